What follows belongs to an exercise in optimizing a design on an open flow for small area, a short achievable clock period and few clock cycles; a production flow would make more cautious choices.
At most, simulation tests tie the RTL to the original design; equivalence was not proved.
The runs stand in the order in which they began. Some may have run side by side, so a run need not build on the results above it, and the first need not be the original design.
Not every run is shown, and edits may drop behaviour that the tests do not exercise.
No functional check of the RTL was part of runs 3, 5, 7, 8, 10, 14, 17, 19 to 22, 25, 26, 32, 35, 36 and 39.
No driver is modelled on the clock port, so clocking that relies on it looks cheaper here than on a real chip.
No activity file was given, so power comes from the tool's default toggle rates.

### design.v
module cpu_pl(
    input clk,
    input rst,
    output [31:0] imem_addr,
    input [31:0] imem_rdata,
    output [31:0] dmem_addr,
    output [31:0] dmem_wdata,
    output [3:0] dmem_wstrb,
    input [31:0] dmem_rdata
);
reg [7:0] pc;
reg [7:0] ras;           
reg d_valid;
reg [31:0] d_inst;
reg [7:0] d_pc;
reg [7:0] d_alt;
reg e_we, e_ld, e_st, e_br, e_jalr;
reg [4:0] e_rd;
reg [31:0] e_a, e_b;
reg [11:0] e_i;
reg e_usei, e_fwda, e_fwdb;
reg [2:0] e_f3;          
reg [2:0] e_mf3;         
reg e_sub, e_arith, e_passb;
reg e_pred;
reg [7:0] e_alt;
reg w_we;
reg [4:0] w_rd;
reg [31:0] w_res;
reg [31:0] w_sdata;
reg [3:0] w_strb;
wire w_st = |w_strb;
wire stall;
wire redirect;
wire [7:0] redirect_pc;
wire [31:0] fi = imem_rdata;
wire f_jal = fi[6:2] == 5'b11011;
wire f_br = fi[6:2] == 5'b11000;
wire f_jalr = fi[6:2] == 5'b11001;
wire [7:0] f_off = f_jal ? fi[29:22] : {fi[29:25], fi[11:9]};
wire [7:0] f_tgt = pc + f_off;
wire [7:0] f_inc = pc + 8'd1;
wire [7:0] f_next = f_jalr ? ras : ((f_jal | (f_br & fi[31])) ? f_tgt : f_inc);
wire [7:0] f_alt = f_jalr ? ras : (fi[31] ? f_inc : f_tgt);
assign imem_addr = {18'b0, 2'b11, 2'b00, pc, 2'b00};
always @(posedge clk or posedge rst) begin
    if (rst) begin
        pc <= 8'd0;
        ras <= 8'd0;
    end else begin
        if (redirect) pc <= redirect_pc;
        else if (!stall) pc <= f_next;
        if (!redirect && !stall && (f_jal | f_jalr) && fi[11:7] == 5'd1) ras <= f_inc;
    end
end
always @(posedge clk or posedge rst) begin
    if (rst) d_valid <= 1'b0;
    else if (redirect) d_valid <= 1'b0;
    else if (!stall) d_valid <= 1'b1;
end
always @(posedge clk) begin
    if (!stall) begin
        d_inst <= fi;
        d_pc <= pc;
        d_alt <= f_alt;
    end
end
wire [4:0] op = d_inst[6:2];
wire [2:0] f3 = d_inst[14:12];
wire [4:0] rs1 = d_inst[19:15];
wire [4:0] rs2 = d_inst[24:20];
wire [4:0] rd = d_inst[11:7];
wire i_lui = op == 5'b01101;
wire i_auipc = op == 5'b00101;
wire i_jal = op == 5'b11011;
wire i_jalr = op == 5'b11001;
wire i_br = op == 5'b11000;
wire i_ld = op == 5'b00000;
wire i_st = op == 5'b01000;
wire i_opi = op == 5'b00100;
wire i_op = op == 5'b01100;
wire uses1 = ~(i_lui | i_auipc | i_jal);
wire uses2 = i_op | i_br | i_st;
wire writes = (i_lui | i_auipc | i_jal | i_jalr | i_ld | i_opi | i_op) && rd != 5'd0;
reg [31:0] rf [1:31];
reg [31:1] rf_v;
function [31:0] rf_init(input [4:0] a);
    rf_init = (a == 5'd2) ? 32'h00002ffc : (a == 5'd3) ? 32'h00001800 : 32'h0;
endfunction
wire [31:0] rf1 = rf[rs1];
wire [31:0] rf2 = rf[rs2];
wire v1 = rs1 != 5'd0 && rf_v[rs1];
wire v2 = rs2 != 5'd0 && rf_v[rs2];
wire [31:0] rv1 = (w_we && w_rd == rs1) ? w_res : (v1 ? rf1 : rf_init(rs1));
wire [31:0] rv2 = (w_we && w_rd == rs2) ? w_res : (v2 ? rf2 : rf_init(rs2));
always @(posedge clk or posedge rst) begin
    if (rst) rf_v <= 31'b0;
    else if (w_we) rf_v[w_rd] <= 1'b1;
end
always @(posedge clk) begin
    if (w_we) rf[w_rd] <= w_res;
end
wire [8:0] d_inc = {1'b0, d_pc} + 9'd1;
wire [31:0] link = {18'b0, 2'b11, 1'b0, d_inc, 2'b00};
wire [31:0] pcfull = {18'b0, 2'b11, 2'b00, d_pc, 2'b00};
always @(posedge clk or posedge rst) begin
    if (rst) begin
        e_we <= 1'b0; e_ld <= 1'b0; e_st <= 1'b0; e_br <= 1'b0; e_jalr <= 1'b0;
    end else if (redirect || (!stall && !d_valid)) begin
        e_we <= 1'b0; e_ld <= 1'b0; e_st <= 1'b0; e_br <= 1'b0; e_jalr <= 1'b0;
    end else if (!stall) begin
        e_we <= writes;
        e_ld <= i_ld;
        e_st <= i_st;
        e_br <= i_br;
        e_jalr <= i_jalr;
    end
end
always @(posedge clk) begin
    if (!stall) begin
        e_rd <= rd;
        e_a <= i_auipc ? pcfull : rv1;
        e_b <= (i_lui | i_auipc) ? {d_inst[31:12], 12'b0} : (i_jal | i_jalr) ? link : rv2;
        e_i <= i_st ? {d_inst[31:25], d_inst[11:7]} : d_inst[31:20];
        e_usei <= i_opi | i_ld | i_st | i_jalr;
        e_fwda <= uses1 && e_we && e_rd == rs1;
        e_fwdb <= uses2 && e_we && e_rd == rs2;
        e_f3 <= (i_opi | i_op | i_br) ? f3 : 3'b000;
        e_mf3 <= f3;
        e_sub <= i_br | ((i_op | i_opi) && (f3 == 3'b010 || f3 == 3'b011)) | (i_op && f3 == 3'b000 && d_inst[30]);
        e_arith <= d_inst[30];
        e_passb <= i_lui | i_jal | i_jalr;
        e_pred <= d_inst[31];
        e_alt <= d_alt;
    end
end
wire [31:0] a = e_fwda ? w_res : e_a;
wire [31:0] bf = e_fwdb ? w_res : e_b;
wire [31:0] isx = {{20{e_i[11]}}, e_i};
wire [31:0] b = e_usei ? isx : bf;
wire [9:0] agu = a[9:0] + e_i[9:0];
wire [32:0] sum = {1'b0, a} + {1'b0, e_sub ? ~b : b} + {32'b0, e_sub};
wire ltu = ~sum[32];
wire lt = (a[31] ^ b[31]) ? a[31] : sum[31];
wire eq = a == b;
wire left = ~e_f3[2];
wire [31:0] sh_in;
wire [31:0] sh_out;
genvar gi;
generate
    for (gi = 0; gi < 32; gi = gi + 1) begin : rev
        assign sh_in[gi] = left ? a[31 - gi] : a[gi];
    end
endgenerate
wire [63:0] sh_wide = {{32{e_arith & a[31] & ~left}}, sh_in} >> b[4:0];
wire [31:0] sh_r = sh_wide[31:0];
generate
    for (gi = 0; gi < 32; gi = gi + 1) begin : rev2
        assign sh_out[gi] = left ? sh_r[31 - gi] : sh_r[gi];
    end
endgenerate
reg [31:0] alu;
always @(*) begin
    if (e_passb) alu = bf;
    else case (e_f3)
        3'b000: alu = sum[31:0];
        3'b001: alu = sh_out;
        3'b010: alu = {31'b0, lt};
        3'b011: alu = {31'b0, ltu};
        3'b100: alu = a ^ b;
        3'b101: alu = sh_out;
        3'b110: alu = a | b;
        default: alu = a & b;
    endcase
end
wire cond = (e_f3[2] ? (e_f3[1] ? ltu : lt) : eq) ^ e_f3[0];
wire br_mis = e_br && (cond != e_pred);
wire jalr_mis = e_jalr && (agu[9:2] != e_alt);
assign redirect = br_mis | jalr_mis;
assign redirect_pc = e_jalr ? agu[9:2] : e_alt;
wire [31:0] ld_sh = dmem_rdata >> {agu[1:0], 3'b000};
reg [31:0] ld;
always @(*) begin
    case (e_mf3)
        3'b000: ld = {{24{ld_sh[7]}}, ld_sh[7:0]};
        3'b001: ld = {{16{ld_sh[15]}}, ld_sh[15:0]};
        3'b100: ld = {24'b0, ld_sh[7:0]};
        3'b101: ld = {16'b0, ld_sh[15:0]};
        default: ld = ld_sh;
    endcase
end
assign stall = w_st & e_ld;
wire [31:0] sdata = e_mf3[1] ? bf : e_mf3[0] ? {2{bf[15:0]}} : {4{bf[7:0]}};
wire [3:0] strb = e_mf3[1] ? 4'b1111 : e_mf3[0] ? (agu[1] ? 4'b1100 : 4'b0011) : (4'b0001 << agu[1:0]);
always @(posedge clk or posedge rst) begin
    if (rst) begin
        w_we <= 1'b0;
        w_strb <= 4'b0;
    end else begin
        w_we <= e_we & ~stall;
        w_strb <= e_st ? strb : 4'b0;
    end
end
always @(posedge clk) begin
    w_rd <= e_rd;
    w_res <= e_ld ? ld : alu;
    w_sdata <= sdata;
end
assign dmem_addr = {w_res[31:10], w_st ? w_res[9:2] : agu[9:2], w_res[1:0]};
assign dmem_wdata = w_sdata;
assign dmem_wstrb = w_strb;
endmodule
### run.sh
#!/bin/bash
# synth_recipe.tcl (not shown) runs the flow's synth.tcl, then flattens the netlist and writes it again
# the make line also repeats each setting of config.mk as NAME=value (left out here)
make -C /OpenROAD-flow-scripts/flow DESIGN_CONFIG=/design/flow/config.mk WORK_HOME=/design/flow/orfs CLKGATE_MAP_FILE= SYNTH_SCRIPT=/design/flow/synth_recipe.tcl finish
### config.mk
export PLATFORM = sky130hd
export DESIGN_NAME = cpu_pl
export DESIGN_NICKNAME = cpu_pl
export VERILOG_FILES = /design/flow/design.v
export SDC_FILE = /design/flow/constraint.sdc
export NUM_CORES = 8
export LEC_CHECK = 0
export CAP_MARGIN = 40
export CORE_MARGIN = 2
export CORE_UTILIZATION = 25
export PLACE_DENSITY = 0.35
export SLEW_MARGIN = 40
### constraint.sdc
create_clock -name core_clock -period 10.5 [get_ports {clk}]
set_input_delay 2.1000 -clock core_clock [delete_from_list [all_inputs] [get_ports {clk}]]
set_output_delay 2.1000 -clock core_clock [all_outputs]
set_load 0.01 [all_outputs]
==> run summary, run 1 <==
CP Launch Type flop; vias per cell 5.24; Clk pwr share 0.356; synth warn 1; RSZ-0062 raised after global routing false; Area contributors post-synth edfxtp_1 50%, mux4_2 20%, mux2i_1 4.3%; Fmax 138 MHz; die height 526 um; postcts setup bufs 0; CTS sink count 1275; largest family of logic cells by synthesized area multiplexers; largest fanout on the critical path 7; outcome no timing/DRC/antenna violations; Slew @ Worst Pin 900 ps; DRC violations left 0; Synth Area in XOR/XNOR 0.0169; Setup-failing EPs final 0; mux cell area share after synthesis 0.254; Synth async-reset ratio 0.0455; antenna-violating nets left 0; compound-cell area share of the yosys netlist 0.0773; dpl cell area 74400 um2; fin area 79700 um2; Clock Path Buffers 3; Comb power frac 0.230; depth of the worst register-to-register path 16; synthesized area per cell 14.8 um2; Power Density 198 nW/um2; post-synth top area cell edfxtp_1; Worst Hold Depth 0; HPWL after detailed placement 182 mm; max-slew violations 0; total of max-cap violations 0; share of the yosys chip area belonging to registers 0.546; CTS tree yes; proportion of layout cells with a drive suffix above 1 0.242; Synth Cell Area 68100 um2; first-pass GRT wire length 383 mm; peak supply drop 0.183 mV; post-synthesis cell type count 87; post-synthesis register bit count 1275; Critical Path AT 5160 ps; Cell Rows 191; CTS Hold Bufs 0; Die ar. 277000 um2; most common flop cell mapped by yosys edfxtp_1; initial antenna violation count 14; Initial DRC Count 4448; Sequential Power Share 0.414; via count 44200; vias in the first global route 45100; Syn Inst Count 4607; Worst-Skew Late Latency 830 ps; wire per inst 32.9 um; GRT overflow 0; number of flops mapped to enable cells by yosys 1138; die width 526 um; sw frac 0.318; final core utilization 0.294; worst r2r src e_fwdb$_DFFE_PN_; hold-critical path endpoint e_alt[7]$_DFFE_PN_; DR pass1 iterations 6; total CTS buffers 157; TNS Setup 0 ps; core area 271000 um2; top-area cell type share of the netlist area 0.501; Hold Crit Class flop to flop; crit-path max cell delay 760 ps; largest net degree at the start of global routing 120; number of I/O pins 166; initial core utilization 0.251; Tot GR Track Use 0.197; static leakage 27.1 nW; fin crit share 0.692; Final Critical Period 7260 ps; Root Driver clkbuf_16; Req. time, crit path 8400 ps; placer congestion estimate 0.956; final hold viol count 0; Power Internal 10.8 mW; Worst R2R End ras[0]$_DFFE_PP0P_; Sw Pwr 5.03 mW; Setup Crit Path Kind flop to output pin; Clock H-tree levels 4; Final nets 4924; PortBufs 139; HP Start d_alt[7]$_DFFE_PN_; worst path cell trace mux2i_1, inv_1, ha_1, a211oi_1, o21ai_0, a31o_2, o21ai_1, xor2_1, a21oi_1, clkdlybuf4s50_1; Crit-path slowest cell mux2i_1; Area Overhead vs Synth 17.0%; Resize count post-CTS 0; crit path capture type output pin; adder-cell share of the synthesized area 0.0251; Reg clk slew, reported paths 60 ps; Clock Skew 37.1 ps; final wirelength 277 mm; r2r setup slk 4000 ps; Relative slew margins 0.383; Post-Synth Simple-Gate Area 0.0503
## per-layer routing
| metal | part of all wire | global-route usage | up-vias | wire [um] |
|---|---|---|---|---|
| li1 | - | - | 18700 | - |
| met1 | 0.46 | 0.275 | 23800 | 127000 |
| met2 | 0.47 | 0.314 | 1362 | 130000 |
| met3 | 0.044 | 0.0264 | 328 | 12200 |
| met4 | 0.031 | 0.0638 | 2 | 8690 |
| met5 | 0.000043 | 0 | - | 12 |
## synth_stat cells, types with 48 or more instances
| cell | instances |
|---|---|
| buf_4 | 48 |
| dfrtp_1 | 58 |
| mux2_2 | 86 |
| nand2_1 | 186 |
| edfxtp_1 | 1138 |
| xnor2_1 | 77 |
| o21ai_0 | 207 |
| buf_1 | 76 |
| ha_1 | 132 |
| dfxtp_1 | 79 |
| inv_1 | 105 |
| nor2_1 | 274 |
| clkbuf_1 | 240 |
| mux2i_1 | 292 |
| nor3_1 | 103 |
| mux4_2 | 595 |
| a21oi_1 | 281 |
## worst max-delay path by stage
| stage | from | to | slack [ps] | depth (start not counted) |
|---|---|---|---|---|
| after floorplan | w_strb[1]$_DFF_PP0_ | d_alt[0]$_DFFE_PN_ | 4580 | 5 |
| after global placement | e_fwdb$_DFFE_PN_ | ras[0]$_DFFE_PP0P_ | 3700 | 16 |
| after detailed placement | e_fwdb$_DFFE_PN_ | ras[7]$_DFFE_PP0P_ | 3770 | 16 |
| after CTS | e_fwda$_DFFE_PN_ | dmem_addr[9] | 3130 | 10 |
| after global routing | e_fwda$_DFFE_PN_ | dmem_addr[9] | 3000 | 10 |
| final | e_fwda$_DFFE_PN_ | dmem_addr[9] | 3240 | 10 |
## area by class of cell
class / count / area, um2
clock inverter: 97 / 1100
antenna: 9 / 22.5
tap: 3570 / 4470
fill: 27100 / 191000
inverter: 112 / 438
timing repair buffer: 314 / 2960
clock buffer: 194 / 4160
sequential: 1275 / 37300
multi-input combinational: 2863 / 29300
## flip-flops by register name (all words and copies together), names as in the netlist, 4 cells and up, named ones only
name and count:
e_rd 5, w_sdata 32, d_alt 8, e_alt 8
w_res 32, w_rd 5, pc 8, ras 8
e_i 11, rf 992, e_b 32, rf_v 31
w_strb 4, d_pc 8, d_inst 30, e_a 32
## layout by cell type (no fill, tap or decap), types with 16 or more instances in the layout
cell             netlist  routed
buf_4                 48     143
clkbuf_16              0     158
mux2_2                86      86
mux2i_1              292     288
nand4_1               16      16
nand2b_1              25      25
o21bai_1              32      32
dfrtp_1               58      57
mux4_2               595     595
o21ai_0              207     207
dfxtp_1               79      64
buf_6                  1      17
nor2_1               274     241
xnor2_1               77      77
a31oi_1               29      28
o211ai_1              46      46
o22ai_1               24      24
a21oi_1              281     281
clkdlybuf4s50_1        0     139
ha_1                 132     132
xor2_1                44      44
clkinv_2               0      22
a211oi_1              38      38
bufinv_16              0      18
clkbuf_1             240      29
nand2_1              186     183
a22oi_1               17      17
nor2_4                 0      31
nor4_1                22      21
nor2b_1               23      23
clkinv_1               5      40
conb_1                 2      24
o21a_1                20      20
edfxtp_1            1138    1138
a21o_1                36      36
nand3_1               44      42
inv_1                105     102
nor3_1               103     101
## metrics by stage
stage / hold WS, ps / setup WS (ps) / power [mW] / std cells
after floorplan: 400 / 4580 / 8.57 / 4629
after global placement: 402 / 3700 / 10.3 / 8123
after detailed placement: 406 / 3770 / 10.3 / 8131
after CTS: 419 / 3130 / 16.0 / 8422
after global routing: 426 / 3000 / 16.4 / 8429
final: 419 / 3240 / 15.8 / 8434
## power groups by stage
stage	Clock (mW)	Combinational (mW)	Sequential, mW
after floorplan	0	1.85	6.72
after global placement	0	3.65	6.64
after detailed placement	0	3.62	6.64
after CTS	5.80	3.64	6.54
after global routing	5.97	3.89	6.57
final	5.62	3.63	6.53
## kinds of logic after synthesis
| group | after synthesis |
|---|---|
| xor gates and xnor gates | 125 |
| other | 2 |
| DFF | 1275 |
| and+or+nand+nor | 755 |
| adders and majority gates | 135 |
| buffers and inverters | 491 |
| AOI/OAI and AO/OA | 850 |
| muxes | 974 |
## worst max-delay path: cells and delay by family (launching register included)
kind                     cells  cell delay [ps]
AO/OA/AOI/OAI                5             1310
buffers and inverters        2             1020
flip-flops                   1              690
adder cells (fa/ha/maj)      1              410
XOR/XNOR                     1              140
multiplexers                 1              760
Testbench counts, summed over its fixed seeds: cycles 428,020.
==> inputs of run 2 (changes only) <==
==> config.mk (replaced) <==
export PLATFORM = sky130hd
export DESIGN_NAME = cpu_pl
export DESIGN_NICKNAME = cpu_pl
export VERILOG_FILES = /design/flow/design.v
export SDC_FILE = /design/flow/constraint.sdc
export NUM_CORES = 8
export LEC_CHECK = 0
export CAP_MARGIN = 20
export CORE_MARGIN = 2
export CORE_UTILIZATION = 50
export GPL_TIMING_DRIVEN = 1
export PLACE_DENSITY = 0.6
export SETUP_SLACK_MARGIN = 5
export SLEW_MARGIN = 20
==> run summary, run 2 <==
DRC violations left 0 (unchanged); Worst-Skew Late Latency 800 ps (was 830 ps); Area Overhead vs Synth 13.3% (was 17.0%); crit path capture type output pin (unchanged); Clock Path Buffers 3 (unchanged); max-slew violations 0 (unchanged); Slew @ Worst Pin 1070 ps (was 900 ps); die width 373 um (was 526 um); Setup-failing EPs final 0 (unchanged); via count 45300 (was 44200); Initial DRC Count 5707 (was 4448); worst path cell trace buf_4, buf_4, mux2_4, ha_4, nor3_1, o21ai_2, a31oi_2, xnor2_2, mux2_2, dlygate4sd2_1 (was mux2i_1, inv_1, ha_1, a211oi_1, o21ai_0, a31o_2, o21ai_1, xor2_1, a21oi_1, clkdlybuf4s50_1); number of flops mapped to enable cells by yosys 1138 (unchanged); Power Density 195 nW/um2 (was 198 nW/um2); commonest non-fill, non-tap cell in the layout edfxtp_1 (unchanged); Area contributors post-synth edfxtp_1 50%, mux4_2 20%, mux2i_1 4.3% (unchanged); vias per cell 6.83 (was 5.24); proportion of layout cells with a drive suffix above 1 0.252 (was 0.242); total CTS buffers 139 (was 157); outcome no timing/DRC/antenna violations (unchanged); Req. time, crit path 8400 ps (about the same); top-area cell type share of the netlist area 0.501 (unchanged); DR pass1 iterations 6 (unchanged); Root Driver clkbuf_16 (unchanged); HP Start d_alt[4]$_DFFE_PN_ (was d_alt[7]$_DFFE_PN_); worst path buffer plus inverter count 3 (was 2); Clock H-tree levels 4 (unchanged); total of max-cap violations 0 (unchanged); most common flop cell mapped by yosys edfxtp_1 (unchanged); Placed Instances 6303 (was 8131); first-pass GRT wire length 328 mm (was 383 mm); Final nets 4938 (was 4924); initial core utilization 0.504 (was 0.251); synth warn 1 (unchanged); Final Critical Period 5630 ps (was 7260 ps); post-synth top area cell edfxtp_1 (unchanged); depth of the worst register-to-register path 39 (was 16); placer congestion estimate 0.991 (was 0.956); PortBufs 139 (unchanged); final wirelength 232 mm (was 277 mm); r2r setup slk 5040 ps (was 4000 ps); TNS Setup 0 ps (unchanged); largest fanout on the critical path 7 (unchanged); hold-critical path endpoint e_alt[4]$_DFFE_PN_ (was e_alt[7]$_DFFE_PN_); Relative slew margins 0.284 (was 0.383); CTS Hold Bufs 0 (unchanged); Worst Hold Depth 0 (unchanged); Crit-path slowest cell edfxtp_1 (was mux2i_1); Syn Inst Count 4607 (unchanged); antenna-violating nets left 0 (unchanged); post-route insts no fill 6628 (was 8434); HPWL after detailed placement 144 mm (was 182 mm); most frequent CP cell buf_4; final hold viol count 0 (unchanged); share of the yosys chip area belonging to registers 0.546 (unchanged); die height 373 um (was 526 um); synthesized area per cell 14.8 um2 (unchanged); max reg flops 992 (unchanged); Clock Skew 46.3 ps (was 37.1 ps); Critical Path AT 3530 ps (was 5160 ps); Cell Rows 135 (was 191); Fmax 178 MHz (was 138 MHz); Die ar. 139000 um2 (was 277000 um2); vias in the first global route 43900 (was 45100); CTS sink count 1275 (unchanged); most frequent cell after synthesis edfxtp_1 (unchanged); post-synthesis register bit count 1275 (unchanged); Hold Crit Class flop to flop (unchanged); number of I/O pins 166 (unchanged); CTS tree yes (unchanged); Synth Cell Area 68100 um2 (unchanged); wire per inst 35.0 um (was 32.9 um); worst r2r src e_fwda$_DFFE_PN_ (was e_fwdb$_DFFE_PN_); largest reg by FF count rf (unchanged); Synth async-reset ratio 0.0455 (unchanged); core area 135000 um2 (was 271000 um2); Worst R2R End pc[3]$_DFFE_PP0P_ (was ras[0]$_DFFE_PP0P_); crit-path max cell delay 500 ps (was 760 ps); static leakage 27.0 nW (was 27.1 nW); synth cell count leaders 1138 x edfxtp_1, 595 x mux4_2, 292 x mux2i_1, 281 x a21oi_1, 274 x nor2_1 (unchanged); Tot GR Track Use 0.331 (was 0.197); fin crit share 0.536 (was 0.692); WHS 427 ps (was 419 ps); post-synthesis cell type count 87 (unchanged); Reg clk slew, reported paths 60 ps (about the same); RSZ-0062 raised after global routing true (was false); peak supply drop 0.129 mV (was 0.183 mV); CP Launch Type flop (unchanged); GRT overflow 0 (unchanged); initial antenna violation count 12 (was 14); Setup Crit Path Kind flop to output pin (unchanged); most frequent cells in the layout 1138 x edfxtp_1, 595 x mux4_2, 283 x mux2i_1 (was 1138 x edfxtp_1, 595 x mux4_2, 288 x mux2i_1); Top delay family on crit path buffers and inverters (was compound AO/OA/AOI/OAI gates); largest net degree at the start of global routing 128 (was 120)
==> run 2: how the worst max path moves through the flow <==
stage / from / to / slack, ps / cells after the start
CTS: e_fwda$_DFFE_PN_ / dmem_addr[8] / 4870 / 12
detailed placement: e_usei$_DFFE_PN_ / ras[7]$_DFFE_PP0P_ / 3900 / 14
global placement: e_usei$_DFFE_PN_ / pc[4]$_DFFE_PP0P_ / 3880 / 14
floorplan: e_fwda$_DFFE_PN_ / dmem_addr[8] / 5340 / 12
finish: e_fwda$_DFFE_PN_ / dmem_addr[7] / 4870 / 10
global route: e_fwda$_DFFE_PN_ / dmem_addr[7] / 4750 / 11
==> run 2: logic make-up after synthesis <==
family	Yosys count	synth area share
adder cells (fa/ha/maj)	135	0.0251
flip-flops	1275	0.546
XOR/XNOR	125	0.0169
AO/OA/AOI/OAI	850	0.0773
buffers and inverters	491	0.0301
AND/OR/NAND/NOR	755	0.0503
multiplexers	974	0.254
other	2	0.000110
==> run 2: area by class of cell <==
type	instances	area, um2
fill	10600	58100
clock inverter	77	762
multi-input combinational	2864	29700
sequential	1275	37200
inverter	112	435
clock buffer	172	3680
tap	1781	2230
timing repair buffer	345	3150
antenna	2	5.00
==> run 2: what timing repair did <==
action                                  4_1_cts  5_1_grt
cloned                                        2        0
endpoints found under the setup margin       36       28
buffers inserted                             61       10
gates resized for setup                      88       43
pin swaps                                    16       11
==> run 2: stage by stage <==
| stage | worst slack [ps] | utilization | total power, mW | instance area [um2] |
|---|---|---|---|---|
| floorplan | 5340 | - | 8.57 | 68200 |
| global placement | 3880 | 0.530 | 10.0 | 71700 |
| detailed placement | 3900 | 0.530 | 10.0 | 71700 |
| CTS | 4870 | 0.569 | 15.0 | 76900 |
| global route | 4750 | 0.570 | 15.5 | 77200 |
| finish | 4870 | 0.570 | 15.1 | 77200 |
==> run 2: report_power, final <==
group	internal, mW	switching (mW)
combinational	1.36	2.35
sequential	6.24	0.268
clock	2.76	2.09
total	10.4	4.71
==> run 2: metal layers <==
layer | vias to the layer above | wire (um) | global-route usage | share of wire
met4 | 4 | 12900 | 0.159 | 0.056
met1 | 23400 | 88300 | 0.443 | 0.38
met3 | 560 | 21000 | 0.0585 | 0.091
met2 | 2617 | 110000 | 0.528 | 0.47
li1 | 18700 | - | - | -
met5 | - | 23 | 0 | 0.000099
==> inputs of run 3 (changes only) <==
==> design.v (replaced) <==
module cpu_pl(
    input clk,
    input rst,
    output [31:0] imem_addr,
    input [31:0] imem_rdata,
    output [31:0] dmem_addr,
    output [31:0] dmem_wdata,
    output [3:0] dmem_wstrb,
    input [31:0] dmem_rdata
);
reg [7:0] pc;
reg [7:0] ras;           
reg d_valid;
reg [31:0] d_inst;
reg [7:0] d_pc;
reg [7:0] d_alt;         
reg e_we, e_ld, e_st, e_br, e_jalr;
reg [4:0] e_rd;
reg [9:0] e_agu;         
reg [2:0] e_mf3;         
reg [31:0] e_a, e_b;
reg [11:0] e_i;          
reg [2:0] e_f3;          
reg e_sub, e_arith, e_passb;
reg e_pred;
reg [7:0] e_alt;
reg w_we;
reg [4:0] w_rd;
reg [31:0] w_res;
reg [31:0] w_sdata;
reg [3:0] w_strb;
reg [31:0] m_addr;
wire w_st = |w_strb;
wire stall;              
wire dstall;             
wire stall_f = stall | dstall;
wire redirect;
wire [7:0] redirect_pc;
wire [31:0] ex_res;
wire [9:0] d_agu;
wire [31:0] st_addr;
wire [31:0] fi = imem_rdata;
wire f_jal = fi[6:2] == 5'b11011;
wire f_br = fi[6:2] == 5'b11000;
wire f_jalr = fi[6:2] == 5'b11001;
wire [7:0] f_tgt_j = pc + fi[29:22];
wire [7:0] f_tgt_b = pc + {fi[29:25], fi[11:9]};
wire [7:0] f_inc = pc + 8'd1;
wire [7:0] f_next = f_jal ? f_tgt_j : (f_br & fi[31]) ? f_tgt_b : f_jalr ? ras : f_inc;
wire [7:0] f_alt = f_br ? (fi[31] ? f_inc : f_tgt_b) : ras;
assign imem_addr = {18'b0, 2'b11, 2'b00, pc, 2'b00};
always @(posedge clk or posedge rst) begin
    if (rst) begin
        pc <= 8'd0;
        ras <= 8'd0;
        d_valid <= 1'b0;
    end else begin
        if (redirect) pc <= redirect_pc;
        else if (!stall_f) pc <= f_next;
        if (!stall_f && (f_jal | f_jalr) && fi[11:7] == 5'd1) ras <= f_inc;
        if (redirect) d_valid <= 1'b0;
        else if (!stall_f) d_valid <= 1'b1;
    end
end
always @(posedge clk) begin
    if (!stall_f) begin
        d_inst <= fi;
        d_pc <= pc;
        d_alt <= f_alt;
    end
end
wire [4:0] op = d_inst[6:2];
wire [2:0] f3 = d_inst[14:12];
wire [4:0] rs1 = d_inst[19:15];
wire [4:0] rs2 = d_inst[24:20];
wire [4:0] rd = d_inst[11:7];
wire i_lui = op == 5'b01101;
wire i_auipc = op == 5'b00101;
wire i_jal = op == 5'b11011;
wire i_jalr = op == 5'b11001;
wire i_br = op == 5'b11000;
wire i_ld = op == 5'b00000;
wire i_st = op == 5'b01000;
wire i_opi = op == 5'b00100;
wire i_op = op == 5'b01100;
wire uses1 = ~(i_lui | i_auipc | i_jal);
wire uses2 = i_op | i_br | i_st;
wire writes = (i_lui | i_auipc | i_jal | i_jalr | i_ld | i_opi | i_op) && rd != 5'd0;
reg [31:0] rf [1:31];
reg [31:1] rf_v;
wire byp1 = w_we && w_rd == rs1;
wire byp2 = w_we && w_rd == rs2;
wire [31:1] sel1, sel2;
genvar gr;
generate
    for (gr = 1; gr < 32; gr = gr + 1) begin : rsel
        assign sel1[gr] = rs1 == gr && rf_v[gr] && !byp1;
        assign sel2[gr] = rs2 == gr && rf_v[gr] && !byp2;
    end
endgenerate
reg [31:0] rf1, rf2;
integer ri;
always @(*) begin
    rf1 = byp1 ? w_res : 32'h0;
    rf2 = byp2 ? w_res : 32'h0;
    for (ri = 1; ri < 32; ri = ri + 1) begin
        rf1 = rf1 | (rf[ri] & {32{sel1[ri]}});
        rf2 = rf2 | (rf[ri] & {32{sel2[ri]}});
    end
end
wire [31:0] rv1 = rf1 | ((rs1 == 5'd2 && !rf_v[2] && !byp1) ? 32'h00002ffc : 32'h0)
                      | ((rs1 == 5'd3 && !rf_v[3] && !byp1) ? 32'h00001800 : 32'h0);
wire [31:0] rv2 = rf2 | ((rs2 == 5'd2 && !rf_v[2] && !byp2) ? 32'h00002ffc : 32'h0)
                      | ((rs2 == 5'd3 && !rf_v[3] && !byp2) ? 32'h00001800 : 32'h0);
always @(posedge clk or posedge rst) begin
    if (rst) rf_v <= 31'b0;
    else if (w_we) rf_v[w_rd] <= 1'b1;
end
always @(posedge clk) begin
    if (w_we) rf[w_rd] <= w_res;
end
assign d_agu = rv1[9:0] + d_inst[29:20];
assign dstall = d_valid && (i_ld | i_jalr) && e_we && e_rd == rs1;
wire fwd1 = uses1 && e_we && e_rd == rs1;
wire fwd2 = uses2 && e_we && e_rd == rs2;
wire [8:0] d_inc = {1'b0, d_pc} + 9'd1;
wire [31:0] link = {18'b0, 2'b11, 1'b0, d_inc, 2'b00};
wire [31:0] pcfull = {18'b0, 2'b11, 2'b00, d_pc, 2'b00};
wire [31:0] imm_i = {{20{d_inst[31]}}, d_inst[31:20]};
wire [31:0] imm_u = {d_inst[31:12], 12'b0};
always @(posedge clk or posedge rst) begin
    if (rst) begin
        e_we <= 1'b0; e_ld <= 1'b0; e_st <= 1'b0; e_br <= 1'b0; e_jalr <= 1'b0;
    end else if (stall) begin
    end else if (redirect || dstall || !d_valid) begin
        e_we <= 1'b0; e_ld <= 1'b0; e_st <= 1'b0; e_br <= 1'b0; e_jalr <= 1'b0;
    end else begin
        e_we <= writes;
        e_ld <= i_ld;
        e_st <= i_st;
        e_br <= i_br;
        e_jalr <= i_jalr;
    end
end
always @(posedge clk) begin
    if (!stall) begin
        e_rd <= rd;
        e_agu <= d_agu;
        e_mf3 <= f3;
    end
end
always @(posedge clk) begin
    e_a <= fwd1 ? ex_res : i_auipc ? pcfull : rv1;
    e_b <= fwd2 ? ex_res : (i_lui | i_auipc) ? imm_u : (i_jal | i_jalr) ? link : i_opi ? imm_i : rv2;
    e_i <= {d_inst[31:25], d_inst[11:7]};
    e_f3 <= (i_opi | i_op | i_br) ? f3 : 3'b000;
    e_sub <= i_op && f3 == 3'b000 && d_inst[30];
    e_arith <= d_inst[30];
    e_passb <= i_lui | i_jal | i_jalr;
    e_pred <= d_inst[31];
    e_alt <= d_alt;
end
wire [31:0] a = e_a;
wire [31:0] b = e_b;
wire [31:0] sum = a + (e_sub ? ~b : b) + {31'b0, e_sub};
wire c_eq = a == b;
wire c_ltu = a < b;
wire c_lt = (a[31] ^ b[31]) ? a[31] : c_ltu;
wire left = ~e_f3[2];
wire [31:0] sh_in;
wire [31:0] sh_out;
genvar gi;
generate
    for (gi = 0; gi < 32; gi = gi + 1) begin : rev
        assign sh_in[gi] = left ? a[31 - gi] : a[gi];
    end
endgenerate
wire [63:0] sh_wide = {{32{e_arith & a[31] & ~left}}, sh_in} >> b[4:0];
wire [31:0] sh_r = sh_wide[31:0];
generate
    for (gi = 0; gi < 32; gi = gi + 1) begin : rev2
        assign sh_out[gi] = left ? sh_r[31 - gi] : sh_r[gi];
    end
endgenerate
reg [31:0] alu;
always @(*) begin
    if (e_passb) alu = b;
    else case (e_f3)
        3'b000: alu = sum;
        3'b001: alu = sh_out;
        3'b010: alu = {31'b0, c_lt};
        3'b011: alu = {31'b0, c_ltu};
        3'b100: alu = a ^ b;
        3'b101: alu = sh_out;
        3'b110: alu = a | b;
        default: alu = a & b;
    endcase
end
wire cond = (e_f3[2] ? (e_f3[1] ? c_ltu : c_lt) : c_eq) ^ e_f3[0];
wire br_mis = e_br && (cond != e_pred);
wire jalr_mis = e_jalr && (e_agu[9:2] != e_alt);
assign redirect = br_mis | jalr_mis;
assign redirect_pc = e_jalr ? e_agu[9:2] : e_alt;
wire [31:0] ld_sh = dmem_rdata >> {e_agu[1:0], 3'b000};
reg [31:0] ld;
always @(*) begin
    case (e_mf3)
        3'b000: ld = {{24{ld_sh[7]}}, ld_sh[7:0]};
        3'b001: ld = {{16{ld_sh[15]}}, ld_sh[15:0]};
        3'b100: ld = {24'b0, ld_sh[7:0]};
        3'b101: ld = {16'b0, ld_sh[15:0]};
        default: ld = ld_sh;
    endcase
end
assign ex_res = e_ld ? ld : alu;
assign stall = w_st & e_ld;
assign st_addr = a + {{20{e_i[11]}}, e_i};
wire [31:0] sdata = e_mf3[1] ? b : e_mf3[0] ? {2{b[15:0]}} : {4{b[7:0]}};
wire [3:0] strb = e_mf3[1] ? 4'b1111 : e_mf3[0] ? (st_addr[1] ? 4'b1100 : 4'b0011) : (4'b0001 << st_addr[1:0]);
always @(posedge clk or posedge rst) begin
    if (rst) begin
        w_we <= 1'b0;
        w_strb <= 4'b0;
    end else begin
        w_we <= e_we & ~stall;
        w_strb <= e_st ? strb : 4'b0;
    end
end
always @(posedge clk) begin
    w_rd <= e_rd;
    w_res <= ex_res;
    w_sdata <= sdata;
    m_addr[31:10] <= st_addr[31:10];
    m_addr[1:0] <= st_addr[1:0];
    m_addr[9:2] <= e_st ? st_addr[9:2] : stall ? e_agu[9:2] : d_agu[9:2];
end
assign dmem_addr = m_addr;
assign dmem_wdata = w_sdata;
assign dmem_wstrb = w_strb;
endmodule
==> run summary, run 3 <==
antenna-violating nets left 0 (unchanged); commonest non-fill, non-tap cell in the layout edfxtp_1 (unchanged); vias per cell 7.98 (was 6.83); Clk pwr share 0.356 (was 0.322); Power Internal 10.1 mW (was 10.4 mW); most common flop cell mapped by yosys edfxtp_1 (unchanged); Area contributors post-synth edfxtp_1 48%, dfxtp_1 5.8%, a22oi_1 5.2% (was edfxtp_1 50%, mux4_2 20%, mux2i_1 4.3%); sw frac 0.312 (was 0.313); most frequent cells in the layout 1056 x edfxtp_1, 457 x a22oi_1, 322 x nand2_1 (was 1138 x edfxtp_1, 595 x mux4_2, 283 x mux2i_1); number of flops mapped to enable cells by yosys 1056 (was 1138); Initial DRC Count 13100 (was 5707); final wirelength 343 mm (was 232 mm); Area Overhead vs Synth 15.1% (was 13.3%); proportion of layout cells with a drive suffix above 1 0.130 (was 0.252); initial antenna violation count 27 (was 12); most frequent CP cell buf_4 (unchanged); RSZ-0062 raised after global routing false (was true); most frequent cell after synthesis edfxtp_1 (unchanged); CTS sink count 1304 (was 1275); synthesized area per cell 11.9 um2 (was 14.8 um2); worst path cell trace buf_4, xnor2_4, buf_4, and4_4, a211oi_4, buf_4, a22oi_1, nand4_1, or3_1, ha_1, nand2_1, o22ai_1, o41ai_2, o21a_2, nand2b_1, a21oi_1, a2111oi_2, a21oi_1 (was buf_4, buf_4, mux2_4, ha_4, nor3_1, o21ai_2, a31oi_2, xnor2_2, mux2_2, dlygate4sd2_1); Setup-failing EPs final 0 (unchanged); worst path buffer plus inverter count 3 (unchanged); Final Critical Period 5480 ps (was 5630 ps); Sw Pwr 4.59 mW (was 4.71 mW); via count 60300 (was 45300); peak supply drop 0.186 mV (was 0.129 mV); HPWL after detailed placement 210 mm (was 144 mm); Crit-path slowest cell buf_4 (was edfxtp_1); number of I/O pins 166 (unchanged); Req. time, crit path 11160 ps (was 8400 ps); largest fanout on the critical path 27 (was 7); Relative slew margins 0.0864 (was 0.284); Root Driver clkbuf_16 (unchanged); GRT overflow 0 (unchanged); CP Launch Type flop (unchanged); Die ar. 134000 um2 (was 139000 um2); Critical Path AT 6140 ps (was 3530 ps); wire per inst 45.4 um (was 35.0 um); Tot GR Track Use 0.496 (was 0.331); static leakage 26.7 nW (was 27.0 nW); Cell Rows 132 (was 135); final hold viol count 0 (unchanged); PortBufs 139 (unchanged); Comb power frac 0.191 (was 0.246); Reg clk slew, reported paths 60 ps (about the same); max-slew violations 0 (unchanged); initial core utilization 0.506 (was 0.504); Fmax 182 MHz (was 178 MHz); Power Density 194 nW/um2 (was 195 nW/um2); Synth Cell Area 65600 um2 (was 68100 um2); max reg flops 992 (unchanged); Clock H-tree levels 4 (unchanged); total CTS buffers 140 (was 139); Synth async-reset ratio 0.0445 (was 0.0455); Hold Crit Class flop to flop (unchanged); die height 366 um (was 373 um); DR pass1 iterations 15 (was 6); crit-path max cell delay 790 ps (was 500 ps); CTS tree yes (unchanged); Clock Skew 40.7 ps (was 46.3 ps); post-synthesis register bit count 1304 (was 1275); first-pass GRT wire length 459 mm (was 328 mm); crit path capture type flop (was output pin); die width 366 um (was 373 um); post-synthesis cell type count 92 (was 87); synth warn 1 (unchanged); Final Total Pwr 14.7 mW (was 15.1 mW); Setup Crit Path Kind flop to flop (was flop to output pin); core area 130000 um2 (was 135000 um2); Final nets 5930 (was 4938); Worst-Skew Late Latency 820 ps (was 800 ps); share of the yosys chip area belonging to registers 0.563 (was 0.546); top-area cell type share of the netlist area 0.483 (was 0.501); Slew @ Worst Pin 1370 ps (was 1070 ps); Top delay family on crit path compound AO/OA/AOI/OAI gates (was buffers and inverters); TNS Setup 0 ps (unchanged); Sequential Power Share 0.453 (was 0.432); total of max-cap violations 0 (unchanged); placer congestion estimate 1.08 (was 0.991); outcome no timing/DRC/antenna violations (unchanged); vias in the first global route 55800 (was 43900); post-synth top area cell edfxtp_1 (unchanged); Syn Inst Count 5507 (was 4607); DRC violations left 0 (unchanged); largest net degree at the start of global routing 65 (was 128); synth cell count leaders 1056 x edfxtp_1, 457 x a22oi_1, 324 x nand2_1, 292 x clkbuf_1, 284 x nor2_1 (was 1138 x edfxtp_1, 595 x mux4_2, 292 x mux2i_1, 281 x a21oi_1, 274 x nor2_1); Clock Path Buffers 3 (unchanged); largest reg by FF count rf (unchanged); fin crit share 0.522 (was 0.536)
run 3: final timing paths:
kind | end | slack [ps] | startpoint | cells after the start
max | m_addr[9]$_DFF_P_ | 5020 | d_inst[18]$_DFFE_PP_ | 18
min | e_alt[1]$_DFF_P_ | 340 | d_alt[1]$_DFFE_PP_ | 0
max reg2reg | m_addr[9]$_DFF_P_ | 5020 | d_inst[18]$_DFFE_PP_ | 18
min reg2reg | e_alt[1]$_DFF_P_ | 340 | d_alt[1]$_DFFE_PP_ | 0
max in group asynchronous | rf_v[27]$_DFFE_PP0P_ | 8080 | rst | 3
min in group asynchronous | ras[6]$_DFFE_PP0P_ | 1860 | rst | 3
run 3: what timing repair did:
item / 4_1_cts / 5_1_grt
cloned: 1 / 0
pin swaps: 3 / 11
hold endpoints to repair: 0 / 0
gates resized for setup: 20 / 31
setup endpoints to repair: 15 / 5
buffers inserted: 5 / 5
hold buffers: 0 / 0
run 3: cell families after synthesis:
group / after synthesis / share of synthesized area
fa+ha+maj: 195 / 0.0377
flops: 1304 / 0.563
xor+xnor: 146 / 0.0195
mux: 178 / 0.0399
buf+inv: 545 / 0.0337
other cells: 2 / 0.000114
simple gates: 1300 / 0.0993
compound gates: 1837 / 0.207
run 3: worst reg2reg max path, stage by stage (launching register included):
cell and delay [ps]:
edfxtp_1 350, buf_4 240, xnor2_4 250, buf_4 180, and4_4 300, a211oi_4 640, buf_4 790, a22oi_1 300
nand4_1 140, or3_1 340, ha_1 350, nand2_1 80, o22ai_1 100, o41ai_2 470, o21a_2 230, nand2b_1 110
a21oi_1 70, a2111oi_2 340, a21oi_1 60
run 3: routing by layer:
metal  routed length, um  global-route usage  up-vias
li1                    -                   -    22500
met3               56100               0.232     2100
met5                 808              0.0353        -
met2              138000               0.691     6514
met1              112000               0.580    29100
met4               35500               0.400       29
run 3: metrics by stage:
step                      utilization  area (um2)  hold WS, ps  setup slack, ps  std cells
after floorplan                     -       65700          323             6000       5529
after global placement          0.541       70300          329             3780       7257
after detailed placement        0.542       70300          327             3740       7257
after CTS                       0.580       75300          343             5010       7515
after global routing            0.582       75500          355             4990       7529
final                           0.582       75600          342             5020       7551
run 3: area by class of cell:
class / instances / area [um2]
inverters: 143 / 537
clock buffers: 179 / 3840
repair buffers: 399 / 3400
multi-input cells: 3681 / 27600
clock inverters: 73 / 968
diodes: 30 / 75.1
well taps: 1742 / 2180
flip-flops and latches: 1304 / 37000
fillers: 10800 / 54300
run 3: power groups by stage:
stage | clock network [mW] | logic, mW | registers [mW]
after global placement | 0 | 2.61 | 6.72
after detailed placement | 0 | 2.63 | 6.72
after CTS | 5.21 | 2.65 | 6.62
final | 5.23 | 2.81 | 6.65
after global routing | 5.43 | 2.90 | 6.66
after floorplan | 0 | 1.34 | 6.65
==> inputs of run 4 (changes only) <==
==> design.v (replaced) <==
module cpu_pl(
    input clk,
    input rst,
    output [31:0] imem_addr,
    input [31:0] imem_rdata,
    output [31:0] dmem_addr,
    output [31:0] dmem_wdata,
    output [3:0] dmem_wstrb,
    input [31:0] dmem_rdata
);
reg [7:0] pc;
reg [7:0] ras;           
reg d_valid;
reg [31:0] d_inst;
reg [7:0] d_pc;
reg [7:0] d_alt;         
reg [31:1] d_sel1, d_sel2;   
reg d_x2i1, d_x3i1, d_x2i2, d_x3i2;   
reg e_we, e_ld, e_st, e_br, e_jalr;
reg [4:0] e_rd;
reg [9:0] e_agu;         
reg [2:0] e_mf3;         
reg [31:0] e_a, e_b;
reg [11:0] e_i;          
reg [2:0] e_f3;          
reg e_sub, e_arith, e_passb;
reg e_pred;
reg [7:0] e_alt;
reg w_we;
reg [4:0] w_rd;
reg [31:0] w_res;
reg [31:0] w_sdata;
reg [3:0] w_strb;
reg [31:0] m_addr;
reg [31:0] rf [1:31];
reg [31:1] rf_v;
wire stall;              
wire redirect;
wire [7:0] redirect_pc;
wire [31:0] alu;
wire [31:0] ld;
wire [31:0] fi = imem_rdata;
wire f_jal = fi[6:2] == 5'b11011;
wire f_br = fi[6:2] == 5'b11000;
wire f_jalr = fi[6:2] == 5'b11001;
wire [7:0] f_tgt_j = pc + fi[29:22];
wire [7:0] f_tgt_b = pc + {fi[29:25], fi[11:9]};
wire [7:0] f_inc = pc + 8'd1;
wire [7:0] f_next = f_jal ? f_tgt_j : (f_br & fi[31]) ? f_tgt_b : f_jalr ? ras : f_inc;
wire [7:0] f_alt = f_br ? (fi[31] ? f_inc : f_tgt_b) : ras;
assign imem_addr = {18'b0, 2'b11, 2'b00, pc, 2'b00};
always @(posedge clk or posedge rst) begin
    if (rst) begin
        pc <= 8'd0;
        ras <= 8'd0;
        d_valid <= 1'b0;
    end else begin
        if (redirect) pc <= redirect_pc;
        else if (!stall) pc <= f_next;
        if (!stall && (f_jal | f_jalr) && fi[11:7] == 5'd1) ras <= f_inc;
        if (redirect) d_valid <= 1'b0;
        else if (!stall) d_valid <= 1'b1;
    end
end
always @(posedge clk) begin
    if (!stall) begin
        d_inst <= fi;
        d_pc <= pc;
        d_alt <= f_alt;
    end
end
wire [4:0] n_rs1 = stall ? d_inst[19:15] : fi[19:15];
wire [4:0] n_rs2 = stall ? d_inst[24:20] : fi[24:20];
wire [31:1] n_v;
genvar gr;
generate
    for (gr = 1; gr < 32; gr = gr + 1) begin : rsel
        assign n_v[gr] = rf_v[gr] | (w_we && w_rd == gr);
        always @(posedge clk) begin
            d_sel1[gr] <= n_rs1 == gr && n_v[gr];
            d_sel2[gr] <= n_rs2 == gr && n_v[gr];
        end
    end
endgenerate
always @(posedge clk) begin
    d_x2i1 <= n_rs1 == 5'd2 && !n_v[2];
    d_x3i1 <= n_rs1 == 5'd3 && !n_v[3];
    d_x2i2 <= n_rs2 == 5'd2 && !n_v[2];
    d_x3i2 <= n_rs2 == 5'd3 && !n_v[3];
end
wire [4:0] op = d_inst[6:2];
wire [2:0] f3 = d_inst[14:12];
wire [4:0] rs1 = d_inst[19:15];
wire [4:0] rs2 = d_inst[24:20];
wire [4:0] rd = d_inst[11:7];
wire i_lui = op == 5'b01101;
wire i_auipc = op == 5'b00101;
wire i_jal = op == 5'b11011;
wire i_jalr = op == 5'b11001;
wire i_br = op == 5'b11000;
wire i_ld = op == 5'b00000;
wire i_st = op == 5'b01000;
wire i_opi = op == 5'b00100;
wire i_op = op == 5'b01100;
wire uses1 = ~(i_lui | i_auipc | i_jal);
wire uses2 = i_op | i_br | i_st;
wire writes = (i_lui | i_auipc | i_jal | i_jalr | i_ld | i_opi | i_op) && rd != 5'd0;
reg [31:0] rf1, rf2;
integer ri;
always @(*) begin
    rf1 = (d_x2i1 ? 32'h00002ffc : 32'h0) | (d_x3i1 ? 32'h00001800 : 32'h0);
    rf2 = (d_x2i2 ? 32'h00002ffc : 32'h0) | (d_x3i2 ? 32'h00001800 : 32'h0);
    for (ri = 1; ri < 32; ri = ri + 1) begin
        rf1 = rf1 | (rf[ri] & {32{d_sel1[ri]}});
        rf2 = rf2 | (rf[ri] & {32{d_sel2[ri]}});
    end
end
wire [31:0] rv1 = (w_we && w_rd == rs1) ? w_res : rf1;
wire [31:0] rv2 = (w_we && w_rd == rs2) ? w_res : rf2;
always @(posedge clk or posedge rst) begin
    if (rst) rf_v <= 31'b0;
    else if (w_we) rf_v[w_rd] <= 1'b1;
end
always @(posedge clk) begin
    if (w_we) rf[w_rd] <= w_res;
end
wire [9:0] d_agu = rv1[9:0] + d_inst[29:20];
assign stall = d_valid && (((i_ld | i_jalr) && e_we && e_rd == rs1) || (i_ld && e_st));
wire fwd1 = uses1 && e_we && e_rd == rs1;
wire fwd2 = uses2 && e_we && e_rd == rs2;
wire [8:0] d_inc = {1'b0, d_pc} + 9'd1;
wire [31:0] link = {18'b0, 2'b11, 1'b0, d_inc, 2'b00};
wire [31:0] pcfull = {18'b0, 2'b11, 2'b00, d_pc, 2'b00};
wire [31:0] imm_i = {{20{d_inst[31]}}, d_inst[31:20]};
wire [31:0] imm_u = {d_inst[31:12], 12'b0};
wire [31:0] a_id = i_auipc ? pcfull : rv1;
wire [31:0] b_id = (i_lui | i_auipc) ? imm_u : (i_jal | i_jalr) ? link : i_opi ? imm_i : rv2;
always @(posedge clk or posedge rst) begin
    if (rst) begin
        e_we <= 1'b0; e_ld <= 1'b0; e_st <= 1'b0; e_br <= 1'b0; e_jalr <= 1'b0;
    end else if (redirect || stall || !d_valid) begin
        e_we <= 1'b0; e_ld <= 1'b0; e_st <= 1'b0; e_br <= 1'b0; e_jalr <= 1'b0;
    end else begin
        e_we <= writes;
        e_ld <= i_ld;
        e_st <= i_st;
        e_br <= i_br;
        e_jalr <= i_jalr;
    end
end
wire fa_ld = fwd1 & e_ld;
wire fa_alu = fwd1 & ~e_ld;
wire fb_ld = fwd2 & e_ld;
wire fb_alu = fwd2 & ~e_ld;
always @(posedge clk) begin
    e_rd <= rd;
    e_agu <= d_agu;
    e_mf3 <= f3;
    e_a <= ({32{fa_ld}} & ld) | ({32{fa_alu}} & alu) | ({32{~fwd1}} & a_id);
    e_b <= ({32{fb_ld}} & ld) | ({32{fb_alu}} & alu) | ({32{~fwd2}} & b_id);
    e_i <= {d_inst[31:25], d_inst[11:7]};
    e_f3 <= (i_opi | i_op | i_br) ? f3 : 3'b000;
    e_sub <= i_op && f3 == 3'b000 && d_inst[30];
    e_arith <= d_inst[30];
    e_passb <= i_lui | i_jal | i_jalr;
    e_pred <= d_inst[31];
    e_alt <= d_alt;
end
wire [31:0] a = e_a;
wire [31:0] b = e_b;
wire [31:0] sum = a + (e_sub ? ~b : b) + {31'b0, e_sub};
wire c_eq = a == b;
wire c_ltu = a < b;
wire c_lt = (a[31] ^ b[31]) ? a[31] : c_ltu;
wire left = ~e_f3[2];
wire [31:0] sh_in;
wire [31:0] sh_out;
genvar gi;
generate
    for (gi = 0; gi < 32; gi = gi + 1) begin : rev
        assign sh_in[gi] = left ? a[31 - gi] : a[gi];
    end
endgenerate
wire [63:0] sh_wide = {{32{e_arith & a[31] & ~left}}, sh_in} >> b[4:0];
wire [31:0] sh_r = sh_wide[31:0];
generate
    for (gi = 0; gi < 32; gi = gi + 1) begin : rev2
        assign sh_out[gi] = left ? sh_r[31 - gi] : sh_r[gi];
    end
endgenerate
reg [31:0] alu_r;
always @(*) begin
    if (e_passb) alu_r = b;
    else case (e_f3)
        3'b000: alu_r = sum;
        3'b001: alu_r = sh_out;
        3'b010: alu_r = {31'b0, c_lt};
        3'b011: alu_r = {31'b0, c_ltu};
        3'b100: alu_r = a ^ b;
        3'b101: alu_r = sh_out;
        3'b110: alu_r = a | b;
        default: alu_r = a & b;
    endcase
end
assign alu = alu_r;
wire cond = (e_f3[2] ? (e_f3[1] ? c_ltu : c_lt) : c_eq) ^ e_f3[0];
wire br_mis = e_br && (cond != e_pred);
wire jalr_mis = e_jalr && (e_agu[9:2] != e_alt);
assign redirect = br_mis | jalr_mis;
assign redirect_pc = e_jalr ? e_agu[9:2] : e_alt;
wire [7:0] ld_b0 = e_agu[1] ? (e_agu[0] ? dmem_rdata[31:24] : dmem_rdata[23:16])
                            : (e_agu[0] ? dmem_rdata[15:8] : dmem_rdata[7:0]);
wire [7:0] ld_b1 = e_agu[1] ? dmem_rdata[31:24] : dmem_rdata[15:8];
wire ld_word = e_mf3[1];
wire ld_half = e_mf3[0];
wire ld_sign = ~e_mf3[2] & (ld_half ? ld_b1[7] : ld_b0[7]);
assign ld[7:0] = ld_b0;
assign ld[15:8] = ld_word ? dmem_rdata[15:8] : ld_half ? ld_b1 : {8{ld_sign}};
assign ld[31:16] = ld_word ? dmem_rdata[31:16] : {16{ld_sign}};
wire [31:0] ex_res = e_ld ? ld : alu;
wire [31:0] st_addr = a + {{20{e_i[11]}}, e_i};
wire [31:0] sdata = e_mf3[1] ? b : e_mf3[0] ? {2{b[15:0]}} : {4{b[7:0]}};
wire [3:0] strb = e_mf3[1] ? 4'b1111 : e_mf3[0] ? (st_addr[1] ? 4'b1100 : 4'b0011) : (4'b0001 << st_addr[1:0]);
always @(posedge clk or posedge rst) begin
    if (rst) begin
        w_we <= 1'b0;
        w_strb <= 4'b0;
    end else begin
        w_we <= e_we;
        w_strb <= e_st ? strb : 4'b0;
    end
end
always @(posedge clk) begin
    w_rd <= e_rd;
    w_res <= ex_res;
    w_sdata <= sdata;
    m_addr[31:10] <= st_addr[31:10];
    m_addr[1:0] <= st_addr[1:0];
    m_addr[9:2] <= e_st ? st_addr[9:2] : d_agu[9:2];
end
assign dmem_addr = m_addr;
assign dmem_wdata = w_sdata;
assign dmem_wstrb = w_strb;
endmodule
==> flow/run.sh (new file) <==
#!/bin/bash
# Layout flow: the standard flow (standard.sh), with the port buffers made
# of a fast buffer cell and timing repair aimed below the clock period.
set -euo pipefail
bash standard.sh synth > flow_synth.log 2>&1
bash standard.sh \
    "BUFFER_PORTS_ARGS=-buffer_cell sky130_fd_sc_hd__buf_4" \
    "SETUP_SLACK_MARGIN=${MARGIN:-7}" \
    finish > flow_layout.log 2>&1
==> standard.sh (new file) <==
#!/bin/bash
# synth_recipe.tcl (not shown) runs the flow's synth.tcl, then flattens the netlist and writes it again
# the make line also repeats each setting of config.mk as NAME=value (left out here)
make -C /OpenROAD-flow-scripts/flow DESIGN_CONFIG=/design/flow/config.mk WORK_HOME=/design/flow/orfs CLKGATE_MAP_FILE= SYNTH_SCRIPT=/design/flow/synth_recipe.tcl "${@:-finish}"
--- a/config.mk
+++ b/config.mk
@@ -7,8 +7,7 @@
 export LEC_CHECK = 0
 export CAP_MARGIN = 20
 export CORE_MARGIN = 2
-export CORE_UTILIZATION = 50
+export CORE_UTILIZATION = 40
 export GPL_TIMING_DRIVEN = 1
-export PLACE_DENSITY = 0.6
-export SETUP_SLACK_MARGIN = 5
+export PLACE_DENSITY = 0.5
 export SLEW_MARGIN = 20
removed: run.sh
==> run summary, run 4 <==
total area of sequential cells 38200 um2 (was 37000 um2); PortBufs 139 (unchanged); synthesized area per cell 12.2 um2 (was 11.9 um2); Hold Crit Class flop to flop (unchanged); total of max-cap violations 0 (unchanged); static leakage 27.8 nW (was 26.7 nW); wire per inst 42.9 um (was 45.4 um); Relative slew margins 0.160 (was 0.0864); most frequent cell after synthesis edfxtp_1 (unchanged); Initial DRC Count 11700 (was 13100); Sw Pwr 4.60 mW (was 4.59 mW); max-slew violations 0 (unchanged); Final nets 5926 (was 5930); via count 57700 (was 60300); share of the yosys chip area belonging to registers 0.583 (was 0.563); Top delay family on crit path compound AO/OA/AOI/OAI gates (unchanged); Routed met2 length 138 mm (about the same); initial antenna violation count 17 (was 27); antenna-violating nets left 0 (unchanged); Synth Area in XOR/XNOR 0.0198 (was 0.0195); total CTS buffers 149 (was 140); Power Internal 10.6 mW (was 10.1 mW); synth cell count leaders 1038 x edfxtp_1, 326 x a22oi_1, 317 x a221oi_1, 309 x a22o_1, 291 x a21oi_1 (was 1056 x edfxtp_1, 457 x a22oi_1, 324 x nand2_1, 292 x clkbuf_1, 284 x nor2_1); die width 408 um (was 366 um); Cell Rows 148 (was 132); TNS Setup 0 ps (unchanged); Slew @ Worst Pin 1260 ps (was 1370 ps); post-synthesis register bit count 1365 (was 1304); max reg flops 992 (unchanged); most frequent cells in the layout 1038 x edfxtp_1, 435 x buf_4, 323 x a22oi_1 (was 1056 x edfxtp_1, 457 x a22oi_1, 322 x nand2_1); Die ar. 166000 um2 (was 134000 um2); Sequential Power Share 0.453 (about the same); Clock H-tree levels 4 (unchanged); multi-input logic area 26600 um2 (was 27600 um2); Area contributors post-synth edfxtp_1 48%, dfxtp_1 8.3%, a221oi_1 4.3% (was edfxtp_1 48%, dfxtp_1 5.8%, a22oi_1 5.2%); compound-cell area share of the yosys netlist 0.207 (about the same); sw frac 0.303 (was 0.312); Met3 Wirelength 48.9 mm (was 56.1 mm); fin area 77900 um2 (was 75600 um2); final hold viol count 0 (unchanged); met1 WL 131 mm (was 112 mm); Synth async-reset ratio 0.0425 (was 0.0445); Root Driver clkbuf_16 (unchanged); Comb power frac 0.197 (was 0.191); mux cell area share after synthesis 0.0350 (was 0.0399); vias in the first global route 53600 (was 55800); core area 162000 um2 (was 130000 um2); DR pass1 iterations 9 (was 15); RSZ-0062 raised after global routing true (was false); number of flops mapped to enable cells by yosys 1038 (was 1056); final wirelength 342 mm (was 343 mm); Setup Crit Path Kind flop to flop (unchanged); post-synth top area cell edfxtp_1 (unchanged); CTS sink count 1365 (was 1304); Syn Inst Count 5350 (was 5507); Area Overhead vs Synth 19.6% (was 15.1%); placer congestion estimate 0.986 (was 1.08); Synth Cell Area 65200 um2 (was 65600 um2); largest fanout on the critical path 4 (was 27); CP Launch Type flop (unchanged); Critical Path AT 4510 ps (was 6140 ps); DRC violations left 0 (unchanged); vias per cell 7.23 (was 7.98); Req. time, crit path 11200 ps (was 11160 ps); top sig layer met5 (unchanged); outcome no timing/DRC/antenna violations (unchanged); Fmax 263 MHz (was 182 MHz); peak supply drop 0.197 mV (was 0.186 mV); Clk pwr share 0.351 (was 0.356); GRT overflow 0 (unchanged); Final Critical Period 3800 ps (was 5480 ps); first-pass GRT wire length 455 mm (was 459 mm); Clock Skew 42.4 ps (was 40.7 ps); Crit-path slowest cell nor3_4 (was buf_4); Worst-Skew Late Latency 820 ps (about the same); synth warn 1 (unchanged); HPWL after detailed placement 199 mm (was 210 mm); most common flop cell mapped by yosys edfxtp_1 (unchanged); largest reg by FF count rf (unchanged); Power Density 195 nW/um2 (was 194 nW/um2); top-area cell type share of the netlist area 0.478 (was 0.483); post-synthesis cell type count 86 (was 92); die height 408 um (was 366 um); crit-path max cell delay 530 ps (was 790 ps); largest family of logic cells by synthesized area compound AO/OA/AOI/OAI gates (unchanged); CTS tree yes (unchanged); worst path buffer plus inverter count 6 (was 3); initial core utilization 0.402 (was 0.506); number of I/O pins 166 (unchanged); proportion of layout cells with a drive suffix above 1 0.209 (was 0.130); largest net degree at the start of global routing 63 (was 65); dpl cell area 69400 um2 (was 70300 um2); crit path capture type flop (unchanged); commonest non-fill, non-tap cell in the layout edfxtp_1 (unchanged); adder-cell share of the synthesized area 0.0382 (was 0.0377); worst path cell trace buf_12, buf_16, a22o_1, a221oi_2, nand4_1, nor3_4, a21oi_2, ha_4, inv_2, fa_2, inv_2, a21oi_2, o21bai_1, a21o_1, a21o_1, buf_4, buf_6, xor2_4, mux2_4 (was buf_4, xnor2_4, buf_4, and4_4, a211oi_4, buf_4, a22oi_1, nand4_1, or3_1, ha_1, nand2_1, o22ai_1, o41ai_2, o21a_2, nand2b_1, a21oi_1, a2111oi_2, a21oi_1); Setup-failing EPs final 0 (unchanged); Clock Path Buffers 3 (unchanged); Tot GR Track Use 0.396 (was 0.496); Post-Synth Simple-Gate Area 0.0831 (was 0.0993); Reg clk slew, reported paths 60 ps (about the same); fin crit share 0.362 (was 0.522); fillers 14600 (was 10800)
==> run 4: changes by cell type in the layout (fill, tap and decap cells not counted), sizes merged, moves of 73 or more <==
cell and delta:
clkdlybuf4s50 -139, a22oi -131, a22o +170, dfxtp +79, buf +254, a221oi +130, nand2 -73
==> run 4: layer usage <==
layer / up-vias / GRT usage
li1: 22100 / -
met1: 28800 / 0.539
met2: 5396 / 0.551
met3: 1313 / 0.130
met4: 14 / 0.228
met5: - / 0.00115
==> run 4: cell type report <==
cell class / count / share of cell area
flip-flops and latches: 1365 / 0.491
multi-input cells: 3476 / 0.341
repair buffers: 526 / 0.0628
clock buffers: 210 / 0.0553
well taps: 2175 / 0.0349
inverters: 146 / 0.00736
clock inverters: 63 / 0.00716
diodes: 12 / 0.000385
==> run 4: through the flow <==
step                hold WS [ps]   util  std cells  setup slack (ps)  power (mW)
floorplan                    323      -       5372              6620        8.22
global placement             324  0.428       7507              5560        9.46
detailed placement           327  0.428       7507              5580        9.46
CTS                          318  0.473       7894              6880        14.9
global route                 332  0.480       7962              6690        15.5
finish                       323  0.480       7973              6700        15.2
==> run 4: cells by family after synthesis <==
| family | Yosys count |
|---|---|
| muxes | 159 |
| adders and majority gates | 196 |
| other | 2 |
| xor gates and xnor gates | 147 |
| AOI/OAI and AO/OA | 1840 |
| buffers and inverters | 532 |
| DFF | 1365 |
| and+or+nand+nor | 1109 |
==> run 4: power by group through the flow <==
stage / clock network (mW) / logic, mW / registers, mW
6_report: 5.32 / 2.98 / 6.86
5_1_grt: 5.54 / 3.11 / 6.88
4_1_cts: 5.33 / 2.75 / 6.84
3_5_place_dp: 0 / 2.48 / 6.98
3_3_place_gp: 0 / 2.48 / 6.98
2_1_floorplan: 0 / 1.32 / 6.90
==> run 4: repair_timing <==
action | in CTS | in global routing
buffers inserted | 102 | 64
endpoints found under the setup margin | 195 | 157
resized for setup | 310 | 149
hold buffers | 0 | 0
cloned | 12 | 3
endpoints found under the hold margin | 0 | 0
pin swaps | 63 | 77
==> run 4: path summary, 6_finish.rpt <==
check,from,end,slack (ps),depth (start not counted)
worst max-delay path,d_sel1[2]$_DFF_P_,m_addr[6]$_DFF_P_,6700,19
worst min-delay path,d_alt[3]$_DFFE_PN_,e_alt[3]$_DFF_P_,320,0
worst max register to register,d_sel1[2]$_DFF_P_,m_addr[6]$_DFF_P_,6700,19
worst min register to register,d_alt[3]$_DFFE_PN_,e_alt[3]$_DFF_P_,320,0
max in group asynchronous,rst,pc[0]$_DFFE_PP0P_,8330,3
min in group asynchronous,rst,ras[4]$_DFFE_PP0P_,1520,3
Testbench counts for the RTL of run 4, summed over its fixed seeds: cycles 446,765.
==> inputs of run 5 (changes only) <==
==> design.v (replaced) <==
module cpu_pl(
    input clk,
    input rst,
    output [31:0] imem_addr,
    input [31:0] imem_rdata,
    output [31:0] dmem_addr,
    output [31:0] dmem_wdata,
    output [3:0] dmem_wstrb,
    input [31:0] dmem_rdata
);
reg [7:0] pc;
reg [7:0] ras;           
reg d_valid;
reg [31:0] d_inst;
reg [7:0] d_pc;
reg [7:0] d_alt;         
reg [31:1] d_sel1, d_sel2;   
reg d_x2i1, d_x3i1, d_x2i2, d_x3i2;   
reg d_byp1, d_byp2;      
reg e_we, e_ld, e_st, e_br, e_jalr;
reg [4:0] e_rd;
reg [9:0] e_agu;         
reg [2:0] e_mf3;         
reg [3:0] e_lane;        
reg e_word;              
reg e_h_lo, e_h_hi;      
reg [3:0] e_sgn;         
reg [31:0] e_a, e_b;
reg [11:0] e_i;          
reg [2:0] e_f3;          
reg e_sub, e_arith, e_passb;
reg e_pred;
reg [7:0] e_alt;
reg w_we;
reg [4:0] w_rd;
reg [31:0] w_res;
reg [31:0] w_sdata;
reg [3:0] w_strb;
reg [31:0] m_addr;
reg [31:0] rf [1:31];
reg [31:1] rf_v;
wire stall;              
wire redirect;
wire [7:0] redirect_pc;
wire [31:0] alu;
wire [7:0] f_next, f_alt;
wire f_push;
cpl_fetch fetch (
    .fi(imem_rdata), .pc(pc), .ras(ras),
    .next(f_next), .alt(f_alt), .push(f_push)
);
assign imem_addr = {18'b0, 2'b11, 2'b00, pc, 2'b00};
always @(posedge clk or posedge rst) begin
    if (rst) begin
        pc <= 8'd0;
        ras <= 8'd0;
        d_valid <= 1'b0;
    end else begin
        if (redirect) pc <= redirect_pc;
        else if (!stall) pc <= f_next;
        if (!stall && f_push) ras <= pc + 8'd1;
        if (redirect) d_valid <= 1'b0;
        else if (!stall) d_valid <= 1'b1;
    end
end
always @(posedge clk) begin
    if (!stall) begin
        d_inst <= imem_rdata;
        d_pc <= pc;
        d_alt <= f_alt;
    end
end
wire [4:0] n_rs1 = stall ? d_inst[19:15] : imem_rdata[19:15];
wire [4:0] n_rs2 = stall ? d_inst[24:20] : imem_rdata[24:20];
wire n_byp1 = e_we && e_rd == n_rs1;
wire n_byp2 = e_we && e_rd == n_rs2;
wire [31:1] n_v;
genvar gr;
generate
    for (gr = 1; gr < 32; gr = gr + 1) begin : rsel
        assign n_v[gr] = rf_v[gr] | (w_we && w_rd == gr);
        always @(posedge clk) begin
            d_sel1[gr] <= n_rs1 == gr && n_v[gr] && !n_byp1;
            d_sel2[gr] <= n_rs2 == gr && n_v[gr] && !n_byp2;
        end
    end
endgenerate
always @(posedge clk) begin
    d_byp1 <= n_byp1;
    d_byp2 <= n_byp2;
    d_x2i1 <= n_rs1 == 5'd2 && !n_v[2] && !n_byp1;
    d_x3i1 <= n_rs1 == 5'd3 && !n_v[3] && !n_byp1;
    d_x2i2 <= n_rs2 == 5'd2 && !n_v[2] && !n_byp2;
    d_x3i2 <= n_rs2 == 5'd3 && !n_v[3] && !n_byp2;
end
wire [4:0] op = d_inst[6:2];
wire [2:0] f3 = d_inst[14:12];
wire [4:0] rs1 = d_inst[19:15];
wire [4:0] rs2 = d_inst[24:20];
wire [4:0] rd = d_inst[11:7];
wire i_lui = op == 5'b01101;
wire i_auipc = op == 5'b00101;
wire i_jal = op == 5'b11011;
wire i_jalr = op == 5'b11001;
wire i_br = op == 5'b11000;
wire i_ld = op == 5'b00000;
wire i_st = op == 5'b01000;
wire i_opi = op == 5'b00100;
wire i_op = op == 5'b01100;
wire uses1 = ~(i_lui | i_auipc | i_jal);
wire uses2 = i_op | i_br | i_st;
wire writes = (i_lui | i_auipc | i_jal | i_jalr | i_ld | i_opi | i_op) && rd != 5'd0;
wire [31*32-1:0] rf_flat;
generate
    for (gr = 1; gr < 32; gr = gr + 1) begin : rflat
        assign rf_flat[(gr-1)*32 +: 32] = rf[gr];
    end
endgenerate
wire [31:0] rv1, rv2;
cpl_rfread read1 (
    .rf(rf_flat), .sel(d_sel1), .byp(d_byp1), .x2i(d_x2i1), .x3i(d_x3i1),
    .wres(w_res), .rv(rv1)
);
cpl_rfread read2 (
    .rf(rf_flat), .sel(d_sel2), .byp(d_byp2), .x2i(d_x2i2), .x3i(d_x3i2),
    .wres(w_res), .rv(rv2)
);
always @(posedge clk or posedge rst) begin
    if (rst) rf_v <= 31'b0;
    else if (w_we) rf_v[w_rd] <= 1'b1;
end
always @(posedge clk) begin
    if (w_we) rf[w_rd] <= w_res;
end
wire [9:0] d_agu;
cpl_add10 agu (.a(rv1[9:0]), .b(d_inst[29:20]), .s(d_agu));
assign stall = d_valid && (((i_ld | i_jalr) && e_we && e_rd == rs1) || (i_ld && e_st));
wire fwd1 = uses1 && e_we && e_rd == rs1;
wire fwd2 = uses2 && e_we && e_rd == rs2;
wire [8:0] d_inc = {1'b0, d_pc} + 9'd1;
wire [31:0] link = {18'b0, 2'b11, 1'b0, d_inc, 2'b00};
wire [31:0] pcfull = {18'b0, 2'b11, 2'b00, d_pc, 2'b00};
wire [31:0] imm_i = {{20{d_inst[31]}}, d_inst[31:20]};
wire [31:0] imm_u = {d_inst[31:12], 12'b0};
wire [31:0] a_id = i_auipc ? pcfull : rv1;
wire [31:0] b_id = (i_lui | i_auipc) ? imm_u : (i_jal | i_jalr) ? link : i_opi ? imm_i : rv2;
always @(posedge clk or posedge rst) begin
    if (rst) begin
        e_we <= 1'b0; e_ld <= 1'b0; e_st <= 1'b0; e_br <= 1'b0; e_jalr <= 1'b0;
    end else if (redirect || stall || !d_valid) begin
        e_we <= 1'b0; e_ld <= 1'b0; e_st <= 1'b0; e_br <= 1'b0; e_jalr <= 1'b0;
    end else begin
        e_we <= writes;
        e_ld <= i_ld;
        e_st <= i_st;
        e_br <= i_br;
        e_jalr <= i_jalr;
    end
end
wire [3:0] lane = 4'b0001 << d_agu[1:0];
wire l_half = ~f3[1] & f3[0];
wire l_byte = ~f3[1] & ~f3[0];
wire l_signed = ~f3[2];
wire [31:0] e_a_d, e_b_d, ex_res;
cpl_operand opnd (
    .rdata(dmem_rdata), .lane(e_lane), .word(e_word), .h_lo(e_h_lo), .h_hi(e_h_hi),
    .sgn(e_sgn), .alu(alu),
    .fa_ld(fwd1 & e_ld), .fa_alu(fwd1 & ~e_ld), .a_id(a_id),
    .fb_ld(fwd2 & e_ld), .fb_alu(fwd2 & ~e_ld), .b_id(b_id),
    .ld_on(e_ld), .a_d(e_a_d), .b_d(e_b_d), .res(ex_res)
);
always @(posedge clk) begin
    e_rd <= rd;
    e_agu <= d_agu;
    e_mf3 <= f3;
    e_lane <= lane;
    e_word <= f3[1];
    e_h_lo <= f3[1] | (l_half & lane[0]);
    e_h_hi <= l_half & lane[2];
    e_sgn <= {4{l_signed}} & ((l_byte ? lane : 4'b0) | (l_half ? {lane[2], 1'b0, lane[0], 1'b0} : 4'b0));
    e_a <= e_a_d;
    e_b <= e_b_d;
    e_i <= {d_inst[31:25], d_inst[11:7]};
    e_f3 <= (i_opi | i_op | i_br) ? f3 : 3'b000;
    e_sub <= i_op && f3 == 3'b000 && d_inst[30];
    e_arith <= d_inst[30];
    e_passb <= i_lui | i_jal | i_jalr;
    e_pred <= d_inst[31];
    e_alt <= d_alt;
end
cpl_alu alu_u (
    .a(e_a), .b(e_b), .f3(e_f3), .sub(e_sub), .arith(e_arith), .passb(e_passb),
    .y(alu)
);
wire br_mis;
cpl_branch branch (
    .a(e_a), .b(e_b), .f3(e_f3), .pred(e_pred), .br(e_br), .mis(br_mis)
);
wire jalr_mis = e_jalr && (e_agu[9:2] != e_alt);
assign redirect = br_mis | jalr_mis;
assign redirect_pc = e_jalr ? e_agu[9:2] : e_alt;
wire [31:0] st_addr = e_a + {{20{e_i[11]}}, e_i};
wire [31:0] sdata = e_mf3[1] ? e_b : e_mf3[0] ? {2{e_b[15:0]}} : {4{e_b[7:0]}};
wire [3:0] strb = e_mf3[1] ? 4'b1111 : e_mf3[0] ? (st_addr[1] ? 4'b1100 : 4'b0011) : (4'b0001 << st_addr[1:0]);
always @(posedge clk or posedge rst) begin
    if (rst) begin
        w_we <= 1'b0;
        w_strb <= 4'b0;
    end else begin
        w_we <= e_we;
        w_strb <= e_st ? strb : 4'b0;
    end
end
always @(posedge clk) begin
    w_rd <= e_rd;
    w_res <= ex_res;
    w_sdata <= sdata;
    m_addr[31:10] <= st_addr[31:10];
    m_addr[1:0] <= st_addr[1:0];
    m_addr[9:2] <= e_st ? st_addr[9:2] : d_agu[9:2];
end
assign dmem_addr = m_addr;
assign dmem_wdata = w_sdata;
assign dmem_wstrb = w_strb;
endmodule
module cpl_fetch(
    input [31:0] fi,
    input [7:0] pc,
    input [7:0] ras,
    output [7:0] next,
    output [7:0] alt,
    output push
);
wire jal = fi[6:2] == 5'b11011;
wire br = fi[6:2] == 5'b11000;
wire jalr = fi[6:2] == 5'b11001;
wire [7:0] tgt_j = pc + fi[29:22];
wire [7:0] tgt_b = pc + {fi[29:25], fi[11:9]};
wire [7:0] inc = pc + 8'd1;
assign next = jal ? tgt_j : (br & fi[31]) ? tgt_b : jalr ? ras : inc;
assign alt = br ? (fi[31] ? inc : tgt_b) : ras;
assign push = (jal | jalr) && fi[11:7] == 5'd1;
endmodule
module cpl_rfread(
    input [31*32-1:0] rf,
    input [31:1] sel,
    input byp,
    input x2i,
    input x3i,
    input [31:0] wres,
    output [31:0] rv
);
reg [31:0] r;
integer i;
always @(*) begin
    r = ({32{byp}} & wres) | (x2i ? 32'h00002ffc : 32'h0) | (x3i ? 32'h00001800 : 32'h0);
    for (i = 1; i < 32; i = i + 1)
        r = r | (rf[(i-1)*32 +: 32] & {32{sel[i]}});
end
assign rv = r;
endmodule
module cpl_add10(
    input [9:0] a,
    input [9:0] b,
    output [9:0] s
);
assign s = a + b;
endmodule
module cpl_operand(
    input [31:0] rdata,
    input [3:0] lane,
    input word,
    input h_lo,
    input h_hi,
    input [3:0] sgn,
    input [31:0] alu,
    input fa_ld,
    input fa_alu,
    input [31:0] a_id,
    input fb_ld,
    input fb_alu,
    input [31:0] b_id,
    input ld_on,
    output [31:0] a_d,
    output [31:0] b_d,
    output [31:0] res
);
wire [7:0] b0 = ({8{lane[0]}} & rdata[7:0]) | ({8{lane[1]}} & rdata[15:8])
              | ({8{lane[2]}} & rdata[23:16]) | ({8{lane[3]}} & rdata[31:24]);
wire s = |(sgn & {rdata[31], rdata[23], rdata[15], rdata[7]});
wire [7:0] b1 = ({8{h_lo}} & rdata[15:8]) | ({8{h_hi}} & rdata[31:24]) | ({8{~h_lo & ~h_hi}} & {8{s}});
wire [15:0] hi = word ? rdata[31:16] : {16{s}};
wire [31:0] ld = {hi, b1, b0};
assign a_d = ({32{fa_ld}} & ld) | ({32{fa_alu}} & alu) | ({32{~fa_ld & ~fa_alu}} & a_id);
assign b_d = ({32{fb_ld}} & ld) | ({32{fb_alu}} & alu) | ({32{~fb_ld & ~fb_alu}} & b_id);
assign res = ld_on ? ld : alu;
endmodule
module cpl_alu(
    input [31:0] a,
    input [31:0] b,
    input [2:0] f3,
    input sub,
    input arith,
    input passb,
    output reg [31:0] y
);
wire [31:0] sum = a + (sub ? ~b : b) + {31'b0, sub};
wire ltu = a < b;
wire lt = (a[31] ^ b[31]) ? a[31] : ltu;
wire left = ~f3[2];
wire [31:0] sh_in;
wire [31:0] sh_out;
genvar gi;
generate
    for (gi = 0; gi < 32; gi = gi + 1) begin : rev
        assign sh_in[gi] = left ? a[31 - gi] : a[gi];
    end
endgenerate
wire [63:0] sh_wide = {{32{arith & a[31] & ~left}}, sh_in} >> b[4:0];
wire [31:0] sh_r = sh_wide[31:0];
generate
    for (gi = 0; gi < 32; gi = gi + 1) begin : rev2
        assign sh_out[gi] = left ? sh_r[31 - gi] : sh_r[gi];
    end
endgenerate
always @(*) begin
    if (passb) y = b;
    else case (f3)
        3'b000: y = sum;
        3'b001: y = sh_out;
        3'b010: y = {31'b0, lt};
        3'b011: y = {31'b0, ltu};
        3'b100: y = a ^ b;
        3'b101: y = sh_out;
        3'b110: y = a | b;
        default: y = a & b;
    endcase
end
endmodule
module cpl_branch(
    input [31:0] a,
    input [31:0] b,
    input [2:0] f3,
    input pred,
    input br,
    output mis
);
wire eq = a == b;
wire ltu = a < b;
wire lt = (a[31] ^ b[31]) ? a[31] : ltu;
wire cond = (f3[2] ? (f3[1] ? ltu : lt) : eq) ^ f3[0];
assign mis = br && (cond != pred);
endmodule
--- a/config.mk
+++ b/config.mk
@@ -11,3 +11,5 @@
 export GPL_TIMING_DRIVEN = 1
 export PLACE_DENSITY = 0.5
 export SLEW_MARGIN = 20
+export SYNTH_HIERARCHICAL = 1
+export SYNTH_MINIMUM_KEEP_SIZE = 0
==> run summary, run 5 <==
worst path cell trace buf_12, buf_6, buf_4, xor2_1, ha_2, a21oi_2, o21ai_1, a22oi_2, o21bai_2, a221oi_1, o31ai_1, xnor2_1, o21ai_2, a221o_2 (was buf_12, buf_16, a22o_1, a221oi_2, nand4_1, nor3_4, a21oi_2, ha_4, inv_2, fa_2, inv_2, a21oi_2, o21bai_1, a21o_1, a21o_1, buf_4, buf_6, xor2_4, mux2_4); HP Start d_alt[0]$_DFFE_PN_ (was d_alt[3]$_DFFE_PN_); Setup Crit Path Kind flop to flop (unchanged); Relative slew margins 0.207 (was 0.160); Power Internal 10.8 mW (was 10.6 mW); Power Density 194 nW/um2 (was 195 nW/um2); Worst R2R End w_res[25]$_DFF_P_ (was m_addr[6]$_DFF_P_); placer congestion estimate 0.963 (was 0.986); GRT overflow 0 (unchanged); static leakage 28.6 nW (was 27.8 nW); synthesized area per cell 11.9 um2 (was 12.2 um2); crit-path max cell delay 500 ps (was 530 ps); Die ar. 175000 um2 (was 166000 um2); proportion of layout cells with a drive suffix above 1 0.202 (was 0.209); Worst Hold Depth 0 (unchanged); Critical Path AT 4400 ps (was 4510 ps); DRC violations left 0 (unchanged); final wirelength 337 mm (was 342 mm); die height 418 um (was 408 um); fin crit share 0.357 (was 0.362); post-route insts no fill 8329 (was 7973); largest fanout on the critical path 6 (was 4); final core utilization 0.476 (was 0.480); dpl cell area 72400 um2 (was 69400 um2); Req. time, crit path 11150 ps (was 11200 ps); CTS sink count 1374 (was 1365); Slew @ Worst Pin 1190 ps (was 1260 ps); Cell Rows 151 (was 148); number of I/O pins 166 (unchanged); Setup-failing EPs final 0 (unchanged); Syn Inst Count 5756 (was 5350); Top delay family on crit path compound AO/OA/AOI/OAI gates (unchanged); Synth Cell Area 68600 um2 (was 65200 um2); hold-critical path endpoint e_alt[0]$_DFF_P_ (was e_alt[3]$_DFF_P_); Sw Pwr 4.87 mW (was 4.60 mW); crit path capture type flop (unchanged); Initial DRC Count 10000 (was 11700); total of max-cap violations 0 (unchanged); initial antenna violation count 23 (was 17); Hold Crit Class flop to flop (unchanged); Post-Synth Simple-Gate Area 0.103 (was 0.0831); adder-cell share of the synthesized area 0.0421 (was 0.0382); PnR worst setup slack 6750 ps (was 6700 ps); number of flops mapped to enable cells by yosys 1038 (unchanged); TNS Setup 0 ps (unchanged); Synth Area in XOR/XNOR 0.0170 (was 0.0198); worst path buffer plus inverter count 3 (was 6); first-pass GRT wire length 452 mm (was 455 mm); top-area cell type share of the netlist area 0.454 (was 0.478); Clock H-tree levels 4 (unchanged); vias in the first global route 54900 (was 53600); max reg flops 992 (unchanged); largest reg by FF count rf (unchanged); final hold viol count 0 (unchanged); Fmax 267 MHz (was 263 MHz); Final Critical Period 3750 ps (was 3800 ps); max-slew violations 0 (unchanged); post-synthesis register bit count 1374 (was 1365); total CTS buffers 153 (was 149); Comb power frac 0.215 (was 0.197); r2r setup slk 6750 ps (was 6700 ps); most common flop cell mapped by yosys edfxtp_1 (unchanged); Clock Path Buffers 3 (unchanged); most frequent cell after synthesis edfxtp_1 (unchanged); pre-CTS WS 5400 ps (was 5580 ps); Synth async-reset ratio 0.0422 (was 0.0425); Tot GR Track Use 0.372 (was 0.396); vias per cell 7.10 (was 7.23); DR pass1 iterations 7 (was 9); core area 170000 um2 (was 162000 um2); Clk pwr share 0.344 (was 0.351); Area Overhead vs Synth 17.8% (was 19.6%); antenna-violating nets left 0 (unchanged); most frequent cells in the layout 1038 x edfxtp_1, 950 x a22oi_1, 334 x buf_4 (was 1038 x edfxtp_1, 435 x buf_4, 323 x a22oi_1); Crit-path slowest cell a221o_2 (was nor3_4); mux cell area share after synthesis 0.0398 (was 0.0350); CP Launch Type flop (unchanged); synth warn 9 (was 1); Final nets 6265 (was 5926); Clock Skew 33.7 ps (was 42.4 ps); depth of the worst register-to-register path 14 (was 19); HPWL after detailed placement 196 mm (was 199 mm); peak supply drop 0.175 mV (was 0.197 mV); die width 418 um (was 408 um); wire per inst 40.5 um (was 42.9 um); fin area 80800 um2 (was 77900 um2); fillers 15300 (was 14600); largest family of logic cells by synthesized area compound AO/OA/AOI/OAI gates (unchanged); Reg clk slew, reported paths 60 ps (about the same); PortBufs 139 (unchanged); CTS Hold Bufs 0 (unchanged); CTS tree yes (unchanged); worst r2r src e_sub$_DFF_P_ (was d_sel1[2]$_DFF_P_); commonest non-fill, non-tap cell in the layout edfxtp_1 (unchanged); via count 59100 (was 57700); Area contributors post-synth edfxtp_1 45%, a22oi_1 10%, dfxtp_1 8.1% (was edfxtp_1 48%, dfxtp_1 8.3%, a221oi_1 4.3%); post-synthesis cell type count 113 (was 86); compound-cell area share of the yosys netlist 0.203 (was 0.207); initial core utilization 0.404 (was 0.402); share of the yosys chip area belonging to registers 0.557 (was 0.583); Sequential Power Share 0.440 (was 0.453); RSZ-0062 raised after global routing true (unchanged); largest net degree at the start of global routing 81 (was 63); post-synth top area cell edfxtp_1 (unchanged); outcome no timing/DRC/antenna violations (unchanged); sw frac 0.311 (was 0.303); Placed Instances 7909 (was 7507); synth cell count leaders 1038 x edfxtp_1, 957 x a22oi_1, 296 x nand2_1, 278 x dfxtp_1, 244 x nand4_1 (was 1038 x edfxtp_1, 326 x a22oi_1, 317 x a221oi_1, 309 x a22o_1, 291 x a21oi_1); Root Driver clkbuf_16 (unchanged); Worst-Skew Late Latency 820 ps (about the same)
==> run 5: changes by cell type after synthesis, moves of 41 or more <==
cell	delta
a21oi_1	-67
a221oi_1	-249
a22o_1	-231
a22oi_1	+631
buf_2	+102
clkbuf_1	-85
nand2_1	+45
nand3_1	+56
nand4_1	+105
nor2_1	-46
or4_1	+41
==> run 5: kinds of logic after synthesis <==
logic type                 count (synthesis)
AOI/OAI and AO/OA                       1914
adders and majority gates                228
xor gates and xnor gates                 132
DFF                                     1374
muxes                                    185
and+or+nand+nor                         1351
buffers and inverters                    570
other                                      2
==> run 5: worst max path at each step <==
| stage | start | end | slack (ps) | cells after the start |
|---|---|---|---|---|
| 5_1_grt | e_sub$_DFF_P_ | w_res[26]$_DFF_P_ | 6710 | 16 |
| 3_3_place_gp | e_b[1]$_DFF_P_ | w_res[30]$_DFF_P_ | 5400 | 13 |
| 6_report | e_sub$_DFF_P_ | w_res[25]$_DFF_P_ | 6750 | 14 |
| 3_5_place_dp | e_b[1]$_DFF_P_ | w_res[30]$_DFF_P_ | 5400 | 13 |
| 4_1_cts | e_sub$_DFF_P_ | w_res[24]$_DFF_P_ | 6820 | 14 |
| 2_1_floorplan | imem_rdata[24] | d_sel2[31]$_DFF_P_ | 6500 | 9 |
==> run 5: final cells by class <==
| class | instances | area, um2 | area share |
|---|---|---|---|
| Tap cell | 2218 | 2780 | 0.0344 |
| Antenna cell | 13 | 32.5 | 0.000403 |
| Multi-Input combinational cell | 3836 | 29700 | 0.368 |
| Sequential cell | 1374 | 38400 | 0.476 |
| Timing Repair Buffer | 436 | 4190 | 0.0518 |
| Clock inverter | 50 | 502 | 0.00621 |
| Clock buffer | 232 | 4460 | 0.0552 |
| Inverter | 170 | 676 | 0.00836 |
==> run 5: timing repair <==
item	4_1_cts	5_1_grt
buffers inserted	52	61
gates resized for setup	259	242
gates cloned	9	3
endpoints found under the setup margin	195	209
pin swaps	34	82
==> run 5: through the flow <==
step / total power, mW / hold WS, ps
floorplan: 8.57 / 323
global placement: 9.88 / 326
detailed placement: 9.89 / 327
CTS: 15.4 / 341
global route: 16.1 / 340
finish: 15.6 / 340
==> run 5: routing by layer <==
metal  GRT usage  up-vias  share of wire
met5           0        -        0.00020
met4       0.215       12          0.069
met3      0.0892     1184           0.12
met2       0.559     4557           0.43
met1       0.491    29800           0.38
li1            -    23500              -
==> run 5: worst register-to-register path, delay by kind of cell, from the launching register on <==
kind | cells | cell delay (ps)
fa+ha+maj | 1 | 340
flops | 1 | 370
xor+xnor | 2 | 480
compound gates | 8 | 2020
buf+inv | 3 | 400
==> run 5: power by group through the flow <==
stage               sequential, mW  combinational (mW)  clock (mW)
global route                  6.91                3.55        5.62
detailed placement            6.99                2.90           0
global placement              6.99                2.89           0
finish                        6.88                3.36        5.39
floorplan                     6.97                1.60           0
CTS                           6.87                3.12        5.40
==> run 5: modules after synthesis (local to each module, per instance) <==
module	flip-flops and latches	area (um2)
cpl_fetch	0	1180
cpl_branch	0	896
cpu_pl	1374	44500
cpl_alu	0	8890
cpl_rfread	0	5410
cpl_operand	0	1940
cpl_add10	0	385
==> inputs of run 6 (changes only) <==
==> design.v: back to that of run 4 <==
==> flow/run.sh (replaced) <==
#!/bin/bash
# Layout flow: the standard flow (standard.sh), with the port buffers made
# of a fast buffer cell and timing repair aimed below the clock period.
set -euo pipefail
bash standard.sh synth > flow_synth.log 2>&1
bash standard.sh \
    "BUFFER_PORTS_ARGS=-buffer_cell sky130_fd_sc_hd__buf_2" \
    "SETUP_SLACK_MARGIN=7" \
    finish > flow_layout.log 2>&1
--- a/config.mk
+++ b/config.mk
@@ -8,8 +8,7 @@
 export CAP_MARGIN = 20
 export CORE_MARGIN = 2
 export CORE_UTILIZATION = 40
+export CTS_BUF_LIST = sky130_fd_sc_hd__clkbuf_4 sky130_fd_sc_hd__clkbuf_8
 export GPL_TIMING_DRIVEN = 1
 export PLACE_DENSITY = 0.5
 export SLEW_MARGIN = 20
-export SYNTH_HIERARCHICAL = 1
-export SYNTH_MINIMUM_KEEP_SIZE = 0
==> run summary, run 6 <==
outcome no timing/DRC/antenna violations (unchanged); synth cell count leaders 1038 x edfxtp_1, 326 x a22oi_1, 317 x a221oi_1, 309 x a22o_1, 291 x a21oi_1 (was 1038 x edfxtp_1, 957 x a22oi_1, 296 x nand2_1, 278 x dfxtp_1, 244 x nand4_1); initial antenna violation count 18 (was 23); peak supply drop 0.141 mV (was 0.175 mV); Worst Hold Depth 0 (unchanged); max reg flops 992 (unchanged); post-synthesis cell type count 86 (was 113); worst path cell trace buf_12, buf_16, a22o_1, a221oi_2, nand4_1, nor3_4, a21oi_4, ha_4, inv_2, fa_2, inv_2, a21oi_2, o21bai_1, a21o_1, a21o_1, a21o_1, a21oi_2, xnor2_1, nor2_1, a21oi_1 (was buf_12, buf_6, buf_4, xor2_1, ha_2, a21oi_2, o21ai_1, a22oi_2, o21bai_2, a221oi_1, o31ai_1, xnor2_1, o21ai_2, a221o_2); TNS Setup 0 ps (unchanged); DR pass1 iterations 13 (was 7); Hold Crit Class flop to flop (unchanged); Critical Path AT 4640 ps (was 4400 ps); number of I/O pins 166 (unchanged); hold-critical path endpoint e_alt[2]$_DFF_P_ (was e_alt[0]$_DFF_P_); Area contributors post-synth edfxtp_1 48%, dfxtp_1 8.3%, a221oi_1 4.3% (was edfxtp_1 45%, a22oi_1 10%, dfxtp_1 8.1%); Clock Skew 63.3 ps (was 33.7 ps); Req. time, crit path 11420 ps (was 11150 ps); dpl cell area 69000 um2 (was 72400 um2); Die ar. 166000 um2 (was 175000 um2); Root Driver clkbuf_8 (was clkbuf_16); Power Density 193 nW/um2 (was 194 nW/um2); Clock Path Buffers 3 (unchanged); Clk pwr share 0.349 (was 0.344); Crit-path slowest cell nor3_4 (was a221o_2); max-slew violations 0 (unchanged); CP Launch Type flop (unchanged); most common flop cell mapped by yosys edfxtp_1 (unchanged); Worst R2R End m_addr[8]$_DFF_P_ (was w_res[25]$_DFF_P_); crit path capture type flop (unchanged); final wirelength 343 mm (was 337 mm); placer congestion estimate 1.04 (was 0.963); Relative slew margins 0.180 (was 0.207); CTS tree yes (unchanged); worst path buffer plus inverter count 4 (was 3); final hold viol count 0 (unchanged); Synth Cell Area 65200 um2 (was 68600 um2); largest fanout on the critical path 3 (was 6); Worst-Skew Late Latency 1020 ps (was 820 ps); Syn Inst Count 5350 (was 5756); Sw Pwr 4.69 mW (was 4.87 mW); pre-CTS WS 5500 ps (was 5400 ps); die width 408 um (was 418 um); post-synth top area cell edfxtp_1 (unchanged); final core utilization 0.483 (was 0.476); share of the yosys chip area belonging to registers 0.583 (was 0.557); CTS Hold Bufs 0 (unchanged); DRC violations left 0 (unchanged); Synth async-reset ratio 0.0425 (was 0.0422); Fmax 269 MHz (was 267 MHz); initial core utilization 0.402 (was 0.404); PnR worst setup slack 6780 ps (was 6750 ps); largest net degree at the start of global routing 72 (was 81); Cell Rows 148 (was 151); number of flops mapped to enable cells by yosys 1038 (unchanged); first-pass GRT wire length 454 mm (was 452 mm); Setup-failing EPs final 0 (unchanged); largest reg by FF count rf (unchanged); antenna-violating nets left 0 (unchanged); Power Internal 10.4 mW (was 10.8 mW); total of max-cap violations 0 (unchanged); most frequent cells in the layout 1038 x edfxtp_1, 323 x a22oi_1, 309 x a22o_1 (was 1038 x edfxtp_1, 950 x a22oi_1, 334 x buf_4); Comb power frac 0.193 (was 0.215); HP Start d_alt[2]$_DFFE_PN_ (was d_alt[0]$_DFFE_PN_); wire per inst 42.3 um (was 40.5 um); Slew @ Worst Pin 1230 ps (was 1190 ps); fin crit share 0.355 (was 0.357); post-synthesis register bit count 1365 (was 1374); core area 162000 um2 (was 170000 um2); RSZ-0062 raised after global routing true (unchanged); Area Overhead vs Synth 20.2% (was 17.8%); Clock H-tree levels 4 (unchanged); synthesized area per cell 12.2 um2 (was 11.9 um2); worst r2r src d_sel1[2]$_DFF_P_ (was e_sub$_DFF_P_); Top delay family on crit path compound AO/OA/AOI/OAI gates (unchanged); Tot GR Track Use 0.395 (was 0.372); r2r setup slk 6780 ps (was 6750 ps); HPWL after detailed placement 198 mm (was 196 mm); sw frac 0.311 (about the same); vias per cell 7.20 (was 7.10); top-area cell type share of the netlist area 0.478 (was 0.454); proportion of layout cells with a drive suffix above 1 0.241 (was 0.202); most frequent cell after synthesis edfxtp_1 (unchanged); synth warn 1 (was 9); static leakage 28.2 nW (was 28.6 nW); via count 58500 (was 59100); total CTS buffers 228 (was 153); PortBufs 139 (unchanged); depth of the worst register-to-register path 20 (was 14); Final nets 6006 (was 6265); Sequential Power Share 0.458 (was 0.440); Reg clk slew, reported paths 70 ps (was 60 ps); Setup Crit Path Kind flop to flop (unchanged); CTS sink count 1365 (was 1374); Final Critical Period 3720 ps (was 3750 ps); fin area 78300 um2 (was 80800 um2); GRT overflow 0 (unchanged); Initial DRC Count 12000 (was 10000); die height 408 um (was 418 um); vias in the first global route 54400 (was 54900); most frequent CP cell a21o_1; commonest non-fill, non-tap cell in the layout edfxtp_1 (unchanged); crit-path max cell delay 490 ps (was 500 ps)
[run 6: changes by cell type in the layout (fill, tap and decap cells not counted), sizes merged, moves of 58 or more]
| cell | change |
|---|---|
| nand4 | -106 |
| a221oi | +233 |
| a22oi | -631 |
| a22o | +229 |
| a21oi | +67 |
| clkbuf | +90 |
| nand3 | -58 |
| buf | +81 |
[run 6: kinds of logic after synthesis]
logic type | share of synthesized area
AND/OR/NAND/NOR | 0.0831
multiplexers | 0.0350
adder cells (fa/ha/maj) | 0.0382
XOR/XNOR | 0.0198
other | 0.000115
flip-flops | 0.583
buffers and inverters | 0.0332
AO/OA/AOI/OAI | 0.207
[run 6: area by class of cell]
type / instances / area, um2
clock buffers: 318 / 4030
diodes: 3 / 7.51
flip-flops and latches: 1365 / 38300
repair buffers: 528 / 5090
clock inverters: 111 / 1000
inverters: 146 / 572
well taps: 2175 / 2720
fillers: 14600 / 83900
multi-input cells: 3475 / 26600
[run 6: layer usage]
layer | GRT usage | share of wire | up-vias
met1 | 0.527 | 0.37 | 29000
met4 | 0.230 | 0.074 | 22
met5 | 0.00345 | 0.00071 | -
met3 | 0.156 | 0.16 | 1450
met2 | 0.540 | 0.40 | 5778
li1 | - | - | 22300
[run 6: stage by stage]
stage	std cells	power (mW)	hold slack, ps
floorplan	5372	8.22	323
global placement	7503	9.37	325
CTS	8033	14.8	342
finish	8121	15.1	339
detailed placement	7503	9.38	328
global route	8119	15.5	347
[run 6: repair_timing]
action | in CTS | in global routing
gates cloned | 12 | 8
setup endpoints to repair | 307 | 234
buffers inserted | 89 | 77
pin swaps | 46 | 73
resized for setup | 384 | 188
[run 6: power groups by stage]
| stage | sequential, mW | clock, mW | combinational (mW) |
|---|---|---|---|
| after floorplan | 6.90 | 0 | 1.32 |
| after global placement | 7.00 | 0 | 2.38 |
| final | 6.91 | 5.27 | 2.92 |
| after CTS | 6.87 | 5.28 | 2.66 |
| after global routing | 6.93 | 5.52 | 3.04 |
| after detailed placement | 7.00 | 0 | 2.38 |
[run 6: worst max path at each step]
stage | end | slack [ps] | cells after the start | startpoint
after floorplan | e_b[31]$_DFF_P_ | 6620 | 9 | dmem_rdata[31]
after global placement | m_addr[9]$_DFF_P_ | 5510 | 16 | d_sel1[23]$_DFF_P_
after detailed placement | m_addr[9]$_DFF_P_ | 5500 | 16 | d_sel1[23]$_DFF_P_
after CTS | imem_addr[2] | 6740 | 1 | pc[0]$_DFFE_PP0P_
after global routing | m_addr[9]$_DFF_P_ | 6690 | 16 | d_sel1[10]$_DFF_P_
final | m_addr[8]$_DFF_P_ | 6780 | 20 | d_sel1[2]$_DFF_P_
[run 6: worst reg2reg max path, delay by kind of cell (launching register included)]
family,cells,cell delay (ps)
compound gates,10,1540
simple gates,3,750
xor+xnor,1,160
fa+ha+maj,2,410
flops,1,360
buf+inv,4,380
Testbench counts for the RTL of run 6, summed over its fixed seeds: cycles 446,765.
## Run 7: large edit since run 6, in outline
design.v: 244 -> 340 lines; modules unchanged: 0
  cpu_pl: edited, 244 -> 228 lines, shown in part
  cpl_fetch: new, 18 lines
  cpl_rfread: new, 18 lines
  cpl_add10: new, 7 lines
  cpl_operand: new, 29 lines
  cpl_cmp: new, 14 lines
  cpl_alu: new, 26 lines
==> module cpu_pl, changes in run 7, first 60 of 250 lines <==
@@ -16,14 +16,20 @@
 reg [7:0] d_alt;         
 reg [31:1] d_sel1, d_sel2;   
 reg d_x2i1, d_x3i1, d_x2i2, d_x3i2;   
+reg d_byp1, d_byp2;      
 reg e_we, e_ld, e_st, e_br, e_jalr;
 reg [4:0] e_rd;
 reg [9:0] e_agu;         
 reg [2:0] e_mf3;         
+reg [3:0] e_lane;        
+reg e_word;              
+reg e_h_lo, e_h_hi;      
+reg [3:0] e_sgn;         
 reg [31:0] e_a, e_b;
 reg [11:0] e_i;          
 reg [2:0] e_f3;          
-reg e_sub, e_arith, e_passb;
+reg e_arith;
+reg [9:0] e_op;          
 reg e_pred;
 reg [7:0] e_alt;
 reg w_we;
@@ -38,16 +44,12 @@
 wire redirect;
 wire [7:0] redirect_pc;
 wire [31:0] alu;
-wire [31:0] ld;
-wire [31:0] fi = imem_rdata;
-wire f_jal = fi[6:2] == 5'b11011;
-wire f_br = fi[6:2] == 5'b11000;
-wire f_jalr = fi[6:2] == 5'b11001;
-wire [7:0] f_tgt_j = pc + fi[29:22];
-wire [7:0] f_tgt_b = pc + {fi[29:25], fi[11:9]};
-wire [7:0] f_inc = pc + 8'd1;
-wire [7:0] f_next = f_jal ? f_tgt_j : (f_br & fi[31]) ? f_tgt_b : f_jalr ? ras : f_inc;
-wire [7:0] f_alt = f_br ? (fi[31] ? f_inc : f_tgt_b) : ras;
+wire [7:0] f_next, f_alt;
+wire f_push;
+cpl_fetch fetch (
+    .fi(imem_rdata), .pc(pc), .ras(ras),
+    .next(f_next), .alt(f_alt), .push(f_push)
+);
 assign imem_addr = {18'b0, 2'b11, 2'b00, pc, 2'b00};
 always @(posedge clk or posedge rst) begin
     if (rst) begin
@@ -57,36 +59,40 @@
     end else begin
         if (redirect) pc <= redirect_pc;
         else if (!stall) pc <= f_next;
-        if (!stall && (f_jal | f_jalr) && fi[11:7] == 5'd1) ras <= f_inc;
+        if (!stall && f_push) ras <= pc + 8'd1;
         if (redirect) d_valid <= 1'b0;
         else if (!stall) d_valid <= 1'b1;
     end
 end
 always @(posedge clk) begin
     if (!stall) begin
-        d_inst <= fi;
+        d_inst <= imem_rdata;
         d_pc <= pc;
==> module cpl_fetch as of run 7 <==
module cpl_fetch(
    input [31:0] fi,
    input [7:0] pc,
    input [7:0] ras,
    output [7:0] next,
    output [7:0] alt,
    output push
);
wire jal = fi[6:2] == 5'b11011;
wire br = fi[6:2] == 5'b11000;
wire jalr = fi[6:2] == 5'b11001;
wire [7:0] tgt_j = pc + fi[29:22];
wire [7:0] tgt_b = pc + {fi[29:25], fi[11:9]};
wire [7:0] inc = pc + 8'd1;
assign next = jal ? tgt_j : (br & fi[31]) ? tgt_b : jalr ? ras : inc;
assign alt = br ? (fi[31] ? inc : tgt_b) : ras;
assign push = (jal | jalr) && fi[11:7] == 5'd1;
endmodule
==> module cpl_rfread as of run 7 <==
module cpl_rfread(
    input [31*32-1:0] rf,
    input [31:1] sel,
    input byp,
    input x2i,
    input x3i,
    input [31:0] wres,
    output [31:0] rv
);
reg [31:0] r;
integer i;
always @(*) begin
    r = ({32{byp}} & wres) | (x2i ? 32'h00002ffc : 32'h0) | (x3i ? 32'h00001800 : 32'h0);
    for (i = 1; i < 32; i = i + 1)
        r = r | (rf[(i-1)*32 +: 32] & {32{sel[i]}});
end
assign rv = r;
endmodule
==> module cpl_add10 as of run 7 <==
module cpl_add10(
    input [9:0] a,
    input [9:0] b,
    output [9:0] s
);
assign s = a + b;
endmodule
==> module cpl_operand as of run 7 <==
module cpl_operand(
    input [31:0] rdata,
    input [3:0] lane,
    input word,
    input h_lo,
    input h_hi,
    input [3:0] sgn,
    input [31:0] alu,
    input fa_ld,
    input fa_alu,
    input [31:0] a_id,
    input fb_ld,
    input fb_alu,
    input [31:0] b_id,
    input ld_on,
    output [31:0] a_d,
    output [31:0] b_d,
    output [31:0] res
);
wire [7:0] b0 = ({8{lane[0]}} & rdata[7:0]) | ({8{lane[1]}} & rdata[15:8])
              | ({8{lane[2]}} & rdata[23:16]) | ({8{lane[3]}} & rdata[31:24]);
wire s = |(sgn & {rdata[31], rdata[23], rdata[15], rdata[7]});
wire [7:0] b1 = ({8{h_lo}} & rdata[15:8]) | ({8{h_hi}} & rdata[31:24]) | ({8{~h_lo & ~h_hi}} & {8{s}});
wire [15:0] hi = word ? rdata[31:16] : {16{s}};
wire [31:0] ld = {hi, b1, b0};
assign a_d = ({32{fa_ld}} & ld) | ({32{fa_alu}} & alu) | ({32{~fa_ld & ~fa_alu}} & a_id);
assign b_d = ({32{fb_ld}} & ld) | ({32{fb_alu}} & alu) | ({32{~fb_ld & ~fb_alu}} & b_id);
assign res = ld_on ? ld : alu;
endmodule
==> module cpl_cmp as of run 7 <==
module cpl_cmp(
    input [31:0] a,
    input [31:0] b,
    output [31:0] diff,
    output eq,
    output lt,
    output ltu
);
wire [32:0] d = {1'b0, a} - {1'b0, b};
assign diff = d[31:0];
assign eq = a == b;
assign ltu = d[32];
assign lt = (a[31] ^ b[31]) ? a[31] : ltu;
endmodule
==> module cpl_alu as of run 7 <==
module cpl_alu(
    input [31:0] a,
    input [31:0] b,
    input [9:0] op,
    input [31:0] diff,
    input arith,
    input lt,
    input ltu,
    output [31:0] y
);
wire [31:0] sum = a + b;
wire [31:0] l0 = b[0] ? {a[30:0], 1'b0} : a;
wire [31:0] l1 = b[1] ? {l0[29:0], 2'b0} : l0;
wire [31:0] l2 = b[2] ? {l1[27:0], 4'b0} : l1;
wire [31:0] l3 = b[3] ? {l2[23:0], 8'b0} : l2;
wire [31:0] shl = b[4] ? {l3[15:0], 16'b0} : l3;
wire f = arith & a[31];
wire [31:0] r0 = b[0] ? {f, a[31:1]} : a;
wire [31:0] r1 = b[1] ? {{2{f}}, r0[31:2]} : r0;
wire [31:0] r2 = b[2] ? {{4{f}}, r1[31:4]} : r1;
wire [31:0] r3 = b[3] ? {{8{f}}, r2[31:8]} : r2;
wire [31:0] shr = b[4] ? {{16{f}}, r3[31:16]} : r3;
assign y = ({32{op[0]}} & sum) | ({32{op[1]}} & shl) | {31'b0, op[2] & lt} | {31'b0, op[3] & ltu}
         | ({32{op[4]}} & (a ^ b)) | ({32{op[5]}} & shr) | ({32{op[6]}} & (a | b))
         | ({32{op[7]}} & (a & b)) | ({32{op[8]}} & b) | ({32{op[9]}} & diff);
endmodule
--- a/flow/run.sh
+++ b/flow/run.sh
@@ -4,6 +4,6 @@
 set -euo pipefail
 bash standard.sh synth > flow_synth.log 2>&1
 bash standard.sh \
-    "BUFFER_PORTS_ARGS=-buffer_cell sky130_fd_sc_hd__buf_2" \
-    "SETUP_SLACK_MARGIN=7" \
+    "BUFFER_PORTS_ARGS=-buffer_cell sky130_fd_sc_hd__buf_4" \
+    "SETUP_SLACK_MARGIN=${MARGIN:-7}" \
     finish > flow_layout.log 2>&1
--- a/config.mk
+++ b/config.mk
@@ -8,7 +8,8 @@
 export CAP_MARGIN = 20
 export CORE_MARGIN = 2
 export CORE_UTILIZATION = 40
-export CTS_BUF_LIST = sky130_fd_sc_hd__clkbuf_4 sky130_fd_sc_hd__clkbuf_8
 export GPL_TIMING_DRIVEN = 1
 export PLACE_DENSITY = 0.5
 export SLEW_MARGIN = 20
+export SYNTH_HIERARCHICAL = 1
+export SYNTH_MINIMUM_KEEP_SIZE = 0
==> run summary, run 7 <==
HP Start d_alt[4]$_DFFE_PN_ (was d_alt[2]$_DFFE_PN_); Sw Pwr 4.83 mW (was 4.69 mW); GRT overflow 0 (unchanged); post-synthesis register bit count 1382 (was 1365); depth of the worst register-to-register path 15 (was 20); commonest non-fill, non-tap cell in the layout edfxtp_1 (unchanged); Critical Path AT 4580 ps (was 4640 ps); Area contributors post-synth edfxtp_1 45%, a22oi_1 11%, dfxtp_1 8.3% (was edfxtp_1 48%, dfxtp_1 8.3%, a221oi_1 4.3%); max reg flops 992 (unchanged); Comb power frac 0.217 (was 0.193); Setup Crit Path Kind flop to flop (unchanged); Initial DRC Count 10100 (was 12000); Die ar. 175000 um2 (was 166000 um2); final hold viol count 0 (unchanged); Synth Cell Area 68700 um2 (was 65200 um2); top sig layer met5 (unchanged); synth cell count leaders 1038 x edfxtp_1, 966 x a22oi_1, 344 x nand2_1, 301 x nor2_1, 286 x dfxtp_1 (was 1038 x edfxtp_1, 326 x a22oi_1, 317 x a221oi_1, 309 x a22o_1, 291 x a21oi_1); TNS Setup 0 ps (unchanged); static leakage 28.9 nW (was 28.2 nW); share of the yosys chip area belonging to registers 0.558 (was 0.583); Root Driver clkbuf_16 (was clkbuf_8); Routed met2 length 159 mm (was 136 mm); CTS sink count 1382 (was 1365); largest fanout on the critical path 4 (was 3); CP Launch Type flop (unchanged); max-slew violations 0 (unchanged); largest net degree at the start of global routing 73 (was 72); total CTS buffers 153 (was 228); number of flops mapped to enable cells by yosys 1038 (unchanged); wire per inst 42.4 um (was 42.3 um); CTS tree yes (unchanged); Slew @ Worst Pin 1190 ps (was 1230 ps); Area Overhead vs Synth 19.1% (was 20.2%); Relative slew margins 0.207 (was 0.180); Clk pwr share 0.351 (was 0.349); Final Critical Period 3900 ps (was 3720 ps); die width 418 um (was 408 um); Req. time, crit path 11180 ps (was 11420 ps); post-synthesis cell type count 124 (was 86); Cell Rows 152 (was 148); initial core utilization 0.401 (was 0.402); DRC violations left 0 (unchanged); first-pass GRT wire length 481 mm (was 454 mm); fin crit share 0.371 (was 0.355); initial antenna violation count 29 (was 18); DR pass1 iterations 10 (was 13); PortBufs 139 (unchanged); vias per cell 7.08 (was 7.20); outcome no timing/DRC/antenna violations (unchanged); Final Total Pwr 15.5 mW (was 15.1 mW); RSZ-0062 raised after global routing true (unchanged); post-synth top area cell edfxtp_1 (unchanged); Final nets 6407 (was 6006); Worst-Skew Late Latency 840 ps (was 1020 ps); largest reg by FF count rf (unchanged); Tot GR Track Use 0.401 (was 0.395); top-area cell type share of the netlist area 0.454 (was 0.478); peak supply drop 0.158 mV (was 0.141 mV); hold-critical path endpoint e_alt[4]$_DFF_P_ (was e_alt[2]$_DFF_P_); worst r2r src e_b[1]$_DFF_P_ (was d_sel1[2]$_DFF_P_); core area 171000 um2 (was 162000 um2); Reg clk slew, reported paths 60 ps (was 70 ps); Power Density 190 nW/um2 (was 193 nW/um2); synthesized area per cell 11.6 um2 (was 12.2 um2); Hold Crit Class flop to flop (unchanged); Worst R2R End w_res[29]$_DFF_P_ (was m_addr[8]$_DFF_P_); Synth async-reset ratio 0.0420 (was 0.0425); placer congestion estimate 0.981 (was 1.04); r2r setup slk 6600 ps (was 6780 ps); proportion of layout cells with a drive suffix above 1 0.209 (was 0.241); Met3 Wirelength 42.0 mm (was 54.6 mm); vias in the first global route 56300 (was 54400); Clock Path Buffers 3 (unchanged); synth warn 8 (was 1); Clock Skew 36.4 ps (was 63.3 ps); HPWL after detailed placement 205 mm (was 198 mm); die height 418 um (was 408 um); most frequent cell after synthesis edfxtp_1 (unchanged); sw frac 0.311 (about the same); most common flop cell mapped by yosys edfxtp_1 (unchanged); Fmax 256 MHz (was 269 MHz); met1 WL 130 mm (was 127 mm); Setup-failing EPs final 0 (unchanged); antenna-violating nets left 0 (unchanged); total of max-cap violations 0 (unchanged); Worst Hold Depth 0 (unchanged); Power Internal 10.7 mW (was 10.4 mW); number of I/O pins 166 (unchanged); final wirelength 363 mm (was 343 mm); Sequential Power Share 0.432 (was 0.458); most frequent cells in the layout 1038 x edfxtp_1, 959 x a22oi_1, 372 x buf_4 (was 1038 x edfxtp_1, 323 x a22oi_1, 309 x a22o_1); crit path capture type flop (unchanged); Clock H-tree levels 4 (unchanged); CTS Hold Bufs 0 (unchanged); via count 60600 (was 58500); Syn Inst Count 5919 (was 5350)
==> run 7: changes by cell type after synthesis, sizes merged, moves of 43 or more <==
| cell | change |
|---|---|
| nand2 | +97 |
| nand3 | +55 |
| nor3 | -52 |
| or4 | +43 |
| a22o | -229 |
| nand4 | +113 |
| clkbuf | -75 |
| buf | +106 |
| a22oi | +641 |
| a221oi | -250 |
==> run 7: repair_timing <==
action | CTS | global route
resized for setup | 429 | 192
pin swaps | 91 | 107
endpoints found under the setup margin | 289 | 132
buffers inserted | 119 | 57
cloned | 7 | 5
==> run 7: final cells by class <==
class	count	area, um2
Antenna cell	23	57.6
Clock buffer	203	4200
Clock inverter	77	786
Fill cell	15400	89300
Inverter	182	727
Multi-Input combinational cell	3961	29800
Sequential cell	1382	38700
Tap cell	2233	2790
Timing Repair Buffer	491	4760
==> run 7: Yosys stat by module (local to each module, per instance) <==
module | cells inside | times used
cpl_add10 | 51 | 1
cpl_operand | 320 | 1
cpl_alu | 1089 | 1
cpu_pl | 2444 | 1
cpl_cmp | 293 | 1
cpl_fetch | 180 | 1
cpl_rfread | 771 | 2
==> run 7: critical path, stage by stage, from the launching register on <==
cell and delay, ps:
dfxtp_4 420, buf_12 140, inv_6 30, ha_4 250, nand3b_1 150, a211oi_4 290
or2_4 190, o221ai_4 170, o31ai_4 330, a221oi_2 100, xnor2_1 150, a222oi_1 300
o2111ai_1 170, a221o_1 320, o21bai_4 210, a221o_2 530
==> run 7: worst max-delay path by stage <==
stage                     slack [ps]  depth (start not counted)      startpoint           endpoint
final                           6600                         15  e_b[1]$_DFF_P_  w_res[29]$_DFF_P_
after detailed placement        5370                         14  e_b[1]$_DFF_P_  w_res[24]$_DFF_P_
after floorplan                 6740                          8  imem_rdata[22]  d_sel2[1]$_DFF_P_
after global routing            6510                         15  e_b[1]$_DFF_P_  w_res[29]$_DFF_P_
after CTS                       6640                         15  e_b[1]$_DFF_P_  w_res[29]$_DFF_P_
after global placement          5370                         14  e_b[1]$_DFF_P_  w_res[24]$_DFF_P_
==> run 7: routing by layer <==
layer,up-vias,global-route usage
li1,24200,-
met1,30300,0.493
met2,4728,0.616
met3,1319,0.103
met4,28,0.280
met5,-,0.00111
==> run 7: logic make-up after synthesis <==
logic type | Yosys count | synth area share
xor gates and xnor gates | 131 | 0.0168
DFF | 1382 | 0.558
buffers and inverters | 599 | 0.0396
AOI/OAI and AO/OA | 2024 | 0.216
muxes | 166 | 0.0300
other | 2 | 0.000109
adders and majority gates | 170 | 0.0316
and+or+nand+nor | 1445 | 0.108
==> run 7: through the flow <==
stage | hold slack (ps) | utilization | setup WS [ps] | cell area, um2 | std cells
2_1_floorplan | 323 | - | 6740 | 68900 | 5941
3_3_place_gp | 326 | 0.423 | 5370 | 72300 | 8059
3_5_place_dp | 327 | 0.423 | 5370 | 72300 | 8059
4_1_cts | 341 | 0.469 | 6640 | 80300 | 8465
5_1_grt | 349 | 0.478 | 6510 | 81800 | 8540
6_report | 339 | 0.478 | 6600 | 81800 | 8552
==> run 7: power by group through the flow <==
stage | sequential (mW) | clock (mW) | combinational [mW]
detailed placement | 6.86 | 0 | 2.58
global route | 6.72 | 5.67 | 3.52
CTS | 6.70 | 5.46 | 3.05
finish | 6.71 | 5.46 | 3.38
floorplan | 6.73 | 0 | 1.52
global placement | 6.85 | 0 | 2.59
==> inputs of run 8 (changes only) <==
==> design.v (replaced) <==
module cpu_pl(
    input clk,
    input rst,
    output [31:0] imem_addr,
    input [31:0] imem_rdata,
    output [31:0] dmem_addr,
    output [31:0] dmem_wdata,
    output [3:0] dmem_wstrb,
    input [31:0] dmem_rdata
);
reg [7:0] pc;
reg [7:0] ras;           
reg d_valid;
reg [31:0] d_inst;
reg [7:0] d_pc;
reg [7:0] d_alt;         
reg [31:1] d_sel1, d_sel2;   
reg d_x2i1, d_x3i1, d_x2i2, d_x3i2;   
reg d_byp1, d_byp2;      
reg e_we, e_ld, e_st, e_br, e_jalr;
reg [4:0] e_rd;
reg [9:0] e_agu;         
reg [2:0] e_mf3;         
reg [31:0] e_a, e_b;
reg [11:0] e_i;          
reg [2:0] e_f3;          
reg e_sub, e_arith, e_passb;
reg e_pred;
reg [7:0] e_alt;
reg w_we;
reg [4:0] w_rd;
reg [31:0] w_res;
reg [31:0] w_sdata;
reg [3:0] w_strb;
wire w_st = |w_strb;
reg [31:0] m_addr;       
reg [31:0] rf [1:31];
reg [31:1] rf_v;
wire stall;              
wire redirect;
wire [7:0] redirect_pc;
wire [31:0] alu;
wire [31:0] ld;
wire [31:0] fi = imem_rdata;
wire f_jal = fi[6:2] == 5'b11011;
wire f_br = fi[6:2] == 5'b11000;
wire f_jalr = fi[6:2] == 5'b11001;
wire [7:0] f_tgt_j = pc + fi[29:22];
wire [7:0] f_tgt_b = pc + {fi[29:25], fi[11:9]};
wire [7:0] f_inc = pc + 8'd1;
wire [7:0] f_next = f_jal ? f_tgt_j : (f_br & fi[31]) ? f_tgt_b : f_jalr ? ras : f_inc;
wire [7:0] f_alt = f_br ? (fi[31] ? f_inc : f_tgt_b) : ras;
assign imem_addr = {18'b0, 2'b11, 2'b00, pc, 2'b00};
always @(posedge clk or posedge rst) begin
    if (rst) begin
        pc <= 8'd0;
        ras <= 8'd0;
        d_valid <= 1'b0;
    end else begin
        if (redirect) pc <= redirect_pc;
        else if (!stall) pc <= f_next;
        if (!stall && (f_jal | f_jalr) && fi[11:7] == 5'd1) ras <= f_inc;
        if (redirect) d_valid <= 1'b0;
        else if (!stall) d_valid <= 1'b1;
    end
end
always @(posedge clk) begin
    if (!stall) begin
        d_inst <= fi;
        d_pc <= pc;
        d_alt <= f_alt;
    end
end
wire [4:0] n_rs1 = stall ? d_inst[19:15] : imem_rdata[19:15];
wire [4:0] n_rs2 = stall ? d_inst[24:20] : imem_rdata[24:20];
wire [31:1] g_e, g_v;
genvar gr;
generate
    for (gr = 1; gr < 32; gr = gr + 1) begin : rsel
        assign g_e[gr] = e_we && e_rd == gr;
        assign g_v[gr] = (rf_v[gr] | (w_we && w_rd == gr)) && !g_e[gr];
        always @(posedge clk) begin
            d_sel1[gr] <= n_rs1 == gr && g_v[gr];
            d_sel2[gr] <= n_rs2 == gr && g_v[gr];
        end
    end
endgenerate
always @(posedge clk) begin
    d_byp1 <= e_we && e_rd == n_rs1;
    d_byp2 <= e_we && e_rd == n_rs2;
    d_x2i1 <= n_rs1 == 5'd2 && !(rf_v[2] | (w_we && w_rd == 5'd2)) && !g_e[2];
    d_x3i1 <= n_rs1 == 5'd3 && !(rf_v[3] | (w_we && w_rd == 5'd3)) && !g_e[3];
    d_x2i2 <= n_rs2 == 5'd2 && !(rf_v[2] | (w_we && w_rd == 5'd2)) && !g_e[2];
    d_x3i2 <= n_rs2 == 5'd3 && !(rf_v[3] | (w_we && w_rd == 5'd3)) && !g_e[3];
end
wire [4:0] op = d_inst[6:2];
wire [2:0] f3 = d_inst[14:12];
wire [4:0] rs1 = d_inst[19:15];
wire [4:0] rs2 = d_inst[24:20];
wire [4:0] rd = d_inst[11:7];
wire i_lui = op == 5'b01101;
wire i_auipc = op == 5'b00101;
wire i_jal = op == 5'b11011;
wire i_jalr = op == 5'b11001;
wire i_br = op == 5'b11000;
wire i_ld = op == 5'b00000;
wire i_st = op == 5'b01000;
wire i_opi = op == 5'b00100;
wire i_op = op == 5'b01100;
wire uses1 = ~(i_lui | i_auipc | i_jal);
wire uses2 = i_op | i_br | i_st;
wire writes = (i_lui | i_auipc | i_jal | i_jalr | i_ld | i_opi | i_op) && rd != 5'd0;
reg [31:0] rv1, rv2;
integer ri;
always @(*) begin
    rv1 = ({32{d_byp1}} & w_res) | (d_x2i1 ? 32'h00002ffc : 32'h0) | (d_x3i1 ? 32'h00001800 : 32'h0);
    rv2 = ({32{d_byp2}} & w_res) | (d_x2i2 ? 32'h00002ffc : 32'h0) | (d_x3i2 ? 32'h00001800 : 32'h0);
    for (ri = 1; ri < 32; ri = ri + 1) begin
        rv1 = rv1 | (rf[ri] & {32{d_sel1[ri]}});
        rv2 = rv2 | (rf[ri] & {32{d_sel2[ri]}});
    end
end
always @(posedge clk or posedge rst) begin
    if (rst) rf_v <= 31'b0;
    else if (w_we) rf_v[w_rd] <= 1'b1;
end
always @(posedge clk) begin
    if (w_we) rf[w_rd] <= w_res;
end
wire [9:0] d_agu = rv1[9:0] + d_inst[29:20];
assign stall = d_valid && (((i_ld | i_jalr) && e_we && e_rd == rs1) || (i_ld && e_st));
wire fwd1 = uses1 && e_we && e_rd == rs1;
wire fwd2 = uses2 && e_we && e_rd == rs2;
wire [8:0] d_inc = {1'b0, d_pc} + 9'd1;
wire [31:0] link = {18'b0, 2'b11, 1'b0, d_inc, 2'b00};
wire [31:0] pcfull = {18'b0, 2'b11, 2'b00, d_pc, 2'b00};
wire [31:0] imm_i = {{20{d_inst[31]}}, d_inst[31:20]};
wire [31:0] imm_u = {d_inst[31:12], 12'b0};
wire [31:0] a_id = i_auipc ? pcfull : rv1;
wire [31:0] b_id = (i_lui | i_auipc) ? imm_u : (i_jal | i_jalr) ? link : i_opi ? imm_i : rv2;
always @(posedge clk or posedge rst) begin
    if (rst) begin
        e_we <= 1'b0; e_ld <= 1'b0; e_st <= 1'b0; e_br <= 1'b0; e_jalr <= 1'b0;
    end else if (redirect || stall || !d_valid) begin
        e_we <= 1'b0; e_ld <= 1'b0; e_st <= 1'b0; e_br <= 1'b0; e_jalr <= 1'b0;
    end else begin
        e_we <= writes;
        e_ld <= i_ld;
        e_st <= i_st;
        e_br <= i_br;
        e_jalr <= i_jalr;
    end
end
wire fa_ld = fwd1 & e_ld;
wire fa_alu = fwd1 & ~e_ld;
wire fb_ld = fwd2 & e_ld;
wire fb_alu = fwd2 & ~e_ld;
always @(posedge clk) begin
    e_rd <= rd;
    e_agu <= d_agu;
    e_mf3 <= f3;
    e_a <= ({32{fa_ld}} & ld) | ({32{fa_alu}} & alu) | ({32{~fwd1}} & a_id);
    e_b <= ({32{fb_ld}} & ld) | ({32{fb_alu}} & alu) | ({32{~fwd2}} & b_id);
    e_i <= {d_inst[31:25], d_inst[11:7]};
    e_f3 <= (i_opi | i_op | i_br) ? f3 : 3'b000;
    e_sub <= i_op && f3 == 3'b000 && d_inst[30];
    e_arith <= d_inst[30];
    e_passb <= i_lui | i_jal | i_jalr;
    e_pred <= d_inst[31];
    e_alt <= d_alt;
end
wire [31:0] a = e_a;
wire [31:0] b = e_b;
wire [31:0] sum = a + b;
wire [32:0] dif = {1'b0, a} - {1'b0, b};
wire c_eq = a == b;
wire c_ltu = dif[32];
wire c_lt = (a[31] ^ b[31]) ? a[31] : c_ltu;
wire left = ~e_f3[2];
wire [31:0] sh_in;
wire [31:0] sh_out;
genvar gi;
generate
    for (gi = 0; gi < 32; gi = gi + 1) begin : rev
        assign sh_in[gi] = left ? a[31 - gi] : a[gi];
    end
endgenerate
wire [63:0] sh_wide = {{32{e_arith & a[31] & ~left}}, sh_in} >> b[4:0];
wire [31:0] sh_r = sh_wide[31:0];
generate
    for (gi = 0; gi < 32; gi = gi + 1) begin : rev2
        assign sh_out[gi] = left ? sh_r[31 - gi] : sh_r[gi];
    end
endgenerate
reg [31:0] alu_r;
always @(*) begin
    if (e_passb) alu_r = b;
    else case (e_f3)
        3'b000: alu_r = e_sub ? dif[31:0] : sum;
        3'b001: alu_r = sh_out;
        3'b010: alu_r = {31'b0, c_lt};
        3'b011: alu_r = {31'b0, c_ltu};
        3'b100: alu_r = a ^ b;
        3'b101: alu_r = sh_out;
        3'b110: alu_r = a | b;
        default: alu_r = a & b;
    endcase
end
assign alu = alu_r;
wire cond = (e_f3[2] ? (e_f3[1] ? c_ltu : c_lt) : c_eq) ^ e_f3[0];
wire br_mis = e_br && (cond != e_pred);
wire jalr_mis = e_jalr && (e_agu[9:2] != e_alt);
assign redirect = br_mis | jalr_mis;
assign redirect_pc = e_jalr ? e_agu[9:2] : e_alt;
wire [7:0] ld_b0 = e_agu[1] ? (e_agu[0] ? dmem_rdata[31:24] : dmem_rdata[23:16])
                            : (e_agu[0] ? dmem_rdata[15:8] : dmem_rdata[7:0]);
wire [7:0] ld_b1 = e_agu[1] ? dmem_rdata[31:24] : dmem_rdata[15:8];
wire ld_word = e_mf3[1];
wire ld_half = e_mf3[0];
wire ld_sign = ~e_mf3[2] & (ld_half ? ld_b1[7] : ld_b0[7]);
assign ld[7:0] = ld_b0;
assign ld[15:8] = ld_word ? dmem_rdata[15:8] : ld_half ? ld_b1 : {8{ld_sign}};
assign ld[31:16] = ld_word ? dmem_rdata[31:16] : {16{ld_sign}};
wire [31:0] ex_res = e_ld ? ld : alu;
wire [31:0] st_addr = a + {{20{e_i[11]}}, e_i};
wire [31:0] sdata = e_mf3[1] ? b : e_mf3[0] ? {2{b[15:0]}} : {4{b[7:0]}};
wire [3:0] strb = e_mf3[1] ? 4'b1111 : e_mf3[0] ? (st_addr[1] ? 4'b1100 : 4'b0011) : (4'b0001 << st_addr[1:0]);
always @(posedge clk or posedge rst) begin
    if (rst) begin
        w_we <= 1'b0;
        w_strb <= 4'b0;
    end else begin
        w_we <= e_we;
        w_strb <= e_st ? strb : 4'b0;
    end
end
always @(posedge clk) begin
    w_rd <= e_rd;
    w_res <= ex_res;
    w_sdata <= sdata;
    m_addr <= st_addr;
end
assign dmem_addr = {m_addr[31:10], w_st ? m_addr[9:2] : e_agu[9:2], m_addr[1:0]};
assign dmem_wdata = w_sdata;
assign dmem_wstrb = w_strb;
endmodule
--- a/config.mk
+++ b/config.mk
@@ -11,5 +11,3 @@
 export GPL_TIMING_DRIVEN = 1
 export PLACE_DENSITY = 0.5
 export SLEW_MARGIN = 20
-export SYNTH_HIERARCHICAL = 1
-export SYNTH_MINIMUM_KEEP_SIZE = 0
==> run summary, run 8 <==
Top delay family on crit path flip-flops (was compound AO/OA/AOI/OAI gates); number of flops mapped to enable cells by yosys 1038 (unchanged); Crit-path slowest cell dfrtp_1 (was a221o_2); sw frac 0.313 (was 0.311); Sequential Power Share 0.423 (was 0.432); fin area 80700 um2 (was 81800 um2); Power Density 199 nW/um2 (was 190 nW/um2); WHS 340 ps (was 339 ps); Setup Crit Path Kind flop to output pin (was flop to flop); post-synthesis register bit count 1367 (was 1382); post-synthesis cell type count 94 (was 124); worst path cell trace nor4_4, buf_12, mux2_4, buf_6 (was buf_12, inv_6, ha_4, nand3b_1, a211oi_4, or2_4, o221ai_4, o31ai_4, a221oi_2, xnor2_1, a222oi_1, o2111ai_1, a221o_1, o21bai_4, a221o_2); HPWL after detailed placement 209 mm (was 205 mm); Root Driver clkbuf_16 (unchanged); wire per inst 44.1 um (was 42.4 um); final hold viol count 0 (unchanged); hold-critical path endpoint e_alt[1]$_DFF_P_ (was e_alt[4]$_DFF_P_); largest net degree at the start of global routing 59 (was 73); depth of the worst register-to-register path 17 (was 15); antenna-violating nets left 0 (unchanged); Reg clk slew, reported paths 60 ps (about the same); Clock H-tree levels 4 (unchanged); Setup-failing EPs final 0 (unchanged); Power Internal 11.0 mW (was 10.7 mW); dpl cell area 70600 um2 (was 72300 um2); synth warn 1 (was 8); proportion of layout cells with a drive suffix above 1 0.230 (was 0.209); peak supply drop 0.178 mV (was 0.158 mV); TNS Setup 0 ps (unchanged); Clock Path Buffers 3 (unchanged); Cell Rows 149 (was 152); die width 411 um (was 418 um); initial core utilization 0.402 (was 0.401); most frequent cells in the layout 1038 x edfxtp_1, 496 x a22oi_1, 452 x buf_4 (was 1038 x edfxtp_1, 959 x a22oi_1, 372 x buf_4); r2r setup slk 6850 ps (was 6600 ps); total CTS buffers 150 (was 153); crit-path max cell delay 410 ps (was 530 ps); Area Overhead vs Synth 21.9% (was 19.1%); first-pass GRT wire length 477 mm (was 481 mm); fillers 14600 (was 15400); max reg flops 992 (unchanged); via count 59400 (was 60600); Crit path depth 4 (was 15); Area contributors post-synth edfxtp_1 47%, dfxtp_1 8.2%, a22oi_1 5.6% (was edfxtp_1 45%, a22oi_1 11%, dfxtp_1 8.3%); Sw Pwr 5.02 mW (was 4.83 mW); outcome no timing/DRC/antenna violations (unchanged); total of max-cap violations 0 (unchanged); number of I/O pins 166 (unchanged); synthesized area per cell 12.0 um2 (was 11.6 um2); Worst R2R End e_st$_DFF_PP0_ (was w_res[29]$_DFF_P_); max-slew violations 0 (unchanged); DR pass1 iterations 10 (unchanged); Tot GR Track Use 0.413 (was 0.401); Clk pwr share 0.347 (was 0.351); Final Critical Period 4300 ps (was 3900 ps); CTS sink count 1367 (was 1382); initial antenna violation count 17 (was 29); vias in the first global route 55200 (was 56300); PortBufs 139 (unchanged); commonest non-fill, non-tap cell in the layout edfxtp_1 (unchanged); Req. time, crit path 8400 ps (was 11180 ps); most frequent cell after synthesis edfxtp_1 (unchanged); Slew @ Worst Pin 1370 ps (was 1190 ps); Synth async-reset ratio 0.0424 (was 0.0420); vias per cell 7.26 (was 7.08); CP Launch Type flop (unchanged); crit path capture type output pin (was flop); Critical Path AT 2200 ps (was 4580 ps); placer congestion estimate 0.992 (was 0.981); Hold Crit Class flop to flop (unchanged); static leakage 28.3 nW (was 28.9 nW); RSZ-0062 raised after global routing true (unchanged); Final nets 6090 (was 6407); worst path buffer plus inverter count 2 (unchanged); largest reg by FF count rf (unchanged); HP Start d_alt[1]$_DFFE_PN_ (was d_alt[4]$_DFFE_PN_); Die ar. 169000 um2 (was 175000 um2); Clock Skew 54.2 ps (was 36.4 ps); DRC violations left 0 (unchanged); post-synth top area cell edfxtp_1 (unchanged); die height 411 um (was 418 um); Worst Hold Depth 0 (unchanged); Worst-Skew Late Latency 830 ps (was 840 ps); Synth Cell Area 66200 um2 (was 68700 um2); Initial DRC Count 11700 (was 10100); worst r2r src e_b[3]$_DFF_P_ (was e_b[1]$_DFF_P_); most common flop cell mapped by yosys edfxtp_1 (unchanged); GRT overflow 0 (unchanged); final wirelength 361 mm (was 363 mm); Fmax 233 MHz (was 256 MHz); core area 165000 um2 (was 171000 um2); share of the yosys chip area belonging to registers 0.575 (was 0.558); Comb power frac 0.230 (was 0.217); Syn Inst Count 5518 (was 5919); Relative slew margins 0.0791 (was 0.207); top-area cell type share of the netlist area 0.471 (was 0.454); synth cell count leaders 1038 x edfxtp_1, 498 x a22oi_1, 280 x nor2_1, 273 x nand2_1, 271 x dfxtp_1 (was 1038 x edfxtp_1, 966 x a22oi_1, 344 x nand2_1, 301 x nor2_1, 286 x dfxtp_1); fin crit share 0.409 (was 0.371); largest fanout on the critical path 8 (was 4); CTS tree yes (unchanged)
## run 8: cell count changes after synthesis, moves of 50 or more
| cell | delta |
|---|---|
| nor3_1 | +67 |
| a221oi_1 | +220 |
| o21ai_1 | +51 |
| nand4_1 | -65 |
| nand2_1 | -71 |
| mux4_2 | +50 |
| a22oi_1 | -468 |
| a22o_1 | +177 |
| buf_1 | +57 |
| buf_2 | -111 |
## run 8: layer usage
layer  part of all wire  global-route usage  vias to the layer above
met3               0.14               0.153                     1549
met2               0.42               0.604                     5595
met1               0.35               0.511                    29400
met4              0.084               0.273                       22
li1                   -                   -                    22900
met5            0.00048                   0                        -
## run 8: cell type report
class | count | area (um2) | share of cell area
Antenna cell | 10 | 25.0 | 0.000310
Clock buffer | 191 | 4070 | 0.0504
Clock inverter | 89 | 1090 | 0.0135
Inverter | 145 | 619 | 0.00767
Multi-Input combinational cell | 3617 | 28400 | 0.351
Sequential cell | 1367 | 38300 | 0.475
Tap cell | 2189 | 2740 | 0.0339
Timing Repair Buffer | 576 | 5510 | 0.0683
## run 8: worst max path at each step
stage / startpoint / end / slack, ps
after global placement: e_b[1]$_DFF_P_ / e_b[23]$_DFF_P_ / 5240
after floorplan: imem_rdata[22] / pc[6]$_DFFE_PP0P_ / 6540
final: w_strb[1]$_DFF_PP0_ / dmem_addr[5] / 6200
after CTS: w_strb[2]$_DFF_PP0_ / dmem_addr[5] / 6180
after global routing: w_strb[1]$_DFF_PP0_ / dmem_addr[5] / 6130
after detailed placement: e_b[1]$_DFF_P_ / e_a[23]$_DFF_P_ / 5260
## run 8: kinds of logic (layout without fill, tap and decap cells)
group | Yosys count | after routing | share of synthesized area
xor gates and xnor gates | 123 | 123 | 0.0163
DFF | 1367 | 1367 | 0.575
muxes | 169 | 169 | 0.0386
buffers and inverters | 557 | 1001 | 0.0351
adders and majority gates | 167 | 167 | 0.0322
and+or+nand+nor | 1233 | 1234 | 0.0920
other | 2 | 34 | 0.000113
AOI/OAI and AO/OA | 1900 | 1900 | 0.211
## run 8: timing repair
action                                  CTS  global route
hold buffers                              0             0
endpoints found under the hold margin     0             0
resized for setup                       398           213
gates cloned                             12             3
pin swaps                                65            99
endpoints found under the setup margin  252           202
setup buffers                           123            85
## run 8: worst reg2reg max path, stage by stage, from the launching register on
cell and delay, ps:
dfxtp_4 350, buf_12 120, clkinvlp_4 130, ha_4 350
nor2b_4 50, o31a_1 340, o31ai_4 290, nand4_1 150
buf_6 160, nand4_1 130, a31oi_4 110, buf_12 180
buf_12 120, or3_4 410, buf_6 160, a21oi_4 110
o21a_4 250, nor4b_4 70
## run 8: per-stage QoR
| step | util | total power [mW] | worst slack, ps | instances |
|---|---|---|---|---|
| floorplan | - | 8.45 | 6540 | 5540 |
| global placement | 0.429 | 9.74 | 5240 | 7669 |
| detailed placement | 0.429 | 9.73 | 5260 | 7669 |
| CTS | 0.479 | 15.7 | 6180 | 8084 |
| global route | 0.490 | 16.4 | 6130 | 8174 |
| finish | 0.490 | 16.1 | 6200 | 8184 |
## run 8: power groups by stage
| stage | Sequential (mW) | Clock [mW] | Combinational, mW |
|---|---|---|---|
| 6_report | 6.79 | 5.57 | 3.69 |
| 4_1_cts | 6.78 | 5.58 | 3.30 |
| 5_1_grt | 6.81 | 5.80 | 3.83 |
| 3_3_place_gp | 6.93 | 0 | 2.81 |
| 3_5_place_dp | 6.93 | 0 | 2.80 |
| 2_1_floorplan | 6.83 | 0 | 1.63 |
==> inputs of run 9 (changes only) <==
==> design.v: back to that of run 4 <==
--- a/flow/run.sh
+++ b/flow/run.sh
@@ -5,5 +5,5 @@
 bash standard.sh synth > flow_synth.log 2>&1
 bash standard.sh \
     "BUFFER_PORTS_ARGS=-buffer_cell sky130_fd_sc_hd__buf_4" \
-    "SETUP_SLACK_MARGIN=${MARGIN:-7}" \
+    "SETUP_SLACK_MARGIN=7" \
     finish > flow_layout.log 2>&1
--- a/config.mk
+++ b/config.mk
@@ -8,6 +8,8 @@
 export CAP_MARGIN = 20
 export CORE_MARGIN = 2
 export CORE_UTILIZATION = 40
+export CTS_CLUSTER_DIAMETER = 120
+export CTS_CLUSTER_SIZE = 22
 export GPL_TIMING_DRIVEN = 1
 export PLACE_DENSITY = 0.5
 export SLEW_MARGIN = 20
==> run summary, run 9 <==
outcome no timing/DRC/antenna violations (unchanged); Initial DRC Count 12100 (was 11700); mux cell area share after synthesis 0.0350 (was 0.0386); DRC violations left 0 (unchanged); Area contributors post-synth edfxtp_1 48%, dfxtp_1 8.3%, a221oi_1 4.3% (was edfxtp_1 47%, dfxtp_1 8.2%, a22oi_1 5.6%); initial antenna violation count 18 (was 17); depth of the worst register-to-register path 19 (was 17); Root Driver clkbuf_16 (unchanged); HPWL after detailed placement 199 mm (was 209 mm); final wirelength 341 mm (was 361 mm); Final nets 5857 (was 6090); post-synthesis cell type count 86 (was 94); Clock Path Buffers 3 (unchanged); Tot GR Track Use 0.393 (was 0.413); most frequent cells in the layout 1038 x edfxtp_1, 451 x buf_4, 323 x a22oi_1 (was 1038 x edfxtp_1, 496 x a22oi_1, 452 x buf_4); share of the yosys chip area belonging to registers 0.583 (was 0.575); first-pass GRT wire length 452 mm (was 477 mm); largest reg by FF count rf (unchanged); CTS tree yes (unchanged); Synth async-reset ratio 0.0425 (was 0.0424); Synth Area in XOR/XNOR 0.0198 (was 0.0163); number of flops mapped to enable cells by yosys 1038 (unchanged); final hold viol count 0 (unchanged); gr busiest metal met2 (unchanged); initial core utilization 0.402 (about the same); Clock H-tree levels 3 (was 4); Final Critical Period 3770 ps (was 4300 ps); peak supply drop 0.123 mV (was 0.178 mV); Hold Crit Class flop to flop (unchanged); largest net degree at the start of global routing 63 (was 59); wire per inst 43.5 um (was 44.1 um); most common flop cell mapped by yosys edfxtp_1 (unchanged); total CTS buffers 73 (was 150); DR pass1 iterations 19 (was 10); RSZ-0062 raised after global routing true (unchanged); vias in the first global route 53100 (was 55200); via count 57300 (was 59400); Relative slew margins 0.175 (was 0.0791); total area of sequential cells 38200 um2 (was 38300 um2); compound-cell area share of the yosys netlist 0.207 (was 0.211); GRT overflow 0 (unchanged); Req. time, crit path 11170 ps (was 8400 ps); commonest non-fill, non-tap cell in the layout edfxtp_1 (unchanged); Setup-failing EPs final 0 (unchanged); Setup Crit Path Kind flop to flop (was flop to output pin); Slew @ Worst Pin 1240 ps (was 1370 ps); Worst Hold Depth 0 (unchanged); fillers 14800 (was 14600); Cell Rows 148 (was 149); total of max-cap violations 0 (unchanged); proportion of layout cells with a drive suffix above 1 0.191 (was 0.230); Clock Skew 58.4 ps (was 54.2 ps); die height 408 um (was 411 um); post-synth top area cell edfxtp_1 (unchanged); number of I/O pins 166 (unchanged); Area Overhead vs Synth 15.5% (was 21.9%); CTS Hold Bufs 0 (unchanged); multi-input logic area 26600 um2 (was 28400 um2); die width 408 um (was 411 um); synthesized area per cell 12.2 um2 (was 12.0 um2); Post-Synth Simple-Gate Area 0.0831 (was 0.0920); final core utilization 0.464 (was 0.490); TNS Setup 0 ps (unchanged); synth cell count leaders 1038 x edfxtp_1, 326 x a22oi_1, 317 x a221oi_1, 309 x a22o_1, 291 x a21oi_1 (was 1038 x edfxtp_1, 498 x a22oi_1, 280 x nor2_1, 273 x nand2_1, 271 x dfxtp_1); Critical Path AT 4440 ps (was 2200 ps); GRT met2 Usage 0.548 (was 0.604); Reg clk slew, reported paths 100 ps (was 60 ps); Fmax 266 MHz (was 233 MHz); CTS sink count 1365 (was 1367); crit path capture type flop (was output pin); Power Density 174 nW/um2 (was 199 nW/um2); post-synthesis register bit count 1365 (was 1367); fin crit share 0.359 (was 0.409); vias per cell 7.31 (was 7.26); CP Launch Type flop (unchanged); top-area cell type share of the netlist area 0.478 (was 0.471); antenna-violating nets left 0 (unchanged); Syn Inst Count 5350 (was 5518); largest family of logic cells by synthesized area compound AO/OA/AOI/OAI gates (unchanged); max reg flops 992 (unchanged); placer congestion estimate 0.986 (was 0.992); PortBufs 139 (unchanged); largest fanout on the critical path 15 (was 8); core area 162000 um2 (was 165000 um2); synth warn 1 (unchanged); Die ar. 166000 um2 (was 169000 um2); Worst-Skew Late Latency 770 ps (was 830 ps); adder-cell share of the synthesized area 0.0382 (was 0.0322); max-slew violations 0 (unchanged); met3 Usage GRT 0.127 (was 0.153); GRT met1 Usage 0.538 (was 0.511); static leakage 26.4 nW (was 28.3 nW); Synth Cell Area 65200 um2 (was 66200 um2); most frequent cell after synthesis edfxtp_1 (unchanged)
## run 9: cell count changes in the layout (fill, tap and decap cells not counted), moves of 48 or more
cell / delta
a22o_1: +54
ha_1: +60
clkbuf_16: -77
nand4_1: -48
a221oi_1: +57
a22oi_1: -173
xor2_1: +50
## run 9: cell type report
type,count,area share
Tap cell,2175,0.0361
Inverter,146,0.00766
Clock inverter,12,0.00224
Clock buffer,120,0.0266
Sequential cell,1365,0.508
Timing Repair Buffer,533,0.0655
Multi-Input combinational cell,3476,0.354
Antenna cell,13,0.000432
## run 9: critical path: stages, from the launching register on
cell	delay (ps)
dfxtp_2	330
buf_8	180
a22o_1	240
a221oi_1	260
nand4_1	250
nor3_4	490
a21oi_4	140
ha_4	200
inv_2	50
fa_2	200
inv_2	40
a21oi_2	130
o21bai_1	100
a21o_1	170
a21o_1	190
a21o_1	170
a21oi_2	180
xnor2_2	150
nor2_1	70
a21oi_1	130
## run 9: power by group
part	total [mW]	internal, mW	switching, mW
clock	3.26	1.35	1.91
combinational	2.98	1.09	1.88
sequential	6.84	6.41	0.436
## run 9: cell families (layout without fill, tap and decap cells)
logic type,count (synthesis),in the layout
xor+xnor,147,147
fa+ha+maj,196,196
buf+inv,532,811
other cells,2,37
simple gates,1109,1110
compound gates,1840,1840
flops,1365,1365
mux,159,159
## run 9: routing by layer
metal | up-vias | share of wire
li1 | 21900 | -
met1 | 28500 | 0.38
met2 | 5557 | 0.40
met5 | - | 0.00061
met4 | 18 | 0.070
met3 | 1302 | 0.15
## run 9: per-stage QoR
step	cells	hold WS [ps]	power, mW	cell area, um2	worst slack [ps]
finish	7840	345	13.1	75300	6730
global route	7827	356	13.4	75300	6720
CTS	7748	349	12.8	73800	6860
detailed placement	7507	327	9.46	69400	5580
global placement	7507	324	9.46	69400	5560
floorplan	5372	323	8.22	65400	6620
## run 9: worst paths after layout
path,startpoint,endpoint,slack [ps]
hold reg to reg,d_alt[3]$_DFFE_PN_,e_alt[3]$_DFF_P_,340
setup reg to reg,d_sel1[16]$_DFF_P_,m_addr[8]$_DFF_P_,6730
min in group asynchronous,rst,ras[4]$_DFFE_PP0P_,1570
hold / removal,d_alt[3]$_DFFE_PN_,e_alt[3]$_DFF_P_,340
max in group asynchronous,rst,pc[0]$_DFFE_PP0P_,8280
setup / recovery,d_sel1[16]$_DFF_P_,m_addr[8]$_DFF_P_,6730
## run 9: what timing repair did
item,in CTS,in global routing
endpoints found under the setup margin,200,151
pin swaps,65,74
gates resized for setup,292,163
buffers inserted,100,72
gates cloned,9,7
Testbench counts for the RTL of run 9, summed over its fixed seeds: cycles 446,765.
==> inputs of run 10 (changes only) <==
--- a/design.v
+++ b/design.v
@@ -16,6 +16,7 @@
 reg [7:0] d_alt;         
 reg [31:1] d_sel1, d_sel2;   
 reg d_x2i1, d_x3i1, d_x2i2, d_x3i2;   
+reg d_byp1, d_byp2;      
 reg e_we, e_ld, e_st, e_br, e_jalr;
 reg [4:0] e_rd;
 reg [9:0] e_agu;         
@@ -69,24 +70,27 @@
         d_alt <= f_alt;
     end
 end
-wire [4:0] n_rs1 = stall ? d_inst[19:15] : fi[19:15];
-wire [4:0] n_rs2 = stall ? d_inst[24:20] : fi[24:20];
-wire [31:1] n_v;
+wire [4:0] n_rs1 = stall ? d_inst[19:15] : imem_rdata[19:15];
+wire [4:0] n_rs2 = stall ? d_inst[24:20] : imem_rdata[24:20];
+wire [31:1] g_e, g_v;
 genvar gr;
 generate
     for (gr = 1; gr < 32; gr = gr + 1) begin : rsel
-        assign n_v[gr] = rf_v[gr] | (w_we && w_rd == gr);
+        assign g_e[gr] = e_we && e_rd == gr;
+        assign g_v[gr] = (rf_v[gr] | (w_we && w_rd == gr)) && !g_e[gr];
         always @(posedge clk) begin
-            d_sel1[gr] <= n_rs1 == gr && n_v[gr];
-            d_sel2[gr] <= n_rs2 == gr && n_v[gr];
+            d_sel1[gr] <= n_rs1 == gr && g_v[gr];
+            d_sel2[gr] <= n_rs2 == gr && g_v[gr];
         end
     end
 endgenerate
 always @(posedge clk) begin
-    d_x2i1 <= n_rs1 == 5'd2 && !n_v[2];
-    d_x3i1 <= n_rs1 == 5'd3 && !n_v[3];
-    d_x2i2 <= n_rs2 == 5'd2 && !n_v[2];
-    d_x3i2 <= n_rs2 == 5'd3 && !n_v[3];
+    d_byp1 <= e_we && e_rd == n_rs1;
+    d_byp2 <= e_we && e_rd == n_rs2;
+    d_x2i1 <= n_rs1 == 5'd2 && !(rf_v[2] | (w_we && w_rd == 5'd2)) && !g_e[2];
+    d_x3i1 <= n_rs1 == 5'd3 && !(rf_v[3] | (w_we && w_rd == 5'd3)) && !g_e[3];
+    d_x2i2 <= n_rs2 == 5'd2 && !(rf_v[2] | (w_we && w_rd == 5'd2)) && !g_e[2];
+    d_x3i2 <= n_rs2 == 5'd3 && !(rf_v[3] | (w_we && w_rd == 5'd3)) && !g_e[3];
 end
 wire [4:0] op = d_inst[6:2];
 wire [2:0] f3 = d_inst[14:12];
@@ -105,18 +109,16 @@
 wire uses1 = ~(i_lui | i_auipc | i_jal);
 wire uses2 = i_op | i_br | i_st;
 wire writes = (i_lui | i_auipc | i_jal | i_jalr | i_ld | i_opi | i_op) && rd != 5'd0;
-reg [31:0] rf1, rf2;
+reg [31:0] rv1, rv2;
 integer ri;
 always @(*) begin
-    rf1 = (d_x2i1 ? 32'h00002ffc : 32'h0) | (d_x3i1 ? 32'h00001800 : 32'h0);
-    rf2 = (d_x2i2 ? 32'h00002ffc : 32'h0) | (d_x3i2 ? 32'h00001800 : 32'h0);
+    rv1 = ({32{d_byp1}} & w_res) | (d_x2i1 ? 32'h00002ffc : 32'h0) | (d_x3i1 ? 32'h00001800 : 32'h0);
+    rv2 = ({32{d_byp2}} & w_res) | (d_x2i2 ? 32'h00002ffc : 32'h0) | (d_x3i2 ? 32'h00001800 : 32'h0);
     for (ri = 1; ri < 32; ri = ri + 1) begin
-        rf1 = rf1 | (rf[ri] & {32{d_sel1[ri]}});
-        rf2 = rf2 | (rf[ri] & {32{d_sel2[ri]}});
-    end
-end
-wire [31:0] rv1 = (w_we && w_rd == rs1) ? w_res : rf1;
-wire [31:0] rv2 = (w_we && w_rd == rs2) ? w_res : rf2;
+        rv1 = rv1 | (rf[ri] & {32{d_sel1[ri]}});
+        rv2 = rv2 | (rf[ri] & {32{d_sel2[ri]}});
+    end
+end
 always @(posedge clk or posedge rst) begin
     if (rst) rf_v <= 31'b0;
     else if (w_we) rf_v[w_rd] <= 1'b1;
@@ -168,9 +170,10 @@
 end
 wire [31:0] a = e_a;
 wire [31:0] b = e_b;
-wire [31:0] sum = a + (e_sub ? ~b : b) + {31'b0, e_sub};
+wire [31:0] sum = a + b;
+wire [32:0] dif = {1'b0, a} - {1'b0, b};
 wire c_eq = a == b;
-wire c_ltu = a < b;
+wire c_ltu = dif[32];
 wire c_lt = (a[31] ^ b[31]) ? a[31] : c_ltu;
 wire left = ~e_f3[2];
 wire [31:0] sh_in;
@@ -192,7 +195,7 @@
 always @(*) begin
     if (e_passb) alu_r = b;
     else case (e_f3)
-        3'b000: alu_r = sum;
+        3'b000: alu_r = e_sub ? dif[31:0] : sum;
         3'b001: alu_r = sh_out;
         3'b010: alu_r = {31'b0, c_lt};
         3'b011: alu_r = {31'b0, c_ltu};
--- a/flow/run.sh
+++ b/flow/run.sh
@@ -5,5 +5,5 @@
 bash standard.sh synth > flow_synth.log 2>&1
 bash standard.sh \
     "BUFFER_PORTS_ARGS=-buffer_cell sky130_fd_sc_hd__buf_4" \
-    "SETUP_SLACK_MARGIN=7" \
+    "SETUP_SLACK_MARGIN=${MARGIN:-7}" \
     finish > flow_layout.log 2>&1
--- a/config.mk
+++ b/config.mk
@@ -8,8 +8,6 @@
 export CAP_MARGIN = 20
 export CORE_MARGIN = 2
 export CORE_UTILIZATION = 40
-export CTS_CLUSTER_DIAMETER = 120
-export CTS_CLUSTER_SIZE = 22
 export GPL_TIMING_DRIVEN = 1
 export PLACE_DENSITY = 0.5
 export SLEW_MARGIN = 20
==> run summary, run 10 <==
outcome no timing/DRC/antenna violations (unchanged); CTS tree yes (unchanged); first-pass GRT wire length 482 mm (was 452 mm); proportion of layout cells with a drive suffix above 1 0.237 (was 0.191); DR pass1 iterations 9 (was 19); PortBufs 139 (unchanged); Syn Inst Count 5475 (was 5350); Worst-Skew Late Latency 830 ps (was 770 ps); Synth Cell Area 66300 um2 (was 65200 um2); GRT overflow 0 (unchanged); placer congestion estimate 0.995 (was 0.986); antenna-violating nets left 0 (unchanged); Clock Path Buffers 3 (unchanged); post-synth top area cell edfxtp_1 (unchanged); max reg flops 992 (unchanged); most frequent cells in the layout 1038 x edfxtp_1, 451 x a22oi_1, 442 x buf_4 (was 1038 x edfxtp_1, 451 x buf_4, 323 x a22oi_1); Hold Crit Class flop to flop (unchanged); CP Launch Type flop (unchanged); Initial DRC Count 12500 (was 12100); synth warn 1 (unchanged); Setup crit start d_sel1[8]$_DFF_P_ (was d_sel1[16]$_DFF_P_); Tot GR Track Use 0.416 (was 0.393); final core utilization 0.494 (was 0.464); TNS Setup 0 ps (unchanged); RSZ-0062 raised after global routing true (unchanged); Area contributors post-synth edfxtp_1 47%, dfxtp_1 8.2%, a22oi_1 5.2% (was edfxtp_1 48%, dfxtp_1 8.3%, a221oi_1 4.3%); synthesized area per cell 12.1 um2 (was 12.2 um2); Final nets 6074 (was 5857); Reg clk slew, reported paths 60 ps (was 100 ps); WHS 330 ps (was 345 ps); Cell Rows 149 (was 148); total CTS buffers 151 (was 73); total of max-cap violations 0 (unchanged); top-area cell type share of the netlist area 0.470 (was 0.478); number of I/O pins 166 (unchanged); DRC violations left 0 (unchanged); most frequent cell after synthesis edfxtp_1 (unchanged); Req. time, crit path 11190 ps (was 11170 ps); Setup Crit Path Kind flop to flop (unchanged); Clock H-tree levels 4 (was 3); final hold viol count 0 (unchanged); Die ar. 169000 um2 (was 166000 um2); Power Density 196 nW/um2 (was 174 nW/um2); max-slew violations 0 (unchanged); via count 60700 (was 57300); Final Critical Period 3730 ps (was 3770 ps); Clock Skew 52.5 ps (was 58.4 ps); sw frac 0.313 (was 0.324); end point of the critical path m_addr[8]$_DFF_P_ (unchanged); die width 411 um (was 408 um); CTS sink count 1367 (was 1365); most common flop cell mapped by yosys edfxtp_1 (unchanged); crit path capture type flop (unchanged); initial antenna violation count 19 (was 18); fin crit share 0.355 (was 0.359); Synth async-reset ratio 0.0424 (was 0.0425); wire per inst 44.5 um (was 43.5 um); largest net degree at the start of global routing 59 (was 63); Critical Path AT 4420 ps (was 4440 ps); largest fanout on the critical path 24 (was 15); vias per cell 7.43 (was 7.31); Root Driver clkbuf_16 (unchanged); Sw Pwr 5.00 mW (was 4.23 mW); core area 165000 um2 (was 162000 um2); number of flops mapped to enable cells by yosys 1038 (unchanged); share of the yosys chip area belonging to registers 0.574 (was 0.583); Comb power frac 0.230 (was 0.227); Clk pwr share 0.347 (was 0.249); Area Overhead vs Synth 22.8% (was 15.5%); Worst R2R End m_addr[8]$_DFF_P_ (unchanged); initial core utilization 0.402 (about the same); Setup-failing EPs final 0 (unchanged); post-synthesis cell type count 90 (was 86); depth of the worst register-to-register path 15 (was 19); static leakage 28.6 nW (was 26.4 nW); Relative slew margins 0.103 (was 0.175); worst r2r src d_sel1[8]$_DFF_P_ (was d_sel1[16]$_DFF_P_); Power Internal 11.0 mW (was 8.85 mW); post-synthesis register bit count 1367 (was 1365); die height 411 um (was 408 um); peak supply drop 0.155 mV (was 0.123 mV); largest reg by FF count rf (unchanged); synth cell count leaders 1038 x edfxtp_1, 455 x a22oi_1, 286 x a221oi_1, 280 x clkbuf_1, 272 x a22o_1 (was 1038 x edfxtp_1, 326 x a22oi_1, 317 x a221oi_1, 309 x a22o_1, 291 x a21oi_1); Fmax 268 MHz (was 266 MHz); r2r setup slk 6770 ps (was 6730 ps); Slew @ Worst Pin 1340 ps (was 1240 ps); HPWL after detailed placement 213 mm (was 199 mm); final wirelength 364 mm (was 341 mm); commonest non-fill, non-tap cell in the layout edfxtp_1 (unchanged); Sequential Power Share 0.423 (was 0.523); vias in the first global route 55800 (was 53100)
==> run 10: through the flow <==
stage / worst slack, ps / total power [mW] / area, um2 / cells
4_1_cts: 6880 / 15.6 / 79800 / 8096
5_1_grt: 6740 / 16.3 / 81400 / 8162
3_5_place_dp: 5160 / 9.62 / 70900 / 7656
2_1_floorplan: 6670 / 8.32 / 66800 / 5497
3_3_place_gp: 5240 / 9.63 / 70800 / 7654
6_report: 6770 / 16.0 / 81400 / 8174
==> run 10: worst min path at each step <==
stage / end / depth (start not counted) / from / slack [ps]
finish: e_alt[0]$_DFF_P_ / 0 / d_alt[0]$_DFFE_PN_ / 330
global route: e_alt[4]$_DFF_P_ / 0 / d_alt[4]$_DFFE_PN_ / 350
CTS: e_alt[2]$_DFF_P_ / 0 / d_alt[2]$_DFFE_PN_ / 330
detailed placement: e_alt[2]$_DFF_P_ / 0 / d_alt[2]$_DFFE_PN_ / 330
global placement: e_alt[0]$_DFF_P_ / 0 / d_alt[0]$_DFFE_PN_ / 330
floorplan: e_alt[0]$_DFF_P_ / 0 / d_alt[0]$_DFFE_PN_ / 320
==> run 10: cell families (layout without fill, tap and decap cells) <==
kind of cell	after synthesis	in the layout	share of synthesized area
AND/OR/NAND/NOR	1163	1164	0.0879
flip-flops	1367	1367	0.574
buffers and inverters	553	1026	0.0341
XOR/XNOR	111	111	0.0147
other	2	38	0.000113
adder cells (fa/ha/maj)	167	167	0.0322
multiplexers	188	188	0.0428
AO/OA/AOI/OAI	1924	1924	0.214
==> run 10: cell type report <==
| class | instances | area, um2 |
|---|---|---|
| Antenna cell | 14 | 35.0 |
| Tap cell | 2189 | 2740 |
| Sequential cell | 1367 | 38200 |
| Clock inverter | 77 | 875 |
| Fill cell | 14500 | 83400 |
| Multi-Input combinational cell | 3578 | 28800 |
| Inverter | 155 | 624 |
| Clock buffer | 206 | 4230 |
| Timing Repair Buffer | 588 | 5870 |
==> run 10: power groups by stage <==
| stage | Clock, mW | Sequential (mW) | Combinational, mW |
|---|---|---|---|
| final | 5.55 | 6.76 | 3.68 |
| after global placement | 0 | 6.87 | 2.75 |
| after floorplan | 0 | 6.83 | 1.50 |
| after CTS | 5.55 | 6.74 | 3.30 |
| after detailed placement | 0 | 6.88 | 2.74 |
| after global routing | 5.75 | 6.78 | 3.81 |
==> run 10: metal layers <==
metal	part of all wire	up-vias	GRT usage
met2	0.41	6017	0.585
met3	0.15	1538	0.151
li1	-	23000	-
met5	0.00021	-	0
met1	0.36	30200	0.543
met4	0.082	6	0.257
==> run 10: repair_timing <==
| item | CTS | global route |
|---|---|---|
| setup buffers | 139 | 61 |
| gates resized for setup | 475 | 214 |
| gates cloned | 18 | 3 |
| hold buffers | 0 | 0 |
| endpoints found under the setup margin | 289 | 198 |
| pin swaps | 94 | 111 |
==> run 10: critical path: stages (launching register included) <==
cell and delay, ps:
dfxtp_2 450, buf_6 340, a22oi_1 240, nand3_1 100, or4_4 580, ha_4 200, fa_2 350, a21oi_2 150
nor2_1 50, nor2_1 150, o21bai_1 110, a21oi_2 160, o21bai_1 110, a21oi_2 190, xnor2_2 120, mux2_2 280
==> inputs of run 11 (changes only) <==
==> design.v: back to that of run 4 <==
--- a/flow/run.sh
+++ b/flow/run.sh
@@ -5,5 +5,5 @@
 bash standard.sh synth > flow_synth.log 2>&1
 bash standard.sh \
     "BUFFER_PORTS_ARGS=-buffer_cell sky130_fd_sc_hd__buf_4" \
-    "SETUP_SLACK_MARGIN=${MARGIN:-7}" \
+    "SETUP_SLACK_MARGIN=6.5" \
     finish > flow_layout.log 2>&1
--- a/config.mk
+++ b/config.mk
@@ -8,6 +8,8 @@
 export CAP_MARGIN = 20
 export CORE_MARGIN = 2
 export CORE_UTILIZATION = 40
+export CTS_CLUSTER_DIAMETER = 120
+export CTS_CLUSTER_SIZE = 22
 export GPL_TIMING_DRIVEN = 1
 export PLACE_DENSITY = 0.5
 export SLEW_MARGIN = 20
==> run summary, run 11 <==
post-synthesis cell type count 86 (was 90); Power Density 176 nW/um2 (was 196 nW/um2); Top delay family on crit path compound AO/OA/AOI/OAI gates (unchanged); placer congestion estimate 1.00 (was 0.995); worst r2r src e_f3[2]$_SDFF_PN0_ (was d_sel1[8]$_DFF_P_); Tot GR Track Use 0.386 (was 0.416); fin crit share 0.385 (was 0.355); Clock Skew 48.6 ps (was 52.5 ps); total area of sequential cells 38200 um2 (about the same); first-pass GRT wire length 444 mm (was 482 mm); initial antenna violation count 14 (was 19); hold-critical path endpoint e_alt[2]$_DFF_P_ (was e_alt[0]$_DFF_P_); die width 408 um (was 411 um); Setup Crit Path Kind flop to flop (unchanged); r2r setup slk 6460 ps (was 6770 ps); synth cell count leaders 1038 x edfxtp_1, 326 x a22oi_1, 317 x a221oi_1, 309 x a22o_1, 291 x a21oi_1 (was 1038 x edfxtp_1, 455 x a22oi_1, 286 x a221oi_1, 280 x clkbuf_1, 272 x a22o_1); Area contributors post-synth edfxtp_1 48%, dfxtp_1 8.3%, a221oi_1 4.3% (was edfxtp_1 47%, dfxtp_1 8.2%, a22oi_1 5.2%); Clk pwr share 0.254 (was 0.347); Worst-Skew Late Latency 750 ps (was 830 ps); CTS tree yes (unchanged); Area Overhead vs Synth 11.2% (was 22.8%); Synth async-reset ratio 0.0425 (was 0.0424); Sequential Power Share 0.545 (was 0.423); sw frac 0.320 (was 0.313); worst path buffer plus inverter count 2 (was 1); largest net degree at the start of global routing 59 (unchanged); Setup-failing EPs final 0 (unchanged); Worst Hold Depth 0 (unchanged); Initial DRC Count 12100 (was 12500); via count 56100 (was 60700); HP Start d_alt[2]$_DFFE_PN_ (was d_alt[0]$_DFFE_PN_); Worst R2R End e_b[16]$_DFF_P_ (was m_addr[8]$_DFF_P_); TNS Setup 0 ps (unchanged); fillers 15100 (was 14500); DR pass1 iterations 12 (was 9); Die ar. 166000 um2 (was 169000 um2); Hold Crit Class flop to flop (unchanged); final wirelength 335 mm (was 364 mm); Sw Pwr 4.09 mW (was 5.00 mW); core area 162000 um2 (was 165000 um2); outcome no timing/DRC/antenna violations (unchanged); vias per cell 7.30 (was 7.43); synthesized area per cell 12.2 um2 (was 12.1 um2); Syn Inst Count 5350 (was 5475); total CTS buffers 73 (was 151); Req. time, crit path 11110 ps (was 11190 ps); PortBufs 139 (unchanged); crit-path max cell delay 570 ps (was 580 ps); top-area cell type share of the netlist area 0.478 (was 0.470); Final nets 5710 (was 6074); Comb power frac 0.201 (was 0.230); final hold viol count 0 (unchanged); RSZ-0062 raised after global routing true (unchanged); largest reg by FF count rf (unchanged); post-synth top area cell edfxtp_1 (unchanged); number of I/O pins 166 (unchanged); synth warn 1 (unchanged); Synth Cell Area 65200 um2 (was 66300 um2); crit path capture type flop (unchanged); commonest non-fill, non-tap cell in the layout edfxtp_1 (unchanged); number of flops mapped to enable cells by yosys 1038 (unchanged); Fmax 248 MHz (was 268 MHz); CTS sink count 1365 (was 1367); largest fanout on the critical path 35 (was 24); share of the yosys chip area belonging to registers 0.583 (was 0.574); GRT overflow 0 (unchanged); depth of the worst register-to-register path 10 (was 15); PnR worst setup slack 6460 ps (was 6770 ps); antenna-violating nets left 0 (unchanged); static leakage 25.4 nW (was 28.6 nW); proportion of layout cells with a drive suffix above 1 0.140 (was 0.237); fin area 72500 um2 (was 81400 um2); most frequent cell after synthesis edfxtp_1 (unchanged); vias in the first global route 51900 (was 55800); worst path cell trace buf_4, buf_12, mux4_2, mux2_2, a21oi_1, mux2i_1, o311ai_2, o221ai_1, a21o_1, a21bo_2 (was buf_6, a22oi_1, nand3_1, or4_4, ha_4, fa_2, a21oi_2, nor2_1, nor2_1, o21bai_1, a21oi_2, o21bai_1, a21oi_2, xnor2_2, mux2_2); multi-input logic area 25700 um2 (was 28800 um2); Relative slew margins 0.131 (was 0.103); total of max-cap violations 0 (unchanged); post-synthesis register bit count 1365 (was 1367); HPWL after detailed placement 200 mm (was 213 mm); CP Launch Type flop (unchanged); Power Internal 8.67 mW (was 11.0 mW); Final Total Pwr 12.8 mW (was 16.0 mW); Slew @ Worst Pin 1290 ps (was 1340 ps); pre-CTS WS 5500 ps (was 5160 ps); Clock H-tree levels 3 (was 4); max-slew violations 0 (unchanged); peak supply drop 0.133 mV (was 0.155 mV); Clock Path Buffers 3 (unchanged); most common flop cell mapped by yosys edfxtp_1 (unchanged); dpl cell area 69400 um2 (was 70900 um2); Root Driver clkbuf_16 (unchanged); die height 408 um (was 411 um); Final Critical Period 4040 ps (was 3730 ps); most frequent cells in the layout 1038 x edfxtp_1, 356 x buf_4, 324 x a22oi_1 (was 1038 x edfxtp_1, 451 x a22oi_1, 442 x buf_4); Critical Path AT 4650 ps (was 4420 ps); initial core utilization 0.402 (about the same); DRC violations left 0 (unchanged); Cell Rows 148 (was 149); Crit-path slowest cell mux4_2 (was or4_4); wire per inst 43.5 um (was 44.5 um); Reg clk slew, reported paths 90 ps (was 60 ps); CTS Hold Bufs 0 (unchanged); max reg flops 992 (unchanged)
run 11: worst max path at each step:
stage / start / end / cells after the start
2_1_floorplan: dmem_rdata[31] / e_b[31]$_DFF_P_ / 9
3_5_place_dp: d_inst[18]$_DFFE_PN_ / m_addr[8]$_DFF_P_ / 18
3_3_place_gp: w_rd[4]$_DFF_P_ / m_addr[8]$_DFF_P_ / 18
4_1_cts: d_inst[16]$_DFFE_PN_ / m_addr[8]$_DFF_P_ / 18
6_report: e_f3[2]$_SDFF_PN0_ / e_b[16]$_DFF_P_ / 10
5_1_grt: d_sel1[16]$_DFF_P_ / m_addr[8]$_DFF_P_ / 20
run 11: layout make-up:
type	count	area share
Inverter	146	0.00765
Timing Repair Buffer	386	0.0437
Antenna cell	15	0.000518
Sequential cell	1365	0.526
Multi-Input combinational cell	3476	0.354
Clock buffer	117	0.0281
Tap cell	2175	0.0376
Clock inverter	8	0.00171
run 11: power by group through the flow:
stage / Combinational, mW / Sequential, mW / Clock [mW]
floorplan: 1.31 / 6.90 / 0
global placement: 2.38 / 7.05 / 0
detailed placement: 2.38 / 7.05 / 0
CTS: 2.42 / 6.93 / 3.26
global route: 2.69 / 6.97 / 3.43
finish: 2.56 / 6.95 / 3.25
run 11: per-layer routing:
layer / global-route usage / wire, um / vias up
met5: 0 / 233 / -
met4: 0.211 / 23300 / 10
met3: 0.112 / 48500 / 1232
met2: 0.548 / 136000 / 5305
met1: 0.530 / 127000 / 28000
li1: - / - / 21600
run 11: timing repair:
item / in CTS / in global routing
setup endpoints to repair: 117 / 117
pin swaps: 7 / 12
gates cloned: 1 / 2
resized for setup: 85 / 61
buffers inserted: 13 / 20
run 11: worst reg2reg max path, delay by kind of cell (launching register included):
kind	cells	cell delay, ps
multiplexers	3	1230
flip-flops	1	320
buffers and inverters	2	740
AO/OA/AOI/OAI	5	1660
run 11: per-stage QoR:
stage	util	cells	hold WS, ps
floorplan	-	5372	323
global placement	0.428	7511	324
detailed placement	0.428	7511	327
CTS	0.444	7650	351
global route	0.447	7673	357
finish	0.447	7688	346
run 11: logic make-up after synthesis:
| group | synth area share |
|---|---|
| flip-flops | 0.583 |
| AND/OR/NAND/NOR | 0.0831 |
| multiplexers | 0.0350 |
| AO/OA/AOI/OAI | 0.207 |
| adder cells (fa/ha/maj) | 0.0382 |
| buffers and inverters | 0.0332 |
| other | 0.000115 |
| XOR/XNOR | 0.0198 |
Testbench counts for the RTL of run 11, summed over its fixed seeds: cycles 446,765.
==> inputs of run 12 (changes only) <==
--- a/flow/run.sh
+++ b/flow/run.sh
@@ -5,5 +5,5 @@
 bash standard.sh synth > flow_synth.log 2>&1
 bash standard.sh \
     "BUFFER_PORTS_ARGS=-buffer_cell sky130_fd_sc_hd__buf_4" \
-    "SETUP_SLACK_MARGIN=6.5" \
+    "SETUP_SLACK_MARGIN=7" \
     finish > flow_layout.log 2>&1
--- a/config.mk
+++ b/config.mk
@@ -8,8 +8,8 @@
 export CAP_MARGIN = 20
 export CORE_MARGIN = 2
 export CORE_UTILIZATION = 40
-export CTS_CLUSTER_DIAMETER = 120
-export CTS_CLUSTER_SIZE = 22
+export CTS_CLUSTER_DIAMETER = 130
+export CTS_CLUSTER_SIZE = 26
 export GPL_TIMING_DRIVEN = 1
 export PLACE_DENSITY = 0.5
 export SLEW_MARGIN = 20
==> run summary, run 12 <==
Tot GR Track Use 0.391 (was 0.386); Worst Hold Depth 0 (unchanged); Hold Crit Class flop to flop (unchanged); post-synth top area cell edfxtp_1 (unchanged); Area Overhead vs Synth 15.0% (was 11.2%); die width 408 um (unchanged); Clock Skew 110 ps (was 48.6 ps); fillers 14900 (was 15100); Area contributors post-synth edfxtp_1 48%, dfxtp_1 8.3%, a221oi_1 4.3% (unchanged); TNS Setup 0 ps (unchanged); Cell Rows 148 (unchanged); CTS sink count 1365 (unchanged); total CTS buffers 60 (was 73); most frequent cell after synthesis edfxtp_1 (unchanged); largest fanout on the critical path 18 (was 35); Final nets 5844 (was 5710); core area 162000 um2 (unchanged); final wirelength 340 mm (was 335 mm); total of max-cap violations 0 (unchanged); vias in the first global route 52600 (was 51900); RSZ-0062 raised after global routing true (unchanged); die height 408 um (unchanged); r2r setup slk 6790 ps (was 6460 ps); largest net degree at the start of global routing 63 (was 59); Initial DRC Count 12100 (about the same); synth cell count leaders 1038 x edfxtp_1, 326 x a22oi_1, 317 x a221oi_1, 309 x a22o_1, 291 x a21oi_1 (unchanged); post-synthesis register bit count 1365 (unchanged); Critical Path AT 4410 ps (was 4650 ps); Setup-failing EPs final 0 (unchanged); GRT overflow 0 (unchanged); antenna-violating nets left 0 (unchanged); Die ar. 166000 um2 (unchanged); PnR worst setup slack 6790 ps (was 6460 ps); Slew @ Worst Pin 1250 ps (was 1290 ps); fin crit share 0.354 (was 0.385); Fmax 269 MHz (was 248 MHz); Worst R2R End m_addr[8]$_DFF_P_ (was e_b[16]$_DFF_P_); vias per cell 7.26 (was 7.30); commonest non-fill, non-tap cell in the layout edfxtp_1 (unchanged); via count 56800 (was 56100); DR pass1 iterations 10 (was 12); worst r2r src d_sel1[20]$_DFF_P_ (was e_f3[2]$_SDFF_PN0_); static leakage 26.3 nW (was 25.4 nW); Clock Path Buffers 3 (unchanged); Syn Inst Count 5350 (unchanged); Req. time, crit path 11200 ps (was 11110 ps); PortBufs 139 (unchanged); Root Driver clkbuf_16 (unchanged); outcome no timing/DRC/antenna violations (unchanged); hold-critical path endpoint e_alt[7]$_DFF_P_ (was e_alt[2]$_DFF_P_); Synth Cell Area 65200 um2 (unchanged); Power Density 171 nW/um2 (was 176 nW/um2); CP Launch Type flop (unchanged); proportion of layout cells with a drive suffix above 1 0.188 (was 0.140); Worst-Skew Late Latency 820 ps (was 750 ps); synth warn 1 (unchanged); Final Total Pwr 12.8 mW (about the same); Final Critical Period 3710 ps (was 4040 ps); synthesized area per cell 12.2 um2 (unchanged); DRC violations left 0 (unchanged); Relative slew margins 0.166 (was 0.131); number of I/O pins 166 (unchanged); max-slew violations 0 (unchanged); largest reg by FF count rf (unchanged); crit path capture type flop (unchanged); HP Start d_alt[7]$_DFFE_PN_ (was d_alt[2]$_DFFE_PN_); peak supply drop 0.159 mV (was 0.133 mV); depth of the worst register-to-register path 19 (was 10); wire per inst 43.6 um (was 43.5 um); Synth async-reset ratio 0.0425 (unchanged); most frequent cells in the layout 1038 x edfxtp_1, 444 x buf_4, 324 x a22oi_1 (was 1038 x edfxtp_1, 356 x buf_4, 324 x a22oi_1); Clock H-tree levels 2 (was 3); first-pass GRT wire length 450 mm (was 444 mm); CTS tree yes (unchanged); Setup Crit Path Kind flop to flop (unchanged); multi-input logic area 26600 um2 (was 25700 um2); max reg flops 992 (unchanged); final hold viol count 0 (unchanged); total area of sequential cells 38200 um2 (about the same); pre-CTS WS 5580 ps (was 5500 ps); placer congestion estimate 0.986 (was 1.00); HPWL after detailed placement 199 mm (was 200 mm); number of flops mapped to enable cells by yosys 1038 (unchanged); most common flop cell mapped by yosys edfxtp_1 (unchanged); top-area cell type share of the netlist area 0.478 (unchanged); share of the yosys chip area belonging to registers 0.583 (unchanged); initial core utilization 0.402 (unchanged); post-synthesis cell type count 86 (unchanged); initial antenna violation count 19 (was 14); Reg clk slew, reported paths 110 ps (was 90 ps)
-- run 12: area by class of cell --
cell class | count | share of cell area
Tap cell | 2175 | 0.0363
Antenna cell | 12 | 0.000401
Multi-Input combinational cell | 3476 | 0.355
Clock inverter | 7 | 0.00194
Clock buffer | 101 | 0.0222
Inverter | 146 | 0.00774
Timing Repair Buffer | 533 | 0.0661
Sequential cell | 1365 | 0.510
-- run 12: layer usage --
metal | vias up | share of wire | GRT usage
met5 | - | 0.00096 | 0.00948
met4 | 22 | 0.068 | 0.207
met3 | 1203 | 0.15 | 0.122
met2 | 5286 | 0.41 | 0.552
met1 | 28400 | 0.38 | 0.536
li1 | 21900 | - | -
-- run 12: per-stage QoR --
stage,cell area [um2],utilization,std cells,hold slack [ps]
2_1_floorplan,65400,-,5372,323
6_report,75000,0.462,7815,351
3_5_place_dp,69400,0.428,7507,327
5_1_grt,74900,0.462,7803,360
3_3_place_gp,69400,0.428,7507,324
4_1_cts,73400,0.453,7718,353
-- run 12: report_power, final --
group	switching (mW)	leakage (nW)	total [mW]	internal, mW
Combinational	1.89	12.8	2.99	1.10
Clock	1.84	0.861	2.96	1.12
Sequential	0.436	12.6	6.84	6.41
Total	4.17	26.3	12.8	8.63
-- run 12: repair_timing --
item,4_1_cts,5_1_grt
endpoints found under the hold margin,0,0
resized for setup,295,169
hold buffers,0,0
pin swaps,59,77
setup buffers,93,77
endpoints found under the setup margin,199,157
cloned,10,8
-- run 12: kinds of logic (layout without fill, tap and decap cells) --
group | after synthesis | in the layout | share of synthesized area
flops | 1365 | 1365 | 0.583
xor+xnor | 147 | 147 | 0.0198
fa+ha+maj | 196 | 196 | 0.0382
simple gates | 1109 | 1110 | 0.0831
other cells | 2 | 36 | 0.000115
mux | 159 | 159 | 0.0350
compound gates | 1840 | 1840 | 0.207
buf+inv | 532 | 787 | 0.0332
-- run 12: critical path, cell delays in order (launching register included) --
cell,delay [ps]
dfxtp_2,330
buf_6,210
buf_8,260
a22oi_1,190
nand4_1,190
nor3_4,430
a21oi_4,140
ha_4,200
inv_2,50
fa_2,200
inv_2,40
a21oi_2,130
o21bai_1,90
a21o_1,170
a21o_1,190
a21o_1,160
a21oi_2,180
xnor2_2,150
nor2_1,70
a21oi_1,130
-- run 12: worst max-delay path by stage --
stage,start,end,depth (start not counted)
2_1_floorplan,dmem_rdata[31],e_b[31]$_DFF_P_,9
3_3_place_gp,dmem_rdata[23],w_res[19]$_DFF_P_,9
3_5_place_dp,dmem_rdata[23],w_res[19]$_DFF_P_,9
4_1_cts,d_sel1[2]$_DFF_P_,m_addr[8]$_DFF_P_,20
5_1_grt,d_sel1[2]$_DFF_P_,m_addr[8]$_DFF_P_,20
6_report,d_sel1[20]$_DFF_P_,m_addr[8]$_DFF_P_,19
==> inputs of run 13 (changes only) <==
--- a/flow/run.sh
+++ b/flow/run.sh
@@ -5,5 +5,5 @@
 bash standard.sh synth > flow_synth.log 2>&1
 bash standard.sh \
     "BUFFER_PORTS_ARGS=-buffer_cell sky130_fd_sc_hd__buf_4" \
-    "SETUP_SLACK_MARGIN=7" \
+    "SETUP_SLACK_MARGIN=7.5" \
     finish > flow_layout.log 2>&1
==> run summary, run 13 <==
Relative slew margins 0.198 (was 0.166); Post-Synth Simple-Gate Area 0.0831 (unchanged); GRT overflow 0 (unchanged); Fmax 276 MHz (was 269 MHz); CTS tree yes (unchanged); Sw Pwr 4.31 mW (was 4.17 mW); Synth Cell Area 65200 um2 (unchanged); adder-cell share of the synthesized area 0.0382 (unchanged); fillers 14600 (was 14900); dpl cell area 69600 um2 (was 69400 um2); Tot GR Track Use 0.397 (was 0.391); largest reg by FF count rf (unchanged); die height 408 um (unchanged); compound-cell area share of the yosys netlist 0.207 (unchanged); CP Launch Type flop (unchanged); Root Driver clkbuf_16 (unchanged); core area 162000 um2 (unchanged); Setup Crit Path Kind flop to flop (unchanged); largest net degree at the start of global routing 65 (was 63); Clock H-tree levels 2 (unchanged); Crit-path slowest cell nor4_4 (was nor3_4); DR pass1 iterations 8 (was 10); hold-critical path endpoint e_alt[3]$_DFF_P_ (was e_alt[7]$_DFF_P_); Final Critical Period 3630 ps (was 3710 ps); post-synthesis cell type count 86 (unchanged); vias in the first global route 53500 (was 52600); number of flops mapped to enable cells by yosys 1038 (unchanged); worst path cell trace buf_12, buf_4, a22o_1, a221oi_1, nand3_1, nor4_4, a21oi_2, ha_4, a21o_1, a21o_1, a21o_1, a21oi_2, xnor2_2, nor2_1, a21oi_1 (was buf_6, buf_8, a22oi_1, nand4_1, nor3_4, a21oi_4, ha_4, inv_2, fa_2, inv_2, a21oi_2, o21bai_1, a21o_1, a21o_1, a21o_1, a21oi_2, xnor2_2, nor2_1, a21oi_1); fin crit share 0.345 (was 0.354); HPWL after detailed placement 197 mm (was 199 mm); synth cell count leaders 1038 x edfxtp_1, 326 x a22oi_1, 317 x a221oi_1, 309 x a22o_1, 291 x a21oi_1 (unchanged); TNS Setup 0 ps (unchanged); Comb power frac 0.255 (was 0.234); post-synthesis register bit count 1365 (unchanged); Critical Path AT 4320 ps (was 4410 ps); commonest non-fill, non-tap cell in the layout edfxtp_1 (unchanged); post-synth top area cell edfxtp_1 (unchanged); worst r2r src d_sel1[31]$_DFF_P_ (was d_sel1[20]$_DFF_P_); Power Density 168 nW/um2 (was 171 nW/um2); r2r setup slk 6870 ps (was 6790 ps); Setup-failing EPs final 0 (unchanged); Worst R2R End m_addr[8]$_DFF_P_ (unchanged); max-slew violations 0 (unchanged); synthesized area per cell 12.2 um2 (unchanged); outcome no timing/DRC/antenna violations (unchanged); HP Start d_alt[3]$_DFFE_PN_ (was d_alt[7]$_DFFE_PN_); Clock Skew 90.4 ps (was 110 ps); antenna-violating nets left 0 (unchanged); Initial DRC Count 11300 (was 12100); Hold Crit Class flop to flop (unchanged); via count 57800 (was 56800); final wirelength 346 mm (was 340 mm); Sequential Power Share 0.521 (was 0.535); CTS sink count 1365 (unchanged); sw frac 0.326 (about the same); number of I/O pins 166 (unchanged); final hold viol count 0 (unchanged); most frequent CP cell a21o_1 (unchanged); Area contributors post-synth edfxtp_1 48%, dfxtp_1 8.3%, a221oi_1 4.3% (unchanged); Cell Rows 148 (unchanged); Synth async-reset ratio 0.0425 (unchanged); crit-path max cell delay 610 ps (was 430 ps); Clk pwr share 0.224 (was 0.232); Worst-Skew Late Latency 790 ps (was 820 ps); initial antenna violation count 21 (was 19); final core utilization 0.484 (was 0.462); placer congestion estimate 1.03 (was 0.986); top-area cell type share of the netlist area 0.478 (unchanged); total of max-cap violations 0 (unchanged); wire per inst 43.6 um (about the same); Synth Area in XOR/XNOR 0.0198 (unchanged); largest fanout on the critical path 4 (was 18); Area Overhead vs Synth 20.5% (was 15.0%); first-pass GRT wire length 457 mm (was 450 mm); pre-CTS WS 5680 ps (was 5580 ps); WHS 358 ps (was 351 ps); Slew @ Worst Pin 1200 ps (was 1250 ps); Die ar. 166000 um2 (unchanged); proportion of layout cells with a drive suffix above 1 0.259 (was 0.188); mux cell area share after synthesis 0.0350 (unchanged); static leakage 27.5 nW (was 26.3 nW); share of the yosys chip area belonging to registers 0.583 (unchanged); most frequent cells in the layout 1038 x edfxtp_1, 414 x buf_4, 319 x a22oi_1 (was 1038 x edfxtp_1, 444 x buf_4, 324 x a22oi_1); DRC violations left 0 (unchanged); initial core utilization 0.402 (unchanged); peak supply drop 0.165 mV (was 0.159 mV); largest family of logic cells by synthesized area compound AO/OA/AOI/OAI gates (unchanged); Worst Hold Depth 0 (unchanged); depth of the worst register-to-register path 15 (was 19); Reg clk slew, reported paths 100 ps (was 110 ps); PortBufs 139 (unchanged); most common flop cell mapped by yosys edfxtp_1 (unchanged); PnR worst setup slack 6870 ps (was 6790 ps); total CTS buffers 60 (unchanged); die width 408 um (unchanged); vias per cell 7.28 (was 7.26); RSZ-0062 raised after global routing true (unchanged); Final nets 5960 (was 5844); most frequent cell after synthesis edfxtp_1 (unchanged); Syn Inst Count 5350 (unchanged); Power Internal 8.89 mW (was 8.63 mW); crit path capture type flop (unchanged); synth warn 1 (unchanged); fin area 78500 um2 (was 75000 um2); Req. time, crit path 11190 ps (was 11200 ps); max reg flops 992 (unchanged); Clock Path Buffers 3 (unchanged)
[run 13: how the worst max path moves through the flow]
stage,startpoint,end,slack (ps),cells past startpoint
finish,d_sel1[31]$_DFF_P_,m_addr[8]$_DFF_P_,6870,15
global route,d_sel1[2]$_DFF_P_,m_addr[8]$_DFF_P_,6830,19
CTS,d_sel1[2]$_DFF_P_,m_addr[8]$_DFF_P_,6870,19
detailed placement,dmem_rdata[23],e_a[30]$_DFF_P_,5680,11
global placement,e_f3[2]$_SDFF_PN0_,e_b[3]$_DFF_P_,5690,12
floorplan,dmem_rdata[31],e_b[31]$_DFF_P_,6620,9
[run 13: cells by family (layout without fill, tap and decap cells)]
logic type,Yosys count,after routing
AO/OA/AOI/OAI,1840,1840
XOR/XNOR,147,147
adder cells (fa/ha/maj),196,196
buffers and inverters,532,907
flip-flops,1365,1365
multiplexers,159,159
other,2,35
AND/OR/NAND/NOR,1109,1112
[run 13: per-stage QoR]
step | cells | power, mW
after global routing | 7925 | 13.5
after floorplan | 5372 | 8.25
after detailed placement | 7501 | 9.46
final | 7936 | 13.2
after CTS | 7853 | 12.9
after global placement | 7501 | 9.45
[run 13: power groups by stage]
stage               Clock (mW)  Sequential, mW  Combinational, mW
floorplan                    0            6.90               1.35
global placement             0            7.01               2.44
detailed placement           0            7.02               2.44
CTS                       2.96            6.87               3.04
global route              3.13            6.90               3.50
finish                    2.96            6.88               3.37
[run 13: worst max-delay path: cells and delay by family (launching register included)]
family | cells | cell delay, ps
DFF | 1 | 360
and+or+nand+nor | 3 | 850
xor gates and xnor gates | 1 | 140
adders and majority gates | 1 | 290
AOI/OAI and AO/OA | 8 | 1550
buffers and inverters | 2 | 340
[run 13: final cells by class]
class                   count  area, um2  share of cell area
repair buffers            646       6500              0.0828
multi-input cells        3478      28400               0.362
inverters                 146        612             0.00779
clock inverters             7        125             0.00159
clock buffers             107       1700              0.0216
repair inverters            1       16.3            0.000207
flip-flops and latches   1365      38400               0.489
well taps                2175       2720              0.0347
diodes                     11       27.5            0.000351
[run 13: routing by layer]
layer | GRT usage | routed length (um) | share of wire
met3 | 0.133 | 50800 | 0.15
met1 | 0.534 | 130000 | 0.38
met2 | 0.557 | 141000 | 0.41
met4 | 0.226 | 24400 | 0.070
met5 | 0.00977 | 426 | 0.0012
[run 13: repair_timing]
item                       4_1_cts  5_1_grt
setup endpoints to repair      405      331
buffers inserted               220       67
gates cloned                    18        4
pin swaps                      192      166
resized for setup              749      280
hold buffers                     0        0
==> inputs of run 14 (changes only) <==
--- a/design.v
+++ b/design.v
@@ -17,7 +17,9 @@
 reg [31:1] d_sel1, d_sel2;   
 reg d_x2i1, d_x3i1, d_x2i2, d_x3i2;   
 reg e_we, e_ld, e_st, e_br, e_jalr;
+reg e_shf;               
 reg [4:0] e_rd;
+reg [4:0] e_rs1;         
 reg [9:0] e_agu;         
 reg [2:0] e_mf3;         
 reg [31:0] e_a, e_b;
@@ -35,6 +37,8 @@
 reg [31:0] rf [1:31];
 reg [31:1] rf_v;
 wire stall;              
+wire d_stall;            
+wire sh_more;            
 wire redirect;
 wire [7:0] redirect_pc;
 wire [31:0] alu;
@@ -125,7 +129,9 @@
     if (w_we) rf[w_rd] <= w_res;
 end
 wire [9:0] d_agu = rv1[9:0] + d_inst[29:20];
-assign stall = d_valid && (((i_ld | i_jalr) && e_we && e_rd == rs1) || (i_ld && e_st));
+wire ld_fwd = i_ld && f3 == 3'b010 && e_st && e_mf3 == 3'b010 && rs1 == e_rs1 && d_inst[31:20] == e_i;
+assign d_stall = d_valid && (((i_ld | i_jalr) && e_we && e_rd == rs1) || (i_ld && e_st && !ld_fwd));
+assign stall = d_stall | sh_more;
 wire fwd1 = uses1 && e_we && e_rd == rs1;
 wire fwd2 = uses2 && e_we && e_rd == rs2;
 wire [8:0] d_inc = {1'b0, d_pc} + 9'd1;
@@ -134,35 +140,43 @@
 wire [31:0] imm_i = {{20{d_inst[31]}}, d_inst[31:20]};
 wire [31:0] imm_u = {d_inst[31:12], 12'b0};
 wire [31:0] a_id = i_auipc ? pcfull : rv1;
-wire [31:0] b_id = (i_lui | i_auipc) ? imm_u : (i_jal | i_jalr) ? link : i_opi ? imm_i : rv2;
+wire [31:0] b_id = ld_fwd ? e_b : (i_lui | i_auipc) ? imm_u : (i_jal | i_jalr) ? link : i_opi ? imm_i : rv2;
 always @(posedge clk or posedge rst) begin
     if (rst) begin
-        e_we <= 1'b0; e_ld <= 1'b0; e_st <= 1'b0; e_br <= 1'b0; e_jalr <= 1'b0;
-    end else if (redirect || stall || !d_valid) begin
-        e_we <= 1'b0; e_ld <= 1'b0; e_st <= 1'b0; e_br <= 1'b0; e_jalr <= 1'b0;
+        e_we <= 1'b0; e_ld <= 1'b0; e_st <= 1'b0; e_br <= 1'b0; e_jalr <= 1'b0; e_shf <= 1'b0;
+    end else if (sh_more) begin
+    end else if (redirect || d_stall || !d_valid) begin
+        e_we <= 1'b0; e_ld <= 1'b0; e_st <= 1'b0; e_br <= 1'b0; e_jalr <= 1'b0; e_shf <= 1'b0;
     end else begin
+        e_shf <= (i_opi | i_op) && f3[1:0] == 2'b01;
         e_we <= writes;
-        e_ld <= i_ld;
+        e_ld <= i_ld && !ld_fwd;
         e_st <= i_st;
         e_br <= i_br;
         e_jalr <= i_jalr;
     end
 end
-wire fa_ld = fwd1 & e_ld;
-wire fa_alu = fwd1 & ~e_ld;
-wire fb_ld = fwd2 & e_ld;
-wire fb_alu = fwd2 & ~e_ld;
-always @(posedge clk) begin
-    e_rd <= rd;
+wire fa_ld = fwd1 & e_ld & ~sh_more;
+wire fa_alu = (fwd1 & ~e_ld) | sh_more;
+wire fa_id = ~fwd1 & ~sh_more;
+wire fb_ld = fwd2 & e_ld & ~sh_more;
+wire fb_alu = fwd2 & ~e_ld & ~sh_more;
+wire fb_id = ~fwd2 & ~sh_more;
+always @(posedge clk) begin
+    if (!sh_more) e_rd <= rd;
+    e_rs1 <= rs1;
     e_agu <= d_agu;
     e_mf3 <= f3;
-    e_a <= ({32{fa_ld}} & ld) | ({32{fa_alu}} & alu) | ({32{~fwd1}} & a_id);
-    e_b <= ({32{fb_ld}} & ld) | ({32{fb_alu}} & alu) | ({32{~fwd2}} & b_id);
+    e_a <= ({32{fa_ld}} & ld) | ({32{fa_alu}} & alu) | ({32{fa_id}} & a_id);
+    e_b <= ({32{fb_ld}} & ld) | ({32{fb_alu}} & alu) | ({32{fb_id}} & b_id)
+         | ({32{sh_more}} & {27'b0, e_b[4:0] - 5'd3});
     e_i <= {d_inst[31:25], d_inst[11:7]};
-    e_f3 <= (i_opi | i_op | i_br) ? f3 : 3'b000;
-    e_sub <= i_op && f3 == 3'b000 && d_inst[30];
-    e_arith <= d_inst[30];
-    e_passb <= i_lui | i_jal | i_jalr;
+    if (!sh_more) begin
+        e_f3 <= (i_opi | i_op | i_br) ? f3 : 3'b000;
+        e_sub <= i_op && f3 == 3'b000 && d_inst[30];
+        e_arith <= d_inst[30];
+        e_passb <= i_lui | i_jal | i_jalr | ld_fwd;
+    end
     e_pred <= d_inst[31];
     e_alt <= d_alt;
 end
@@ -172,6 +186,8 @@
 wire c_eq = a == b;
 wire c_ltu = a < b;
 wire c_lt = (a[31] ^ b[31]) ? a[31] : c_ltu;
+assign sh_more = e_shf && b[4:2] != 3'b000;
+wire [1:0] sh_n = b[1:0] | {2{sh_more}};
 wire left = ~e_f3[2];
 wire [31:0] sh_in;
 wire [31:0] sh_out;
@@ -181,8 +197,9 @@
         assign sh_in[gi] = left ? a[31 - gi] : a[gi];
     end
 endgenerate
-wire [63:0] sh_wide = {{32{e_arith & a[31] & ~left}}, sh_in} >> b[4:0];
-wire [31:0] sh_r = sh_wide[31:0];
+wire sh_fill = e_arith & a[31] & ~left;
+wire [31:0] sh_1 = sh_n[0] ? {sh_fill, sh_in[31:1]} : sh_in;
+wire [31:0] sh_r = sh_n[1] ? {{2{sh_fill}}, sh_1[31:2]} : sh_1;
 generate
     for (gi = 0; gi < 32; gi = gi + 1) begin : rev2
         assign sh_out[gi] = left ? sh_r[31 - gi] : sh_r[gi];
@@ -226,7 +243,7 @@
         w_we <= 1'b0;
         w_strb <= 4'b0;
     end else begin
-        w_we <= e_we;
+        w_we <= e_we & ~sh_more;
         w_strb <= e_st ? strb : 4'b0;
     end
 end
--- a/flow/run.sh
+++ b/flow/run.sh
@@ -5,5 +5,5 @@
 bash standard.sh synth > flow_synth.log 2>&1
 bash standard.sh \
     "BUFFER_PORTS_ARGS=-buffer_cell sky130_fd_sc_hd__buf_4" \
-    "SETUP_SLACK_MARGIN=7.5" \
+    "SETUP_SLACK_MARGIN=7" \
     finish > flow_layout.log 2>&1
==> run summary, run 14 <==
DRC violations left 0 (unchanged); total CTS buffers 60 (unchanged); fillers 14900 (was 14600); share of the yosys chip area belonging to registers 0.584 (was 0.583); Slew @ Worst Pin 1270 ps (was 1200 ps); Root Driver clkbuf_16 (unchanged); synth warn 1 (unchanged); Final nets 5914 (was 5960); via count 57500 (was 57800); vias in the first global route 52600 (was 53500); most common flop cell mapped by yosys edfxtp_1 (unchanged); Crit path depth 13 (was 15); vias per cell 7.30 (was 7.28); total area of sequential cells 38600 um2 (was 38400 um2); max reg flops 992 (unchanged); first-pass GRT wire length 449 mm (was 457 mm); Top delay family on crit path compound AO/OA/AOI/OAI gates (unchanged); largest reg by FF count rf (unchanged); Req. time, crit path 11100 ps (was 11190 ps); DR pass1 iterations 10 (was 8); worst path buffer plus inverter count 2 (unchanged); Clock H-tree levels 2 (unchanged); Area contributors post-synth edfxtp_1 48%, dfxtp_1 8.2%, a22oi_1 4.3% (was edfxtp_1 48%, dfxtp_1 8.3%, a221oi_1 4.3%); Fmax 269 MHz (was 276 MHz); largest net degree at the start of global routing 63 (was 65); core area 163000 um2 (was 162000 um2); Setup-failing EPs final 0 (unchanged); peak supply drop 0.157 mV (was 0.165 mV); largest fanout on the critical path 12 (was 4); Syn Inst Count 5405 (was 5350); Critical Path AT 4320 ps (about the same); final core utilization 0.464 (was 0.484); proportion of layout cells with a drive suffix above 1 0.198 (was 0.259); Tot GR Track Use 0.388 (was 0.397); number of I/O pins 166 (unchanged); worst path cell trace buf_4, mux2i_4, fa_2, nor2b_2, o31a_1, o311ai_4, buf_6, a32oi_4, a2111oi_4, nor3_4, xor2_2, a2111oi_4, o31ai_2 (was buf_12, buf_4, a22o_1, a221oi_1, nand3_1, nor4_4, a21oi_2, ha_4, a21o_1, a21o_1, a21o_1, a21oi_2, xnor2_2, nor2_1, a21oi_1); most frequent cell after synthesis edfxtp_1 (unchanged); synth cell count leaders 1049 x edfxtp_1, 378 x a22oi_1, 322 x a221oi_1, 298 x nor2_1, 297 x clkbuf_1 (was 1038 x edfxtp_1, 326 x a22oi_1, 317 x a221oi_1, 309 x a22o_1, 291 x a21oi_1); Setup Crit Path Kind flop to flop (unchanged); post-synthesis register bit count 1377 (was 1365); Area Overhead vs Synth 15.2% (was 20.5%); Synth Cell Area 65700 um2 (was 65200 um2); GRT overflow 0 (unchanged); static leakage 26.4 nW (was 27.5 nW); Hold Crit Class flop to flop (unchanged); outcome no timing/DRC/antenna violations (unchanged); post-synthesis cell type count 102 (was 86); Crit-path slowest cell a2111oi_4 (was nor4_4); fin crit share 0.354 (was 0.345); multi-input logic area 27300 um2 (was 28400 um2); Power Density 181 nW/um2 (was 168 nW/um2); wire per inst 43.1 um (was 43.6 um); Clock Skew 112 ps (was 90.4 ps); RSZ-0062 raised after global routing true (unchanged); Die ar. 168000 um2 (was 166000 um2); depth of the worst register-to-register path 13 (was 15); final wirelength 340 mm (was 346 mm); most frequent CP cell a2111oi_4 (was a21o_1); synthesized area per cell 12.2 um2 (about the same); Reg clk slew, reported paths 120 ps (was 100 ps); commonest non-fill, non-tap cell in the layout edfxtp_1 (unchanged); post-synth top area cell edfxtp_1 (unchanged); placer congestion estimate 1.00 (was 1.03); CTS tree yes (unchanged); Relative slew margins 0.153 (was 0.198); TNS Setup 0 ps (unchanged); CTS sink count 1377 (was 1365); Initial DRC Count 11500 (was 11300); Final Critical Period 3720 ps (was 3630 ps); crit-path max cell delay 450 ps (was 610 ps); Synth async-reset ratio 0.0428 (was 0.0425); die height 409 um (was 408 um); CTS Hold Bufs 0 (unchanged); top-area cell type share of the netlist area 0.479 (was 0.478); CP Launch Type flop (unchanged); initial core utilization 0.403 (was 0.402); crit path capture type flop (unchanged); Clock Path Buffers 3 (unchanged); PortBufs 139 (unchanged); Worst-Skew Late Latency 820 ps (was 790 ps); Worst Hold Depth 0 (unchanged); dpl cell area 70000 um2 (was 69600 um2); antenna-violating nets left 0 (unchanged); max-slew violations 0 (unchanged); initial antenna violation count 13 (was 21); HPWL after detailed placement 199 mm (was 197 mm); fin area 75700 um2 (was 78500 um2); die width 409 um (was 408 um); number of flops mapped to enable cells by yosys 1049 (was 1038); most frequent cells in the layout 1049 x edfxtp_1, 472 x buf_4, 376 x a22oi_1 (was 1038 x edfxtp_1, 414 x buf_4, 319 x a22oi_1); total of max-cap violations 0 (unchanged); final hold viol count 0 (unchanged); Cell Rows 148 (unchanged)
## run 14: worst reg2reg max path, stage by stage (launching register included)
cell and delay (ps):
dfxtp_1 330, buf_4 280, mux2i_4 380, fa_2 280, nor2b_2 60, o31a_1 310
o311ai_4 240, buf_6 170, a32oi_4 160, a2111oi_4 450, nor3_4 120, xor2_2 180
a2111oi_4 450, o31ai_2 140
## run 14: timing repair
action	CTS	global route
setup endpoints to repair	264	235
resized for setup	262	202
gates cloned	5	6
buffers inserted	102	84
pin swaps	47	104
## run 14: cell type report
class,instances,share of cell area
Antenna cell,10,0.000331
Clock buffer,90,0.0213
Clock inverter,10,0.00215
Inverter,127,0.00658
Multi-Input combinational cell,3541,0.361
Sequential cell,1377,0.510
Tap cell,2175,0.0360
Timing Repair Buffer,542,0.0628
Timing Repair inverter,1,0.0000827
## run 14: stage by stage
stage	hold slack, ps	setup WS [ps]	cells	total power [mW]
3_3_place_gp	326	5550	7565	10.3
6_report	344	6780	7873	13.7
5_1_grt	347	6680	7863	14.1
4_1_cts	352	6790	7772	13.4
2_1_floorplan	323	6650	5427	8.85
3_5_place_dp	327	5590	7565	10.3
## run 14: metal layers
layer	vias to the layer above	track usage	share of wire
met3	1123	0.137	0.16
li1	22100	-	-
met2	5414	0.538	0.40
met1	28800	0.529	0.37
met5	-	0	0.00029
met4	16	0.204	0.068
## run 14: final timing paths
kind                                        end  slack [ps]               start
max                           w_res[30]$_DFF_P_        6780      e_b[0]$_DFF_P_
min                            e_alt[1]$_DFF_P_         340  d_alt[1]$_DFFE_PN_
min reg2reg                    e_alt[1]$_DFF_P_         340  d_alt[1]$_DFFE_PN_
max in group asynchronous      e_st$_DFFE_PP0N_        8260                 rst
min in group asynchronous  rf_v[20]$_DFFE_PP0P_        1580                 rst
max reg2reg                   w_res[30]$_DFF_P_        6780      e_b[0]$_DFF_P_
## run 14: cell families after synthesis
kind of cell,after synthesis,share of synthesized area
simple gates,1152,0.0861
compound gates,1896,0.213
xor+xnor,161,0.0215
mux,109,0.0242
flops,1377,0.584
fa+ha+maj,198,0.0383
other cells,2,0.000114
buf+inv,510,0.0326
## run 14: where the power goes
group	total, mW	switching (mW)	internal, mW
logic	3.58	2.26	1.33
registers	7.19	0.534	6.65
clock network	2.94	1.83	1.12
total	13.7	4.62	9.10
==> inputs of run 15 (changes only) <==
--- a/design.v
+++ b/design.v
@@ -17,7 +17,6 @@
 reg [31:1] d_sel1, d_sel2;   
 reg d_x2i1, d_x3i1, d_x2i2, d_x3i2;   
 reg e_we, e_ld, e_st, e_br, e_jalr;
-reg e_shf;               
 reg [4:0] e_rd;
 reg [4:0] e_rs1;         
 reg [9:0] e_agu;         
@@ -37,8 +36,6 @@
 reg [31:0] rf [1:31];
 reg [31:1] rf_v;
 wire stall;              
-wire d_stall;            
-wire sh_more;            
 wire redirect;
 wire [7:0] redirect_pc;
 wire [31:0] alu;
@@ -130,8 +127,7 @@
 end
 wire [9:0] d_agu = rv1[9:0] + d_inst[29:20];
 wire ld_fwd = i_ld && f3 == 3'b010 && e_st && e_mf3 == 3'b010 && rs1 == e_rs1 && d_inst[31:20] == e_i;
-assign d_stall = d_valid && (((i_ld | i_jalr) && e_we && e_rd == rs1) || (i_ld && e_st && !ld_fwd));
-assign stall = d_stall | sh_more;
+assign stall = d_valid && (((i_ld | i_jalr) && e_we && e_rd == rs1) || (i_ld && e_st && !ld_fwd));
 wire fwd1 = uses1 && e_we && e_rd == rs1;
 wire fwd2 = uses2 && e_we && e_rd == rs2;
 wire [8:0] d_inc = {1'b0, d_pc} + 9'd1;
@@ -143,12 +139,10 @@
 wire [31:0] b_id = ld_fwd ? e_b : (i_lui | i_auipc) ? imm_u : (i_jal | i_jalr) ? link : i_opi ? imm_i : rv2;
 always @(posedge clk or posedge rst) begin
     if (rst) begin
-        e_we <= 1'b0; e_ld <= 1'b0; e_st <= 1'b0; e_br <= 1'b0; e_jalr <= 1'b0; e_shf <= 1'b0;
-    end else if (sh_more) begin
-    end else if (redirect || d_stall || !d_valid) begin
-        e_we <= 1'b0; e_ld <= 1'b0; e_st <= 1'b0; e_br <= 1'b0; e_jalr <= 1'b0; e_shf <= 1'b0;
+        e_we <= 1'b0; e_ld <= 1'b0; e_st <= 1'b0; e_br <= 1'b0; e_jalr <= 1'b0;
+    end else if (redirect || stall || !d_valid) begin
+        e_we <= 1'b0; e_ld <= 1'b0; e_st <= 1'b0; e_br <= 1'b0; e_jalr <= 1'b0;
     end else begin
-        e_shf <= (i_opi | i_op) && f3[1:0] == 2'b01;
         e_we <= writes;
         e_ld <= i_ld && !ld_fwd;
         e_st <= i_st;
@@ -156,27 +150,22 @@
         e_jalr <= i_jalr;
     end
 end
-wire fa_ld = fwd1 & e_ld & ~sh_more;
-wire fa_alu = (fwd1 & ~e_ld) | sh_more;
-wire fa_id = ~fwd1 & ~sh_more;
-wire fb_ld = fwd2 & e_ld & ~sh_more;
-wire fb_alu = fwd2 & ~e_ld & ~sh_more;
-wire fb_id = ~fwd2 & ~sh_more;
-always @(posedge clk) begin
-    if (!sh_more) e_rd <= rd;
+wire fa_ld = fwd1 & e_ld;
+wire fa_alu = fwd1 & ~e_ld;
+wire fb_ld = fwd2 & e_ld;
+wire fb_alu = fwd2 & ~e_ld;
+always @(posedge clk) begin
+    e_rd <= rd;
     e_rs1 <= rs1;
     e_agu <= d_agu;
     e_mf3 <= f3;
-    e_a <= ({32{fa_ld}} & ld) | ({32{fa_alu}} & alu) | ({32{fa_id}} & a_id);
-    e_b <= ({32{fb_ld}} & ld) | ({32{fb_alu}} & alu) | ({32{fb_id}} & b_id)
-         | ({32{sh_more}} & {27'b0, e_b[4:0] - 5'd3});
+    e_a <= ({32{fa_ld}} & ld) | ({32{fa_alu}} & alu) | ({32{~fwd1}} & a_id);
+    e_b <= ({32{fb_ld}} & ld) | ({32{fb_alu}} & alu) | ({32{~fwd2}} & b_id);
     e_i <= {d_inst[31:25], d_inst[11:7]};
-    if (!sh_more) begin
-        e_f3 <= (i_opi | i_op | i_br) ? f3 : 3'b000;
-        e_sub <= i_op && f3 == 3'b000 && d_inst[30];
-        e_arith <= d_inst[30];
-        e_passb <= i_lui | i_jal | i_jalr | ld_fwd;
-    end
+    e_f3 <= (i_opi | i_op | i_br) ? f3 : 3'b000;
+    e_sub <= i_op && f3 == 3'b000 && d_inst[30];
+    e_arith <= d_inst[30];
+    e_passb <= i_lui | i_jal | i_jalr | ld_fwd;
     e_pred <= d_inst[31];
     e_alt <= d_alt;
 end
@@ -186,8 +175,6 @@
 wire c_eq = a == b;
 wire c_ltu = a < b;
 wire c_lt = (a[31] ^ b[31]) ? a[31] : c_ltu;
-assign sh_more = e_shf && b[4:2] != 3'b000;
-wire [1:0] sh_n = b[1:0] | {2{sh_more}};
 wire left = ~e_f3[2];
 wire [31:0] sh_in;
 wire [31:0] sh_out;
@@ -197,9 +184,8 @@
         assign sh_in[gi] = left ? a[31 - gi] : a[gi];
     end
 endgenerate
-wire sh_fill = e_arith & a[31] & ~left;
-wire [31:0] sh_1 = sh_n[0] ? {sh_fill, sh_in[31:1]} : sh_in;
-wire [31:0] sh_r = sh_n[1] ? {{2{sh_fill}}, sh_1[31:2]} : sh_1;
+wire [63:0] sh_wide = {{32{e_arith & a[31] & ~left}}, sh_in} >> b[4:0];
+wire [31:0] sh_r = sh_wide[31:0];
 generate
     for (gi = 0; gi < 32; gi = gi + 1) begin : rev2
         assign sh_out[gi] = left ? sh_r[31 - gi] : sh_r[gi];
@@ -243,7 +229,7 @@
         w_we <= 1'b0;
         w_strb <= 4'b0;
     end else begin
-        w_we <= e_we & ~sh_more;
+        w_we <= e_we;
         w_strb <= e_st ? strb : 4'b0;
     end
 end
==> run summary, run 15 <==
CP Launch Type flop (unchanged); largest net degree at the start of global routing 61 (was 63); Tot GR Track Use 0.404 (was 0.388); core area 165000 um2 (was 163000 um2); Synth async-reset ratio 0.0423 (was 0.0428); Fmax 273 MHz (was 269 MHz); antenna-violating nets left 0 (unchanged); pre-CTS WS 5840 ps (was 5590 ps); Hold Crit Class flop to flop (unchanged); placer congestion estimate 1.00 (unchanged); synth cell count leaders 1038 x edfxtp_1, 330 x a221oi_1, 326 x a22o_1, 301 x a22oi_1, 300 x clkbuf_1 (was 1049 x edfxtp_1, 378 x a22oi_1, 322 x a221oi_1, 298 x nor2_1, 297 x clkbuf_1); HP Start d_alt[4]$_DFFE_PN_ (was d_alt[1]$_DFFE_PN_); Req. time, crit path 11160 ps (was 11100 ps); fin crit share 0.349 (was 0.354); die width 412 um (was 409 um); outcome no timing/DRC/antenna violations (unchanged); post-synthesis cell type count 99 (was 102); via count 59300 (was 57500); post-synth top area cell edfxtp_1 (unchanged); Setup Crit Path Kind flop to flop (unchanged); Area Overhead vs Synth 15.3% (was 15.2%); final hold viol count 0 (unchanged); fillers 15000 (was 14900); most common flop cell mapped by yosys edfxtp_1 (unchanged); number of flops mapped to enable cells by yosys 1038 (was 1049); peak supply drop 0.138 mV (was 0.157 mV); Worst-Skew Late Latency 790 ps (was 820 ps); Power Density 169 nW/um2 (was 181 nW/um2); die height 412 um (was 409 um); Critical Path AT 4330 ps (was 4320 ps); PortBufs 139 (unchanged); wire per inst 44.8 um (was 43.1 um); Relative slew margins 0.150 (was 0.153); Clock H-tree levels 2 (unchanged); vias per cell 7.42 (was 7.30); DR pass1 iterations 9 (was 10); PnR worst setup slack 6830 ps (was 6780 ps); most frequent cell after synthesis edfxtp_1 (unchanged); max-slew violations 0 (unchanged); most frequent CP cell a21oi_2 (was a2111oi_4); Final Critical Period 3670 ps (was 3720 ps); final wirelength 358 mm (was 340 mm); Setup-failing EPs final 0 (unchanged); Final nets 6004 (was 5914); crit-path max cell delay 410 ps (was 450 ps); DRC violations left 0 (unchanged); initial core utilization 0.403 (about the same); crit path capture type flop (unchanged); vias in the first global route 53400 (was 52600); Reg clk slew, reported paths 110 ps (was 120 ps); TNS Setup 0 ps (unchanged); Clock Skew 69.6 ps (was 112 ps); static leakage 26.9 nW (was 26.4 nW); Setup crit start d_sel1[5]$_DFF_P_ (was e_b[0]$_DFF_P_); total CTS buffers 59 (was 60); first-pass GRT wire length 469 mm (was 449 mm); Crit-path slowest cell nor3_4 (was a2111oi_4); max reg flops 992 (unchanged); CTS sink count 1370 (was 1377); Synth Cell Area 66600 um2 (was 65700 um2); Syn Inst Count 5520 (was 5405); largest fanout on the critical path 14 (was 12); Root Driver clkbuf_16 (unchanged); largest reg by FF count rf (unchanged); worst r2r src d_sel1[5]$_DFF_P_ (was e_b[0]$_DFF_P_); number of I/O pins 166 (unchanged); Cell Rows 149 (was 148); top-area cell type share of the netlist area 0.468 (was 0.479); RSZ-0062 raised after global routing true (unchanged); CTS tree yes (unchanged); worst path cell trace buf_4, a221oi_2, nand4_1, nor3_4, a21oi_2, ha_2, fa_2, a21o_1, a21oi_2, o21bai_1, a21oi_2, o21bai_1, a21oi_2, xnor2_2, nand2_2, o21ai_2 (was buf_4, mux2i_4, fa_2, nor2b_2, o31a_1, o311ai_4, buf_6, a32oi_4, a2111oi_4, nor3_4, xor2_2, a2111oi_4, o31ai_2); post-synthesis register bit count 1370 (was 1377); Die ar. 170000 um2 (was 168000 um2); synth warn 1 (unchanged); synthesized area per cell 12.1 um2 (was 12.2 um2); Clock Path Buffers 3 (unchanged); Slew @ Worst Pin 1270 ps (about the same); total of max-cap violations 0 (unchanged); share of the yosys chip area belonging to registers 0.572 (was 0.584); GRT overflow 0 (unchanged); Initial DRC Count 12600 (was 11500); proportion of layout cells with a drive suffix above 1 0.189 (was 0.198); commonest non-fill, non-tap cell in the layout edfxtp_1 (unchanged); HPWL after detailed placement 206 mm (was 199 mm); most frequent cells in the layout 1038 x edfxtp_1, 435 x buf_4, 324 x a22o_1 (was 1049 x edfxtp_1, 472 x buf_4, 376 x a22oi_1); initial antenna violation count 19 (was 13); Area contributors post-synth edfxtp_1 47%, dfxtp_1 8.2%, a221oi_1 4.3% (was edfxtp_1 48%, dfxtp_1 8.2%, a22oi_1 4.3%)
## run 15: cell count changes after synthesis, moves of 19 or more
cell / delta
xor2_1: -19
o21ai_1: +40
mux4_2: +25
o22ai_1: +21
a22oi_1: -77
inv_1: +27
and3_1: +20
nand2_1: +27
o21ai_0: -74
a211oi_1: +30
a22o_1: +30
## run 15: worst paths after layout
kind / end / slack (ps) / depth (start not counted)
hold reg to reg: e_alt[4]$_DFF_P_ / 350 / 0
setup reg to reg: m_addr[8]$_DFF_P_ / 6830 / 16
max in group asynchronous: pc[2]$_DFFE_PP0P_ / 8290 / 3
hold / removal: e_alt[4]$_DFF_P_ / 350 / 0
min in group asynchronous: ras[3]$_DFFE_PP0P_ / 1570 / 3
setup / recovery: m_addr[8]$_DFF_P_ / 6830 / 16
## run 15: what timing repair did
action | CTS | global route
cloned | 11 | 10
gates resized for setup | 279 | 213
endpoints found under the setup margin | 268 | 188
hold buffers | 0 | 0
pin swaps | 37 | 71
buffers inserted | 70 | 92
## run 15: layout make-up
class	instances	area [um2]	share of cell area
inverters	153	593	0.00772
clock inverters	5	87.6	0.00114
clock buffers	106	1680	0.0219
well taps	2189	2740	0.0357
flip-flops and latches	1370	38300	0.498
multi-input cells	3614	28000	0.364
repair buffers	544	5410	0.0704
diodes	10	25.0	0.000326
## run 15: layer usage
metal	wire, um	GRT usage	vias to the layer above
met5	103	0	-
met4	26700	0.233	14
met3	51600	0.114	1354
met2	146000	0.572	5717
met1	133000	0.552	29600
li1	-	-	22600
## run 15: power by group
| part | internal [mW] | switching, mW | leakage [nW] | total [mW] |
|---|---|---|---|---|
| logic | 1.14 | 2.01 | 13.4 | 3.15 |
| registers | 6.44 | 0.476 | 12.7 | 6.92 |
| clock network | 1.11 | 1.82 | 0.839 | 2.93 |
## run 15: logic make-up (layout without fill, tap and decap cells)
family | after synthesis | count (layout) | synth area share
mux | 155 | 155 | 0.0368
buf+inv | 558 | 808 | 0.0345
other cells | 2 | 34 | 0.000113
flops | 1370 | 1370 | 0.572
simple gates | 1192 | 1192 | 0.0869
xor+xnor | 153 | 153 | 0.0201
compound gates | 1894 | 1894 | 0.212
fa+ha+maj | 196 | 196 | 0.0374
## run 15: metrics by stage
stage	power (mW)	area, um2	hold slack [ps]	instances	util
after floorplan	8.33	66800	323	5542	-
after CTS	12.7	74800	348	7879	0.453
after global placement	9.67	70900	326	7687	0.429
final	13.0	76800	347	7991	0.465
after detailed placement	9.67	70900	327	7687	0.429
after global routing	13.3	76800	358	7981	0.465
## run 15: critical path: cells and delay by family (launching register included)
family / cells / cell delay [ps]
AO/OA/AOI/OAI: 9 / 1460
AND/OR/NAND/NOR: 3 / 730
adder cells (fa/ha/maj): 2 / 610
flip-flops: 1 / 330
buffers and inverters: 1 / 250
XOR/XNOR: 1 / 150
Testbench counts for the RTL of run 15, summed over its fixed seeds: cycles 440,911.
==> inputs of run 16 (changes only) <==
--- a/config.mk
+++ b/config.mk
@@ -7,9 +7,9 @@
 export LEC_CHECK = 0
 export CAP_MARGIN = 20
 export CORE_MARGIN = 2
-export CORE_UTILIZATION = 40
+export CORE_UTILIZATION = 50
 export CTS_CLUSTER_DIAMETER = 130
 export CTS_CLUSTER_SIZE = 26
 export GPL_TIMING_DRIVEN = 1
-export PLACE_DENSITY = 0.5
+export PLACE_DENSITY = 0.58
 export SLEW_MARGIN = 20
==> run summary, run 16 <==
post-synthesis register bit count 1370 (unchanged); Req. time, crit path 11200 ps (was 11160 ps); wire per inst 44.3 um (was 44.8 um); placer congestion estimate 1.04 (was 1.00); Power Density 171 nW/um2 (was 169 nW/um2); Fmax 271 MHz (was 273 MHz); Final Total Pwr 12.8 mW (was 13.0 mW); crit path capture type flop (unchanged); share of the yosys chip area belonging to registers 0.572 (unchanged); Clock Skew 98.6 ps (was 69.6 ps); Worst Hold Depth 0 (unchanged); total CTS buffers 60 (was 59); final hold viol count 0 (unchanged); largest net degree at the start of global routing 63 (was 61); most common flop cell mapped by yosys edfxtp_1 (unchanged); Clock H-tree levels 2 (unchanged); Reg clk slew, reported paths 110 ps (about the same); CP Launch Type flop (unchanged); synthesized area per cell 12.1 um2 (unchanged); vias in the first global route 53600 (was 53400); Area Overhead vs Synth 13.0% (was 15.3%); Setup-failing EPs final 0 (unchanged); largest fanout on the critical path 7 (was 14); antenna-violating nets left 0 (unchanged); proportion of layout cells with a drive suffix above 1 0.178 (was 0.189); max-slew violations 0 (unchanged); largest reg by FF count rf (unchanged); Final nets 5946 (was 6004); synth warn 1 (unchanged); Initial DRC Count 13900 (was 12600); synth cell count leaders 1038 x edfxtp_1, 330 x a221oi_1, 326 x a22o_1, 301 x a22oi_1, 300 x clkbuf_1 (unchanged); peak supply drop 0.177 mV (was 0.138 mV); total of max-cap violations 0 (unchanged); fin crit share 0.352 (was 0.349); initial antenna violation count 18 (was 19); Tot GR Track Use 0.469 (was 0.404); number of I/O pins 166 (unchanged); Die ar. 136000 um2 (was 170000 um2); post-synthesis cell type count 99 (unchanged); most frequent cells in the layout 1038 x edfxtp_1, 415 x buf_4, 324 x a22o_1 (was 1038 x edfxtp_1, 435 x buf_4, 324 x a22o_1); Syn Inst Count 5520 (unchanged); Clock Path Buffers 3 (unchanged); vias per cell 7.91 (was 7.42); Worst-Skew Late Latency 800 ps (was 790 ps); post-synth top area cell edfxtp_1 (unchanged); Slew @ Worst Pin 1250 ps (was 1270 ps); Setup Crit Path Kind flop to flop (unchanged); PnR worst setup slack 6800 ps (was 6830 ps); Cell Rows 133 (was 149); Critical Path AT 4390 ps (was 4330 ps); DRC violations left 0 (unchanged); CTS sink count 1370 (unchanged); most frequent cell after synthesis edfxtp_1 (unchanged); Final Critical Period 3700 ps (was 3670 ps); final wirelength 332 mm (was 358 mm); static leakage 26.4 nW (was 26.9 nW); Area contributors post-synth edfxtp_1 47%, dfxtp_1 8.2%, a221oi_1 4.3% (unchanged); PortBufs 139 (unchanged); core area 132000 um2 (was 165000 um2); initial core utilization 0.505 (was 0.403); CTS Hold Bufs 0 (unchanged); Hold Crit Class flop to flop (unchanged); first-pass GRT wire length 441 mm (was 469 mm); top-area cell type share of the netlist area 0.468 (unchanged); Relative slew margins 0.163 (was 0.150); Synth async-reset ratio 0.0423 (unchanged); depth of the worst register-to-register path 17 (was 16); die height 369 um (was 412 um); via count 59400 (was 59300); GRT overflow 0 (unchanged); commonest non-fill, non-tap cell in the layout edfxtp_1 (unchanged); CTS tree yes (unchanged); number of flops mapped to enable cells by yosys 1038 (unchanged); pre-CTS WS 5660 ps (was 5840 ps); Root Driver clkbuf_16 (unchanged); HPWL after detailed placement 193 mm (was 206 mm); Synth Cell Area 66600 um2 (unchanged); die width 369 um (was 412 um); max reg flops 992 (unchanged); TNS Setup 0 ps (unchanged); outcome no timing/DRC/antenna violations (unchanged); RSZ-0062 raised after global routing true (unchanged); DR pass1 iterations 13 (was 9)
## run 16: cell counts after synthesis
Identical to the previous run, type by type.
## run 16: per-layer routing
metal / vias to the layer above / GRT usage / share of wire / wire length, um
li1: 22500 / - / - / -
met4: 22 / 0.254 / 0.072 / 23900
met5: - / 0.00285 / 0.0012 / 403
met1: 29100 / 0.631 / 0.35 / 117000
met3: 1427 / 0.197 / 0.18 / 59500
met2: 6334 / 0.637 / 0.40 / 131000
## run 16: cell families (layout without fill, tap and decap cells)
kind of cell / count (synthesis) / count (layout) / share of synthesized area
compound gates: 1894 / 1894 / 0.212
flops: 1370 / 1370 / 0.572
simple gates: 1192 / 1192 / 0.0869
buf+inv: 558 / 751 / 0.0345
fa+ha+maj: 196 / 196 / 0.0374
mux: 155 / 155 / 0.0368
xor+xnor: 153 / 153 / 0.0201
other cells: 2 / 36 / 0.000113
## run 16: area by class of cell
type / instances / area, um2
Fill cell: 11100 / 56500
Inverter: 153 / 597
Antenna cell: 12 / 30.0
Clock inverter: 7 / 144
Timing Repair Buffer: 485 / 4400
Multi-Input combinational cell: 3614 / 27900
Sequential cell: 1370 / 38300
Clock buffer: 106 / 1670
Tap cell: 1755 / 2200
## run 16: report_power, final
group	leakage (nW)	internal, mW	switching, mW
combinational	12.9	1.08	1.88
clock	0.853	1.12	1.82
sequential	12.7	6.44	0.513
total	26.4	8.64	4.21
## run 16: final timing paths
path	start	end	slack, ps
worst min register to register	d_alt[4]$_DFFE_PN_	e_alt[4]$_DFF_P_	350
worst min-delay path	d_alt[4]$_DFFE_PN_	e_alt[4]$_DFF_P_	350
min in group asynchronous	rst	ras[7]$_DFFE_PP0P_	1590
max in group asynchronous	rst	pc[1]$_DFFE_PP0P_	8290
worst max register to register	d_sel1[3]$_DFF_P_	m_addr[8]$_DFF_P_	6800
worst max-delay path	d_sel1[3]$_DFF_P_	m_addr[8]$_DFF_P_	6800
## run 16: through the flow
step                      hold slack (ps)  cells  instance area (um2)   util
after detailed placement              327   7223                70100  0.532
after global placement                325   7222                70100  0.532
final                                 350   7502                75300  0.571
after CTS                             353   7386                73300  0.556
after floorplan                       323   5542                66800      -
after global routing                  362   7491                75200  0.571
## run 16: what timing repair did
item	CTS	global route
gates resized for setup	220	215
setup buffers	45	97
cloned	5	4
pin swaps	23	82
setup endpoints to repair	273	139
## run 16: critical path: stages (launching register included)
cell and delay, ps:
dfxtp_4 430, buf_4 250, a22o_1 230, a221oi_1 270, nand4_1 190, nor3_2 240, buf_6 200, a21oi_1 120
ha_1 370, a21o_1 220, a21oi_2 160, o21bai_1 120, a21oi_2 160, o21bai_1 100, a21oi_2 180, xnor2_2 170
nand2_1 90, o21ai_1 90
==> inputs of run 17 (changes only) <==
--- a/design.v
+++ b/design.v
@@ -14,8 +14,9 @@
 reg [31:0] d_inst;
 reg [7:0] d_pc;
 reg [7:0] d_alt;         
-reg [31:1] d_sel1, d_sel2;   
-reg d_x2i1, d_x3i1, d_x2i2, d_x3i2;   
+reg [31:0] d_rv1;        
+reg [31:1] d_sel2;       
+reg d_x2i2, d_x3i2;      
 reg e_we, e_ld, e_st, e_br, e_jalr;
 reg [4:0] e_rd;
 reg [4:0] e_rs1;         
@@ -70,7 +71,6 @@
         d_alt <= f_alt;
     end
 end
-wire [4:0] n_rs1 = stall ? d_inst[19:15] : fi[19:15];
 wire [4:0] n_rs2 = stall ? d_inst[24:20] : fi[24:20];
 wire [31:1] n_v;
 genvar gr;
@@ -78,14 +78,11 @@
     for (gr = 1; gr < 32; gr = gr + 1) begin : rsel
         assign n_v[gr] = rf_v[gr] | (w_we && w_rd == gr);
         always @(posedge clk) begin
-            d_sel1[gr] <= n_rs1 == gr && n_v[gr];
             d_sel2[gr] <= n_rs2 == gr && n_v[gr];
         end
     end
 endgenerate
 always @(posedge clk) begin
-    d_x2i1 <= n_rs1 == 5'd2 && !n_v[2];
-    d_x3i1 <= n_rs1 == 5'd3 && !n_v[3];
     d_x2i2 <= n_rs2 == 5'd2 && !n_v[2];
     d_x3i2 <= n_rs2 == 5'd3 && !n_v[3];
 end
@@ -106,17 +103,23 @@
 wire uses1 = ~(i_lui | i_auipc | i_jal);
 wire uses2 = i_op | i_br | i_st;
 wire writes = (i_lui | i_auipc | i_jal | i_jalr | i_ld | i_opi | i_op) && rd != 5'd0;
-reg [31:0] rf1, rf2;
+wire [4:0] f_rs1 = imem_rdata[19:15];
+reg [31:0] f_rf1, rf2;
 integer ri;
 always @(*) begin
-    rf1 = (d_x2i1 ? 32'h00002ffc : 32'h0) | (d_x3i1 ? 32'h00001800 : 32'h0);
+    f_rf1 = ((f_rs1 == 5'd2 && !rf_v[2]) ? 32'h00002ffc : 32'h0)
+          | ((f_rs1 == 5'd3 && !rf_v[3]) ? 32'h00001800 : 32'h0);
     rf2 = (d_x2i2 ? 32'h00002ffc : 32'h0) | (d_x3i2 ? 32'h00001800 : 32'h0);
     for (ri = 1; ri < 32; ri = ri + 1) begin
-        rf1 = rf1 | (rf[ri] & {32{d_sel1[ri]}});
+        f_rf1 = f_rf1 | (rf[ri] & {32{f_rs1 == ri && rf_v[ri]}});
         rf2 = rf2 | (rf[ri] & {32{d_sel2[ri]}});
     end
 end
-wire [31:0] rv1 = (w_we && w_rd == rs1) ? w_res : rf1;
+wire [31:0] f_rv1 = (w_we && w_rd == f_rs1) ? w_res : f_rf1;
+wire [31:0] rv1 = (w_we && w_rd == rs1) ? w_res : d_rv1;
+always @(posedge clk) begin
+    d_rv1 <= stall ? rv1 : f_rv1;
+end
 wire [31:0] rv2 = (w_we && w_rd == rs2) ? w_res : rf2;
 always @(posedge clk or posedge rst) begin
     if (rst) rf_v <= 31'b0;
--- a/config.mk
+++ b/config.mk
@@ -7,9 +7,9 @@
 export LEC_CHECK = 0
 export CAP_MARGIN = 20
 export CORE_MARGIN = 2
-export CORE_UTILIZATION = 50
+export CORE_UTILIZATION = 40
 export CTS_CLUSTER_DIAMETER = 130
 export CTS_CLUSTER_SIZE = 26
 export GPL_TIMING_DRIVEN = 1
-export PLACE_DENSITY = 0.58
+export PLACE_DENSITY = 0.5
 export SLEW_MARGIN = 20
==> run summary, run 17 <==
commonest non-fill, non-tap cell in the layout edfxtp_1 (unchanged); vias per cell 7.31 (was 7.91); worst path cell trace buf_6, and3_4, and3_4, buf_6, a22o_1, a221oi_2, nand4_1, a211oi_2, nand2_1, o221a_2 (was buf_4, a22o_1, a221oi_1, nand4_1, nor3_2, buf_6, a21oi_1, ha_1, a21o_1, a21oi_2, o21bai_1, a21oi_2, o21bai_1, a21oi_2, xnor2_2, nand2_1, o21ai_1); synth warn 1 (unchanged); Top delay family on crit path compound AO/OA/AOI/OAI gates (unchanged); worst path buffer plus inverter count 2 (unchanged); Final Critical Period 3660 ps (was 3700 ps); Hold Crit Class flop to flop (unchanged); antenna-violating nets left 0 (unchanged); most frequent cell after synthesis edfxtp_1 (unchanged); max-slew violations 0 (unchanged); post-synth top area cell edfxtp_1 (unchanged); total CTS buffers 59 (was 60); Synth Cell Area 67100 um2 (was 66600 um2); number of I/O pins 166 (unchanged); die width 413 um (was 369 um); CTS tree yes (unchanged); worst r2r src w_rd[2]$_DFF_P_ (was d_sel1[3]$_DFF_P_); Met3 Wirelength 50.1 mm (was 59.5 mm); crit-path max cell delay 420 ps (was 430 ps); fin area 79700 um2 (was 75300 um2); Syn Inst Count 5519 (was 5520); Slew @ Worst Pin 1230 ps (was 1250 ps); Critical Path AT 4270 ps (was 4390 ps); Setup Crit Path Kind primary input to flop (was flop to flop); synth cell count leaders 1038 x edfxtp_1, 325 x clkbuf_1, 314 x a221oi_1, 305 x a22oi_1, 298 x a22o_1 (was 1038 x edfxtp_1, 330 x a221oi_1, 326 x a22o_1, 301 x a22oi_1, 300 x clkbuf_1); Root Driver clkbuf_16 (unchanged); outcome no timing/DRC/antenna violations (unchanged); Final nets 6085 (was 5946); number of flops mapped to enable cells by yosys 1038 (unchanged); HPWL after detailed placement 206 mm (was 193 mm); synthesized area per cell 12.1 um2 (about the same); Fmax 274 MHz (was 271 MHz); post-synthesis cell type count 93 (was 99); Setup-failing EPs final 0 (unchanged); CTS sink count 1369 (was 1370); Clock H-tree levels 2 (unchanged); Relative slew margins 0.181 (was 0.163); Crit path depth 10 (was 17); final wirelength 359 mm (was 332 mm); Crit-path slowest cell a211oi_2 (was dfxtp_4); Clock Skew 110 ps (was 98.6 ps); crit path capture type flop (unchanged); via count 59200 (was 59400); total of max-cap violations 0 (unchanged); proportion of layout cells with a drive suffix above 1 0.239 (was 0.178); end point of the critical path d_rv1[13]$_DFF_P_ (was m_addr[8]$_DFF_P_); CP Launch Type primary input (was flop); fin crit share 0.348 (was 0.352); Clock Path Buffers 3 (unchanged); die height 413 um (was 369 um); CTS Hold Bufs 0 (unchanged); peak supply drop 0.199 mV (was 0.177 mV); fillers 14900 (was 11100); Req. time, crit path 11120 ps (was 11200 ps); max reg flops 992 (unchanged); Worst R2R End m_addr[8]$_DFF_P_ (unchanged); Power Density 161 nW/um2 (was 171 nW/um2); Setup crit start imem_rdata[17] (was d_sel1[3]$_DFF_P_); initial antenna violation count 15 (was 18); Cell Rows 150 (was 133); initial core utilization 0.402 (was 0.505); Initial DRC Count 11800 (was 13900); wire per inst 44.3 um (about the same); static leakage 28.4 nW (was 26.4 nW); DRC violations left 0 (unchanged); Area Overhead vs Synth 18.8% (was 13.0%); met1 WL 127 mm (was 117 mm); Worst-Skew Late Latency 820 ps (was 800 ps); Tot GR Track Use 0.403 (was 0.469); TNS Setup 0 ps (unchanged); Routed met2 length 149 mm (was 131 mm); top-area cell type share of the netlist area 0.465 (was 0.468); vias in the first global route 53900 (was 53600); core area 167000 um2 (was 132000 um2); top sig layer met5 (unchanged); Die ar. 171000 um2 (was 136000 um2); DR pass1 iterations 12 (was 13); Reg clk slew, reported paths 110 ps (about the same); RSZ-0062 raised after global routing true (unchanged); largest reg by FF count rf (unchanged); r2r setup slk 6920 ps (was 6800 ps); largest fanout on the critical path 18 (was 7); first-pass GRT wire length 472 mm (was 441 mm); dpl cell area 71800 um2 (was 70100 um2); Area contributors post-synth edfxtp_1 46%, dfxtp_1 8.2%, a221oi_1 4.1% (was edfxtp_1 47%, dfxtp_1 8.2%, a221oi_1 4.3%); placer congestion estimate 0.979 (was 1.04); share of the yosys chip area belonging to registers 0.568 (was 0.572); most frequent cells in the layout 1038 x edfxtp_1, 514 x buf_4, 299 x a22oi_1 (was 1038 x edfxtp_1, 415 x buf_4, 324 x a22o_1); Synth async-reset ratio 0.0424 (was 0.0423); GRT overflow 0 (unchanged); depth of the worst register-to-register path 18 (was 17); post-synthesis register bit count 1369 (was 1370); largest net degree at the start of global routing 59 (was 63); most common flop cell mapped by yosys edfxtp_1 (unchanged); PortBufs 139 (unchanged); final hold viol count 0 (unchanged)
[run 17: cell types whose count changed after synthesis, sizes merged, moves of 20 or more]
cell,change
o21ai,-20
nand2,-38
a22o,-28
nor3,-50
mux2i,+45
xor2,+20
o221a,+20
nand3,+49
a21oi,-62
nand4,-24
clkbuf,+24
[run 17: cell type report]
cell class	instances	area, um2	area share
diodes	18	45.0	0.000565
repair buffers	657	6690	0.0840
flip-flops and latches	1369	38200	0.480
multi-input cells	3600	29600	0.372
clock inverters	5	113	0.00141
well taps	2204	2760	0.0346
inverters	137	529	0.00664
clock buffers	106	1670	0.0210
[run 17: kinds of logic after synthesis]
logic type                 share of synthesized area
AOI/OAI and AO/OA                              0.205
xor gates and xnor gates                      0.0213
adders and majority gates                     0.0369
buffers and inverters                         0.0349
DFF                                            0.568
muxes                                         0.0446
other                                       0.000112
and+or+nand+nor                               0.0889
[run 17: worst min-delay path by stage]
stage	from	end	slack, ps	cells past startpoint
floorplan	d_alt[0]$_DFFE_PN_	e_alt[0]$_DFF_P_	320	0
global placement	d_alt[1]$_DFFE_PN_	e_alt[1]$_DFF_P_	330	0
detailed placement	d_alt[1]$_DFFE_PN_	e_alt[1]$_DFF_P_	330	0
CTS	d_alt[2]$_DFFE_PN_	e_alt[2]$_DFF_P_	350	0
global route	d_alt[1]$_DFFE_PN_	e_alt[1]$_DFF_P_	360	0
finish	d_alt[2]$_DFFE_PN_	e_alt[2]$_DFF_P_	350	0
[run 17: worst reg2reg max path: cells and delay by family, from the launching register on]
family,cells,cell delay [ps]
xor gates and xnor gates,2,350
AOI/OAI and AO/OA,6,850
DFF,1,420
and+or+nand+nor,2,560
buffers and inverters,4,320
adders and majority gates,2,390
muxes,2,590
[run 17: stage by stage]
step	power, mW	instances	hold WS [ps]	utilization	worst slack [ps]
2_1_floorplan	8.27	5541	323	-	6600
3_3_place_gp	9.51	7662	325	0.430	5160
3_5_place_dp	9.52	7663	330	0.431	5190
4_1_cts	12.6	7967	351	0.465	6940
5_1_grt	13.2	8089	359	0.477	6770
6_report	12.8	8096	350	0.477	6840
[run 17: repair_timing]
action                     in CTS  in global routing
gates cloned                   15                  5
pin swaps                      99                122
buffers inserted              178                105
setup endpoints to repair     281                184
resized for setup             402                216
[run 17: power breakdown]
group / switching [mW] / leakage [nW] / internal, mW
clock network: 1.83 / 0.841 / 1.11
registers: 0.424 / 12.6 / 6.41
logic: 1.92 / 14.9 / 1.15
total: 4.17 / 28.4 / 8.67
[run 17: per-layer routing]
| layer | global-route usage | vias to the layer above |
|---|---|---|
| met4 | 0.272 | 18 |
| met5 | 0.00961 | - |
| met2 | 0.591 | 5470 |
| met1 | 0.504 | 29400 |
| li1 | - | 22800 |
| met3 | 0.134 | 1569 |
==> inputs of run 18 (changes only) <==
--- a/design.v
+++ b/design.v
@@ -14,9 +14,8 @@
 reg [31:0] d_inst;
 reg [7:0] d_pc;
 reg [7:0] d_alt;         
-reg [31:0] d_rv1;        
-reg [31:1] d_sel2;       
-reg d_x2i2, d_x3i2;      
+reg [31:1] d_sel1, d_sel2;   
+reg d_x2i1, d_x3i1, d_x2i2, d_x3i2;   
 reg e_we, e_ld, e_st, e_br, e_jalr;
 reg [4:0] e_rd;
 reg [4:0] e_rs1;         
@@ -71,6 +70,7 @@
         d_alt <= f_alt;
     end
 end
+wire [4:0] n_rs1 = stall ? d_inst[19:15] : fi[19:15];
 wire [4:0] n_rs2 = stall ? d_inst[24:20] : fi[24:20];
 wire [31:1] n_v;
 genvar gr;
@@ -78,11 +78,14 @@
     for (gr = 1; gr < 32; gr = gr + 1) begin : rsel
         assign n_v[gr] = rf_v[gr] | (w_we && w_rd == gr);
         always @(posedge clk) begin
+            d_sel1[gr] <= n_rs1 == gr && n_v[gr];
             d_sel2[gr] <= n_rs2 == gr && n_v[gr];
         end
     end
 endgenerate
 always @(posedge clk) begin
+    d_x2i1 <= n_rs1 == 5'd2 && !n_v[2];
+    d_x3i1 <= n_rs1 == 5'd3 && !n_v[3];
     d_x2i2 <= n_rs2 == 5'd2 && !n_v[2];
     d_x3i2 <= n_rs2 == 5'd3 && !n_v[3];
 end
@@ -103,23 +106,17 @@
 wire uses1 = ~(i_lui | i_auipc | i_jal);
 wire uses2 = i_op | i_br | i_st;
 wire writes = (i_lui | i_auipc | i_jal | i_jalr | i_ld | i_opi | i_op) && rd != 5'd0;
-wire [4:0] f_rs1 = imem_rdata[19:15];
-reg [31:0] f_rf1, rf2;
+reg [31:0] rf1, rf2;
 integer ri;
 always @(*) begin
-    f_rf1 = ((f_rs1 == 5'd2 && !rf_v[2]) ? 32'h00002ffc : 32'h0)
-          | ((f_rs1 == 5'd3 && !rf_v[3]) ? 32'h00001800 : 32'h0);
+    rf1 = (d_x2i1 ? 32'h00002ffc : 32'h0) | (d_x3i1 ? 32'h00001800 : 32'h0);
     rf2 = (d_x2i2 ? 32'h00002ffc : 32'h0) | (d_x3i2 ? 32'h00001800 : 32'h0);
     for (ri = 1; ri < 32; ri = ri + 1) begin
-        f_rf1 = f_rf1 | (rf[ri] & {32{f_rs1 == ri && rf_v[ri]}});
+        rf1 = rf1 | (rf[ri] & {32{d_sel1[ri]}});
         rf2 = rf2 | (rf[ri] & {32{d_sel2[ri]}});
     end
 end
-wire [31:0] f_rv1 = (w_we && w_rd == f_rs1) ? w_res : f_rf1;
-wire [31:0] rv1 = (w_we && w_rd == rs1) ? w_res : d_rv1;
-always @(posedge clk) begin
-    d_rv1 <= stall ? rv1 : f_rv1;
-end
+wire [31:0] rv1 = (w_we && w_rd == rs1) ? w_res : rf1;
 wire [31:0] rv2 = (w_we && w_rd == rs2) ? w_res : rf2;
 always @(posedge clk or posedge rst) begin
     if (rst) rf_v <= 31'b0;
--- a/config.mk
+++ b/config.mk
@@ -5,11 +5,11 @@
 export SDC_FILE = /design/flow/constraint.sdc
 export NUM_CORES = 8
 export LEC_CHECK = 0
-export CAP_MARGIN = 20
+export CAP_MARGIN = 10
 export CORE_MARGIN = 2
 export CORE_UTILIZATION = 40
 export CTS_CLUSTER_DIAMETER = 130
 export CTS_CLUSTER_SIZE = 26
 export GPL_TIMING_DRIVEN = 1
 export PLACE_DENSITY = 0.5
-export SLEW_MARGIN = 20
+export SLEW_MARGIN = 10
==> run summary, run 18 <==
post-synth top area cell edfxtp_1 (unchanged); Tot GR Track Use 0.404 (was 0.403); total of max-cap violations 0 (unchanged); final wirelength 358 mm (was 359 mm); compound-cell area share of the yosys netlist 0.212 (was 0.205); post-synthesis cell type count 99 (was 93); final core utilization 0.465 (was 0.477); antenna-violating nets left 0 (unchanged); initial antenna violation count 19 (was 15); Final nets 6004 (was 6085); synth cell count leaders 1038 x edfxtp_1, 330 x a221oi_1, 326 x a22o_1, 301 x a22oi_1, 300 x clkbuf_1 (was 1038 x edfxtp_1, 325 x clkbuf_1, 314 x a221oi_1, 305 x a22oi_1, 298 x a22o_1); Area contributors post-synth edfxtp_1 47%, dfxtp_1 8.2%, a221oi_1 4.3% (was edfxtp_1 46%, dfxtp_1 8.2%, a221oi_1 4.1%); Die ar. 170000 um2 (was 171000 um2); Setup crit start d_sel1[5]$_DFF_P_ (was imem_rdata[17]); GRT overflow 0 (unchanged); HPWL after detailed placement 206 mm (about the same); Synth Area in XOR/XNOR 0.0201 (was 0.0213); CTS tree yes (unchanged); Syn Inst Count 5520 (was 5519); Fmax 274 MHz (about the same); Worst R2R End m_addr[8]$_DFF_P_ (unchanged); Cell Rows 149 (was 150); Root Driver clkbuf_16 (unchanged); final hold viol count 0 (unchanged); Area Overhead vs Synth 15.3% (was 18.8%); Hold Crit Class flop to flop (unchanged); max-slew violations 0 (unchanged); via count 59200 (about the same); CP Launch Type flop (was primary input); static leakage 26.9 nW (was 28.4 nW); peak supply drop 0.138 mV (was 0.199 mV); number of flops mapped to enable cells by yosys 1038 (unchanged); crit path capture type flop (unchanged); TNS Setup 0 ps (unchanged); Relative slew margins 0.153 (was 0.181); Post-Synth Simple-Gate Area 0.0869 (was 0.0889); r2r setup slk 6850 ps (was 6920 ps); fin crit share 0.347 (was 0.348); Slew @ Worst Pin 1270 ps (was 1230 ps); largest net degree at the start of global routing 61 (was 59); vias in the first global route 53400 (was 53900); largest family of logic cells by synthesized area compound AO/OA/AOI/OAI gates (unchanged); synthesized area per cell 12.1 um2 (about the same); DR pass1 iterations 10 (was 12); largest fanout on the critical path 14 (was 18); top-area cell type share of the netlist area 0.468 (was 0.465); wire per inst 44.8 um (was 44.3 um); most frequent cells in the layout 1038 x edfxtp_1, 435 x buf_4, 324 x a22o_1 (was 1038 x edfxtp_1, 514 x buf_4, 299 x a22oi_1); placer congestion estimate 1.00 (was 0.979); Synth async-reset ratio 0.0423 (was 0.0424); vias per cell 7.42 (was 7.31); Clock H-tree levels 2 (unchanged); adder-cell share of the synthesized area 0.0374 (was 0.0369); CTS sink count 1370 (was 1369); end point of the critical path m_addr[8]$_DFF_P_ (was d_rv1[13]$_DFF_P_); commonest non-fill, non-tap cell in the layout edfxtp_1 (unchanged); Power Density 169 nW/um2 (was 161 nW/um2); initial core utilization 0.403 (was 0.402); Reg clk slew, reported paths 110 ps (about the same); Critical Path AT 4310 ps (was 4270 ps); Setup Crit Path Kind flop to flop (was primary input to flop); Synth Cell Area 66600 um2 (was 67100 um2); Initial DRC Count 12500 (was 11800); most frequent cell after synthesis edfxtp_1 (unchanged); core area 165000 um2 (was 167000 um2); mux cell area share after synthesis 0.0368 (was 0.0446); Clock Skew 71.1 ps (was 110 ps); depth of the worst register-to-register path 16 (was 18); largest reg by FF count rf (unchanged); Worst-Skew Late Latency 790 ps (was 820 ps); HP Start d_alt[4]$_DFFE_PN_ (was d_alt[2]$_DFFE_PN_); post-synthesis register bit count 1370 (was 1369); Final Critical Period 3650 ps (was 3660 ps); Req. time, crit path 11160 ps (was 11120 ps); PortBufs 139 (unchanged); max reg flops 992 (unchanged); synth warn 1 (unchanged); worst r2r src d_sel1[5]$_DFF_P_ (was w_rd[2]$_DFF_P_); first-pass GRT wire length 469 mm (was 472 mm); Clock Path Buffers 3 (unchanged); share of the yosys chip area belonging to registers 0.572 (was 0.568); Setup-failing EPs final 0 (unchanged); RSZ-0062 raised after global routing true (unchanged); outcome no timing/DRC/antenna violations (unchanged); most common flop cell mapped by yosys edfxtp_1 (unchanged); number of I/O pins 166 (unchanged); die width 412 um (was 413 um); proportion of layout cells with a drive suffix above 1 0.187 (was 0.239); total CTS buffers 59 (unchanged); die height 412 um (was 413 um); DRC violations left 0 (unchanged)
## run 18: changes by cell type after synthesis, sizes merged, moves of 19 or more
cell	delta
clkbuf	-24
a21oi	+62
nand4	+24
mux2i	-45
nor4	-19
nand3	-49
o21ai	+20
a22o	+28
o221a	-20
xor2	-20
nor3	+50
nand2	+38
## run 18: worst min path at each step
stage / to / slack (ps) / cells past startpoint
after global routing: e_alt[3]$_DFF_P_ / 360 / 0
after detailed placement: e_alt[4]$_DFF_P_ / 330 / 0
after global placement: e_alt[7]$_DFF_P_ / 330 / 0
after CTS: e_alt[4]$_DFF_P_ / 350 / 0
after floorplan: e_alt[0]$_DFF_P_ / 320 / 0
final: e_alt[4]$_DFF_P_ / 350 / 0
## run 18: where the power goes
group          switching [mW]  internal [mW]  leakage (nW)
Combinational            2.01           1.14          13.4
Sequential              0.478           6.44          12.6
Clock                    1.82           1.11         0.839
Total                    4.31           8.69          26.9
## run 18: cell type report
type                       count  area (um2)
multi-input combinational   3614       28000
antenna                        4        10.0
clock buffer                 106        1680
clock inverter                 5        87.6
fill                       15000       88400
sequential                  1370       38300
timing repair buffer         544        5410
tap                         2189        2740
inverter                     153         593
## run 18: worst max-delay path: stages, from the launching register on
cell      delay, ps
dfxtp_2         340
buf_4           260
a221oi_2        330
nand4_1         210
nor3_4          400
a21oi_2         140
ha_2            210
fa_2            400
a21o_1          180
a21oi_2         170
o21bai_1        100
a21oi_2         140
o21bai_1         80
a21oi_2         190
xnor2_2         150
nand2_2         100
o21ai_2         100
## run 18: logic make-up (layout without fill, tap and decap cells)
logic type                 after synthesis  after routing
AOI/OAI and AO/OA                     1894           1894
xor gates and xnor gates               153            153
other                                    2             28
DFF                                   1370           1370
adders and majority gates              196            196
buffers and inverters                  558            808
and+or+nand+nor                       1192           1192
muxes                                  155            155
## run 18: metrics by stage
step | instance area, um2 | worst slack (ps) | hold slack [ps] | std cells | power, mW
after floorplan | 66800 | 6650 | 323 | 5542 | 8.33
after global routing | 76800 | 6770 | 358 | 7981 | 13.3
after CTS | 74800 | 6850 | 348 | 7879 | 12.7
after detailed placement | 70900 | 5840 | 327 | 7687 | 9.67
final | 76800 | 6850 | 345 | 7985 | 13.0
after global placement | 70900 | 5900 | 326 | 7687 | 9.67
## run 18: repair_timing
action | 4_1_cts | 5_1_grt
buffers inserted | 70 | 92
resized for setup | 279 | 212
pin swaps | 37 | 71
hold buffers | 0 | 0
endpoints found under the setup margin | 268 | 187
gates cloned | 11 | 10
## run 18: layer usage
metal | track usage | wire length [um] | up-vias
met5 | 0 | 130 | -
met4 | 0.233 | 26600 | 18
met3 | 0.114 | 51600 | 1338
met2 | 0.572 | 147000 | 5817
met1 | 0.552 | 133000 | 29500
li1 | - | - | 22600
Testbench counts for the RTL of run 18, summed over its fixed seeds: cycles 440,911.
==> inputs of run 19 (changes only) <==
--- a/design.v
+++ b/design.v
@@ -15,7 +15,6 @@
 reg [7:0] d_pc;
 reg [7:0] d_alt;         
 reg [31:1] d_sel1, d_sel2;   
-reg d_x2i1, d_x3i1, d_x2i2, d_x3i2;   
 reg e_we, e_ld, e_st, e_br, e_jalr;
 reg [4:0] e_rd;
 reg [4:0] e_rs1;         
@@ -33,8 +32,7 @@
 reg [31:0] w_sdata;
 reg [3:0] w_strb;
 reg [31:0] m_addr;
-reg [31:0] rf [1:31];
-reg [31:1] rf_v;
+wire [31:0] rf [1:31];
 wire stall;              
 wire redirect;
 wire [7:0] redirect_pc;
@@ -72,23 +70,15 @@
 end
 wire [4:0] n_rs1 = stall ? d_inst[19:15] : fi[19:15];
 wire [4:0] n_rs2 = stall ? d_inst[24:20] : fi[24:20];
-wire [31:1] n_v;
 genvar gr;
 generate
     for (gr = 1; gr < 32; gr = gr + 1) begin : rsel
-        assign n_v[gr] = rf_v[gr] | (w_we && w_rd == gr);
         always @(posedge clk) begin
-            d_sel1[gr] <= n_rs1 == gr && n_v[gr];
-            d_sel2[gr] <= n_rs2 == gr && n_v[gr];
+            d_sel1[gr] <= n_rs1 == gr;
+            d_sel2[gr] <= n_rs2 == gr;
         end
     end
 endgenerate
-always @(posedge clk) begin
-    d_x2i1 <= n_rs1 == 5'd2 && !n_v[2];
-    d_x3i1 <= n_rs1 == 5'd3 && !n_v[3];
-    d_x2i2 <= n_rs2 == 5'd2 && !n_v[2];
-    d_x3i2 <= n_rs2 == 5'd3 && !n_v[3];
-end
 wire [4:0] op = d_inst[6:2];
 wire [2:0] f3 = d_inst[14:12];
 wire [4:0] rs1 = d_inst[19:15];
@@ -109,8 +99,8 @@
 reg [31:0] rf1, rf2;
 integer ri;
 always @(*) begin
-    rf1 = (d_x2i1 ? 32'h00002ffc : 32'h0) | (d_x3i1 ? 32'h00001800 : 32'h0);
-    rf2 = (d_x2i2 ? 32'h00002ffc : 32'h0) | (d_x3i2 ? 32'h00001800 : 32'h0);
+    rf1 = 32'h0;
+    rf2 = 32'h0;
     for (ri = 1; ri < 32; ri = ri + 1) begin
         rf1 = rf1 | (rf[ri] & {32{d_sel1[ri]}});
         rf2 = rf2 | (rf[ri] & {32{d_sel2[ri]}});
@@ -118,13 +108,20 @@
 end
 wire [31:0] rv1 = (w_we && w_rd == rs1) ? w_res : rf1;
 wire [31:0] rv2 = (w_we && w_rd == rs2) ? w_res : rf2;
-always @(posedge clk or posedge rst) begin
-    if (rst) rf_v <= 31'b0;
-    else if (w_we) rf_v[w_rd] <= 1'b1;
-end
-always @(posedge clk) begin
-    if (w_we) rf[w_rd] <= w_res;
-end
+wire [31:0] rf_wd = rst ? 32'h0 : w_res;
+generate
+    for (gr = 1; gr < 32; gr = gr + 1) begin : rfile
+        reg [31:0] q;
+        always @(posedge clk) begin
+            if (rst || (w_we && w_rd == gr)) begin
+                if (gr == 2) q <= rst ? 32'h00002ffc : w_res;
+                else if (gr == 3) q <= rst ? 32'h00001800 : w_res;
+                else q <= rf_wd;
+            end
+        end
+        assign rf[gr] = q;
+    end
+endgenerate
 wire [9:0] d_agu = rv1[9:0] + d_inst[29:20];
 wire ld_fwd = i_ld && f3 == 3'b010 && e_st && e_mf3 == 3'b010 && rs1 == e_rs1 && d_inst[31:20] == e_i;
 assign stall = d_valid && (((i_ld | i_jalr) && e_we && e_rd == rs1) || (i_ld && e_st && !ld_fwd));
==> run summary, run 19 <==
Synth async-reset ratio 0.0202 (was 0.0423); Worst-Skew Late Latency 800 ps (was 790 ps); number of flops mapped to enable cells by yosys 1038 (unchanged); largest reg by FF count rfile.q (was rf); crit-path max cell delay 970 ps (was 400 ps); Setup Crit Path Kind flop to flop (unchanged); CTS Hold Bufs 0 (unchanged); crit path capture type flop (unchanged); CTS tree yes (unchanged); number of I/O pins 166 (unchanged); largest net degree at the start of global routing 56 (was 61); Hold Crit Class flop to flop (unchanged); GRT met1 Usage 0.485 (was 0.552); initial antenna violation count 21 (was 19); synth warn 1 (unchanged); RSZ-0062 raised after global routing true (unchanged); total CTS buffers 59 (unchanged); antenna-violating nets left 0 (unchanged); share of the yosys chip area belonging to registers 0.575 (was 0.572); Clock Path Buffers 3 (unchanged); Critical Path AT 4200 ps (was 4310 ps); commonest non-fill, non-tap cell in the layout edfxtp_1 (unchanged); worst path cell trace nand2b_1, nor2_2, a21o_4, buf_4 (was buf_4, a221oi_2, nand4_1, nor3_4, a21oi_2, ha_2, fa_2, a21o_1, a21oi_2, o21bai_1, a21oi_2, o21bai_1, a21oi_2, xnor2_2, nand2_2, o21ai_2); max reg flops 992 (unchanged); PnR worst setup slack 6680 ps (was 6850 ps); most frequent cell after synthesis edfxtp_1 (unchanged); Final nets 5684 (was 6004); most frequent cells in the layout 1038 x edfxtp_1, 391 x buf_4, 356 x a22o_1 (was 1038 x edfxtp_1, 435 x buf_4, 324 x a22o_1); DR pass1 iterations 11 (was 10); post-synth top area cell edfxtp_1 (unchanged); Initial DRC Count 11700 (was 12500); Area contributors post-synth edfxtp_1 48%, dfxtp_1 8.3%, a221oi_1 4.9% (was edfxtp_1 47%, dfxtp_1 8.2%, a221oi_1 4.3%); dpl cell area 69000 um2 (was 70900 um2); synthesized area per cell 12.3 um2 (was 12.1 um2); worst path buffer plus inverter count 1 (unchanged); Die ar. 165000 um2 (was 170000 um2); final wirelength 338 mm (was 358 mm); Clock Skew 68.7 ps (was 71.1 ps); GRT overflow 0 (unchanged); top-area cell type share of the netlist area 0.481 (was 0.468); Top delay family on crit path simple AND/OR/NAND/NOR gates (was compound AO/OA/AOI/OAI gates); placer congestion estimate 1.02 (was 1.00); Crit-path slowest cell dfrtp_1 (was nor3_4); die width 406 um (was 412 um); Setup-failing EPs final 0 (unchanged); fin crit share 0.364 (was 0.347); initial core utilization 0.403 (about the same); max-slew violations 0 (unchanged); CP Launch Type flop (unchanged); Synth Cell Area 64800 um2 (was 66600 um2); met3 Usage GRT 0.132 (was 0.114); Slew @ Worst Pin 1380 ps (was 1270 ps); CTS sink count 1335 (was 1370); Power Density 218 nW/um2 (was 169 nW/um2); Root Driver clkbuf_16 (unchanged); post-synthesis cell type count 85 (was 99); final hold viol count 0 (unchanged); Tot GR Track Use 0.394 (was 0.404); synth cell count leaders 1038 x edfxtp_1, 363 x a221oi_1, 357 x a22o_1, 295 x clkbuf_1, 270 x dfxtp_1 (was 1038 x edfxtp_1, 330 x a221oi_1, 326 x a22o_1, 301 x a22oi_1, 300 x clkbuf_1); HP Start d_alt[6]$_DFFE_PN_ (was d_alt[4]$_DFFE_PN_); GRT met2 Usage 0.588 (was 0.572); total of max-cap violations 0 (unchanged); Syn Inst Count 5259 (was 5520); vias per cell 7.31 (was 7.42); static leakage 27.0 nW (was 26.9 nW); peak supply drop 0.163 mV (was 0.138 mV); TNS Setup 0 ps (unchanged); most common flop cell mapped by yosys edfxtp_1 (unchanged); DRC violations left 0 (unchanged); Final Critical Period 3820 ps (was 3650 ps); Setup crit start w_we$_DFF_PP0_ (was d_sel1[5]$_DFF_P_); wire per inst 44.2 um (was 44.8 um); die height 406 um (was 412 um); core area 161000 um2 (was 165000 um2); Req. time, crit path 10880 ps (was 11160 ps); Cell Rows 147 (was 149); Reg clk slew, reported paths 120 ps (was 110 ps); Clock H-tree levels 2 (unchanged); outcome no timing/DRC/antenna violations (unchanged); gr busiest metal met2 (unchanged); largest fanout on the critical path 17 (was 14); Area Overhead vs Synth 15.5% (was 15.3%); Fmax 262 MHz (was 274 MHz); fin area 74800 um2 (was 76800 um2); via count 56000 (was 59200); pre-CTS WS 5410 ps (was 5840 ps); post-synthesis register bit count 1335 (was 1370); PortBufs 139 (unchanged); worst r2r src w_we$_DFF_PP0_ (was d_sel1[5]$_DFF_P_); first-pass GRT wire length 445 mm (was 469 mm); final core utilization 0.465 (about the same); HPWL after detailed placement 192 mm (was 206 mm); Relative slew margins 0.0789 (was 0.153); vias in the first global route 51600 (was 53400); proportion of layout cells with a drive suffix above 1 0.207 (was 0.187)
[run 19: cell types whose count changed after synthesis, moves of 33 or more]
cell / before / now
a221oi_1: 330 / 363
a22oi_1: 301 / 199
nand2_1: 279 / 233
nand3_1: 113 / 79
nor2b_1: 27 / 92
nor3_1: 153 / 65
o21ai_1: 42 / 8
[run 19: logic make-up after synthesis]
| kind of cell | after synthesis | share of synthesized area |
|---|---|---|
| adder cells (fa/ha/maj) | 183 | 0.0359 |
| other | 2 | 0.000116 |
| buffers and inverters | 537 | 0.0337 |
| flip-flops | 1335 | 0.575 |
| multiplexers | 196 | 0.0448 |
| XOR/XNOR | 152 | 0.0206 |
| AO/OA/AOI/OAI | 1801 | 0.209 |
| AND/OR/NAND/NOR | 1053 | 0.0806 |
[run 19: repair_timing]
action                                  4_1_cts  5_1_grt
gates resized for setup                     295      192
gates cloned                                 13        4
pin swaps                                    58       95
endpoints found under the setup margin      760      393
buffers inserted                            104       71
[run 19: path summary, 6_finish.rpt]
path | endpoint | slack (ps) | cells past startpoint
hold reg to reg | e_alt[6]$_DFF_P_ | 350 | 0
setup reg to reg | rfile[11].q[10]$_DFFE_PP_ | 6680 | 4
setup / recovery | rfile[11].q[10]$_DFFE_PP_ | 6680 | 4
min in group asynchronous | w_strb[2]$_DFF_PP0_ | 1980 | 3
max in group asynchronous | pc[7]$_DFFE_PP0P_ | 8160 | 3
hold / removal | e_alt[6]$_DFF_P_ | 350 | 0
[run 19: through the flow]
step                total power [mW]  hold WS [ps]  cells
floorplan                       10.4           323   5281
global placement                12.5           326   7342
detailed placement              12.5           330   7342
CTS                             15.7           358   7571
global route                    16.8           362   7646
finish                          16.3           353   7652
[run 19: metal layers]
| metal | vias to the layer above | wire [um] |
|---|---|---|
| met4 | 22 | 29200 |
| met3 | 1522 | 46600 |
| met1 | 27800 | 118000 |
| met2 | 5150 | 144000 |
| li1 | 21500 | - |
| met5 | - | 195 |
[run 19: power by group]
part / switching, mW / internal (mW) / leakage (nW) / total [mW]
clock network: 1.82 / 1.10 / 0.844 / 2.92
logic: 3.30 / 2.09 / 12.9 / 5.40
registers: 0.956 / 7.05 / 13.3 / 8.00
total: 6.08 / 10.2 / 27.0 / 16.3
[run 19: cell type report]
cell class	instances	area, um2
clock inverters	8	149
diodes	6	15.0
well taps	2160	2700
flip-flops and latches	1335	37500
multi-input cells	3413	27600
repair buffers	487	4630
fillers	14500	86000
clock buffers	104	1650
repair inverters	1	5.00
inverters	138	537
==> inputs of run 20 (changes only) <==
--- a/design.v
+++ b/design.v
@@ -18,7 +18,6 @@
 reg e_we, e_ld, e_st, e_br, e_jalr;
 reg [4:0] e_rd;
 reg [4:0] e_rs1;         
-reg [9:0] e_agu;         
 reg [2:0] e_mf3;         
 reg [31:0] e_a, e_b;
 reg [11:0] e_i;          
@@ -108,14 +107,16 @@
 end
 wire [31:0] rv1 = (w_we && w_rd == rs1) ? w_res : rf1;
 wire [31:0] rv2 = (w_we && w_rd == rs2) ? w_res : rf2;
-wire [31:0] rf_wd = rst ? 32'h0 : w_res;
+reg rf_rst;
+always @(posedge clk) rf_rst <= rst;
+wire [31:0] rf_wd = rf_rst ? 32'h0 : w_res;
 generate
     for (gr = 1; gr < 32; gr = gr + 1) begin : rfile
         reg [31:0] q;
         always @(posedge clk) begin
-            if (rst || (w_we && w_rd == gr)) begin
-                if (gr == 2) q <= rst ? 32'h00002ffc : w_res;
-                else if (gr == 3) q <= rst ? 32'h00001800 : w_res;
+            if (rf_rst || (w_we && w_rd == gr)) begin
+                if (gr == 2) q <= rf_rst ? 32'h00002ffc : w_res;
+                else if (gr == 3) q <= rf_rst ? 32'h00001800 : w_res;
                 else q <= rf_wd;
             end
         end
@@ -124,7 +125,7 @@
 endgenerate
 wire [9:0] d_agu = rv1[9:0] + d_inst[29:20];
 wire ld_fwd = i_ld && f3 == 3'b010 && e_st && e_mf3 == 3'b010 && rs1 == e_rs1 && d_inst[31:20] == e_i;
-assign stall = d_valid && (((i_ld | i_jalr) && e_we && e_rd == rs1) || (i_ld && e_st && !ld_fwd));
+assign stall = d_valid && (((i_ld | i_jalr) && e_we && e_rd == rs1) || (i_ld && e_st && !ld_fwd) || (i_jalr && e_st));
 wire fwd1 = uses1 && e_we && e_rd == rs1;
 wire fwd2 = uses2 && e_we && e_rd == rs2;
 wire [8:0] d_inc = {1'b0, d_pc} + 9'd1;
@@ -154,7 +155,6 @@
 always @(posedge clk) begin
     e_rd <= rd;
     e_rs1 <= rs1;
-    e_agu <= d_agu;
     e_mf3 <= f3;
     e_a <= ({32{fa_ld}} & ld) | ({32{fa_alu}} & alu) | ({32{~fwd1}} & a_id);
     e_b <= ({32{fb_ld}} & ld) | ({32{fb_alu}} & alu) | ({32{~fwd2}} & b_id);
@@ -205,6 +205,7 @@
 assign alu = alu_r;
 wire cond = (e_f3[2] ? (e_f3[1] ? c_ltu : c_lt) : c_eq) ^ e_f3[0];
 wire br_mis = e_br && (cond != e_pred);
+wire [9:0] e_agu = m_addr[9:0];
 wire jalr_mis = e_jalr && (e_agu[9:2] != e_alt);
 assign redirect = br_mis | jalr_mis;
 assign redirect_pc = e_jalr ? e_agu[9:2] : e_alt;
@@ -235,8 +236,7 @@
     w_res <= ex_res;
     w_sdata <= sdata;
     m_addr[31:10] <= st_addr[31:10];
-    m_addr[1:0] <= st_addr[1:0];
-    m_addr[9:2] <= e_st ? st_addr[9:2] : d_agu[9:2];
+    m_addr[9:0] <= e_st ? st_addr[9:0] : d_agu;
 end
 assign dmem_addr = m_addr;
 assign dmem_wdata = w_sdata;
==> run summary, run 20 <==
Worst-Skew Late Latency 820 ps (was 800 ps); peak supply drop 0.158 mV (was 0.163 mV); Tot GR Track Use 0.401 (was 0.394); number of I/O pins 166 (unchanged); DR pass1 iterations 10 (was 11); most frequent cells in the layout 1038 x edfxtp_1, 429 x buf_4, 386 x a22o_1, 386 x a221oi_1, 302 x nor2_1 (was 1038 x edfxtp_1, 391 x buf_4, 356 x a22o_1); Area contributors post-synth edfxtp_1 48%, dfxtp_1 8.1%, a221oi_1 5.4% (was edfxtp_1 48%, dfxtp_1 8.3%, a221oi_1 4.9%); vias in the first global route 52300 (was 51600); Placed Instances 7489 (was 7342); CTS sink count 1326 (was 1335); largest net degree at the start of global routing 53 (was 56); top-area cell type share of the netlist area 0.481 (about the same); adder-cell share of the synthesized area 0.0359 (about the same); vias per cell 7.32 (was 7.31); max reg flops 992 (unchanged); largest family of logic cells by synthesized area compound AO/OA/AOI/OAI gates (unchanged); synth cell count leaders 1038 x edfxtp_1, 401 x a221oi_1, 387 x a22o_1, 309 x clkbuf_1, 309 x nor2_1 (was 1038 x edfxtp_1, 363 x a221oi_1, 357 x a22o_1, 295 x clkbuf_1, 270 x dfxtp_1); RSZ-0062 raised after global routing true (unchanged); Final nets 5790 (was 5684); proportion of layout cells with a drive suffix above 1 0.186 (was 0.207); wire per inst 44.4 um (was 44.2 um); initial core utilization 0.403 (about the same); crit-path max cell delay 730 ps (was 970 ps); DRC violations left 0 (unchanged); via count 56700 (was 56000); crit path capture type flop (unchanged); core area 161000 um2 (unchanged); static leakage 27.0 nW (about the same); Final Total Pwr 16.1 mW (was 16.3 mW); placer congestion estimate 0.994 (was 1.02); post-synth top area cell edfxtp_1 (unchanged); CTS Hold Bufs 0 (unchanged); Relative slew margins 0.148 (was 0.0789); Setup-failing EPs final 0 (unchanged); Fmax 273 MHz (was 262 MHz); post-route insts no fill 7742 (was 7652); Synth Area in XOR/XNOR 0.0193 (was 0.0206); worst path buffer plus inverter count 2 (was 1); TNS Setup 0 ps (unchanged); first-pass GRT wire length 453 mm (was 445 mm); post-synthesis cell type count 83 (was 85); Syn Inst Count 5341 (was 5259); total of max-cap violations 0 (unchanged); final core utilization 0.462 (was 0.465); final hold viol count 0 (unchanged); share of the yosys chip area belonging to registers 0.572 (was 0.575); Req. time, crit path 11160 ps (was 10880 ps); total CTS buffers 58 (was 59); max-slew violations 0 (unchanged); Crit-path slowest cell dfxtp_2 (was dfrtp_1); Slew @ Worst Pin 1280 ps (was 1380 ps); Critical Path AT 4320 ps (was 4200 ps); HPWL after detailed placement 198 mm (was 192 mm); CP Launch Type flop (unchanged); Area Overhead vs Synth 14.6% (was 15.5%); Final Critical Period 3660 ps (was 3820 ps); Hold Crit Class flop to flop (unchanged); synthesized area per cell 12.1 um2 (was 12.3 um2); Die ar. 165000 um2 (about the same); initial antenna violation count 18 (was 21); CTS tree yes (unchanged); most common flop cell mapped by yosys edfxtp_1 (unchanged); mux cell area share after synthesis 0.0396 (was 0.0448); Clock Skew 113 ps (was 68.7 ps); Synth Cell Area 64800 um2 (about the same); Root Driver clkbuf_16 (unchanged); post-synthesis register bit count 1326 (was 1335); Setup Crit Path Kind flop to flop (unchanged); Post-Synth Simple-Gate Area 0.0873 (was 0.0806); fillers 14700 (was 14500); antenna-violating nets left 0 (unchanged); largest fanout on the critical path 24 (was 17); outcome no timing/DRC/antenna violations (unchanged); Top delay family on crit path compound AO/OA/AOI/OAI gates (was simple AND/OR/NAND/NOR gates); Reg clk slew, reported paths 110 ps (was 120 ps); synth warn 1 (unchanged); Cell Rows 147 (unchanged); PortBufs 139 (unchanged); Synth async-reset ratio 0.0204 (was 0.0202); GRT overflow 0 (unchanged); Initial DRC Count 11400 (was 11700); Clock H-tree levels 2 (unchanged); Power Density 217 nW/um2 (was 218 nW/um2); commonest non-fill, non-tap cell in the layout edfxtp_1 (unchanged); die width 407 um (was 406 um); fin crit share 0.348 (was 0.364); most frequent cell after synthesis edfxtp_1 (unchanged); worst path cell trace buf_8, a22oi_1, nand4_1, nor3_4, a21oi_4, ha_4, inv_2, fa_2, nor2b_2, o21ai_2, a21boi_2, o21ai_1, nand2b_1, a21o_1, a21oi_2, xor2_1, mux2i_1 (was nand2b_1, nor2_2, a21o_4, buf_4); number of flops mapped to enable cells by yosys 1038 (unchanged); compound-cell area share of the yosys netlist 0.211 (was 0.209); largest reg by FF count rfile.q (unchanged); final wirelength 344 mm (was 338 mm); die height 407 um (was 406 um); Clock Path Buffers 3 (unchanged)
[run 20: cell types whose count changed in the layout (fill, tap and decap cells not counted), moves of 30 or more]
cell      previous run  this run
a221oi_1           354       386
nor2b_2             33         2
a22oi_1            198       161
nor2_1             254       302
a22o_1             356       386
nor3_1              49        86
buf_4              391       429
nand2_1            214       259
[run 20: report_power, final]
part           internal, mW  switching (mW)
Sequential             6.99            1.00
Clock                  1.06            1.78
Combinational          1.93            3.32
[run 20: final timing paths]
check | startpoint | to | slack, ps | cells past startpoint
setup reg to reg | d_sel1[31]$_DFF_P_ | m_addr[8]$_DFF_P_ | 6840 | 17
hold / removal | d_alt[0]$_DFFE_PN_ | e_alt[0]$_DFF_P_ | 350 | 0
setup / recovery | d_sel1[31]$_DFF_P_ | m_addr[8]$_DFF_P_ | 6840 | 17
min in group asynchronous | rst | w_we$_DFF_PP0_ | 1420 | 3
hold reg to reg | d_alt[0]$_DFFE_PN_ | e_alt[0]$_DFF_P_ | 350 | 0
max in group asynchronous | rst | pc[5]$_DFFE_PP0P_ | 8730 | 3
[run 20: per-layer routing]
layer / wire length (um) / vias up / track usage
met5: 115 / - / 0
met4: 31500 / 16 / 0.289
met3: 48000 / 1572 / 0.130
met2: 145000 / 5283 / 0.594
met1: 119000 / 28000 / 0.490
li1: - / 21800 / -
[run 20: layout make-up]
class	instances	area, um2	share of cell area
tap	2160	2700	0.0364
clock buffer	86	1570	0.0211
multi-input combinational	3477	27100	0.365
inverter	160	627	0.00844
timing repair buffer	518	4820	0.0649
clock inverter	8	140	0.00189
antenna	7	17.5	0.000236
sequential	1326	37300	0.502
[run 20: stage by stage]
| stage | cell area [um2] | hold slack (ps) | setup WS, ps |
|---|---|---|---|
| global placement | 69300 | 325 | 5550 |
| detailed placement | 69300 | 329 | 5580 |
| CTS | 73000 | 355 | 6980 |
| finish | 74300 | 355 | 6840 |
| floorplan | 65300 | 323 | 6600 |
| global route | 74200 | 361 | 6810 |
[run 20: worst register-to-register path, delay by kind of cell (launching register included)]
family                   cells  cell delay (ps)
flip-flops                   1              730
buffers and inverters        2              490
adder cells (fa/ha/maj)      2              550
XOR/XNOR                     1              210
multiplexers                 1              100
AND/OR/NAND/NOR              4              530
AO/OA/AOI/OAI                7              940
[run 20: timing repair]
item	CTS	global route
gates cloned	6	8
endpoints found under the setup margin	250	129
pin swaps	35	58
gates resized for setup	283	139
buffers inserted	83	54
[run 20: cells by family (layout without fill, tap and decap cells)]
group | Yosys count | count (layout)
muxes | 165 | 165
buffers and inverters | 560 | 772
adders and majority gates | 183 | 183
xor gates and xnor gates | 143 | 143
and+or+nand+nor | 1158 | 1158
AOI/OAI and AO/OA | 1804 | 1804
DFF | 1326 | 1326
other | 2 | 31
==> inputs of run 21 (changes only) <==
--- a/design.v
+++ b/design.v
@@ -16,6 +16,7 @@
 reg [7:0] d_alt;         
 reg [31:1] d_sel1, d_sel2;   
 reg e_we, e_ld, e_st, e_br, e_jalr;
+reg e_shf;               
 reg [4:0] e_rd;
 reg [4:0] e_rs1;         
 reg [2:0] e_mf3;         
@@ -33,6 +34,8 @@
 reg [31:0] m_addr;
 wire [31:0] rf [1:31];
 wire stall;              
+wire d_stall;            
+wire sh_more;            
 wire redirect;
 wire [7:0] redirect_pc;
 wire [31:0] alu;
@@ -125,7 +128,8 @@
 endgenerate
 wire [9:0] d_agu = rv1[9:0] + d_inst[29:20];
 wire ld_fwd = i_ld && f3 == 3'b010 && e_st && e_mf3 == 3'b010 && rs1 == e_rs1 && d_inst[31:20] == e_i;
-assign stall = d_valid && (((i_ld | i_jalr) && e_we && e_rd == rs1) || (i_ld && e_st && !ld_fwd) || (i_jalr && e_st));
+assign d_stall = d_valid && (((i_ld | i_jalr) && e_we && e_rd == rs1) || (i_ld && e_st && !ld_fwd) || (i_jalr && e_st));
+assign stall = d_stall | sh_more;
 wire fwd1 = uses1 && e_we && e_rd == rs1;
 wire fwd2 = uses2 && e_we && e_rd == rs2;
 wire [8:0] d_inc = {1'b0, d_pc} + 9'd1;
@@ -137,10 +141,12 @@
 wire [31:0] b_id = ld_fwd ? e_b : (i_lui | i_auipc) ? imm_u : (i_jal | i_jalr) ? link : i_opi ? imm_i : rv2;
 always @(posedge clk or posedge rst) begin
     if (rst) begin
-        e_we <= 1'b0; e_ld <= 1'b0; e_st <= 1'b0; e_br <= 1'b0; e_jalr <= 1'b0;
-    end else if (redirect || stall || !d_valid) begin
-        e_we <= 1'b0; e_ld <= 1'b0; e_st <= 1'b0; e_br <= 1'b0; e_jalr <= 1'b0;
+        e_we <= 1'b0; e_ld <= 1'b0; e_st <= 1'b0; e_br <= 1'b0; e_jalr <= 1'b0; e_shf <= 1'b0;
+    end else if (sh_more) begin
+    end else if (redirect || d_stall || !d_valid) begin
+        e_we <= 1'b0; e_ld <= 1'b0; e_st <= 1'b0; e_br <= 1'b0; e_jalr <= 1'b0; e_shf <= 1'b0;
     end else begin
+        e_shf <= (i_opi | i_op) && f3[1:0] == 2'b01;
         e_we <= writes;
         e_ld <= i_ld && !ld_fwd;
         e_st <= i_st;
@@ -148,21 +154,26 @@
         e_jalr <= i_jalr;
     end
 end
-wire fa_ld = fwd1 & e_ld;
-wire fa_alu = fwd1 & ~e_ld;
-wire fb_ld = fwd2 & e_ld;
-wire fb_alu = fwd2 & ~e_ld;
+wire fa_ld = fwd1 & e_ld & ~sh_more;
+wire fa_alu = (fwd1 & ~e_ld) | sh_more;
+wire fa_id = ~fwd1 & ~sh_more;
+wire fb_ld = fwd2 & e_ld & ~sh_more;
+wire fb_alu = fwd2 & ~e_ld & ~sh_more;
+wire fb_id = ~fwd2 & ~sh_more;
 always @(posedge clk) begin
-    e_rd <= rd;
+    if (!sh_more) e_rd <= rd;
     e_rs1 <= rs1;
     e_mf3 <= f3;
-    e_a <= ({32{fa_ld}} & ld) | ({32{fa_alu}} & alu) | ({32{~fwd1}} & a_id);
-    e_b <= ({32{fb_ld}} & ld) | ({32{fb_alu}} & alu) | ({32{~fwd2}} & b_id);
+    e_a <= ({32{fa_ld}} & ld) | ({32{fa_alu}} & alu) | ({32{fa_id}} & a_id);
+    e_b <= ({32{fb_ld}} & ld) | ({32{fb_alu}} & alu) | ({32{fb_id}} & b_id)
+         | ({32{sh_more}} & {27'b0, e_b[4:0] - 5'd3});
     e_i <= {d_inst[31:25], d_inst[11:7]};
-    e_f3 <= (i_opi | i_op | i_br) ? f3 : 3'b000;
-    e_sub <= i_op && f3 == 3'b000 && d_inst[30];
-    e_arith <= d_inst[30];
-    e_passb <= i_lui | i_jal | i_jalr | ld_fwd;
+    if (!sh_more) begin
+        e_f3 <= (i_opi | i_op | i_br) ? f3 : 3'b000;
+        e_sub <= i_op && f3 == 3'b000 && d_inst[30];
+        e_arith <= d_inst[30];
+        e_passb <= i_lui | i_jal | i_jalr | ld_fwd;
+    end
     e_pred <= d_inst[31];
     e_alt <= d_alt;
 end
@@ -172,6 +183,8 @@
 wire c_eq = a == b;
 wire c_ltu = a < b;
 wire c_lt = (a[31] ^ b[31]) ? a[31] : c_ltu;
+assign sh_more = e_shf && b[4:2] != 3'b000;
+wire [1:0] sh_n = b[1:0] | {2{sh_more}};
 wire left = ~e_f3[2];
 wire [31:0] sh_in;
 wire [31:0] sh_out;
@@ -181,8 +194,9 @@
         assign sh_in[gi] = left ? a[31 - gi] : a[gi];
     end
 endgenerate
-wire [63:0] sh_wide = {{32{e_arith & a[31] & ~left}}, sh_in} >> b[4:0];
-wire [31:0] sh_r = sh_wide[31:0];
+wire sh_fill = e_arith & a[31] & ~left;
+wire [31:0] sh_1 = sh_n[0] ? {sh_fill, sh_in[31:1]} : sh_in;
+wire [31:0] sh_r = sh_n[1] ? {{2{sh_fill}}, sh_1[31:2]} : sh_1;
 generate
     for (gi = 0; gi < 32; gi = gi + 1) begin : rev2
         assign sh_out[gi] = left ? sh_r[31 - gi] : sh_r[gi];
@@ -227,7 +241,7 @@
         w_we <= 1'b0;
         w_strb <= 4'b0;
     end else begin
-        w_we <= e_we;
+        w_we <= e_we & ~sh_more;
         w_strb <= e_st ? strb : 4'b0;
     end
 end
==> run summary, run 21 <==
Fmax 251 MHz (was 273 MHz); vias in the first global route 51600 (was 52300); total area of sequential cells 37500 um2 (was 37300 um2); multi-input logic area 26400 um2 (was 27100 um2); Relative slew margins 0.0722 (was 0.148); PnR worst setup slack 6520 ps (was 6840 ps); total CTS buffers 58 (unchanged); synth warn 1 (unchanged); post-synthesis cell type count 81 (was 83); PortBufs 139 (unchanged); CTS tree yes (unchanged); Setup crit start e_sub$_DFFE_PN_ (was d_sel1[31]$_DFF_P_); pre-CTS WS 5600 ps (was 5580 ps); HP Start d_alt[0]$_DFFE_PN_ (unchanged); Reg clk slew, reported paths 120 ps (was 110 ps); Root Driver clkbuf_16 (unchanged); commonest non-fill, non-tap cell in the layout edfxtp_1 (unchanged); crit path capture type flop (unchanged); core area 158000 um2 (was 161000 um2); fin crit share 0.380 (was 0.348); TNS Setup 0 ps (unchanged); CP Launch Type flop (unchanged); Die ar. 162000 um2 (was 165000 um2); Final nets 5684 (was 5790); Area Overhead vs Synth 14.7% (was 14.6%); final core utilization 0.462 (about the same); max-slew violations 0 (unchanged); initial core utilization 0.402 (was 0.403); Clock H-tree levels 2 (unchanged); post-synthesis register bit count 1333 (was 1326); max reg flops 992 (unchanged); via count 55700 (was 56700); post-synth top area cell edfxtp_1 (unchanged); Setup Crit Path Kind flop to flop (unchanged); GRT met2 Usage 0.534 (was 0.594); Cell Rows 146 (was 147); die width 403 um (was 407 um); DR pass1 iterations 10 (unchanged); initial antenna violation count 14 (was 18); fillers 14300 (was 14700); Clock Path Buffers 3 (unchanged); Hold Crit Class flop to flop (unchanged); Syn Inst Count 5249 (was 5341); vias per cell 7.38 (was 7.32); proportion of layout cells with a drive suffix above 1 0.188 (was 0.186); first-pass GRT wire length 438 mm (was 453 mm); peak supply drop 0.166 mV (was 0.158 mV); total of max-cap violations 0 (unchanged); placer congestion estimate 0.973 (was 0.994); Initial DRC Count 11800 (was 11400); most frequent cell after synthesis edfxtp_1 (unchanged); final wirelength 329 mm (was 344 mm); Synth Cell Area 63600 um2 (was 64800 um2); static leakage 26.3 nW (was 27.0 nW); worst path cell trace buf_12, mux2_4, inv_1, fa_2, nor2b_2, o21a_1, o21ai_4, a2111oi_4, nor2_2, or4_4, a32oi_4, xor2_2, a221o_1, o21a_1 (was buf_8, a22oi_1, nand4_1, nor3_4, a21oi_4, ha_4, inv_2, fa_2, nor2b_2, o21ai_2, a21boi_2, o21ai_1, nand2b_1, a21o_1, a21oi_2, xor2_1, mux2i_1); most common flop cell mapped by yosys edfxtp_1 (unchanged); Critical Path AT 4600 ps (was 4320 ps); Top delay family on crit path compound AO/OA/AOI/OAI gates (unchanged); number of I/O pins 166 (unchanged); synthesized area per cell 12.1 um2 (about the same); RSZ-0062 raised after global routing true (unchanged); Slew @ Worst Pin 1380 ps (was 1280 ps); crit-path max cell delay 510 ps (was 730 ps); Worst-Skew Late Latency 810 ps (was 820 ps); Placed Instances 7300 (was 7489); GRT overflow 0 (unchanged); number of flops mapped to enable cells by yosys 1049 (was 1038); share of the yosys chip area belonging to registers 0.587 (was 0.572); Final Total Pwr 19.4 mW (was 16.1 mW); largest reg by FF count rfile.q (unchanged); Synth async-reset ratio 0.0210 (was 0.0204); outcome no timing/DRC/antenna violations (unchanged); Crit-path slowest cell or4_4 (was dfxtp_2); post-route insts no fill 7553 (was 7742); met3 Usage GRT 0.143 (was 0.130); Final Critical Period 3980 ps (was 3660 ps); GRT met1 Usage 0.530 (was 0.490); most frequent CP cell o21a_1; most frequent cells in the layout 1049 x edfxtp_1, 416 x buf_4, 365 x a22oi_1 (was 1038 x edfxtp_1, 429 x buf_4, 386 x a22o_1, 386 x a221oi_1, 302 x nor2_1); die height 403 um (was 407 um); top-area cell type share of the netlist area 0.495 (was 0.481); Req. time, crit path 11120 ps (was 11160 ps); Area contributors post-synth edfxtp_1 50%, dfxtp_1 8.1%, a22oi_1 4.3% (was edfxtp_1 48%, dfxtp_1 8.1%, a221oi_1 5.4%); Setup-failing EPs final 0 (unchanged); largest fanout on the critical path 8 (was 24); Tot GR Track Use 0.390 (was 0.401); worst r2r src e_sub$_DFFE_PN_ (was d_sel1[31]$_DFF_P_); wire per inst 43.6 um (was 44.4 um); antenna-violating nets left 0 (unchanged); Clock Skew 98.1 ps (was 113 ps); worst path buffer plus inverter count 2 (unchanged); HPWL after detailed placement 192 mm (was 198 mm); final hold viol count 0 (unchanged); CTS sink count 1333 (was 1326); synth cell count leaders 1049 x edfxtp_1, 367 x a22oi_1, 308 x clkbuf_1, 299 x a221oi_1, 289 x nor2_1 (was 1038 x edfxtp_1, 401 x a221oi_1, 387 x a22o_1, 309 x clkbuf_1, 309 x nor2_1); gr busiest metal met2 (unchanged); DRC violations left 0 (unchanged); Power Density 265 nW/um2 (was 217 nW/um2); largest net degree at the start of global routing 74 (was 53)
[run 21: final timing paths]
check / endpoint / slack [ps] / cells after the start
max: w_res[30]$_DFF_P_ / 6520 / 14
min: e_alt[0]$_DFF_P_ / 340 / 0
max reg2reg: w_res[30]$_DFF_P_ / 6520 / 14
min reg2reg: e_alt[0]$_DFF_P_ / 340 / 0
max in group asynchronous: e_st$_DFFE_PP0N_ / 8650 / 3
min in group asynchronous: w_we$_DFF_PP0_ / 1460 / 3
[run 21: layout make-up]
class	instances	area share
repair buffers	483	0.0579
clock inverters	9	0.00171
flip-flops and latches	1333	0.514
diodes	11	0.000377
multi-input cells	3415	0.361
clock buffers	87	0.0214
well taps	2072	0.0355
inverters	141	0.00764
repair inverters	2	0.000188
[run 21: where the power goes]
part	switching, mW	total, mW	internal (mW)	leakage, nW
clock network	1.78	2.84	1.05	0.801
logic	4.94	8.04	3.10	12.2
registers	1.34	8.51	7.17	13.3
total	8.06	19.4	11.3	26.3
[run 21: logic make-up after synthesis]
group	Yosys count	synth area share
AO/OA/AOI/OAI	1845	0.214
flip-flops	1333	0.587
AND/OR/NAND/NOR	1097	0.0835
buffers and inverters	524	0.0326
adder cells (fa/ha/maj)	184	0.0368
XOR/XNOR	153	0.0211
multiplexers	111	0.0255
other	2	0.000118
[run 21: worst reg2reg max path: stages (launching register included)]
cell       delay, ps
edfxtp_1         470
buf_12           190
mux2_4           160
inv_1             60
fa_2             360
nor2b_2          140
o21a_1           210
o21ai_4          130
a2111oi_4        470
nor2_2            90
or4_4            510
a32oi_4          290
xor2_2           140
a221o_1          410
o21a_1           220
[run 21: repair_timing]
item / CTS / global route
endpoints found under the setup margin: 236 / 197
gates cloned: 6 / 4
pin swaps: 75 / 106
hold buffers: 0 / 0
setup buffers: 84 / 52
resized for setup: 303 / 211
[run 21: metrics by stage]
step           area (um2)  hold WS, ps
2_1_floorplan       64000          323
3_3_place_gp        67900          327
3_5_place_dp        67900          327
4_1_cts             71700          345
5_1_grt             73000          355
6_report            73000          341
[run 21: layer usage]
metal	vias up	part of all wire
li1	21400	-
met1	27800	0.38
met2	5345	0.40
met3	1188	0.16
met4	10	0.073
met5	-	0.00029
==> inputs of run 22 (changes only) <==
--- a/design.v
+++ b/design.v
@@ -154,6 +154,21 @@
         e_jalr <= i_jalr;
     end
 end
+always @(posedge clk or posedge rst) begin
+    if (rst) begin
+        e_rd <= 5'd0;
+        e_f3 <= 3'b000;
+        e_sub <= 1'b0;
+        e_arith <= 1'b0;
+        e_passb <= 1'b0;
+    end else if (!sh_more) begin
+        e_rd <= rd;
+        e_f3 <= (i_opi | i_op | i_br) ? f3 : 3'b000;
+        e_sub <= i_op && f3 == 3'b000 && d_inst[30];
+        e_arith <= d_inst[30];
+        e_passb <= i_lui | i_jal | i_jalr | ld_fwd;
+    end
+end
 wire fa_ld = fwd1 & e_ld & ~sh_more;
 wire fa_alu = (fwd1 & ~e_ld) | sh_more;
 wire fa_id = ~fwd1 & ~sh_more;
@@ -161,19 +176,12 @@
 wire fb_alu = fwd2 & ~e_ld & ~sh_more;
 wire fb_id = ~fwd2 & ~sh_more;
 always @(posedge clk) begin
-    if (!sh_more) e_rd <= rd;
     e_rs1 <= rs1;
     e_mf3 <= f3;
     e_a <= ({32{fa_ld}} & ld) | ({32{fa_alu}} & alu) | ({32{fa_id}} & a_id);
     e_b <= ({32{fb_ld}} & ld) | ({32{fb_alu}} & alu) | ({32{fb_id}} & b_id)
          | ({32{sh_more}} & {27'b0, e_b[4:0] - 5'd3});
     e_i <= {d_inst[31:25], d_inst[11:7]};
-    if (!sh_more) begin
-        e_f3 <= (i_opi | i_op | i_br) ? f3 : 3'b000;
-        e_sub <= i_op && f3 == 3'b000 && d_inst[30];
-        e_arith <= d_inst[30];
-        e_passb <= i_lui | i_jal | i_jalr | ld_fwd;
-    end
     e_pred <= d_inst[31];
     e_alt <= d_alt;
 end
==> run summary, run 22 <==
number of flops mapped to enable cells by yosys 1038 (was 1049); Fmax 273 MHz (was 251 MHz); peak supply drop 0.162 mV (was 0.166 mV); CTS sink count 1333 (unchanged); Synth Cell Area 64300 um2 (was 63600 um2); Slew @ Worst Pin 1340 ps (was 1380 ps); CP Launch Type flop (unchanged); largest fanout on the critical path 5 (was 8); wire per inst 43.5 um (was 43.6 um); most frequent cell after synthesis edfxtp_1 (unchanged); Crit-path slowest cell dfrtp_2 (was or4_4); placer congestion estimate 0.974 (was 0.973); post-synth top area cell edfxtp_1 (unchanged); Syn Inst Count 5278 (was 5249); GRT overflow 0 (unchanged); fin area 73500 um2 (was 73000 um2); outcome no timing/DRC/antenna violations (unchanged); Relative slew margins 0.0953 (was 0.0722); total of max-cap violations 0 (unchanged); Reg clk slew, reported paths 110 ps (was 120 ps); max-slew violations 0 (unchanged); Req. time, crit path 11140 ps (was 11120 ps); Placed Instances 7420 (was 7300); RSZ-0062 raised after global routing true (unchanged); number of I/O pins 166 (unchanged); crit-path max cell delay 450 ps (was 510 ps); synth warn 1 (unchanged); Synth async-reset ratio 0.0293 (was 0.0210); most frequent CP cell xor2_2 (was o21a_1); TNS Setup 0 ps (unchanged); final wirelength 333 mm (was 329 mm); post-route insts no fill 7663 (was 7553); top-area cell type share of the netlist area 0.484 (was 0.495); crit path capture type flop (unchanged); Setup-failing EPs final 0 (unchanged); vias per cell 7.29 (was 7.38); Critical Path AT 4310 ps (was 4600 ps); Hold Crit Class flop to flop (unchanged); fillers 14500 (was 14300); Final nets 5710 (was 5684); total CTS buffers 58 (unchanged); met1 WL 123 mm (about the same); Worst-Skew Late Latency 800 ps (was 810 ps); Area contributors post-synth edfxtp_1 48%, dfxtp_1 8.0%, a221oi_1 4.8% (was edfxtp_1 50%, dfxtp_1 8.1%, a22oi_1 4.3%); Cell Rows 147 (was 146); synth cell count leaders 1038 x edfxtp_1, 352 x a221oi_1, 336 x a22o_1, 314 x nor2_1, 287 x clkbuf_1 (was 1049 x edfxtp_1, 367 x a22oi_1, 308 x clkbuf_1, 299 x a221oi_1, 289 x nor2_1); Power Density 260 nW/um2 (was 265 nW/um2); dpl cell area 68700 um2 (was 67900 um2); Final Total Pwr 19.1 mW (was 19.4 mW); Root Driver clkbuf_16 (unchanged); Die ar. 164000 um2 (was 162000 um2); Final Critical Period 3670 ps (was 3980 ps); final hold viol count 0 (unchanged); DR pass1 iterations 12 (was 10); fin crit share 0.349 (was 0.380); static leakage 26.7 nW (was 26.3 nW); Area Overhead vs Synth 14.2% (was 14.7%); PortBufs 139 (unchanged); share of the yosys chip area belonging to registers 0.579 (was 0.587); Clock H-tree levels 2 (unchanged); Met3 Wirelength 51.0 mm (about the same); post-synthesis register bit count 1333 (unchanged); Routed met2 length 135 mm (was 130 mm); DRC violations left 0 (unchanged); CTS Hold Bufs 0 (unchanged); CTS tree yes (unchanged); most frequent cells in the layout 1038 x edfxtp_1, 426 x buf_4, 341 x a221oi_1 (was 1049 x edfxtp_1, 416 x buf_4, 365 x a22oi_1); top sig layer met5 (unchanged); via count 55900 (was 55700); synthesized area per cell 12.2 um2 (was 12.1 um2); die height 405 um (was 403 um); initial antenna violation count 19 (was 14); HPWL after detailed placement 193 mm (was 192 mm); post-synthesis cell type count 97 (was 81); initial core utilization 0.402 (about the same); largest reg by FF count rfile.q (unchanged); first-pass GRT wire length 444 mm (was 438 mm); Clock Skew 77.1 ps (was 98.1 ps); most common flop cell mapped by yosys edfxtp_1 (unchanged); commonest non-fill, non-tap cell in the layout edfxtp_1 (unchanged); Clock Path Buffers 3 (unchanged); multi-input logic area 26800 um2 (was 26400 um2); total area of sequential cells 37500 um2 (about the same); worst path cell trace buf_12, buf_16, xor2_2, ha_1, and2_4, a221o_1, o32a_1, o21ai_4, buf_4, buf_6, xor2_2, o32ai_2, o221ai_4, o21ai_2, o21a_1 (was buf_12, mux2_4, inv_1, fa_2, nor2b_2, o21a_1, o21ai_4, a2111oi_4, nor2_2, or4_4, a32oi_4, xor2_2, a221o_1, o21a_1); die width 405 um (was 403 um); Setup Crit Path Kind flop to flop (unchanged); Initial DRC Count 11500 (was 11800); vias in the first global route 51500 (was 51600); Tot GR Track Use 0.393 (was 0.390); largest net degree at the start of global routing 60 (was 74); proportion of layout cells with a drive suffix above 1 0.184 (was 0.188); antenna-violating nets left 0 (unchanged); max reg flops 992 (unchanged); core area 160000 um2 (was 158000 um2)
==> run 22: changes by cell type in the layout (fill, tap and decap cells not counted), sizes merged, moves of 11 or more <==
cell    delta
a22o      +53
a222oi    -11
o211ai    +23
a221oi    +54
nor2      +26
nor3      +15
inv       -15
edfxtp    -11
o21a      +12
a21oi     -22
nand2     -29
o21ai     -42
a22oi    -101
dfrtp     +11
==> run 22: kinds of logic (layout without fill, tap and decap cells) <==
logic type      count (synthesis)  in the layout  share of synthesized area
fa+ha+maj                     184            184                     0.0364
mux                           121            121                     0.0278
other cells                     2             30                   0.000117
flops                        1333           1333                      0.579
compound gates               1829           1831                      0.215
buf+inv                       519            713                     0.0333
xor+xnor                      156            156                     0.0215
simple gates                 1134           1135                     0.0868
==> run 22: path summary, 6_finish.rpt <==
path,cells past startpoint,to,slack (ps),from
max reg2reg,15,w_res[9]$_DFF_P_,6830,e_sub$_DFFE_PP0N_
min reg2reg,0,e_alt[2]$_DFF_P_,350,d_alt[2]$_DFFE_PN_
min,0,e_alt[2]$_DFF_P_,350,d_alt[2]$_DFFE_PN_
min in group asynchronous,2,w_strb[3]$_DFF_PP0_,1560,rst
max,15,w_res[9]$_DFF_P_,6830,e_sub$_DFFE_PP0N_
max in group asynchronous,2,pc[6]$_DFFE_PP0P_,8210,rst
==> run 22: per-stage QoR <==
stage               utilization  hold slack, ps  setup slack [ps]
global placement          0.429             325              5330
CTS                       0.451             351              6840
finish                    0.459             350              6830
detailed placement        0.429             327              5300
global route              0.459             357              6770
floorplan                     -             323              6600
==> run 22: area by class of cell <==
class | instances | share of cell area
Sequential cell | 1333 | 0.510
Multi-Input combinational cell | 3451 | 0.365
Timing Repair Buffer | 492 | 0.0586
Tap cell | 2160 | 0.0368
Clock buffer | 88 | 0.0213
Inverter | 124 | 0.00659
Clock inverter | 9 | 0.00177
Antenna cell | 6 | 0.000204
==> run 22: routing by layer <==
layer | up-vias | global-route usage
met5 | - | 0.00773
met4 | 16 | 0.218
met3 | 1218 | 0.138
met2 | 5292 | 0.551
met1 | 27800 | 0.527
li1 | 21600 | -
==> run 22: repair_timing <==
action,in CTS,in global routing
pin swaps,51,68
gates cloned,7,2
gates resized for setup,266,179
endpoints found under the setup margin,249,192
setup buffers,85,45
==> run 22: power breakdown <==
part	switching, mW	internal, mW
Clock	1.79	1.06
Combinational	4.85	2.93
Sequential	1.29	7.19
==> run 22: critical path, delay by kind of cell (launching register included) <==
kind / cells / cell delay (ps)
compound gates: 7 / 1770
xor+xnor: 2 / 300
fa+ha+maj: 1 / 340
buf+inv: 4 / 520
flops: 1 / 450
simple gates: 1 / 150
==> inputs of run 23 (changes only) <==
--- a/design.v
+++ b/design.v
@@ -16,7 +16,6 @@
 reg [7:0] d_alt;         
 reg [31:1] d_sel1, d_sel2;   
 reg e_we, e_ld, e_st, e_br, e_jalr;
-reg e_shf;               
 reg [4:0] e_rd;
 reg [4:0] e_rs1;         
 reg [2:0] e_mf3;         
@@ -34,8 +33,6 @@
 reg [31:0] m_addr;
 wire [31:0] rf [1:31];
 wire stall;              
-wire d_stall;            
-wire sh_more;            
 wire redirect;
 wire [7:0] redirect_pc;
 wire [31:0] alu;
@@ -126,10 +123,10 @@
         assign rf[gr] = q;
     end
 endgenerate
-wire [9:0] d_agu = rv1[9:0] + d_inst[29:20];
+wire [9:0] d_agu;
+cpl_add10 agu (.a(rv1[9:0]), .b(d_inst[29:20]), .s(d_agu));
 wire ld_fwd = i_ld && f3 == 3'b010 && e_st && e_mf3 == 3'b010 && rs1 == e_rs1 && d_inst[31:20] == e_i;
-assign d_stall = d_valid && (((i_ld | i_jalr) && e_we && e_rd == rs1) || (i_ld && e_st && !ld_fwd) || (i_jalr && e_st));
-assign stall = d_stall | sh_more;
+assign stall = d_valid && (((i_ld | i_jalr) && e_we && e_rd == rs1) || (i_ld && e_st && !ld_fwd) || (i_jalr && e_st));
 wire fwd1 = uses1 && e_we && e_rd == rs1;
 wire fwd2 = uses2 && e_we && e_rd == rs2;
 wire [8:0] d_inc = {1'b0, d_pc} + 9'd1;
@@ -141,12 +138,10 @@
 wire [31:0] b_id = ld_fwd ? e_b : (i_lui | i_auipc) ? imm_u : (i_jal | i_jalr) ? link : i_opi ? imm_i : rv2;
 always @(posedge clk or posedge rst) begin
     if (rst) begin
-        e_we <= 1'b0; e_ld <= 1'b0; e_st <= 1'b0; e_br <= 1'b0; e_jalr <= 1'b0; e_shf <= 1'b0;
-    end else if (sh_more) begin
-    end else if (redirect || d_stall || !d_valid) begin
-        e_we <= 1'b0; e_ld <= 1'b0; e_st <= 1'b0; e_br <= 1'b0; e_jalr <= 1'b0; e_shf <= 1'b0;
+        e_we <= 1'b0; e_ld <= 1'b0; e_st <= 1'b0; e_br <= 1'b0; e_jalr <= 1'b0;
+    end else if (redirect || stall || !d_valid) begin
+        e_we <= 1'b0; e_ld <= 1'b0; e_st <= 1'b0; e_br <= 1'b0; e_jalr <= 1'b0;
     end else begin
-        e_shf <= (i_opi | i_op) && f3[1:0] == 2'b01;
         e_we <= writes;
         e_ld <= i_ld && !ld_fwd;
         e_st <= i_st;
@@ -154,34 +149,21 @@
         e_jalr <= i_jalr;
     end
 end
-always @(posedge clk or posedge rst) begin
-    if (rst) begin
-        e_rd <= 5'd0;
-        e_f3 <= 3'b000;
-        e_sub <= 1'b0;
-        e_arith <= 1'b0;
-        e_passb <= 1'b0;
-    end else if (!sh_more) begin
-        e_rd <= rd;
-        e_f3 <= (i_opi | i_op | i_br) ? f3 : 3'b000;
-        e_sub <= i_op && f3 == 3'b000 && d_inst[30];
-        e_arith <= d_inst[30];
-        e_passb <= i_lui | i_jal | i_jalr | ld_fwd;
-    end
-end
-wire fa_ld = fwd1 & e_ld & ~sh_more;
-wire fa_alu = (fwd1 & ~e_ld) | sh_more;
-wire fa_id = ~fwd1 & ~sh_more;
-wire fb_ld = fwd2 & e_ld & ~sh_more;
-wire fb_alu = fwd2 & ~e_ld & ~sh_more;
-wire fb_id = ~fwd2 & ~sh_more;
+wire fa_ld = fwd1 & e_ld;
+wire fa_alu = fwd1 & ~e_ld;
+wire fb_ld = fwd2 & e_ld;
+wire fb_alu = fwd2 & ~e_ld;
 always @(posedge clk) begin
+    e_rd <= rd;
     e_rs1 <= rs1;
     e_mf3 <= f3;
-    e_a <= ({32{fa_ld}} & ld) | ({32{fa_alu}} & alu) | ({32{fa_id}} & a_id);
-    e_b <= ({32{fb_ld}} & ld) | ({32{fb_alu}} & alu) | ({32{fb_id}} & b_id)
-         | ({32{sh_more}} & {27'b0, e_b[4:0] - 5'd3});
+    e_a <= ({32{fa_ld}} & ld) | ({32{fa_alu}} & alu) | ({32{~fwd1}} & a_id);
+    e_b <= ({32{fb_ld}} & ld) | ({32{fb_alu}} & alu) | ({32{~fwd2}} & b_id);
     e_i <= {d_inst[31:25], d_inst[11:7]};
+    e_f3 <= (i_opi | i_op | i_br) ? f3 : 3'b000;
+    e_sub <= i_op && f3 == 3'b000 && d_inst[30];
+    e_arith <= d_inst[30];
+    e_passb <= i_lui | i_jal | i_jalr | ld_fwd;
     e_pred <= d_inst[31];
     e_alt <= d_alt;
 end
@@ -191,8 +173,6 @@
 wire c_eq = a == b;
 wire c_ltu = a < b;
 wire c_lt = (a[31] ^ b[31]) ? a[31] : c_ltu;
-assign sh_more = e_shf && b[4:2] != 3'b000;
-wire [1:0] sh_n = b[1:0] | {2{sh_more}};
 wire left = ~e_f3[2];
 wire [31:0] sh_in;
 wire [31:0] sh_out;
@@ -202,9 +182,8 @@
         assign sh_in[gi] = left ? a[31 - gi] : a[gi];
     end
 endgenerate
-wire sh_fill = e_arith & a[31] & ~left;
-wire [31:0] sh_1 = sh_n[0] ? {sh_fill, sh_in[31:1]} : sh_in;
-wire [31:0] sh_r = sh_n[1] ? {{2{sh_fill}}, sh_1[31:2]} : sh_1;
+wire [63:0] sh_wide = {{32{e_arith & a[31] & ~left}}, sh_in} >> b[4:0];
+wire [31:0] sh_r = sh_wide[31:0];
 generate
     for (gi = 0; gi < 32; gi = gi + 1) begin : rev2
         assign sh_out[gi] = left ? sh_r[31 - gi] : sh_r[gi];
@@ -249,7 +228,7 @@
         w_we <= 1'b0;
         w_strb <= 4'b0;
     end else begin
-        w_we <= e_we & ~sh_more;
+        w_we <= e_we;
         w_strb <= e_st ? strb : 4'b0;
     end
 end
@@ -264,3 +243,10 @@
 assign dmem_wdata = w_sdata;
 assign dmem_wstrb = w_strb;
 endmodule
+module cpl_add10(
+    input [9:0] a,
+    input [9:0] b,
+    output [9:0] s
+);
+assign s = a + b;
+endmodule
--- a/config.mk
+++ b/config.mk
@@ -13,3 +13,5 @@
 export GPL_TIMING_DRIVEN = 1
 export PLACE_DENSITY = 0.5
 export SLEW_MARGIN = 10
+export SYNTH_HIERARCHICAL = 1
+export SYNTH_MINIMUM_KEEP_SIZE = 0
==> run summary, run 23 <==
r2r setup slk 6910 ps (was 6830 ps); Clock H-tree levels 2 (unchanged); worst path buffer plus inverter count 5 (was 4); Area contributors post-synth edfxtp_1 48%, dfxtp_1 8.1%, a22o_1 4.4% (was edfxtp_1 48%, dfxtp_1 8.0%, a221oi_1 4.8%); Power Internal 10.1 mW (was 11.2 mW); post-synthesis cell type count 82 (was 97); Tot GR Track Use 0.401 (was 0.393); top-area cell type share of the netlist area 0.483 (was 0.484); Setup Crit Path Kind flop to flop (unchanged); share of the yosys chip area belonging to registers 0.575 (was 0.579); adder-cell share of the synthesized area 0.0361 (was 0.0364); total of max-cap violations 0 (unchanged); Final nets 5763 (was 5710); CTS sink count 1326 (was 1333); Sw Pwr 6.15 mW (was 7.92 mW); Cell Rows 147 (unchanged); fillers 14500 (about the same); mux cell area share after synthesis 0.0356 (was 0.0278); Fmax 278 MHz (was 273 MHz); core area 160000 um2 (about the same); via count 56800 (was 55900); Critical Path AT 4250 ps (was 4310 ps); crit path capture type flop (unchanged); TNS Setup 0 ps (unchanged); Synth Area in XOR/XNOR 0.0205 (was 0.0215); post-synth top area cell edfxtp_1 (unchanged); largest fanout on the critical path 7 (was 5); Clk pwr share 0.182 (was 0.149); Top delay family on crit path compound AO/OA/AOI/OAI gates (unchanged); Reg clk slew, reported paths 110 ps (about the same); sw frac 0.378 (was 0.415); most frequent cells in the layout 1038 x edfxtp_1, 430 x buf_4, 323 x a22o_1 (was 1038 x edfxtp_1, 426 x buf_4, 341 x a221oi_1); antenna-violating nets left 0 (unchanged); Relative slew margins 0.165 (was 0.0953); CP Launch Type flop (unchanged); Clock Skew 135 ps (was 77.1 ps); synth cell count leaders 1038 x edfxtp_1, 325 x a22o_1, 323 x a221oi_1, 303 x clkbuf_1, 278 x a21oi_1 (was 1038 x edfxtp_1, 352 x a221oi_1, 336 x a22o_1, 314 x nor2_1, 287 x clkbuf_1); initial core utilization 0.402 (about the same); fin crit share 0.342 (was 0.349); Hold Crit Class flop to flop (unchanged); Crit-path slowest cell dfxtp_4 (was dfrtp_2); largest net degree at the start of global routing 64 (was 60); Setup-failing EPs final 0 (unchanged); Die ar. 164000 um2 (about the same); Post-Synth Simple-Gate Area 0.0815 (was 0.0868); total CTS buffers 60 (was 58); RSZ-0062 raised after global routing true (unchanged); Final Total Pwr 16.3 mW (was 19.1 mW); peak supply drop 0.227 mV (was 0.162 mV); PortBufs 139 (unchanged); CTS tree yes (unchanged); GRT overflow 0 (unchanged); Slew @ Worst Pin 1250 ps (was 1340 ps); first-pass GRT wire length 450 mm (was 444 mm); final wirelength 345 mm (was 333 mm); Area Overhead vs Synth 16.2% (was 14.2%); outcome no timing/DRC/antenna violations (unchanged); final hold viol count 0 (unchanged); max reg flops 992 (unchanged); compound-cell area share of the yosys netlist 0.217 (was 0.215); Worst-Skew Late Latency 830 ps (was 800 ps); Sequential Power Share 0.493 (was 0.444); proportion of layout cells with a drive suffix above 1 0.207 (was 0.184); Synth async-reset ratio 0.0204 (was 0.0293); number of I/O pins 166 (unchanged); most common flop cell mapped by yosys edfxtp_1 (unchanged); largest family of logic cells by synthesized area compound AO/OA/AOI/OAI gates (unchanged); Synth Cell Area 64500 um2 (was 64300 um2); Root Driver clkbuf_16 (unchanged); post-synthesis register bit count 1326 (was 1333); Power Density 217 nW/um2 (was 260 nW/um2); crit-path max cell delay 370 ps (was 450 ps); synth warn 7 (was 1); most frequent CP cell buf_6 (was xor2_2); DRC violations left 0 (unchanged); DR pass1 iterations 13 (was 12); max-slew violations 0 (unchanged); initial antenna violation count 17 (was 19); vias per cell 7.35 (was 7.29); worst path cell trace buf_12, buf_12, buf_6, xor2_1, ha_1, buf_6, a21oi_2, o21bai_1, a32o_2, a211oi_2, nand3b_1, buf_6, o21a_1, a2111oi_2, a31oi_1, or2_1, o211ai_1 (was buf_12, buf_16, xor2_2, ha_1, and2_4, a221o_1, o32a_1, o21ai_4, buf_4, buf_6, xor2_2, o32ai_2, o221ai_4, o21ai_2, o21a_1); commonest non-fill, non-tap cell in the layout edfxtp_1 (unchanged); vias in the first global route 51900 (was 51500); die height 406 um (was 405 um); static leakage 26.9 nW (was 26.7 nW); Final Critical Period 3590 ps (was 3670 ps); placer congestion estimate 1.01 (was 0.974); most frequent cell after synthesis edfxtp_1 (unchanged); wire per inst 44.5 um (was 43.5 um); HPWL after detailed placement 195 mm (was 193 mm); Comb power frac 0.325 (was 0.407); largest reg by FF count rfile.q (unchanged); number of flops mapped to enable cells by yosys 1038 (unchanged); die width 406 um (was 405 um); synthesized area per cell 12.2 um2 (about the same); Initial DRC Count 11100 (was 11500); Clock Path Buffers 3 (unchanged); Syn Inst Count 5293 (was 5278); Req. time, crit path 11160 ps (was 11140 ps)
-- run 23: cell count changes after synthesis, sizes merged, moves of 17 or more --
| cell | before | now |
|---|---|---|
| nor2 | 315 | 253 |
| a21oi | 234 | 278 |
| o22ai | 21 | 56 |
| a211oi | 29 | 61 |
| nor3 | 119 | 88 |
| a221oi | 353 | 326 |
| mux4 | 39 | 64 |
| inv | 120 | 144 |
| and3 | 32 | 54 |
| mux2i | 64 | 47 |
-- run 23: final cells by class --
cell class / instances / area, um2 / area share
clock inverters: 11 / 200 / 0.00267
inverters: 149 / 586 / 0.00781
multi-input cells: 3443 / 27300 / 0.365
clock buffers: 101 / 1660 / 0.0221
well taps: 2160 / 2700 / 0.0361
repair buffers: 534 / 5110 / 0.0682
flip-flops and latches: 1326 / 37300 / 0.498
diodes: 14 / 35.0 / 0.000468
-- run 23: cell families (layout without fill, tap and decap cells) --
logic type,count (synthesis),count (layout)
buffers and inverters,549,795
xor gates and xnor gates,151,151
and+or+nand+nor,1056,1059
other,2,38
muxes,145,145
adders and majority gates,183,183
AOI/OAI and AO/OA,1881,1881
DFF,1326,1326
-- run 23: worst reg2reg max path, delay by kind of cell (launching register included) --
| kind | cells | cell delay (ps) |
|---|---|---|
| compound gates | 8 | 1400 |
| buf+inv | 5 | 730 |
| simple gates | 2 | 490 |
| flops | 1 | 370 |
| fa+ha+maj | 1 | 350 |
| xor+xnor | 1 | 130 |
-- run 23: final timing paths --
path	start	endpoint	cells after the start
worst min-delay path	d_alt[7]$_DFFE_PN_	e_alt[7]$_DFF_P_	0
worst max-delay path	e_sub$_DFF_P_	e_b[31]$_DFF_P_	17
worst max register to register	e_sub$_DFF_P_	e_b[31]$_DFF_P_	17
min in group asynchronous	rst	w_strb[1]$_DFF_PP0_	3
max in group asynchronous	rst	pc[0]$_DFFE_PP0P_	3
worst min register to register	d_alt[7]$_DFFE_PN_	e_alt[7]$_DFF_P_	0
-- run 23: timing repair --
item / CTS / global route
resized for setup: 310 / 243
buffers inserted: 87 / 88
endpoints found under the setup margin: 269 / 172
gates cloned: 7 / 12
pin swaps: 46 / 101
hold buffers: 0 / 0
-- run 23: power by group through the flow --
stage	Clock [mW]	Combinational (mW)	Sequential, mW
3_3_place_gp	0	4.39	8.08
2_1_floorplan	0	2.61	7.63
3_5_place_dp	0	4.40	8.06
6_report	2.96	5.29	8.02
5_1_grt	3.11	5.54	8.05
4_1_cts	2.95	4.81	7.92
-- run 23: Yosys stat by module (local to each module, per instance) --
module     cells inside  times used
cpl_add10            51           1
cpu_pl             5242           1
-- run 23: routing by layer --
metal	part of all wire	up-vias	wire (um)	track usage
li1	-	21800	-	-
met5	0.00038	-	130	0.00208
met4	0.090	18	31000	0.272
met3	0.14	1556	49200	0.135
met2	0.42	5479	145000	0.592
met1	0.35	28000	119000	0.495
-- run 23: metrics by stage --
| stage | hold WS [ps] | setup WS [ps] | cells | utilization | area, um2 |
|---|---|---|---|---|---|
| global route | 360 | 6770 | 7726 | 0.467 | 74900 |
| CTS | 351 | 6900 | 7624 | 0.454 | 72800 |
| detailed placement | 327 | 5160 | 7418 | 0.429 | 68800 |
| finish | 350 | 6910 | 7738 | 0.467 | 74900 |
| floorplan | 323 | 6600 | 5315 | - | 64900 |
| global placement | 324 | 5120 | 7418 | 0.429 | 68800 |
Testbench counts for the RTL of run 23, summed over its fixed seeds: cycles 440,911.
==> inputs of run 24 (changes only) <==
--- a/design.v
+++ b/design.v
@@ -16,6 +16,7 @@
 reg [7:0] d_alt;         
 reg [31:1] d_sel1, d_sel2;   
 reg e_we, e_ld, e_st, e_br, e_jalr;
+reg e_shf;               
 reg [4:0] e_rd;
 reg [4:0] e_rs1;         
 reg [2:0] e_mf3;         
@@ -33,6 +34,8 @@
 reg [31:0] m_addr;
 wire [31:0] rf [1:31];
 wire stall;              
+wire d_stall;            
+wire sh_more;            
 wire redirect;
 wire [7:0] redirect_pc;
 wire [31:0] alu;
@@ -126,7 +129,8 @@
 wire [9:0] d_agu;
 cpl_add10 agu (.a(rv1[9:0]), .b(d_inst[29:20]), .s(d_agu));
 wire ld_fwd = i_ld && f3 == 3'b010 && e_st && e_mf3 == 3'b010 && rs1 == e_rs1 && d_inst[31:20] == e_i;
-assign stall = d_valid && (((i_ld | i_jalr) && e_we && e_rd == rs1) || (i_ld && e_st && !ld_fwd) || (i_jalr && e_st));
+assign d_stall = d_valid && (((i_ld | i_jalr) && e_we && e_rd == rs1) || (i_ld && e_st && !ld_fwd) || (i_jalr && e_st));
+assign stall = d_stall | sh_more;
 wire fwd1 = uses1 && e_we && e_rd == rs1;
 wire fwd2 = uses2 && e_we && e_rd == rs2;
 wire [8:0] d_inc = {1'b0, d_pc} + 9'd1;
@@ -138,10 +142,12 @@
 wire [31:0] b_id = ld_fwd ? e_b : (i_lui | i_auipc) ? imm_u : (i_jal | i_jalr) ? link : i_opi ? imm_i : rv2;
 always @(posedge clk or posedge rst) begin
     if (rst) begin
-        e_we <= 1'b0; e_ld <= 1'b0; e_st <= 1'b0; e_br <= 1'b0; e_jalr <= 1'b0;
-    end else if (redirect || stall || !d_valid) begin
-        e_we <= 1'b0; e_ld <= 1'b0; e_st <= 1'b0; e_br <= 1'b0; e_jalr <= 1'b0;
+        e_we <= 1'b0; e_ld <= 1'b0; e_st <= 1'b0; e_br <= 1'b0; e_jalr <= 1'b0; e_shf <= 1'b0;
+    end else if (sh_more) begin
+    end else if (redirect || d_stall || !d_valid) begin
+        e_we <= 1'b0; e_ld <= 1'b0; e_st <= 1'b0; e_br <= 1'b0; e_jalr <= 1'b0; e_shf <= 1'b0;
     end else begin
+        e_shf <= (i_opi | i_op) && f3[1:0] == 2'b01;
         e_we <= writes;
         e_ld <= i_ld && !ld_fwd;
         e_st <= i_st;
@@ -149,21 +155,34 @@
         e_jalr <= i_jalr;
     end
 end
-wire fa_ld = fwd1 & e_ld;
-wire fa_alu = fwd1 & ~e_ld;
-wire fb_ld = fwd2 & e_ld;
-wire fb_alu = fwd2 & ~e_ld;
+always @(posedge clk or posedge rst) begin
+    if (rst) begin
+        e_rd <= 5'd0;
+        e_f3 <= 3'b000;
+        e_sub <= 1'b0;
+        e_arith <= 1'b0;
+        e_passb <= 1'b0;
+    end else if (!sh_more) begin
+        e_rd <= rd;
+        e_f3 <= (i_opi | i_op | i_br) ? f3 : 3'b000;
+        e_sub <= i_op && f3 == 3'b000 && d_inst[30];
+        e_arith <= d_inst[30];
+        e_passb <= i_lui | i_jal | i_jalr | ld_fwd;
+    end
+end
+wire fa_ld = fwd1 & e_ld & ~sh_more;
+wire fa_alu = (fwd1 & ~e_ld) | sh_more;
+wire fa_id = ~fwd1 & ~sh_more;
+wire fb_ld = fwd2 & e_ld & ~sh_more;
+wire fb_alu = fwd2 & ~e_ld & ~sh_more;
+wire fb_id = ~fwd2 & ~sh_more;
 always @(posedge clk) begin
-    e_rd <= rd;
     e_rs1 <= rs1;
     e_mf3 <= f3;
-    e_a <= ({32{fa_ld}} & ld) | ({32{fa_alu}} & alu) | ({32{~fwd1}} & a_id);
-    e_b <= ({32{fb_ld}} & ld) | ({32{fb_alu}} & alu) | ({32{~fwd2}} & b_id);
+    e_a <= ({32{fa_ld}} & ld) | ({32{fa_alu}} & alu) | ({32{fa_id}} & a_id);
+    e_b <= ({32{fb_ld}} & ld) | ({32{fb_alu}} & alu) | ({32{fb_id}} & b_id)
+         | ({32{sh_more}} & {27'b0, e_b[4:0] - 5'd3});
     e_i <= {d_inst[31:25], d_inst[11:7]};
-    e_f3 <= (i_opi | i_op | i_br) ? f3 : 3'b000;
-    e_sub <= i_op && f3 == 3'b000 && d_inst[30];
-    e_arith <= d_inst[30];
-    e_passb <= i_lui | i_jal | i_jalr | ld_fwd;
     e_pred <= d_inst[31];
     e_alt <= d_alt;
 end
@@ -173,6 +192,8 @@
 wire c_eq = a == b;
 wire c_ltu = a < b;
 wire c_lt = (a[31] ^ b[31]) ? a[31] : c_ltu;
+assign sh_more = e_shf && b[4:2] != 3'b000;
+wire [1:0] sh_n = b[1:0] | {2{sh_more}};
 wire left = ~e_f3[2];
 wire [31:0] sh_in;
 wire [31:0] sh_out;
@@ -182,8 +203,9 @@
         assign sh_in[gi] = left ? a[31 - gi] : a[gi];
     end
 endgenerate
-wire [63:0] sh_wide = {{32{e_arith & a[31] & ~left}}, sh_in} >> b[4:0];
-wire [31:0] sh_r = sh_wide[31:0];
+wire sh_fill = e_arith & a[31] & ~left;
+wire [31:0] sh_1 = sh_n[0] ? {sh_fill, sh_in[31:1]} : sh_in;
+wire [31:0] sh_r = sh_n[1] ? {{2{sh_fill}}, sh_1[31:2]} : sh_1;
 generate
     for (gi = 0; gi < 32; gi = gi + 1) begin : rev2
         assign sh_out[gi] = left ? sh_r[31 - gi] : sh_r[gi];
@@ -228,7 +250,7 @@
         w_we <= 1'b0;
         w_strb <= 4'b0;
     end else begin
-        w_we <= e_we;
+        w_we <= e_we & ~sh_more;
         w_strb <= e_st ? strb : 4'b0;
     end
 end
--- a/config.mk
+++ b/config.mk
@@ -8,8 +8,8 @@
 export CAP_MARGIN = 10
 export CORE_MARGIN = 2
 export CORE_UTILIZATION = 40
-export CTS_CLUSTER_DIAMETER = 130
-export CTS_CLUSTER_SIZE = 26
+export CTS_CLUSTER_DIAMETER = 125
+export CTS_CLUSTER_SIZE = 24
 export GPL_TIMING_DRIVEN = 1
 export PLACE_DENSITY = 0.5
 export SLEW_MARGIN = 10
==> run summary, run 24 <==
antenna-violating nets left 0 (unchanged); worst r2r src e_sub$_DFFE_PP0N_ (was e_sub$_DFF_P_); Setup Crit Path Kind flop to flop (unchanged); Area contributors post-synth edfxtp_1 48%, dfxtp_1 7.9%, a221oi_1 4.3% (was edfxtp_1 48%, dfxtp_1 8.1%, a22o_1 4.4%); Final Critical Period 3690 ps (was 3590 ps); DR pass1 iterations 10 (was 13); Initial DRC Count 11200 (was 11100); post-synth top area cell edfxtp_1 (unchanged); Setup-failing EPs final 0 (unchanged); CTS sink count 1333 (was 1326); Relative slew margins 0.0825 (was 0.165); number of I/O pins 166 (unchanged); synthesized area per cell 11.9 um2 (was 12.2 um2); final hold viol count 0 (unchanged); outcome no timing/DRC/antenna violations (unchanged); Setup crit start e_sub$_DFFE_PP0N_ (was e_sub$_DFF_P_); Synth Area in XOR/XNOR 0.0211 (was 0.0205); CP Launch Type flop (unchanged); Clock H-tree levels 3 (was 2); Tot GR Track Use 0.392 (was 0.401); HPWL after detailed placement 197 mm (was 195 mm); Req. time, crit path 11090 ps (was 11160 ps); wire per inst 43.1 um (was 44.5 um); WHS 349 ps (was 350 ps); fin crit share 0.351 (was 0.342); synth cell count leaders 1038 x edfxtp_1, 350 x a22oi_1, 344 x clkbuf_1, 318 x a221oi_1, 298 x a22o_1 (was 1038 x edfxtp_1, 325 x a22o_1, 323 x a221oi_1, 303 x clkbuf_1, 278 x a21oi_1); crit path capture type flop (unchanged); adder-cell share of the synthesized area 0.0362 (was 0.0361); largest fanout on the critical path 9 (was 7); Worst-Skew Late Latency 740 ps (was 830 ps); Synth async-reset ratio 0.0293 (was 0.0204); top-area cell type share of the netlist area 0.482 (was 0.483); Hold Crit Class flop to flop (unchanged); Die ar. 165000 um2 (was 164000 um2); core area 161000 um2 (was 160000 um2); static leakage 26.1 nW (was 26.9 nW); synth warn 7 (unchanged); Area Overhead vs Synth 13.3% (was 16.2%); initial antenna violation count 10 (was 17); Synth Cell Area 64700 um2 (was 64500 um2); Syn Inst Count 5426 (was 5293); r2r setup slk 6810 ps (was 6910 ps); PnR worst setup slack 6810 ps (was 6910 ps); via count 57300 (was 56800); Post-Synth Simple-Gate Area 0.0917 (was 0.0815); GRT overflow 0 (unchanged); Root Driver clkbuf_16 (unchanged); Worst R2R End e_b[30]$_DFF_P_ (was e_b[31]$_DFF_P_); DRC violations left 0 (unchanged); depth of the worst register-to-register path 13 (was 17); die height 406 um (about the same); Clock Skew 49.1 ps (was 135 ps); compound-cell area share of the yosys netlist 0.218 (was 0.217); Slew @ Worst Pin 1370 ps (was 1250 ps); total of max-cap violations 0 (unchanged); peak supply drop 0.137 mV (was 0.227 mV); fin area 73300 um2 (was 74900 um2); vias in the first global route 52500 (was 51900); mux cell area share after synthesis 0.0242 (was 0.0356); post-synthesis register bit count 1333 (was 1326); most frequent cells in the layout 1038 x edfxtp_1, 389 x buf_4, 348 x a22oi_1 (was 1038 x edfxtp_1, 430 x buf_4, 323 x a22o_1); end point of the critical path e_b[30]$_DFF_P_ (was e_b[31]$_DFF_P_); RSZ-0062 raised after global routing true (unchanged); share of the yosys chip area belonging to registers 0.576 (was 0.575); placer congestion estimate 0.985 (was 1.01); Critical Path AT 4280 ps (was 4250 ps); TNS Setup 0 ps (unchanged); Fmax 271 MHz (was 278 MHz); most common flop cell mapped by yosys edfxtp_1 (unchanged); commonest non-fill, non-tap cell in the layout edfxtp_1 (unchanged); first-pass GRT wire length 444 mm (was 450 mm); post-synthesis cell type count 86 (was 82); max-slew violations 0 (unchanged); most frequent cell after synthesis edfxtp_1 (unchanged); Final Total Pwr 18.6 mW (was 16.3 mW); largest reg by FF count rfile.q (unchanged); CTS tree yes (unchanged); largest family of logic cells by synthesized area compound AO/OA/AOI/OAI gates (unchanged); Cell Rows 147 (unchanged); largest net degree at the start of global routing 65 (was 64); PortBufs 139 (unchanged); Final nets 5787 (was 5763); dpl cell area 69000 um2 (was 68800 um2); number of flops mapped to enable cells by yosys 1038 (unchanged); Power Density 254 nW/um2 (was 217 nW/um2); Clock Path Buffers 3 (unchanged); die width 406 um (about the same); max reg flops 992 (unchanged); pre-CTS WS 5480 ps (was 5160 ps); Reg clk slew, reported paths 100 ps (was 110 ps); final wirelength 334 mm (was 345 mm); total CTS buffers 67 (was 60); CTS Hold Bufs 0 (unchanged); initial core utilization 0.403 (was 0.402); vias per cell 7.40 (was 7.35); proportion of layout cells with a drive suffix above 1 0.170 (was 0.207)
[run 24: critical path, stage by stage (launching register included)]
cell and delay [ps]:
dfrtp_4 510, buf_12 160, xor2_1 140, ha_1 340, nor2b_4 150, o31a_1 360
o31ai_4 390, buf_6 160, o2bb2ai_4 90, o31ai_4 210, a21oi_2 110, or3_4 360
a311oi_4 440, o31ai_2 100
[run 24: repair_timing]
item                       4_1_cts  5_1_grt
setup endpoints to repair      252      111
gates cloned                     6        1
buffers inserted                43       43
resized for setup              195      176
pin swaps                       18       65
[run 24: how the worst min path moves through the flow]
stage                                  start               end  depth (start not counted)
after detailed placement  d_alt[7]$_DFFE_PN_  e_alt[7]$_DFF_P_                          0
after CTS                 d_alt[7]$_DFFE_PN_  e_alt[7]$_DFF_P_                          0
final                     d_alt[2]$_DFFE_PN_  e_alt[2]$_DFF_P_                          0
after floorplan           d_alt[0]$_DFFE_PN_  e_alt[0]$_DFF_P_                          0
after global routing      d_alt[2]$_DFFE_PN_  e_alt[2]$_DFF_P_                          0
after global placement    d_alt[5]$_DFFE_PN_  e_alt[5]$_DFF_P_                          0
[run 24: kinds of logic after synthesis]
kind of cell | Yosys count
mux | 108
buf+inv | 538
flops | 1333
other cells | 2
xor+xnor | 156
compound gates | 1904
simple gates | 1201
fa+ha+maj | 184
[run 24: final cells by class]
| cell class | instances | area (um2) |
|---|---|---|
| Tap cell | 2160 | 2700 |
| Timing Repair Buffer | 431 | 3550 |
| Clock buffer | 93 | 1830 |
| Inverter | 121 | 458 |
| Fill cell | 14700 | 87300 |
| Timing Repair inverter | 3 | 22.5 |
| Multi-Input combinational cell | 3580 | 27100 |
| Antenna cell | 11 | 27.5 |
| Sequential cell | 1333 | 37500 |
| Clock inverter | 8 | 129 |
[run 24: metal layers]
metal / track usage / part of all wire
met1: 0.528 / 0.38
met3: 0.136 / 0.15
met4: 0.234 / 0.073
met2: 0.541 / 0.40
met5: 0.00416 / 0.00077
[run 24: report_power, final]
group / switching, mW / leakage, nW / internal (mW) / total (mW)
sequential: 1.29 / 13.3 / 7.17 / 8.46
clock: 1.84 / 0.941 / 1.25 / 3.09
combinational: 4.49 / 11.9 / 2.60 / 7.09
[run 24: through the flow]
| step | utilization | cells |
|---|---|---|
| after CTS | 0.449 | 7685 |
| final | 0.456 | 7740 |
| after global placement | 0.430 | 7535 |
| after floorplan | - | 5448 |
| after global routing | 0.456 | 7730 |
| after detailed placement | 0.430 | 7535 |
[run 24: modules after synthesis (local to each module, per instance)]
module     copies in the design  cells inside  flip-flops and latches  area, um2
cpl_add10                     1            51                       0        385
cpu_pl                        1          5375                    1333      64300
Testbench counts for the RTL of run 24, summed over its fixed seeds: cycles 442,009.
==> inputs of run 25 (changes only) <==
--- a/design.v
+++ b/design.v
@@ -20,6 +20,10 @@
 reg [4:0] e_rd;
 reg [4:0] e_rs1;         
 reg [2:0] e_mf3;         
+reg [3:0] e_lane;        
+reg e_word;              
+reg e_h_lo, e_h_hi;      
+reg [3:0] e_sgn;         
 reg [31:0] e_a, e_b;
 reg [11:0] e_i;          
 reg [2:0] e_f3;          
@@ -170,6 +174,9 @@
         e_passb <= i_lui | i_jal | i_jalr | ld_fwd;
     end
 end
+wire [3:0] lane = 4'b0001 << d_agu[1:0];
+wire l_half = ~f3[1] & f3[0];
+wire l_byte = ~f3[1] & ~f3[0];
 wire fa_ld = fwd1 & e_ld & ~sh_more;
 wire fa_alu = (fwd1 & ~e_ld) | sh_more;
 wire fa_id = ~fwd1 & ~sh_more;
@@ -179,6 +186,11 @@
 always @(posedge clk) begin
     e_rs1 <= rs1;
     e_mf3 <= f3;
+    e_lane <= lane;
+    e_word <= f3[1];
+    e_h_lo <= f3[1] | (l_half & lane[0]);
+    e_h_hi <= l_half & lane[2];
+    e_sgn <= {4{~f3[2]}} & ((l_byte ? lane : 4'b0) | (l_half ? {lane[2], 1'b0, lane[0], 1'b0} : 4'b0));
     e_a <= ({32{fa_ld}} & ld) | ({32{fa_alu}} & alu) | ({32{fa_id}} & a_id);
     e_b <= ({32{fb_ld}} & ld) | ({32{fb_alu}} & alu) | ({32{fb_id}} & b_id)
          | ({32{sh_more}} & {27'b0, e_b[4:0] - 5'd3});
@@ -232,15 +244,13 @@
 wire jalr_mis = e_jalr && (e_agu[9:2] != e_alt);
 assign redirect = br_mis | jalr_mis;
 assign redirect_pc = e_jalr ? e_agu[9:2] : e_alt;
-wire [7:0] ld_b0 = e_agu[1] ? (e_agu[0] ? dmem_rdata[31:24] : dmem_rdata[23:16])
-                            : (e_agu[0] ? dmem_rdata[15:8] : dmem_rdata[7:0]);
-wire [7:0] ld_b1 = e_agu[1] ? dmem_rdata[31:24] : dmem_rdata[15:8];
-wire ld_word = e_mf3[1];
-wire ld_half = e_mf3[0];
-wire ld_sign = ~e_mf3[2] & (ld_half ? ld_b1[7] : ld_b0[7]);
+wire [7:0] ld_b0 = ({8{e_lane[0]}} & dmem_rdata[7:0]) | ({8{e_lane[1]}} & dmem_rdata[15:8])
+                 | ({8{e_lane[2]}} & dmem_rdata[23:16]) | ({8{e_lane[3]}} & dmem_rdata[31:24]);
+wire ld_sign = |(e_sgn & {dmem_rdata[31], dmem_rdata[23], dmem_rdata[15], dmem_rdata[7]});
 assign ld[7:0] = ld_b0;
-assign ld[15:8] = ld_word ? dmem_rdata[15:8] : ld_half ? ld_b1 : {8{ld_sign}};
-assign ld[31:16] = ld_word ? dmem_rdata[31:16] : {16{ld_sign}};
+assign ld[15:8] = ({8{e_h_lo}} & dmem_rdata[15:8]) | ({8{e_h_hi}} & dmem_rdata[31:24])
+                | ({8{~e_h_lo & ~e_h_hi & ld_sign}});
+assign ld[31:16] = e_word ? dmem_rdata[31:16] : {16{ld_sign}};
 wire [31:0] ex_res = e_ld ? ld : alu;
 wire [31:0] st_addr = a + {{20{e_i[11]}}, e_i};
 wire [31:0] sdata = e_mf3[1] ? b : e_mf3[0] ? {2{b[15:0]}} : {4{b[7:0]}};
==> run summary, run 25 <==
first-pass GRT wire length 451 mm (was 444 mm); Power Density 251 nW/um2 (was 254 nW/um2); Setup-failing EPs final 0 (unchanged); Area contributors post-synth edfxtp_1 48%, dfxtp_1 8.2%, a221oi_1 5.1% (was edfxtp_1 48%, dfxtp_1 7.9%, a221oi_1 4.3%); synthesized area per cell 12.1 um2 (was 11.9 um2); initial core utilization 0.404 (was 0.403); PortBufs 139 (unchanged); depth of the worst register-to-register path 10 (was 13); Syn Inst Count 5377 (was 5426); commonest non-fill, non-tap cell in the layout edfxtp_1 (unchanged); r2r setup slk 6840 ps (was 6810 ps); DR pass1 iterations 9 (was 10); Setup Crit Path Kind flop to flop (unchanged); placer congestion estimate 0.976 (was 0.985); initial antenna violation count 14 (was 10); fin crit share 0.348 (was 0.351); post-route insts no fill 7749 (was 7740); largest fanout on the critical path 15 (was 9); most frequent cells in the layout 1038 x edfxtp_1, 427 x buf_4, 373 x a221oi_1 (was 1038 x edfxtp_1, 389 x buf_4, 348 x a22oi_1); WHS 351 ps (was 349 ps); Req. time, crit path 11110 ps (was 11090 ps); PnR worst setup slack 6840 ps (was 6810 ps); CTS tree yes (unchanged); Relative slew margins 0.142 (was 0.0825); most frequent cell after synthesis edfxtp_1 (unchanged); max reg flops 992 (unchanged); total of max-cap violations 0 (unchanged); Slew @ Worst Pin 1280 ps (was 1370 ps); Root Driver clkbuf_16 (unchanged); Tot GR Track Use 0.393 (was 0.392); peak supply drop 0.130 mV (was 0.137 mV); Clock Skew 57.1 ps (was 49.1 ps); Reg clk slew, reported paths 100 ps (about the same); hold-critical path endpoint e_alt[5]$_DFF_P_ (was e_alt[2]$_DFF_P_); GRT overflow 0 (unchanged); number of flops mapped to enable cells by yosys 1038 (unchanged); DRC violations left 0 (unchanged); Area Overhead vs Synth 14.3% (was 13.3%); most common flop cell mapped by yosys edfxtp_1 (unchanged); HP Start d_alt[5]$_DFFE_PN_ (was d_alt[2]$_DFFE_PN_); final hold viol count 0 (unchanged); Worst-Skew Late Latency 740 ps (about the same); synth cell count leaders 1038 x edfxtp_1, 381 x a221oi_1, 366 x a22o_1, 311 x clkbuf_1, 266 x dfxtp_1 (was 1038 x edfxtp_1, 350 x a22oi_1, 344 x clkbuf_1, 318 x a221oi_1, 298 x a22o_1); crit path capture type flop (unchanged); TNS Setup 0 ps (unchanged); dpl cell area 69400 um2 (was 69000 um2); Final nets 5797 (was 5787); largest net degree at the start of global routing 80 (was 65); vias per cell 7.39 (was 7.40); outcome no timing/DRC/antenna violations (unchanged); worst r2r src d_sel1[14]$_DFF_P_ (was e_sub$_DFFE_PP0N_); Initial DRC Count 11300 (was 11200); number of I/O pins 166 (unchanged); HPWL after detailed placement 202 mm (was 197 mm); vias in the first global route 52700 (was 52500); post-synthesis register bit count 1343 (was 1333); Critical Path AT 4270 ps (was 4280 ps); final wirelength 340 mm (was 334 mm); total CTS buffers 67 (unchanged); CTS sink count 1343 (was 1333); Synth async-reset ratio 0.0290 (was 0.0293); Clock H-tree levels 3 (unchanged); antenna-violating nets left 0 (unchanged); die width 407 um (was 406 um); share of the yosys chip area belonging to registers 0.576 (about the same); pre-CTS WS 5830 ps (was 5480 ps); synth warn 7 (unchanged); top-area cell type share of the netlist area 0.479 (was 0.482); max-slew violations 0 (unchanged); wire per inst 43.9 um (was 43.1 um); Synth Cell Area 65000 um2 (was 64700 um2); Die ar. 166000 um2 (was 165000 um2); Worst R2R End e_a[10]$_DFF_P_ (was e_b[30]$_DFF_P_); Hold Crit Class flop to flop (unchanged); proportion of layout cells with a drive suffix above 1 0.185 (was 0.170); die height 407 um (was 406 um); via count 57300 (about the same); core area 161000 um2 (about the same); CP Launch Type flop (unchanged); Placed Instances 7514 (was 7535); fin area 74400 um2 (was 73300 um2); static leakage 26.5 nW (was 26.1 nW); Final Critical Period 3660 ps (was 3690 ps); largest reg by FF count rfile.q (unchanged); RSZ-0062 raised after global routing true (unchanged); Cell Rows 147 (unchanged); post-synth top area cell edfxtp_1 (unchanged); Clock Path Buffers 3 (unchanged); post-synthesis cell type count 95 (was 86); Fmax 273 MHz (was 271 MHz); Worst Hold Depth 0 (unchanged)
run 25: cell count changes after synthesis, sizes merged, moves of 15 or more:
cell | previous run | this run
a22oi | 350 | 238
a22o | 298 | 366
a221oi | 319 | 382
a21oi | 234 | 194
clkbuf | 344 | 317
nand4 | 173 | 146
o21ai | 254 | 227
nor2 | 253 | 227
buf | 73 | 98
nand2 | 282 | 259
o21a | 16 | 31
run 25: worst max-delay path by stage:
stage	slack [ps]	depth (start not counted)	startpoint	to
final	6840	10	d_sel1[14]$_DFF_P_	e_a[10]$_DFF_P_
after global routing	6790	13	e_b[26]$_DFF_P_	pc[3]$_DFFE_PP0P_
after CTS	6860	13	e_sub$_DFFE_PP0N_	e_b[20]$_DFF_P_
after detailed placement	5830	11	e_sub$_DFFE_PP0N_	e_a[24]$_DFF_P_
after global placement	5900	11	e_sub$_DFFE_PP0N_	e_a[24]$_DFF_P_
after floorplan	6600	4	w_rd[3]$_DFF_P_	rfile[25].q[0]$_DFFE_PP_
run 25: critical path: stages (launching register included):
cell and delay [ps]:
dfxtp_2 340, buf_12 180, buf_12 200, buf_4 270, a22o_1 300, a221oi_1 230
nand4_1 160, nor3_1 790, nand2_1 480, o211ai_1 330, o221ai_1 180
run 25: cell families (layout without fill, tap and decap cells):
family,Yosys count,in the layout,share of synthesized area
flip-flops,1343,1343,0.576
AND/OR/NAND/NOR,1154,1156,0.0893
other,2,40,0.000115
adder cells (fa/ha/maj),184,184,0.0360
AO/OA/AOI/OAI,1895,1895,0.222
multiplexers,109,109,0.0229
XOR/XNOR,151,151,0.0203
buffers and inverters,539,711,0.0334
run 25: what timing repair did:
item	in CTS	in global routing
cloned	3	2
hold buffers	0	0
gates resized for setup	290	162
pin swaps	55	62
setup endpoints to repair	263	153
setup buffers	65	53
run 25: area by class of cell:
class,instances,area (um2)
Antenna cell,16,40.0
Clock buffer,84,1740
Tap cell,2160,2700
Inverter,124,469
Timing Repair Buffer,492,4250
Sequential cell,1343,37700
Clock inverter,11,163
Multi-Input combinational cell,3519,27300
Fill cell,14600,86600
run 25: per-stage QoR:
step,total power [mW],utilization
after global placement,14.5,0.431
after CTS,18.0,0.454
final,18.7,0.462
after detailed placement,14.5,0.431
after global routing,19.2,0.462
after floorplan,11.5,-
run 25: where the power goes:
group          internal, mW  switching, mW
Clock                  1.21           1.83
Sequential             7.20           1.22
Combinational          2.65           4.54
run 25: metal layers:
layer / vias to the layer above / global-route usage / share of wire
met5: - / 0 / 0.00049
met4: 14 / 0.217 / 0.072
met3: 1309 / 0.154 / 0.15
met2: 5403 / 0.549 / 0.40
met1: 28600 / 0.518 / 0.37
li1: 22000 / - / -
run 25: Yosys stat by module (local to each module, per instance):
module     cells inside  flip-flops and latches  area (um2)  copies in the design
cpl_add10            51                       0         385                     1
cpu_pl             5326                    1343       64600                     1
==> inputs of run 26 (changes only) <==
--- a/design.v
+++ b/design.v
@@ -20,10 +20,6 @@
 reg [4:0] e_rd;
 reg [4:0] e_rs1;         
 reg [2:0] e_mf3;         
-reg [3:0] e_lane;        
-reg e_word;              
-reg e_h_lo, e_h_hi;      
-reg [3:0] e_sgn;         
 reg [31:0] e_a, e_b;
 reg [11:0] e_i;          
 reg [2:0] e_f3;          
@@ -174,9 +170,6 @@
         e_passb <= i_lui | i_jal | i_jalr | ld_fwd;
     end
 end
-wire [3:0] lane = 4'b0001 << d_agu[1:0];
-wire l_half = ~f3[1] & f3[0];
-wire l_byte = ~f3[1] & ~f3[0];
 wire fa_ld = fwd1 & e_ld & ~sh_more;
 wire fa_alu = (fwd1 & ~e_ld) | sh_more;
 wire fa_id = ~fwd1 & ~sh_more;
@@ -186,11 +179,6 @@
 always @(posedge clk) begin
     e_rs1 <= rs1;
     e_mf3 <= f3;
-    e_lane <= lane;
-    e_word <= f3[1];
-    e_h_lo <= f3[1] | (l_half & lane[0]);
-    e_h_hi <= l_half & lane[2];
-    e_sgn <= {4{~f3[2]}} & ((l_byte ? lane : 4'b0) | (l_half ? {lane[2], 1'b0, lane[0], 1'b0} : 4'b0));
     e_a <= ({32{fa_ld}} & ld) | ({32{fa_alu}} & alu) | ({32{fa_id}} & a_id);
     e_b <= ({32{fb_ld}} & ld) | ({32{fb_alu}} & alu) | ({32{fb_id}} & b_id)
          | ({32{sh_more}} & {27'b0, e_b[4:0] - 5'd3});
@@ -200,10 +188,10 @@
 end
 wire [31:0] a = e_a;
 wire [31:0] b = e_b;
-wire [31:0] sum = a + (e_sub ? ~b : b) + {31'b0, e_sub};
-wire c_eq = a == b;
-wire c_ltu = a < b;
-wire c_lt = (a[31] ^ b[31]) ? a[31] : c_ltu;
+wire [31:0] sum;
+cpl_addsub addsub (.a(a), .b(b), .sub(e_sub), .s(sum));
+wire c_eq, c_lt, c_ltu;
+cpl_cmp cmp (.a(a), .b(b), .eq(c_eq), .lt(c_lt), .ltu(c_ltu));
 assign sh_more = e_shf && b[4:2] != 3'b000;
 wire [1:0] sh_n = b[1:0] | {2{sh_more}};
 wire left = ~e_f3[2];
@@ -244,13 +232,15 @@
 wire jalr_mis = e_jalr && (e_agu[9:2] != e_alt);
 assign redirect = br_mis | jalr_mis;
 assign redirect_pc = e_jalr ? e_agu[9:2] : e_alt;
-wire [7:0] ld_b0 = ({8{e_lane[0]}} & dmem_rdata[7:0]) | ({8{e_lane[1]}} & dmem_rdata[15:8])
-                 | ({8{e_lane[2]}} & dmem_rdata[23:16]) | ({8{e_lane[3]}} & dmem_rdata[31:24]);
-wire ld_sign = |(e_sgn & {dmem_rdata[31], dmem_rdata[23], dmem_rdata[15], dmem_rdata[7]});
+wire [7:0] ld_b0 = e_agu[1] ? (e_agu[0] ? dmem_rdata[31:24] : dmem_rdata[23:16])
+                            : (e_agu[0] ? dmem_rdata[15:8] : dmem_rdata[7:0]);
+wire [7:0] ld_b1 = e_agu[1] ? dmem_rdata[31:24] : dmem_rdata[15:8];
+wire ld_word = e_mf3[1];
+wire ld_half = e_mf3[0];
+wire ld_sign = ~e_mf3[2] & (ld_half ? ld_b1[7] : ld_b0[7]);
 assign ld[7:0] = ld_b0;
-assign ld[15:8] = ({8{e_h_lo}} & dmem_rdata[15:8]) | ({8{e_h_hi}} & dmem_rdata[31:24])
-                | ({8{~e_h_lo & ~e_h_hi & ld_sign}});
-assign ld[31:16] = e_word ? dmem_rdata[31:16] : {16{ld_sign}};
+assign ld[15:8] = ld_word ? dmem_rdata[15:8] : ld_half ? ld_b1 : {8{ld_sign}};
+assign ld[31:16] = ld_word ? dmem_rdata[31:16] : {16{ld_sign}};
 wire [31:0] ex_res = e_ld ? ld : alu;
 wire [31:0] st_addr = a + {{20{e_i[11]}}, e_i};
 wire [31:0] sdata = e_mf3[1] ? b : e_mf3[0] ? {2{b[15:0]}} : {4{b[7:0]}};
@@ -282,3 +272,22 @@
 );
 assign s = a + b;
 endmodule
+module cpl_addsub(
+    input [31:0] a,
+    input [31:0] b,
+    input sub,
+    output [31:0] s
+);
+assign s = a + (sub ? ~b : b) + {31'b0, sub};
+endmodule
+module cpl_cmp(
+    input [31:0] a,
+    input [31:0] b,
+    output eq,
+    output lt,
+    output ltu
+);
+assign eq = a == b;
+assign ltu = a < b;
+assign lt = (a[31] ^ b[31]) ? a[31] : ltu;
+endmodule
==> run summary, run 26 <==
Initial DRC Count 11900 (was 11300); first-pass GRT wire length 443 mm (was 451 mm); Fmax 256 MHz (was 273 MHz); placer congestion estimate 0.964 (was 0.976); r2r setup slk 6590 ps (was 6840 ps); vias in the first global route 52300 (was 52700); CTS Hold Bufs 0 (unchanged); Slew @ Worst Pin 1460 ps (was 1280 ps); Area contributors post-synth edfxtp_1 48%, dfxtp_1 7.9%, a22o_1 4.6% (was edfxtp_1 48%, dfxtp_1 8.2%, a221oi_1 5.1%); Area Overhead vs Synth 15.4% (was 14.3%); depth of the worst register-to-register path 17 (was 10); Synth Cell Area 65000 um2 (about the same); largest fanout on the critical path 6 (was 15); final wirelength 335 mm (was 340 mm); Req. time, crit path 11190 ps (was 11110 ps); Final nets 5858 (was 5797); Syn Inst Count 5375 (was 5377); total area of sequential cells 37500 um2 (was 37700 um2); end point of the critical path e_b[28]$_DFF_P_ (was e_a[10]$_DFF_P_); Tot GR Track Use 0.391 (was 0.393); peak supply drop 0.138 mV (was 0.130 mV); most frequent cells in the layout 1038 x edfxtp_1, 466 x buf_4, 341 x a22o_1 (was 1038 x edfxtp_1, 427 x buf_4, 373 x a221oi_1); synth cell count leaders 1038 x edfxtp_1, 341 x a22o_1, 337 x a221oi_1, 293 x clkbuf_1, 288 x nand2_1 (was 1038 x edfxtp_1, 381 x a221oi_1, 366 x a22o_1, 311 x clkbuf_1, 266 x dfxtp_1); Die ar. 166000 um2 (about the same); Root Driver clkbuf_16 (unchanged); via count 57400 (was 57300); post-synthesis register bit count 1333 (was 1343); final hold viol count 0 (unchanged); post-route insts no fill 7814 (was 7749); DRC violations left 0 (unchanged); fin crit share 0.372 (was 0.348); Reg clk slew, reported paths 110 ps (was 100 ps); CP Launch Type flop (unchanged); synthesized area per cell 12.1 um2 (about the same); commonest non-fill, non-tap cell in the layout edfxtp_1 (unchanged); Clock Skew 35.3 ps (was 57.1 ps); DR pass1 iterations 12 (was 9); post-synth top area cell edfxtp_1 (unchanged); Final Critical Period 3910 ps (was 3660 ps); RSZ-0062 raised after global routing true (unchanged); CTS tree yes (unchanged); fillers 14500 (was 14600); Worst R2R End e_b[28]$_DFF_P_ (was e_a[10]$_DFF_P_); pre-CTS WS 5220 ps (was 5830 ps); wire per inst 42.9 um (was 43.9 um); Critical Path AT 4590 ps (was 4270 ps); Synth async-reset ratio 0.0293 (was 0.0290); Setup crit start e_sub$_DFFE_PP0N_ (was d_sel1[14]$_DFF_P_); post-synthesis cell type count 103 (was 95); WHS 347 ps (was 351 ps); crit-path max cell delay 560 ps (was 790 ps); Clock H-tree levels 3 (unchanged); GRT overflow 0 (unchanged); Clock Path Buffers 3 (unchanged); initial antenna violation count 11 (was 14); share of the yosys chip area belonging to registers 0.574 (was 0.576); Crit path depth 17 (was 10); core area 161000 um2 (unchanged); CTS sink count 1333 (was 1343); die height 407 um (about the same); number of I/O pins 166 (unchanged); Relative slew margins 0.0190 (was 0.142); fin area 74900 um2 (was 74400 um2); most frequent cell after synthesis edfxtp_1 (unchanged); max reg flops 992 (unchanged); worst r2r src e_sub$_DFFE_PP0N_ (was d_sel1[14]$_DFF_P_); Top delay family on crit path compound AO/OA/AOI/OAI gates (was simple AND/OR/NAND/NOR gates); vias per cell 7.34 (was 7.39); total CTS buffers 68 (was 67); Power Density 263 nW/um2 (was 251 nW/um2); Setup Crit Path Kind flop to flop (unchanged); TNS Setup 0 ps (unchanged); Crit-path slowest cell dfrtp_4 (was nor3_1); proportion of layout cells with a drive suffix above 1 0.197 (was 0.185); PnR worst setup slack 6590 ps (was 6840 ps); Cell Rows 147 (unchanged); Worst-Skew Late Latency 740 ps (about the same); static leakage 27.3 nW (was 26.5 nW); synth warn 7 (unchanged); crit path capture type flop (unchanged); antenna-violating nets left 0 (unchanged); top-area cell type share of the netlist area 0.480 (was 0.479); Placed Instances 7523 (was 7514); PortBufs 139 (unchanged); Hold Crit Class flop to flop (unchanged); worst path buffer plus inverter count 3 (unchanged); most common flop cell mapped by yosys edfxtp_1 (unchanged); worst path cell trace buf_12, xor2_2, ha_4, buf_6, nand3_4, a21oi_4, nor2_2, o211ai_1, buf_4, o22ai_4, o311a_1, nor3_4, a32oi_2, a31oi_4, a21oi_2, mux2i_2, a22o_1 (was buf_12, buf_12, buf_4, a22o_1, a221oi_1, nand4_1, nor3_1, nand2_1, o211ai_1, o221ai_1); die width 407 um (about the same); HPWL after detailed placement 195 mm (was 202 mm); multi-input logic area 27500 um2 (was 27300 um2); initial core utilization 0.404 (about the same); total of max-cap violations 0 (unchanged); Setup-failing EPs final 0 (unchanged); outcome no timing/DRC/antenna violations (unchanged); max-slew violations 0 (unchanged); number of flops mapped to enable cells by yosys 1038 (unchanged); largest reg by FF count rfile.q (unchanged); dpl cell area 69300 um2 (was 69400 um2); largest net degree at the start of global routing 71 (was 80)
==> run 26: cell count changes after synthesis, sizes merged, moves of 17 or more <==
cell and change:
a221oi -44, a22o -25, a22oi +19, nor2b +17, inv +29, clkbuf -23, a21oi +43, o21a -17
nand3 -25, xor2 +29, nand2 +29, xnor2 -17, mux2i +19
==> run 26: cell type report <==
type / count / share of cell area
antenna: 12 / 0.000401
inverter: 154 / 0.00771
tap: 2160 / 0.0361
timing repair buffer: 537 / 0.0608
clock inverter: 12 / 0.00230
multi-input combinational: 3511 / 0.367
clock buffer: 95 / 0.0250
sequential: 1333 / 0.501
==> run 26: worst reg2reg max path: cells and delay by family, from the launching register on <==
| kind | cells | cell delay (ps) |
|---|---|---|
| multiplexers | 1 | 210 |
| adder cells (fa/ha/maj) | 1 | 310 |
| XOR/XNOR | 1 | 190 |
| flip-flops | 1 | 560 |
| AO/OA/AOI/OAI | 8 | 1590 |
| AND/OR/NAND/NOR | 3 | 520 |
| buffers and inverters | 3 | 470 |
==> run 26: metal layers <==
| metal | GRT usage | routed length [um] |
|---|---|---|
| met1 | 0.527 | 125000 |
| met2 | 0.537 | 133000 |
| met3 | 0.137 | 50400 |
| met4 | 0.238 | 26000 |
| met5 | 0 | 296 |
==> run 26: through the flow <==
stage,utilization,power (mW)
3_3_place_gp,0.431,15.0
6_report,0.466,19.7
2_1_floorplan,-,12.0
4_1_cts,0.457,18.9
5_1_grt,0.465,20.4
3_5_place_dp,0.431,15.0
==> run 26: what timing repair did <==
item / in CTS / in global routing
pin swaps: 73 / 103
endpoints found under the setup margin: 198 / 159
gates resized for setup: 343 / 160
cloned: 4 / 2
buffers inserted: 85 / 81
==> run 26: how the worst min path moves through the flow <==
stage	to	start	slack (ps)	depth (start not counted)
global placement	e_alt[6]$_DFF_P_	d_alt[6]$_DFFE_PN_	330	0
CTS	e_alt[2]$_DFF_P_	d_alt[2]$_DFFE_PN_	350	0
finish	e_alt[0]$_DFF_P_	d_alt[0]$_DFFE_PN_	350	0
floorplan	e_alt[0]$_DFF_P_	d_alt[0]$_DFFE_PN_	320	0
detailed placement	e_alt[0]$_DFF_P_	d_alt[0]$_DFFE_PN_	330	0
global route	e_alt[7]$_DFF_P_	d_alt[7]$_DFFE_PN_	360	0
==> run 26: cell families after synthesis <==
kind of cell / count (synthesis) / share of synthesized area
AO/OA/AOI/OAI: 1851 / 0.216
XOR/XNOR: 163 / 0.0220
adder cells (fa/ha/maj): 187 / 0.0366
buffers and inverters: 556 / 0.0351
flip-flops: 1333 / 0.574
multiplexers: 134 / 0.0285
other: 2 / 0.000116
AND/OR/NAND/NOR: 1149 / 0.0878
==> run 26: power by group <==
part	total [mW]	switching (mW)	internal, mW
registers	8.39	1.22	7.17
clock network	3.18	1.86	1.31
logic	8.16	4.94	3.22
==> run 26: Yosys stat by module, one instance, submodules excluded <==
module	area [um2]	copies in the design	flops+latches
cpu_pl	61600	1	1333
cpl_cmp	843	1	0
cpl_add10	385	1	0
cpl_addsub	2150	1	0
==> inputs of run 27 (changes only) <==
--- a/design.v
+++ b/design.v
@@ -188,10 +188,10 @@
 end
 wire [31:0] a = e_a;
 wire [31:0] b = e_b;
-wire [31:0] sum;
-cpl_addsub addsub (.a(a), .b(b), .sub(e_sub), .s(sum));
-wire c_eq, c_lt, c_ltu;
-cpl_cmp cmp (.a(a), .b(b), .eq(c_eq), .lt(c_lt), .ltu(c_ltu));
+wire [31:0] sum = a + (e_sub ? ~b : b) + {31'b0, e_sub};
+wire c_eq = a == b;
+wire c_ltu = a < b;
+wire c_lt = (a[31] ^ b[31]) ? a[31] : c_ltu;
 assign sh_more = e_shf && b[4:2] != 3'b000;
 wire [1:0] sh_n = b[1:0] | {2{sh_more}};
 wire left = ~e_f3[2];
@@ -272,22 +272,3 @@
 );
 assign s = a + b;
 endmodule
-module cpl_addsub(
-    input [31:0] a,
-    input [31:0] b,
-    input sub,
-    output [31:0] s
-);
-assign s = a + (sub ? ~b : b) + {31'b0, sub};
-endmodule
-module cpl_cmp(
-    input [31:0] a,
-    input [31:0] b,
-    output eq,
-    output lt,
-    output ltu
-);
-assign eq = a == b;
-assign ltu = a < b;
-assign lt = (a[31] ^ b[31]) ? a[31] : ltu;
-endmodule
--- a/config.mk
+++ b/config.mk
@@ -11,7 +11,7 @@
 export CTS_CLUSTER_DIAMETER = 125
 export CTS_CLUSTER_SIZE = 24
 export GPL_TIMING_DRIVEN = 1
-export PLACE_DENSITY = 0.5
+export PLACE_DENSITY = 0.6
 export SLEW_MARGIN = 10
 export SYNTH_HIERARCHICAL = 1
 export SYNTH_MINIMUM_KEEP_SIZE = 0
==> run summary, run 27 <==
outcome no timing/DRC/antenna violations (unchanged); Area contributors post-synth edfxtp_1 48%, dfxtp_1 7.9%, a221oi_1 4.3% (was edfxtp_1 48%, dfxtp_1 7.9%, a22o_1 4.6%); Worst-Skew Late Latency 760 ps (was 740 ps); first-pass GRT wire length 420 mm (was 443 mm); Req. time, crit path 11090 ps (was 11190 ps); most common flop cell mapped by yosys edfxtp_1 (unchanged); initial antenna violation count 19 (was 11); Final Critical Period 3640 ps (was 3910 ps); fin area 73800 um2 (was 74900 um2); Slew @ Worst Pin 1270 ps (was 1460 ps); Tot GR Track Use 0.366 (was 0.391); total of max-cap violations 0 (unchanged); Reg clk slew, reported paths 110 ps (about the same); static leakage 26.2 nW (was 27.3 nW); met3 Usage GRT 0.155 (was 0.137); initial core utilization 0.403 (was 0.404); Synth Cell Area 64700 um2 (was 65000 um2); Clock Path Buffers 3 (unchanged); fin crit share 0.347 (was 0.372); HPWL after detailed placement 178 mm (was 195 mm); via count 57400 (about the same); Fmax 274 MHz (was 256 MHz); DRC violations left 0 (unchanged); die height 406 um (was 407 um); Sw Pwr 7.82 mW (was 8.02 mW); largest net degree at the start of global routing 127 (was 71); max reg flops 992 (unchanged); GRT met1 Usage 0.451 (was 0.527); synthesized area per cell 11.9 um2 (was 12.1 um2); final wirelength 313 mm (was 335 mm); Clk pwr share 0.156 (was 0.161); Power Density 259 nW/um2 (was 263 nW/um2); Root Driver clkbuf_16 (unchanged); Clock Skew 59.8 ps (was 35.3 ps); proportion of layout cells with a drive suffix above 1 0.177 (was 0.197); Hold Crit Class flop to flop (unchanged); post-synthesis cell type count 86 (was 103); largest fanout on the critical path 25 (was 6); CTS sink count 1333 (unchanged); commonest non-fill, non-tap cell in the layout edfxtp_1 (unchanged); number of I/O pins 166 (unchanged); final core utilization 0.460 (was 0.466); Comb power frac 0.396 (was 0.414); core area 161000 um2 (about the same); RSZ-0062 raised after global routing true (unchanged); CTS tree yes (unchanged); WHS 353 ps (was 347 ps); most frequent cells in the layout 1038 x edfxtp_1, 375 x buf_4, 347 x a22oi_1 (was 1038 x edfxtp_1, 466 x buf_4, 341 x a22o_1); Sequential Power Share 0.448 (was 0.425); CP Launch Type flop (unchanged); Relative slew margins 0.141 (was 0.0190); max-slew violations 0 (unchanged); Synth async-reset ratio 0.0293 (unchanged); placer congestion estimate 0.997 (was 0.964); crit path capture type flop (unchanged); antenna-violating nets left 0 (unchanged); Initial DRC Count 12500 (was 11900); total CTS buffers 66 (was 68); DR pass1 iterations 13 (was 12); post-synth top area cell edfxtp_1 (unchanged); gr busiest metal met2 (unchanged); number of flops mapped to enable cells by yosys 1038 (unchanged); Syn Inst Count 5426 (was 5375); vias in the first global route 52300 (about the same); pre-CTS WS 5690 ps (was 5220 ps); Placed Instances 7506 (was 7523); dpl cell area 68800 um2 (was 69300 um2); TNS Setup 0 ps (unchanged); Die ar. 165000 um2 (was 166000 um2); post-route insts no fill 7759 (was 7814); sw frac 0.409 (was 0.407); Final nets 5788 (was 5858); PortBufs 139 (unchanged); most frequent cell after synthesis edfxtp_1 (unchanged); Area Overhead vs Synth 14.1% (was 15.4%); synth cell count leaders 1038 x edfxtp_1, 350 x a22oi_1, 344 x clkbuf_1, 318 x a221oi_1, 298 x a22o_1 (was 1038 x edfxtp_1, 341 x a22o_1, 337 x a221oi_1, 293 x clkbuf_1, 288 x nand2_1); share of the yosys chip area belonging to registers 0.576 (was 0.574); die width 406 um (was 407 um); Final Total Pwr 19.1 mW (was 19.7 mW); top-area cell type share of the netlist area 0.482 (was 0.480); Setup Crit Path Kind flop to flop (unchanged); final hold viol count 0 (unchanged); Clock H-tree levels 3 (unchanged); Setup-failing EPs final 0 (unchanged); CTS Hold Bufs 0 (unchanged); PnR worst setup slack 6860 ps (was 6590 ps); largest reg by FF count rfile.q (unchanged); wire per inst 40.3 um (was 42.9 um); vias per cell 7.39 (was 7.34); peak supply drop 0.139 mV (was 0.138 mV); GRT met2 Usage 0.513 (was 0.537); post-synthesis register bit count 1333 (unchanged); synth warn 7 (unchanged); Power Internal 11.3 mW (was 11.7 mW); GRT overflow 0 (unchanged); Cell Rows 147 (unchanged); Critical Path AT 4240 ps (was 4590 ps)
-- run 27: cell types whose count changed after synthesis, sizes merged, moves of 18 or more --
cell    change
nand4      +18
nor2       +30
a22o       -43
inv        -33
a22oi      +93
nand3      +18
buf        -35
mux2i      -20
a31oi      +26
a221oi     -19
o21ai      +31
clkbuf     +50
-- run 27: area by class of cell --
class	instances	area [um2]
Fill cell	14400	86700
Clock inverter	8	168
Clock buffer	98	1770
Inverter	121	464
Timing Repair inverter	3	22.5
Multi-Input combinational cell	3578	27400
Sequential cell	1333	37500
Antenna cell	23	57.6
Timing Repair Buffer	435	3800
Tap cell	2160	2700
-- run 27: what timing repair did --
item                       4_1_cts  5_1_grt
setup buffers                   58       60
setup endpoints to repair      247      220
gates resized for setup        228      211
cloned                           4        2
pin swaps                       50       80
-- run 27: Yosys stat by module (local to each module, per instance) --
module	times used	cells
cpl_add10	1	51
cpu_pl	1	5375
-- run 27: power by group through the flow --
stage | combinational [mW] | sequential, mW | clock, mW
global route | 7.91 | 8.58 | 3.15
global placement | 6.04 | 8.56 | 0
detailed placement | 6.06 | 8.56 | 0
floorplan | 3.78 | 7.90 | 0
CTS | 6.67 | 8.42 | 2.97
finish | 7.57 | 8.56 | 2.99
-- run 27: critical path, stage by stage (launching register included) --
cell,delay [ps]
dfxtp_2,470
buf_4,380
a222oi_1,470
nand4_1,170
nor3_2,970
a21oi_1,190
o21ai_0,200
a31oi_1,130
a221oi_1,260
o21ai_1,100
-- run 27: final timing paths --
path,cells past startpoint,to,from,slack [ps]
max,9,e_b[24]$_DFF_P_,d_sel2[7]$_DFF_P_,6860
min,0,e_alt[3]$_DFF_P_,d_alt[3]$_DFFE_PN_,350
max reg2reg,9,e_b[24]$_DFF_P_,d_sel2[7]$_DFF_P_,6860
min reg2reg,0,e_alt[3]$_DFF_P_,d_alt[3]$_DFFE_PN_,350
max in group asynchronous,2,pc[0]$_DFFE_PP0P_,rst,8110
min in group asynchronous,2,e_ld$_DFFE_PP0N_,rst,1660
-- run 27: layer usage --
layer	routed length, um	vias up
li1	-	22000
met1	106000	27700
met5	212	-
met2	127000	5979
met4	28600	20
met3	51200	1706
-- run 27: kinds of logic (layout without fill, tap and decap cells) --
kind of cell	Yosys count	count (layout)	synth area share
other	2	47	0.000116
and+or+nand+nor	1201	1202	0.0917
AOI/OAI and AO/OA	1904	1904	0.218
xor gates and xnor gates	156	156	0.0211
muxes	108	108	0.0242
adders and majority gates	184	184	0.0362
DFF	1333	1333	0.576
buffers and inverters	538	665	0.0330
Testbench counts for the RTL of run 27, summed over its fixed seeds: cycles 442,009.
==> inputs of run 28 (changes only) <==
--- a/config.mk
+++ b/config.mk
@@ -10,8 +10,9 @@
 export CORE_UTILIZATION = 40
 export CTS_CLUSTER_DIAMETER = 125
 export CTS_CLUSTER_SIZE = 24
+export GPL_ROUTABILITY_DRIVEN = 0
 export GPL_TIMING_DRIVEN = 1
-export PLACE_DENSITY = 0.6
+export PLACE_DENSITY = 0.5
 export SLEW_MARGIN = 10
 export SYNTH_HIERARCHICAL = 1
 export SYNTH_MINIMUM_KEEP_SIZE = 0
==> run summary, run 28 <==
outcome no timing/DRC/antenna violations (unchanged); Initial DRC Count 11800 (was 12500); static leakage 26.3 nW (was 26.2 nW); CTS Hold Bufs 0 (unchanged); largest reg by FF count rfile.q (unchanged); Power Density 253 nW/um2 (was 259 nW/um2); initial core utilization 0.403 (unchanged); commonest non-fill, non-tap cell in the layout edfxtp_1 (unchanged); Setup Crit Path Kind flop to flop (unchanged); Worst-Skew Late Latency 740 ps (was 760 ps); largest net degree at the start of global routing 96 (was 127); number of I/O pins 166 (unchanged); largest fanout on the critical path 10 (was 25); Tot GR Track Use 0.391 (was 0.366); share of the yosys chip area belonging to registers 0.576 (unchanged); CTS tree yes (unchanged); Critical Path AT 4230 ps (was 4240 ps); worst path cell trace a22o_1, a221oi_1, nand4_1, nor3_4, a21oi_4, ha_4, nand3_1, o211ai_1, buf_4, a31oi_1, xnor2_1, mux2_2 (was buf_4, a222oi_1, nand4_1, nor3_2, a21oi_1, o21ai_0, a31oi_1, a221oi_1, o21ai_1); most frequent cell after synthesis edfxtp_1 (unchanged); pre-CTS WS 5800 ps (was 5690 ps); number of flops mapped to enable cells by yosys 1038 (unchanged); DRC violations left 0 (unchanged); Root Driver clkbuf_16 (unchanged); PortBufs 139 (unchanged); fillers 14600 (was 14400); fin crit share 0.343 (was 0.347); peak supply drop 0.159 mV (was 0.139 mV); DR pass1 iterations 10 (was 13); post-synthesis cell type count 86 (unchanged); CTS sink count 1333 (unchanged); initial antenna violation count 12 (was 19); total CTS buffers 66 (unchanged); HPWL after detailed placement 196 mm (was 178 mm); Slew @ Worst Pin 1270 ps (about the same); Relative slew margins 0.149 (was 0.141); RSZ-0062 raised after global routing true (unchanged); Hold Crit Class flop to flop (unchanged); PnR worst setup slack 6900 ps (was 6860 ps); synthesized area per cell 11.9 um2 (unchanged); via count 57400 (about the same); proportion of layout cells with a drive suffix above 1 0.179 (was 0.177); max-slew violations 0 (unchanged); wire per inst 43.1 um (was 40.3 um); Synth async-reset ratio 0.0293 (unchanged); Final nets 5830 (was 5788); crit-path max cell delay 580 ps (was 970 ps); most frequent cells in the layout 1038 x edfxtp_1, 428 x buf_4, 350 x a22oi_1 (was 1038 x edfxtp_1, 375 x buf_4, 347 x a22oi_1); Final Total Pwr 18.6 mW (was 19.1 mW); post-synthesis register bit count 1333 (unchanged); TNS Setup 0 ps (unchanged); final hold viol count 0 (unchanged); final wirelength 335 mm (was 313 mm); Clock H-tree levels 3 (unchanged); Clock Path Buffers 3 (unchanged); Area contributors post-synth edfxtp_1 48%, dfxtp_1 7.9%, a221oi_1 4.3% (unchanged); Reg clk slew, reported paths 100 ps (was 110 ps); Req. time, crit path 11130 ps (was 11090 ps); Clock Skew 48.8 ps (was 59.8 ps); Syn Inst Count 5426 (unchanged); die width 406 um (unchanged); first-pass GRT wire length 443 mm (was 420 mm); max reg flops 992 (unchanged); synth cell count leaders 1038 x edfxtp_1, 350 x a22oi_1, 344 x clkbuf_1, 318 x a221oi_1, 298 x a22o_1 (unchanged); CP Launch Type flop (unchanged); Cell Rows 147 (unchanged); vias in the first global route 52100 (was 52300); Synth Cell Area 64700 um2 (unchanged); GRT overflow 0 (unchanged); core area 161000 um2 (unchanged); dpl cell area 69000 um2 (was 68800 um2); Area Overhead vs Synth 13.9% (was 14.1%); most common flop cell mapped by yosys edfxtp_1 (unchanged); Die ar. 165000 um2 (unchanged); vias per cell 7.38 (was 7.39); top-area cell type share of the netlist area 0.482 (unchanged); Final Critical Period 3600 ps (was 3640 ps); Crit-path slowest cell nor3_4 (was nor3_2); antenna-violating nets left 0 (unchanged); crit path capture type flop (unchanged); Fmax 277 MHz (was 274 MHz); total of max-cap violations 0 (unchanged); fin area 73700 um2 (was 73800 um2); synth warn 7 (unchanged); Setup-failing EPs final 0 (unchanged); post-synth top area cell edfxtp_1 (unchanged); die height 406 um (unchanged)
==> run 28: cell counts after synthesis <==
Identical to the previous run, type by type.
==> run 28: final cells by class <==
class                           instances  area, um2  area share
Antenna cell                           11       27.5    0.000374
Clock buffer                           90       1780      0.0242
Clock inverter                          8        113     0.00153
Inverter                              121        468     0.00635
Multi-Input combinational cell       3580      27100       0.368
Sequential cell                      1333      37500       0.509
Tap cell                             2160       2700      0.0367
Timing Repair Buffer                  475       3990      0.0542
Timing Repair inverter                  3       22.5    0.000306
==> run 28: per-module statistics from Yosys (local to each module, per instance) <==
module	cell area, um2	cells	flip-flops and latches
cpl_add10	385	51	0
cpu_pl	64300	5375	1333
==> run 28: critical path: cells and delay by family, from the launching register on <==
family	cells	cell delay, ps
XOR/XNOR	1	140
flip-flops	1	500
adder cells (fa/ha/maj)	1	320
multiplexers	1	250
AND/OR/NAND/NOR	3	880
AO/OA/AOI/OAI	5	1210
buffers and inverters	1	170
==> run 28: cell families after synthesis <==
logic type	share of synthesized area
other	0.000116
and+or+nand+nor	0.0917
muxes	0.0242
adders and majority gates	0.0362
DFF	0.576
xor gates and xnor gates	0.0211
buffers and inverters	0.0330
AOI/OAI and AO/OA	0.218
==> run 28: final timing paths <==
path	startpoint	cells after the start	slack, ps	to
setup / recovery	d_sel1[14]$_DFF_P_	12	6900	m_addr[7]$_DFF_P_
hold / removal	d_alt[1]$_DFFE_PN_	0	350	e_alt[1]$_DFF_P_
setup reg to reg	d_sel1[14]$_DFF_P_	12	6900	m_addr[7]$_DFF_P_
hold reg to reg	d_alt[1]$_DFFE_PN_	0	350	e_alt[1]$_DFF_P_
max in group asynchronous	rst	2	8100	pc[0]$_DFFE_PP0P_
min in group asynchronous	rst	2	1630	ras[1]$_DFFE_PP0P_
==> run 28: metal layers <==
| layer | vias up | GRT usage | part of all wire |
|---|---|---|---|
| li1 | 22000 | - | - |
| met5 | - | 0.00238 | 0.00024 |
| met3 | 1290 | 0.138 | 0.15 |
| met1 | 28500 | 0.525 | 0.37 |
| met2 | 5613 | 0.541 | 0.40 |
| met4 | 12 | 0.231 | 0.073 |
==> run 28: repair_timing <==
action                                  CTS  global route
gates cloned                              7             5
gates resized for setup                 202           191
buffers inserted                         65            56
endpoints found under the setup margin  242           141
pin swaps                                31            67
==> run 28: per-stage QoR <==
stage / instances / hold slack (ps) / utilization
after global routing: 7771 / 364 / 0.459
after detailed placement: 7539 / 329 / 0.430
after CTS: 7709 / 359 / 0.450
after floorplan: 5448 / 323 / -
after global placement: 7539 / 324 / 0.430
final: 7781 / 352 / 0.459
==> run 28: power breakdown <==
group / switching (mW) / internal [mW]
Clock: 1.82 / 1.22
Sequential: 1.32 / 7.18
Combinational: 4.43 / 2.65
Total: 7.56 / 11.0
==> inputs of run 29 (changes only) <==
==> design.v: back to that of run 23 <==
--- a/flow/run.sh
+++ b/flow/run.sh
@@ -4,6 +4,6 @@
 set -euo pipefail
 bash standard.sh synth > flow_synth.log 2>&1
 bash standard.sh \
-    "BUFFER_PORTS_ARGS=-buffer_cell sky130_fd_sc_hd__buf_4" \
+    "BUFFER_PORTS_ARGS=-buffer_cell sky130_fd_sc_hd__buf_1" \
     "SETUP_SLACK_MARGIN=7" \
     finish > flow_layout.log 2>&1
--- a/config.mk
+++ b/config.mk
@@ -10,7 +10,6 @@
 export CORE_UTILIZATION = 40
 export CTS_CLUSTER_DIAMETER = 125
 export CTS_CLUSTER_SIZE = 24
-export GPL_ROUTABILITY_DRIVEN = 0
 export GPL_TIMING_DRIVEN = 1
 export PLACE_DENSITY = 0.5
 export SLEW_MARGIN = 10
==> run summary, run 29 <==
top-area cell type share of the netlist area 0.483 (was 0.482); most frequent cells in the layout 1038 x edfxtp_1, 323 x a22o_1, 311 x a221oi_1 (was 1038 x edfxtp_1, 428 x buf_4, 350 x a22oi_1); CTS tree yes (unchanged); top sig layer met5 (unchanged); DRC violations left 0 (unchanged); number of flops mapped to enable cells by yosys 1038 (unchanged); Syn Inst Count 5293 (was 5426); fin area 74400 um2 (was 73700 um2); largest fanout on the critical path 4 (was 10); Setup Crit Path Kind primary input to flop (was flop to flop); wire per inst 43.5 um (was 43.1 um); outcome no timing/DRC/antenna violations (unchanged); post-synthesis register bit count 1326 (was 1333); Sw Pwr 6.08 mW (was 7.56 mW); Power Internal 10.2 mW (was 11.0 mW); DR pass1 iterations 10 (unchanged); sw frac 0.374 (was 0.406); Routed met2 length 145 mm (was 134 mm); core area 160000 um2 (was 161000 um2); total of max-cap violations 0 (unchanged); crit-path max cell delay 260 ps (was 580 ps); post-synthesis cell type count 82 (was 86); die height 406 um (about the same); initial antenna violation count 12 (unchanged); CTS Hold Bufs 0 (unchanged); initial core utilization 0.402 (was 0.403); total CTS buffers 68 (was 66); first-pass GRT wire length 443 mm (about the same); met1 WL 117 mm (was 125 mm); static leakage 26.5 nW (was 26.3 nW); GRT overflow 0 (unchanged); synth warn 7 (unchanged); most common flop cell mapped by yosys edfxtp_1 (unchanged); most frequent CP cell buf_4; Root Driver clkbuf_16 (unchanged); Final Critical Period 3580 ps (was 3600 ps); PortBufs 139 (unchanged); die width 406 um (about the same); vias in the first global route 52000 (was 52100); HP Start d_alt[1]$_DFFE_PN_ (unchanged); synth cell count leaders 1038 x edfxtp_1, 325 x a22o_1, 323 x a221oi_1, 303 x clkbuf_1, 278 x a21oi_1 (was 1038 x edfxtp_1, 350 x a22oi_1, 344 x clkbuf_1, 318 x a221oi_1, 298 x a22o_1); largest reg by FF count rfile.q (unchanged); Slew @ Worst Pin 1400 ps (was 1270 ps); CTS sink count 1326 (was 1333); Worst-Skew Late Latency 740 ps (about the same); Comb power frac 0.316 (was 0.380); Clock H-tree levels 3 (unchanged); dpl cell area 68400 um2 (was 69000 um2); Setup crit start dmem_rdata[23] (was d_sel1[14]$_DFF_P_); Met3 Wirelength 43.3 mm (was 51.2 mm); worst path buffer plus inverter count 3 (was 1); max-slew violations 0 (unchanged); fillers 14600 (about the same); Tot GR Track Use 0.393 (was 0.391); Die ar. 164000 um2 (was 165000 um2); Area contributors post-synth edfxtp_1 48%, dfxtp_1 8.1%, a22o_1 4.4% (was edfxtp_1 48%, dfxtp_1 7.9%, a221oi_1 4.3%); Setup-failing EPs final 0 (unchanged); Clock Skew 57.9 ps (was 48.8 ps); Final nets 5754 (was 5830); largest net degree at the start of global routing 59 (was 96); proportion of layout cells with a drive suffix above 1 0.177 (was 0.179); via count 56000 (was 57400); most frequent cell after synthesis edfxtp_1 (unchanged); synthesized area per cell 12.2 um2 (was 11.9 um2); worst r2r src e_f3[2]$_SDFF_PN0_ (was d_sel1[14]$_DFF_P_); PnR worst setup slack 6920 ps (was 6900 ps); Critical Path AT 4230 ps (about the same); Initial DRC Count 10200 (was 11800); Clk pwr share 0.196 (was 0.163); Cell Rows 147 (unchanged); final hold viol count 0 (unchanged); final wirelength 336 mm (was 335 mm); TNS Setup 0 ps (unchanged); Fmax 280 MHz (was 277 MHz); Synth async-reset ratio 0.0204 (was 0.0293); placer congestion estimate 1.00; RSZ-0062 raised after global routing true (unchanged); Area Overhead vs Synth 15.3% (was 13.9%); antenna-violating nets left 0 (unchanged); Crit-path slowest cell o31ai_4 (was nor3_4); commonest non-fill, non-tap cell in the layout edfxtp_1 (unchanged); Synth Cell Area 64500 um2 (was 64700 um2); Relative slew margins 0.0628 (was 0.149); Top delay family on crit path compound AO/OA/AOI/OAI gates (unchanged); vias per cell 7.25 (was 7.38); worst path cell trace buf_1, mux2i_1, nor2_2, a21oi_4, o21a_1, o31ai_4, buf_4, a21oi_2, o21bai_1, a31oi_2, a211oi_4, buf_4, o22ai_1 (was a22o_1, a221oi_1, nand4_1, nor3_4, a21oi_4, ha_4, nand3_1, o211ai_1, buf_4, a31oi_1, xnor2_1, mux2_2); CP Launch Type primary input (was flop); Power Density 219 nW/um2 (was 253 nW/um2); post-synth top area cell edfxtp_1 (unchanged); Clock Path Buffers 3 (unchanged); share of the yosys chip area belonging to registers 0.575 (was 0.576); crit path capture type flop (unchanged); pre-CTS WS 5060 ps (was 5800 ps); Sequential Power Share 0.489 (was 0.457); Reg clk slew, reported paths 100 ps (about the same); number of I/O pins 166 (unchanged); peak supply drop 0.154 mV (was 0.159 mV); Req. time, crit path 11150 ps (was 11130 ps); fin crit share 0.341 (was 0.343); Hold Crit Class flop to flop (unchanged); HPWL after detailed placement 193 mm (was 196 mm); max reg flops 992 (unchanged)
[run 29: cell types whose count changed in the layout (fill, tap and decap cells not counted), moves of 23 or more]
cell / previous run / this run
a21oi_1: 198 / 229
a22o_1: 297 / 323
a22oi_1: 350 / 274
and3_1: 24 / 52
buf_1: 0 / 129
buf_12: 10 / 35
buf_4: 428 / 286
inv_1: 113 / 136
mux4_2: 37 / 64
nand2_1: 263 / 223
nand3_1: 150 / 73
nand4_1: 173 / 144
o21ai_0: 205 / 134
o31ai_1: 43 / 6
[run 29: power groups by stage]
stage | sequential (mW) | combinational (mW) | clock, mW
2_1_floorplan | 7.63 | 2.61 | 0
3_3_place_gp | 8.00 | 4.33 | 0
3_5_place_dp | 7.99 | 4.34 | 0
4_1_cts | 7.84 | 4.69 | 3.19
5_1_grt | 7.98 | 5.37 | 3.35
6_report | 7.94 | 5.13 | 3.18
[run 29: repair_timing]
item,CTS,global route
gates resized for setup,283,212
buffers inserted,94,60
pin swaps,56,84
endpoints found under the setup margin,250,159
gates cloned,9,7
[run 29: Yosys stat by module (local to each module, per instance)]
module | area (um2) | cells | copies in the design
cpu_pl | 64100 | 5242 | 1
cpl_add10 | 385 | 51 | 1
[run 29: logic make-up after synthesis]
kind of cell / after synthesis / synth area share
flops: 1326 / 0.575
mux: 145 / 0.0356
fa+ha+maj: 183 / 0.0361
compound gates: 1881 / 0.217
buf+inv: 549 / 0.0341
other cells: 2 / 0.000116
simple gates: 1056 / 0.0815
xor+xnor: 151 / 0.0205
[run 29: final cells by class]
cell class              count  area (um2)  share of cell area
flip-flops and latches   1326       37300               0.501
multi-input cells        3442       27200               0.366
repair buffers            518        4440              0.0597
well taps                2160        2700              0.0363
clock buffers             104        1910              0.0257
inverters                 149         591             0.00794
clock inverters            12         218             0.00293
diodes                      7        17.5            0.000236
[run 29: metal layers]
layer	vias to the layer above	GRT usage
li1	21700	-
met1	27600	0.481
met2	5090	0.594
met3	1494	0.119
met4	12	0.277
met5	-	0.00208
[run 29: path summary, 6_finish.rpt]
path                                  endpoint  slack (ps)  cells past startpoint
min reg2reg                   e_alt[1]$_DFF_P_         350                      0
max                            e_a[30]$_DFF_P_        6920                     13
min                           e_alt[1]$_DFF_P_         350                      0
max reg2reg                     e_a[2]$_DFF_P_        6960                     10
max in group asynchronous    pc[1]$_DFFE_PP0P_        8670                      3
min in group asynchronous  w_strb[3]$_DFF_PP0_        1460                      3
[run 29: metrics by stage]
stage / power, mW / cells / hold slack (ps) / util
3_3_place_gp: 12.3 / 7422 / 326 / 0.426
2_1_floorplan: 10.2 / 5315 / 323 / -
4_1_cts: 15.7 / 7643 / 350 / 0.453
6_report: 16.2 / 7718 / 349 / 0.464
3_5_place_dp: 12.3 / 7424 / 328 / 0.426
5_1_grt: 16.7 / 7711 / 352 / 0.464
[run 29: worst reg2reg max path: stages (launching register included)]
cell and delay, ps:
dfxtp_4 480, buf_12 240, mux4_2 520, mux2_2 310, mux2i_1 240, mux2i_1 240, a221o_1 520, o211ai_1 150
a21oi_1 110, o22a_1 340, o21a_1 250
Testbench counts for the RTL of run 29, summed over its fixed seeds: cycles 440,911.
==> inputs of run 30 (changes only) <==
--- a/design.v
+++ b/design.v
@@ -14,15 +14,18 @@
 reg [31:0] d_inst;
 reg [7:0] d_pc;
 reg [7:0] d_alt;         
+reg d_apc, d_bu, d_blink, d_bimm, d_brs2;   
 reg [31:1] d_sel1, d_sel2;   
 reg e_we, e_ld, e_st, e_br, e_jalr;
+reg e_shf;               
 reg [4:0] e_rd;
 reg [4:0] e_rs1;         
 reg [2:0] e_mf3;         
 reg [31:0] e_a, e_b;
 reg [11:0] e_i;          
 reg [2:0] e_f3;          
-reg e_sub, e_arith, e_passb;
+reg e_sub, e_arith;
+reg [8:0] e_op;          
 reg e_pred;
 reg [7:0] e_alt;
 reg w_we;
@@ -33,6 +36,8 @@
 reg [31:0] m_addr;
 wire [31:0] rf [1:31];
 wire stall;              
+wire d_stall;            
+wire sh_more;            
 wire redirect;
 wire [7:0] redirect_pc;
 wire [31:0] alu;
@@ -78,6 +83,14 @@
         end
     end
 endgenerate
+wire [4:0] n_op = stall ? d_inst[6:2] : fi[6:2];
+always @(posedge clk) begin
+    d_apc <= n_op == 5'b00101;
+    d_bu <= n_op == 5'b01101 || n_op == 5'b00101;
+    d_blink <= n_op == 5'b11011 || n_op == 5'b11001;
+    d_bimm <= n_op == 5'b00100;
+    d_brs2 <= !(n_op == 5'b01101 || n_op == 5'b00101 || n_op == 5'b11011 || n_op == 5'b11001 || n_op == 5'b00100);
+end
 wire [4:0] op = d_inst[6:2];
 wire [2:0] f3 = d_inst[14:12];
 wire [4:0] rs1 = d_inst[19:15];
@@ -126,7 +139,8 @@
 wire [9:0] d_agu;
 cpl_add10 agu (.a(rv1[9:0]), .b(d_inst[29:20]), .s(d_agu));
 wire ld_fwd = i_ld && f3 == 3'b010 && e_st && e_mf3 == 3'b010 && rs1 == e_rs1 && d_inst[31:20] == e_i;
-assign stall = d_valid && (((i_ld | i_jalr) && e_we && e_rd == rs1) || (i_ld && e_st && !ld_fwd) || (i_jalr && e_st));
+assign d_stall = d_valid && (((i_ld | i_jalr) && e_we && e_rd == rs1) || (i_ld && e_st && !ld_fwd) || (i_jalr && e_st));
+assign stall = d_stall | sh_more;
 wire fwd1 = uses1 && e_we && e_rd == rs1;
 wire fwd2 = uses2 && e_we && e_rd == rs2;
 wire [8:0] d_inc = {1'b0, d_pc} + 9'd1;
@@ -134,14 +148,17 @@
 wire [31:0] pcfull = {18'b0, 2'b11, 2'b00, d_pc, 2'b00};
 wire [31:0] imm_i = {{20{d_inst[31]}}, d_inst[31:20]};
 wire [31:0] imm_u = {d_inst[31:12], 12'b0};
-wire [31:0] a_id = i_auipc ? pcfull : rv1;
-wire [31:0] b_id = ld_fwd ? e_b : (i_lui | i_auipc) ? imm_u : (i_jal | i_jalr) ? link : i_opi ? imm_i : rv2;
-always @(posedge clk or posedge rst) begin
-    if (rst) begin
-        e_we <= 1'b0; e_ld <= 1'b0; e_st <= 1'b0; e_br <= 1'b0; e_jalr <= 1'b0;
-    end else if (redirect || stall || !d_valid) begin
-        e_we <= 1'b0; e_ld <= 1'b0; e_st <= 1'b0; e_br <= 1'b0; e_jalr <= 1'b0;
+wire [31:0] a_id = d_apc ? pcfull : rv1;
+wire [31:0] b_id = ({32{ld_fwd}} & e_b) | ({32{d_bu}} & imm_u) | ({32{d_blink}} & link)
+                 | ({32{d_bimm}} & imm_i) | ({32{d_brs2 & ~ld_fwd}} & rv2);
+always @(posedge clk or posedge rst) begin
+    if (rst) begin
+        e_we <= 1'b0; e_ld <= 1'b0; e_st <= 1'b0; e_br <= 1'b0; e_jalr <= 1'b0; e_shf <= 1'b0;
+    end else if (sh_more) begin
+    end else if (redirect || d_stall || !d_valid) begin
+        e_we <= 1'b0; e_ld <= 1'b0; e_st <= 1'b0; e_br <= 1'b0; e_jalr <= 1'b0; e_shf <= 1'b0;
     end else begin
+        e_shf <= (i_opi | i_op) && f3[1:0] == 2'b01;
         e_we <= writes;
         e_ld <= i_ld && !ld_fwd;
         e_st <= i_st;
@@ -149,21 +166,34 @@
         e_jalr <= i_jalr;
     end
 end
-wire fa_ld = fwd1 & e_ld;
-wire fa_alu = fwd1 & ~e_ld;
-wire fb_ld = fwd2 & e_ld;
-wire fb_alu = fwd2 & ~e_ld;
-always @(posedge clk) begin
-    e_rd <= rd;
+always @(posedge clk or posedge rst) begin
+    if (rst) begin
+        e_rd <= 5'd0;
+        e_f3 <= 3'b000;
+        e_sub <= 1'b0;
+        e_arith <= 1'b0;
+        e_op <= 9'b0;
+    end else if (!sh_more) begin
+        e_rd <= rd;
+        e_f3 <= (i_opi | i_op | i_br) ? f3 : 3'b000;
+        e_sub <= i_op && f3 == 3'b000 && d_inst[30];
+        e_arith <= d_inst[30];
+        e_op <= (i_lui | i_jal | i_jalr | ld_fwd) ? 9'b100000000 : (i_opi | i_op) ? (9'b000000001 << f3) : 9'b000000001;
+    end
+end
+wire fa_ld = fwd1 & e_ld & ~sh_more;
+wire fa_alu = (fwd1 & ~e_ld) | sh_more;
+wire fa_id = ~fwd1 & ~sh_more;
+wire fb_ld = fwd2 & e_ld & ~sh_more;
+wire fb_alu = fwd2 & ~e_ld & ~sh_more;
+wire fb_id = ~fwd2 & ~sh_more;
+always @(posedge clk) begin
     e_rs1 <= rs1;
     e_mf3 <= f3;
-    e_a <= ({32{fa_ld}} & ld) | ({32{fa_alu}} & alu) | ({32{~fwd1}} & a_id);
-    e_b <= ({32{fb_ld}} & ld) | ({32{fb_alu}} & alu) | ({32{~fwd2}} & b_id);
+    e_a <= ({32{fa_ld}} & ld) | ({32{fa_alu}} & alu) | ({32{fa_id}} & a_id);
+    e_b <= ({32{fb_ld}} & ld) | ({32{fb_alu}} & alu) | ({32{fb_id}} & b_id)
+         | ({32{sh_more}} & {27'b0, e_b[4:0] - 5'd3});
     e_i <= {d_inst[31:25], d_inst[11:7]};
-    e_f3 <= (i_opi | i_op | i_br) ? f3 : 3'b000;
-    e_sub <= i_op && f3 == 3'b000 && d_inst[30];
-    e_arith <= d_inst[30];
-    e_passb <= i_lui | i_jal | i_jalr | ld_fwd;
     e_pred <= d_inst[31];
     e_alt <= d_alt;
 end
@@ -173,6 +203,8 @@
 wire c_eq = a == b;
 wire c_ltu = a < b;
 wire c_lt = (a[31] ^ b[31]) ? a[31] : c_ltu;
+assign sh_more = e_shf && b[4:2] != 3'b000;
+wire [1:0] sh_n = b[1:0] | {2{sh_more}};
 wire left = ~e_f3[2];
 wire [31:0] sh_in;
 wire [31:0] sh_out;
@@ -182,28 +214,18 @@
         assign sh_in[gi] = left ? a[31 - gi] : a[gi];
     end
 endgenerate
-wire [63:0] sh_wide = {{32{e_arith & a[31] & ~left}}, sh_in} >> b[4:0];
-wire [31:0] sh_r = sh_wide[31:0];
+wire sh_fill = e_arith & a[31] & ~left;
+wire [31:0] sh_1 = sh_n[0] ? {sh_fill, sh_in[31:1]} : sh_in;
+wire [31:0] sh_r = sh_n[1] ? {{2{sh_fill}}, sh_1[31:2]} : sh_1;
 generate
     for (gi = 0; gi < 32; gi = gi + 1) begin : rev2
         assign sh_out[gi] = left ? sh_r[31 - gi] : sh_r[gi];
     end
 endgenerate
-reg [31:0] alu_r;
-always @(*) begin
-    if (e_passb) alu_r = b;
-    else case (e_f3)
-        3'b000: alu_r = sum;
-        3'b001: alu_r = sh_out;
-        3'b010: alu_r = {31'b0, c_lt};
-        3'b011: alu_r = {31'b0, c_ltu};
-        3'b100: alu_r = a ^ b;
-        3'b101: alu_r = sh_out;
-        3'b110: alu_r = a | b;
-        default: alu_r = a & b;
-    endcase
-end
-assign alu = alu_r;
+assign alu = ({32{e_op[0]}} & sum) | ({32{e_op[1] | e_op[5]}} & sh_out)
+           | {31'b0, (e_op[2] & c_lt) | (e_op[3] & c_ltu)}
+           | ({32{e_op[4]}} & (a ^ b)) | ({32{e_op[6]}} & (a | b))
+           | ({32{e_op[7]}} & (a & b)) | ({32{e_op[8]}} & b);
 wire cond = (e_f3[2] ? (e_f3[1] ? c_ltu : c_lt) : c_eq) ^ e_f3[0];
 wire br_mis = e_br && (cond != e_pred);
 wire [9:0] e_agu = m_addr[9:0];
@@ -228,7 +250,7 @@
         w_we <= 1'b0;
         w_strb <= 4'b0;
     end else begin
-        w_we <= e_we;
+        w_we <= e_we & ~sh_more;
         w_strb <= e_st ? strb : 4'b0;
     end
 end
==> run summary, run 30 <==
fin crit share 0.346 (was 0.341); Req. time, crit path 11090 ps (was 11150 ps); TNS Setup 0 ps (unchanged); initial core utilization 0.403 (was 0.402); RSZ-0062 raised after global routing true (unchanged); final wirelength 326 mm (was 336 mm); share of the yosys chip area belonging to registers 0.588 (was 0.575); crit-path max cell delay 900 ps (was 260 ps); Area Overhead vs Synth 12.9% (was 15.3%); most common flop cell mapped by yosys edfxtp_1 (unchanged); dpl cell area 67600 um2 (was 68400 um2); total of max-cap violations 0 (unchanged); Clock Skew 54.2 ps (was 57.9 ps); Sw Pwr 7.30 mW (was 6.08 mW); peak supply drop 0.148 mV (was 0.154 mV); synthesized area per cell 12.4 um2 (was 12.2 um2); Root Driver clkbuf_16 (unchanged); Hold Crit Class flop to flop (unchanged); Setup Crit Path Kind flop to flop (was primary input to flop); Slew @ Worst Pin 1330 ps (was 1400 ps); post-synth top area cell edfxtp_1 (unchanged); die height 404 um (was 406 um); post-synthesis register bit count 1346 (was 1326); crit path capture type flop (unchanged); total area of sequential cells 37800 um2 (was 37300 um2); core area 159000 um2 (was 160000 um2); top-area cell type share of the netlist area 0.487 (was 0.483); die width 404 um (was 406 um); max-slew violations 0 (unchanged); Synth async-reset ratio 0.0349 (was 0.0204); WHS 342 ps (was 349 ps); Critical Path AT 4220 ps (was 4230 ps); max reg flops 992 (unchanged); Power Internal 10.9 mW (was 10.2 mW); synth cell count leaders 1038 x edfxtp_1, 335 x a22oi_1, 316 x a221oi_1, 297 x a22o_1, 290 x nand2_1 (was 1038 x edfxtp_1, 325 x a22o_1, 323 x a221oi_1, 303 x clkbuf_1, 278 x a21oi_1); worst path cell trace buf_4, buf_4, a221oi_1, nand4_1, nor3_1, a21oi_1, o21bai_1, o221ai_1 (was buf_1, mux2i_1, nor2_2, a21oi_4, o21a_1, o31ai_4, buf_4, a21oi_2, o21bai_1, a31oi_2, a211oi_4, buf_4, o22ai_1); Die ar. 163000 um2 (was 164000 um2); number of I/O pins 166 (unchanged); initial antenna violation count 9 (was 12); post-route insts no fill 7431 (was 7718); Tot GR Track Use 0.384 (was 0.393); most frequent cell after synthesis edfxtp_1 (unchanged); HPWL after detailed placement 189 mm (was 193 mm); largest net degree at the start of global routing 65 (was 59); post-synthesis cell type count 96 (was 82); Cell Rows 146 (was 147); Setup-failing EPs final 0 (unchanged); Area contributors post-synth edfxtp_1 49%, dfxtp_1 8.2%, a221oi_1 4.3% (was edfxtp_1 48%, dfxtp_1 8.1%, a22o_1 4.4%); Clk pwr share 0.170 (was 0.196); Crit-path slowest cell a21oi_1 (was o31ai_4); sw frac 0.400 (was 0.374); DR pass1 iterations 9 (was 10); Relative slew margins 0.105 (was 0.0628); Placed Instances 7194 (was 7424); PortBufs 139 (unchanged); largest reg by FF count rfile.q (unchanged); vias in the first global route 50300 (was 52000); number of flops mapped to enable cells by yosys 1038 (unchanged); most frequent cells in the layout 1038 x edfxtp_1, 335 x a22oi_1, 302 x a221oi_1 (was 1038 x edfxtp_1, 323 x a22o_1, 311 x a221oi_1); synth warn 7 (unchanged); final hold viol count 0 (unchanged); fin area 72200 um2 (was 74400 um2); outcome no timing/DRC/antenna violations (unchanged); Final nets 5571 (was 5754); vias per cell 7.34 (was 7.25); Fmax 275 MHz (was 280 MHz); CTS tree yes (unchanged); proportion of layout cells with a drive suffix above 1 0.155 (was 0.177); commonest non-fill, non-tap cell in the layout edfxtp_1 (unchanged); Synth Cell Area 63900 um2 (was 64500 um2); fillers 14400 (was 14600); first-pass GRT wire length 431 mm (was 443 mm); Sequential Power Share 0.467 (was 0.489); Syn Inst Count 5138 (was 5293); Initial DRC Count 10700 (was 10200); via count 54600 (was 56000); Worst-Skew Late Latency 740 ps (about the same); CTS Hold Bufs 0 (unchanged); Clock H-tree levels 3 (unchanged); antenna-violating nets left 0 (unchanged); Comb power frac 0.363 (was 0.316); DRC violations left 0 (unchanged); Power Density 253 nW/um2 (was 219 nW/um2); multi-input logic area 25800 um2 (was 27200 um2); Final Total Pwr 18.3 mW (was 16.2 mW); static leakage 25.9 nW (was 26.5 nW); wire per inst 43.8 um (was 43.5 um); largest fanout on the critical path 16 (was 4); total CTS buffers 67 (was 68); GRT overflow 0 (unchanged); Reg clk slew, reported paths 120 ps (was 100 ps); most frequent CP cell buf_4 (unchanged); CTS sink count 1346 (was 1326); Clock Path Buffers 3 (unchanged); CP Launch Type flop (was primary input); Final Critical Period 3630 ps (was 3580 ps); placer congestion estimate 0.973 (was 1.00)
==> run 30: changes by cell type after synthesis, moves of 22 or more <==
| cell | delta |
|---|---|
| a22oi_1 | +61 |
| and3_1 | -22 |
| o22ai_1 | -46 |
| mux4_2 | -25 |
| nand3_1 | +33 |
| clkbuf_1 | -33 |
| nand2_1 | +55 |
| a22o_1 | -28 |
| o221ai_1 | +25 |
| a21oi_1 | -78 |
| o21ai_0 | -26 |
| nor2_1 | -44 |
| mux2i_1 | +38 |
| a211oi_1 | -45 |
==> run 30: power by group through the flow <==
stage               Clock [mW]  Combinational (mW)  Sequential [mW]
finish                    3.11                6.63             8.52
global route              3.30                6.96             8.55
CTS                       3.12                6.06             8.41
detailed placement           0                5.62             8.56
global placement             0                5.62             8.57
floorplan                    0                3.59             7.94
==> run 30: final timing paths <==
path / from / to / slack, ps / cells past startpoint
worst max register to register: d_sel1[21]$_DFF_P_ / e_a[12]$_DFF_P_ / 6870 / 8
min in group asynchronous: rst / e_shf$_DFFE_PP0N_ / 1370 / 2
worst min-delay path: d_alt[1]$_DFFE_PN_ / e_alt[1]$_DFF_P_ / 340 / 0
worst min register to register: d_alt[1]$_DFFE_PN_ / e_alt[1]$_DFF_P_ / 340 / 0
max in group asynchronous: rst / pc[0]$_DFFE_PP0P_ / 8200 / 3
worst max-delay path: d_sel1[21]$_DFF_P_ / e_a[12]$_DFF_P_ / 6870 / 8
==> run 30: metal layers <==
metal,GRT usage,vias up,share of wire
li1,-,21000,-
met1,0.517,27300,0.38
met2,0.545,5034,0.41
met3,0.125,1170,0.14
met4,0.215,14,0.070
met5,0,-,0.00036
==> run 30: logic make-up after synthesis <==
group,count (synthesis),synth area share
other cells,2,0.000117
fa+ha+maj,184,0.0366
buf+inv,511,0.0322
compound gates,1728,0.208
xor+xnor,165,0.0226
mux,146,0.0309
simple gates,1056,0.0820
flops,1346,0.588
==> run 30: worst max-delay path, delay by kind of cell, from the launching register on <==
kind / cells / cell delay (ps)
AOI/OAI and AO/OA: 4 / 1600
and+or+nand+nor: 2 / 230
buffers and inverters: 2 / 1050
DFF: 1 / 610
==> run 30: modules after synthesis, one instance, submodules excluded <==
module,cells inside,flip-flops and latches,area (um2),times used
cpl_add10,51,0,385,1
cpu_pl,5087,1346,63600,1
==> run 30: layout make-up <==
| class | instances | share of cell area |
|---|---|---|
| diodes | 6 | 0.000208 |
| well taps | 2072 | 0.0359 |
| multi-input cells | 3305 | 0.357 |
| clock buffers | 92 | 0.0251 |
| repair buffers | 467 | 0.0491 |
| clock inverters | 9 | 0.00201 |
| flip-flops and latches | 1346 | 0.523 |
| inverters | 134 | 0.00709 |
==> run 30: repair_timing <==
| item | 4_1_cts | 5_1_grt |
|---|---|---|
| cloned | 5 | 3 |
| resized for setup | 200 | 151 |
| pin swaps | 29 | 43 |
| buffers inserted | 61 | 61 |
| endpoints found under the setup margin | 241 | 143 |
==> run 30: metrics by stage <==
stage	util	setup slack, ps
global placement	0.427	5670
floorplan	-	6600
finish	0.455	6870
global route	0.455	6880
CTS	0.448	6960
detailed placement	0.427	5630
Testbench counts for the RTL of run 30, summed over its fixed seeds: cycles 442,009.
==> inputs of run 31 (changes only) <==
==> flow/run.sh (replaced) <==
#!/bin/bash
# Layout flow: the standard flow (standard.sh), with the port buffers made
# of a small buffer cell, timing repair aimed below the clock period, and a
# second round of setup repair after clock tree synthesis.
set -euo pipefail
F=$(cd "$(dirname "$0")" && pwd)
bash standard.sh synth > flow_synth.log 2>&1
bash standard.sh \
    "BUFFER_PORTS_ARGS=-buffer_cell sky130_fd_sc_hd__buf_1" \
    "SETUP_SLACK_MARGIN=7" \
    "POST_CTS_TCL=$F/post_cts.tcl" \
    "MATCH_CELL_FOOTPRINT=0" \
    finish > flow_layout.log 2>&1
==> flow/post_cts.tcl (new file) <==
# a second round of setup repair after clock tree synthesis
estimate_parasitics -placement
repair_timing -setup -setup_margin $::env(SETUP_SLACK_MARGIN) -repair_tns 100 -max_passes 1000 -verbose
detailed_placement
check_placement -verbose
==> run summary, run 31 <==
outcome no timing/DRC/antenna violations (unchanged); worst path cell trace buf_4, a22o_1, a221oi_1, nand4_1, nor3_1, nand2_1, o211ai_1, a31oi_1, a21oi_1, o21ai_0 (was buf_4, buf_4, a221oi_1, nand4_1, nor3_1, a21oi_1, o21bai_1, o221ai_1); Power Internal 10.9 mW (about the same); WHS 346 ps (was 342 ps); first-pass GRT wire length 432 mm (was 431 mm); Setup-failing EPs final 0 (unchanged); final wirelength 325 mm (was 326 mm); fin area 72100 um2 (was 72200 um2); most frequent cells in the layout 1038 x edfxtp_1, 335 x a22oi_1, 303 x a221oi_1 (was 1038 x edfxtp_1, 335 x a22oi_1, 302 x a221oi_1); die width 404 um (unchanged); synth cell count leaders 1038 x edfxtp_1, 335 x a22oi_1, 316 x a221oi_1, 297 x a22o_1, 290 x nand2_1 (unchanged); HPWL after detailed placement 189 mm (about the same); crit path capture type flop (unchanged); placer congestion estimate 0.951 (was 0.973); final hold viol count 0 (unchanged); post-synth top area cell edfxtp_1 (unchanged); Final Critical Period 3740 ps (was 3630 ps); fin crit share 0.356 (was 0.346); Fmax 267 MHz (was 275 MHz); CTS tree yes (unchanged); TNS Setup 0 ps (unchanged); CTS sink count 1346 (unchanged); Final Total Pwr 18.3 mW (about the same); Final nets 5561 (was 5571); largest net degree at the start of global routing 65 (unchanged); Setup Crit Path Kind flop to flop (unchanged); peak supply drop 0.130 mV (was 0.148 mV); Hold Crit Class flop to flop (unchanged); Die ar. 163000 um2 (unchanged); Initial DRC Count 11500 (was 10700); PnR worst setup slack 6760 ps (was 6870 ps); most common flop cell mapped by yosys edfxtp_1 (unchanged); max reg flops 992 (unchanged); Slew @ Worst Pin 1410 ps (was 1330 ps); Req. time, crit path 11100 ps (was 11090 ps); number of flops mapped to enable cells by yosys 1038 (unchanged); number of I/O pins 166 (unchanged); end point of the critical path e_b[4]$_DFF_P_ (was e_a[12]$_DFF_P_); Sequential Power Share 0.467 (about the same); top-area cell type share of the netlist area 0.487 (unchanged); largest fanout on the critical path 20 (was 16); Area contributors post-synth edfxtp_1 49%, dfxtp_1 8.2%, a221oi_1 4.3% (unchanged); Sw Pwr 7.35 mW (was 7.30 mW); initial core utilization 0.403 (unchanged); vias in the first global route 50600 (was 50300); Relative slew margins 0.0533 (was 0.105); final core utilization 0.455 (about the same); GRT overflow 0 (unchanged); commonest non-fill, non-tap cell in the layout edfxtp_1 (unchanged); DRC violations left 0 (unchanged); Tot GR Track Use 0.385 (was 0.384); Area Overhead vs Synth 12.7% (was 12.9%); via count 54800 (was 54600); wire per inst 43.9 um (was 43.8 um); synth warn 7 (unchanged); worst r2r src d_sel2[20]$_DFF_P_ (was d_sel1[21]$_DFF_P_); synthesized area per cell 12.4 um2 (unchanged); Power Density 253 nW/um2 (about the same); Worst-Skew Late Latency 750 ps (was 740 ps); sw frac 0.402 (was 0.400); post-synthesis register bit count 1346 (unchanged); r2r setup slk 6760 ps (was 6870 ps); Cell Rows 146 (unchanged); Synth Cell Area 63900 um2 (unchanged); Clock Skew 40.0 ps (was 54.2 ps); Comb power frac 0.364 (was 0.363); Crit-path slowest cell nor3_1 (was a21oi_1); Worst R2R End e_b[4]$_DFF_P_ (was e_a[12]$_DFF_P_); Synth async-reset ratio 0.0349 (unchanged); most frequent cell after synthesis edfxtp_1 (unchanged); Clk pwr share 0.169 (was 0.170); Syn Inst Count 5138 (unchanged); Reg clk slew, reported paths 110 ps (was 120 ps); DR pass1 iterations 13 (was 9); depth of the worst register-to-register path 10 (was 8); vias per cell 7.39 (was 7.34); static leakage 25.8 nW (was 25.9 nW); PortBufs 139 (unchanged); CP Launch Type flop (unchanged); Placed Instances 7185 (was 7194); proportion of layout cells with a drive suffix above 1 0.154 (was 0.155); RSZ-0062 raised after global routing true (unchanged); initial antenna violation count 16 (was 9); crit-path max cell delay 1140 ps (was 900 ps); share of the yosys chip area belonging to registers 0.588 (unchanged); Critical Path AT 4340 ps (was 4220 ps); post-route insts no fill 7418 (was 7431); dpl cell area 67600 um2 (about the same); pre-CTS WS 5740 ps (was 5630 ps); Setup crit start d_sel2[20]$_DFF_P_ (was d_sel1[21]$_DFF_P_); max-slew violations 0 (unchanged); total of max-cap violations 0 (unchanged); largest reg by FF count rfile.q (unchanged); die height 404 um (unchanged); antenna-violating nets left 0 (unchanged); post-synthesis cell type count 96 (unchanged); core area 159000 um2 (unchanged)
-- run 31: worst min path at each step --
stage	startpoint	end	slack (ps)	depth (start not counted)
final	d_alt[7]$_DFFE_PN_	e_alt[7]$_DFF_P_	350	0
after global routing	d_alt[4]$_DFFE_PN_	e_alt[4]$_DFF_P_	360	0
after detailed placement	d_alt[7]$_DFFE_PN_	e_alt[7]$_DFF_P_	330	0
after global placement	d_alt[4]$_DFFE_PN_	e_alt[4]$_DFF_P_	320	0
after floorplan	d_alt[0]$_DFFE_PN_	e_alt[0]$_DFF_P_	320	0
-- run 31: cells by family after synthesis --
| family | synth area share |
|---|---|
| mux | 0.0309 |
| compound gates | 0.208 |
| xor+xnor | 0.0226 |
| other cells | 0.000117 |
| flops | 0.588 |
| buf+inv | 0.0322 |
| simple gates | 0.0820 |
| fa+ha+maj | 0.0366 |
-- run 31: power by group through the flow --
stage | Clock [mW] | Combinational [mW] | Sequential, mW
5_1_grt | 3.26 | 7.00 | 8.57
2_1_floorplan | 0 | 3.59 | 7.94
6_report | 3.09 | 6.66 | 8.53
3_3_place_gp | 0 | 5.62 | 8.60
3_5_place_dp | 0 | 5.62 | 8.59
-- run 31: cell type report --
class                   instances  area [um2]
fillers                     14400       86500
flip-flops and latches       1346       37800
multi-input cells            3307       25900
repair buffers                454        3310
well taps                    2072        2590
clock buffers                  83        1760
inverters                     134         515
clock inverters                12         199
diodes                         10        25.0
-- run 31: worst max-delay path, delay by kind of cell (launching register included) --
| kind | cells | cell delay (ps) |
|---|---|---|
| simple gates | 3 | 1460 |
| compound gates | 6 | 1000 |
| flops | 1 | 620 |
| buf+inv | 1 | 490 |
-- run 31: metal layers --
metal	track usage	wire length, um	up-vias	part of all wire
met5	0.00208	265	-	0.00081
met4	0.218	23600	23	0.073
met3	0.131	47400	1266	0.15
met2	0.542	133000	5139	0.41
met1	0.515	121000	27400	0.37
li1	-	-	21000	-
-- run 31: modules after synthesis (local to each module, per instance) --
module | area [um2] | cells
cpl_add10 | 385 | 51
cpu_pl | 63600 | 5087
==> inputs of run 32 (changes only) <==
--- a/design.v
+++ b/design.v
@@ -15,6 +15,8 @@
 reg [7:0] d_pc;
 reg [7:0] d_alt;         
 reg d_apc, d_bu, d_blink, d_bimm, d_brs2;   
+reg d_fwd1, d_fwd2;      
+reg d_ldfwd;             
 reg [31:1] d_sel1, d_sel2;   
 reg e_we, e_ld, e_st, e_br, e_jalr;
 reg e_shf;               
@@ -91,6 +93,15 @@
     d_bimm <= n_op == 5'b00100;
     d_brs2 <= !(n_op == 5'b01101 || n_op == 5'b00101 || n_op == 5'b11011 || n_op == 5'b11001 || n_op == 5'b00100);
 end
+wire f_uses1 = ~(fi[6:2] == 5'b01101 || fi[6:2] == 5'b00101 || fi[6:2] == 5'b11011);
+wire f_uses2 = fi[6:2] == 5'b01100 || fi[6:2] == 5'b11000 || fi[6:2] == 5'b01000;
+wire f_lw = fi[6:2] == 5'b00000 && fi[14:12] == 3'b010;
+always @(posedge clk) begin
+    d_fwd1 <= sh_more ? fwd1 : !d_stall && d_valid && writes && rd == fi[19:15] && f_uses1;
+    d_fwd2 <= sh_more ? fwd2 : !d_stall && d_valid && writes && rd == fi[24:20] && f_uses2;
+    d_ldfwd <= !stall && d_valid && i_st && f3 == 3'b010 && f_lw
+               && rs1 == fi[19:15] && {d_inst[31:25], d_inst[11:7]} == fi[31:20];
+end
 wire [4:0] op = d_inst[6:2];
 wire [2:0] f3 = d_inst[14:12];
 wire [4:0] rs1 = d_inst[19:15];
@@ -138,7 +149,7 @@
 endgenerate
 wire [9:0] d_agu;
 cpl_add10 agu (.a(rv1[9:0]), .b(d_inst[29:20]), .s(d_agu));
-wire ld_fwd = i_ld && f3 == 3'b010 && e_st && e_mf3 == 3'b010 && rs1 == e_rs1 && d_inst[31:20] == e_i;
+wire ld_fwd = d_ldfwd;
 assign d_stall = d_valid && (((i_ld | i_jalr) && e_we && e_rd == rs1) || (i_ld && e_st && !ld_fwd) || (i_jalr && e_st));
 assign stall = d_stall | sh_more;
 wire fwd1 = uses1 && e_we && e_rd == rs1;
@@ -181,12 +192,12 @@
         e_op <= (i_lui | i_jal | i_jalr | ld_fwd) ? 9'b100000000 : (i_opi | i_op) ? (9'b000000001 << f3) : 9'b000000001;
     end
 end
-wire fa_ld = fwd1 & e_ld & ~sh_more;
-wire fa_alu = (fwd1 & ~e_ld) | sh_more;
-wire fa_id = ~fwd1 & ~sh_more;
-wire fb_ld = fwd2 & e_ld & ~sh_more;
-wire fb_alu = fwd2 & ~e_ld & ~sh_more;
-wire fb_id = ~fwd2 & ~sh_more;
+wire fa_ld = d_fwd1 & e_ld & ~sh_more;
+wire fa_alu = (d_fwd1 & ~e_ld) | sh_more;
+wire fa_id = ~d_fwd1 & ~sh_more;
+wire fb_ld = d_fwd2 & e_ld & ~sh_more;
+wire fb_alu = d_fwd2 & ~e_ld & ~sh_more;
+wire fb_id = ~d_fwd2 & ~sh_more;
 always @(posedge clk) begin
     e_rs1 <= rs1;
     e_mf3 <= f3;
--- a/flow/run.sh
+++ b/flow/run.sh
@@ -9,5 +9,4 @@
     "BUFFER_PORTS_ARGS=-buffer_cell sky130_fd_sc_hd__buf_1" \
     "SETUP_SLACK_MARGIN=7" \
     "POST_CTS_TCL=$F/post_cts.tcl" \
-    "MATCH_CELL_FOOTPRINT=0" \
     finish > flow_layout.log 2>&1
==> run summary, run 32 <==
largest net degree at the start of global routing 61 (was 65); final hold viol count 0 (unchanged); via count 54900 (was 54800); Syn Inst Count 5105 (was 5138); commonest non-fill, non-tap cell in the layout edfxtp_1 (unchanged); crit path capture type flop (unchanged); core area 159000 um2 (about the same); DR pass1 iterations 10 (was 13); Setup-failing EPs final 0 (unchanged); GRT overflow 0 (unchanged); synth cell count leaders 1038 x edfxtp_1, 372 x a221oi_1, 340 x a22o_1, 279 x clkbuf_1, 259 x dfxtp_1 (was 1038 x edfxtp_1, 335 x a22oi_1, 316 x a221oi_1, 297 x a22o_1, 290 x nand2_1); die height 404 um (about the same); Cell Rows 146 (unchanged); Slew @ Worst Pin 1320 ps (was 1410 ps); Worst-Skew Late Latency 740 ps (was 750 ps); Tot GR Track Use 0.392 (was 0.385); Final nets 5538 (was 5561); CTS tree yes (unchanged); Initial DRC Count 11600 (was 11500); peak supply drop 0.160 mV (was 0.130 mV); number of I/O pins 166 (unchanged); Relative slew margins 0.115 (was 0.0533); final wirelength 332 mm (was 325 mm); placer congestion estimate 0.987 (was 0.951); multi-input logic area 26000 um2 (was 25900 um2); share of the yosys chip area belonging to registers 0.585 (was 0.588); vias per cell 7.42 (was 7.39); CTS sink count 1344 (was 1346); static leakage 26.0 nW (was 25.8 nW); HPWL after detailed placement 197 mm (was 189 mm); Top delay family on crit path compound AO/OA/AOI/OAI gates (was simple AND/OR/NAND/NOR gates); first-pass GRT wire length 438 mm (was 432 mm); proportion of layout cells with a drive suffix above 1 0.158 (was 0.154); Hold Crit Class flop to flop (unchanged); initial antenna violation count 10 (was 16); max-slew violations 0 (unchanged); antenna-violating nets left 0 (unchanged); die width 404 um (about the same); wire per inst 44.8 um (was 43.9 um); DRC violations left 0 (unchanged); most frequent cell after synthesis edfxtp_1 (unchanged); Power Density 258 nW/um2 (was 253 nW/um2); post-synth top area cell edfxtp_1 (unchanged); synthesized area per cell 12.6 um2 (was 12.4 um2); Fmax 276 MHz (was 267 MHz); total area of sequential cells 37800 um2 (about the same); max reg flops 992 (unchanged); worst path cell trace buf_12, buf_16, mux2i_4, fa_2, nor2b_1, o21ai_2, a21boi_2, or4_1, a21oi_1, xor2_1, o221ai_2, mux2_4, o211a_1 (was buf_4, a22o_1, a221oi_1, nand4_1, nor3_1, nand2_1, o211ai_1, a31oi_1, a21oi_1, o21ai_0); Clock Skew 42.5 ps (was 40.0 ps); fillers 14300 (was 14400); Reg clk slew, reported paths 110 ps (about the same); number of flops mapped to enable cells by yosys 1038 (unchanged); Synth Cell Area 64100 um2 (was 63900 um2); top-area cell type share of the netlist area 0.486 (was 0.487); Placed Instances 7166 (was 7185); Die ar. 164000 um2 (was 163000 um2); largest fanout on the critical path 7 (was 20); Critical Path AT 4250 ps (was 4340 ps); Crit path depth 13 (was 10); post-synthesis register bit count 1344 (was 1346); worst path buffer plus inverter count 2 (was 1); CP Launch Type flop (unchanged); PnR worst setup slack 6880 ps (was 6760 ps); depth of the worst register-to-register path 13 (was 10); synth warn 7 (unchanged); Area Overhead vs Synth 13.1% (was 12.7%); Final Critical Period 3620 ps (was 3740 ps); crit-path max cell delay 560 ps (was 1140 ps); fin crit share 0.345 (was 0.356); largest reg by FF count rfile.q (unchanged); pre-CTS WS 5940 ps (was 5740 ps); post-route insts no fill 7401 (was 7418); PortBufs 139 (unchanged); TNS Setup 0 ps (unchanged); post-synthesis cell type count 90 (was 96); Crit-path slowest cell or4_1 (was nor3_1); initial core utilization 0.404 (was 0.403); Req. time, crit path 11130 ps (was 11100 ps); total of max-cap violations 0 (unchanged); vias in the first global route 50600 (about the same); Setup Crit Path Kind flop to flop (unchanged); most common flop cell mapped by yosys edfxtp_1 (unchanged); Synth async-reset ratio 0.0350 (was 0.0349); outcome no timing/DRC/antenna violations (unchanged); most frequent cells in the layout 1038 x edfxtp_1, 363 x a221oi_1, 340 x a22o_1 (was 1038 x edfxtp_1, 335 x a22oi_1, 303 x a221oi_1); RSZ-0062 raised after global routing true (unchanged); Area contributors post-synth edfxtp_1 49%, dfxtp_1 8.1%, a221oi_1 5.1% (was edfxtp_1 49%, dfxtp_1 8.2%, a221oi_1 4.3%); Worst Hold Depth 0 (unchanged)
## run 32: cell count changes in the layout (fill, tap and decap cells not counted), moves of 16 or more
cell / previous run / this run
a21oi_1: 179 / 133
and3_1: 31 / 59
a221oi_1: 303 / 363
o21bai_4: 0 / 16
nor2_1: 203 / 231
nand2_1: 275 / 224
a22oi_1: 335 / 248
o211ai_1: 57 / 40
a22o_1: 297 / 340
nor3_1: 72 / 39
nand3_1: 111 / 63
nand2b_1: 14 / 32
## run 32: final timing paths
| check | startpoint | endpoint | slack, ps |
|---|---|---|---|
| min reg2reg | d_alt[2]$_DFFE_PN_ | e_alt[2]$_DFF_P_ | 350 |
| min in group asynchronous | rst | e_arith$_DFFE_PP0N_ | 1590 |
| min | d_alt[2]$_DFFE_PN_ | e_alt[2]$_DFF_P_ | 350 |
| max reg2reg | e_sub$_DFFE_PP0N_ | e_b[10]$_DFF_P_ | 6880 |
| max in group asynchronous | rst | pc[0]$_DFFE_PP0P_ | 8080 |
| max | e_sub$_DFFE_PP0N_ | e_b[10]$_DFF_P_ | 6880 |
## run 32: modules after synthesis (local to each module, per instance)
| module | flops+latches | times used | area [um2] |
|---|---|---|---|
| cpl_add10 | 0 | 1 | 385 |
| cpu_pl | 1344 | 1 | 63700 |
## run 32: cell families after synthesis
| family | share of synthesized area |
|---|---|
| fa+ha+maj | 0.0365 |
| xor+xnor | 0.0227 |
| simple gates | 0.0798 |
| buf+inv | 0.0321 |
| other cells | 0.000117 |
| compound gates | 0.213 |
| mux | 0.0310 |
| flops | 0.585 |
## run 32: area by class of cell
class	instances	share of cell area
well taps	2072	0.0357
multi-input cells	3274	0.359
repair buffers	464	0.0499
flip-flops and latches	1344	0.521
inverters	137	0.00718
diodes	10	0.000345
clock buffers	90	0.0250
clock inverters	10	0.00236
## run 32: routing by layer
layer	up-vias	part of all wire	track usage
met5	-	0.00021	0.00178
li1	21000	-	-
met2	5188	0.41	0.549
met4	10	0.072	0.216
met1	27400	0.37	0.522
met3	1262	0.15	0.146
## run 32: stage by stage
stage	hold WS [ps]	total power, mW	cell area, um2	util
after floorplan	323	11.7	64400	-
after global placement	325	14.6	67800	0.427
after detailed placement	329	14.6	67800	0.427
after global routing	359	19.2	72500	0.457
final	350	18.7	72500	0.457
## run 32: where the power goes
group | internal (mW) | switching [mW]
Sequential | 7.22 | 1.23
Combinational | 2.61 | 4.51
Clock | 1.29 | 1.81
==> inputs of run 33 (changes only) <==
--- a/design.v
+++ b/design.v
@@ -15,8 +15,6 @@
 reg [7:0] d_pc;
 reg [7:0] d_alt;         
 reg d_apc, d_bu, d_blink, d_bimm, d_brs2;   
-reg d_fwd1, d_fwd2;      
-reg d_ldfwd;             
 reg [31:1] d_sel1, d_sel2;   
 reg e_we, e_ld, e_st, e_br, e_jalr;
 reg e_shf;               
@@ -93,15 +91,6 @@
     d_bimm <= n_op == 5'b00100;
     d_brs2 <= !(n_op == 5'b01101 || n_op == 5'b00101 || n_op == 5'b11011 || n_op == 5'b11001 || n_op == 5'b00100);
 end
-wire f_uses1 = ~(fi[6:2] == 5'b01101 || fi[6:2] == 5'b00101 || fi[6:2] == 5'b11011);
-wire f_uses2 = fi[6:2] == 5'b01100 || fi[6:2] == 5'b11000 || fi[6:2] == 5'b01000;
-wire f_lw = fi[6:2] == 5'b00000 && fi[14:12] == 3'b010;
-always @(posedge clk) begin
-    d_fwd1 <= sh_more ? fwd1 : !d_stall && d_valid && writes && rd == fi[19:15] && f_uses1;
-    d_fwd2 <= sh_more ? fwd2 : !d_stall && d_valid && writes && rd == fi[24:20] && f_uses2;
-    d_ldfwd <= !stall && d_valid && i_st && f3 == 3'b010 && f_lw
-               && rs1 == fi[19:15] && {d_inst[31:25], d_inst[11:7]} == fi[31:20];
-end
 wire [4:0] op = d_inst[6:2];
 wire [2:0] f3 = d_inst[14:12];
 wire [4:0] rs1 = d_inst[19:15];
@@ -149,7 +138,7 @@
 endgenerate
 wire [9:0] d_agu;
 cpl_add10 agu (.a(rv1[9:0]), .b(d_inst[29:20]), .s(d_agu));
-wire ld_fwd = d_ldfwd;
+wire ld_fwd = i_ld && f3 == 3'b010 && e_st && e_mf3 == 3'b010 && rs1 == e_rs1 && d_inst[31:20] == e_i;
 assign d_stall = d_valid && (((i_ld | i_jalr) && e_we && e_rd == rs1) || (i_ld && e_st && !ld_fwd) || (i_jalr && e_st));
 assign stall = d_stall | sh_more;
 wire fwd1 = uses1 && e_we && e_rd == rs1;
@@ -192,12 +181,12 @@
         e_op <= (i_lui | i_jal | i_jalr | ld_fwd) ? 9'b100000000 : (i_opi | i_op) ? (9'b000000001 << f3) : 9'b000000001;
     end
 end
-wire fa_ld = d_fwd1 & e_ld & ~sh_more;
-wire fa_alu = (d_fwd1 & ~e_ld) | sh_more;
-wire fa_id = ~d_fwd1 & ~sh_more;
-wire fb_ld = d_fwd2 & e_ld & ~sh_more;
-wire fb_alu = d_fwd2 & ~e_ld & ~sh_more;
-wire fb_id = ~d_fwd2 & ~sh_more;
+wire fa_ld = fwd1 & e_ld & ~sh_more;
+wire fa_alu = (fwd1 & ~e_ld) | sh_more;
+wire fa_id = ~fwd1 & ~sh_more;
+wire fb_ld = fwd2 & e_ld & ~sh_more;
+wire fb_alu = fwd2 & ~e_ld & ~sh_more;
+wire fb_id = ~fwd2 & ~sh_more;
 always @(posedge clk) begin
     e_rs1 <= rs1;
     e_mf3 <= f3;
==> run summary, run 33 <==
Sw Pwr 7.31 mW (was 7.56 mW); post-synthesis cell type count 96 (was 90); Reg clk slew, reported paths 110 ps (about the same); RSZ-0062 raised after global routing true (unchanged); number of I/O pins 166 (unchanged); Final Critical Period 3530 ps (was 3620 ps); Tot GR Track Use 0.384 (was 0.392); fin crit share 0.337 (was 0.345); outcome no timing/DRC/antenna violations (unchanged); synth warn 7 (unchanged); Initial DRC Count 10900 (was 11600); Critical Path AT 4100 ps (was 4250 ps); first-pass GRT wire length 431 mm (was 438 mm); largest reg by FF count rfile.q (unchanged); Area contributors post-synth edfxtp_1 49%, dfxtp_1 8.2%, a221oi_1 4.3% (was edfxtp_1 49%, dfxtp_1 8.1%, a221oi_1 5.1%); core area 159000 um2 (about the same); TNS Setup 0 ps (unchanged); PnR worst setup slack 6970 ps (was 6880 ps); HPWL after detailed placement 189 mm (was 197 mm); Power Density 253 nW/um2 (was 258 nW/um2); Comb power frac 0.364 (was 0.381); proportion of layout cells with a drive suffix above 1 0.153 (was 0.158); Setup Crit Path Kind flop to flop (unchanged); initial antenna violation count 10 (unchanged); initial core utilization 0.403 (was 0.404); Cell Rows 146 (unchanged); CP Launch Type flop (unchanged); CTS sink count 1346 (was 1344); Die ar. 163000 um2 (was 164000 um2); Hold Crit Class flop to flop (unchanged); CTS tree yes (unchanged); post-synthesis register bit count 1346 (was 1344); vias per cell 7.34 (was 7.42); Synth async-reset ratio 0.0349 (was 0.0350); peak supply drop 0.149 mV (was 0.160 mV); Setup-failing EPs final 0 (unchanged); largest fanout on the critical path 16 (was 7); die height 404 um (about the same); commonest non-fill, non-tap cell in the layout edfxtp_1 (unchanged); via count 54500 (was 54900); max reg flops 992 (unchanged); Worst-Skew Late Latency 740 ps (about the same); Setup crit start d_sel1[21]$_DFF_P_ (was e_sub$_DFFE_PP0N_); worst r2r src d_sel1[21]$_DFF_P_ (was e_sub$_DFFE_PP0N_); max-slew violations 0 (unchanged); share of the yosys chip area belonging to registers 0.588 (was 0.585); Synth Cell Area 63900 um2 (was 64100 um2); vias in the first global route 50300 (was 50600); wire per inst 43.8 um (was 44.8 um); Clock Skew 53.5 ps (was 42.5 ps); Fmax 283 MHz (was 276 MHz); GRT overflow 0 (unchanged); post-synth top area cell edfxtp_1 (unchanged); Clk pwr share 0.170 (was 0.166); largest net degree at the start of global routing 65 (was 61); Area Overhead vs Synth 12.8% (was 13.1%); top-area cell type share of the netlist area 0.487 (was 0.486); Sequential Power Share 0.466 (was 0.453); PortBufs 139 (unchanged); Syn Inst Count 5138 (was 5105); most frequent cells in the layout 1038 x edfxtp_1, 335 x a22oi_1, 304 x a221oi_1 (was 1038 x edfxtp_1, 363 x a221oi_1, 340 x a22o_1); final hold viol count 0 (unchanged); synth cell count leaders 1038 x edfxtp_1, 335 x a22oi_1, 316 x a221oi_1, 297 x a22o_1, 290 x nand2_1 (was 1038 x edfxtp_1, 372 x a221oi_1, 340 x a22o_1, 279 x clkbuf_1, 259 x dfxtp_1); crit path capture type flop (unchanged); pre-CTS WS 5630 ps (was 5940 ps); DR pass1 iterations 10 (unchanged); most frequent cell after synthesis edfxtp_1 (unchanged); Req. time, crit path 11070 ps (was 11130 ps); HP Start d_alt[1]$_DFFE_PN_ (was d_alt[2]$_DFFE_PN_); static leakage 25.9 nW (was 26.0 nW); number of flops mapped to enable cells by yosys 1038 (unchanged); most common flop cell mapped by yosys edfxtp_1 (unchanged); Final nets 5560 (was 5538); sw frac 0.400 (was 0.405); antenna-violating nets left 0 (unchanged); placer congestion estimate 0.973 (was 0.987); Power Internal 11.0 mW (was 11.1 mW); final wirelength 325 mm (was 332 mm); die width 404 um (about the same); DRC violations left 0 (unchanged); Relative slew margins 0.158 (was 0.115); Slew @ Worst Pin 1250 ps (was 1320 ps); total of max-cap violations 0 (unchanged); synthesized area per cell 12.4 um2 (was 12.6 um2)
[run 33: layer usage]
layer	track usage	vias to the layer above	wire length, um
met5	0	-	138
met4	0.218	18	23800
met3	0.127	1204	47700
met2	0.543	4961	133000
met1	0.515	27300	121000
li1	-	21000	-
[run 33: cells by family (layout without fill, tap and decap cells)]
kind of cell	after synthesis	after routing	share of synthesized area
and+or+nand+nor	1056	1059	0.0820
xor gates and xnor gates	165	165	0.0226
other	2	28	0.000117
AOI/OAI and AO/OA	1728	1728	0.208
DFF	1346	1346	0.588
buffers and inverters	511	690	0.0322
muxes	146	146	0.0309
adders and majority gates	184	184	0.0366
[run 33: per-module statistics from Yosys (local to each module, per instance)]
module,flops+latches,cells inside
cpu_pl,1346,5087
cpl_add10,0,51
[run 33: through the flow]
stage          power (mW)  instances  utilization  cell area [um2]  hold WS [ps]
3_3_place_gp         14.2       7194        0.427            67600           325
5_1_grt              18.8       7416        0.455            72100           355
6_report             18.3       7418        0.455            72100           342
3_5_place_dp         14.2       7194        0.427            67600           327
2_1_floorplan        11.5       5160            -            64300           323
[run 33: final cells by class]
type / count / area, um2
multi-input combinational: 3306 / 25800
antenna: 4 / 10.0
inverter: 134 / 512
sequential: 1346 / 37800
timing repair buffer: 455 / 3450
fill: 14400 / 86400
clock buffer: 92 / 1810
tap: 2072 / 2590
clock inverter: 9 / 145
[run 33: power groups by stage]
stage	Clock, mW	Combinational [mW]	Sequential (mW)
finish	3.11	6.65	8.51
global route	3.30	6.99	8.55
detailed placement	0	5.62	8.56
global placement	0	5.62	8.57
floorplan	0	3.59	7.94
[run 33: path summary, 6_finish.rpt]
check / to / slack [ps] / cells past startpoint
max in group asynchronous: pc[0]$_DFFE_PP0P_ / 8200 / 3
hold reg to reg: e_alt[1]$_DFF_P_ / 340 / 0
hold / removal: e_alt[1]$_DFF_P_ / 340 / 0
setup reg to reg: e_a[13]$_DFF_P_ / 6970 / 8
min in group asynchronous: e_ld$_DFFE_PP0N_ / 1380 / 2
setup / recovery: e_a[13]$_DFF_P_ / 6970 / 8
[run 33: worst max-delay path: stages, from the launching register on]
cell and delay (ps):
dfxtp_2 590, buf_4 470, buf_4 590, a221oi_1 160, nand4_1 130, nor3_1 110
a21oi_1 820, o21bai_1 250, o221ai_1 250
Testbench counts for the RTL of run 33, summed over its fixed seeds: cycles 442,009.
==> inputs of run 34 (changes only) <==
==> flow/post_cts.tcl (replaced) <==
# a second round of setup repair after clock tree synthesis
estimate_parasitics -placement
repair_timing -setup -setup_margin 7.3 -repair_tns 100 -max_passes 1000 -verbose
detailed_placement
check_placement -verbose
==> run summary, run 34 <==
Reg clk slew, reported paths 110 ps (about the same); post-synthesis cell type count 96 (unchanged); Slew @ Worst Pin 1200 ps (was 1250 ps); Placed Instances 7194 (unchanged); Fmax 285 MHz (was 283 MHz); Top delay family on crit path compound AO/OA/AOI/OAI gates (unchanged); post-synth top area cell edfxtp_1 (unchanged); Comb power frac 0.381 (was 0.364); total of max-cap violations 0 (unchanged); fillers 14300 (was 14400); PnR worst setup slack 7000 ps (was 6970 ps); GRT overflow 0 (unchanged); worst path buffer plus inverter count 6 (was 2); crit-path max cell delay 460 ps (was 820 ps); Synth Area in XOR/XNOR 0.0226 (unchanged); HPWL after detailed placement 189 mm (unchanged); Cell Rows 146 (unchanged); Setup-failing EPs final 0 (unchanged); largest family of logic cells by synthesized area compound AO/OA/AOI/OAI gates (unchanged); number of I/O pins 166 (unchanged); largest fanout on the critical path 5 (was 16); sw frac 0.397 (was 0.400); proportion of layout cells with a drive suffix above 1 0.192 (was 0.153); Clock Skew 47.9 ps (was 53.5 ps); Area Overhead vs Synth 15.0% (was 12.8%); largest net degree at the start of global routing 65 (unchanged); Final nets 5608 (was 5560); final hold viol count 0 (unchanged); compound-cell area share of the yosys netlist 0.208 (unchanged); Sequential Power Share 0.453 (was 0.466); fin crit share 0.334 (was 0.337); post-synthesis register bit count 1346 (unchanged); top-area cell type share of the netlist area 0.487 (unchanged); Tot GR Track Use 0.389 (was 0.384); Worst-Skew Late Latency 740 ps (about the same); CTS sink count 1346 (unchanged); Clk pwr share 0.166 (was 0.170); Synth Cell Area 63900 um2 (unchanged); DRC violations left 0 (unchanged); largest reg by FF count rfile.q (unchanged); worst path cell trace buf_12, buf_16, xor2_1, ha_1, and3_4, a221o_1, a41oi_2, a31oi_4, buf_4, buf_4, buf_6, nand3b_1, a21oi_4, nor4_4, buf_6, nand2_2, a21boi_2 (was buf_4, buf_4, a221oi_1, nand4_1, nor3_1, a21oi_1, o21bai_1, o221ai_1); placer congestion estimate 0.973 (unchanged); RSZ-0062 raised after global routing true (unchanged); max-slew violations 0 (unchanged); Power Internal 11.3 mW (was 11.0 mW); Power Density 255 nW/um2 (was 253 nW/um2); DR pass1 iterations 9 (was 10); Sw Pwr 7.46 mW (was 7.31 mW); Setup Crit Path Kind flop to flop (unchanged); pre-CTS WS 5630 ps (unchanged); antenna-violating nets left 0 (unchanged); outcome no timing/DRC/antenna violations (unchanged); most common flop cell mapped by yosys edfxtp_1 (unchanged); most frequent cells in the layout 1038 x edfxtp_1, 335 x a22oi_1, 302 x a221oi_1 (was 1038 x edfxtp_1, 335 x a22oi_1, 304 x a221oi_1); Critical Path AT 4090 ps (was 4100 ps); crit path capture type flop (unchanged); most frequent cell after synthesis edfxtp_1 (unchanged); synthesized area per cell 12.4 um2 (unchanged); core area 159000 um2 (unchanged); number of flops mapped to enable cells by yosys 1038 (unchanged); Req. time, crit path 11090 ps (was 11070 ps); Hold Crit Class flop to flop (unchanged); static leakage 26.5 nW (was 25.9 nW); Synth async-reset ratio 0.0349 (unchanged); PortBufs 139 (unchanged); CTS tree yes (unchanged); die height 404 um (unchanged); TNS Setup 0 ps (unchanged); Crit-path slowest cell dfrtp_2 (was a21oi_1); mux cell area share after synthesis 0.0309 (unchanged); via count 55400 (was 54500); die width 404 um (unchanged); final wirelength 328 mm (was 325 mm); initial antenna violation count 12 (was 10); Final Total Pwr 18.8 mW (was 18.3 mW); adder-cell share of the synthesized area 0.0366 (unchanged); Area contributors post-synth edfxtp_1 49%, dfxtp_1 8.2%, a221oi_1 4.3% (unchanged); max reg flops 992 (unchanged); share of the yosys chip area belonging to registers 0.588 (unchanged); post-route insts no fill 7477 (was 7418); wire per inst 43.9 um (was 43.8 um); synth cell count leaders 1038 x edfxtp_1, 335 x a22oi_1, 316 x a221oi_1, 297 x a22o_1, 290 x nand2_1 (unchanged); Die ar. 163000 um2 (unchanged); first-pass GRT wire length 436 mm (was 431 mm); vias per cell 7.41 (was 7.34); Syn Inst Count 5138 (unchanged); CP Launch Type flop (unchanged); peak supply drop 0.152 mV (was 0.149 mV); vias in the first global route 51000 (was 50300); initial core utilization 0.403 (unchanged); commonest non-fill, non-tap cell in the layout edfxtp_1 (unchanged); Initial DRC Count 11000 (was 10900); Final Critical Period 3500 ps (was 3530 ps); synth warn 7 (unchanged); Post-Synth Simple-Gate Area 0.0820 (unchanged); Relative slew margins 0.200 (was 0.158)
## run 34: cells by family (layout without fill, tap and decap cells)
family | count (synthesis) | count (layout)
XOR/XNOR | 165 | 165
multiplexers | 146 | 146
adder cells (fa/ha/maj) | 184 | 184
other | 2 | 39
AO/OA/AOI/OAI | 1728 | 1728
flip-flops | 1346 | 1346
buffers and inverters | 511 | 739
AND/OR/NAND/NOR | 1056 | 1058
## run 34: area by class of cell
class	count	area, um2	area share
Antenna cell	15	37.5	0.000510
Timing Repair Buffer	504	4370	0.0595
Clock inverter	9	145	0.00197
Sequential cell	1346	37900	0.515
Multi-Input combinational cell	3305	26200	0.356
Clock buffer	92	1810	0.0247
Inverter	134	515	0.00701
Tap cell	2072	2590	0.0353
## run 34: metrics by stage
stage | area [um2] | utilization | hold WS (ps)
finish | 73500 | 0.464 | 343
global route | 73500 | 0.464 | 355
detailed placement | 67600 | 0.427 | 327
global placement | 67600 | 0.427 | 325
floorplan | 64300 | - | 323
## run 34: power groups by stage
stage | logic (mW) | clock network (mW) | registers [mW]
after floorplan | 3.59 | 0 | 7.94
after global placement | 5.62 | 0 | 8.57
after detailed placement | 5.62 | 0 | 8.56
after global routing | 7.48 | 3.29 | 8.54
final | 7.15 | 3.11 | 8.51
## run 34: final timing paths
check	endpoint	from	slack [ps]	cells after the start
max	w_res[20]$_DFF_P_	e_sub$_DFFE_PP0N_	7000	17
min	e_alt[1]$_DFF_P_	d_alt[1]$_DFFE_PN_	340	0
max reg2reg	w_res[20]$_DFF_P_	e_sub$_DFFE_PP0N_	7000	17
min reg2reg	e_alt[1]$_DFF_P_	d_alt[1]$_DFFE_PN_	340	0
max in group asynchronous	pc[0]$_DFFE_PP0P_	rst	8200	3
min in group asynchronous	e_st$_DFFE_PP0N_	rst	1370	2
## run 34: worst reg2reg max path, cell delays in order, from the launching register on
cell and delay [ps]:
dfrtp_2 460, buf_12 150, buf_16 140, xor2_1 140, ha_1 340, and3_4 200, a221o_1 300, a41oi_2 270
a31oi_4 170, buf_4 170, buf_4 130, buf_6 100, nand3b_1 120, a21oi_4 70, nor4_4 170, buf_6 180
nand2_2 70, a21boi_2 190
## run 34: layer usage
| layer | global-route usage | vias up | wire (um) |
|---|---|---|---|
| met5 | 0 | - | 69 |
| met4 | 0.227 | 10 | 23300 |
| met3 | 0.127 | 1208 | 46800 |
| met2 | 0.549 | 5179 | 134000 |
| met1 | 0.521 | 27900 | 123000 |
| li1 | - | 21100 | - |
## run 34: per-module statistics from Yosys, one instance, submodules excluded
module | area, um2 | copies in the design
cpl_add10 | 385 | 1
cpu_pl | 63600 | 1
==> inputs of run 35 (changes only) <==
--- a/design.v
+++ b/design.v
@@ -199,9 +199,10 @@
 end
 wire [31:0] a = e_a;
 wire [31:0] b = e_b;
-wire [31:0] sum = a + (e_sub ? ~b : b) + {31'b0, e_sub};
+wire [31:0] sum = a + b;
+wire [32:0] dif = {1'b0, a} - {1'b0, b};
 wire c_eq = a == b;
-wire c_ltu = a < b;
+wire c_ltu = dif[32];
 wire c_lt = (a[31] ^ b[31]) ? a[31] : c_ltu;
 assign sh_more = e_shf && b[4:2] != 3'b000;
 wire [1:0] sh_n = b[1:0] | {2{sh_more}};
@@ -222,7 +223,7 @@
         assign sh_out[gi] = left ? sh_r[31 - gi] : sh_r[gi];
     end
 endgenerate
-assign alu = ({32{e_op[0]}} & sum) | ({32{e_op[1] | e_op[5]}} & sh_out)
+assign alu = ({32{e_op[0] & ~e_sub}} & sum) | ({32{e_op[0] & e_sub}} & dif[31:0]) | ({32{e_op[1] | e_op[5]}} & sh_out)
            | {31'b0, (e_op[2] & c_lt) | (e_op[3] & c_ltu)}
            | ({32{e_op[4]}} & (a ^ b)) | ({32{e_op[6]}} & (a | b))
            | ({32{e_op[7]}} & (a & b)) | ({32{e_op[8]}} & b);
==> flow/post_cts.tcl (replaced) <==
# a second round of setup repair after clock tree synthesis
estimate_parasitics -placement
repair_timing -setup -setup_margin $::env(SETUP_SLACK_MARGIN) -repair_tns 100 -max_passes 1000 -verbose
detailed_placement
check_placement -verbose
==> run summary, run 35 <==
die width 406 um (was 404 um); Req. time, crit path 11110 ps (was 11090 ps); peak supply drop 0.182 mV (was 0.152 mV); PortBufs 139 (unchanged); post-synthesis cell type count 115 (was 96); CP Launch Type flop (unchanged); via count 55700 (was 55400); post-synth top area cell edfxtp_1 (unchanged); synthesized area per cell 12.4 um2 (about the same); post-route insts no fill 7589 (was 7477); Syn Inst Count 5214 (was 5138); Sw Pwr 8.07 mW (was 7.46 mW); number of flops mapped to enable cells by yosys 1038 (unchanged); vias in the first global route 51500 (was 51000); crit path capture type flop (unchanged); number of I/O pins 166 (unchanged); DR pass1 iterations 13 (was 9); Area Overhead vs Synth 13.7% (was 15.0%); vias per cell 7.34 (was 7.41); Final Total Pwr 19.4 mW (was 18.8 mW); antenna-violating nets left 0 (unchanged); GRT overflow 0 (unchanged); HP Start d_alt[4]$_DFFE_PN_ (was d_alt[1]$_DFFE_PN_); Sequential Power Share 0.441 (was 0.453); Hold Crit Class flop to flop (unchanged); most frequent cell after synthesis edfxtp_1 (unchanged); max reg flops 992 (unchanged); placer congestion estimate 1.03 (was 0.973); largest net degree at the start of global routing 55 (was 65); Critical Path AT 4250 ps (was 4090 ps); Clk pwr share 0.160 (was 0.166); total of max-cap violations 0 (unchanged); Initial DRC Count 10300 (was 11000); r2r setup slk 6850 ps (was 7000 ps); CTS sink count 1346 (unchanged); Slew @ Worst Pin 1320 ps (was 1200 ps); wire per inst 44.4 um (was 43.9 um); top-area cell type share of the netlist area 0.483 (was 0.487); Setup Crit Path Kind flop to flop (unchanged); share of the yosys chip area belonging to registers 0.582 (was 0.588); HPWL after detailed placement 200 mm (was 189 mm); depth of the worst register-to-register path 11 (was 17); Synth Cell Area 64600 um2 (was 63900 um2); Area contributors post-synth edfxtp_1 48%, dfxtp_1 8.1%, a221oi_1 5.0% (was edfxtp_1 49%, dfxtp_1 8.2%, a221oi_1 4.3%); core area 160000 um2 (was 159000 um2); DRC violations left 0 (unchanged); most common flop cell mapped by yosys edfxtp_1 (unchanged); Final nets 5614 (was 5608); Power Density 265 nW/um2 (was 255 nW/um2); Comb power frac 0.399 (was 0.381); Power Internal 11.4 mW (was 11.3 mW); die height 406 um (was 404 um); fin area 73400 um2 (was 73500 um2); Cell Rows 147 (was 146); Placed Instances 7336 (was 7194); RSZ-0062 raised after global routing true (unchanged); Clock Skew 74.1 ps (was 47.9 ps); Synth async-reset ratio 0.0349 (unchanged); CTS tree yes (unchanged); final hold viol count 0 (unchanged); sw frac 0.415 (was 0.397); synth warn 7 (unchanged); pre-CTS WS 5770 ps (was 5630 ps); synth cell count leaders 1038 x edfxtp_1, 368 x a221oi_1, 340 x a22o_1, 280 x clkbuf_1, 261 x dfxtp_1 (was 1038 x edfxtp_1, 335 x a22oi_1, 316 x a221oi_1, 297 x a22o_1, 290 x nand2_1); Fmax 274 MHz (was 285 MHz); Tot GR Track Use 0.397 (was 0.389); largest fanout on the critical path 6 (was 5); hold-critical path endpoint e_alt[4]$_DFF_P_ (was e_alt[1]$_DFF_P_); Setup-failing EPs final 0 (unchanged); commonest non-fill, non-tap cell in the layout edfxtp_1 (unchanged); outcome no timing/DRC/antenna violations (unchanged); Worst Hold Depth 0 (unchanged); initial antenna violation count 12 (unchanged); worst r2r src e_b[3]$_DFF_P_ (was e_sub$_DFFE_PP0N_); Relative slew margins 0.113 (was 0.200); most frequent cells in the layout 1038 x edfxtp_1, 355 x a221oi_1, 340 x a22o_1 (was 1038 x edfxtp_1, 335 x a22oi_1, 302 x a221oi_1); largest reg by FF count rfile.q (unchanged); fin crit share 0.347 (was 0.334); final wirelength 337 mm (was 328 mm); static leakage 25.7 nW (was 26.5 nW); post-synthesis register bit count 1346 (unchanged); Die ar. 165000 um2 (was 163000 um2); PnR worst setup slack 6850 ps (was 7000 ps); initial core utilization 0.403 (about the same); dpl cell area 68200 um2 (was 67600 um2); Reg clk slew, reported paths 110 ps (about the same); Final Critical Period 3650 ps (was 3500 ps); Worst-Skew Late Latency 750 ps (was 740 ps); first-pass GRT wire length 447 mm (was 436 mm); proportion of layout cells with a drive suffix above 1 0.170 (was 0.192); max-slew violations 0 (unchanged); Worst R2R End e_b[30]$_DFF_P_ (was w_res[20]$_DFF_P_); TNS Setup 0 ps (unchanged)
## run 35: changes by cell type in the layout (fill, tap and decap cells not counted), sizes merged, moves of 30 or more
| cell | change |
|---|---|
| xor2 | -46 |
| ha | -30 |
| a221oi | +53 |
| a22o | +43 |
| nand2 | -51 |
| a22oi | -85 |
## run 35: per-module statistics from Yosys, one instance, submodules excluded
module	flip-flops and latches	cell area [um2]	cells
cpu_pl	1346	64200	5163
cpl_add10	0	385	51
## run 35: area by class of cell
type                       count  area (um2)
antenna                        6        15.0
sequential                  1346       37900
timing repair buffer         480        3680
fill                       14600       86900
inverter                     147         577
multi-input combinational   3351       26600
clock inverter                11         191
clock buffer                  88        1800
tap                         2160        2700
## run 35: cells by family after synthesis
logic type	after synthesis	synth area share
AO/OA/AOI/OAI	1819	0.218
adder cells (fa/ha/maj)	155	0.0307
flip-flops	1346	0.582
buffers and inverters	546	0.0358
multiplexers	154	0.0327
XOR/XNOR	129	0.0175
AND/OR/NAND/NOR	1063	0.0831
other	2	0.000116
## run 35: power groups by stage
stage | clock [mW] | combinational [mW] | sequential (mW)
after floorplan | 0 | 4.10 | 7.92
after global placement | 0 | 6.37 | 8.60
after detailed placement | 0 | 6.36 | 8.59
after global routing | 3.28 | 8.12 | 8.59
final | 3.11 | 7.75 | 8.56
## run 35: worst max-delay path by stage
stage	startpoint	to	depth (start not counted)
2_1_floorplan	w_rd[3]$_DFF_P_	rfile[25].q[0]$_DFFE_PP_	4
3_3_place_gp	e_b[2]$_DFF_P_	e_b[30]$_DFF_P_	10
3_5_place_dp	e_b[2]$_DFF_P_	e_b[30]$_DFF_P_	10
5_1_grt	e_b[3]$_DFF_P_	e_b[30]$_DFF_P_	11
6_report	e_b[3]$_DFF_P_	e_b[30]$_DFF_P_	11
## run 35: metrics by stage
step | util | hold WS [ps]
after floorplan | - | 323
after global placement | 0.425 | 327
after detailed placement | 0.425 | 328
after global routing | 0.458 | 358
final | 0.458 | 348
## run 35: routing by layer
metal	GRT usage	vias to the layer above	part of all wire
met2	0.591	5041	0.42
met4	0.258	10	0.082
met5	0	-	0.00019
li1	-	21500	-
met1	0.499	27800	0.36
met3	0.122	1410	0.14
## run 35: critical path: stages (launching register included)
cell and delay (ps):
dfxtp_2 350, buf_12 130, o31a_4 390, nor2_8 180, mux4_2 330, mux2_4 280
o211ai_1 660, o211ai_1 340, nor4_4 280, buf_4 190, mux2i_2 80, o221a_1 280
==> inputs of run 36 (changes only) <==
==> design.v: back to that of run 32 <==
==> flow/post_cts.tcl (replaced) <==
# a second round of setup repair after clock tree synthesis
estimate_parasitics -placement
repair_timing -setup -setup_margin 7.3 -repair_tns 100 -max_passes 1000 -verbose
detailed_placement
check_placement -verbose
==> run summary, run 36 <==
outcome no timing/DRC/antenna violations (unchanged); synthesized area per cell 12.6 um2 (was 12.4 um2); wire per inst 45.0 um (was 44.4 um); met1 WL 125 mm (was 120 mm); synth cell count leaders 1038 x edfxtp_1, 372 x a221oi_1, 340 x a22o_1, 279 x clkbuf_1, 259 x dfxtp_1 (was 1038 x edfxtp_1, 368 x a221oi_1, 340 x a22o_1, 280 x clkbuf_1, 261 x dfxtp_1); Setup-failing EPs final 0 (unchanged); Clock Skew 49.4 ps (was 74.1 ps); dpl cell area 67800 um2 (was 68200 um2); Worst-Skew Late Latency 740 ps (was 750 ps); Worst R2R End e_b[29]$_DFF_P_ (was e_b[30]$_DFF_P_); largest net degree at the start of global routing 61 (was 55); final core utilization 0.473 (was 0.458); total of max-cap violations 0 (unchanged); post-synthesis register bit count 1344 (was 1346); CTS tree yes (unchanged); Cell Rows 146 (was 147); Final Critical Period 3580 ps (was 3650 ps); CTS sink count 1344 (was 1346); Synth async-reset ratio 0.0350 (was 0.0349); initial antenna violation count 15 (was 12); fillers 14100 (was 14600); Power Density 260 nW/um2 (was 265 nW/um2); Tot GR Track Use 0.402 (was 0.397); Fmax 279 MHz (was 274 MHz); Req. time, crit path 11070 ps (was 11110 ps); Met3 Wirelength 51.5 mm (was 45.9 mm); most frequent cells in the layout 1038 x edfxtp_1, 360 x a221oi_1, 340 x a22o_1 (was 1038 x edfxtp_1, 355 x a221oi_1, 340 x a22o_1); core area 159000 um2 (was 160000 um2); r2r setup slk 6920 ps (was 6850 ps); Synth Cell Area 64100 um2 (was 64600 um2); vias per cell 7.44 (was 7.34); most frequent cell after synthesis edfxtp_1 (unchanged); depth of the worst register-to-register path 14 (was 11); max reg flops 992 (unchanged); antenna-violating nets left 0 (unchanged); post-synthesis cell type count 90 (was 115); max-slew violations 0 (unchanged); static leakage 27.1 nW (was 25.7 nW); RSZ-0062 raised after global routing true (unchanged); die height 404 um (was 406 um); final wirelength 338 mm (was 337 mm); Final nets 5655 (was 5614); DRC violations left 0 (unchanged); Crit-path slowest cell dfrtp_2 (was o211ai_1); post-route insts no fill 7516 (was 7589); Initial DRC Count 12300 (was 10300); vias in the first global route 51700 (was 51500); Setup Crit Path Kind flop to flop (unchanged); crit path capture type flop (unchanged); Final Total Pwr 19.5 mW (was 19.4 mW); die width 404 um (was 406 um); Placed Instances 7166 (was 7336); largest fanout on the critical path 7 (was 6); Syn Inst Count 5105 (was 5214); Worst Hold Depth 0 (unchanged); hold-critical path endpoint e_alt[1]$_DFF_P_ (was e_alt[4]$_DFF_P_); worst r2r src e_sub$_DFFE_PP0N_ (was e_b[3]$_DFF_P_); share of the yosys chip area belonging to registers 0.585 (was 0.582); via count 55900 (was 55700); worst path cell trace buf_12, buf_16, xor2_2, ha_1, o21a_1, o211ai_1, buf_4, o211ai_1, a31oi_4, buf_4, nand3_2, a211o_4, a2111oi_4, a2111oi_2 (was buf_12, o31a_4, nor2_8, mux4_2, mux2_4, o211ai_1, o211ai_1, nor4_4, buf_4, mux2i_2, o221a_1); DR pass1 iterations 9 (was 13); initial core utilization 0.404 (was 0.403); Area Overhead vs Synth 17.0% (was 13.7%); Critical Path AT 4150 ps (was 4250 ps); TNS Setup 0 ps (unchanged); number of flops mapped to enable cells by yosys 1038 (unchanged); fin crit share 0.341 (was 0.347); Routed met2 length 136 mm (was 143 mm); final hold viol count 0 (unchanged); commonest non-fill, non-tap cell in the layout edfxtp_1 (unchanged); Die ar. 164000 um2 (was 165000 um2); worst path buffer plus inverter count 4 (was 2); synth warn 7 (unchanged); HPWL after detailed placement 197 mm (was 200 mm); post-synth top area cell edfxtp_1 (unchanged); Relative slew margins 0.0554 (was 0.113); top sig layer met5 (unchanged); top-area cell type share of the netlist area 0.486 (was 0.483); largest reg by FF count rfile.q (unchanged); Hold Crit Class flop to flop (unchanged); Top delay family on crit path compound AO/OA/AOI/OAI gates (unchanged); fin area 75000 um2 (was 73400 um2); number of I/O pins 166 (unchanged); Reg clk slew, reported paths 100 ps (was 110 ps); HP Start d_alt[1]$_DFFE_PN_ (was d_alt[4]$_DFFE_PN_); first-pass GRT wire length 448 mm (was 447 mm); peak supply drop 0.161 mV (was 0.182 mV); Slew @ Worst Pin 1420 ps (was 1320 ps); Area contributors post-synth edfxtp_1 49%, dfxtp_1 8.1%, a221oi_1 5.1% (was edfxtp_1 48%, dfxtp_1 8.1%, a221oi_1 5.0%); CP Launch Type flop (unchanged); PortBufs 139 (unchanged); proportion of layout cells with a drive suffix above 1 0.210 (was 0.170); placer congestion estimate 0.987 (was 1.03); GRT overflow 0 (unchanged); crit-path max cell delay 460 ps (was 660 ps); most common flop cell mapped by yosys edfxtp_1 (unchanged)
==> run 36: changes by cell type in the layout (fill, tap and decap cells not counted), sizes merged, moves of 14 or more <==
| cell | delta |
|---|---|
| o22ai | -25 |
| ha | +30 |
| xor2 | +38 |
| nor3 | -56 |
| a21oi | -22 |
| nor2 | +14 |
| o21ai | -32 |
| nand3 | -26 |
| buf | +93 |
==> run 36: cells by family (layout without fill, tap and decap cells) <==
logic type                 Yosys count  after routing  synth area share
AOI/OAI and AO/OA                 1741           1741             0.213
DFF                               1344           1344             0.585
and+or+nand+nor                   1013           1015            0.0798
buffers and inverters              510            817            0.0321
adders and majority gates          184            184            0.0365
xor gates and xnor gates           166            166            0.0227
muxes                              145            145            0.0310
other                                2             32          0.000117
==> run 36: Yosys stat by module, one instance, submodules excluded <==
module	cell area [um2]	cells inside
cpl_add10	385	51
cpu_pl	63700	5054
==> run 36: power by group <==
group	internal, mW	switching (mW)	total, mW
clock network	1.29	1.82	3.11
logic	3.10	4.88	7.98
registers	7.25	1.18	8.42
total	11.6	7.87	19.5
==> run 36: cell type report <==
type | count | area, um2 | share of cell area
clock inverters | 10 | 171 | 0.00229
repair buffers | 580 | 5240 | 0.0699
clock buffers | 90 | 1820 | 0.0242
inverters | 137 | 532 | 0.00709
diodes | 8 | 20.0 | 0.000267
flip-flops and latches | 1344 | 37900 | 0.505
well taps | 2072 | 2590 | 0.0346
multi-input cells | 3275 | 26800 | 0.357
==> run 36: worst max-delay path by stage <==
stage / startpoint / to / slack, ps / cells after the start
2_1_floorplan: imem_rdata[9] / pc[6]$_DFFE_PP0P_ / 6690 / 12
3_3_place_gp: imem_rdata[23] / pc[6]$_DFFE_PP0P_ / 5940 / 12
3_5_place_dp: imem_rdata[23] / pc[6]$_DFFE_PP0P_ / 5940 / 12
5_1_grt: e_sub$_DFFE_PP0N_ / e_b[29]$_DFF_P_ / 6850 / 13
6_report: e_sub$_DFFE_PP0N_ / e_b[29]$_DFF_P_ / 6920 / 14
==> run 36: layer usage <==
metal	GRT usage	vias up
li1	-	21300
met1	0.532	28000
met2	0.558	5343
met3	0.149	1321
met4	0.236	16
met5	0	-
==> run 36: metrics by stage <==
step                setup slack, ps  hold WS [ps]
detailed placement             5940           329
finish                         6920           350
global route                   6850           359
global placement               5940           325
floorplan                      6690           323
==> run 36: worst reg2reg max path: cells and delay by family, from the launching register on <==
family | cells | cell delay (ps)
AOI/OAI and AO/OA | 7 | 1800
xor gates and xnor gates | 1 | 140
adders and majority gates | 1 | 300
buffers and inverters | 4 | 640
DFF | 1 | 460
and+or+nand+nor | 1 | 100
==> inputs of run 37 (changes only) <==
--- a/design.v
+++ b/design.v
@@ -15,8 +15,6 @@
 reg [7:0] d_pc;
 reg [7:0] d_alt;         
 reg d_apc, d_bu, d_blink, d_bimm, d_brs2;   
-reg d_fwd1, d_fwd2;      
-reg d_ldfwd;             
 reg [31:1] d_sel1, d_sel2;   
 reg e_we, e_ld, e_st, e_br, e_jalr;
 reg e_shf;               
@@ -93,15 +91,6 @@
     d_bimm <= n_op == 5'b00100;
     d_brs2 <= !(n_op == 5'b01101 || n_op == 5'b00101 || n_op == 5'b11011 || n_op == 5'b11001 || n_op == 5'b00100);
 end
-wire f_uses1 = ~(fi[6:2] == 5'b01101 || fi[6:2] == 5'b00101 || fi[6:2] == 5'b11011);
-wire f_uses2 = fi[6:2] == 5'b01100 || fi[6:2] == 5'b11000 || fi[6:2] == 5'b01000;
-wire f_lw = fi[6:2] == 5'b00000 && fi[14:12] == 3'b010;
-always @(posedge clk) begin
-    d_fwd1 <= sh_more ? fwd1 : !d_stall && d_valid && writes && rd == fi[19:15] && f_uses1;
-    d_fwd2 <= sh_more ? fwd2 : !d_stall && d_valid && writes && rd == fi[24:20] && f_uses2;
-    d_ldfwd <= !stall && d_valid && i_st && f3 == 3'b010 && f_lw
-               && rs1 == fi[19:15] && {d_inst[31:25], d_inst[11:7]} == fi[31:20];
-end
 wire [4:0] op = d_inst[6:2];
 wire [2:0] f3 = d_inst[14:12];
 wire [4:0] rs1 = d_inst[19:15];
@@ -149,7 +138,7 @@
 endgenerate
 wire [9:0] d_agu;
 cpl_add10 agu (.a(rv1[9:0]), .b(d_inst[29:20]), .s(d_agu));
-wire ld_fwd = d_ldfwd;
+wire ld_fwd = i_ld && f3 == 3'b010 && e_st && e_mf3 == 3'b010 && rs1 == e_rs1 && d_inst[31:20] == e_i;
 assign d_stall = d_valid && (((i_ld | i_jalr) && e_we && e_rd == rs1) || (i_ld && e_st && !ld_fwd) || (i_jalr && e_st));
 assign stall = d_stall | sh_more;
 wire fwd1 = uses1 && e_we && e_rd == rs1;
@@ -192,12 +181,12 @@
         e_op <= (i_lui | i_jal | i_jalr | ld_fwd) ? 9'b100000000 : (i_opi | i_op) ? (9'b000000001 << f3) : 9'b000000001;
     end
 end
-wire fa_ld = d_fwd1 & e_ld & ~sh_more;
-wire fa_alu = (d_fwd1 & ~e_ld) | sh_more;
-wire fa_id = ~d_fwd1 & ~sh_more;
-wire fb_ld = d_fwd2 & e_ld & ~sh_more;
-wire fb_alu = d_fwd2 & ~e_ld & ~sh_more;
-wire fb_id = ~d_fwd2 & ~sh_more;
+wire fa_ld = fwd1 & e_ld & ~sh_more;
+wire fa_alu = (fwd1 & ~e_ld) | sh_more;
+wire fa_id = ~fwd1 & ~sh_more;
+wire fb_ld = fwd2 & e_ld & ~sh_more;
+wire fb_alu = fwd2 & ~e_ld & ~sh_more;
+wire fb_id = ~fwd2 & ~sh_more;
 always @(posedge clk) begin
     e_rs1 <= rs1;
     e_mf3 <= f3;
==> flow/run.sh (replaced) <==
#!/bin/bash
# Layout flow: the standard flow (standard.sh), with the port buffers made
# of a small buffer cell, timing repair aimed below the clock period, and a
# second round of setup repair after clock tree synthesis and after global
# routing.
set -euo pipefail
F=$(cd "$(dirname "$0")" && pwd)
bash standard.sh synth > flow_synth.log 2>&1
bash standard.sh \
    "BUFFER_PORTS_ARGS=-buffer_cell sky130_fd_sc_hd__buf_1" \
    "SETUP_SLACK_MARGIN=7" \
    "POST_CTS_TCL=$F/post_cts.tcl" \
    "POST_GLOBAL_ROUTE_TCL=$F/post_grt.tcl" \
    finish > flow_layout.log 2>&1
==> flow/post_cts.tcl (replaced) <==
# a second round of setup repair after clock tree synthesis
estimate_parasitics -placement
repair_timing -setup -setup_margin $::env(SETUP_SLACK_MARGIN) -repair_tns 100 -max_passes 1000 -verbose
detailed_placement
check_placement -verbose
==> flow/post_grt.tcl (new file) <==
# a second round of setup repair on global-route parasitics, with the routing
# of the changed nets redone and the route guides written again
global_route -start_incremental
repair_timing -setup -setup_margin $::env(SETUP_SLACK_MARGIN) -repair_tns 100 -max_passes 1000 -verbose
detailed_placement
global_route -end_incremental
estimate_parasitics -global_routing
write_guides $::env(RESULTS_DIR)/route.guide
==> run summary, run 37 <==
post-route insts no fill 7425 (was 7516); Die ar. 163000 um2 (was 164000 um2); Routed met2 length 132 mm (was 136 mm); most common flop cell mapped by yosys edfxtp_1 (unchanged); TNS Setup 0 ps (unchanged); max-slew violations 0 (unchanged); GRT overflow 0 (unchanged); Syn Inst Count 5138 (was 5105); initial core utilization 0.403 (was 0.404); Initial DRC Count 11000 (was 12300); vias in the first global route 50300 (was 51700); Final Total Pwr 18.3 mW (was 19.5 mW); static leakage 25.9 nW (was 27.1 nW); post-synth top area cell edfxtp_1 (unchanged); Cell Rows 146 (unchanged); peak supply drop 0.150 mV (was 0.161 mV); Tot GR Track Use 0.384 (was 0.402); largest reg by FF count rfile.q (unchanged); Met3 Wirelength 47.1 mm (was 51.5 mm); Synth async-reset ratio 0.0349 (was 0.0350); mux cell area share after synthesis 0.0309 (was 0.0310); initial antenna violation count 10 (was 15); Req. time, crit path 11100 ps (was 11070 ps); most frequent cell after synthesis edfxtp_1 (unchanged); Final Critical Period 3540 ps (was 3580 ps); core area 159000 um2 (about the same); WHS 343 ps (was 350 ps); top sig layer met5 (unchanged); outcome no timing/DRC/antenna violations (unchanged); Area contributors post-synth edfxtp_1 49%, dfxtp_1 8.2%, a221oi_1 4.3% (was edfxtp_1 49%, dfxtp_1 8.1%, a221oi_1 5.1%); final hold viol count 0 (unchanged); most frequent cells in the layout 1038 x edfxtp_1, 335 x a22oi_1, 303 x a221oi_1 (was 1038 x edfxtp_1, 360 x a221oi_1, 340 x a22o_1); PortBufs 139 (unchanged); Slew @ Worst Pin 1280 ps (was 1420 ps); total of max-cap violations 0 (unchanged); wire per inst 43.7 um (was 45.0 um); Final nets 5564 (was 5655); proportion of layout cells with a drive suffix above 1 0.155 (was 0.210); die height 404 um (about the same); antenna-violating nets left 0 (unchanged); worst r2r src d_sel1[21]$_DFF_P_ (was e_sub$_DFFE_PP0N_); final wirelength 325 mm (was 338 mm); Setup Crit Path Kind flop to flop (unchanged); Hold Crit Class flop to flop (unchanged); crit path capture type flop (unchanged); via count 54600 (was 55900); DRC violations left 0 (unchanged); Post-Synth Simple-Gate Area 0.0820 (was 0.0798); synthesized area per cell 12.4 um2 (was 12.6 um2); Fmax 282 MHz (was 279 MHz); Setup-failing EPs final 0 (unchanged); Setup crit start d_sel1[21]$_DFF_P_ (was e_sub$_DFFE_PP0N_); share of the yosys chip area belonging to registers 0.588 (was 0.585); CTS tree yes (unchanged); Area Overhead vs Synth 13.0% (was 17.0%); fin crit share 0.337 (was 0.341); synth cell count leaders 1038 x edfxtp_1, 335 x a22oi_1, 316 x a221oi_1, 297 x a22o_1, 290 x nand2_1 (was 1038 x edfxtp_1, 372 x a221oi_1, 340 x a22o_1, 279 x clkbuf_1, 259 x dfxtp_1); r2r setup slk 6960 ps (was 6920 ps); largest family of logic cells by synthesized area compound AO/OA/AOI/OAI gates (unchanged); die width 404 um (about the same); CTS sink count 1346 (was 1344); DR pass1 iterations 10 (was 9); commonest non-fill, non-tap cell in the layout edfxtp_1 (unchanged); placer congestion estimate 0.973 (was 0.987); max reg flops 992 (unchanged); total area of sequential cells 37800 um2 (was 37900 um2); largest fanout on the critical path 16 (was 7); compound-cell area share of the yosys netlist 0.208 (was 0.213); synth warn 7 (unchanged); adder-cell share of the synthesized area 0.0366 (was 0.0365); met1 WL 121 mm (was 125 mm); post-synthesis register bit count 1346 (was 1344); Placed Instances 7194 (was 7166); Worst R2R End e_a[12]$_DFF_P_ (was e_b[29]$_DFF_P_); Worst-Skew Late Latency 740 ps (about the same); number of flops mapped to enable cells by yosys 1038 (unchanged); fin area 72300 um2 (was 75000 um2); largest net degree at the start of global routing 65 (was 61); dpl cell area 67600 um2 (was 67800 um2); CP Launch Type flop (unchanged); top-area cell type share of the netlist area 0.487 (was 0.486); post-synthesis cell type count 96 (was 90); number of I/O pins 166 (unchanged); first-pass GRT wire length 431 mm (was 448 mm); Critical Path AT 4140 ps (was 4150 ps); HPWL after detailed placement 189 mm (was 197 mm); vias per cell 7.36 (was 7.44); Reg clk slew, reported paths 120 ps (was 100 ps); end point of the critical path e_a[12]$_DFF_P_ (was e_b[29]$_DFF_P_); Synth Cell Area 63900 um2 (was 64100 um2); Clock Skew 50.1 ps (was 49.4 ps); Synth Area in XOR/XNOR 0.0226 (was 0.0227); Power Density 253 nW/um2 (was 260 nW/um2); multi-input logic area 25900 um2 (was 26800 um2); depth of the worst register-to-register path 8 (was 14); Relative slew margins 0.139 (was 0.0554); fillers 14400 (was 14100)
## run 37: power breakdown
group / total, mW / switching, mW / leakage, nW / internal [mW]
clock: 3.11 / 1.85 / 0.947 / 1.27
combinational: 6.67 / 4.17 / 11.5 / 2.50
sequential: 8.52 / 1.29 / 13.4 / 7.22
total: 18.3 / 7.31 / 25.9 / 11.0
## run 37: worst min-delay path by stage
stage	depth (start not counted)	from	to
after global placement	0	d_alt[7]$_DFFE_PN_	e_alt[7]$_DFF_P_
after detailed placement	0	d_alt[2]$_DFFE_PN_	e_alt[2]$_DFF_P_
after floorplan	0	d_alt[0]$_DFFE_PN_	e_alt[0]$_DFF_P_
final	0	d_alt[1]$_DFFE_PN_	e_alt[1]$_DFF_P_
## run 37: through the flow
step,util,setup WS [ps]
after floorplan,-,6600
after global placement,0.427,5670
after detailed placement,0.427,5630
final,0.456,6960
## run 37: cell type report
cell class / instances / share of cell area
Tap cell: 2072 / 0.0359
Antenna cell: 7 / 0.000242
Sequential cell: 1346 / 0.523
Timing Repair Buffer: 459 / 0.0486
Inverter: 134 / 0.00708
Multi-Input combinational cell: 3306 / 0.358
Clock inverter: 9 / 0.00201
Clock buffer: 92 / 0.0251
## run 37: kinds of logic after synthesis
logic type	count (synthesis)
xor+xnor	165
buf+inv	511
compound gates	1728
other cells	2
flops	1346
simple gates	1056
mux	146
fa+ha+maj	184
## run 37: critical path, cell delays in order, from the launching register on
cell and delay (ps):
dfxtp_2 600, buf_4 470, buf_4 570, a221oi_1 170
nand4_1 130, nor3_1 80, a21oi_1 860, o21bai_1 250
o221ai_1 240
## run 37: routing by layer
| metal | vias up | track usage |
|---|---|---|
| met5 | - | 0 |
| met2 | 4977 | 0.543 |
| met3 | 1197 | 0.127 |
| met4 | 10 | 0.218 |
| met1 | 27400 | 0.515 |
| li1 | 21000 | - |
## run 37: Yosys stat by module, one instance, submodules excluded
module | flops+latches | cells | times used | area [um2]
cpl_add10 | 0 | 51 | 1 | 385
cpu_pl | 1346 | 5087 | 1 | 63600
Testbench counts for the RTL of run 37, summed over its fixed seeds: cycles 442,009.
==> inputs of run 38 (changes only) <==
==> flow/run.sh (replaced) <==
#!/bin/bash
# Layout flow: the standard flow (standard.sh), with the port buffers made
# of a small buffer cell, timing repair aimed below the clock period, and a
# second round of setup repair after clock tree synthesis.
set -euo pipefail
F=$(cd "$(dirname "$0")" && pwd)
bash standard.sh synth > flow_synth.log 2>&1
bash standard.sh \
    "BUFFER_PORTS_ARGS=-buffer_cell sky130_fd_sc_hd__buf_1" \
    "SETUP_SLACK_MARGIN=7" \
    "POST_CTS_TCL=$F/post_cts.tcl" \
    finish > flow_layout.log 2>&1
--- a/config.mk
+++ b/config.mk
@@ -5,13 +5,13 @@
 export SDC_FILE = /design/flow/constraint.sdc
 export NUM_CORES = 8
 export LEC_CHECK = 0
-export CAP_MARGIN = 10
+export CAP_MARGIN = 5
 export CORE_MARGIN = 2
 export CORE_UTILIZATION = 40
 export CTS_CLUSTER_DIAMETER = 125
 export CTS_CLUSTER_SIZE = 24
 export GPL_TIMING_DRIVEN = 1
 export PLACE_DENSITY = 0.5
-export SLEW_MARGIN = 10
+export SLEW_MARGIN = 5
 export SYNTH_HIERARCHICAL = 1
 export SYNTH_MINIMUM_KEEP_SIZE = 0
removed: flow/post_grt.tcl
==> run summary, run 38 <==
peak supply drop 0.149 mV (was 0.150 mV); placer congestion estimate 0.973 (unchanged); most common flop cell mapped by yosys edfxtp_1 (unchanged); final hold viol count 0 (unchanged); static leakage 25.9 nW (about the same); largest reg by FF count rfile.q (unchanged); fin crit share 0.337 (about the same); CP Launch Type flop (unchanged); Synth async-reset ratio 0.0349 (unchanged); share of the yosys chip area belonging to registers 0.588 (unchanged); HPWL after detailed placement 189 mm (unchanged); vias in the first global route 50300 (unchanged); Req. time, crit path 11070 ps (was 11100 ps); Synth Cell Area 63900 um2 (unchanged); pre-CTS WS 5630 ps (unchanged); initial core utilization 0.403 (unchanged); outcome no timing/DRC/antenna violations (unchanged); proportion of layout cells with a drive suffix above 1 0.153 (was 0.155); via count 54500 (was 54600); largest fanout on the critical path 16 (unchanged); most frequent cells in the layout 1038 x edfxtp_1, 335 x a22oi_1, 304 x a221oi_1 (was 1038 x edfxtp_1, 335 x a22oi_1, 303 x a221oi_1); Relative slew margins 0.158 (was 0.139); Final Critical Period 3530 ps (was 3540 ps); Power Density 253 nW/um2 (about the same); Slew @ Worst Pin 1250 ps (was 1280 ps); Area contributors post-synth edfxtp_1 49%, dfxtp_1 8.2%, a221oi_1 4.3% (unchanged); Initial DRC Count 10900 (was 11000); crit path capture type flop (unchanged); most frequent cell after synthesis edfxtp_1 (unchanged); CTS tree yes (unchanged); DRC violations left 0 (unchanged); initial antenna violation count 10 (unchanged); Fmax 283 MHz (was 282 MHz); PnR worst setup slack 6970 ps (was 6960 ps); first-pass GRT wire length 431 mm (unchanged); Critical Path AT 4100 ps (was 4140 ps); Tot GR Track Use 0.384 (unchanged); Reg clk slew, reported paths 110 ps (was 120 ps); core area 159000 um2 (unchanged); Syn Inst Count 5138 (unchanged); post-synthesis cell type count 96 (unchanged); Final nets 5560 (was 5564); CTS sink count 1346 (unchanged); max reg flops 992 (unchanged); GRT overflow 0 (unchanged); total area of sequential cells 37800 um2 (about the same); Cell Rows 146 (unchanged); DR pass1 iterations 10 (unchanged); post-synth top area cell edfxtp_1 (unchanged); commonest non-fill, non-tap cell in the layout edfxtp_1 (unchanged); top-area cell type share of the netlist area 0.487 (unchanged); synth cell count leaders 1038 x edfxtp_1, 335 x a22oi_1, 316 x a221oi_1, 297 x a22o_1, 290 x nand2_1 (unchanged); wire per inst 43.8 um (was 43.7 um); Hold Crit Class flop to flop (unchanged); total of max-cap violations 0 (unchanged); synthesized area per cell 12.4 um2 (unchanged); Setup-failing EPs final 0 (unchanged); multi-input logic area 25800 um2 (was 25900 um2); PortBufs 139 (unchanged); Clock Skew 53.5 ps (was 50.1 ps); synth warn 7 (unchanged); Setup Crit Path Kind flop to flop (unchanged); vias per cell 7.34 (was 7.36); antenna-violating nets left 0 (unchanged); fillers 14400 (about the same); number of flops mapped to enable cells by yosys 1038 (unchanged); largest net degree at the start of global routing 65 (unchanged); post-synthesis register bit count 1346 (unchanged); max-slew violations 0 (unchanged); TNS Setup 0 ps (unchanged); Die ar. 163000 um2 (unchanged); Area Overhead vs Synth 12.8% (was 13.0%); number of I/O pins 166 (unchanged); die height 404 um (unchanged); die width 404 um (unchanged); final wirelength 325 mm (about the same); Worst-Skew Late Latency 740 ps (about the same); RSZ-0062 raised after global routing true
==> run 38: power breakdown <==
group | internal (mW) | total, mW | switching, mW
Clock | 1.27 | 3.11 | 1.85
Combinational | 2.48 | 6.65 | 4.18
Sequential | 7.22 | 8.51 | 1.29
Total | 11.0 | 18.3 | 7.31
==> run 38: worst paths after layout <==
check,start,endpoint,slack [ps],depth (start not counted)
setup / recovery,d_sel1[21]$_DFF_P_,e_a[13]$_DFF_P_,6970,8
min in group asynchronous,rst,e_ld$_DFFE_PP0N_,1380,2
setup reg to reg,d_sel1[21]$_DFF_P_,e_a[13]$_DFF_P_,6970,8
hold / removal,d_alt[1]$_DFFE_PN_,e_alt[1]$_DFF_P_,340,0
max in group asynchronous,rst,pc[0]$_DFFE_PP0P_,8200,3
hold reg to reg,d_alt[1]$_DFFE_PN_,e_alt[1]$_DFF_P_,340,0
==> run 38: worst max-delay path, cell delays in order, from the launching register on <==
cell      delay (ps)
dfxtp_2          590
buf_4            470
buf_4            590
a221oi_1         160
nand4_1          130
nor3_1           110
a21oi_1          820
o21bai_1         250
o221ai_1         250
==> run 38: layout make-up <==
cell class                 instances  area share
timing repair buffer             455      0.0478
sequential                      1346       0.524
tap                             2072      0.0359
antenna                            4    0.000139
clock buffer                      92      0.0251
inverter                         134     0.00709
clock inverter                     9     0.00201
multi-input combinational       3306       0.358
==> run 38: logic make-up (layout without fill, tap and decap cells) <==
kind of cell | Yosys count | count (layout) | share of synthesized area
adder cells (fa/ha/maj) | 184 | 184 | 0.0366
XOR/XNOR | 165 | 165 | 0.0226
buffers and inverters | 511 | 690 | 0.0322
AO/OA/AOI/OAI | 1728 | 1728 | 0.208
AND/OR/NAND/NOR | 1056 | 1059 | 0.0820
flip-flops | 1346 | 1346 | 0.588
multiplexers | 146 | 146 | 0.0309
other | 2 | 28 | 0.000117
==> run 38: modules after synthesis (local to each module, per instance) <==
module     area, um2  flip-flops and latches  cells inside  times used
cpl_add10        385                       0            51           1
cpu_pl         63600                    1346          5087           1
==> run 38: metrics by stage <==
| step | std cells | hold slack [ps] | utilization | total power, mW | area, um2 |
|---|---|---|---|---|---|
| floorplan | 5160 | 323 | - | 11.5 | 64300 |
| global placement | 7194 | 325 | 0.427 | 14.2 | 67600 |
| detailed placement | 7194 | 327 | 0.427 | 14.2 | 67600 |
| global route | 7416 | 355 | 0.455 | 18.8 | 72100 |
| finish | 7418 | 342 | 0.455 | 18.3 | 72100 |
==> run 38: per-layer routing <==
layer | track usage | part of all wire
met3 | 0.127 | 0.15
met2 | 0.543 | 0.41
met1 | 0.515 | 0.37
met4 | 0.218 | 0.073
met5 | 0 | 0.00042
==> inputs of run 39 (changes only) <==
--- a/design.v
+++ b/design.v
@@ -39,6 +39,7 @@
 wire d_stall;            
 wire sh_more;            
 wire redirect;
+wire id_mis;             
 wire [7:0] redirect_pc;
 wire [31:0] alu;
 wire [31:0] ld;
@@ -59,9 +60,10 @@
         d_valid <= 1'b0;
     end else begin
         if (redirect) pc <= redirect_pc;
+        else if (id_mis) pc <= d_alt;
         else if (!stall) pc <= f_next;
         if (!stall && (f_jal | f_jalr) && fi[11:7] == 5'd1) ras <= f_inc;
-        if (redirect) d_valid <= 1'b0;
+        if (redirect || id_mis) d_valid <= 1'b0;
         else if (!stall) d_valid <= 1'b1;
     end
 end
@@ -143,6 +145,8 @@
 assign stall = d_stall | sh_more;
 wire fwd1 = uses1 && e_we && e_rd == rs1;
 wire fwd2 = uses2 && e_we && e_rd == rs2;
+assign id_mis = d_valid && !stall && i_br && f3[2:1] == 2'b00 && rs2 == 5'd0 && !fwd1
+                && ((~|rv1) ^ f3[0]) != d_inst[31];
 wire [8:0] d_inc = {1'b0, d_pc} + 9'd1;
 wire [31:0] link = {18'b0, 2'b11, 1'b0, d_inc, 2'b00};
 wire [31:0] pcfull = {18'b0, 2'b11, 2'b00, d_pc, 2'b00};
@@ -162,7 +166,7 @@
         e_we <= writes;
         e_ld <= i_ld && !ld_fwd;
         e_st <= i_st;
-        e_br <= i_br;
+        e_br <= i_br && !id_mis;
         e_jalr <= i_jalr;
     end
 end
--- a/config.mk
+++ b/config.mk
@@ -5,13 +5,13 @@
 export SDC_FILE = /design/flow/constraint.sdc
 export NUM_CORES = 8
 export LEC_CHECK = 0
-export CAP_MARGIN = 5
+export CAP_MARGIN = 10
 export CORE_MARGIN = 2
 export CORE_UTILIZATION = 40
 export CTS_CLUSTER_DIAMETER = 125
 export CTS_CLUSTER_SIZE = 24
 export GPL_TIMING_DRIVEN = 1
 export PLACE_DENSITY = 0.5
-export SLEW_MARGIN = 5
+export SLEW_MARGIN = 10
 export SYNTH_HIERARCHICAL = 1
 export SYNTH_MINIMUM_KEEP_SIZE = 0
==> run summary, run 39 <==
total area of sequential cells 37800 um2 (about the same); share of the yosys chip area belonging to registers 0.586 (was 0.588); final wirelength 333 mm (was 325 mm); Worst R2R End pc[1]$_DFFE_PP0P_ (was e_a[13]$_DFF_P_); top-area cell type share of the netlist area 0.486 (was 0.487); commonest non-fill, non-tap cell in the layout edfxtp_1 (unchanged); vias per cell 7.31 (was 7.34); final hold viol count 0 (unchanged); outcome no timing/DRC/antenna violations (unchanged); CP Launch Type flop (unchanged); Initial DRC Count 11400 (was 10900); die height 405 um (was 404 um); first-pass GRT wire length 443 mm (was 431 mm); core area 159000 um2 (about the same); RSZ-0062 raised after global routing true (unchanged); Fmax 266 MHz (was 283 MHz); Power Density 251 nW/um2 (was 253 nW/um2); Setup Crit Path Kind flop to flop (unchanged); synth warn 7 (unchanged); crit-path max cell delay 370 ps (was 820 ps); depth of the worst register-to-register path 14 (was 8); HPWL after detailed placement 195 mm (was 189 mm); total of max-cap violations 0 (unchanged); Syn Inst Count 5228 (was 5138); CTS tree yes (unchanged); worst path cell trace buf_4, buf_12, buf_4, a22oi_1, nand3_1, nor2_1, a31oi_4, nor4_4, and4_4, nand3_2, a2111oi_4, buf_6, mux2_4, o221a_1 (was buf_4, buf_4, a221oi_1, nand4_1, nor3_1, a21oi_1, o21bai_1, o221ai_1); Hold Crit Class flop to flop (unchanged); Crit-path slowest cell nor4_4 (was a21oi_1); multi-input logic area 27000 um2 (was 25800 um2); Synth async-reset ratio 0.0349 (unchanged); Area Overhead vs Synth 16.4% (was 12.8%); vias in the first global route 51800 (was 50300); initial core utilization 0.404 (was 0.403); Reg clk slew, reported paths 110 ps (about the same); placer congestion estimate 0.982 (was 0.973); fillers 14300 (was 14400); via count 55700 (was 54500); post-synthesis cell type count 88 (was 96); synth cell count leaders 1038 x edfxtp_1, 658 x a22oi_1, 294 x clkbuf_1, 287 x nor2_1, 261 x dfxtp_1 (was 1038 x edfxtp_1, 335 x a22oi_1, 316 x a221oi_1, 297 x a22o_1, 290 x nand2_1); r2r setup slk 6750 ps (was 6970 ps); number of flops mapped to enable cells by yosys 1038 (unchanged); Relative slew margins 0.133 (was 0.158); max reg flops 992 (unchanged); most common flop cell mapped by yosys edfxtp_1 (unchanged); Worst Hold Depth 0 (unchanged); static leakage 26.5 nW (was 25.9 nW); most frequent cells in the layout 1038 x edfxtp_1, 658 x a22oi_1, 309 x buf_4 (was 1038 x edfxtp_1, 335 x a22oi_1, 304 x a221oi_1); Final nets 5758 (was 5560); die width 405 um (was 404 um); largest reg by FF count rfile.q (unchanged); Clock Skew 43.4 ps (was 53.5 ps); largest fanout on the critical path 15 (was 16); WHS 384 ps (was 342 ps); PortBufs 139 (unchanged); Slew @ Worst Pin 1290 ps (was 1250 ps); Worst-Skew Late Latency 740 ps (about the same); CTS sink count 1346 (unchanged); post-synthesis register bit count 1346 (unchanged); Critical Path AT 4380 ps (was 4100 ps); Final Total Pwr 18.7 mW (was 18.3 mW); Cell Rows 146 (unchanged); Tot GR Track Use 0.395 (was 0.384); GRT overflow 0 (unchanged); wire per inst 43.7 um (was 43.8 um); largest net degree at the start of global routing 58 (was 65); most frequent CP cell buf_4 (unchanged); antenna-violating nets left 0 (unchanged); Die ar. 164000 um2 (was 163000 um2); TNS Setup 0 ps (unchanged); DR pass1 iterations 9 (was 10); most frequent cell after synthesis edfxtp_1 (unchanged); worst r2r src d_sel1[2]$_DFF_P_ (was d_sel1[21]$_DFF_P_); crit path capture type flop (unchanged); Setup-failing EPs final 0 (unchanged); hold-critical path endpoint e_alt[2]$_DFF_P_ (was e_alt[1]$_DFF_P_); HP Start d_alt[2]$_DFFE_PN_ (was d_alt[1]$_DFFE_PN_); Synth Cell Area 64200 um2 (was 63900 um2); number of I/O pins 166 (unchanged); peak supply drop 0.136 mV (was 0.149 mV); Req. time, crit path 11120 ps (was 11070 ps); Area contributors post-synth edfxtp_1 49%, dfxtp_1 8.1%, a22oi_1 7.7% (was edfxtp_1 49%, dfxtp_1 8.2%, a221oi_1 4.3%); max-slew violations 0 (unchanged); post-synth top area cell edfxtp_1 (unchanged); fin crit share 0.358 (was 0.337); DRC violations left 0 (unchanged); initial antenna violation count 16 (was 10); proportion of layout cells with a drive suffix above 1 0.191 (was 0.153); Final Critical Period 3750 ps (was 3530 ps); synthesized area per cell 12.3 um2 (was 12.4 um2)
==> run 39: cell types whose count changed in the layout (fill, tap and decap cells not counted), moves of 36 or more <==
cell      change
o211ai_1     -36
nor2_1       +45
a22oi_1     +323
a221oi_1    -146
buf_4        +48
a22o_1      -146
nand2_1      -54
==> run 39: worst max path at each step <==
stage                                    start                        to  slack, ps
after floorplan                w_rd[3]$_DFF_P_  rfile[25].q[0]$_DFFE_PP_       6570
after global placement         e_a[31]$_DFF_P_          e_st$_DFFE_PP0N_       4950
after detailed placement       e_a[31]$_DFF_P_          e_ld$_DFFE_PP0N_       4830
after global routing      d_inst[18]$_DFFE_PN_         pc[1]$_DFFE_PP0P_       6700
final                        d_sel1[2]$_DFF_P_         pc[1]$_DFFE_PP0P_       6750
==> run 39: report_power, final <==
group | switching (mW) | total (mW) | leakage, nW | internal (mW)
Clock | 1.88 | 3.11 | 0.942 | 1.23
Combinational | 4.46 | 7.20 | 12.1 | 2.75
Sequential | 1.22 | 8.43 | 13.4 | 7.21
==> run 39: cell families after synthesis <==
family,count (synthesis),share of synthesized area
other,2,0.000117
muxes,165,0.0340
adders and majority gates,184,0.0365
DFF,1346,0.586
xor gates and xnor gates,161,0.0223
and+or+nand+nor,1113,0.0860
buffers and inverters,518,0.0332
AOI/OAI and AO/OA,1739,0.202
==> run 39: per-stage QoR <==
| step | instance area [um2] | utilization | instances | worst slack, ps |
|---|---|---|---|---|
| finish | 74700 | 0.470 | 7622 | 6750 |
| global route | 74700 | 0.470 | 7619 | 6700 |
| detailed placement | 68000 | 0.428 | 7319 | 4830 |
| global placement | 68000 | 0.428 | 7319 | 4950 |
| floorplan | 64500 | - | 5250 | 6570 |
==> run 39: cell type report <==
type | instances | area share
tap | 2072 | 0.0347
multi-input combinational | 3386 | 0.362
sequential | 1346 | 0.506
timing repair buffer | 559 | 0.0633
clock inverter | 11 | 0.00214
inverter | 148 | 0.00781
antenna | 4 | 0.000134
clock buffer | 96 | 0.0240
==> run 39: worst max-delay path: cells and delay by family, from the launching register on <==
family	cells	cell delay, ps
flip-flops	1	330
AND/OR/NAND/NOR	5	1120
multiplexers	1	310
buffers and inverters	4	930
AO/OA/AOI/OAI	4	900
==> run 39: modules after synthesis (local to each module, per instance) <==
module	cell area [um2]	cells inside	times used	flops+latches
cpu_pl	63800	5177	1	1346
cpl_add10	385	51	1	0
==> run 39: layer usage <==
| layer | vias up | wire (um) | track usage |
|---|---|---|---|
| li1 | 21400 | - | - |
| met1 | 27800 | 124000 | 0.532 |
| met2 | 5160 | 134000 | 0.546 |
| met3 | 1208 | 51600 | 0.139 |
| met4 | 22 | 23800 | 0.227 |
| met5 | - | 210 | 0.00208 |
==> inputs of run 40 (changes only) <==
--- a/design.v
+++ b/design.v
@@ -39,7 +39,6 @@
 wire d_stall;            
 wire sh_more;            
 wire redirect;
-wire id_mis;             
 wire [7:0] redirect_pc;
 wire [31:0] alu;
 wire [31:0] ld;
@@ -60,10 +59,9 @@
         d_valid <= 1'b0;
     end else begin
         if (redirect) pc <= redirect_pc;
-        else if (id_mis) pc <= d_alt;
         else if (!stall) pc <= f_next;
         if (!stall && (f_jal | f_jalr) && fi[11:7] == 5'd1) ras <= f_inc;
-        if (redirect || id_mis) d_valid <= 1'b0;
+        if (redirect) d_valid <= 1'b0;
         else if (!stall) d_valid <= 1'b1;
     end
 end
@@ -145,8 +143,6 @@
 assign stall = d_stall | sh_more;
 wire fwd1 = uses1 && e_we && e_rd == rs1;
 wire fwd2 = uses2 && e_we && e_rd == rs2;
-assign id_mis = d_valid && !stall && i_br && f3[2:1] == 2'b00 && rs2 == 5'd0 && !fwd1
-                && ((~|rv1) ^ f3[0]) != d_inst[31];
 wire [8:0] d_inc = {1'b0, d_pc} + 9'd1;
 wire [31:0] link = {18'b0, 2'b11, 1'b0, d_inc, 2'b00};
 wire [31:0] pcfull = {18'b0, 2'b11, 2'b00, d_pc, 2'b00};
@@ -166,7 +162,7 @@
         e_we <= writes;
         e_ld <= i_ld && !ld_fwd;
         e_st <= i_st;
-        e_br <= i_br && !id_mis;
+        e_br <= i_br;
         e_jalr <= i_jalr;
     end
 end
==> flow/post_cts.tcl (replaced) <==
# a second round of setup repair after clock tree synthesis, then smaller
# cells where the slack allows
estimate_parasitics -placement
repair_timing -setup -setup_margin $::env(SETUP_SLACK_MARGIN) -repair_tns 100 -max_passes 1000 -verbose
repair_timing -recover_power 100 -setup_margin 6.9 -verbose
detailed_placement
check_placement -verbose
==> run summary, run 40 <==
Req. time, crit path 11060 ps (was 11120 ps); fillers 14300 (about the same); via count 54500 (was 55700); synthesized area per cell 12.4 um2 (was 12.3 um2); fin crit share 0.344 (was 0.358); outcome no timing/DRC/antenna violations (unchanged); Initial DRC Count 10900 (was 11400); Final Total Pwr 18.3 mW (was 18.7 mW); Placed Instances 7194 (was 7319); total of max-cap violations 0 (unchanged); HP Start d_alt[1]$_DFFE_PN_ (was d_alt[2]$_DFFE_PN_); initial core utilization 0.403 (was 0.404); Area Overhead vs Synth 14.1% (was 16.4%); largest net degree at the start of global routing 65 (was 58); crit path capture type flop (unchanged); Power Density 251 nW/um2 (about the same); GRT overflow 0 (unchanged); placer congestion estimate 0.973 (was 0.982); CP Launch Type flop (unchanged); core area 159000 um2 (about the same); post-synthesis register bit count 1346 (unchanged); die height 404 um (was 405 um); PortBufs 139 (unchanged); wire per inst 43.4 um (was 43.7 um); PnR worst setup slack 6890 ps (was 6750 ps); Reg clk slew, reported paths 110 ps (about the same); WHS 336 ps (was 384 ps); RSZ-0062 raised after global routing true (unchanged); Setup Crit Path Kind flop to flop (unchanged); Cell Rows 146 (unchanged); Met3 Wirelength 46.2 mm (was 51.6 mm); static leakage 26.1 nW (was 26.5 nW); synth warn 7 (unchanged); worst r2r src d_sel2[28]$_DFF_P_ (was d_sel1[2]$_DFF_P_); first-pass GRT wire length 430 mm (was 443 mm); number of I/O pins 166 (unchanged); DR pass1 iterations 7 (was 9); top-area cell type share of the netlist area 0.487 (was 0.486); die width 404 um (was 405 um); proportion of layout cells with a drive suffix above 1 0.153 (was 0.191); Final nets 5607 (was 5758); Setup crit start d_sel2[28]$_DFF_P_ (was d_sel1[2]$_DFF_P_); number of flops mapped to enable cells by yosys 1038 (unchanged); post-synth top area cell edfxtp_1 (unchanged); Final Critical Period 3610 ps (was 3750 ps); top sig layer met5 (unchanged); hold-critical path endpoint e_alt[1]$_DFF_P_ (was e_alt[2]$_DFF_P_); DRC violations left 0 (unchanged); Slew @ Worst Pin 1240 ps (was 1290 ps); commonest non-fill, non-tap cell in the layout edfxtp_1 (unchanged); peak supply drop 0.138 mV (was 0.136 mV); Hold Crit Class flop to flop (unchanged); Clock Skew 53.5 ps (was 43.4 ps); Worst Hold Depth 0 (unchanged); Synth Cell Area 63900 um2 (was 64200 um2); final core utilization 0.460 (was 0.470); TNS Setup 0 ps (unchanged); Worst R2R End e_b[16]$_DFF_P_ (was pc[1]$_DFFE_PP0P_); max-slew violations 0 (unchanged); HPWL after detailed placement 189 mm (was 195 mm); post-route insts no fill 7463 (was 7622); Relative slew margins 0.164 (was 0.133); largest reg by FF count rfile.q (unchanged); most frequent cells in the layout 1038 x edfxtp_1, 335 x a22oi_1, 300 x a221oi_1 (was 1038 x edfxtp_1, 658 x a22oi_1, 309 x buf_4); Routed met2 length 133 mm (was 134 mm); Area contributors post-synth edfxtp_1 49%, dfxtp_1 8.2%, a221oi_1 4.3% (was edfxtp_1 49%, dfxtp_1 8.1%, a22oi_1 7.7%); max reg flops 992 (unchanged); Setup-failing EPs final 0 (unchanged); Tot GR Track Use 0.384 (was 0.395); antenna-violating nets left 0 (unchanged); Synth async-reset ratio 0.0349 (unchanged); most common flop cell mapped by yosys edfxtp_1 (unchanged); CTS tree yes (unchanged); pre-CTS WS 5630 ps (was 4830 ps); final wirelength 324 mm (was 333 mm); most frequent cell after synthesis edfxtp_1 (unchanged); Fmax 277 MHz (was 266 MHz); share of the yosys chip area belonging to registers 0.588 (was 0.586); dpl cell area 67600 um2 (was 68000 um2); Die ar. 163000 um2 (was 164000 um2); synth cell count leaders 1038 x edfxtp_1, 335 x a22oi_1, 316 x a221oi_1, 297 x a22o_1, 290 x nand2_1 (was 1038 x edfxtp_1, 658 x a22oi_1, 294 x clkbuf_1, 287 x nor2_1, 261 x dfxtp_1); vias in the first global route 50400 (was 51800); Worst-Skew Late Latency 750 ps (was 740 ps); r2r setup slk 6890 ps (was 6750 ps); vias per cell 7.31 (about the same); final hold viol count 0 (unchanged); post-synthesis cell type count 96 (was 88); CTS sink count 1346 (unchanged); fin area 72900 um2 (was 74700 um2); Critical Path AT 4170 ps (was 4380 ps); met1 WL 121 mm (was 124 mm); depth of the worst register-to-register path 10 (was 14); initial antenna violation count 18 (was 16); Syn Inst Count 5138 (was 5228); largest fanout on the critical path 19 (was 15)
==> run 40: worst max-delay path by stage <==
stage / slack (ps) / cells after the start / endpoint
floorplan: 6600 / 4 / rfile[25].q[0]$_DFFE_PP_
global placement: 5670 / 12 / d_sel1[30]$_DFF_P_
detailed placement: 5630 / 12 / d_sel1[30]$_DFF_P_
global route: 6870 / 13 / e_a[20]$_DFF_P_
finish: 6890 / 10 / e_b[16]$_DFF_P_
==> run 40: critical path, stage by stage (launching register included) <==
cell and delay [ps]:
dfxtp_2 550, buf_4 430, a22o_1 290, a221oi_1 290, nand4_1 180, nor3_1 1010, nand2_1 160, o211ai_1 170
nand3_1 130, nand3_1 120, a21oi_1 50
==> run 40: final cells by class <==
class | count | area [um2] | area share
tap | 2072 | 2590 | 0.0355
clock buffer | 92 | 1810 | 0.0249
clock inverter | 9 | 145 | 0.00199
multi-input combinational | 3306 | 25900 | 0.355
timing repair buffer | 502 | 4200 | 0.0576
sequential | 1346 | 37800 | 0.518
inverter | 134 | 514 | 0.00705
antenna | 2 | 5.00 | 0.0000686
==> run 40: per-module statistics from Yosys, one instance, submodules excluded <==
module	cells inside	flops+latches	area, um2
cpu_pl	5087	1346	63600
cpl_add10	51	0	385
==> run 40: routing by layer <==
metal,up-vias,track usage
met5,-,0
met4,28,0.223
met3,1176,0.126
met2,4915,0.541
met1,27300,0.515
li1,21100,-
==> run 40: cells by family after synthesis <==
group / share of synthesized area
other: 0.000117
buffers and inverters: 0.0322
multiplexers: 0.0309
AO/OA/AOI/OAI: 0.208
AND/OR/NAND/NOR: 0.0820
flip-flops: 0.588
adder cells (fa/ha/maj): 0.0366
XOR/XNOR: 0.0226
==> run 40: power breakdown <==
| part | total (mW) | switching (mW) | internal (mW) | leakage (nW) |
|---|---|---|---|---|
| clock network | 3.11 | 1.85 | 1.27 | 0.947 |
| logic | 6.66 | 4.17 | 2.49 | 11.8 |
| registers | 8.52 | 1.28 | 7.23 | 13.4 |
Testbench counts for the RTL of run 40, summed over its fixed seeds: cycles 442,009.
==> inputs of run 41 (changes only) <==
==> flow/post_cts.tcl (replaced) <==
# a second round of setup repair after clock tree synthesis
estimate_parasitics -placement
repair_timing -setup -setup_margin $::env(SETUP_SLACK_MARGIN) -repair_tns 100 -max_passes 1000 -verbose
detailed_placement
check_placement -verbose
--- a/config.mk
+++ b/config.mk
@@ -8,8 +8,8 @@
 export CAP_MARGIN = 10
 export CORE_MARGIN = 2
 export CORE_UTILIZATION = 40
-export CTS_CLUSTER_DIAMETER = 125
-export CTS_CLUSTER_SIZE = 24
+export CTS_CLUSTER_DIAMETER = 130
+export CTS_CLUSTER_SIZE = 26
 export GPL_TIMING_DRIVEN = 1
 export PLACE_DENSITY = 0.5
 export SLEW_MARGIN = 10
==> run summary, run 41 <==
Die ar. 163000 um2 (unchanged); Clk pwr share 0.161 (was 0.170); largest reg by FF count rfile.q (unchanged); peak supply drop 0.162 mV (was 0.138 mV); Crit path depth 8 (was 10); Worst R2R End e_a[12]$_DFF_P_ (was e_b[16]$_DFF_P_); RSZ-0062 raised after global routing true (unchanged); initial core utilization 0.403 (unchanged); Area Overhead vs Synth 12.1% (was 14.1%); first-pass GRT wire length 429 mm (was 430 mm); Comb power frac 0.366 (was 0.364); most frequent CP cell buf_4 (was nand3_1); worst path buffer plus inverter count 2 (was 1); Synth async-reset ratio 0.0349 (unchanged); hold-critical path endpoint e_alt[4]$_DFF_P_ (was e_alt[1]$_DFF_P_); static leakage 25.6 nW (was 26.1 nW); Clock Skew 58.2 ps (was 53.5 ps); post-synth top area cell edfxtp_1 (unchanged); Setup Crit Path Kind flop to flop (unchanged); CTS sink count 1346 (unchanged); wire per inst 43.8 um (was 43.4 um); Sequential Power Share 0.474 (was 0.466); GRT overflow 0 (unchanged); top-area cell type share of the netlist area 0.487 (unchanged); Sw Pwr 7.23 mW (was 7.30 mW); Power Internal 10.7 mW (was 11.0 mW); PortBufs 139 (unchanged); TNS Setup 0 ps (unchanged); HP Start d_alt[4]$_DFFE_PN_ (was d_alt[1]$_DFFE_PN_); Synth Cell Area 63900 um2 (unchanged); max reg flops 992 (unchanged); DR pass1 iterations 13 (was 7); die width 404 um (unchanged); Setup-failing EPs final 0 (unchanged); Final Critical Period 3750 ps (was 3610 ps); crit-path max cell delay 990 ps (was 1010 ps); crit path capture type flop (unchanged); initial antenna violation count 10 (was 18); largest net degree at the start of global routing 65 (unchanged); most common flop cell mapped by yosys edfxtp_1 (unchanged); synth cell count leaders 1038 x edfxtp_1, 335 x a22oi_1, 316 x a221oi_1, 297 x a22o_1, 290 x nand2_1 (unchanged); via count 54200 (was 54500); sw frac 0.403 (was 0.399); total area of sequential cells 37800 um2 (about the same); HPWL after detailed placement 189 mm (unchanged); Tot GR Track Use 0.382 (was 0.384); post-synthesis register bit count 1346 (unchanged); synth warn 7 (unchanged); vias in the first global route 50400 (about the same); core area 159000 um2 (unchanged); fillers 14400 (was 14300); Initial DRC Count 11100 (was 10900); Worst-Skew Late Latency 780 ps (was 750 ps); depth of the worst register-to-register path 8 (was 10); Area contributors post-synth edfxtp_1 49%, dfxtp_1 8.2%, a221oi_1 4.3% (unchanged); proportion of layout cells with a drive suffix above 1 0.146 (was 0.153); commonest non-fill, non-tap cell in the layout edfxtp_1 (unchanged); most frequent cell after synthesis edfxtp_1 (unchanged); number of I/O pins 166 (unchanged); number of flops mapped to enable cells by yosys 1038 (unchanged); Cell Rows 146 (unchanged); synthesized area per cell 12.4 um2 (unchanged); vias per cell 7.34 (was 7.31); most frequent cells in the layout 1038 x edfxtp_1, 335 x a22oi_1, 302 x a221oi_1 (was 1038 x edfxtp_1, 335 x a22oi_1, 300 x a221oi_1); DRC violations left 0 (unchanged); Syn Inst Count 5138 (unchanged); r2r setup slk 6750 ps (was 6890 ps); CTS tree yes (unchanged); max-slew violations 0 (unchanged); placer congestion estimate 0.973 (unchanged); die height 404 um (unchanged); final wirelength 324 mm (about the same); CP Launch Type flop (unchanged); outcome no timing/DRC/antenna violations (unchanged); Power Density 251 nW/um2 (about the same); Top delay family on crit path compound AO/OA/AOI/OAI gates (was simple AND/OR/NAND/NOR gates); multi-input logic area 25700 um2 (was 25900 um2); Final nets 5526 (was 5607); Slew @ Worst Pin 1270 ps (was 1240 ps); post-synthesis cell type count 96 (unchanged); worst path cell trace buf_4, buf_4, a221oi_1, nand4_1, nor3_1, a21oi_1, o21bai_1, o221ai_1 (was buf_4, a22o_1, a221oi_1, nand4_1, nor3_1, nand2_1, o211ai_1, nand3_1, nand3_1, a21oi_1); total of max-cap violations 0 (unchanged); largest fanout on the critical path 16 (was 19); Critical Path AT 4370 ps (was 4170 ps); Worst Hold Depth 0 (unchanged); final hold viol count 0 (unchanged); Crit-path slowest cell a21oi_1 (was nor3_1); Req. time, crit path 11120 ps (was 11060 ps); fin crit share 0.357 (was 0.344); Fmax 267 MHz (was 277 MHz); worst r2r src d_sel1[21]$_DFF_P_ (was d_sel2[28]$_DFF_P_); share of the yosys chip area belonging to registers 0.588 (unchanged); Reg clk slew, reported paths 110 ps (about the same); antenna-violating nets left 0 (unchanged); WHS 356 ps (was 336 ps); Relative slew margins 0.155 (was 0.164); final core utilization 0.452 (was 0.460); Hold Crit Class flop to flop (unchanged)
[run 41: cell types whose count changed in the layout (fill, tap and decap cells not counted), sizes merged]
cell	previous run	this run
clkbuf	198	100
buf	394	419
diode	2	7
clkinv	4	7
clkinvlp	3	1
bufbuf	2	1
bufinv	1	0
inv	135	134
or4	5	4
[run 41: worst max-delay path by stage]
stage | slack [ps] | startpoint | to
2_1_floorplan | 6600 | w_rd[3]$_DFF_P_ | rfile[25].q[0]$_DFFE_PP_
3_3_place_gp | 5670 | e_i[11]$_DFF_P_ | d_sel1[30]$_DFF_P_
3_5_place_dp | 5630 | e_i[11]$_DFF_P_ | d_sel1[30]$_DFF_P_
5_1_grt | 6870 | e_sub$_DFFE_PP0N_ | e_a[29]$_DFF_P_
6_report | 6750 | d_sel1[21]$_DFF_P_ | e_a[12]$_DFF_P_
[run 41: cell type report]
class | instances | area share
Timing Repair Buffer | 430 | 0.0456
Clock buffer | 90 | 0.0222
Inverter | 134 | 0.00714
Tap cell | 2072 | 0.0362
Sequential cell | 1346 | 0.527
Antenna cell | 7 | 0.000244
Multi-Input combinational cell | 3305 | 0.359
Clock inverter | 8 | 0.00196
[run 41: power groups by stage]
stage          sequential [mW]  clock [mW]  combinational [mW]
6_report                  8.50        2.88                6.57
2_1_floorplan             7.94           0                3.59
5_1_grt                   8.54        3.06                6.90
3_3_place_gp              8.57           0                5.62
3_5_place_dp              8.56           0                5.62
[run 41: cells by family after synthesis]
kind of cell / after synthesis / share of synthesized area
adder cells (fa/ha/maj): 184 / 0.0366
buffers and inverters: 511 / 0.0322
other: 2 / 0.000117
flip-flops: 1346 / 0.588
multiplexers: 146 / 0.0309
AO/OA/AOI/OAI: 1728 / 0.208
AND/OR/NAND/NOR: 1056 / 0.0820
XOR/XNOR: 165 / 0.0226
[run 41: stage by stage]
step                      instance area, um2  cells  total power, mW  setup WS, ps
after floorplan                        64300   5160             11.5          6600
after global placement                 67600   7194             14.2          5670
after detailed placement               67600   7194             14.2          5630
after global routing                   71600   7386             18.5          6870
final                                  71700   7392             18.0          6750
[run 41: per-module statistics from Yosys (local to each module, per instance)]
module / flops+latches / copies in the design / area [um2]
cpu_pl: 1346 / 1 / 63600
cpl_add10: 0 / 1 / 385
[run 41: routing by layer]
metal  vias up  GRT usage  part of all wire
met1     27200      0.515              0.38
met2      4963      0.539              0.41
met5         -          0           0.00017
met3      1133      0.122              0.14
li1      20900          -                 -
met4         8      0.219             0.073

re-timing with driven ports:
No port has a modelled driver above. Below, the same layouts with a new extraction and two added sets of constraints.
Step 1, drivers: a clkbuf_16 drives clk and a buf_2 each remaining input, both assumed.
Step 2 also shifts input and output timing later by t, the mid clock arrival at the registers, as if the neighbouring blocks saw the same clock.
a / b / c = no drivers / after step 1 / after step 2; a / b = the first two.
| run | t (ns) | setup slack, ns | worst slew at a driven data input, ns |
|---|---|---|---|
| run 1 | 0.900 | 3.238 / 3.147 / 3.996 | 0.07 |
| run 2 | 0.849 | 4.868 / 4.795 / 4.868 | 0.08 |
| run 3 | 0.875 | 5.018 / 5.018 / 5.018 | 0.09 |
| run 4 | 0.887 | 6.695 / 6.695 / 6.184 | 0.08 |
| run 5 | 0.883 | 6.751 / 6.751 / 6.094 | 0.18 |
| run 6 | 1.067 | 6.777 / 6.762 / 5.944 | 0.08 |
| run 7 | 0.912 | 6.600 / 6.600 / 6.140 | 0.16 |
| run 8 | 0.876 | 6.202 / 6.121 / 6.025 | 0.08 |
| run 9 | 0.836 | 6.735 / 6.735 / 6.272 | 0.08 |
| run 10 | 0.902 | 6.775 / 6.775 / 6.111 | 0.12 |
| run 11 | 0.801 | 6.463 / 6.463 / 5.870 | 0.07 |
| run 12 | 0.850 | 6.786 / 6.786 / 6.261 | 0.08 |
| run 13 | 0.844 | 6.873 / 6.873 / 6.241 | 0.09 |
| run 14 | 0.847 | 6.779 / 6.779 / 6.237 | 0.12 |
| run 15 | 0.840 | 6.830 / 6.830 / 6.163 | 0.12 |
| run 16 | 0.828 | 6.805 / 6.805 / 6.311 | 0.06 |
| run 17 | 0.837 | 6.844 / 6.898 / 6.061 | 0.06 |
| run 18 | 0.838 | 6.854 / 6.854 / 6.167 | 0.12 |
| run 19 | 0.844 | 6.682 / 6.682 / 6.051 | 0.30 |
| run 20 | 0.847 | 6.844 / 6.844 / 6.171 | 0.07 |
| run 21 | 0.846 | 6.515 / 6.515 / 6.231 | 0.08 |
| run 22 | 0.842 | 6.835 / 6.835 / 6.081 | 0.06 |
| run 23 | 0.850 | 6.907 / 6.907 / 6.210 | 0.04 |
| run 24 | 0.803 | 6.811 / 6.811 / 6.309 | 0.09 |
| run 25 | 0.828 | 6.843 / 6.843 / 6.137 | 0.11 |
| run 26 | 0.796 | 6.593 / 6.593 / 6.002 | 0.05 |
| run 27 | 0.810 | 6.856 / 6.856 / 6.223 | 0.10 |
| run 28 | 0.808 | 6.896 / 6.896 / 6.306 | 0.11 |
| run 29 | 0.804 | 6.923 / 6.956 / 6.180 | 0.04 |
| run 30 | 0.786 | 6.867 / 6.867 / 6.253 | 0.17 |
| run 31 | 0.810 | 6.759 / 6.759 / 6.249 | 0.15 |
| run 32 | 0.797 | 6.881 / 6.881 / 6.234 | 0.17 |
| run 33 | 0.791 | 6.966 / 6.934 / 6.212 | 0.16 |
| run 34 | 0.797 | 6.997 / 6.954 / 6.386 | 0.15 |
| run 35 | 0.794 | 6.852 / 6.852 / 6.271 | 0.05 |
| run 36 | 0.796 | 6.918 / 6.918 / 6.282 | 0.16 |
| run 37 | 0.789 | 6.957 / 6.957 / 6.266 | 0.17 |
| run 38 | 0.791 | 6.966 / 6.934 / 6.212 | 0.16 |
| run 39 | 0.807 | 6.746 / 6.746 / 6.133 | 0.19 |
| run 40 | 0.801 | 6.892 / 6.892 / 6.229 | 0.17 |
| run 41 | 0.841 | 6.748 / 6.748 / 6.200 | 0.15 |
After both steps setup and hold are still met in every run listed. The setup slack of run 6, which loses most, moves by -0.015 ns with the drivers and by -0.833 ns with both steps.
